Context: an optimization exercise on an open-source flow, tuned for small area, a short achievable clock period and few clock cycles per item. The choices shown serve that exercise and are no tape-out recipe.
At most, simulation tests tie the RTL to the original design; equivalence was not proved.
Runs are listed by start time; runs that overlapped did not see each other's results, and the first one shown may already differ from the original design.
Not every run is shown, and edits may drop behaviour that the tests do not exercise.
Function not checked in runs 3 to 11, 14, 15, 18, 21 to 27, 29, 31, 32, 35 and 36: the RTL went through the layout flow alone.
No activity file was given, so power comes from the tool's default toggle rates.

==> design/flow/config.mk <==
export PLATFORM = sky130hd
export DESIGN_NAME = huffman_top
export DESIGN_NICKNAME = huffman_top
export VERILOG_FILES = /design/flow/design.v
export SDC_FILE = /design/flow/constraint.sdc
export NUM_CORES = 4
export LEC_CHECK = 0
export CAP_MARGIN = 20
export CORE_MARGIN = 2
export CORE_UTILIZATION = 40
export SLEW_MARGIN = 20
==> design/flow/constraint.sdc <==
create_clock -name core_clock -period 10.0 [get_ports {clk}]
set_input_delay 2.0000 -clock core_clock [delete_from_list [all_inputs] [get_ports {clk}]]
set_output_delay 2.0000 -clock core_clock [all_outputs]
set_load 0.01 [all_outputs]
==> design/flow/design.v <==
module sort (
    in_Aid_all, in_CNT_all,
    out_Aid_all,  out_CNT_all
);
input [47:0]  in_Aid_all;
input [47:0]  in_CNT_all;
output reg [47:0] out_Aid_all;
output reg [47:0] out_CNT_all;
reg [7:0] in_Aid  [5:0];
reg [7:0] in_CNT  [5:0];
reg [7:0] out_Aid [5:0];
reg [7:0] out_CNT [5:0];
always @(*) begin
    {in_Aid[5], in_Aid[4], in_Aid[3], in_Aid[2], in_Aid[1], in_Aid[0]} = in_Aid_all;
    {in_CNT[5], in_CNT[4], in_CNT[3], in_CNT[2], in_CNT[1], in_CNT[0]} = in_CNT_all;
end
wire f0_1 = (in_CNT[0] > in_CNT[1]) ? 1'd1 : 1'd0;
wire f0_2 = (in_CNT[0] > in_CNT[2]) ? 1'd1 : 1'd0;
wire f0_3 = (in_CNT[0] > in_CNT[3]) ? 1'd1 : 1'd0;
wire f0_4 = (in_CNT[0] > in_CNT[4]) ? 1'd1 : 1'd0;
wire f0_5 = (in_CNT[0] > in_CNT[5]) ? 1'd1 : 1'd0;
wire [2:0] addr_0 = f0_1 + f0_2 + f0_3 + f0_4 + f0_5;
wire f1_0 = ~f0_1;
wire f1_2 = (in_CNT[1] > in_CNT[2]) ? 1'd1 : 1'd0;
wire f1_3 = (in_CNT[1] > in_CNT[3]) ? 1'd1 : 1'd0;
wire f1_4 = (in_CNT[1] > in_CNT[4]) ? 1'd1 : 1'd0;
wire f1_5 = (in_CNT[1] > in_CNT[5]) ? 1'd1 : 1'd0;
wire [2:0] addr_1 = f1_0 + f1_2 + f1_3 + f1_4 + f1_5;
wire f2_0 = ~f0_2;
wire f2_1 = ~f1_2;
wire f2_3 = (in_CNT[2] > in_CNT[3]) ? 1'd1 : 1'd0;
wire f2_4 = (in_CNT[2] > in_CNT[4]) ? 1'd1 : 1'd0;
wire f2_5 = (in_CNT[2] > in_CNT[5]) ? 1'd1 : 1'd0;
wire [2:0] addr_2 = f2_0 + f2_1 + f2_3 + f2_4 + f2_5;
wire f3_0 = ~f0_3;
wire f3_1 = ~f1_3;
wire f3_2 = ~f2_3;
wire f3_4 = (in_CNT[3] > in_CNT[4]) ? 1'd1 : 1'd0;
wire f3_5 = (in_CNT[3] > in_CNT[5]) ? 1'd1 : 1'd0;
wire [2:0] addr_3 = f3_0 + f3_1 + f3_2 + f3_4 + f3_5;
wire f4_0 = ~f0_4;
wire f4_1 = ~f1_4;
wire f4_2 = ~f2_4;
wire f4_3 = ~f3_4;
wire f4_5 = (in_CNT[4] > in_CNT[5]) ? 1'd1 : 1'd0;
wire [2:0] addr_4 = f4_0 + f4_1 + f4_2 + f4_3 + f4_5;
wire f5_0 = ~f0_5;
wire f5_1 = ~f1_5;
wire f5_2 = ~f2_5;
wire f5_3 = ~f3_5;
wire f5_4 = ~f4_5;
wire [2:0] addr_5 = f5_0 + f5_1 + f5_2 + f5_3 + f5_4;
always @(*) begin
    out_Aid[0] = 0;
    out_Aid[1] = 0;
    out_Aid[2] = 0;
    out_Aid[3] = 0;
    out_Aid[4] = 0;
    out_Aid[5] = 0;
    out_Aid[addr_0] = in_Aid[0];
    out_Aid[addr_1] = in_Aid[1];
    out_Aid[addr_2] = in_Aid[2];
    out_Aid[addr_3] = in_Aid[3];
    out_Aid[addr_4] = in_Aid[4];
    out_Aid[addr_5] = in_Aid[5];
end
always @(*) begin
    out_CNT[0] = 0;
    out_CNT[1] = 0;
    out_CNT[2] = 0;
    out_CNT[3] = 0;
    out_CNT[4] = 0;
    out_CNT[5] = 0;
    out_CNT[addr_0] = in_CNT[0];
    out_CNT[addr_1] = in_CNT[1];
    out_CNT[addr_2] = in_CNT[2];
    out_CNT[addr_3] = in_CNT[3];
    out_CNT[addr_4] = in_CNT[4];
    out_CNT[addr_5] = in_CNT[5];
end
always @(*) begin
    out_Aid_all = {out_Aid[5], out_Aid[4], out_Aid[3], out_Aid[2], out_Aid[1], out_Aid[0]};
    out_CNT_all = {out_CNT[5], out_CNT[4], out_CNT[3], out_CNT[2], out_CNT[1], out_CNT[0]};
end
endmodule
`timescale 1ns/10ps
module huffman(
    clk,
    reset,
    gray_valid,
    gray_data,
    CNT_valid,
    CNT,
    code_valid,
    HC,
    M,
    in_Aid_all,
    in_CNT_all,
    out_Aid_all,
    out_CNT_all
);
input               clk;
input               reset;
input               gray_valid;
input       [7:0]   gray_data;
output reg          CNT_valid;
output reg  [47:0]  CNT;
output reg          code_valid;
output reg  [47:0]  HC;
output reg  [47:0]  M;
reg [2:0] state, next_state;     
reg [7:0] phase, next_phase;     
reg [7:0] mask [0:5];
reg [7:0] huff_code [0:5];
reg [3:0] ID [0:5];
localparam MAX = 8'd127;
localparam Aid_MAX = 8'd5;
output reg [47:0]   in_Aid_all;
output reg [47:0]   in_CNT_all;
input      [47:0]   out_Aid_all;
input      [47:0]   out_CNT_all;
reg [7:0] in_Aid [5:0];
reg [7:0] in_CNT [5:0];
reg [7:0] out_Aid [5:0];
reg [7:0] out_CNT [5:0];
always @(*) begin
    in_Aid_all = {in_Aid[0], in_Aid[1], in_Aid[2], in_Aid[3], in_Aid[4], in_Aid[5]};
    in_CNT_all = {in_CNT[0], in_CNT[1], in_CNT[2], in_CNT[3], in_CNT[4], in_CNT[5]};
end
always @(*) begin
    {out_Aid[0], out_Aid[1], out_Aid[2], out_Aid[3], out_Aid[4], out_Aid[5]} = out_Aid_all;
    {out_CNT[0], out_CNT[1], out_CNT[2], out_CNT[3], out_CNT[4], out_CNT[5]} = out_CNT_all;
end
always @(*) begin
    CNT = {in_CNT[0], in_CNT[1], in_CNT[2], in_CNT[3], in_CNT[4], in_CNT[5]};
end
localparam IDLE     = 2'd0;
localparam SORTING  = 2'd1;
localparam CODING = 2'd2;
localparam OUT      = 2'd3;
always @(posedge clk or posedge reset) begin
    if(reset)begin
        state <= IDLE;
        phase <= 'd0;
    end
    else begin
        state <= next_state;
        phase <= next_phase;
    end
end
always @(*) begin
    case(state)
        IDLE: begin
            if(gray_valid) begin
                next_state = SORTING;
            end
            else begin
                next_state = IDLE;
            end
            next_phase = 'd0;
        end
        SORTING: begin
            if(phase == 'd99) begin              
                next_state = CODING;
                next_phase = 'd0;
            end
            else begin
                next_state = SORTING;
                next_phase = phase + 'd1;
            end
        end
        CODING: begin
            if(phase == 'd3) begin
                next_state = OUT;
                next_phase = 'd0;
            end
            else begin
                next_state = CODING;
                next_phase = phase + 'd1;
            end
        end
        OUT: begin
            next_state = IDLE;
            next_phase = 'd0;
        end
        default: begin
            next_state = state;
            next_phase = phase;
        end
    endcase
end
always @(posedge clk or posedge reset) begin
    if(reset) begin
        in_CNT[0] <= 'd0;
        in_CNT[1] <= 'd0;
        in_CNT[2] <= 'd0;
        in_CNT[3] <= 'd0;
        in_CNT[4] <= 'd0;
        in_CNT[5] <= 'd0;
    end
    else if(next_state == SORTING) begin
        case(gray_data)
            'd1: in_CNT[0] <= in_CNT[0] + 'd1;
            'd2: in_CNT[1] <= in_CNT[1] + 'd1;
            'd3: in_CNT[2] <= in_CNT[2] + 'd1;
            'd4: in_CNT[3] <= in_CNT[3] + 'd1;
            'd5: in_CNT[4] <= in_CNT[4] + 'd1;
            'd6: in_CNT[5] <= in_CNT[5] + 'd1;
            default: ;
        endcase
    end
    else if(next_state == CODING || next_state == OUT) begin
        in_CNT[0] <= out_CNT[0];
        in_CNT[1] <= out_CNT[1];
        in_CNT[2] <= out_CNT[2];
        in_CNT[3] <= out_CNT[3];
        in_CNT[4] <= out_CNT[4] + out_CNT[5];
        in_CNT[5] <= MAX;
    end
    else if(state == OUT) begin
        in_CNT[0] <= 'd0;
        in_CNT[1] <= 'd0;
        in_CNT[2] <= 'd0;
        in_CNT[3] <= 'd0;
        in_CNT[4] <= 'd0;
        in_CNT[5] <= 'd0;
    end
    else begin
        in_CNT[0] <= in_CNT[0];
        in_CNT[1] <= in_CNT[1];
        in_CNT[2] <= in_CNT[2];
        in_CNT[3] <= in_CNT[3];
        in_CNT[4] <= in_CNT[4];
        in_CNT[5] <= in_CNT[5];
    end
end
always @(posedge clk or posedge reset) begin
    if(reset) begin
        in_Aid[0] <= 'd5;
        in_Aid[1] <= 'd4;
        in_Aid[2] <= 'd3;
        in_Aid[3] <= 'd2;
        in_Aid[4] <= 'd1;
        in_Aid[5] <= 'd0;
    end
    else if(state == OUT) begin
        in_Aid[0] <= 'd5;
        in_Aid[1] <= 'd4;
        in_Aid[2] <= 'd3;
        in_Aid[3] <= 'd2;
        in_Aid[4] <= 'd1;
        in_Aid[5] <= 'd0;
    end
    else if(next_state == CODING || next_state == OUT) begin
        in_Aid[0] <= out_Aid[0];
        in_Aid[1] <= out_Aid[1];
        in_Aid[2] <= out_Aid[2];
        in_Aid[3] <= out_Aid[3];
        in_Aid[4] <= Aid_MAX + next_phase + 1;
        in_Aid[5] <= MAX;
    end
end
reg [3:0] ID_MAX;
always @(posedge clk or posedge reset) begin
    if(reset) begin
        ID_MAX <= 'd6;
    end
    else if(next_state == CODING || next_state == OUT) begin
        if(ID_MAX == 'd10) begin
            ID_MAX <= 'd6;
        end
        else begin
            ID_MAX <= ID_MAX + 'd1;
        end
    end
    else begin
        ID_MAX <= ID_MAX;
    end
end
always @(posedge clk) begin
    if(next_state == CODING || next_state == OUT) begin
        if((ID[0] == out_Aid[5]) || (ID[0] == out_Aid[4])) ID[0] <= ID_MAX;
        else ID[0] <= ID[0];
        if((ID[1] == out_Aid[5]) || (ID[1] == out_Aid[4])) ID[1] <= ID_MAX;
        else ID[1] <= ID[1];
        if((ID[2] == out_Aid[5]) || (ID[2] == out_Aid[4])) ID[2] <= ID_MAX;
        else ID[2] <= ID[2];
        if((ID[3] == out_Aid[5]) || (ID[3] == out_Aid[4])) ID[3] <= ID_MAX;
        else ID[3] <= ID[3];
        if((ID[4] == out_Aid[5]) || (ID[4] == out_Aid[4])) ID[4] <= ID_MAX;
        else ID[4] <= ID[4];
        if((ID[5] == out_Aid[5]) || (ID[5] == out_Aid[4])) ID[5] <= ID_MAX;
        else ID[5] <= ID[5];
    end
    else begin
        ID[0] <= 'd5;
        ID[1] <= 'd4;
        ID[2] <= 'd3;
        ID[3] <= 'd2;
        ID[4] <= 'd1;
        ID[5] <= 'd0;
    end
end
always @(posedge clk) begin
    if(next_state == CODING || next_state == OUT) begin
        if((ID[0] == out_Aid[5]) || (ID[0] == out_Aid[4])) mask[0] <= (mask[0] << 1) + 'd1;
        else mask[0] <= mask[0];
        if((ID[1] == out_Aid[5]) || (ID[1] == out_Aid[4])) mask[1] <= (mask[1] << 1) + 'd1;
        else mask[1] <= mask[1];
        if((ID[2] == out_Aid[5]) || (ID[2] == out_Aid[4])) mask[2] <= (mask[2] << 1) + 'd1;
        else mask[2] <= mask[2];
        if((ID[3] == out_Aid[5]) || (ID[3] == out_Aid[4])) mask[3] <= (mask[3] << 1) + 'd1;
        else mask[3] <= mask[3];
        if((ID[4] == out_Aid[5]) || (ID[4] == out_Aid[4])) mask[4] <= (mask[4] << 1) + 'd1;
        else mask[4] <= mask[4];
        if((ID[5] == out_Aid[5]) || (ID[5] == out_Aid[4])) mask[5] <= (mask[5] << 1) + 'd1;
        else mask[5] <= mask[5];
    end
    else begin
        mask[0] <= 'd0;
        mask[1] <= 'd0;
        mask[2] <= 'd0;
        mask[3] <= 'd0;
        mask[4] <= 'd0;
        mask[5] <= 'd0;
    end
end
reg [2:0] pointer[0:5];
always @(posedge clk) begin
    if(next_state == CODING || next_state == OUT) begin
        if((ID[0] == out_Aid[5]) || (ID[0] == out_Aid[4])) pointer[0] <= pointer[0] + 1;
        else pointer[0] <= pointer[0];
        if((ID[1] == out_Aid[5]) || (ID[1] == out_Aid[4])) pointer[1] <= pointer[1] + 1;
        else pointer[1] <= pointer[1];
        if((ID[2] == out_Aid[5]) || (ID[2] == out_Aid[4])) pointer[2] <= pointer[2] + 1;
        else pointer[2] <= pointer[2];
        if((ID[3] == out_Aid[5]) || (ID[3] == out_Aid[4])) pointer[3] <= pointer[3] + 1;
        else pointer[3] <= pointer[3];
        if((ID[4] == out_Aid[5]) || (ID[4] == out_Aid[4])) pointer[4] <= pointer[4] + 1;
        else pointer[4] <= pointer[4];
        if((ID[5] == out_Aid[5]) || (ID[5] == out_Aid[4])) pointer[5] <= pointer[5] + 1;
        else pointer[5] <= pointer[5];
    end
    else begin
        pointer[0] <= 'd0;
        pointer[1] <= 'd0;
        pointer[2] <= 'd0;
        pointer[3] <= 'd0;
        pointer[4] <= 'd0;
        pointer[5] <= 'd0;
    end
end
always @(posedge clk) begin
    if(next_state == CODING || next_state == OUT) begin
        if(ID[0] == out_Aid[5]) huff_code[0] <= huff_code[0] + ('d1 << pointer[0]);
        else huff_code[0] <= huff_code[0];
        if(ID[1] == out_Aid[5]) huff_code[1] <= huff_code[1] + ('d1 << pointer[1]);
        else huff_code[1] <= huff_code[1];
        if(ID[2] == out_Aid[5]) huff_code[2] <= huff_code[2] + ('d1 << pointer[2]);
        else huff_code[2] <= huff_code[2];
        if(ID[3] == out_Aid[5]) huff_code[3] <= huff_code[3] + ('d1 << pointer[3]);
        else huff_code[3] <= huff_code[3];
        if(ID[4] == out_Aid[5]) huff_code[4] <= huff_code[4] + ('d1 << pointer[4]);
        else huff_code[4] <= huff_code[4];
        if(ID[5] == out_Aid[5]) huff_code[5] <= huff_code[5] + ('d1 << pointer[5]);
        else huff_code[5] <= huff_code[5];
    end
    else begin
        huff_code[0] <= 'd0;
        huff_code[1] <= 'd0;
        huff_code[2] <= 'd0;
        huff_code[3] <= 'd0;
        huff_code[4] <= 'd0;
        huff_code[5] <= 'd0;
    end
end
always @(*) begin
    if(state == SORTING) begin
        if(phase == 'd99) begin
            CNT_valid = 1;
        end
        else begin
            CNT_valid = 0;
        end
    end
    else begin
        CNT_valid = 0;
    end
end
always @(*) begin
    if(state == OUT) begin
        code_valid = 1;
        HC = {huff_code[0], huff_code[1], huff_code[2], huff_code[3], huff_code[4], huff_code[5]};
        M = {mask[0], mask[1], mask[2], mask[3], mask[4], mask[5]};
    end
    else begin
        code_valid = 0;
        HC = 'd0;
        M = 'd0;
    end
end
endmodule
module huffman_top (
    input         clk,
    input         reset,
    input         gray_valid,
    input  [7:0]  gray_data,
    output        CNT_valid,
    output [47:0] CNT,
    output        code_valid,
    output [47:0] HC,
    output [47:0] M
);
wire [47:0] in_Aid_all;
wire [47:0] in_CNT_all;
wire [47:0] out_Aid_all;
wire [47:0] out_CNT_all;
huffman u_huffman (
    .clk        (clk),
    .reset      (reset),
    .gray_valid (gray_valid),
    .gray_data  (gray_data),
    .CNT_valid  (CNT_valid),
    .CNT        (CNT),
    .code_valid (code_valid),
    .HC         (HC),
    .M          (M),
    .in_Aid_all (in_Aid_all),
    .in_CNT_all (in_CNT_all),
    .out_Aid_all(out_Aid_all),
    .out_CNT_all(out_CNT_all)
);
sort u_sort (
    .in_Aid_all (in_Aid_all),
    .in_CNT_all (in_CNT_all),
    .out_Aid_all(out_Aid_all),
    .out_CNT_all(out_CNT_all)
);
endmodule
==> design/flow/run.sh <==
#!/bin/bash
# synth_recipe.tcl (not shown) runs the flow's synth.tcl, then flattens the netlist and writes it again
# the make line also repeats each setting of config.mk as NAME=value (left out here)
make -C /OpenROAD-flow-scripts/flow DESIGN_CONFIG=/design/flow/config.mk WORK_HOME=/design/flow/orfs CLKGATE_MAP_FILE= SYNTH_SCRIPT=/design/flow/synth_recipe.tcl finish
==> results of run 1 <==
-- cells by family after synthesis --
family                     Yosys count  share of synthesized area
AOI/OAI and AO/OA                  757                     0.2336
and+or+nand+nor                    853                     0.2146
muxes                              104                    0.04918
DFF                                242                     0.2537
adders and majority gates          246                     0.1520
xor gates and xnor gates            99                    0.04091
buffers and inverters              288                    0.05608
-- flip-flops by register name (all words and copies together), names as in the netlist --
register / cells
u_huffman.huff_code: 48
u_huffman.in_CNT: 48
u_huffman.mask: 48
u_huffman.in_Aid: 41
u_huffman.ID: 24
u_huffman.pointer: 18
u_huffman.phase: 8
u_huffman.ID_MAX: 4
u_huffman.state: 3
-- power groups by stage --
stage               clock, uW  combinational [uW]  sequential [uW]
floorplan                   0                3570             1160
global placement            0                4590             1220
detailed placement          0                4660             1230
CTS                      1190                4680             1210
global route             1230                5170             1230
finish                   1170                4760             1220
-- worst paths after layout --
check | start | end | cells past startpoint
max | u_huffman.in_CNT[4][1] | u_huffman.in_CNT[4][5] | 30
min | u_huffman.mask[3][7] | u_huffman.mask[3][7] | 2
max reg2reg | u_huffman.in_CNT[4][1] | u_huffman.in_CNT[4][5] | 30
min reg2reg | u_huffman.mask[3][7] | u_huffman.mask[3][7] | 2
max in group asynchronous | reset | u_huffman.ID_MAX[0] | 3
min in group asynchronous | reset | u_huffman.in_CNT[3][3] | 2
-- cells in the mapped netlist, types with 48 or more instances --
cell and n:
a211oi_1 51, a21oi_1 174, a221oi_1 55, and2_1 121, clkbuf_1 134, dfrtp_1 95
dfxtp_1 138, ha_1 227, inv_1 116, mux2i_1 103, nand2_1 178, nand3_1 80
nor2_1 201, nor2b_1 48, nor3_1 48, o21ai_0 226, xnor2_1 48, xor2_1 51
-- area by class of cell --
| type | instances | area [sq um] |
|---|---|---|
| clock buffers | 43 | 932.1 |
| clock inverters | 13 | 142.6 |
| fillers | 4982 | 28200 |
| inverters | 117 | 441.7 |
| multi-input cells | 2059 | 14700 |
| flip-flops and latches | 242 | 5376 |
| well taps | 688 | 860.8 |
| repair buffers | 187 | 1794 |
-- metrics by stage --
step | utilization | hold WS [ps] | instance area [sq um] | setup slack [ps]
3_3_place_gp | 0.4416 | 443.2 | 23160 | 2781
5_1_grt | 0.4624 | 481.8 | 24250 | 1685
2_1_floorplan | - | 433.6 | 21190 | 3684
6_report | 0.4624 | 459.6 | 24250 | 2312
4_1_cts | 0.4624 | 461.1 | 24250 | 2450
3_5_place_dp | 0.4419 | 452.8 | 23170 | 2483
-- cell usage in the layout (no fill, tap or decap), drive strengths merged, types with 12 or more instances in the layout --
master | netlist | final
clkdlybuf4s50 | 0 | 156
and3 | 22 | 22
a21oi | 175 | 175
nor2b | 48 | 48
xor2 | 51 | 51
fa | 19 | 19
nor2 | 208 | 208
xnor2 | 48 | 48
o21a | 38 | 38
or3 | 12 | 12
nand2b | 33 | 33
nand4 | 14 | 14
nor4 | 12 | 12
a31oi | 12 | 12
dfrtp | 95 | 95
and2 | 121 | 121
o22ai | 21 | 21
a21o | 37 | 37
a221oi | 57 | 57
clkbuf | 136 | 43
nand2 | 184 | 184
nor3b | 13 | 13
a211oi | 52 | 52
ha | 227 | 227
o211ai | 20 | 20
nand3 | 80 | 80
buf | 35 | 31
o21ai | 233 | 233
mux2i | 103 | 103
inv | 116 | 121
nor3 | 49 | 49
dfxtp | 138 | 138
o311ai | 22 | 22
-- worst reg2reg max path: cells and delay by family, from the launching register on --
kind                     cells  cell delay [ps]
AO/OA/AOI/OAI               14             2530
XOR/XNOR                     1               80
adder cells (fa/ha/maj)      6             2300
buffers and inverters        3              180
flip-flops                   1              740
AND/OR/NAND/NOR              6             1730
-- layer usage --
layer  vias up  part of all wire
met4         0             0.031
li1       9479                 -
met3       167             0.097
met5         -                 0
met1      9759              0.43
met2       926              0.44
==> key figures, run 1 <==
Pwr
  – Int Power: 3502 uW
  – Pwr Total: 7151 uW
  – Flop pwr share: 0.170
  – Net load switching power: 3649 uW
  – Switching share of power: 0.5102
  – Power per cell area: 294.9 mW/mm^2
  – Peak VDD IR: 0.3129 mV
  – Clock power share: 0.164
  – Leakage Power: 0.009944 uW
  – Part of the power in combinational logic: 0.666

Critical path
  – Crit Path Max Fanout: 17
  – Setup crit start kind: flop
  – WP data required: 10480 ps
  – Critical path's top delay family: compound AO/OA/AOI/OAI gates
  – CP bufs+invs: 3
  – Setup CP Type: reg2reg
  – CP arrival: 8160 ps
  – Slowest-stage cell, CP: nor3b_2
  – Reg2Reg Setup Slack: 2310 ps
  – CP endpoint kind: flop
  – Worst path most repeated cell: o21ai_0
  – Largest stage delay, worst path: 900 ps

Logic synthesis
  – Number of flops mapped to enable cells by yosys: 0
  – Post-synth top area share: 0.1340
  – Mapped Area: 0.02119 sq mm
  – Yosys reg bits: 242
  – Yosys top cell by area: ha_1
  – Register area share after synthesis: 0.2537
  – Largest cells by area after synthesis: ha_1 13%, dfxtp_1 13%, dfrtp_1 11%, o21ai_0 5.3%, mux2i_1 4.9%
  – YS warnings: 14
  – Main synth FF type: dfxtp_1
  – Post-synthesis instance total: 2589
  – Post-synth ARST share: 0.4298
  – Synthesized area per cell: 8.186 sq um
  – Synth cell types: 96

Drt
  – Via density: 6.071
  – Initial DRC count: 1848
  – Pre-antenna DRT Iters: 6
  – Wire per inst: 22.41 um
  – Vias: 20330
  – DRC Markers: 0
  – Final ANT Viol Nets: 0
  – Post-Route WL: 75.06 mm

Layout
  – Area Overhead vs Synth: 14.42%
  – Antenna Cells: 0
  – Post-Layout Cell Count: 3349
  – Layout cell share with drive strength beyond 1: 0.06614
  – Post-layout nets: 2894

CTS
  – Reg clk slew, reported paths: 70 ps
  – Num CTS Buffers: 30
  – Worst-Skew Late Latency: 590 ps
  – Post-CTS Setup Inserts: 0
  – CTS Buffer Depth: 3
  – Hold Buf Count CTS: 0
  – Clock Sinks: 242
  – Post-CTS resize count: 0
  – CTS tree: done
  – H-Tree Depth: 1
  – Root buffer cell: clkbuf_16

Timing
  – Final setup TNS: 0 ps
  – Final Critical Period: 7688 ps
  – RSZ-0062 raised after global routing: false
  – Slew Limit Fails: 0
  – Final Cycle Share: 0.7688
  – Worst-Margin Slew: 1154 ps
  – Worst Skew: 19.11 ps
  – Fmax: 130.1 MHz
  – Worst relative slew slack: 0.2288
  – Final setup viols: 0
  – Count of final hold-check violations: 0

Global route
  – Vias in the first global route: 19510
  – Total GRT Usage: 0.2680
  – Met2 usage: 0.4180
  – Global-route wire length before repair: 114.4 mm
  – Top Usage Layer GRT: met2
  – Met1 Use GR: 0.3660
  – Pin count of the biggest net entering global routing: 88
  – Met3 usage: 0.06274
  – Antenna violations before repair: 0
  – Overflow after GRT: 0

Floorplan
  – Full die area: 0.05484 sq mm
  – Die H: 234.2 um
  – I/O Pins: 157
  – Site Rows: 84
  – Core area: 0.05245 sq mm
  – Initial Utilization: 0.4041
  – Die W: 234.2 um

Min path
  – Hold Crit Class: reg2reg

Run status
  – Status: timing/DRC/antenna clean

Flow run
  – Max cap viols: 0

Placement
  – Dpl hpwl: 53.17 mm
  – Post-placement cell count: 3293
  – Final GP Congestion: 0.9455
  – Port-buffer cells: 156
Testbench counts, summed over its fixed seeds: cycles 33,920, images 320.
==> run 2: changes to the inputs <==
==> design/flow/design.v (replaced) <==
module huffman_top (
    input         clk,
    input         reset,
    input         gray_valid,
    input  [7:0]  gray_data,
    output        CNT_valid,
    output [47:0] CNT,
    output        code_valid,
    output [47:0] HC,
    output [47:0] M
);
localparam [3:0] S_CLR  = 4'd0,   
                 S_IDLE = 4'd1,   
                 S_CNT  = 4'd2,   
                 S_S1   = 4'd3,   
                 S_S5   = 4'd7,
                 S_M1   = 4'd8,   
                 S_M5   = 4'd12,
                 S_DONE = 4'd13;  
reg  [3:0] st;
reg        cnt_v, code_v;
reg  [6:0] R [0:5];
reg  [2:0] p [0:5];
reg  [4:0] hc [0:5];
reg  [4:0] mk [0:5];
wire sort  = (st >= S_S1) && (st <= S_S5);
wire merge = (st >= S_M1) && (st <= S_M5);
wire clr   = (st == S_CLR) || (st == S_DONE);
always @(posedge clk or posedge reset) begin
    if (reset) begin
        st     <= S_CLR;
        cnt_v  <= 1'b0;
        code_v <= 1'b0;
    end else begin
        cnt_v  <= (st == S_CNT) && !gray_valid;
        code_v <= (st == S_M5);
        case (st)
            S_CLR:   st <= S_IDLE;
            S_IDLE:  st <= gray_valid ? S_CNT : S_IDLE;
            S_CNT:   st <= gray_valid ? S_CNT : S_S1;
            S_DONE:  st <= S_IDLE;
            default: st <= st + 4'd1;
        endcase
    end
end
wire [6:0] X = (clr ? 7'd0 : R[0]) + (merge ? R[1] : 7'd0);
reg  [7:0] b;
integer m;
always @(*) begin
    b = 8'd0;
    for (m = 1; m <= 5; m = m + 1)
        b[m] = (R[m] < X) || (sort && (m + st < S_S1 + 5));
    if (merge) b[1] = 1'b0;
end
reg  [2:0] q;
always @(*) begin
    q = 3'd0;
    for (m = 1; m <= 5; m = m + 1)
        if (b[m]) q = q + 3'd1;
end
wire [5:0] inc;
genvar g;
generate for (g = 0; g < 6; g = g + 1) begin : sym
    assign inc[g] = gray_valid && (gray_data[2:0] == ((g == 5) ? 3'd1 : g + 2));
end endgenerate
reg [6:0] Rn [0:5];
reg [6:0] r1, r2;
always @(*) begin
    for (m = 0; m < 6; m = m + 1) begin
        r1 = (m < 5) ? R[m + 1] : 7'd127;
        r2 = (m < 4) ? R[m + 2] : 7'd127;
        if (clr)
            Rn[m] = X;
        else if (sort)
            Rn[m] = b[m + 1] ? r1 : (b[m] || m == 0) ? X : R[m];
        else if (merge)
            Rn[m] = b[m + 2] ? r2 : (b[m + 1] || m == 0) ? X : r1;
        else
            Rn[m] = R[m] + inc[m];
    end
end
always @(posedge clk)
    for (m = 0; m < 6; m = m + 1) R[m] <= Rn[m];
integer k;
always @(posedge clk) begin
    for (k = 0; k < 6; k = k + 1) begin
        if (sort)
            p[k] <= (p[k] == 3'd0) ? q : b[p[k]] ? p[k] - 3'd1 : p[k];
        else if (merge)
            p[k] <= (p[k] < 3'd2) ? q : b[p[k]] ? p[k] - 3'd2 : p[k] - 3'd1;
        else
            p[k] <= (k == 0) ? 3'd5 : k - 1;
        if (merge && p[k] < 3'd2) begin
            mk[k] <= {mk[k][3:0], 1'b1};
            hc[k] <= hc[k] | ((p[k] == 3'd0) ? ({mk[k][3:0], 1'b1} & ~mk[k]) : 5'd0);
        end else if (!merge) begin
            mk[k] <= 5'd0;
            hc[k] <= 5'd0;
        end
    end
end
assign CNT_valid  = cnt_v;
assign code_valid = code_v;
assign CNT = {1'b0, R[5], 1'b0, R[0], 1'b0, R[1], 1'b0, R[2], 1'b0, R[3], 1'b0, R[4]};
assign HC  = {3'b0, hc[0], 3'b0, hc[1], 3'b0, hc[2], 3'b0, hc[3], 3'b0, hc[4], 3'b0, hc[5]};
assign M   = {3'b0, mk[0], 3'b0, mk[1], 3'b0, mk[2], 3'b0, mk[3], 3'b0, mk[4], 3'b0, mk[5]};
endmodule
==> run 2 against run 1 <==
  * Still clean
  * Die area is 54% lower
  * Non-clock buffer count down 65
  * Clock-buffer cell count down 25
  * Maximum frequency up 4.3%
  * Flip-flop and latch count fell by 116
  * Worst setup slack better by 320 ps
  * First-iteration DRC count is 71% lower
  * Final cell count shrank 53%
  * Global-route usage is 5.8 points lower
  * Utilization up 2.1 points
  * Via count down 57%
  * Critical path type unchanged
  * Critical endpoint is now p[4][2]
  * Highest routed layer unchanged
==> key figures, run 2 <==
Run status
  – Status: timing/DRC/antenna clean

CTS
  – CTS tree: done
  – Worst-Skew Late Latency: 430 ps
  – Post-CTS resize count: 0
  – Root buffer cell: clkbuf_16
  – Post-CTS Setup Inserts: 0
  – CTS Buffer Depth: 2
  – Hold Buf Count CTS: 0
  – Num CTS Buffers: 17
  – Clock Sinks: 126
  – H-Tree Depth: 4
  – Reg clk slew, reported paths: 60 ps

Timing
  – Slew Limit Fails: 0
  – Worst relative slew slack: 0.4291
  – Count of final hold-check violations: 0
  – RSZ-0062 raised after global routing: false
  – Final Cycle Share: 0.7373
  – Final setup viols: 0
  – Fmax: 135.6 MHz
  – Final Critical Period: 7373 ps
  – Worst-Margin Slew: 856.4 ps
  – Final setup TNS: 0 ps
  – Worst Skew: 12.73 ps

Global route
  – Pin count of the biggest net entering global routing: 57
  – Vias in the first global route: 8382
  – Total GRT Usage: 0.2097
  – Global-route wire length before repair: 43.39 mm
  – Overflow after GRT: 0
  – Antenna violations before repair: 0

Flow run
  – Max cap viols: 0

Critical path
  – Setup CP Type: reg2reg
  – Reg2Reg Setup Slack: 2630 ps
  – Slowest-stage cell, CP: ha_1
  – Worst path most repeated cell: ha_1
  – CP endpoint kind: flop
  – WP data required: 10140 ps
  – CP bufs+invs: 4
  – Critical R2R Launch: st[0]
  – Crit Path Max Fanout: 12
  – Setup crit start kind: flop
  – CP arrival: 7510 ps
  – Critical path's top delay family: adder cells
  – Largest stage delay, worst path: 530 ps
  – Register-to-Register Path Depth: 27
  – Stages on the worst setup path: 27
  – Reg2Reg Capture Point: p[4][2]

Layout
  – Multi-input gate area: 0.005573 sq mm
  – Top Registers: R: 42 flops, hc: 30 flops, mk: 30 flops
  – Area Overhead vs Synth: 18.41%
  – Antenna Cells: 0
  – Sequential cell area: 0.003343 sq mm
  – Post-layout nets: 1304
  – Layout cell share with drive strength beyond 1: 0.06838
  – Util after Layout: 0.4832
  – FILL cells: 2281
  – Most frequent cells in the layout: 151 x nor2_1, 109 x clkdlybuf4s50_1, 108 x nand2_1, 98 x a21oi_1, 79 x edfxtp_1
  – Commonest non-fill, non-tap cell in the layout: nor2_1
  – Largest register FFs: 42
  – Reg with most FFs: R
  – Post-route cell area: 0.01134 sq mm

Floorplan
  – Site Rows: 56
  – I/O Pins: 157
  – Die W: 158.7 um
  – Initial Utilization: 0.4080
  – Core area: 0.02347 sq mm
  – Full die area: 0.02520 sq mm
  – Die H: 158.7 um

Logic synthesis
  – Register area share after synthesis: 0.3491
  – Yosys top cell by area: edfxtp_1
  – Main synth FF type: edfxtp_1
  – YS warnings: 6
  – Mapped Area: 0.009578 sq mm
  – Largest cells by area after synthesis: edfxtp_1 25%, dfxtp_1 8.6%, ha_1 8.1%, nor2_1 6.0%, a21oi_1 5.1%
  – Most frequent cell after synthesis: nor2_1
  – Synthesized area per cell: 8.321 sq um
  – Synth cell count leaders: 152 x nor2_1, 109 x nand2_1, 98 x a21oi_1
  – Yosys reg bits: 126
  – Synth cell types: 78
  – Post-synth top area share: 0.2477
  – Post-synthesis instance total: 1151
  – Number of flops mapped to enable cells by yosys: 79
  – Post-synth ARST share: 0.04762

Drt
  – Initial DRC count: 536
  – Wire per inst: 16.88 um
  – Met2 routed WL: 12.61 mm
  – Metal-1 WL: 12.15 mm
  – Vias: 8658
  – Top Metal Used: met4
  – Post-Route WL: 26.37 mm
  – DRC Markers: 0
  – Met3 WL: 1.197 mm
  – Via density: 5.543
  – Final ANT Viol Nets: 0
  – Pre-antenna DRT Iters: 5

Placement
  – Port-buffer cells: 109
  – Final GP Congestion: 0.8383
  – Dpl hpwl: 18.29 mm
  – Area of placed instances: 0.01075 sq mm

Min path
  – Worst Hold End: mk[2][0]
  – Hold path cells: 2
  – HP Start: mk[2][0]
  – Hold Crit Class: reg2reg
[run 2: cell type report]
type	instances	share of cell area
flip-flops and latches	126	0.2948
repair buffers	122	0.1048
clock buffers	18	0.03872
well taps	319	0.03519
clock inverters	14	0.01368
inverters	64	0.02140
multi-input cells	899	0.4914
[run 2: tightest hold or removal path, stage by stage (launching register included)]
cell     delay [ps]
dfxtp_1         340
nor2_1          110
nor2_1           40
[run 2: kinds of logic (layout without fill, tap and decap cells)]
group | Yosys count | after routing | synth area share
xor+xnor | 49 | 49 | 0.04873
flops | 126 | 126 | 0.3491
simple gates | 379 | 379 | 0.1732
buf+inv | 167 | 218 | 0.08635
fa+ha+maj | 70 | 70 | 0.09092
mux | 23 | 23 | 0.02547
other cells | 1 | 42 | 0.0003915
compound gates | 336 | 336 | 0.2259
[run 2: worst max path at each step]
stage               start       to
global route        st[0]  p[4][2]
floorplan           st[0]  p[4][2]
detailed placement  st[0]  p[4][2]
CTS                 st[0]  p[4][2]
global placement    st[0]  p[4][2]
finish              st[0]  p[4][2]
[run 2: through the flow]
step | hold WS (ps) | instances | worst slack, ps
after global placement | 515.1 | 1530 | 2691
after floorplan | 527.2 | 1192 | 3050
after detailed placement | 529.1 | 1530 | 2587
after global routing | 557.9 | 1562 | 1946
after CTS | 533.1 | 1562 | 2540
final | 527.0 | 1562 | 2627
[run 2: per-layer routing]
metal,vias up,GRT usage
li1,4224,-
met1,4146,0.2762
met2,251,0.3549
met3,37,0.03213
met4,0,0.06339
met5,-,0
Testbench counts for the RTL of run 2, summed over its fixed seeds: cycles 35,840, images 320.
Power of run 2 is not shown: default switching activity piles up to over one toggle a cycle in this logic, so the estimate is an artifact.
==> run 3: changes to the inputs <==
==> design/flow/design.v (replaced) <==
module huffman_top (
    input         clk,
    input         reset,
    input         gray_valid,
    input  [7:0]  gray_data,
    output        CNT_valid,
    output [47:0] CNT,
    output        code_valid,
    output [47:0] HC,
    output [47:0] M
);
reg        vld, srt, mrg, clr, cnt_v, code_v, srt_d, mrg_d;
reg  [4:1] F;
always @(posedge clk or posedge reset) begin
    if (reset) begin
        vld <= 1'b0; srt <= 1'b0; mrg <= 1'b0; clr <= 1'b1;
        F <= 4'b0; cnt_v <= 1'b0; code_v <= 1'b0;
        srt_d <= 1'b0; mrg_d <= 1'b0;
    end else begin
        vld    <= gray_valid;
        cnt_v  <= vld && !gray_valid;
        code_v <= mrg && !F[1];
        clr    <= mrg && !F[1];
        srt_d  <= srt;
        mrg_d  <= mrg;
        if (vld && !gray_valid) begin
            srt <= 1'b1;
            F   <= 4'b1111;
        end else if (srt || mrg) begin
            if (!F[1]) begin
                srt <= 1'b0;
                mrg <= srt;
                F   <= {4{srt}};
            end else
                F <= {1'b0, F[4:2]};
        end
    end
end
reg  [6:0] R [0:5];
reg  [2:0] p [0:5];
reg  [4:0] hc [0:5];
reg  [4:0] mk [0:5];
reg  [5:1] bq;
wire [6:0] sum = R[0] + R[1];
wire [6:0] X = ({7{srt}} & R[0]) | ({7{mrg}} & sum);
wire [7:0] b;
assign b[0] = 1'b0;
assign b[1] = srt && (F[1] || R[1] < X);
assign b[2] = (srt && F[2]) || R[2] < X;
assign b[3] = (srt && F[3]) || R[3] < X;
assign b[4] = (srt && F[4]) || R[4] < X;
assign b[5] = R[5] < X;
assign b[6] = 1'b0;
assign b[7] = 1'b0;
wire [5:0] inc;
genvar g;
generate for (g = 0; g < 6; g = g + 1) begin : sym
    assign inc[g] = gray_valid && (gray_data[2:0] == ((g == 5) ? 3'd1 : g + 2));
end endgenerate
integer m;
reg [6:0] r1, r2, ra, rb;
reg       s1, s0;
always @(posedge clk) begin
    for (m = 0; m < 6; m = m + 1) begin
        r1 = (m < 5) ? R[m + 1] : 7'd127;
        r2 = (m < 4) ? R[m + 2] : 7'd127;
        ra = srt ? r1 : r2;
        rb = mrg ? r1 : R[m] + inc[m];
        s1 = (srt && b[m + 1]) || (mrg && b[m + 2]);
        s0 = (srt && b[m]) || (mrg && b[m + 1]) || ((srt || mrg) && m == 0) || clr;
        R[m] <= s1 ? ra : s0 ? X : rb;
    end
    bq <= b[5:1];
end
wire [5:1] t = srt_d ? bq[5:1] : {1'b0, bq[5:2]};
wire [2:0] q = {t[4], t[2] & !t[4], (t[1] & !t[2]) | (t[3] & !t[4]) | t[5]};
integer k;
reg [2:0] pc;
reg       bp;
always @(posedge clk) begin
    for (k = 0; k < 6; k = k + 1) begin
        bp = (p[k] == 3'd0) ? 1'b0 : bq[p[k]];
        if (srt_d)
            pc = (p[k] == 3'd0) ? q : bp ? p[k] - 3'd1 : p[k];
        else if (mrg_d)
            pc = (p[k] < 3'd2) ? q : bp ? p[k] - 3'd2 : p[k] - 3'd1;
        else
            pc = p[k];
        if (srt || mrg)
            p[k] <= pc;
        else
            p[k] <= (k == 0) ? 3'd5 : k - 1;
        if (mrg && pc < 3'd2) begin
            mk[k] <= {mk[k][3:0], 1'b1};
            hc[k] <= hc[k] | ((pc == 3'd0) ? ({mk[k][3:0], 1'b1} & ~mk[k]) : 5'd0);
        end else if (!mrg) begin
            mk[k] <= 5'd0;
            hc[k] <= 5'd0;
        end
    end
end
assign CNT_valid  = cnt_v;
assign code_valid = code_v;
assign CNT = {1'b0, R[5], 1'b0, R[0], 1'b0, R[1], 1'b0, R[2], 1'b0, R[3], 1'b0, R[4]};
assign HC  = {3'b0, hc[0], 3'b0, hc[1], 3'b0, hc[2], 3'b0, hc[3], 3'b0, hc[4], 3'b0, hc[5]};
assign M   = {3'b0, mk[0], 3'b0, mk[1], 3'b0, mk[2], 3'b0, mk[3], 3'b0, mk[4], 3'b0, mk[5]};
endmodule
==> run 3 against run 2 <==
  * Utilization down 0.83 points
  * Maximum frequency up 73%
  * Die area up 11%
==> key figures, run 3 <==
Run status
  – Status: timing/DRC/antenna clean

Layout
  – Top Registers: R: 42 flops, hc: 30 flops, mk: 30 flops
  – Most frequent cells in the layout: 109 x clkdlybuf4s50_1, 72 x ha_1, 71 x dfxtp_1, 70 x nor2_1, 69 x nand2_1
  – Area Overhead vs Synth: 16.23%
  – Largest register FFs: 42
  – Layout cell share with drive strength beyond 1: 0.08178
  – Reg with most FFs: R
  – Commonest non-fill, non-tap cell in the layout: clkdlybuf4s50_1
  – Antenna Cells: 0
  – FILL cells: 2534
  – Post-layout nets: 1355

Timing
  – Count of final hold-check violations: 0
  – Final setup TNS: 0 ps
  – RSZ-0062 raised after global routing: false
  – WHS: 527.0 ps
  – Final setup viols: 0
  – Final Cycle Share: 0.4267
  – Slew Limit Fails: 0
  – Final Critical Period: 4267 ps
  – Worst Skew: 12.77 ps
  – Worst-Margin Slew: 903.8 ps
  – Worst relative slew slack: 0.3956
  – Fmax: 234.3 MHz

CTS
  – Num CTS Buffers: 17
  – Root buffer cell: clkbuf_16
  – Reg clk slew, reported paths: 70 ps
  – H-Tree Depth: 4
  – Post-CTS Setup Inserts: 0
  – CTS Buffer Depth: 2
  – Post-CTS resize count: 0
  – Clock Sinks: 137
  – Worst-Skew Late Latency: 430 ps
  – Hold Buf Count CTS: 0
  – CTS tree: done

Drt
  – Wire per inst: 18.22 um
  – Final ANT Viol Nets: 0
  – Vias: 9466
  – Initial DRC count: 792
  – Pre-antenna DRT Iters: 6
  – DRC Markers: 0
  – Via density: 5.847
  – Post-Route WL: 29.50 mm

Floorplan
  – Core area: 0.02621 sq mm
  – Die H: 167.6 um
  – Initial Utilization: 0.4085
  – Die W: 167.6 um
  – Full die area: 0.02809 sq mm
  – I/O Pins: 157
  – Site Rows: 59

Critical path
  – Critical path's top delay family: compound AO/OA/AOI/OAI gates
  – Setup crit start kind: flop
  – CP arrival: 4590 ps
  – CP bufs+invs: 1
  – CP Cell Sequence: ha_1 -> fa_1 -> a21oi_1 -> o31ai_1 -> nor2b_1 -> a22o_1 -> inv_1 -> ha_1 -> o2111ai_1 -> a211o_1 -> a41o_1 -> a31oi_4 -> a21boi_2 -> a222oi_1
  – Largest stage delay, worst path: 470 ps
  – Slowest-stage cell, CP: a31oi_4
  – WP data required: 10320 ps
  – CP endpoint kind: flop
  – Setup CP Type: reg2reg
  – Crit Path Max Fanout: 17
  – Worst path most repeated cell: ha_1

Logic synthesis
  – Post-synth ARST share: 0.08759
  – Synth cell types: 95
  – Synth cell count leaders: 72 x ha_1, 71 x dfxtp_1, 71 x nor2_1
  – Yosys reg bits: 137
  – Synthesized area per cell: 8.892 sq um
  – Main synth FF type: dfxtp_1
  – Mapped Area: 0.01071 sq mm
  – Largest cells by area after synthesis: edfxtp_1 15%, dfxtp_1 13%, ha_1 8.4%, mux2i_1 3.9%, buf_4 2.9%
  – Yosys top cell by area: edfxtp_1
  – Register area share after synthesis: 0.3124
  – Post-synth top area share: 0.1515
  – Synth Area in Compound Gates: 0.2340
  – Number of flops mapped to enable cells by yosys: 54
  – Largest family of logic cells by synthesized area: compound AO/OA/AOI/OAI gates
  – Post-synthesis instance total: 1204
  – Synth Area in Simple Gates: 0.1807
  – Mux cell area share after synthesis: 0.07292
  – Adder-Cell Fraction of Synth Area: 0.08601
  – Most frequent cell after synthesis: ha_1
  – YS warnings: 5
  – Synth Area in XOR/XNOR: 0.03272

Global route
  – Overflow after GRT: 0
  – Total GRT Usage: 0.2081
  – Vias in the first global route: 8902
  – Antenna violations before repair: 0
  – Global-route wire length before repair: 47.86 mm
  – Pin count of the biggest net entering global routing: 56

Placement
  – Dpl hpwl: 20.57 mm
  – Final GP Congestion: 0.8645
  – Port-buffer cells: 109

Min path
  – Hold Crit Class: reg2reg

Flow run
  – Max cap viols: 0
==> run 3: cell count changes after synthesis, moves of 17 or more <==
cell and change:
dfxtp_1 +30, a211oi_1 +17, nand2_1 -40, mux2i_1 +27
nor2_1 -81, nor3_1 +19, edfxtp_1 -25, a21oi_1 -50
==> run 3: layer usage <==
metal / wire length [um] / GRT usage / vias up
met4: 592 / 0.06314 / 0
met5: 0 / 0 / -
met1: 13480 / 0.2778 / 4589
li1: - / - / 4575
met3: 1269 / 0.02978 / 42
met2: 14160 / 0.3498 / 260
==> run 3: final timing paths <==
check / startpoint / endpoint / slack [ps] / cells past startpoint
setup / recovery: R[1][0] / R[4][5] / 5730 / 14
hold / removal: mk[5][0] / mk[5][0] / 530 / 2
setup reg to reg: R[1][0] / R[4][5] / 5730 / 14
hold reg to reg: mk[5][0] / mk[5][0] / 530 / 2
max in group asynchronous: reset / clr / 7720 / 2
min in group asynchronous: reset / srt / 1930 / 2
==> run 3: final cells by class <==
cell class	count	area, sq um	area share
Multi-Input combinational cell	929	6651	0.5345
Tap cell	335	419.2	0.03368
Clock buffer	21	503.0	0.04042
Inverter	67	251.5	0.02021
Clock inverter	11	106.4	0.008546
Sequential cell	137	3347	0.2690
Timing Repair Buffer	119	1166	0.09371
==> run 3: cell families (layout without fill, tap and decap cells) <==
logic type | count (synthesis) | in the layout
muxes | 69 | 69
buffers and inverters | 179 | 218
other | 1 | 42
DFF | 137 | 137
xor gates and xnor gates | 40 | 40
adders and majority gates | 73 | 73
AOI/OAI and AO/OA | 339 | 339
and+or+nand+nor | 366 | 366
==> run 3: worst reg2reg max path: cells and delay by family, from the launching register on <==
kind                     cells  cell delay (ps)
AND/OR/NAND/NOR              1              120
buffers and inverters        1              240
flip-flops                   1              370
AO/OA/AOI/OAI                9             2430
adder cells (fa/ha/maj)      3             1030
==> run 3: per-stage QoR <==
| step | cell area (sq um) | setup slack (ps) | utilization | cells |
|---|---|---|---|---|
| final | 12440 | 5733 | 0.4749 | 1619 |
| after global routing | 12440 | 5402 | 0.4749 | 1619 |
| after CTS | 12440 | 5584 | 0.4749 | 1619 |
| after detailed placement | 11840 | 5576 | 0.4516 | 1587 |
| after global placement | 11830 | 5624 | 0.4515 | 1587 |
| after floorplan | 10860 | 5977 | - | 1245 |
Power of run 3 is left out for the same reason.
==> run 4: changes to the inputs <==
==> design/flow/flow/run.sh (new file) <==
#!/bin/bash
set -euo pipefail
export BUFFER_PORTS_ARGS="-buffer_cell sky130_fd_sc_hd__buf_1"
bash standard.sh finish > flow.log 2>&1
==> design/flow/standard.sh (new file) <==
#!/bin/bash
# synth_recipe.tcl (not shown) runs the flow's synth.tcl, then flattens the netlist and writes it again
# the make line also repeats each setting of config.mk as NAME=value (left out here)
make -C /OpenROAD-flow-scripts/flow DESIGN_CONFIG=/design/flow/config.mk WORK_HOME=/design/flow/orfs CLKGATE_MAP_FILE= SYNTH_SCRIPT=/design/flow/synth_recipe.tcl "${@:-finish}"
removed: design/flow/run.sh
==> run 4 against run 3 <==
  * Still clean on timing, DRC and antenna
  * Non-clock buffer count did not move
  * Register-to-register slack got worse by 110 ps
  * Utilization fell by 2.5 points
  * Via count fell by 0.59%
  * Worst hold slack got worse by 6.2 ps
  * Design area fell by 5.4%
  * Die area did not move
  * Maximum frequency fell by 2.5%
==> key figures, run 4 <==
Timing
  – Final setup TNS: 0 ps
  – RSZ-0062 raised after global routing: false
  – Slew Limit Fails: 0
  – Fmax: 228.5 MHz
  – Count of final hold-check violations: 0
  – Final Critical Period: 4375 ps
  – Worst-Margin Slew: 1021 ps
  – Worst relative slew slack: 0.3195
  – Final setup viols: 0
  – Final Cycle Share: 0.4375
  – Worst Skew: 12.92 ps

Floorplan
  – I/O Pins: 157
  – Site Rows: 59
  – Initial Utilization: 0.4085
  – Full die area: 0.02809 sq mm
  – Die W: 167.6 um
  – Die H: 167.6 um
  – Core area: 0.02621 sq mm

Layout
  – Post-layout nets: 1355
  – Antenna Cells: 0
  – Commonest non-fill, non-tap cell in the layout: buf_1
  – Layout cell share with drive strength beyond 1: 0.08178
  – FILL cells: 2574
  – Most frequent cells in the layout: 109 x buf_1, 72 x ha_1, 71 x dfxtp_1, 70 x nor2_1, 69 x nand2_1
  – Top Registers: R: 42 flops, hc: 30 flops, mk: 30 flops
  – Largest register FFs: 42
  – Area Overhead vs Synth: 9.992%
  – Reg with most FFs: R

Drt
  – Post-Route WL: 28.91 mm
  – Vias: 9410
  – Final ANT Viol Nets: 0
  – Via density: 5.812
  – DRC Markers: 0
  – Wire per inst: 17.86 um
  – Initial DRC count: 721
  – Pre-antenna DRT Iters: 5

CTS
  – Hold Buf Count CTS: 0
  – Worst-Skew Late Latency: 430 ps
  – Num CTS Buffers: 17
  – Post-CTS Setup Inserts: 0
  – Clock Sinks: 137
  – Root buffer cell: clkbuf_16
  – CTS tree: done
  – CTS Buffer Depth: 2
  – Reg clk slew, reported paths: 70 ps
  – H-Tree Depth: 4
  – Post-CTS resize count: 0

Logic synthesis
  – Synthesized area per cell: 8.892 sq um
  – Post-synthesis instance total: 1204
  – Post-synth ARST share: 0.08759
  – Largest cells by area after synthesis: edfxtp_1 15%, dfxtp_1 13%, ha_1 8.4%, mux2i_1 3.9%, buf_4 2.9%
  – Mapped Area: 0.01071 sq mm
  – Main synth FF type: dfxtp_1
  – Synth cell count leaders: 72 x ha_1, 71 x dfxtp_1, 71 x nor2_1
  – Synth cell types: 95
  – Yosys reg bits: 137
  – YS warnings: 5
  – Post-synth top area share: 0.1515
  – Yosys top cell by area: edfxtp_1
  – Most frequent cell after synthesis: ha_1
  – Number of flops mapped to enable cells by yosys: 54
  – Register area share after synthesis: 0.3124

Critical path
  – Largest stage delay, worst path: 590 ps
  – CP arrival: 4680 ps
  – WP data required: 10300 ps
  – CP Cell Sequence: ha_1 -> or3b_2 -> a311o_1 -> o311ai_0 -> a21boi_1 -> buf_4 -> ha_1 -> o2111ai_1 -> a211o_1 -> a41o_1 -> or2_0 -> o311ai_1 -> o21ai_0
  – Worst path most repeated cell: ha_1
  – CP endpoint kind: flop
  – Setup CP Type: reg2reg
  – Setup crit start kind: flop
  – Reg2Reg Setup Slack: 5620 ps
  – Crit Path Max Fanout: 19
  – Slowest-stage cell, CP: or2_0

Min path
  – Hold Crit Class: reg2reg

Global route
  – Total GRT Usage: 0.2045
  – Met1 Use GR: 0.2693
  – Overflow after GRT: 0
  – Global-route wire length before repair: 47.11 mm
  – Met2 usage: 0.3449
  – Pin count of the biggest net entering global routing: 59
  – Met3 usage: 0.03427
  – Vias in the first global route: 9013
  – Antenna violations before repair: 0
  – Top Usage Layer GRT: met2

Flow run
  – Max cap viols: 0

Placement
  – Final GP Congestion: 0.9077
  – Port-buffer cells: 109
  – Dpl hpwl: 20.28 mm

Run status
  – Status: timing/DRC/antenna clean
==> run 4: cell counts after synthesis <==
Identical to the previous run, type by type.
==> run 4: path summary, 6_finish.rpt <==
check	startpoint	cells past startpoint	to
setup / recovery	R[1][5]	13	R[3][1]
hold / removal	mk[5][0]	2	mk[5][0]
setup reg to reg	R[1][5]	13	R[3][1]
hold reg to reg	mk[5][0]	2	mk[5][0]
max in group asynchronous	reset	2	clr
min in group asynchronous	reset	2	mrg_d
==> run 4: final cells by class <==
type,instances,area [sq um],area share
clock buffers,17,425.4,0.03612
inverters,67,251.5,0.02136
clock inverters,15,197.7,0.01679
repair buffers,119,484.2,0.04112
flip-flops and latches,137,3347,0.2842
multi-input cells,929,6651,0.5648
well taps,335,419.2,0.03559
==> run 4: kinds of logic after synthesis <==
family,after synthesis,share of synthesized area
DFF,137,0.3124
muxes,69,0.07292
adders and majority gates,73,0.08601
other,1,0.0003503
buffers and inverters,179,0.08099
xor gates and xnor gates,40,0.03272
and+or+nand+nor,366,0.1807
AOI/OAI and AO/OA,339,0.2340
==> run 4: stage by stage <==
| stage | setup slack [ps] | hold WS (ps) | util | cells | instance area (sq um) |
|---|---|---|---|---|---|
| finish | 5625 | 520.8 | 0.4494 | 1619 | 11780 |
| global route | 5262 | 560.6 | 0.4494 | 1619 | 11780 |
| CTS | 5614 | 522.4 | 0.4494 | 1619 | 11780 |
| detailed placement | 5646 | 511.7 | 0.4256 | 1587 | 11150 |
| global placement | 5647 | 510.8 | 0.4255 | 1587 | 11150 |
| floorplan | 5977 | 348.7 | - | 1245 | 10860 |
==> run 4: worst max-delay path: cells and delay by family (launching register included) <==
family	cells	cell delay [ps]
adders and majority gates	2	760
and+or+nand+nor	2	1060
buffers and inverters	1	220
AOI/OAI and AO/OA	8	1810
DFF	1	390
==> run 4: layer usage <==
metal | share of wire | vias to the layer above
met3 | 0.052 | 30
li1 | - | 4581
met2 | 0.48 | 261
met4 | 0.015 | 0
met1 | 0.45 | 4538
met5 | 0 | -
Power of run 4 is left out for the same reason.
==> run 5: changes to the inputs <==
==> design/flow/flow/run.sh (replaced) <==
#!/bin/bash
set -euo pipefail
export BUFFER_PORTS_ARGS="-buffer_cell sky130_fd_sc_hd__buf_1"
export SETUP_SLACK_MARGIN=5
bash standard.sh finish > flow.log 2>&1
==> run 5 against run 4 <==
  * Clock-buffer cell count stayed put
  * Non-clock buffer count is the same
  * Die area is the same
  * Area after synthesis unchanged
  * Maximum frequency unchanged
  * Register-to-register slack barely moved
  * Flip-flop and latch count unchanged
  * Sequential share of layout area is the same
==> key figures, run 5 <==
CTS
  – Num CTS Buffers: 17
  – CTS Buffer Depth: 2
  – Worst-Skew Late Latency: 430 ps
  – Post-CTS resize count: 0
  – CTS tree: done
  – Reg clk slew, reported paths: 70 ps
  – Clock Sinks: 137
  – Root buffer cell: clkbuf_16
  – H-Tree Depth: 4
  – Hold Buf Count CTS: 0
  – Post-CTS Setup Inserts: 0

Layout
  – Most frequent cells in the layout: 109 x buf_1, 72 x ha_1, 71 x dfxtp_1, 70 x nor2_1, 69 x nand2_1
  – Antenna Cells: 0
  – Layout cell share with drive strength beyond 1: 0.08178
  – Commonest non-fill, non-tap cell in the layout: buf_1
  – Reg with most FFs: R
  – Post-layout nets: 1355
  – FILL cells: 2574
  – Area Overhead vs Synth: 9.992%
  – Largest register FFs: 42
  – Top Registers: R: 42 flops, hc: 30 flops, mk: 30 flops

Global route
  – Antenna violations before repair: 0
  – Vias in the first global route: 9013
  – Overflow after GRT: 0
  – Total GRT Usage: 0.2045
  – Pin count of the biggest net entering global routing: 59
  – Global-route wire length before repair: 47.11 mm

Critical path
  – Slowest-stage cell, CP: or2_0
  – Critical Path End: R[3][1]
  – Worst path most repeated cell: ha_1
  – CP arrival: 4680 ps
  – Setup crit start kind: flop
  – Setup CP Type: reg2reg
  – WP data required: 10300 ps
  – Reg2Reg Capture Point: R[3][1]
  – Setup crit start: R[1][5]
  – Crit Path Max Fanout: 19
  – Reg2Reg Setup Slack: 5620 ps
  – Critical path's top delay family: compound AO/OA/AOI/OAI gates
  – CP bufs+invs: 1
  – Stages on the worst setup path: 13
  – Critical R2R Launch: R[1][5]
  – CP endpoint kind: flop
  – Largest stage delay, worst path: 590 ps
  – Register-to-Register Path Depth: 13
  – CP Cell Sequence: ha_1 -> or3b_2 -> a311o_1 -> o311ai_0 -> a21boi_1 -> buf_4 -> ha_1 -> o2111ai_1 -> a211o_1 -> a41o_1 -> or2_0 -> o311ai_1 -> o21ai_0

Logic synthesis
  – Synthesized area per cell: 8.892 sq um
  – Post-synth ARST share: 0.08759
  – Number of flops mapped to enable cells by yosys: 54
  – Largest family of logic cells by synthesized area: compound AO/OA/AOI/OAI gates
  – Largest cells by area after synthesis: edfxtp_1 15%, dfxtp_1 13%, ha_1 8.4%, mux2i_1 3.9%, buf_4 2.9%
  – Main synth FF type: dfxtp_1
  – Most frequent cell after synthesis: ha_1
  – Synth Area in Compound Gates: 0.2340
  – Synth cell count leaders: 72 x ha_1, 71 x dfxtp_1, 71 x nor2_1
  – Yosys top cell by area: edfxtp_1
  – YS warnings: 5
  – Mapped Area: 0.01071 sq mm
  – Register area share after synthesis: 0.3124
  – Post-synthesis instance total: 1204
  – Synth Area in Simple Gates: 0.1807
  – Mux cell area share after synthesis: 0.07292
  – Synth Area in XOR/XNOR: 0.03272
  – Adder-Cell Fraction of Synth Area: 0.08601
  – Post-synth top area share: 0.1515
  – Synth cell types: 95
  – Yosys reg bits: 137

Flow run
  – Max cap viols: 0

Floorplan
  – Site Rows: 59
  – Initial Utilization: 0.4085
  – Core area: 0.02621 sq mm
  – Full die area: 0.02809 sq mm
  – I/O Pins: 157
  – Die H: 167.6 um
  – Die W: 167.6 um

Timing
  – Final Critical Period: 4375 ps
  – Worst Skew: 12.92 ps
  – Final Cycle Share: 0.4375
  – Worst relative slew slack: 0.3195
  – Worst-Margin Slew: 1021 ps
  – Count of final hold-check violations: 0
  – Final worst slack: 5625 ps
  – RSZ-0062 raised after global routing: false
  – WHS: 520.8 ps
  – Final setup viols: 0
  – Slew Limit Fails: 0
  – Fmax: 228.5 MHz
  – Final setup TNS: 0 ps

Placement
  – Worst slack, placed: 5646 ps
  – Dpl hpwl: 20.28 mm
  – Final GP Congestion: 0.9077
  – Port-buffer cells: 109

Run status
  – Status: timing/DRC/antenna clean

Drt
  – Final ANT Viol Nets: 0
  – Pre-antenna DRT Iters: 5
  – Via density: 5.812
  – Initial DRC count: 721
  – Wire per inst: 17.86 um
  – Post-Route WL: 28.91 mm
  – DRC Markers: 0
  – Vias: 9410

Min path
  – Hold Crit Class: reg2reg
## run 5: worst reg2reg max path, cell delays in order (launching register included)
cell	delay (ps)
dfxtp_1	390
ha_1	440
or3b_2	470
a311o_1	280
o311ai_0	160
a21boi_1	140
buf_4	220
ha_1	320
o2111ai_1	110
a211o_1	290
a41o_1	310
or2_0	590
o311ai_1	410
o21ai_0	110
## run 5: kinds of logic (layout without fill, tap and decap cells)
logic type / count (synthesis) / in the layout
AO/OA/AOI/OAI: 339 / 339
XOR/XNOR: 40 / 40
adder cells (fa/ha/maj): 73 / 73
buffers and inverters: 179 / 218
flip-flops: 137 / 137
multiplexers: 69 / 69
other: 1 / 42
AND/OR/NAND/NOR: 366 / 366
## run 5: worst min path at each step
stage                         from  endpoint  slack, ps  depth (start not counted)
after floorplan                srt     srt_d        350                          0
after global placement    mk[5][0]  mk[5][0]        510                          2
after detailed placement  mk[5][0]  mk[5][0]        510                          2
after CTS                 mk[5][0]  mk[5][0]        520                          2
after global routing      mk[4][0]  mk[4][0]        560                          2
final                     mk[5][0]  mk[5][0]        520                          2
## run 5: through the flow
step	instance area [sq um]	instances	utilization
2_1_floorplan	10860	1245	-
3_3_place_gp	11150	1587	0.4255
3_5_place_dp	11150	1587	0.4256
4_1_cts	11780	1619	0.4494
5_1_grt	11780	1619	0.4494
6_report	11780	1619	0.4494
## run 5: per-layer routing
metal / up-vias / part of all wire / GRT usage
met5: - / 0 / 0
met4: 0 / 0.015 / 0.06125
met3: 30 / 0.052 / 0.03427
met2: 261 / 0.48 / 0.3449
met1: 4538 / 0.45 / 0.2693
li1: 4581 / - / -
## run 5: area by class of cell
| class | instances | area, sq um | share of cell area |
|---|---|---|---|
| Multi-Input combinational cell | 929 | 6651 | 0.5648 |
| Inverter | 67 | 251.5 | 0.02136 |
| Timing Repair Buffer | 119 | 484.2 | 0.04112 |
| Clock inverter | 15 | 197.7 | 0.01679 |
| Clock buffer | 17 | 425.4 | 0.03612 |
| Sequential cell | 137 | 3347 | 0.2842 |
| Tap cell | 335 | 419.2 | 0.03559 |
Power of run 5 is left out for the same reason.
==> run 6: changes to the inputs <==
==> design/flow/flow/run.sh (replaced) <==
#!/bin/bash
set -euo pipefail
export BUFFER_PORTS_ARGS="-buffer_cell sky130_fd_sc_hd__buf_1"
export SETUP_SLACK_MARGIN=6.5
bash standard.sh finish > flow.log 2>&1
==> run 6 against run 5 <==
  * Final cell count rose by 3.3%
  * Wire length rose by 8.2%
  * Register-to-register slack improved by 700 ps
  * Clock skew fell by 3.8 ps
  * Die area did not move
  * Critical path depth rose by 4
  * First-iteration DRC count rose by 19%
  * Area after synthesis did not move
  * Design area rose by 9.9%
  * Maximum frequency rose by 19%
  * Critical endpoint is now R[1][1]
==> key figures, run 6 <==
Run status
  – Status: timing/DRC/antenna clean

Timing
  – Fmax: 272.3 MHz
  – Slew Limit Fails: 0
  – Worst relative slew slack: 0.3851
  – Count of final hold-check violations: 0
  – Final Critical Period: 3672 ps
  – Worst-Margin Slew: 919.5 ps
  – Final setup TNS: 0 ps
  – RSZ-0062 raised after global routing: true
  – Final setup viols: 0
  – Final Cycle Share: 0.3672
  – Worst Skew: 9.083 ps

Placement
  – Dpl hpwl: 20.66 mm
  – Final GP Congestion: 0.8726
  – Port-buffer cells: 109

Drt
  – Post-Route WL: 31.28 mm
  – Final ANT Viol Nets: 0
  – Vias: 9742
  – Wire per inst: 18.71 um
  – Via density: 5.827
  – DRC Markers: 0
  – Pre-antenna DRT Iters: 8
  – Initial DRC count: 857

Logic synthesis
  – Yosys top cell by area: edfxtp_1
  – Yosys reg bits: 137
  – Main synth FF type: dfxtp_1
  – Synth cell count leaders: 72 x ha_1, 71 x dfxtp_1, 71 x nor2_1
  – Register area share after synthesis: 0.3124
  – Mapped Area: 0.01071 sq mm
  – Synth cell types: 95
  – Post-synthesis instance total: 1204
  – Post-synth top area share: 0.1515
  – Synthesized area per cell: 8.892 sq um
  – Most frequent cell after synthesis: ha_1
  – Number of flops mapped to enable cells by yosys: 54
  – Post-synth ARST share: 0.08759
  – Largest cells by area after synthesis: edfxtp_1 15%, dfxtp_1 13%, ha_1 8.4%, mux2i_1 3.9%, buf_4 2.9%
  – YS warnings: 5

Critical path
  – CP endpoint kind: flop
  – Largest stage delay, worst path: 410 ps
  – CP arrival: 3980 ps
  – Crit Path Max Fanout: 10
  – Critical R2R Launch: R[1][0]
  – Slowest-stage cell, CP: o31ai_1
  – Stages on the worst setup path: 17
  – CP Cell Sequence: ha_4 -> fa_2 -> a21oi_4 -> o31ai_4 -> nor2b_1 -> a22o_4 -> clkinvlp_4 -> buf_6 -> ha_4 -> a21oi_4 -> nand2_1 -> o31ai_1 -> a211oi_2 -> buf_4 -> buf_12 -> a211oi_1 -> a21oi_2
  – Register-to-Register Path Depth: 17
  – Setup CP Type: reg2reg
  – Critical path's top delay family: compound AO/OA/AOI/OAI gates
  – Reg2Reg Setup Slack: 6330 ps
  – Setup crit start kind: flop
  – CP bufs+invs: 4
  – WP data required: 10310 ps
  – Reg2Reg Capture Point: R[1][1]

Layout
  – Layout cell share with drive strength beyond 1: 0.1795
  – Util after Layout: 0.4937
  – Reg with most FFs: R
  – Area Overhead vs Synth: 20.85%
  – Largest register FFs: 42
  – Top Registers: R: 42 flops, hc: 30 flops, mk: 30 flops
  – Commonest non-fill, non-tap cell in the layout: buf_1
  – Antenna Cells: 0
  – Most frequent cells in the layout: 109 x buf_1, 69 x nand2_1, 67 x nor2_1, 61 x inv_1, 59 x dfxtp_1
  – Post-layout nets: 1408

Min path
  – HP Start: mk[4][0]
  – Worst Hold End: mk[4][0]
  – Hold Crit Class: reg2reg
  – Hold path cells: 2

CTS
  – Root buffer cell: clkbuf_16
  – Clock Sinks: 137
  – Num CTS Buffers: 17
  – CTS Buffer Depth: 2
  – Worst-Skew Late Latency: 420 ps
  – CTS tree: done
  – Hold Buf Count CTS: 0
  – Reg clk slew, reported paths: 60 ps
  – H-Tree Depth: 4

Floorplan
  – I/O Pins: 157
  – Die W: 167.6 um
  – Die H: 167.6 um
  – Full die area: 0.02809 sq mm
  – Site Rows: 59
  – Initial Utilization: 0.4085
  – Core area: 0.02621 sq mm

Global route
  – Overflow after GRT: 0
  – Antenna violations before repair: 0
  – Global-route wire length before repair: 49.40 mm
  – Total GRT Usage: 0.2152
  – Pin count of the biggest net entering global routing: 60
  – Vias in the first global route: 9376

Flow run
  – Max cap viols: 0
-- run 6: cell counts after synthesis --
No cell type changed its count.
-- run 6: worst min-delay path, stage by stage (launching register included) --
cell and delay [ps]:
dfxtp_1 320, inv_1 90, a21oi_1 60
-- run 6: worst max-delay path by stage --
stage | end | from | slack [ps]
2_1_floorplan | R[4][2] | R[1][0] | 6500
3_3_place_gp | R[2][6] | R[1][0] | 5650
3_5_place_dp | R[2][6] | R[1][0] | 5670
4_1_cts | R[2][5] | R[1][0] | 6440
5_1_grt | R[1][1] | R[1][0] | 6220
6_report | R[1][1] | R[1][0] | 6330
-- run 6: cells by family (layout without fill, tap and decap cells) --
| group | after synthesis | after routing | share of synthesized area |
|---|---|---|---|
| multiplexers | 69 | 69 | 0.07292 |
| AO/OA/AOI/OAI | 339 | 339 | 0.2340 |
| other | 1 | 42 | 0.0003503 |
| flip-flops | 137 | 137 | 0.3124 |
| XOR/XNOR | 40 | 40 | 0.03272 |
| AND/OR/NAND/NOR | 366 | 367 | 0.1807 |
| buffers and inverters | 179 | 270 | 0.08099 |
| adder cells (fa/ha/maj) | 73 | 73 | 0.08601 |
-- run 6: final cells by class --
type,instances,area [sq um]
sequential,137,3377
timing repair buffer,171,962.2
multi-input combinational,930,7247
clock inverter,12,220.2
fill,2433,13270
inverter,67,266.5
clock buffer,20,446.7
tap,335,419.2
-- run 6: timing repair --
item	CTS	global route
cloned	3	0
endpoints found under the setup margin	61	78
pin swaps	30	33
setup buffers	34	17
resized for setup	77	56
-- run 6: metal layers --
layer | vias up | wire length, um | GRT usage
met3 | 39 | 1517 | 0.03782
met2 | 335 | 15450 | 0.3709
met4 | 0 | 581 | 0.06692
met5 | - | 0 | 0
li1 | 4678 | - | -
met1 | 4690 | 13730 | 0.2748
-- run 6: stage by stage --
step / instances / hold WS, ps / area (sq um) / worst slack [ps]
3_3_place_gp: 1585 / 511.3 / 11200 / 5645
6_report: 1672 / 527.3 / 12940 / 6328
5_1_grt: 1672 / 573.2 / 12940 / 6222
3_5_place_dp: 1586 / 519.7 / 11210 / 5672
2_1_floorplan: 1245 / 348.7 / 10930 / 6504
4_1_cts: 1655 / 528.7 / 12540 / 6437
Power of run 6 is left out for the same reason.
==> run 7: changes to the inputs <==
--- a/design/flow/design.v
+++ b/design/flow/design.v
@@ -10,5 +10,5 @@
     output [47:0] M
 );
-reg        vld, srt, mrg, clr, cnt_v, code_v, srt_d, mrg_d;
+reg        vld, srt, mrg, clr, cnt_v, code_v;
 reg  [4:1] F;
 always @(posedge clk or posedge reset) begin
@@ -16,5 +16,4 @@
         vld <= 1'b0; srt <= 1'b0; mrg <= 1'b0; clr <= 1'b1;
         F <= 4'b0; cnt_v <= 1'b0; code_v <= 1'b0;
-        srt_d <= 1'b0; mrg_d <= 1'b0;
     end else begin
         vld    <= gray_valid;
@@ -22,6 +21,4 @@
         code_v <= mrg && !F[1];
         clr    <= mrg && !F[1];
-        srt_d  <= srt;
-        mrg_d  <= mrg;
         if (vld && !gray_valid) begin
             srt <= 1'b1;
@@ -41,5 +38,4 @@
 reg  [4:0] hc [0:5];
 reg  [4:0] mk [0:5];
-reg  [5:1] bq;
 wire [6:0] sum = R[0] + R[1];
 wire [6:0] X = ({7{srt}} & R[0]) | ({7{mrg}} & sum);
@@ -71,27 +67,34 @@
         R[m] <= s1 ? ra : s0 ? X : rb;
     end
-    bq <= b[5:1];
 end
-wire [5:1] t = srt_d ? bq[5:1] : {1'b0, bq[5:2]};
-wire [2:0] q = {t[4], t[2] & !t[4], (t[1] & !t[2]) | (t[3] & !t[4]) | t[5]};
+wire [5:1] t = srt ? b[5:1] : {1'b0, b[5:2]};
+wire [2:0] q = {t[3], t[2] & !t[5], t[1] & !t[4]};
+function [2:0] jdec1(input [2:0] j);    
+    jdec1 = {!j[0], j[2], j[1]};
+endfunction
+function [2:0] jdec2(input [2:0] j);    
+    jdec2 = {!j[1], !j[0], j[2]};
+endfunction
+function [5:0] jhot(input [2:0] j);     
+    jhot = {j[2] & !j[1], j[1] & !j[0], j[2] & j[0], !j[2] & j[1], !j[1] & j[0], !j[2] & !j[0]};
+endfunction
+localparam [17:0] PINIT = {3'b110, 3'b111, 3'b011, 3'b001, 3'b000, 3'b100};
 integer k;
-reg [2:0] pc;
-reg       bp;
+reg [5:0] h;
+reg       bp, first2;
 always @(posedge clk) begin
     for (k = 0; k < 6; k = k + 1) begin
-        bp = (p[k] == 3'd0) ? 1'b0 : bq[p[k]];
-        if (srt_d)
-            pc = (p[k] == 3'd0) ? q : bp ? p[k] - 3'd1 : p[k];
-        else if (mrg_d)
-            pc = (p[k] < 3'd2) ? q : bp ? p[k] - 3'd2 : p[k] - 3'd1;
+        h = jhot(p[k]);
+        bp = |(h[5:1] & b[5:1]);
+        first2 = h[0] | h[1];
+        if (srt)
+            p[k] <= h[0] ? q : bp ? jdec1(p[k]) : p[k];
+        else if (mrg)
+            p[k] <= first2 ? q : bp ? jdec2(p[k]) : jdec1(p[k]);
         else
-            pc = p[k];
-        if (srt || mrg)
-            p[k] <= pc;
-        else
-            p[k] <= (k == 0) ? 3'd5 : k - 1;
-        if (mrg && pc < 3'd2) begin
+            p[k] <= PINIT[3 * k +: 3];
+        if (mrg && first2) begin
             mk[k] <= {mk[k][3:0], 1'b1};
-            hc[k] <= hc[k] | ((pc == 3'd0) ? ({mk[k][3:0], 1'b1} & ~mk[k]) : 5'd0);
+            hc[k] <= hc[k] | (h[0] ? ({mk[k][3:0], 1'b1} & ~mk[k]) : 5'd0);
         end else if (!mrg) begin
             mk[k] <= 5'd0;
==> design/flow/flow/run.sh (replaced) <==
#!/bin/bash
set -euo pipefail
export BUFFER_PORTS_ARGS="-buffer_cell sky130_fd_sc_hd__buf_1"
bash standard.sh finish > flow.log 2>&1
==> run 7 against run 6 <==
  * Still clean
  * Design area fell by 21%
  * Flip-flop and latch count shrank 7
  * Via count fell by 20%
  * Synthesized cell count shrank 16%
  * Highest routed layer unchanged
==> key figures, run 7 <==
Logic synthesis
  – Register area share after synthesis: 0.3719
  – Synth Area in Simple Gates: 0.1538
  – Adder-Cell Fraction of Synth Area: 0.06839
  – Most frequent cell after synthesis: nor2_1
  – Mux cell area share after synthesis: 0.07667
  – Synth Area in Compound Gates: 0.2202
  – Mapped Area: 0.009074 sq mm
  – Number of flops mapped to enable cells by yosys: 72
  – Synth cell count leaders: 121 x nor2_1, 76 x nand2_1, 72 x edfxtp_1
  – Yosys top cell by area: edfxtp_1
  – Post-synth top area share: 0.2383
  – Largest cells by area after synthesis: edfxtp_1 24%, dfxtp_1 11%, ha_1 6.6%, nor2_1 5.0%, mux2i_1 4.2%
  – Yosys reg bits: 130
  – Synth cell types: 87
  – Post-synthesis instance total: 1013
  – YS warnings: 5
  – Synth Area in XOR/XNOR: 0.02992
  – Main synth FF type: edfxtp_1
  – Largest family of logic cells by synthesized area: compound AO/OA/AOI/OAI gates
  – Synthesized area per cell: 8.957 sq um
  – Post-synth ARST share: 0.07692

Floorplan
  – Full die area: 0.02390 sq mm
  – I/O Pins: 157
  – Initial Utilization: 0.4045
  – Site Rows: 55
  – Die H: 154.6 um
  – Core area: 0.02243 sq mm
  – Die W: 154.6 um

CTS
  – CTS Buffer Depth: 2
  – Post-CTS Setup Inserts: 0
  – Reg clk slew, reported paths: 60 ps
  – CTS tree: done
  – Clock Sinks: 130
  – Hold Buf Count CTS: 0
  – Post-CTS resize count: 0
  – H-Tree Depth: 4
  – Num CTS Buffers: 17
  – Worst-Skew Late Latency: 430 ps
  – Root buffer cell: clkbuf_16

Layout
  – Area Overhead vs Synth: 12.04%
  – Layout cell share with drive strength beyond 1: 0.07741
  – Post-route cell area: 0.01017 sq mm
  – Most frequent cells in the layout: 121 x nor2_1, 109 x buf_1, 76 x nand2_1, 72 x edfxtp_1, 56 x a21oi_1
  – Commonest non-fill, non-tap cell in the layout: nor2_1
  – Antenna Cells: 0
  – Top Registers: R: 42 flops, hc: 30 flops, mk: 30 flops
  – Reg with most FFs: R
  – Util after Layout: 0.4532
  – Largest register FFs: 42
  – Post-layout nets: 1158

Min path
  – Hold path cells: 2
  – Hold Crit Class: reg2reg

Timing
  – Fmax: 210.6 MHz
  – Final setup TNS: 0 ps
  – Final Critical Period: 4749 ps
  – Worst-Margin Slew: 963.5 ps
  – Count of final hold-check violations: 0
  – Final setup viols: 0
  – Final Cycle Share: 0.4749
  – Slew Limit Fails: 0
  – Worst relative slew slack: 0.3534
  – Worst Skew: 9.698 ps
  – RSZ-0062 raised after global routing: false

Critical path
  – Register-to-Register Path Depth: 14
  – Setup crit start kind: flop
  – Setup CP Type: reg2reg
  – Reg2Reg Setup Slack: 5250 ps
  – Crit Path Max Fanout: 11
  – CP endpoint kind: flop
  – CP arrival: 5010 ps
  – WP data required: 10260 ps

Placement
  – Dpl hpwl: 17.15 mm
  – Area of placed instances: 0.009533 sq mm
  – Port-buffer cells: 109
  – Final GP Congestion: 0.8400

Global route
  – Total GRT Usage: 0.2057
  – Antenna violations before repair: 0
  – Global-route wire length before repair: 39.70 mm
  – Overflow after GRT: 0
  – Pin count of the biggest net entering global routing: 68
  – Vias in the first global route: 7442

Drt
  – Post-Route WL: 24.48 mm
  – Pre-antenna DRT Iters: 5
  – Initial DRC count: 579
  – Via density: 5.602
  – Wire per inst: 17.53 um
  – Final ANT Viol Nets: 0
  – DRC Markers: 0
  – Vias: 7821

Run status
  – Status: timing/DRC/antenna clean

Flow run
  – Max cap viols: 0
[run 7: cell types whose count changed in the layout (fill, tap and decap cells not counted), moves of 16 or more]
cell,delta
edfxtp_1,+18
o21a_1,-21
buf_4,-38
nor2_1,+54
and2_1,-20
a21oi_1,+16
nand2b_1,-16
[run 7: final cells by class]
cell class,instances,area [sq um]
Sequential cell,130,3377
Multi-Input combinational cell,780,5145
Tap cell,285,356.6
Timing Repair Buffer,116,461.7
Clock buffer,19,442.9
Clock inverter,13,183.9
Fill cell,2240,12270
Inverter,53,198.9
[run 7: routing by layer]
metal	global-route usage	up-vias	routed length (um)
met5	0	-	0
met4	0.05820	0	264
met3	0.03811	18	1191
met2	0.3501	219	11880
met1	0.2679	3760	11140
li1	-	3824	-
[run 7: path summary, 6_finish.rpt]
| path | start | end |
|---|---|---|
| min in group asynchronous | reset | cnt_v |
| max reg2reg | R[1][0] | R[4][4] |
| min reg2reg | vld | srt |
| max in group asynchronous | reset | clr |
| min | vld | srt |
| max | R[1][0] | R[4][4] |
[run 7: kinds of logic after synthesis]
group / count (synthesis)
buf+inv: 144
compound gates: 285
flops: 130
fa+ha+maj: 49
other cells: 1
simple gates: 307
xor+xnor: 31
mux: 66
[run 7: stage by stage]
stage | setup slack (ps) | cells | hold WS [ps]
final | 5251 | 1396 | 502.8
after global routing | 4945 | 1396 | 545.1
after CTS | 5268 | 1396 | 499.2
after detailed placement | 5286 | 1364 | 484.5
after global placement | 5310 | 1364 | 492.8
after floorplan | 6109 | 1054 | 460.9
[run 7: worst max-delay path: stages (launching register included)]
cell      delay (ps)
dfxtp_1          360
ha_1             250
fa_1             410
a21o_1           190
a22o_1           220
mux2i_1          120
a221o_1          360
inv_1            270
ha_1             300
and4_1           210
and2_1           210
a22oi_2          680
a21oi_1          150
o22ai_1          620
a221oi_1         220
Power of run 7 is left out for the same reason.
==> run 8: changes to the inputs <==
--- a/design/flow/design.v
+++ b/design/flow/design.v
@@ -38,13 +38,24 @@
 reg  [4:0] hc [0:5];
 reg  [4:0] mk [0:5];
-wire [6:0] sum = R[0] + R[1];
-wire [6:0] X = ({7{srt}} & R[0]) | ({7{mrg}} & sum);
+wire [6:0] r0g = clr ? 7'd0 : R[0];
+wire [6:0] r1g = mrg ? R[1] : 7'd0;
+wire [6:0] X = r0g + r1g;
+function lt3(input [6:0] a, input [6:0] c, input [6:0] r);
+    reg [6:0] s, k;
+    reg [7:0] t;
+    begin
+        s = a ^ c ^ ~r;
+        k = (a & c) | (a & ~r) | (c & ~r);
+        t = {1'b0, s} + {k[5:0], 1'b0};
+        lt3 = k[6] | t[7];
+    end
+endfunction
 wire [7:0] b;
 assign b[0] = 1'b0;
-assign b[1] = srt && (F[1] || R[1] < X);
-assign b[2] = (srt && F[2]) || R[2] < X;
-assign b[3] = (srt && F[3]) || R[3] < X;
-assign b[4] = (srt && F[4]) || R[4] < X;
-assign b[5] = R[5] < X;
+assign b[1] = srt && (F[1] || R[1] < R[0]);
+assign b[2] = (srt && F[2]) || lt3(r0g, r1g, R[2]);
+assign b[3] = (srt && F[3]) || lt3(r0g, r1g, R[3]);
+assign b[4] = (srt && F[4]) || lt3(r0g, r1g, R[4]);
+assign b[5] = lt3(r0g, r1g, R[5]);
 assign b[6] = 1'b0;
 assign b[7] = 1'b0;
--- a/design/flow/config.mk
+++ b/design/flow/config.mk
@@ -9,3 +9,4 @@
 export CORE_MARGIN = 2
 export CORE_UTILIZATION = 40
+export CTS_BUF_LIST = sky130_fd_sc_hd__clkbuf_8
 export SLEW_MARGIN = 20
==> run 8 against run 7 <==
  * Utilization shrank 1.0 points
  * Area after synthesis increased by 1.8%
  * Critical path type unchanged
  * Flip-flop and latch count unchanged
  * Critical path depth decreased by 1
  * Design area decreased by 1.4%
  * Wire length shrank 0.76%
==> key figures, run 8 <==
Global route
  – Global-route wire length before repair: 38.85 mm
  – Antenna violations before repair: 0
  – Pin count of the biggest net entering global routing: 58
  – Vias in the first global route: 7235
  – Total GRT Usage: 0.2024
  – Overflow after GRT: 0

Floorplan
  – Full die area: 0.02431 sq mm
  – Initial Utilization: 0.4078
  – Site Rows: 55
  – Die W: 155.9 um
  – Die H: 155.9 um
  – Core area: 0.02264 sq mm
  – I/O Pins: 157

Logic synthesis
  – Register area share after synthesis: 0.3655
  – Post-synthesis instance total: 1031
  – Synth cell count leaders: 126 x nor2_1, 83 x inv_1, 72 x edfxtp_1
  – Main synth FF type: edfxtp_1
  – Synthesized area per cell: 8.955 sq um
  – Post-synth ARST share: 0.07692
  – Largest cells by area after synthesis: edfxtp_1 23%, dfxtp_1 10%, ha_1 6.1%, nor2_1 5.1%, fa_1 4.6%
  – Yosys top cell by area: edfxtp_1
  – Most frequent cell after synthesis: nor2_1
  – Number of flops mapped to enable cells by yosys: 72
  – Synth cell types: 77
  – Yosys reg bits: 130
  – Post-synth top area share: 0.2342
  – YS warnings: 5
  – Mapped Area: 0.009233 sq mm

Critical path
  – Setup crit start kind: flop
  – Critical R2R Launch: mrg
  – Register-to-Register Path Depth: 13
  – Largest stage delay, worst path: 890 ps
  – Reg2Reg Setup Slack: 4610 ps
  – Crit Path Max Fanout: 57
  – Worst path most repeated cell: inv_1
  – CP endpoint kind: flop
  – Slowest-stage cell, CP: nor2_1
  – CP Cell Sequence: buf_4 -> and2_1 -> inv_1 -> fa_1 -> inv_1 -> ha_1 -> nand2_1 -> o2111ai_1 -> a21o_1 -> nor2_1 -> o21ai_0 -> a221oi_1 -> o311ai_0
  – WP data required: 10110 ps
  – Setup CP Type: reg2reg
  – CP arrival: 5500 ps
  – Reg2Reg Capture Point: p[3][1]

Min path
  – Hold path cells: 2
  – HP Start: vld
  – Worst Hold End: srt
  – Hold Crit Class: reg2reg

Placement
  – Area of placed instances: 0.009637 sq mm
  – Dpl hpwl: 17.84 mm
  – Port-buffer cells: 109
  – Final GP Congestion: 0.8514

Drt
  – Wire per inst: 17.28 um
  – DRC Markers: 0
  – Initial DRC count: 628
  – Final ANT Viol Nets: 0
  – Post-Route WL: 24.29 mm
  – Via density: 5.392
  – Vias: 7581
  – Pre-antenna DRT Iters: 5

CTS
  – CTS tree: done
  – H-Tree Depth: 4
  – Hold Buf Count CTS: 0
  – Reg clk slew, reported paths: 80 ps
  – Post-CTS Setup Inserts: 0
  – Clock Sinks: 130
  – Worst-Skew Late Latency: 470 ps
  – Post-CTS resize count: 0
  – CTS Buffer Depth: 2
  – Root buffer cell: clkbuf_8
  – Num CTS Buffers: 17

Timing
  – Slew Limit Fails: 0
  – Final setup viols: 0
  – Final Cycle Share: 0.5388
  – Count of final hold-check violations: 0
  – Worst-Margin Slew: 1163 ps
  – Final setup TNS: 0 ps
  – Fmax: 185.6 MHz
  – RSZ-0062 raised after global routing: false
  – Final Critical Period: 5388 ps
  – WHS: 512.7 ps
  – Worst Skew: 20.20 ps
  – Worst relative slew slack: 0.2219

Layout
  – Post-route cell area: 0.01002 sq mm
  – Commonest non-fill, non-tap cell in the layout: nor2_1
  – Top Registers: R: 42 flops, hc: 30 flops, mk: 30 flops
  – Reg with most FFs: R
  – Antenna Cells: 0
  – Most frequent cells in the layout: 126 x nor2_1, 109 x buf_1, 83 x inv_1, 72 x edfxtp_1, 63 x nand2_1
  – Largest register FFs: 42
  – FILL cells: 2255
  – Layout cell share with drive strength beyond 1: 0.06690
  – Post-layout nets: 1185
  – Util after Layout: 0.4428
  – Area Overhead vs Synth: 8.578%

Flow run
  – Max cap viols: 0

Run status
  – Status: timing/DRC/antenna clean
[run 8: kinds of logic (layout without fill, tap and decap cells)]
family	after synthesis	count (layout)	share of synthesized area
other	1	42	0.0004062
muxes	53	53	0.06058
AOI/OAI and AO/OA	259	259	0.1823
DFF	130	130	0.3655
adders and majority gates	66	66	0.1065
buffers and inverters	181	230	0.09310
and+or+nand+nor	294	294	0.1470
xor gates and xnor gates	47	47	0.04459
[run 8: worst max path at each step]
stage / start / to / slack (ps) / depth (start not counted)
after CTS: mrg / p[3][1] / 4660 / 13
after detailed placement: mrg / p[3][0] / 4710 / 13
after floorplan: mrg / p[3][0] / 5810 / 17
after global routing: mrg / p[3][1] / 4300 / 13
after global placement: mrg / p[3][0] / 4730 / 11
final: mrg / p[3][1] / 4610 / 13
[run 8: layout make-up]
class                   instances  area [sq um]  share of cell area
multi-input cells             761          5152              0.5140
inverters                      85         319.1             0.03183
well taps                     285         356.6             0.03557
flip-flops and latches        130          3377              0.3369
clock buffers                  17         234.0             0.02334
repair buffers                113         439.2             0.04381
clock inverters                15         146.4             0.01460
[run 8: per-stage QoR]
stage,worst slack (ps),std cells
2_1_floorplan,5812,1072
3_3_place_gp,4728,1373
3_5_place_dp,4709,1373
4_1_cts,4663,1405
5_1_grt,4302,1406
6_report,4612,1406
[run 8: worst max-delay path, delay by kind of cell, from the launching register on]
family | cells | cell delay, ps
adders and majority gates | 2 | 810
DFF | 1 | 660
buffers and inverters | 3 | 740
AOI/OAI and AO/OA | 5 | 1420
and+or+nand+nor | 3 | 1370
[run 8: routing by layer]
layer | vias to the layer above | GRT usage | wire length [um] | share of wire
li1 | 3737 | - | - | -
met1 | 3631 | 0.2659 | 10990 | 0.45
met2 | 189 | 0.3456 | 11940 | 0.49
met3 | 24 | 0.03139 | 1015 | 0.042
met4 | 0 | 0.05898 | 343 | 0.014
met5 | - | 0 | 0 | 0
Power of run 8 is left out for the same reason.
==> run 9: changes to the inputs <==
--- a/design/flow/config.mk
+++ b/design/flow/config.mk
@@ -9,4 +9,4 @@
 export CORE_MARGIN = 2
 export CORE_UTILIZATION = 40
-export CTS_BUF_LIST = sky130_fd_sc_hd__clkbuf_8
+export CTS_BUF_LIST = sky130_fd_sc_hd__clkbuf_2 sky130_fd_sc_hd__clkbuf_4 sky130_fd_sc_hd__clkbuf_8
 export SLEW_MARGIN = 20
==> run 9 against run 8 <==
  * Die area did not move
  * Design area did not move
  * Still clean
  * Final cell count did not move
  * Critical path depth is the same
==> key figures, run 9 <==
Placement
  – Port-buffer cells: 109
  – Dpl hpwl: 17.84 mm
  – Final GP Congestion: 0.8514

Drt
  – DRC Markers: 0
  – Via density: 5.392
  – Met3 WL: 1.015 mm
  – Top Metal Used: met4
  – Wire per inst: 17.28 um
  – Final ANT Viol Nets: 0
  – Post-Route WL: 24.29 mm
  – Metal-1 WL: 10.99 mm
  – Vias: 7581
  – Pre-antenna DRT Iters: 5
  – Met2 routed WL: 11.94 mm
  – Initial DRC count: 628

CTS
  – CTS tree: done
  – Post-CTS Setup Inserts: 0
  – H-Tree Depth: 4
  – Post-CTS resize count: 0
  – CTS Buffer Depth: 2
  – Root buffer cell: clkbuf_8
  – Reg clk slew, reported paths: 80 ps
  – Clock Sinks: 130
  – Hold Buf Count CTS: 0
  – Worst-Skew Late Latency: 470 ps
  – Num CTS Buffers: 17

Floorplan
  – Die H: 155.9 um
  – Full die area: 0.02431 sq mm
  – Die W: 155.9 um
  – Initial Utilization: 0.4078
  – Core area: 0.02264 sq mm
  – Site Rows: 55
  – I/O Pins: 157

Logic synthesis
  – YS warnings: 5
  – Synth cell count leaders: 126 x nor2_1, 83 x inv_1, 72 x edfxtp_1
  – Post-synth top area share: 0.2342
  – Post-synthesis instance total: 1031
  – Main synth FF type: edfxtp_1
  – Synthesized area per cell: 8.955 sq um
  – Largest cells by area after synthesis: edfxtp_1 23%, dfxtp_1 10%, ha_1 6.1%, nor2_1 5.1%, fa_1 4.6%
  – Mapped Area: 0.009233 sq mm
  – Number of flops mapped to enable cells by yosys: 72
  – Yosys top cell by area: edfxtp_1
  – Post-synth ARST share: 0.07692
  – Synth cell types: 77
  – Yosys reg bits: 130
  – Most frequent cell after synthesis: nor2_1
  – Register area share after synthesis: 0.3655

Global route
  – Overflow after GRT: 0
  – Global-route wire length before repair: 38.85 mm
  – Total GRT Usage: 0.2024
  – Antenna violations before repair: 0
  – Pin count of the biggest net entering global routing: 58
  – Vias in the first global route: 7235

Layout
  – Antenna Cells: 0
  – Largest register FFs: 42
  – Layout cell share with drive strength beyond 1: 0.06690
  – Commonest non-fill, non-tap cell in the layout: nor2_1
  – Reg with most FFs: R
  – Area Overhead vs Synth: 8.578%
  – Top Registers: R: 42 flops, hc: 30 flops, mk: 30 flops
  – Post-layout nets: 1185
  – Most frequent cells in the layout: 126 x nor2_1, 109 x buf_1, 83 x inv_1, 72 x edfxtp_1, 63 x nand2_1

Critical path
  – Setup crit start kind: flop
  – CP endpoint kind: flop
  – Reg2Reg Setup Slack: 4610 ps
  – Reg2Reg Capture Point: p[3][1]
  – Setup CP Type: reg2reg
  – WP data required: 10110 ps
  – CP arrival: 5500 ps
  – Crit Path Max Fanout: 57
  – Critical R2R Launch: mrg
  – Register-to-Register Path Depth: 13

Min path
  – Hold Crit Class: reg2reg
  – Hold path cells: 2
  – HP Start: vld
  – Worst Hold End: srt

Timing
  – Fmax: 185.6 MHz
  – Final setup TNS: 0 ps
  – Slew Limit Fails: 0
  – Worst Skew: 20.20 ps
  – RSZ-0062 raised after global routing: false
  – Final Cycle Share: 0.5388
  – Final Critical Period: 5388 ps
  – Final setup viols: 0
  – Worst-Margin Slew: 1163 ps
  – Worst relative slew slack: 0.2219
  – Count of final hold-check violations: 0

Run status
  – Status: timing/DRC/antenna clean

Flow run
  – Max cap viols: 0
==> run 9: worst max-delay path by stage <==
stage,startpoint,end,cells after the start
after floorplan,mrg,p[3][0],17
after global placement,mrg,p[3][0],11
after detailed placement,mrg,p[3][0],13
after CTS,mrg,p[3][1],13
after global routing,mrg,p[3][1],13
final,mrg,p[3][1],13
==> run 9: cell families after synthesis <==
logic type | count (synthesis) | share of synthesized area
compound gates | 259 | 0.1823
xor+xnor | 47 | 0.04459
fa+ha+maj | 66 | 0.1065
buf+inv | 181 | 0.09310
flops | 130 | 0.3655
mux | 53 | 0.06058
other cells | 1 | 0.0004062
simple gates | 294 | 0.1470
==> run 9: layout make-up <==
cell class | count | area (sq um)
Tap cell | 285 | 356.6
Inverter | 85 | 319.1
Sequential cell | 130 | 3377
Timing Repair Buffer | 113 | 439.2
Clock inverter | 15 | 146.4
Multi-Input combinational cell | 761 | 5152
Clock buffer | 17 | 234.0
Fill cell | 2255 | 12620
==> run 9: metrics by stage <==
step,cell area [sq um],worst slack (ps),utilization,instances,hold WS [ps]
final,10020,4612,0.4428,1406,512.7
after floorplan,9387,5812,-,1072,466.5
after detailed placement,9637,4709,0.4256,1373,502.2
after global placement,9637,4728,0.4256,1373,496.3
after CTS,10020,4663,0.4424,1405,521.4
after global routing,10020,4302,0.4428,1406,559.7
==> run 9: layer usage <==
layer | track usage | vias up
met3 | 0.03139 | 24
met4 | 0.05898 | 0
met2 | 0.3456 | 189
met1 | 0.2659 | 3631
li1 | - | 3737
met5 | 0 | -
==> run 9: critical path, cell delays in order (launching register included) <==
cell and delay [ps]:
dfrtp_2 660, buf_4 590, and2_1 400, inv_1 110, fa_1 510, inv_1 40
ha_1 300, nand2_1 80, o2111ai_1 310, a21o_1 320, nor2_1 890, o21ai_0 170
a221oi_1 280, o311ai_0 340
Power of run 9 is left out for the same reason.
==> run 10: changes to the inputs <==
--- a/design/flow/design.v
+++ b/design/flow/design.v
@@ -66,5 +66,5 @@
 end endgenerate
 integer m;
-reg [6:0] r1, r2, ra, rb;
+reg [6:0] r1, r2, ra, rb, ones;
 reg       s1, s0;
 always @(posedge clk) begin
@@ -73,5 +73,6 @@
         r2 = (m < 4) ? R[m + 2] : 7'd127;
         ra = srt ? r1 : r2;
-        rb = mrg ? r1 : R[m] + inc[m];
+        ones = {&R[m][5:0], &R[m][4:0], &R[m][3:0], &R[m][2:0], &R[m][1:0], R[m][0], 1'b1};
+        rb = mrg ? r1 : R[m] ^ (ones & {7{inc[m]}});
         s1 = (srt && b[m + 1]) || (mrg && b[m + 2]);
         s0 = (srt && b[m]) || (mrg && b[m + 1]) || ((srt || mrg) && m == 0) || clr;
==> design/flow/flow/run.sh (replaced) <==
#!/bin/bash
set -euo pipefail
export BUFFER_PORTS_ARGS="-buffer_cell sky130_fd_sc_hd__buf_1"
export SETUP_SLACK_MARGIN=7
bash standard.sh finish > flow.log 2>&1
--- a/design/flow/config.mk
+++ b/design/flow/config.mk
@@ -9,4 +9,4 @@
 export CORE_MARGIN = 2
 export CORE_UTILIZATION = 40
-export CTS_BUF_LIST = sky130_fd_sc_hd__clkbuf_2 sky130_fd_sc_hd__clkbuf_4 sky130_fd_sc_hd__clkbuf_8
+export CTS_BUF_LIST = sky130_fd_sc_hd__clkbuf_8
 export SLEW_MARGIN = 20
==> run 10 against run 9 <==
  * Largest cell class unchanged
  * Highest routed layer unchanged
  * Still clean
  * Critical endpoint is now R[2][4]
  * Critical path type unchanged
  * Die area up 1.1%
  * Register-to-register slack better by 1800 ps
  * Synthesized cell count up 4.3%
==> key figures, run 10 <==
Placement
  – Final GP Congestion: 0.8961
  – Port-buffer cells: 109
  – Worst slack, placed: 5637 ps
  – Post-placement cell count: 1443
  – Dpl hpwl: 18.61 mm

Critical path
  – Critical path's top delay family: compound AO/OA/AOI/OAI gates
  – CP endpoint kind: flop
  – WP data required: 10360 ps
  – Setup crit start kind: flop
  – CP Cell Sequence: nor2_2 -> inv_2 -> fa_1 -> inv_1 -> ha_1 -> and4_1 -> a21boi_4 -> or4_4 -> a221o_4 -> buf_4 -> a2111oi_4 -> a221oi_2
  – CP arrival: 3930 ps
  – Largest stage delay, worst path: 510 ps
  – Setup CP Type: reg2reg
  – Slowest-stage cell, CP: dfstp_4
  – Crit Path Max Fanout: 4
  – CP bufs+invs: 3

Drt
  – Metal-1 WL: 12.94 mm
  – Met2 routed WL: 15.63 mm
  – Via density: 5.534
  – Final ANT Viol Nets: 0
  – Vias: 9330
  – DRC Markers: 0
  – Top Metal Used: met4
  – Initial DRC count: 743
  – Pre-antenna DRT Iters: 5
  – Post-Route WL: 31.68 mm
  – Wire per inst: 18.79 um
  – Met3 WL: 2.057 mm

Layout
  – Post-Layout Cell Count: 1686
  – Post-layout nets: 1431
  – Largest register FFs: 42
  – Antenna Cells: 0
  – Area Overhead vs Synth: 45.44%
  – Top Registers: R: 42 flops, hc: 30 flops, mk: 30 flops
  – Reg with most FFs: R
  – Layout cell share with drive strength beyond 1: 0.4275
  – Util after Layout: 0.5962
  – Commonest non-fill, non-tap cell in the layout: buf_4
  – Most frequent cells in the layout: 172 x buf_4, 117 x nor2_1, 82 x nand2_1, 72 x edfxtp_1, 70 x inv_1

Global route
  – Total GRT Usage: 0.2409
  – Pin count of the biggest net entering global routing: 63
  – Vias in the first global route: 8406
  – Overflow after GRT: 0
  – Global-route wire length before repair: 45.96 mm
  – Antenna violations before repair: 0

Logic synthesis
  – Largest cells by area after synthesis: edfxtp_1 23%, dfxtp_1 10%, nor2_1 5.6%, ha_1 5.2%, fa_1 4.5%
  – Adder-Cell Fraction of Synth Area: 0.09729
  – Main synth FF type: edfxtp_1
  – Mapped Area: 0.009336 sq mm
  – Yosys top cell by area: edfxtp_1
  – YS warnings: 5
  – Post-synth ARST share: 0.07692
  – Synth cell count leaders: 140 x nor2_1, 90 x nand2_1, 82 x inv_1
  – Synthesized area per cell: 8.685 sq um
  – Largest family of logic cells by synthesized area: compound AO/OA/AOI/OAI gates
  – Post-synthesis instance total: 1075
  – Most frequent cell after synthesis: nor2_1
  – Register area share after synthesis: 0.3614
  – Post-synth top area share: 0.2316
  – Synth Area in Simple Gates: 0.1698
  – Yosys reg bits: 130
  – Mux cell area share after synthesis: 0.04396
  – Synth Area in Compound Gates: 0.1886
  – Number of flops mapped to enable cells by yosys: 72
  – Synth cell types: 81
  – Synth Area in XOR/XNOR: 0.04409

Flow run
  – Max cap viols: 0

Timing
  – Count of final hold-check violations: 0
  – Final Critical Period: 3574 ps
  – Worst Skew: 16.25 ps
  – Worst relative slew slack: 0.3431
  – RSZ-0062 raised after global routing: true
  – Final setup viols: 0
  – Final Cycle Share: 0.3574
  – Final worst slack: 6426 ps
  – Fmax: 279.8 MHz
  – Final setup TNS: 0 ps
  – Slew Limit Fails: 0
  – Worst-Margin Slew: 978.3 ps

Floorplan
  – Core area: 0.02278 sq mm
  – Initial Utilization: 0.4099
  – Die W: 156.8 um
  – Full die area: 0.02458 sq mm
  – Die H: 156.8 um
  – Site Rows: 55
  – I/O Pins: 157

CTS
  – CTS tree: done
  – Worst-Skew Late Latency: 480 ps
  – H-Tree Depth: 4
  – Root buffer cell: clkbuf_8
  – CTS Buffer Depth: 2
  – Num CTS Buffers: 17
  – Hold Buf Count CTS: 0
  – Clock Sinks: 130
  – Reg clk slew, reported paths: 90 ps

Run status
  – Status: timing/DRC/antenna clean

Min path
  – Hold Crit Class: reg2reg
[run 10: worst reg2reg max path, stage by stage, from the launching register on]
cell,delay (ps)
dfstp_4,510
nor2_2,180
inv_2,110
fa_1,500
inv_1,50
ha_1,330
and4_1,250
a21boi_4,150
or4_4,470
a221o_4,470
buf_4,160
a2111oi_4,220
a221oi_2,70
[run 10: cell families after synthesis]
family | Yosys count
other cells | 1
compound gates | 268
simple gates | 342
buf+inv | 188
fa+ha+maj | 60
mux | 39
xor+xnor | 47
flops | 130
[run 10: final timing paths]
path	from	to	slack, ps	depth (start not counted)
min in group asynchronous	reset	F[4]	1490	2
hold / removal	mk[4][0]	mk[4][0]	510	2
hold reg to reg	mk[4][0]	mk[4][0]	510	2
setup / recovery	clr	R[2][4]	6430	12
setup reg to reg	clr	R[2][4]	6430	12
max in group asynchronous	reset	clr	8180	2
[run 10: layout make-up]
class	instances	area (sq um)
clock buffer	18	247.7
clock inverter	14	166.4
fill	1920	9199
inverter	84	317.8
multi-input combinational	801	6289
sequential	130	3548
tap	313	391.6
timing repair buffer	326	2619
[run 10: timing repair]
action                     CTS  global route
cloned                       4             2
setup endpoints to repair  180           172
buffers inserted           134            71
resized for setup          244           190
pin swaps                   52            53
[run 10: layer usage]
layer	global-route usage	vias up
met5	0	-
met3	0.03655	82
met2	0.4081	398
li1	-	4308
met4	0.08912	0
met1	0.3106	4542
[run 10: stage by stage]
stage / instance area [sq um] / hold slack, ps
after floorplan: 9917 / 464.2
after global placement: 10070 / 514.4
after detailed placement: 10070 / 519.6
after CTS: 12400 / 519.6
after global routing: 13580 / 535.7
final: 13580 / 511.7
Power of run 10 is left out for the same reason.
==> run 11: changes to the inputs <==
==> design/flow/flow/run.sh (replaced) <==
#!/bin/bash
set -euo pipefail
export BUFFER_PORTS_ARGS="-buffer_cell sky130_fd_sc_hd__buf_1"
export SETUP_SLACK_MARGIN=6.5
bash standard.sh finish > flow.log 2>&1
==> run 11 against run 10 <==
  * First-iteration DRC count decreased by 1.1%
  * Worst setup slack worse by 3.6 ps
  * Register-to-register slack is essentially flat
  * Wire length decreased by 13%
  * Flip-flop and latch count is the same
  * Sequential share of layout area increased by 4.2 points
  * Global-route usage down 2.0 points
  * Critical path type unchanged
  * Critical endpoint is now p[0][0]
==> key figures, run 11 <==
CTS
  – Hold Buf Count CTS: 0
  – Clock Sinks: 130
  – Reg clk slew, reported paths: 90 ps
  – Num CTS Buffers: 17
  – CTS Buffer Depth: 2
  – H-Tree Depth: 4
  – Worst-Skew Late Latency: 470 ps
  – Root buffer cell: clkbuf_8
  – CTS tree: done

Flow run
  – Max cap viols: 0

Logic synthesis
  – Synth cell types: 81
  – Yosys reg bits: 130
  – Largest cells by area after synthesis: edfxtp_1 23%, dfxtp_1 10%, nor2_1 5.6%, ha_1 5.2%, fa_1 4.5%
  – Mapped Area: 0.009336 sq mm
  – Synth cell count leaders: 140 x nor2_1, 90 x nand2_1, 82 x inv_1
  – Register area share after synthesis: 0.3614
  – Yosys top cell by area: edfxtp_1
  – Synthesized area per cell: 8.685 sq um
  – Main synth FF type: edfxtp_1
  – Most frequent cell after synthesis: nor2_1
  – Number of flops mapped to enable cells by yosys: 72
  – Post-synthesis instance total: 1075
  – Post-synth ARST share: 0.07692
  – Post-synth top area share: 0.2316
  – YS warnings: 5

Layout
  – Area Overhead vs Synth: 19.58%
  – Commonest non-fill, non-tap cell in the layout: nor2_1
  – FILL cells: 2214
  – Post-layout nets: 1266
  – Reg with most FFs: R
  – Most frequent cells in the layout: 130 x nor2_1, 108 x buf_1, 87 x nand2_1, 75 x inv_1, 72 x edfxtp_1
  – Top Registers: R: 42 flops, hc: 30 flops, mk: 30 flops
  – Largest register FFs: 42
  – Antenna Cells: 0
  – Layout cell share with drive strength beyond 1: 0.1589

Timing
  – RSZ-0062 raised after global routing: true
  – Final Critical Period: 3577 ps
  – Worst relative slew slack: 0.3256
  – Worst-Margin Slew: 1012 ps
  – Final setup viols: 0
  – Final Cycle Share: 0.3577
  – Count of final hold-check violations: 0
  – Final setup TNS: 0 ps
  – Slew Limit Fails: 0
  – Fmax: 279.5 MHz
  – Worst Skew: 10.37 ps

Critical path
  – CP Cell Sequence: buf_8 -> nor2_4 -> buf_12 -> fa_1 -> ha_1 -> o21ai_0 -> o211a_1 -> buf_4 -> nand2_4 -> a311o_1 -> a221o_1
  – Slowest-stage cell, CP: dfstp_4
  – Critical path's top delay family: compound AO/OA/AOI/OAI gates
  – CP arrival: 3790 ps
  – WP data required: 10210 ps
  – Setup crit start kind: flop
  – CP bufs+invs: 3
  – Crit Path Max Fanout: 10
  – CP endpoint kind: flop
  – Setup CP Type: reg2reg
  – Largest stage delay, worst path: 720 ps

Drt
  – Vias: 8344
  – Pre-antenna DRT Iters: 6
  – Final ANT Viol Nets: 0
  – Initial DRC count: 735
  – DRC Markers: 0
  – Post-Route WL: 27.52 mm
  – Wire per inst: 18.09 um
  – Via density: 5.486

Global route
  – Pin count of the biggest net entering global routing: 86
  – Vias in the first global route: 7746
  – Overflow after GRT: 0
  – Global-route wire length before repair: 42.19 mm
  – Total GRT Usage: 0.2204
  – Antenna violations before repair: 0

Floorplan
  – Initial Utilization: 0.4099
  – I/O Pins: 157
  – Die H: 156.8 um
  – Full die area: 0.02458 sq mm
  – Core area: 0.02278 sq mm
  – Site Rows: 55
  – Die W: 156.8 um

Placement
  – Dpl hpwl: 18.36 mm
  – Port-buffer cells: 109
  – Final GP Congestion: 0.8921

Run status
  – Status: timing/DRC/antenna clean

Min path
  – Hold Crit Class: reg2reg
==> run 11: cell count changes in the layout (fill, tap and decap cells not counted), moves of 9 or more <==
cell      change
a21oi_1      +10
nor2_4       -10
nor2_1       +13
clkbuf_2     -53
buf_6        -42
dfxtp_1      +45
buf_1       +103
buf_4       -134
dfxtp_4      -43
o21ai_0      +20
buf_2        -28
a21oi_2       -9
o21ai_1      -13
==> run 11: repair_timing <==
item | CTS | global route
endpoints found under the setup margin | 78 | 66
pin swaps | 16 | 22
cloned | 2 | 1
buffers inserted | 31 | 13
gates resized for setup | 56 | 45
==> run 11: cell families (layout without fill, tap and decap cells) <==
group	after synthesis	count (layout)	share of synthesized area
flops	130	130	0.3614
xor+xnor	47	47	0.04409
other cells	1	42	0.0004017
mux	39	39	0.04396
simple gates	342	343	0.1698
compound gates	268	270	0.1886
fa+ha+maj	60	60	0.09729
buf+inv	188	277	0.09448
==> run 11: final timing paths <==
kind | from | to | slack (ps) | cells after the start
worst max register to register | clr | p[0][0] | 6420 | 11
worst max-delay path | clr | p[0][0] | 6420 | 11
worst min-delay path | F[4] | F[4] | 520 | 2
worst min register to register | F[4] | F[4] | 520 | 2
max in group asynchronous | reset | clr | 8190 | 2
min in group asynchronous | reset | F[2] | 1480 | 2
==> run 11: layout make-up <==
type                            count  area (sq um)  share of cell area
Timing Repair Buffer              161         883.3             0.07912
Clock buffer                       17         234.0             0.02096
Tap cell                          313         391.6             0.03508
Multi-Input combinational cell    801          5779              0.5176
Clock inverter                     15         171.4             0.01535
Inverter                           84         317.8             0.02847
Sequential cell                   130          3387              0.3034
==> run 11: stage by stage <==
| stage | cell area, sq um | setup WS [ps] | hold WS, ps | util | instances |
|---|---|---|---|---|---|
| floorplan | 9688 | 6458 | 464.2 | - | 1116 |
| global placement | 9912 | 5526 | 504.9 | 0.4352 | 1441 |
| detailed placement | 9917 | 5443 | 501.5 | 0.4354 | 1442 |
| CTS | 10830 | 6471 | 522.2 | 0.4756 | 1507 |
| global route | 11160 | 6348 | 565.7 | 0.4901 | 1521 |
| finish | 11160 | 6423 | 524.3 | 0.4901 | 1521 |
==> run 11: per-layer routing <==
metal  vias up  global-route usage  routed length [um]
li1       3978                   -                   -
met1      4031              0.2924               11930
met2       293              0.3716               13490
met3        42             0.03406                1668
met4         0             0.06378                 434
met5         -                   0                   0
==> run 11: tightest hold or removal path, delay by kind of cell, from the launching register on <==
family	cells	cell delay, ps
flip-flops	1	380
AND/OR/NAND/NOR	2	120
Power of run 11 is left out for the same reason.
==> run 12: changes to the inputs <==
--- a/design/flow/design.v
+++ b/design/flow/design.v
@@ -10,10 +10,10 @@
     output [47:0] M
 );
-reg        vld, srt, mrg, clr, cnt_v, code_v;
+reg        vld, srt, mrg, clr, cnt_v, code_v, nsrt;
 reg  [4:1] F;
 always @(posedge clk or posedge reset) begin
     if (reset) begin
         vld <= 1'b0; srt <= 1'b0; mrg <= 1'b0; clr <= 1'b1;
-        F <= 4'b0; cnt_v <= 1'b0; code_v <= 1'b0;
+        F <= 4'b0; cnt_v <= 1'b0; code_v <= 1'b0; nsrt <= 1'b1;
     end else begin
         vld    <= gray_valid;
@@ -23,8 +23,10 @@
         if (vld && !gray_valid) begin
             srt <= 1'b1;
+            nsrt <= 1'b0;
             F   <= 4'b1111;
         end else if (srt || mrg) begin
             if (!F[1]) begin
                 srt <= 1'b0;
+                nsrt <= 1'b1;
                 mrg <= srt;
                 F   <= {4{srt}};
@@ -38,7 +40,6 @@
 reg  [4:0] hc [0:5];
 reg  [4:0] mk [0:5];
-wire [6:0] r0g = clr ? 7'd0 : R[0];
-wire [6:0] r1g = mrg ? R[1] : 7'd0;
-wire [6:0] X = r0g + r1g;
+wire [6:0] X = (clr ? 7'd0 : R[0]) + (mrg ? R[1] : 7'd0);
+wire [6:0] r1c = nsrt ? R[1] : 7'd0;
 function lt3(input [6:0] a, input [6:0] c, input [6:0] r);
     reg [6:0] s, k;
@@ -54,8 +55,8 @@
 assign b[0] = 1'b0;
 assign b[1] = srt && (F[1] || R[1] < R[0]);
-assign b[2] = (srt && F[2]) || lt3(r0g, r1g, R[2]);
-assign b[3] = (srt && F[3]) || lt3(r0g, r1g, R[3]);
-assign b[4] = (srt && F[4]) || lt3(r0g, r1g, R[4]);
-assign b[5] = lt3(r0g, r1g, R[5]);
+assign b[2] = (srt && F[2]) || lt3(R[0], r1c, R[2]);
+assign b[3] = (srt && F[3]) || lt3(R[0], r1c, R[3]);
+assign b[4] = (srt && F[4]) || lt3(R[0], r1c, R[4]);
+assign b[5] = lt3(R[0], r1c, R[5]);
 assign b[6] = 1'b0;
 assign b[7] = 1'b0;
==> design/flow/flow/run.sh (replaced) <==
#!/bin/bash
set -euo pipefail
export BUFFER_PORTS_ARGS="-buffer_cell sky130_fd_sc_hd__buf_1"
export SETUP_SLACK_MARGIN=6.8
bash standard.sh finish > flow.log 2>&1
==> run 12 against run 11 <==
  * Still clean
  * Register-to-register slack gained 130 ps
  * Area after synthesis rose by 1.8%
  * Sequential share of layout area fell by 1.4 points
  * First-iteration DRC count shrank 4.4%
  * Non-clock buffer count rose by 20
  * Worst hold slack got worse by 29 ps
  * Global-route usage shrank 0.25 points
  * Via count increased by 1.7%
  * Clock-buffer cell count unchanged
  * Critical path type unchanged
==> key figures, run 12 <==
Drt
  – Via density: 5.434
  – Initial DRC count: 703
  – Post-Route WL: 27.76 mm
  – Wire per inst: 17.78 um
  – Vias: 8482
  – Pre-antenna DRT Iters: 5
  – DRC Markers: 0
  – Final ANT Viol Nets: 0

Layout
  – Layout cell share with drive strength beyond 1: 0.2214
  – Post-layout nets: 1303
  – Area Overhead vs Synth: 25.52%
  – Reg with most FFs: R
  – Most frequent cells in the layout: 125 x nor2_1, 104 x buf_1, 85 x nand2_1, 77 x inv_1, 72 x edfxtp_1
  – Top Registers: R: 42 flops, hc: 30 flops, mk: 30 flops
  – Largest register FFs: 42
  – Commonest non-fill, non-tap cell in the layout: nor2_1
  – Antenna Cells: 0

Run status
  – Status: timing/DRC/antenna clean

Critical path
  – CP endpoint kind: flop
  – WP data required: 10360 ps
  – CP arrival: 3810 ps
  – Critical path's top delay family: simple AND/OR/NAND/NOR gates
  – Largest stage delay, worst path: 630 ps
  – Register-to-Register Path Depth: 14
  – Worst path most repeated cell: buf_6
  – Slowest-stage cell, CP: dfstp_2
  – Reg2Reg Setup Slack: 6550 ps
  – Stages on the worst setup path: 14
  – Crit Path Max Fanout: 7
  – Setup crit start kind: flop
  – CP bufs+invs: 4
  – Setup CP Type: reg2reg
  – CP Cell Sequence: and2_4 -> buf_6 -> buf_6 -> fa_2 -> ha_4 -> and4_4 -> a211oi_2 -> buf_4 -> o21ai_4 -> a22oi_2 -> nor2b_4 -> buf_6 -> mux2i_2 -> o21ai_1

Timing
  – Worst-Margin Slew: 1041 ps
  – Final Critical Period: 3448 ps
  – Count of final hold-check violations: 0
  – Final setup viols: 0
  – Slew Limit Fails: 0
  – Final Cycle Share: 0.3448
  – Worst relative slew slack: 0.3035
  – Worst Skew: 10.99 ps
  – Fmax: 290.0 MHz
  – Final setup TNS: 0 ps
  – RSZ-0062 raised after global routing: true

Logic synthesis
  – Register area share after synthesis: 0.3578
  – Most frequent cell after synthesis: nor2_1
  – Main synth FF type: edfxtp_1
  – Synth cell types: 79
  – Post-synth ARST share: 0.08397
  – YS warnings: 5
  – Largest cells by area after synthesis: edfxtp_1 23%, dfxtp_1 10%, fa_1 5.3%, nor2_1 5.1%, ha_1 5.0%
  – Post-synthesis instance total: 1081
  – Synthesized area per cell: 8.793 sq um
  – Number of flops mapped to enable cells by yosys: 72
  – Post-synth top area share: 0.2275
  – Mapped Area: 0.009505 sq mm
  – Yosys reg bits: 131
  – Yosys top cell by area: edfxtp_1
  – Synth cell count leaders: 129 x nor2_1, 94 x nand2_1, 80 x inv_1

Floorplan
  – Die H: 158.2 um
  – Full die area: 0.02501 sq mm
  – Die W: 158.2 um
  – Core area: 0.02340 sq mm
  – I/O Pins: 157
  – Site Rows: 56
  – Initial Utilization: 0.4062

Min path
  – Hold Crit Class: reg2reg
  – Hold path cells: 2

CTS
  – Hold Buf Count CTS: 0
  – Worst-Skew Late Latency: 480 ps
  – Root buffer cell: clkbuf_8
  – Num CTS Buffers: 17
  – CTS tree: done
  – Reg clk slew, reported paths: 90 ps
  – H-Tree Depth: 4
  – CTS Buffer Depth: 2
  – Clock Sinks: 131

Global route
  – Vias in the first global route: 7804
  – Overflow after GRT: 0
  – Pin count of the biggest net entering global routing: 71
  – Global-route wire length before repair: 42.30 mm
  – Antenna violations before repair: 0
  – Total GRT Usage: 0.2180

Flow run
  – Max cap viols: 0

Placement
  – Port-buffer cells: 109
  – Final GP Congestion: 0.8529
  – Dpl hpwl: 17.72 mm
## run 12: cell count changes after synthesis, sizes merged, moves of 6 or more
cell and delta:
xor2 -7, buf +13, nor2b +13, o31ai +6, mux2i +14, mux2 -7, nor2 -10, clkbuf -19
a31oi -7, o211ai +6
## run 12: logic make-up after synthesis
| kind of cell | Yosys count | synth area share |
|---|---|---|
| flops | 131 | 0.3578 |
| xor+xnor | 43 | 0.03962 |
| buf+inv | 178 | 0.08964 |
| simple gates | 360 | 0.1790 |
| fa+ha+maj | 63 | 0.1027 |
| other cells | 1 | 0.0003945 |
| compound gates | 259 | 0.1817 |
| mux | 46 | 0.04923 |
## run 12: final cells by class
cell class / instances / area (sq um)
clock buffer: 17 / 234.0
clock inverter: 15 / 193.9
fill: 2171 / 11470
inverter: 80 / 304.0
multi-input combinational: 817 / 6162
sequential: 131 / 3447
tap: 319 / 399.1
timing repair buffer: 181 / 1186
timing repair inverter: 1 / 5.005
## run 12: repair_timing
item,4_1_cts,5_1_grt
cloned,5,3
setup endpoints to repair,96,86
buffers inserted,43,21
resized for setup,107,108
pin swaps,42,54
## run 12: path summary, 6_finish.rpt
check	from	end
max	nsrt	R[1][6]
min	R[5][5]	R[4][5]
max reg2reg	nsrt	R[1][6]
min reg2reg	R[5][5]	R[4][5]
max in group asynchronous	reset	mrg
min in group asynchronous	reset	code_v
## run 12: worst reg2reg max path, stage by stage (launching register included)
cell,delay [ps]
dfstp_2,630
and2_4,220
buf_6,100
buf_6,80
fa_2,440
ha_4,170
and4_4,180
a211oi_2,230
buf_4,160
o21ai_4,60
a22oi_2,260
nor2b_4,320
buf_6,150
mux2i_2,210
o21ai_1,100
## run 12: metal layers
| layer | routed length [um] | track usage |
|---|---|---|
| met2 | 13630 | 0.3706 |
| met5 | 0 | 0 |
| met4 | 687 | 0.07465 |
| met1 | 11960 | 0.2792 |
| met3 | 1481 | 0.03915 |
## run 12: per-stage QoR
stage	instance area [sq um]	hold WS, ps	util	setup WS (ps)	std cells
floorplan	9758	449.5	-	6734	1122
global placement	10030	462.4	0.4287	5829	1457
detailed placement	10040	467.0	0.4289	5788	1457
CTS	11270	497.1	0.4817	6647	1537
global route	11930	498.1	0.5098	6473	1561
finish	11930	495.5	0.5098	6552	1561
Testbench counts for the RTL of run 12, summed over its fixed seeds: cycles 35,840, images 320.
Power of run 12 is left out for the same reason.
==> run 13: changes to the inputs <==
==> design/flow/flow/run.sh (replaced) <==
#!/bin/bash
set -euo pipefail
export BUFFER_PORTS_ARGS="-buffer_cell sky130_fd_sc_hd__buf_1"
export SETUP_SLACK_MARGIN=6.5
bash standard.sh finish > flow.log 2>&1
==> run 13 against run 12 <==
  * Maximum frequency is 0.70% higher
  * Non-clock buffer count is 32 lower
  * Critical endpoint is now p[5][1]
  * Wire length is 6.2% lower
  * Highest routed layer unchanged
  * Flip-flop and latch count stayed put
  * Sequential share of layout area is 2.2 points higher
  * Area after synthesis stayed put
  * Synthesized cell count stayed put
  * Global-route usage is 1.3 points lower
  * Clock-buffer cell count stayed put
==> key figures, run 13 <==
Logic synthesis
  – Synth cell count leaders: 129 x nor2_1, 94 x nand2_1, 80 x inv_1
  – Largest family of logic cells by synthesized area: compound AO/OA/AOI/OAI gates
  – Largest cells by area after synthesis: edfxtp_1 23%, dfxtp_1 10%, fa_1 5.3%, nor2_1 5.1%, ha_1 5.0%
  – Yosys top cell by area: edfxtp_1
  – Post-synthesis instance total: 1081
  – Post-synth ARST share: 0.08397
  – Synthesized area per cell: 8.793 sq um
  – Synth Area in Simple Gates: 0.1790
  – Synth cell types: 79
  – Main synth FF type: edfxtp_1
  – Register area share after synthesis: 0.3578
  – Mux cell area share after synthesis: 0.04923
  – Most frequent cell after synthesis: nor2_1
  – Mapped Area: 0.009505 sq mm
  – Number of flops mapped to enable cells by yosys: 72
  – Synth Area in Compound Gates: 0.1817
  – YS warnings: 5
  – Yosys reg bits: 131
  – Adder-Cell Fraction of Synth Area: 0.1027
  – Synth Area in XOR/XNOR: 0.03962
  – Post-synth top area share: 0.2275

Critical path
  – Largest stage delay, worst path: 650 ps
  – Crit Path Max Fanout: 10
  – Critical path's top delay family: compound AO/OA/AOI/OAI gates
  – CP Cell Sequence: and2_4 -> fa_1 -> ha_1 -> nand4_1 -> or2_2 -> o211ai_1 -> buf_6 -> nand2b_2 -> o21a_2 -> o21ai_0 -> a22o_1
  – Slowest-stage cell, CP: dfstp_2
  – CP arrival: 3650 ps
  – CP endpoint kind: flop
  – Setup crit start kind: flop
  – WP data required: 10230 ps
  – CP bufs+invs: 1
  – Setup CP Type: reg2reg

Timing
  – WHS: 487.9 ps
  – Final Critical Period: 3424 ps
  – Fmax: 292.1 MHz
  – Final setup viols: 0
  – Worst relative slew slack: 0.2470
  – Count of final hold-check violations: 0
  – Final setup TNS: 0 ps
  – Worst-Margin Slew: 1125 ps
  – Slew Limit Fails: 0
  – Final Cycle Share: 0.3424
  – Worst Skew: 19.49 ps
  – RSZ-0062 raised after global routing: true

Placement
  – Dpl hpwl: 17.89 mm
  – Port-buffer cells: 109
  – Final GP Congestion: 0.8968
  – Area of placed instances: 0.009960 sq mm

Drt
  – Post-Route WL: 26.04 mm
  – Wire per inst: 17.06 um
  – Final ANT Viol Nets: 0
  – Vias: 8240
  – DRC Markers: 0
  – Via density: 5.396
  – Pre-antenna DRT Iters: 6
  – Initial DRC count: 631

CTS
  – Root buffer cell: clkbuf_8
  – Reg clk slew, reported paths: 90 ps
  – Clock Sinks: 131
  – Hold Buf Count CTS: 0
  – CTS Buffer Depth: 2
  – CTS tree: done
  – Worst-Skew Late Latency: 470 ps
  – Num CTS Buffers: 17
  – H-Tree Depth: 4

Layout
  – Sequential cell area: 0.003403 sq mm
  – Post-route cell area: 0.01094 sq mm
  – Multi-input gate area: 0.005692 sq mm
  – Layout cell share with drive strength beyond 1: 0.1159
  – Antenna Cells: 0
  – Reg with most FFs: R
  – Top Registers: R: 42 flops, hc: 30 flops, mk: 30 flops
  – FILL cells: 2353
  – Util after Layout: 0.4677
  – Largest register FFs: 42
  – Most frequent cells in the layout: 128 x nor2_1, 108 x buf_1, 90 x nand2_1, 80 x inv_1, 72 x edfxtp_1
  – Area Overhead vs Synth: 15.14%
  – Commonest non-fill, non-tap cell in the layout: nor2_1
  – Post-layout nets: 1269

Floorplan
  – Full die area: 0.02501 sq mm
  – I/O Pins: 157
  – Site Rows: 56
  – Die H: 158.2 um
  – Die W: 158.2 um
  – Core area: 0.02340 sq mm
  – Initial Utilization: 0.4062

Run status
  – Status: timing/DRC/antenna clean

Global route
  – Overflow after GRT: 0
  – Pin count of the biggest net entering global routing: 80
  – Global-route wire length before repair: 39.94 mm
  – Antenna violations before repair: 0
  – Total GRT Usage: 0.2049
  – Vias in the first global route: 7381

Min path
  – Hold Crit Class: reg2reg

Flow run
  – Max cap viols: 0
run 13: cell counts after synthesis:
No cell type changed its count.
run 13: final timing paths:
check | startpoint | endpoint | slack (ps) | depth (start not counted)
max in group asynchronous | reset | nsrt | 8170 | 2
min in group asynchronous | reset | F[1] | 1490 | 2
setup / recovery | nsrt | p[5][1] | 6580 | 11
setup reg to reg | nsrt | p[5][1] | 6580 | 11
hold reg to reg | F[4] | F[4] | 490 | 1
hold / removal | F[4] | F[4] | 490 | 1
run 13: per-stage QoR:
step | setup WS (ps) | instances
CTS | 6456 | 1506
global route | 6439 | 1527
global placement | 5661 | 1457
finish | 6576 | 1527
floorplan | 6592 | 1122
detailed placement | 5600 | 1457
run 13: cell families after synthesis:
group / after synthesis
buf+inv: 178
mux: 46
xor+xnor: 43
other cells: 1
flops: 131
simple gates: 360
fa+ha+maj: 63
compound gates: 259
run 13: cell type report:
| cell class | instances | area share |
|---|---|---|
| Tap cell | 319 | 0.03647 |
| Clock inverter | 15 | 0.01235 |
| Multi-Input combinational cell | 815 | 0.5201 |
| Clock buffer | 17 | 0.02138 |
| Sequential cell | 131 | 0.3110 |
| Inverter | 80 | 0.02778 |
| Timing Repair inverter | 1 | 0.0004573 |
| Timing Repair Buffer | 149 | 0.07054 |
run 13: timing repair:
| action | 4_1_cts | 5_1_grt |
|---|---|---|
| gates cloned | 3 | 2 |
| pin swaps | 8 | 17 |
| setup buffers | 14 | 19 |
| resized for setup | 23 | 49 |
| hold endpoints to repair | 0 | 0 |
| setup endpoints to repair | 67 | 68 |
run 13: metal layers:
metal | up-vias | part of all wire | GRT usage
met5 | - | 0 | 0
met4 | 0 | 0.018 | 0.05920
met3 | 37 | 0.057 | 0.03969
met2 | 278 | 0.48 | 0.3391
met1 | 3970 | 0.45 | 0.2725
li1 | 3955 | - | -
Power of run 13 is left out for the same reason.
==> run 14: changes to the inputs <==
--- a/design/flow/design.v
+++ b/design/flow/design.v
@@ -10,10 +10,10 @@
     output [47:0] M
 );
-reg        vld, srt, mrg, clr, cnt_v, code_v, nsrt;
+reg        vld, srt, mrg, clr, cnt_v, code_v, gm;
 reg  [4:1] F;
 always @(posedge clk or posedge reset) begin
     if (reset) begin
         vld <= 1'b0; srt <= 1'b0; mrg <= 1'b0; clr <= 1'b1;
-        F <= 4'b0; cnt_v <= 1'b0; code_v <= 1'b0; nsrt <= 1'b1;
+        F <= 4'b0; cnt_v <= 1'b0; code_v <= 1'b0; gm <= 1'b0;
     end else begin
         vld    <= gray_valid;
@@ -23,10 +23,10 @@
         if (vld && !gray_valid) begin
             srt <= 1'b1;
-            nsrt <= 1'b0;
+            gm  <= 1'b0;
             F   <= 4'b1111;
         end else if (srt || mrg) begin
             if (!F[1]) begin
                 srt <= 1'b0;
-                nsrt <= 1'b1;
+                if (srt) gm <= 1'b1;
                 mrg <= srt;
                 F   <= {4{srt}};
@@ -41,5 +41,5 @@
 reg  [4:0] mk [0:5];
 wire [6:0] X = (clr ? 7'd0 : R[0]) + (mrg ? R[1] : 7'd0);
-wire [6:0] r1c = nsrt ? R[1] : 7'd0;
+wire [6:0] r1c = gm ? R[1] : 7'd0;
 function lt3(input [6:0] a, input [6:0] c, input [6:0] r);
     reg [6:0] s, k;
@@ -95,5 +95,5 @@
 integer k;
 reg [5:0] h;
-reg       bp, first2;
+reg       bp, first2, inv, one;
 always @(posedge clk) begin
     for (k = 0; k < 6; k = k + 1) begin
@@ -101,17 +101,13 @@
         bp = |(h[5:1] & b[5:1]);
         first2 = h[0] | h[1];
-        if (srt)
-            p[k] <= h[0] ? q : bp ? jdec1(p[k]) : p[k];
-        else if (mrg)
-            p[k] <= first2 ? q : bp ? jdec2(p[k]) : jdec1(p[k]);
-        else
-            p[k] <= PINIT[3 * k +: 3];
-        if (mrg && first2) begin
-            mk[k] <= {mk[k][3:0], 1'b1};
-            hc[k] <= hc[k] | (h[0] ? ({mk[k][3:0], 1'b1} & ~mk[k]) : 5'd0);
-        end else if (!mrg) begin
-            mk[k] <= 5'd0;
-            hc[k] <= 5'd0;
-        end
+        p[k] <= ({3{srt & h[0]}} & q) | ({3{srt & !h[0] & bp}} & jdec1(p[k]))
+              | ({3{srt & !h[0] & !bp}} & p[k])
+              | ({3{mrg & first2}} & q) | ({3{mrg & !first2 & bp}} & jdec2(p[k]))
+              | ({3{mrg & !first2 & !bp}} & jdec1(p[k]))
+              | ({3{!srt & !mrg}} & PINIT[3 * k +: 3]);
+        inv = mrg && first2;
+        one = mrg && h[0];
+        mk[k] <= ({5{mrg}} & mk[k]) | ({5{inv}} & {mk[k][3:0], 1'b1});
+        hc[k] <= ({5{mrg}} & hc[k]) | ({5{one}} & {mk[k][3:0], 1'b1} & ~mk[k]);
     end
 end
==> run 14 against run 13 <==
  * Critical endpoint is now p[0][0]
  * Still clean on timing, DRC and antenna
  * Clock skew down 1.8 ps
  * First-iteration DRC count is 4.3% higher
  * Utilization hardly changed
==> key figures, run 14 <==
Global route
  – Pin count of the biggest net entering global routing: 71
  – Vias in the first global route: 7444
  – Overflow after GRT: 0
  – Global-route wire length before repair: 40.01 mm
  – Total GRT Usage: 0.2100
  – Antenna violations before repair: 0

Drt
  – Initial DRC count: 658
  – Via density: 5.417
  – Wire per inst: 16.57 um
  – Post-Route WL: 25.07 mm
  – Pre-antenna DRT Iters: 7
  – Vias: 8196
  – DRC Markers: 0
  – Final ANT Viol Nets: 0

Timing
  – Worst-Margin Slew: 747.8 ps
  – WHS: 470.2 ps
  – Fmax: 291.4 MHz
  – Worst Skew: 17.65 ps
  – Slew Limit Fails: 0
  – Final setup viols: 0
  – Worst relative slew slack: 0.4962
  – Count of final hold-check violations: 0
  – RSZ-0062 raised after global routing: true
  – Final Cycle Share: 0.3432
  – Final setup TNS: 0 ps
  – Final Critical Period: 3432 ps

Run status
  – Status: timing/DRC/antenna clean

Logic synthesis
  – Synth cell types: 77
  – Post-synth ARST share: 0.08397
  – Yosys reg bits: 131
  – Synth Area in Simple Gates: 0.1855
  – Most frequent cell after synthesis: dfxtp_1
  – Synthesized area per cell: 7.940 sq um
  – Synth Area in XOR/XNOR: 0.03999
  – Post-synth top area share: 0.2675
  – Register area share after synthesis: 0.2983
  – Synth Area in Compound Gates: 0.2208
  – Largest cells by area after synthesis: dfxtp_1 27%, o21ai_0 5.9%, fa_1 5.6%, ha_1 5.3%, nor2_1 4.8%
  – YS warnings: 5
  – Post-synthesis instance total: 1131
  – Mapped Area: 0.008980 sq mm
  – Adder-Cell Fraction of Synth Area: 0.1087
  – Main synth FF type: dfxtp_1
  – Largest family of logic cells by synthesized area: compound AO/OA/AOI/OAI gates
  – Synth cell count leaders: 120 x dfxtp_1, 115 x nor2_1, 108 x nand2_1
  – Number of flops mapped to enable cells by yosys: 0
  – Yosys top cell by area: dfxtp_1
  – Mux cell area share after synthesis: 0.04640

Floorplan
  – Core area: 0.02196 sq mm
  – I/O Pins: 157
  – Site Rows: 54
  – Initial Utilization: 0.4089
  – Full die area: 0.02366 sq mm
  – Die W: 153.8 um
  – Die H: 153.8 um

Layout
  – Antenna Cells: 0
  – Layout cell share with drive strength beyond 1: 0.1160
  – Most frequent cells in the layout: 114 x dfxtp_1, 112 x nor2_1, 107 x buf_1, 105 x nand2_1, 102 x o21ai_0
  – Multi-input gate area: 0.005817 sq mm
  – Reg with most FFs: R
  – Post-layout nets: 1295
  – Largest register FFs: 42
  – FILL cells: 2169
  – Area Overhead vs Synth: 14.27%
  – Sequential cell area: 0.002698 sq mm
  – Top Registers: R: 42 flops, hc: 30 flops, mk: 30 flops
  – Commonest non-fill, non-tap cell in the layout: dfxtp_1

CTS
  – CTS Buffer Depth: 2
  – Num CTS Buffers: 17
  – Root buffer cell: clkbuf_8
  – Reg clk slew, reported paths: 80 ps
  – Hold Buf Count CTS: 0
  – Clock Sinks: 131
  – CTS tree: done
  – H-Tree Depth: 4
  – Worst-Skew Late Latency: 470 ps

Placement
  – Final GP Congestion: 0.8380
  – Dpl hpwl: 17.69 mm
  – Port-buffer cells: 109

Critical path
  – CP arrival: 3790 ps
  – WP data required: 10350 ps
  – Setup CP Type: reg2reg
  – Setup crit start kind: flop
  – CP endpoint kind: flop
  – Crit Path Max Fanout: 7

Min path
  – Hold Crit Class: reg2reg

Flow run
  – Max cap viols: 0
==> run 14: cell count changes after synthesis, sizes merged, moves of 9 or more <==
cell    previous run  this run
o21ai             69       110
xnor2             36        27
a21oi             53        62
o22ai             13         4
edfxtp            72         0
a21o               6        16
nor2             130       116
dfxtp             48       120
nand2             94       108
mux2i             40        30
clkbuf            34        50
nor2b             21        10
nand3             16        25
==> run 14: final timing paths <==
| path | from | to | slack [ps] | cells past startpoint |
|---|---|---|---|---|
| setup / recovery | gm | p[0][0] | 6570 | 13 |
| hold / removal | hc[2][3] | hc[2][3] | 470 | 2 |
| setup reg to reg | gm | p[0][0] | 6570 | 13 |
| hold reg to reg | hc[2][3] | hc[2][3] | 470 | 2 |
| max in group asynchronous | reset | mrg | 8170 | 2 |
| min in group asynchronous | reset | srt | 1490 | 2 |
==> run 14: cells by family after synthesis <==
group                    after synthesis
other                                  1
multiplexers                          40
flip-flops                           131
buffers and inverters                189
AND/OR/NAND/NOR                      358
adder cells (fa/ha/maj)               63
AO/OA/AOI/OAI                        308
XOR/XNOR                              41
==> run 14: critical path, cell delays in order (launching register included) <==
cell	delay [ps]
dfrtp_2	480
buf_4	160
and2_2	210
fa_1	380
ha_1	280
a21o_1	130
nand2_1	90
o211a_1	260
buf_4	150
o32a_1	320
o32ai_4	170
a211oi_1	120
a221o_1	330
a211o_1	220
==> run 14: cell type report <==
type	instances	share of cell area
Multi-Input combinational cell	852	0.5669
Sequential cell	131	0.2629
Timing Repair Buffer	138	0.06475
Tap cell	280	0.03414
Inverter	81	0.03036
Clock buffer	18	0.02414
Clock inverter	13	0.01683
==> run 14: through the flow <==
step,cell area [sq um],utilization,setup WS [ps],cells
6_report,10260,0.4673,6568,1513
5_1_grt,10260,0.4673,6426,1513
4_1_cts,9992,0.4550,6458,1500
3_5_place_dp,9356,0.4261,5757,1459
3_3_place_gp,9356,0.4261,5787,1459
2_1_floorplan,9140,-,6589,1172
==> run 14: repair_timing <==
action	CTS	global route
gates resized for setup	33	41
setup buffers	10	13
endpoints found under the setup margin	54	43
pin swaps	6	12
==> run 14: layer usage <==
layer,vias up,part of all wire,global-route usage
met4,0,0.011,0.05830
met5,-,0,0
met3,24,0.047,0.04059
li1,4050,-,-
met1,3879,0.50,0.2989
met2,243,0.45,0.3254
Power of run 14 is left out for the same reason.
==> run 15: changes to the inputs <==
--- a/design/flow/config.mk
+++ b/design/flow/config.mk
@@ -10,3 +10,5 @@
 export CORE_UTILIZATION = 40
 export CTS_BUF_LIST = sky130_fd_sc_hd__clkbuf_8
+export CTS_CLUSTER_DIAMETER = 100
+export CTS_CLUSTER_SIZE = 30
 export SLEW_MARGIN = 20
==> run 15 against run 14 <==
  * Highest routed layer unchanged
  * Clock skew unchanged
  * First-iteration DRC count unchanged
  * Non-clock buffer count unchanged
  * Critical path depth unchanged
  * Register-to-register slack about the same
  * Global-route usage unchanged
  * Utilization unchanged
  * Still clean
==> key figures, run 15 <==
Floorplan
  – Core area: 0.02196 sq mm
  – Full die area: 0.02366 sq mm
  – I/O Pins: 157
  – Initial Utilization: 0.4089
  – Die H: 153.8 um
  – Site Rows: 54
  – Die W: 153.8 um

Logic synthesis
  – Largest cells by area after synthesis: dfxtp_1 27%, o21ai_0 5.9%, fa_1 5.6%, ha_1 5.3%, nor2_1 4.8%
  – Synth cell types: 77
  – Post-synth ARST share: 0.08397
  – YS warnings: 5
  – Mapped Area: 0.008980 sq mm
  – Register area share after synthesis: 0.2983
  – Number of flops mapped to enable cells by yosys: 0
  – Yosys top cell by area: dfxtp_1
  – Synthesized area per cell: 7.940 sq um
  – Yosys reg bits: 131
  – Post-synthesis instance total: 1131
  – Post-synth top area share: 0.2675
  – Most frequent cell after synthesis: dfxtp_1
  – Main synth FF type: dfxtp_1
  – Synth cell count leaders: 120 x dfxtp_1, 115 x nor2_1, 108 x nand2_1

Timing
  – Worst relative slew slack: 0.4962
  – Fmax: 291.4 MHz
  – Final setup TNS: 0 ps
  – Worst-Margin Slew: 747.8 ps
  – RSZ-0062 raised after global routing: true
  – Worst Skew: 17.65 ps
  – Final Critical Period: 3432 ps
  – Count of final hold-check violations: 0
  – WHS: 470.2 ps
  – Final worst slack: 6568 ps
  – Slew Limit Fails: 0
  – Final setup viols: 0
  – Final Cycle Share: 0.3432

Drt
  – Wire per inst: 16.57 um
  – DRC Markers: 0
  – Via density: 5.417
  – Initial DRC count: 658
  – Vias: 8196
  – Pre-antenna DRT Iters: 7
  – Post-Route WL: 25.07 mm
  – Final ANT Viol Nets: 0

Placement
  – Area of placed instances: 0.009356 sq mm
  – Worst slack, placed: 5757 ps
  – Dpl hpwl: 17.69 mm
  – Final GP Congestion: 0.8380
  – Port-buffer cells: 109

Layout
  – Sequential cell area: 0.002698 sq mm
  – FILL cells: 2169
  – Largest register FFs: 42
  – Post-layout nets: 1295
  – Antenna Cells: 0
  – Top Registers: R: 42 flops, hc: 30 flops, mk: 30 flops
  – Commonest non-fill, non-tap cell in the layout: dfxtp_1
  – Multi-input gate area: 0.005817 sq mm
  – Most frequent cells in the layout: 114 x dfxtp_1, 112 x nor2_1, 107 x buf_1, 105 x nand2_1, 102 x o21ai_0
  – Reg with most FFs: R
  – Area Overhead vs Synth: 14.27%
  – Post-route cell area: 0.01026 sq mm
  – Layout cell share with drive strength beyond 1: 0.1160

CTS
  – Clock Sinks: 131
  – Root buffer cell: clkbuf_8
  – CTS Buffer Depth: 2
  – Worst-Skew Late Latency: 470 ps
  – Num CTS Buffers: 17
  – Hold Buf Count CTS: 0
  – Reg clk slew, reported paths: 80 ps
  – H-Tree Depth: 4
  – CTS tree: done

Global route
  – Antenna violations before repair: 0
  – Met3 usage: 0.04059
  – Top Usage Layer GRT: met2
  – Met2 usage: 0.3254
  – Total GRT Usage: 0.2100
  – Vias in the first global route: 7444
  – Met1 Use GR: 0.2989
  – Global-route wire length before repair: 40.01 mm
  – Overflow after GRT: 0
  – Pin count of the biggest net entering global routing: 71

Critical path
  – Crit Path Max Fanout: 7
  – CP endpoint kind: flop
  – WP data required: 10350 ps
  – Setup CP Type: reg2reg
  – CP arrival: 3790 ps
  – Setup crit start kind: flop

Flow run
  – Max cap viols: 0

Run status
  – Status: timing/DRC/antenna clean

Min path
  – Hold Crit Class: reg2reg
run 15: cell counts after synthesis:
No cell type changed its count.
run 15: per-stage QoR:
stage | cells | util
after global routing | 1513 | 0.4673
after CTS | 1500 | 0.4550
after global placement | 1459 | 0.4261
final | 1513 | 0.4673
after floorplan | 1172 | -
after detailed placement | 1459 | 0.4261
run 15: layer usage:
layer	vias up	share of wire	routed length [um]
met4	0	0.011	274
li1	4050	-	-
met3	24	0.047	1190
met5	-	0	0
met2	243	0.45	11170
met1	3879	0.50	12440
run 15: final cells by class:
| class | instances | area share |
|---|---|---|
| Timing Repair Buffer | 138 | 0.06475 |
| Clock inverter | 13 | 0.01683 |
| Inverter | 81 | 0.03036 |
| Tap cell | 280 | 0.03414 |
| Sequential cell | 131 | 0.2629 |
| Clock buffer | 18 | 0.02414 |
| Multi-Input combinational cell | 852 | 0.5669 |
run 15: what timing repair did:
action,CTS,global route
setup endpoints to repair,54,43
gates resized for setup,33,41
buffers inserted,10,13
pin swaps,6,12
run 15: cell families (layout without fill, tap and decap cells):
kind of cell | after synthesis | in the layout | synth area share
other | 1 | 42 | 0.0004176
AO/OA/AOI/OAI | 308 | 308 | 0.2208
AND/OR/NAND/NOR | 358 | 358 | 0.1855
flip-flops | 131 | 131 | 0.2983
adder cells (fa/ha/maj) | 63 | 63 | 0.1087
XOR/XNOR | 41 | 41 | 0.03999
buffers and inverters | 189 | 250 | 0.09990
multiplexers | 40 | 40 | 0.04640
run 15: worst max-delay path, cell delays in order (launching register included):
cell and delay, ps:
dfrtp_2 480, buf_4 160, and2_2 210, fa_1 380, ha_1 280, a21o_1 130, nand2_1 90, o211a_1 260
buf_4 150, o32a_1 320, o32ai_4 170, a211oi_1 120, a221o_1 330, a211o_1 220
run 15: path summary, 6_finish.rpt:
kind / from / endpoint / slack, ps / cells past startpoint
max: gm / p[0][0] / 6570 / 13
min in group asynchronous: reset / srt / 1490 / 2
max in group asynchronous: reset / mrg / 8170 / 2
min reg2reg: hc[2][3] / hc[2][3] / 470 / 2
max reg2reg: gm / p[0][0] / 6570 / 13
min: hc[2][3] / hc[2][3] / 470 / 2
Power of run 15 is left out for the same reason.
==> run 16: changes to the inputs <==
--- a/design/flow/design.v
+++ b/design/flow/design.v
@@ -39,5 +39,5 @@
 reg  [2:0] p [0:5];
 reg  [4:0] hc [0:5];
-reg  [4:0] mk [0:5];
+reg  [2:0] ln [0:5];    
 wire [6:0] X = (clr ? 7'd0 : R[0]) + (mrg ? R[1] : 7'd0);
 wire [6:0] r1c = gm ? R[1] : 7'd0;
@@ -94,5 +94,5 @@
 localparam [17:0] PINIT = {3'b110, 3'b111, 3'b011, 3'b001, 3'b000, 3'b100};
 integer k;
-reg [5:0] h;
+reg [5:0] h, lh;
 reg       bp, first2, inv, one;
 always @(posedge clk) begin
@@ -108,6 +108,7 @@
         inv = mrg && first2;
         one = mrg && h[0];
-        mk[k] <= ({5{mrg}} & mk[k]) | ({5{inv}} & {mk[k][3:0], 1'b1});
-        hc[k] <= ({5{mrg}} & hc[k]) | ({5{one}} & {mk[k][3:0], 1'b1} & ~mk[k]);
+        ln[k] <= ({3{mrg & !first2}} & ln[k]) | ({3{inv}} & {ln[k][1:0], !ln[k][2]});
+        lh = jhot(ln[k]);
+        hc[k] <= ({5{mrg}} & hc[k]) | ({5{one}} & lh[4:0]);
     end
 end
@@ -116,4 +117,7 @@
 assign CNT = {1'b0, R[5], 1'b0, R[0], 1'b0, R[1], 1'b0, R[2], 1'b0, R[3], 1'b0, R[4]};
 assign HC  = {3'b0, hc[0], 3'b0, hc[1], 3'b0, hc[2], 3'b0, hc[3], 3'b0, hc[4], 3'b0, hc[5]};
-assign M   = {3'b0, mk[0], 3'b0, mk[1], 3'b0, mk[2], 3'b0, mk[3], 3'b0, mk[4], 3'b0, mk[5]};
+function [7:0] mask(input [2:0] j);
+    mask = {3'b0, j[2] & !j[1], j[2] & !j[0], j[2], j[2] | j[1], 1'b1};
+endfunction
+assign M   = {mask(ln[0]), mask(ln[1]), mask(ln[2]), mask(ln[3]), mask(ln[4]), mask(ln[5])};
 endmodule
==> design/flow/flow/run.sh (replaced) <==
#!/bin/bash
set -euo pipefail
export BUFFER_PORTS_ARGS="-buffer_cell sky130_fd_sc_hd__buf_1"
export SETUP_SLACK_MARGIN=6.5
export TNS_END_PERCENT=0
bash standard.sh finish > flow.log 2>&1
--- a/design/flow/config.mk
+++ b/design/flow/config.mk
@@ -10,5 +10,3 @@
 export CORE_UTILIZATION = 40
 export CTS_BUF_LIST = sky130_fd_sc_hd__clkbuf_8
-export CTS_CLUSTER_DIAMETER = 100
-export CTS_CLUSTER_SIZE = 30
 export SLEW_MARGIN = 20
==> run 16 against run 15 <==
  * Utilization shrank 1.7 points
  * Clock-buffer cell count grew 1
  * First-iteration DRC count shrank 18%
  * Critical path depth is the same
  * Final cell count shrank 2.7%
  * Non-clock buffer count shrank 18
  * Via count shrank 3.0%
  * Global-route usage shrank 0.27 points
  * Die area shrank 0.40%
  * Flip-flop and latch count shrank 12
  * Wire length shrank 2.9%
  * Critical endpoint is now p[2][1]
  * Highest routed layer unchanged
==> key figures, run 16 <==
Run status
  – Status: timing/DRC/antenna clean

Critical path
  – CP bufs+invs: 3
  – Setup crit start: R[0][4]
  – Critical R2R Launch: R[0][4]
  – CP Cell Sequence: clkinvlp_4 -> buf_4 -> fa_1 -> inv_1 -> ha_1 -> nand4_1 -> nor2_2 -> a21boi_4 -> or3_2 -> o311ai_4 -> a21oi_2 -> mux2i_1 -> or3_1
  – Slowest-stage cell, CP: fa_1
  – WP data required: 10350 ps
  – Stages on the worst setup path: 13
  – CP endpoint kind: flop
  – Largest stage delay, worst path: 490 ps
  – Setup crit start kind: flop
  – CP arrival: 3810 ps
  – Critical path's top delay family: simple AND/OR/NAND/NOR gates
  – Setup CP Type: reg2reg
  – Register-to-Register Path Depth: 13
  – Crit Path Max Fanout: 7

Logic synthesis
  – Yosys reg bits: 119
  – Synth cell types: 90
  – Register area share after synthesis: 0.2727
  – Most frequent cell after synthesis: nor2_1
  – Post-synthesis instance total: 1107
  – YS warnings: 5
  – Synth cell count leaders: 127 x nor2_1, 108 x dfxtp_1, 93 x nand2_1
  – Number of flops mapped to enable cells by yosys: 0
  – Synthesized area per cell: 8.078 sq um
  – Post-synth ARST share: 0.09244
  – Yosys top cell by area: dfxtp_1
  – Largest cells by area after synthesis: dfxtp_1 24%, fa_1 5.6%, nor2_1 5.3%, ha_1 5.3%, buf_4 4.7%
  – Post-synth top area share: 0.2418
  – Mapped Area: 0.008942 sq mm
  – Main synth FF type: dfxtp_1

Layout
  – Antenna Cells: 0
  – Area Overhead vs Synth: 10.35%
  – Layout cell share with drive strength beyond 1: 0.1124
  – Reg with most FFs: R
  – Largest register FFs: 42
  – Post-layout nets: 1253
  – Top Registers: R: 42 flops, hc: 30 flops
  – Most frequent cells in the layout: 123 x nor2_1, 105 x dfxtp_1, 101 x buf_1, 91 x nand2_1, 68 x o21ai_0
  – Commonest non-fill, non-tap cell in the layout: nor2_1

Timing
  – Fmax: 289.6 MHz
  – Count of final hold-check violations: 0
  – Final Critical Period: 3453 ps
  – Worst Skew: 14.08 ps
  – Slew Limit Fails: 0
  – Worst relative slew slack: 0.3889
  – Final setup viols: 0
  – RSZ-0062 raised after global routing: true
  – Worst-Margin Slew: 910.1 ps
  – Final setup TNS: 0 ps
  – Final Cycle Share: 0.3453
  – Final worst slack: 6547 ps

Drt
  – Final ANT Viol Nets: 0
  – Vias: 7947
  – Pre-antenna DRT Iters: 5
  – Wire per inst: 16.54 um
  – Post-Route WL: 24.35 mm
  – Initial DRC count: 542
  – Via density: 5.399
  – DRC Markers: 0

CTS
  – CTS Buffer Depth: 2
  – Reg clk slew, reported paths: 80 ps
  – Clock Sinks: 119
  – H-Tree Depth: 4
  – Worst-Skew Late Latency: 460 ps
  – CTS tree: done
  – Root buffer cell: clkbuf_8
  – Num CTS Buffers: 17
  – Hold Buf Count CTS: 0

Global route
  – Pin count of the biggest net entering global routing: 70
  – Vias in the first global route: 7503
  – Overflow after GRT: 0
  – Total GRT Usage: 0.2073
  – Antenna violations before repair: 0
  – Global-route wire length before repair: 39.86 mm

Min path
  – Hold path cells: 2
  – Hold Crit Class: reg2reg
  – HP Start: hc[3][1]

Placement
  – Final GP Congestion: 0.8346
  – Port-buffer cells: 103
  – Dpl hpwl: 17.21 mm
  – Worst slack, placed: 5601 ps

Floorplan
  – Die W: 153.5 um
  – Initial Utilization: 0.4085
  – Core area: 0.02189 sq mm
  – I/O Pins: 157
  – Site Rows: 54
  – Die H: 153.5 um
  – Full die area: 0.02357 sq mm

Flow run
  – Max cap viols: 0
[run 16: stage by stage]
stage,hold WS (ps),area [sq um],utilization,instances
final,468.3,9868,0.4508,1472
after global routing,504.8,9868,0.4508,1472
after CTS,477.0,9704,0.4433,1461
after detailed placement,457.9,9213,0.4208,1426
after global placement,444.5,9213,0.4208,1426
after floorplan,471.6,9121,-,1153
[run 16: final timing paths]
kind	endpoint	slack, ps
max	p[2][1]	6550
min	hc[3][1]	470
max reg2reg	p[2][1]	6550
min reg2reg	hc[3][1]	470
max in group asynchronous	clr	8170
min in group asynchronous	cnt_v	1500
[run 16: tightest hold or removal path, stage by stage, from the launching register on]
cell	delay [ps]
dfxtp_1	330
a31oi_1	40
nor2_1	70
[run 16: final cells by class]
type	instances	area, sq um
inverter	67	256.5
timing repair buffer	120	524.3
clock buffer	19	261.5
clock inverter	13	148.9
fill	2226	12020
multi-input combinational	854	5881
tap	280	350.3
sequential	119	2446
[run 16: what timing repair did]
action / 4_1_cts / 5_1_grt
setup buffers: 3 / 11
setup endpoints to repair: 51 / 59
pin swaps: 2 / 6
resized for setup: 12 / 27
[run 16: logic make-up after synthesis]
logic type	after synthesis	synth area share
AOI/OAI and AO/OA	288	0.2188
other	2	0.0008398
muxes	54	0.06394
xor gates and xnor gates	41	0.04016
DFF	119	0.2727
buffers and inverters	180	0.1031
adders and majority gates	63	0.1091
and+or+nand+nor	360	0.1913
[run 16: routing by layer]
layer  part of all wire  routed length (um)  GRT usage  vias to the layer above
met2               0.48               11570     0.3437                      246
met1               0.45               11000     0.2741                     3764
met3              0.053                1293    0.04171                       35
li1                   -                   -          -                     3902
met5                  0                   0          0                        -
met4              0.020                 482    0.06073                        0
Testbench counts for the RTL of run 16, summed over its fixed seeds: cycles 35,840, images 320.
Power of run 16 is not shown: the default activity estimate is doubtful for this run.
==> run 17: changes to the inputs <==
==> design/flow/flow/run.sh (replaced) <==
#!/bin/bash
set -euo pipefail
export BUFFER_PORTS_ARGS="-buffer_cell sky130_fd_sc_hd__buf_1"
export SETUP_SLACK_MARGIN=6.5
bash standard.sh finish > flow.log 2>&1
==> run 17 against run 16 <==
  * Critical path depth down 2
  * Utilization is 0.18 points higher
  * Critical path type unchanged
  * Die area unchanged
  * Global-route usage barely moved
  * Synthesized cell count unchanged
  * Largest cell class unchanged
  * Clock skew barely moved
  * Worst hold slack barely moved
  * Design area increased by 0.39%
  * Still clean
==> key figures, run 17 <==
Min path
  – Hold path cells: 2
  – Hold Crit Class: reg2reg
  – HP Start: hc[3][1]

Floorplan
  – Initial Utilization: 0.4085
  – Core area: 0.02189 sq mm
  – I/O Pins: 157
  – Die H: 153.5 um
  – Die W: 153.5 um
  – Full die area: 0.02357 sq mm
  – Site Rows: 54

Logic synthesis
  – Mapped Area: 0.008942 sq mm
  – Post-synth ARST share: 0.09244
  – Synth cell types: 90
  – Most frequent cell after synthesis: nor2_1
  – Main synth FF type: dfxtp_1
  – Number of flops mapped to enable cells by yosys: 0
  – Largest cells by area after synthesis: dfxtp_1 24%, fa_1 5.6%, nor2_1 5.3%, ha_1 5.3%, buf_4 4.7%
  – Yosys reg bits: 119
  – YS warnings: 5
  – Yosys top cell by area: dfxtp_1
  – Synthesized area per cell: 8.078 sq um
  – Synth cell count leaders: 127 x nor2_1, 108 x dfxtp_1, 93 x nand2_1
  – Post-synthesis instance total: 1107
  – Register area share after synthesis: 0.2727
  – Post-synth top area share: 0.2418

Global route
  – Total GRT Usage: 0.2069
  – Antenna violations before repair: 0
  – Global-route wire length before repair: 39.81 mm
  – Overflow after GRT: 0
  – Pin count of the biggest net entering global routing: 70
  – Vias in the first global route: 7506

Timing
  – RSZ-0062 raised after global routing: false
  – Worst Skew: 14.00 ps
  – Fmax: 295.6 MHz
  – Final setup TNS: 0 ps
  – Final Cycle Share: 0.3383
  – Worst relative slew slack: 0.3914
  – Final setup viols: 0
  – Final Critical Period: 3383 ps
  – Slew Limit Fails: 0
  – Count of final hold-check violations: 0
  – Worst-Margin Slew: 906.4 ps
  – Final worst slack: 6617 ps

Placement
  – Area of placed instances: 0.009213 sq mm
  – Port-buffer cells: 103
  – Dpl hpwl: 17.21 mm
  – Post-placement cell count: 1426
  – Worst slack, placed: 5601 ps
  – Final GP Congestion: 0.8346

Layout
  – Area Overhead vs Synth: 10.79%
  – Sequential cell area: 0.002450 sq mm
  – Largest register FFs: 42
  – Layout cell share with drive strength beyond 1: 0.1174
  – Post-Layout Cell Count: 1472
  – Post-layout nets: 1253
  – Most frequent cells in the layout: 123 x nor2_1, 104 x dfxtp_1, 99 x buf_1, 92 x nand2_1, 68 x o21ai_0
  – Commonest non-fill, non-tap cell in the layout: nor2_1
  – Post-route cell area: 0.009907 sq mm
  – Multi-input gate area: 0.005909 sq mm
  – Reg with most FFs: R
  – Antenna Cells: 0
  – FILL cells: 2230
  – Top Registers: R: 42 flops, hc: 30 flops

Critical path
  – Critical R2R Launch: R[0][4]
  – WP data required: 10360 ps
  – Largest stage delay, worst path: 540 ps
  – CP Cell Sequence: clkinvlp_4 -> fa_1 -> inv_1 -> ha_1 -> a211oi_1 -> nor2_4 -> nor2_4 -> o22ai_1 -> o211a_1 -> or4_1 -> a31o_1
  – Setup CP Type: reg2reg
  – CP arrival: 3740 ps
  – Crit Path Max Fanout: 7
  – Setup crit start kind: flop
  – CP endpoint kind: flop
  – Worst path most repeated cell: nor2_4
  – Register-to-Register Path Depth: 11
  – Reg2Reg Setup Slack: 6620 ps
  – Setup crit start: R[0][4]
  – Slowest-stage cell, CP: fa_1

CTS
  – Clock Sinks: 119
  – Reg clk slew, reported paths: 80 ps
  – Worst-Skew Late Latency: 470 ps
  – Hold Buf Count CTS: 0
  – Root buffer cell: clkbuf_8
  – Num CTS Buffers: 17
  – CTS Buffer Depth: 2
  – CTS tree: done
  – H-Tree Depth: 4

Drt
  – Pre-antenna DRT Iters: 6
  – DRC Markers: 0
  – Wire per inst: 16.57 um
  – Post-Route WL: 24.39 mm
  – Final ANT Viol Nets: 0
  – Via density: 5.394
  – Vias: 7940
  – Initial DRC count: 568

Run status
  – Status: timing/DRC/antenna clean

Flow run
  – Max cap viols: 0
[run 17: what timing repair did]
action | 4_1_cts | 5_1_grt
buffers inserted | 5 | 9
pin swaps | 4 | 5
endpoints found under the setup margin | 51 | 44
gates resized for setup | 21 | 29
[run 17: path summary, 6_finish.rpt]
| path | to |
|---|---|
| min in group asynchronous | srt |
| max in group asynchronous | clr |
| min reg2reg | hc[3][1] |
| max reg2reg | p[3][1] |
| min | hc[3][1] |
| max | p[3][1] |
[run 17: logic make-up after synthesis]
| logic type | Yosys count | synth area share |
|---|---|---|
| buffers and inverters | 180 | 0.1031 |
| AO/OA/AOI/OAI | 288 | 0.2188 |
| XOR/XNOR | 41 | 0.04016 |
| multiplexers | 54 | 0.06394 |
| AND/OR/NAND/NOR | 360 | 0.1913 |
| flip-flops | 119 | 0.2727 |
| adder cells (fa/ha/maj) | 63 | 0.1091 |
| other | 2 | 0.0008398 |
[run 17: final cells by class]
cell class,instances,share of cell area
Clock buffer,19,0.02640
Clock inverter,13,0.01503
Inverter,67,0.02589
Multi-Input combinational cell,854,0.5965
Sequential cell,119,0.2473
Tap cell,280,0.03536
Timing Repair Buffer,120,0.05355
[run 17: metal layers]
layer  vias to the layer above  routed length (um)  GRT usage
li1                       3895                   -          -
met1                      3775               11000     0.2732
met2                       237               11710     0.3441
met3                        33                1247    0.04171
met4                         0                 429    0.05898
met5                         -                   0          0
[run 17: critical path: cells and delay by family (launching register included)]
family | cells | cell delay [ps]
AOI/OAI and AO/OA | 4 | 970
and+or+nand+nor | 3 | 840
adders and majority gates | 2 | 850
DFF | 1 | 370
buffers and inverters | 2 | 240
[run 17: per-stage QoR]
stage | hold slack (ps) | util
after floorplan | 471.6 | -
after global placement | 444.5 | 0.4208
after CTS | 477.0 | 0.4450
final | 468.3 | 0.4526
after detailed placement | 457.9 | 0.4208
after global routing | 504.8 | 0.4526
Power of run 17 is not shown: the default activity estimate is doubtful for this run.
==> run 18: changes to the inputs <==
--- a/design/flow/design.v
+++ b/design/flow/design.v
@@ -37,7 +37,4 @@
 end
 reg  [6:0] R [0:5];
-reg  [2:0] p [0:5];
-reg  [4:0] hc [0:5];
-reg  [2:0] ln [0:5];    
 wire [6:0] X = (clr ? 7'd0 : R[0]) + (mrg ? R[1] : 7'd0);
 wire [6:0] r1c = gm ? R[1] : 7'd0;
@@ -81,32 +78,33 @@
     end
 end
-wire [5:1] t = srt ? b[5:1] : {1'b0, b[5:2]};
-wire [2:0] q = {t[3], t[2] & !t[5], t[1] & !t[4]};
-function [2:0] jdec1(input [2:0] j);    
-    jdec1 = {!j[0], j[2], j[1]};
-endfunction
-function [2:0] jdec2(input [2:0] j);    
-    jdec2 = {!j[1], !j[0], j[2]};
-endfunction
+wire [7:0] bb = {b[7:1], 1'b1};
+wire [5:0] A, B, C, Q;
+genvar j;
+generate for (j = 0; j < 6; j = j + 1) begin : pos
+    assign A[j] = srt && j > 0 && !b[j];
+    assign B[j] = (srt && b[j + 1]) || (mrg && j > 0 && !b[j + 1]);
+    assign C[j] = mrg && b[j + 2];
+    assign Q[j] = srt ? (bb[j] && !b[j + 1]) : ((j == 0 || b[j + 1]) && !b[j + 2]);
+end endgenerate
+localparam [35:0] OHINIT = {6'b010000, 6'b001000, 6'b000100, 6'b000010, 6'b000001, 6'b100000};
+reg  [5:0] oh [0:5];
+reg  [2:0] ln [0:5];    
+reg  [4:0] hc [0:5];
 function [5:0] jhot(input [2:0] j);     
     jhot = {j[2] & !j[1], j[1] & !j[0], j[2] & j[0], !j[2] & j[1], !j[1] & j[0], !j[2] & !j[0]};
 endfunction
-localparam [17:0] PINIT = {3'b110, 3'b111, 3'b011, 3'b001, 3'b000, 3'b100};
 integer k;
-reg [5:0] h, lh;
-reg       bp, first2, inv, one;
+reg [7:0] o;
+reg [5:0] lh;
+reg       mv, inv, one;
 always @(posedge clk) begin
     for (k = 0; k < 6; k = k + 1) begin
-        h = jhot(p[k]);
-        bp = |(h[5:1] & b[5:1]);
-        first2 = h[0] | h[1];
-        p[k] <= ({3{srt & h[0]}} & q) | ({3{srt & !h[0] & bp}} & jdec1(p[k]))
-              | ({3{srt & !h[0] & !bp}} & p[k])
-              | ({3{mrg & first2}} & q) | ({3{mrg & !first2 & bp}} & jdec2(p[k]))
-              | ({3{mrg & !first2 & !bp}} & jdec1(p[k]))
-              | ({3{!srt & !mrg}} & PINIT[3 * k +: 3]);
-        inv = mrg && first2;
-        one = mrg && h[0];
-        ln[k] <= ({3{mrg & !first2}} & ln[k]) | ({3{inv}} & {ln[k][1:0], !ln[k][2]});
+        o = {2'b00, oh[k]};
+        mv = (srt && o[0]) || (mrg && (o[0] || o[1]));
+        oh[k] <= (o[5:0] & A) | (o[6:1] & B) | (o[7:2] & C) | ({6{mv}} & Q)
+               | ({6{!srt && !mrg}} & OHINIT[6 * k +: 6]);
+        inv = mrg && (o[0] || o[1]);
+        one = mrg && o[0];
+        ln[k] <= ({3{mrg & !inv}} & ln[k]) | ({3{inv}} & {ln[k][1:0], !ln[k][2]});
         lh = jhot(ln[k]);
         hc[k] <= ({5{mrg}} & hc[k]) | ({5{one}} & lh[4:0]);
==> run 18 against run 17 <==
  * Non-clock buffer count is 11 higher
  * Utilization is 0.62 points higher
  * Final cell count is 0.34% higher
  * Synthesized cell count is 1.1% lower
  * Via count is 0.88% higher
  * Critical path depth is 1 higher
  * Register-to-register slack better by 20 ps
  * Critical path type unchanged
  * Highest routed layer unchanged
==> key figures, run 18 <==
Run status
  – Status: timing/DRC/antenna clean

Layout
  – Top Registers: R: 42 flops, oh: 36 flops, hc: 30 flops
  – Reg with most FFs: R
  – Post-layout nets: 1258
  – Area Overhead vs Synth: 12.69%
  – Antenna Cells: 0
  – Layout cell share with drive strength beyond 1: 0.1019
  – Commonest non-fill, non-tap cell in the layout: nor2_1
  – Largest register FFs: 42
  – Most frequent cells in the layout: 121 x nor2_1, 119 x dfxtp_1, 102 x buf_1, 88 x o21ai_0, 82 x nand2_1

Critical path
  – Reg2Reg Setup Slack: 6630 ps
  – CP endpoint kind: flop
  – CP arrival: 3700 ps
  – Reg2Reg Capture Point: R[3][0]
  – WP data required: 10330 ps
  – Setup CP Type: reg2reg
  – Setup crit start kind: flop
  – Critical R2R Launch: gm
  – Register-to-Register Path Depth: 12
  – Crit Path Max Fanout: 8

Logic synthesis
  – Mapped Area: 0.008884 sq mm
  – Yosys top cell by area: dfxtp_1
  – Largest cells by area after synthesis: dfxtp_1 28%, fa_1 5.6%, ha_1 5.4%, nor2_1 5.2%, o21ai_0 5.0%
  – Synth cell types: 69
  – Post-synthesis instance total: 1095
  – Post-synth top area share: 0.2839
  – Synth cell count leaders: 126 x dfxtp_1, 124 x nor2_1, 88 x o21ai_0
  – Most frequent cell after synthesis: dfxtp_1
  – Main synth FF type: dfxtp_1
  – Register area share after synthesis: 0.3151
  – YS warnings: 5
  – Yosys reg bits: 137
  – Number of flops mapped to enable cells by yosys: 0
  – Post-synth ARST share: 0.08029
  – Synthesized area per cell: 8.113 sq um

Drt
  – Via density: 5.423
  – DRC Markers: 0
  – Final ANT Viol Nets: 0
  – Wire per inst: 16.77 um
  – Vias: 8010
  – Metal-1 WL: 11.46 mm
  – Met3 WL: 1.220 mm
  – Initial DRC count: 585
  – Post-Route WL: 24.77 mm
  – Pre-antenna DRT Iters: 5
  – Met2 routed WL: 11.71 mm
  – Top Metal Used: met4

Flow run
  – Max cap viols: 0

Timing
  – Slew Limit Fails: 0
  – Final setup viols: 0
  – Fmax: 297.0 MHz
  – Final Cycle Share: 0.3368
  – Worst relative slew slack: 0.4327
  – Count of final hold-check violations: 0
  – Worst-Margin Slew: 845.0 ps
  – Worst Skew: 10.97 ps
  – RSZ-0062 raised after global routing: true
  – Final setup TNS: 0 ps
  – Final Critical Period: 3368 ps

Placement
  – Final GP Congestion: 0.8672
  – Dpl hpwl: 17.23 mm
  – Port-buffer cells: 103

CTS
  – Num CTS Buffers: 17
  – Clock Sinks: 137
  – Root buffer cell: clkbuf_8
  – Worst-Skew Late Latency: 450 ps
  – CTS tree: done
  – H-Tree Depth: 4
  – Reg clk slew, reported paths: 80 ps
  – CTS Buffer Depth: 2
  – Hold Buf Count CTS: 0

Global route
  – Antenna violations before repair: 0
  – Pin count of the biggest net entering global routing: 64
  – Overflow after GRT: 0
  – Total GRT Usage: 0.2059
  – Global-route wire length before repair: 39.41 mm
  – Vias in the first global route: 7279

Floorplan
  – Site Rows: 54
  – Core area: 0.02182 sq mm
  – Initial Utilization: 0.4071
  – Full die area: 0.02342 sq mm
  – Die W: 153.0 um
  – I/O Pins: 157
  – Die H: 153.0 um

Min path
  – HP Start: hc[3][0]
  – Hold Crit Class: reg2reg
  – Hold path cells: 2
  – Worst Hold End: hc[3][0]
==> run 18: cell types whose count changed in the layout (fill, tap and decap cells not counted), sizes merged, moves of 11 or more <==
cell	change
buf	+14
inv	+21
nor2b	-12
a21oi	+13
dfxtp	+18
mux2	-14
mux2i	-20
a221oi	+11
a22oi	+12
==> run 18: logic make-up (layout without fill, tap and decap cells) <==
family / Yosys count / count (layout) / share of synthesized area
multiplexers: 20 / 20 / 0.02282
AO/OA/AOI/OAI: 335 / 335 / 0.2476
other: 2 / 48 / 0.0008454
XOR/XNOR: 40 / 40 / 0.03944
flip-flops: 137 / 137 / 0.3151
buffers and inverters: 191 / 246 / 0.1063
AND/OR/NAND/NOR: 306 / 307 / 0.1568
adder cells (fa/ha/maj): 64 / 64 / 0.1111
==> run 18: per-stage QoR <==
| stage | worst slack, ps | hold slack (ps) | instance area [sq um] | utilization | instances |
|---|---|---|---|---|---|
| 5_1_grt | 6463 | 490.4 | 10010 | 0.4587 | 1477 |
| 4_1_cts | 6470 | 475.5 | 9674 | 0.4433 | 1456 |
| 3_3_place_gp | 5980 | 446.2 | 9218 | 0.4224 | 1423 |
| 3_5_place_dp | 5939 | 455.5 | 9218 | 0.4224 | 1423 |
| 2_1_floorplan | 6687 | 453.3 | 9056 | - | 1141 |
| 6_report | 6632 | 469.9 | 10010 | 0.4587 | 1477 |
==> run 18: timing repair <==
| item | 4_1_cts | 5_1_grt |
|---|---|---|
| pin swaps | 1 | 8 |
| resized for setup | 19 | 36 |
| gates cloned | 0 | 2 |
| buffers inserted | 1 | 19 |
| endpoints found under the setup margin | 55 | 59 |
==> run 18: routing by layer <==
| metal | up-vias | track usage |
|---|---|---|
| met3 | 27 | 0.03799 |
| li1 | 3949 | - |
| met4 | 0 | 0.04453 |
| met1 | 3785 | 0.2830 |
| met5 | - | 0 |
| met2 | 249 | 0.3382 |
==> run 18: area by class of cell <==
type / count / area, sq um
sequential: 137 / 2814
clock inverter: 12 / 115.1
timing repair buffer: 131 / 628.1
clock buffer: 20 / 275.3
inverter: 83 / 315.3
fill: 2183 / 11810
multi-input combinational: 814 / 5513
tap: 280 / 350.3
==> run 18: worst max-delay path, stage by stage, from the launching register on <==
cell and delay [ps]:
dfrtp_2 470, nand2_2 130, inv_2 80, fa_1 440, ha_1 330, a211oi_1 210, nand2_1 170, a2111oi_4 290
buf_4 190, nor2_4 70, a221o_2 490, a2111oi_4 290, a221oi_1 100
==> run 18: worst max-delay path by stage <==
stage	from	endpoint	slack, ps
after floorplan	gray_data[2]	R[1][6]	6690
after global placement	gray_valid	R[5][4]	5980
after CTS	R[1][6]	R[3][0]	6470
after detailed placement	gray_valid	R[5][4]	5940
after global routing	gm	R[2][4]	6460
final	gm	R[3][0]	6630
Power of run 18 is left out: the tool's default activity adds up to more than one toggle a clock period on the data nets, which glitch-free logic cannot reach.
==> run 19: changes to the inputs <==
==> design/flow/design.v: back to that of run 16 <==
--- a/design/flow/config.mk
+++ b/design/flow/config.mk
@@ -6,4 +6,5 @@
 export NUM_CORES = 4
 export LEC_CHECK = 0
+export ABC_AREA = 1
 export CAP_MARGIN = 20
 export CORE_MARGIN = 2
==> run 19 against run 18 <==
  * First-iteration DRC count is 3.6% lower
  * Clock-buffer cell count is 2 lower
  * Clock skew decreased by 2.1 ps
  * Sequential share of layout area down 2.6 points
  * Maximum frequency grew 0.33%
  * Worst setup slack better by 11 ps
  * Critical endpoint is now CNT[35]
==> key figures, run 19 <==
Logic synthesis
  – Post-synthesis instance total: 1308
  – YS warnings: 5
  – Post-synth ARST share: 0.09244
  – Main synth FF type: dfxtp_1
  – Largest cells by area after synthesis: dfxtp_1 25%, nand2_1 15%, inv_1 7.6%, fa_1 5.7%, ha_1 5.4%
  – Yosys reg bits: 119
  – Number of flops mapped to enable cells by yosys: 0
  – Most frequent cell after synthesis: nand2_1
  – Register area share after synthesis: 0.2784
  – Synth cell types: 47
  – Synthesized area per cell: 6.697 sq um
  – Yosys top cell by area: dfxtp_1
  – Mapped Area: 0.008760 sq mm
  – Synth cell count leaders: 359 x nand2_1, 177 x inv_1, 124 x nor2_1
  – Post-synth top area share: 0.2468

Min path
  – Hold Crit Class: reg2reg

Layout
  – Most frequent cells in the layout: 357 x nand2_1, 177 x inv_1, 123 x nor2_1, 106 x dfxtp_1, 102 x buf_1
  – Reg with most FFs: R
  – FILL cells: 2338
  – Post-layout nets: 1469
  – Area Overhead vs Synth: 9.527%
  – Top Registers: R: 42 flops, hc: 30 flops
  – Sequential cell area: 0.002445 sq mm
  – Antenna Cells: 0
  – Multi-input gate area: 0.005260 sq mm
  – Largest register FFs: 42
  – Layout cell share with drive strength beyond 1: 0.05540
  – Commonest non-fill, non-tap cell in the layout: nand2_1

CTS
  – CTS Buffer Depth: 2
  – Reg clk slew, reported paths: 90 ps
  – CTS tree: done
  – H-Tree Depth: 4
  – Worst-Skew Late Latency: 460 ps
  – Clock Sinks: 119
  – Hold Buf Count CTS: 0
  – Root buffer cell: clkbuf_8
  – Post-CTS Setup Inserts: 0
  – Num CTS Buffers: 17

Critical path
  – CP endpoint kind: output pin
  – Setup crit start kind: flop
  – Slowest-stage cell, CP: dfxtp_1
  – Setup CP Type: reg2out
  – CP bufs+invs: 1
  – Largest stage delay, worst path: 690 ps
  – Crit Path Max Fanout: 9
  – WP data required: 8000 ps
  – CP Cell Sequence: buf_1
  – Critical path's top delay family: flip-flops
  – CP arrival: 1360 ps

Global route
  – Overflow after GRT: 0
  – Total GRT Usage: 0.2114
  – Antenna violations before repair: 0
  – Pin count of the biggest net entering global routing: 74
  – Vias in the first global route: 7782
  – Global-route wire length before repair: 39.95 mm

Placement
  – Worst slack, placed: 6057 ps
  – Dpl hpwl: 18.30 mm
  – Final GP Congestion: 0.9098
  – Port-buffer cells: 103

Drt
  – Vias: 8487
  – Post-Route WL: 24.56 mm
  – Via density: 5.028
  – DRC Markers: 0
  – Final ANT Viol Nets: 0
  – Wire per inst: 14.55 um
  – Initial DRC count: 564
  – Pre-antenna DRT Iters: 5

Floorplan
  – I/O Pins: 157
  – Die W: 152.0 um
  – Die H: 152.0 um
  – Full die area: 0.02310 sq mm
  – Initial Utilization: 0.4039
  – Site Rows: 54
  – Core area: 0.02169 sq mm

Timing
  – Worst relative slew slack: 0.3671
  – Final Cycle Share: 0.3357
  – Fmax: 297.9 MHz
  – Final worst slack: 6643 ps
  – Final Critical Period: 3357 ps
  – Final setup TNS: 0 ps
  – Slew Limit Fails: 0
  – Worst-Margin Slew: 948.2 ps
  – Worst Skew: 8.835 ps
  – RSZ-0062 raised after global routing: false
  – Final setup viols: 0
  – Count of final hold-check violations: 0

Flow run
  – Max cap viols: 0

Run status
  – Status: timing/DRC/antenna clean
run 19: cells by family after synthesis:
group                      count (synthesis)  synth area share
buffers and inverters                    268            0.1434
other                                      2         0.0008573
adders and majority gates                 63            0.1114
muxes                                      1          0.001143
xor gates and xnor gates                  12           0.01200
and+or+nand+nor                          601            0.2895
AOI/OAI and AO/OA                        242            0.1633
DFF                                      119            0.2784
run 19: stage by stage:
stage | cell area, sq um | instances | util | hold WS (ps)
after floorplan | 8932 | 1354 | - | 444.6
after global placement | 9131 | 1656 | 0.4210 | 439.5
after detailed placement | 9131 | 1656 | 0.4210 | 445.9
after CTS | 9572 | 1688 | 0.4413 | 469.0
after global routing | 9594 | 1688 | 0.4424 | 494.0
final | 9594 | 1688 | 0.4424 | 463.2
run 19: worst paths after layout:
check | startpoint | to | slack, ps | cells after the start
worst max-delay path | R[0][3] | CNT[35] | 6640 | 1
worst min-delay path | hc[5][2] | hc[5][2] | 460 | 2
worst max register to register | R[1][5] | R[4][2] | 6800 | 16
worst min register to register | hc[5][2] | hc[5][2] | 460 | 2
max in group asynchronous | reset | clr | 8190 | 2
min in group asynchronous | reset | cnt_v | 1490 | 2
run 19: routing by layer:
| layer | share of wire | track usage | vias to the layer above |
|---|---|---|---|
| li1 | - | - | 4309 |
| met1 | 0.46 | 0.2805 | 3905 |
| met2 | 0.47 | 0.3477 | 244 |
| met3 | 0.049 | 0.04050 | 29 |
| met4 | 0.021 | 0.06854 | 0 |
| met5 | 0 | 0 | - |
run 19: layout make-up:
class / instances / area share
multi-input combinational: 967 / 0.5483
sequential: 119 / 0.2548
inverter: 184 / 0.07225
timing repair buffer: 106 / 0.04278
tap: 280 / 0.03652
clock buffer: 18 / 0.02582
clock inverter: 14 / 0.01956
run 19: repair_timing:
action                                  CTS  global route
gates resized for setup                   1             9
pin swaps                                 0             1
endpoints found under the setup margin    7            31
Testbench counts for the RTL of run 19, summed over its fixed seeds: cycles 35,840, images 320.
Power of run 19 is left out for the same reason.
==> run 20: changes to the inputs <==
--- a/design/flow/config.mk
+++ b/design/flow/config.mk
@@ -6,8 +6,7 @@
 export NUM_CORES = 4
 export LEC_CHECK = 0
-export ABC_AREA = 1
 export CAP_MARGIN = 20
 export CORE_MARGIN = 2
-export CORE_UTILIZATION = 40
+export CORE_UTILIZATION = 55
 export CTS_BUF_LIST = sky130_fd_sc_hd__clkbuf_8
 export SLEW_MARGIN = 20
==> run 20 against run 19 <==
  * Worst hold slack improved by 3.4 ps
  * Worst setup slack got worse by 250 ps
  * Maximum frequency fell by 6.8%
  * Critical path type is now in2reg
==> key figures, run 20 <==
Run status
  – Status: timing/DRC/antenna clean

CTS
  – H-Tree Depth: 4
  – Reg clk slew, reported paths: 80 ps
  – Clock Sinks: 119
  – Num CTS Buffers: 17
  – CTS Buffer Depth: 2
  – Root buffer cell: clkbuf_8
  – CTS tree: done
  – Hold Buf Count CTS: 0
  – Worst-Skew Late Latency: 450 ps

Drt
  – Pre-antenna DRT Iters: 5
  – Initial DRC count: 701
  – Wire per inst: 17.01 um
  – Final ANT Viol Nets: 0
  – Post-Route WL: 24.02 mm
  – Vias: 8001
  – Via density: 5.666
  – DRC Markers: 0

Layout
  – Post-layout nets: 1257
  – Util after Layout: 0.6207
  – Largest register FFs: 42
  – FILL cells: 1489
  – Antenna Cells: 0
  – Layout cell share with drive strength beyond 1: 0.1237
  – Top Registers: R: 42 flops, hc: 30 flops
  – Most frequent cells in the layout: 124 x nor2_1, 102 x buf_1, 100 x dfxtp_1, 92 x nand2_1, 69 x o21ai_0
  – Reg with most FFs: R
  – Commonest non-fill, non-tap cell in the layout: nor2_1
  – Area Overhead vs Synth: 10.26%

Floorplan
  – Core area: 0.01589 sq mm
  – Full die area: 0.01729 sq mm
  – Site Rows: 46
  – Initial Utilization: 0.5629
  – Die W: 131.5 um
  – I/O Pins: 157
  – Die H: 131.5 um

Critical path
  – Reg2Reg Capture Point: p[3][1]
  – Setup crit start kind: input port
  – Setup CP Type: in2reg
  – Crit Path Max Fanout: 7
  – Register-to-Register Path Depth: 11
  – Critical R2R Launch: R[0][2]
  – Reg2Reg Setup Slack: 6600 ps
  – CP arrival: 3900 ps
  – CP endpoint kind: flop
  – WP data required: 10300 ps

Logic synthesis
  – Main synth FF type: dfxtp_1
  – Synth Area in Simple Gates: 0.1913
  – Largest family of logic cells by synthesized area: compound AO/OA/AOI/OAI gates
  – Yosys reg bits: 119
  – Mux cell area share after synthesis: 0.06394
  – Synth cell types: 90
  – Register area share after synthesis: 0.2727
  – YS warnings: 5
  – Synth Area in XOR/XNOR: 0.04016
  – Post-synthesis instance total: 1107
  – Synthesized area per cell: 8.078 sq um
  – Mapped Area: 0.008942 sq mm
  – Synth Area in Compound Gates: 0.2188
  – Post-synth ARST share: 0.09244
  – Largest cells by area after synthesis: dfxtp_1 24%, fa_1 5.6%, nor2_1 5.3%, ha_1 5.3%, buf_4 4.7%
  – Post-synth top area share: 0.2418
  – Synth cell count leaders: 127 x nor2_1, 108 x dfxtp_1, 93 x nand2_1
  – Most frequent cell after synthesis: nor2_1
  – Yosys top cell by area: dfxtp_1
  – Number of flops mapped to enable cells by yosys: 0
  – Adder-Cell Fraction of Synth Area: 0.1091

Timing
  – Final worst slack: 6398 ps
  – Worst relative slew slack: 0.3633
  – Worst-Margin Slew: 948.3 ps
  – RSZ-0062 raised after global routing: true
  – Worst Skew: 10.45 ps
  – Final setup TNS: 0 ps
  – Final Critical Period: 3602 ps
  – Fmax: 277.6 MHz
  – Final Cycle Share: 0.3602
  – Count of final hold-check violations: 0
  – Final setup viols: 0
  – Slew Limit Fails: 0

Min path
  – Hold Crit Class: reg2reg
  – HP Start: hc[0][4]
  – Hold path cells: 2
  – Worst Hold End: hc[0][4]

Global route
  – Global-route wire length before repair: 38.01 mm
  – Antenna violations before repair: 0
  – Pin count of the biggest net entering global routing: 60
  – Vias in the first global route: 7036
  – Total GRT Usage: 0.2736
  – Overflow after GRT: 0

Placement
  – Worst slack, placed: 5562 ps
  – Final GP Congestion: 0.8761
  – Dpl hpwl: 16.76 mm
  – Port-buffer cells: 103

Flow run
  – Max cap viols: 0
-- run 20: how the worst max path moves through the flow --
stage	start	endpoint	depth (start not counted)
final	gray_data[0]	R[5][5]	8
after global routing	gray_data[0]	R[5][5]	8
after CTS	R[1][6]	p[2][1]	11
after detailed placement	R[1][4]	R[4][0]	12
after global placement	R[1][4]	R[4][4]	12
after floorplan	gray_valid	R[2][6]	8
-- run 20: routing by layer --
layer  share of wire  GRT usage  up-vias
li1                -          -     3906
met1            0.48     0.4074     3768
met2            0.44     0.4139      302
met3           0.064    0.04861       25
met4           0.012    0.05857        0
met5               0          0        -
-- run 20: area by class of cell --
type                            count  area (sq um)  area share
Clock buffer                       17         234.0     0.02373
Inverter                           67         259.0     0.02627
Multi-Input combinational cell    854          5924      0.6009
Sequential cell                   119          2455      0.2490
Clock inverter                     15         167.7     0.01701
Tap cell                          216         270.3     0.02741
Timing Repair Buffer              124         549.3     0.05571
-- run 20: kinds of logic (layout without fill, tap and decap cells) --
family,Yosys count,count (layout)
flip-flops,119,119
AND/OR/NAND/NOR,360,360
AO/OA/AOI/OAI,288,288
XOR/XNOR,41,41
buffers and inverters,180,223
adder cells (fa/ha/maj),63,63
other,2,48
multiplexers,54,54
-- run 20: metrics by stage --
step / std cells / hold slack, ps / area (sq um)
after detailed placement: 1362 / 451.9 / 9133
final: 1412 / 466.6 / 9859
after global routing: 1412 / 493.7 / 9859
after floorplan: 1153 / 471.6 / 9121
after global placement: 1362 / 447.3 / 9133
after CTS: 1401 / 471.6 / 9678
-- run 20: repair_timing --
| action | CTS | global route |
|---|---|---|
| endpoints found under the hold margin | 0 | 0 |
| resized for setup | 21 | 27 |
| endpoints found under the setup margin | 49 | 49 |
| buffers inserted | 7 | 11 |
| pin swaps | 2 | 4 |
-- run 20: worst max-delay path, stage by stage --
cell and delay (ps):
buf_1 310, nor4bb_2 580, and3_1 280, and2_1 220, nand3_1 140, xnor2_1 150, o21ai_0 130, o21ai_0 90
Power of run 20 is left out for the same reason.
==> run 21: changes to the inputs <==
--- a/design/flow/design.v
+++ b/design/flow/design.v
@@ -10,10 +10,10 @@
     output [47:0] M
 );
-reg        vld, srt, mrg, clr, cnt_v, code_v, gm;
+reg        vld, srt, mrg, clr, cnt_v, code_v;
 reg  [4:1] F;
 always @(posedge clk or posedge reset) begin
     if (reset) begin
         vld <= 1'b0; srt <= 1'b0; mrg <= 1'b0; clr <= 1'b1;
-        F <= 4'b0; cnt_v <= 1'b0; code_v <= 1'b0; gm <= 1'b0;
+        F <= 4'b0; cnt_v <= 1'b0; code_v <= 1'b0;
     end else begin
         vld    <= gray_valid;
@@ -23,10 +23,8 @@
         if (vld && !gray_valid) begin
             srt <= 1'b1;
-            gm  <= 1'b0;
             F   <= 4'b1111;
         end else if (srt || mrg) begin
             if (!F[1]) begin
                 srt <= 1'b0;
-                if (srt) gm <= 1'b1;
                 mrg <= srt;
                 F   <= {4{srt}};
@@ -40,25 +38,19 @@
 reg  [4:0] hc [0:5];
 reg  [2:0] ln [0:5];    
-wire [6:0] X = (clr ? 7'd0 : R[0]) + (mrg ? R[1] : 7'd0);
-wire [6:0] r1c = gm ? R[1] : 7'd0;
-function lt3(input [6:0] a, input [6:0] c, input [6:0] r);
-    reg [6:0] s, k;
-    reg [7:0] t;
-    begin
-        s = a ^ c ^ ~r;
-        k = (a & c) | (a & ~r) | (c & ~r);
-        t = {1'b0, s} + {k[5:0], 1'b0};
-        lt3 = k[6] | t[7];
-    end
-endfunction
+reg  [6:0] S;
+wire [6:0] X = ({7{srt}} & R[0]) | ({7{mrg}} & S);
 wire [7:0] b;
 assign b[0] = 1'b0;
-assign b[1] = srt && (F[1] || R[1] < R[0]);
-assign b[2] = (srt && F[2]) || lt3(R[0], r1c, R[2]);
-assign b[3] = (srt && F[3]) || lt3(R[0], r1c, R[3]);
-assign b[4] = (srt && F[4]) || lt3(R[0], r1c, R[4]);
-assign b[5] = lt3(R[0], r1c, R[5]);
+assign b[1] = srt && (F[1] || R[1] < X);
+assign b[2] = (srt && F[2]) || R[2] < X;
+assign b[3] = (srt && F[3]) || R[3] < X;
+assign b[4] = (srt && F[4]) || R[4] < X;
+assign b[5] = R[5] < X;
 assign b[6] = 1'b0;
 assign b[7] = 1'b0;
+wire [6:0] A1 = R[2] + (srt ? R[1] : R[3]);
+wire [6:0] A2 = (srt ? R[0] : R[2]) + (srt ? R[1] : S);
+always @(posedge clk)
+    S <= (srt ? b[2] : b[3]) ? A1 : A2;
 wire [5:0] inc;
 genvar g;
--- a/design/flow/config.mk
+++ b/design/flow/config.mk
@@ -8,5 +8,5 @@
 export CAP_MARGIN = 20
 export CORE_MARGIN = 2
-export CORE_UTILIZATION = 55
+export CORE_UTILIZATION = 40
 export CTS_BUF_LIST = sky130_fd_sc_hd__clkbuf_8
 export SLEW_MARGIN = 20
==> run 21 against run 20 <==
  * Final cell count grew 5.0%
  * Synthesized cell count grew 0.36%
  * First-iteration DRC count shrank 1.3%
  * Utilization shrank 17 points
  * Die area grew 38%
  * Non-clock buffer count grew 15
  * Critical endpoint is now R[0][6]
==> key figures, run 21 <==
Logic synthesis
  – YS warnings: 5
  – Yosys reg bits: 125
  – Synth cell count leaders: 115 x dfxtp_1, 95 x nor2_1, 87 x nand2_1
  – Mapped Area: 0.009071 sq mm
  – Synthesized area per cell: 8.165 sq um
  – Largest cells by area after synthesis: dfxtp_1 25%, buf_4 4.6%, o21ai_0 4.6%, ha_1 4.4%, mux2i_1 4.2%
  – Main synth FF type: dfxtp_1
  – Number of flops mapped to enable cells by yosys: 0
  – Post-synthesis instance total: 1111
  – Yosys top cell by area: dfxtp_1
  – Synth cell types: 100
  – Most frequent cell after synthesis: dfxtp_1
  – Register area share after synthesis: 0.2815
  – Post-synth top area share: 0.2538
  – Post-synth ARST share: 0.08000

Min path
  – Hold Crit Class: reg2reg
  – Worst Hold End: hc[2][4]
  – Hold path cells: 2
  – HP Start: hc[2][4]

CTS
  – Num CTS Buffers: 17
  – Reg clk slew, reported paths: 90 ps
  – Worst-Skew Late Latency: 450 ps
  – CTS Buffer Depth: 2
  – H-Tree Depth: 4
  – Clock Sinks: 125
  – Root buffer cell: clkbuf_8
  – CTS tree: done

Floorplan
  – Initial Utilization: 0.4044
  – I/O Pins: 157
  – Full die area: 0.02390 sq mm
  – Die W: 154.6 um
  – Site Rows: 55
  – Core area: 0.02243 sq mm
  – Die H: 154.6 um

Critical path
  – Register-to-Register Path Depth: 13
  – WP data required: 10340 ps
  – Setup crit start kind: input port
  – CP arrival: 3750 ps
  – Reg2Reg Capture Point: p[0][2]
  – CP endpoint kind: flop
  – Reg2Reg Setup Slack: 6650 ps
  – Critical R2R Launch: mrg
  – Setup CP Type: in2reg
  – Crit Path Max Fanout: 6

Timing
  – Worst Skew: 9.170 ps
  – Final setup viols: 0
  – Final setup TNS: 0 ps
  – Final Critical Period: 3408 ps
  – Final Cycle Share: 0.3408
  – RSZ-0062 raised after global routing: true
  – Slew Limit Fails: 0
  – Worst relative slew slack: 0.4051
  – Worst-Margin Slew: 892.3 ps
  – Count of final hold-check violations: 0
  – Fmax: 293.4 MHz

Layout
  – Area Overhead vs Synth: 11.20%
  – Antenna Cells: 0
  – Layout cell share with drive strength beyond 1: 0.1319
  – Post-layout nets: 1230
  – Commonest non-fill, non-tap cell in the layout: dfxtp_1
  – Reg with most FFs: R
  – Top Registers: R: 42 flops, hc: 30 flops
  – Largest register FFs: 42
  – Most frequent cells in the layout: 115 x dfxtp_1, 102 x buf_1, 95 x nor2_1, 86 x nand2_1, 83 x o21ai_0

Placement
  – Port-buffer cells: 103
  – Dpl hpwl: 15.97 mm
  – Final GP Congestion: 0.8291

Drt
  – Final ANT Viol Nets: 0
  – Via density: 5.555
  – Pre-antenna DRT Iters: 5
  – Wire per inst: 16.59 um
  – Vias: 8238
  – Initial DRC count: 692
  – DRC Markers: 0
  – Post-Route WL: 24.60 mm

Global route
  – Vias in the first global route: 7396
  – Antenna violations before repair: 0
  – Total GRT Usage: 0.2044
  – Overflow after GRT: 0
  – Global-route wire length before repair: 39.44 mm
  – Pin count of the biggest net entering global routing: 79

Run status
  – Status: timing/DRC/antenna clean

Flow run
  – Max cap viols: 0
[run 21: cell count changes in the layout (fill, tap and decap cells not counted), moves of 12 or more]
| cell | previous run | this run |
|---|---|---|
| inv_1 | 63 | 48 |
| fa_1 | 25 | 2 |
| nor2_1 | 124 | 95 |
| mux2_2 | 9 | 21 |
| dfxtp_1 | 100 | 115 |
| o21ai_0 | 69 | 83 |
[run 21: cell families (layout without fill, tap and decap cells)]
family,count (synthesis),in the layout,synth area share
AO/OA/AOI/OAI,350,351,0.2748
XOR/XNOR,49,49,0.04814
adder cells (fa/ha/maj),34,34,0.04855
buffers and inverters,180,220,0.1072
flip-flops,125,125,0.2815
multiplexers,62,62,0.07296
other,2,48,0.0008279
AND/OR/NAND/NOR,309,309,0.1661
[run 21: cell type report]
type / count / area (sq um)
tap: 285 / 356.6
clock inverter: 13 / 110.1
fill: 2268 / 12350
multi-input combinational: 853 / 5838
inverter: 49 / 187.7
timing repair buffer: 139 / 774.5
clock buffer: 19 / 261.5
sequential: 125 / 2559
[run 21: metrics by stage]
step / instances / setup WS, ps / utilization / cell area (sq um) / hold WS [ps]
after global routing: 1483 / 6429 / 0.4496 / 10090 / 507.5
after CTS: 1473 / 6511 / 0.4432 / 9943 / 477.8
after floorplan: 1157 / 6506 / - / 9260 / 455.6
after global placement: 1422 / 5389 / 0.4133 / 9273 / 449.7
after detailed placement: 1422 / 5390 / 0.4133 / 9273 / 456.2
final: 1483 / 6592 / 0.4496 / 10090 / 470.5
[run 21: how the worst max path moves through the flow]
stage	from	to	slack [ps]	cells past startpoint
after floorplan	gray_valid	R[3][4]	6510	9
after global routing	gray_data[2]	R[4][6]	6430	9
after CTS	mrg	p[3][0]	6510	12
after detailed placement	mrg	R[1][0]	5390	12
after global placement	mrg	R[1][0]	5390	12
final	gray_data[1]	R[0][6]	6590	9
[run 21: routing by layer]
metal,up-vias,track usage,part of all wire
met3,23,0.03783,0.061
met1,3878,0.2835,0.47
li1,4061,-,-
met4,0,0.05071,0.0096
met5,-,0,0
met2,276,0.3291,0.46
[run 21: worst max-delay path, cell delays in order]
cell,delay (ps)
buf_1,230
nor4bb_2,410
and3_1,230
and2_0,280
nand4_1,160
xor2_1,160
nand2_1,60
o211ai_1,110
o21ai_0,100
[run 21: repair_timing]
item                                    4_1_cts  5_1_grt
resized for setup                            18       15
pin swaps                                     4        6
endpoints found under the setup margin       63       27
hold buffers                                  0        0
gates cloned                                  2        1
buffers inserted                             17        9
Power of run 21 is not shown: the default activity estimate is doubtful for this run.
==> run 22: changes to the inputs <==
--- a/design/flow/design.v
+++ b/design/flow/design.v
@@ -88,4 +88,5 @@
 reg [5:0] h, lh;
 reg       bp, first2, inv, one;
+reg [2:0] base, nxt;
 always @(posedge clk) begin
     for (k = 0; k < 6; k = k + 1) begin
@@ -93,9 +94,8 @@
         bp = |(h[5:1] & b[5:1]);
         first2 = h[0] | h[1];
-        p[k] <= ({3{srt & h[0]}} & q) | ({3{srt & !h[0] & bp}} & jdec1(p[k]))
-              | ({3{srt & !h[0] & !bp}} & p[k])
-              | ({3{mrg & first2}} & q) | ({3{mrg & !first2 & bp}} & jdec2(p[k]))
-              | ({3{mrg & !first2 & !bp}} & jdec1(p[k]))
-              | ({3{!srt & !mrg}} & PINIT[3 * k +: 3]);
+        base = srt ? p[k] : jdec1(p[k]);
+        nxt = bp ? jdec1(base) : base;
+        p[k] <= (srt || mrg) ? (((srt && h[0]) || (mrg && first2)) ? q : nxt)
+                             : PINIT[3 * k +: 3];
         inv = mrg && first2;
         one = mrg && h[0];
--- a/design/flow/config.mk
+++ b/design/flow/config.mk
@@ -6,4 +6,5 @@
 export NUM_CORES = 4
 export LEC_CHECK = 0
+export ABC_AREA = 1
 export CAP_MARGIN = 20
 export CORE_MARGIN = 2
==> run 22 against run 21 <==
  * Clock skew is 5.8 ps higher
  * Worst hold slack got worse by 16 ps
  * Final cell count increased by 19%
  * Synthesized cell count increased by 24%
  * Via count rose by 7.8%
  * Sequential share of layout area increased by 0.67 points
  * Area after synthesis decreased by 1.9%
  * Non-clock buffer count is 19 lower
  * Die area down 1.9%
  * Register-to-register slack improved by 90 ps
  * Global-route usage is 1.1 points higher
  * Critical path type unchanged
==> key figures, run 22 <==
Timing
  – RSZ-0062 raised after global routing: true
  – Worst-Margin Slew: 887.1 ps
  – Count of final hold-check violations: 0
  – Slew Limit Fails: 0
  – Final Critical Period: 3314 ps
  – Worst relative slew slack: 0.4023
  – Final Cycle Share: 0.3314
  – Final setup TNS: 0 ps
  – Final setup viols: 0
  – Fmax: 301.7 MHz
  – Worst Skew: 14.96 ps

Critical path
  – Reg2Reg Capture Point: p[4][1]
  – Crit Path Max Fanout: 3
  – CP arrival: 3670 ps
  – WP data required: 10350 ps
  – Setup CP Type: in2reg
  – CP endpoint kind: flop
  – Register-to-Register Path Depth: 16
  – Critical R2R Launch: mrg
  – Setup crit start kind: input port
  – Reg2Reg Setup Slack: 6740 ps

Layout
  – Layout cell share with drive strength beyond 1: 0.08108
  – Area Overhead vs Synth: 10.56%
  – Util after Layout: 0.4507
  – Top Registers: R: 42 flops, hc: 30 flops
  – Post-route cell area: 0.009836 sq mm
  – Commonest non-fill, non-tap cell in the layout: nand2_1
  – Reg with most FFs: R
  – Post-Layout Cell Count: 1760
  – Largest register FFs: 42
  – Post-layout nets: 1512
  – Most frequent cells in the layout: 377 x nand2_1, 170 x inv_1, 123 x o21ai_0, 115 x dfxtp_1
  – Antenna Cells: 0

Drt
  – Final ANT Viol Nets: 0
  – Initial DRC count: 509
  – Post-Route WL: 25.58 mm
  – Vias: 8881
  – Pre-antenna DRT Iters: 5
  – Wire per inst: 14.54 um
  – DRC Markers: 0
  – Via density: 5.046

Placement
  – Dpl hpwl: 18.71 mm
  – Area of placed instances: 0.009258 sq mm
  – Post-placement cell count: 1717
  – Port-buffer cells: 103
  – Final GP Congestion: 0.9094

Logic synthesis
  – YS warnings: 5
  – Post-synth ARST share: 0.08000
  – Yosys reg bits: 125
  – Number of flops mapped to enable cells by yosys: 0
  – Yosys top cell by area: dfxtp_1
  – Largest cells by area after synthesis: dfxtp_1 26%, nand2_1 16%, inv_1 7.3%, o21ai_0 6.9%, nand3_1 5.5%
  – Most frequent cell after synthesis: nand2_1
  – Synth cell types: 46
  – Main synth FF type: dfxtp_1
  – Synthesized area per cell: 6.479 sq um
  – Post-synthesis instance total: 1373
  – Register area share after synthesis: 0.2871
  – Synth cell count leaders: 380 x nand2_1, 172 x inv_1, 123 x o21ai_0
  – Post-synth top area share: 0.2588
  – Mapped Area: 0.008896 sq mm

CTS
  – Clock Sinks: 125
  – CTS tree: done
  – Reg clk slew, reported paths: 90 ps
  – Worst-Skew Late Latency: 470 ps
  – Hold Buf Count CTS: 0
  – Root buffer cell: clkbuf_8
  – Num CTS Buffers: 17
  – CTS Buffer Depth: 2
  – H-Tree Depth: 4

Flow run
  – Max cap viols: 0

Run status
  – Status: timing/DRC/antenna clean

Min path
  – Worst Hold End: hc[0][2]
  – Hold Crit Class: reg2reg
  – HP Start: hc[0][2]
  – Hold path cells: 2

Floorplan
  – Full die area: 0.02345 sq mm
  – Die W: 153.1 um
  – Die H: 153.1 um
  – Core area: 0.02182 sq mm
  – I/O Pins: 157
  – Initial Utilization: 0.4076
  – Site Rows: 54

Global route
  – Antenna violations before repair: 0
  – Vias in the first global route: 7816
  – Global-route wire length before repair: 40.90 mm
  – Pin count of the biggest net entering global routing: 70
  – Overflow after GRT: 0
  – Total GRT Usage: 0.2149
run 22: worst max-delay path by stage:
stage,from,endpoint,slack (ps),depth (start not counted)
2_1_floorplan,gray_data[2],R[0][6],6660,11
3_3_place_gp,gray_valid,R[0][6],6040,11
3_5_place_dp,gray_valid,R[0][6],6010,11
4_1_cts,gray_valid,R[0][6],6520,11
5_1_grt,mrg,p[4][1],6480,16
6_report,gray_data[2],R[0][6],6690,12
run 22: cell type report:
type                            instances  area, sq um
Clock buffer                           17        234.0
Clock inverter                         15        186.4
Fill cell                            2362        11990
Inverter                              179        690.7
Multi-Input combinational cell       1024         5280
Sequential cell                       125         2561
Tap cell                              280        350.3
Timing Repair Buffer                  120        533.0
run 22: timing repair:
action	CTS	global route
gates resized for setup	2	18
setup buffers	1	10
setup endpoints to repair	19	37
pin swaps	0	1
run 22: cell families after synthesis:
kind of cell / share of synthesized area
AO/OA/AOI/OAI: 0.1907
XOR/XNOR: 0.01477
multiplexers: 0.001125
buffers and inverters: 0.1436
adder cells (fa/ha/maj): 0.04951
flip-flops: 0.2871
other: 0.0008442
AND/OR/NAND/NOR: 0.3124
run 22: routing by layer:
| metal | GRT usage | wire [um] | vias to the layer above |
|---|---|---|---|
| met4 | 0.07231 | 590 | 0 |
| met1 | 0.2797 | 11860 | 4002 |
| met5 | 0 | 0 | - |
| met3 | 0.03572 | 1152 | 43 |
| li1 | - | - | 4587 |
| met2 | 0.3614 | 11980 | 249 |
run 22: worst max-delay path, cell delays in order:
cell	delay [ps]
buf_1	130
inv_1	100
nand3_1	80
nor2_2	210
nand4_1	160
or2_2	350
nor2_2	170
nand2_1	90
o21ai_0	150
o21ai_0	90
nand2_1	70
o21ai_0	70
run 22: stage by stage:
step	worst slack [ps]	hold slack (ps)
after floorplan	6660	444.6
after global placement	6044	438.8
after detailed placement	6012	440.7
after CTS	6516	460.7
after global routing	6482	478.8
final	6686	454.8
Power of run 22 is not shown: the default activity estimate is doubtful for this run.
==> run 23: changes to the inputs <==
--- a/design/flow/design.v
+++ b/design/flow/design.v
@@ -53,8 +53,11 @@
 always @(posedge clk)
     S <= (srt ? b[2] : b[3]) ? A1 : A2;
+reg  [2:0] px;
+always @(posedge clk)
+    px <= gray_data[2:0];
 wire [5:0] inc;
 genvar g;
 generate for (g = 0; g < 6; g = g + 1) begin : sym
-    assign inc[g] = gray_valid && (gray_data[2:0] == ((g == 5) ? 3'd1 : g + 2));
+    assign inc[g] = vld && (px == ((g == 5) ? 3'd1 : g + 2));
 end endgenerate
 integer m;
==> run 23 against run 22 <==
  * Area after synthesis up 0.98%
  * Maximum frequency is essentially flat
  * Worst setup slack improved by 2.0 ps
  * Final cell count is 0.63% lower
  * Critical path type is now reg2reg
  * Highest routed layer unchanged
==> key figures, run 23 <==
Drt
  – Pre-antenna DRT Iters: 5
  – DRC Markers: 0
  – Met2 routed WL: 11.96 mm
  – Post-Route WL: 25.10 mm
  – Vias: 8828
  – Metal-1 WL: 11.53 mm
  – Top Metal Used: met4
  – Via density: 5.047
  – Met3 WL: 1.303 mm
  – Wire per inst: 14.35 um
  – Final ANT Viol Nets: 0
  – Initial DRC count: 630

Global route
  – Overflow after GRT: 0
  – Vias in the first global route: 7898
  – Antenna violations before repair: 0
  – Total GRT Usage: 0.2088
  – Pin count of the biggest net entering global routing: 75
  – Global-route wire length before repair: 40.02 mm

Logic synthesis
  – Yosys top cell by area: dfxtp_1
  – Largest cells by area after synthesis: dfxtp_1 26%, nand2_1 15%, inv_1 6.8%, o21ai_0 6.6%, nor2_1 5.4%
  – Mapped Area: 0.008984 sq mm
  – Yosys reg bits: 128
  – Post-synth ARST share: 0.07813
  – Synth cell count leaders: 362 x nand2_1, 162 x inv_1, 129 x nor2_1
  – Main synth FF type: dfxtp_1
  – Most frequent cell after synthesis: nand2_1
  – Post-synthesis instance total: 1370
  – Register area share after synthesis: 0.2909
  – Number of flops mapped to enable cells by yosys: 0
  – Synth cell types: 55
  – Post-synth top area share: 0.2630
  – Synthesized area per cell: 6.557 sq um
  – YS warnings: 5

CTS
  – CTS tree: done
  – Clock Sinks: 128
  – CTS Buffer Depth: 2
  – Reg clk slew, reported paths: 90 ps
  – Root buffer cell: clkbuf_8
  – Worst-Skew Late Latency: 460 ps
  – H-Tree Depth: 4
  – Num CTS Buffers: 17

Layout
  – Top Registers: R: 42 flops, hc: 30 flops
  – Layout cell share with drive strength beyond 1: 0.07897
  – Post-layout nets: 1501
  – Area Overhead vs Synth: 8.928%
  – Most frequent cells in the layout: 362 x nand2_1, 161 x inv_1, 129 x nor2_1, 118 x dfxtp_1, 118 x o21ai_0
  – Commonest non-fill, non-tap cell in the layout: nand2_1
  – Largest register FFs: 42
  – Post-route cell area: 0.009786 sq mm
  – Antenna Cells: 0
  – Multi-input gate area: 0.005290 sq mm
  – Sequential cell area: 0.002621 sq mm
  – Reg with most FFs: R
  – FILL cells: 2349

Floorplan
  – Site Rows: 54
  – Initial Utilization: 0.4091
  – Die H: 153.9 um
  – Full die area: 0.02367 sq mm
  – I/O Pins: 157
  – Die W: 153.9 um
  – Core area: 0.02196 sq mm

Critical path
  – CP arrival: 3650 ps
  – CP endpoint kind: flop
  – Setup crit start kind: flop
  – WP data required: 10340 ps
  – Crit Path Max Fanout: 37
  – Setup CP Type: reg2reg

Timing
  – Count of final hold-check violations: 0
  – Worst Skew: 11.48 ps
  – Final setup viols: 0
  – Worst relative slew slack: 0.4204
  – Fmax: 301.9 MHz
  – Final Critical Period: 3312 ps
  – Slew Limit Fails: 0
  – Worst-Margin Slew: 869.4 ps
  – RSZ-0062 raised after global routing: true
  – Final setup TNS: 0 ps
  – Final Cycle Share: 0.3312

Flow run
  – Max cap viols: 0

Run status
  – Status: timing/DRC/antenna clean

Placement
  – Port-buffer cells: 103
  – Area of placed instances: 0.009333 sq mm
  – Dpl hpwl: 18.33 mm
  – Final GP Congestion: 0.8837

Min path
  – Hold Crit Class: reg2reg
run 23: worst max-delay path, cell delays in order, from the launching register on:
cell and delay, ps:
dfrtp_4 440, clkinvlp_4 150, buf_6 230, o21ai_0 210, buf_4 190, clkinvlp_4 200, ha_1 370, inv_1 40
o21ai_0 200, nor2_2 80, nand2_4 160, nand2_4 130, a21oi_4 280, nand2_4 180, o21ai_0 180, o21ai_0 100
run 23: timing repair:
item,4_1_cts,5_1_grt
endpoints found under the hold margin,0,0
gates resized for setup,2,8
buffers inserted,1,2
hold buffers,0,0
endpoints found under the setup margin,29,54
run 23: per-layer routing:
| layer | vias to the layer above | global-route usage |
|---|---|---|
| met3 | 28 | 0.03269 |
| met5 | - | 0 |
| met2 | 287 | 0.3655 |
| met1 | 3959 | 0.2694 |
| met4 | 0 | 0.05162 |
| li1 | 4554 | - |
run 23: final cells by class:
class | instances | area share
Inverter | 171 | 0.06802
Tap cell | 280 | 0.03580
Timing Repair Buffer | 111 | 0.04641
Sequential cell | 128 | 0.2679
Multi-Input combinational cell | 1027 | 0.5406
Clock buffer | 17 | 0.02391
Clock inverter | 15 | 0.01739
run 23: through the flow:
stage | hold slack, ps | instances | util | worst slack, ps
finish | 457.1 | 1749 | 0.4456 | 6688
global route | 479.2 | 1749 | 0.4456 | 6476
CTS | 462.5 | 1747 | 0.4441 | 6484
detailed placement | 441.6 | 1714 | 0.4250 | 6332
global placement | 434.7 | 1714 | 0.4250 | 6353
floorplan | 444.6 | 1416 | - | 7053
run 23: kinds of logic after synthesis:
family                     synth area share
other                             0.0008360
DFF                                  0.2909
muxes                              0.001114
and+or+nand+nor                      0.3109
buffers and inverters                0.1394
xor gates and xnor gates            0.01657
AOI/OAI and AO/OA                    0.1912
adders and majority gates           0.04902
run 23: final timing paths:
kind,endpoint,slack [ps],from,cells past startpoint
worst max-delay path,R[1][5],6690,mrg,15
worst min-delay path,hc[0][1],460,hc[0][1],2
worst max register to register,R[1][5],6690,mrg,15
worst min register to register,hc[0][1],460,hc[0][1],2
max in group asynchronous,srt,8140,reset,2
min in group asynchronous,mrg,1510,reset,2
Power of run 23 is not shown: the default activity estimate is doubtful for this run.
==> run 24: changes to the inputs <==
--- a/design/flow/design.v
+++ b/design/flow/design.v
@@ -10,10 +10,10 @@
     output [47:0] M
 );
-reg        vld, srt, mrg, clr, cnt_v, code_v;
+reg        vld, srt, mrg, clr, cnt_v, code_v, gm;
 reg  [4:1] F;
 always @(posedge clk or posedge reset) begin
     if (reset) begin
         vld <= 1'b0; srt <= 1'b0; mrg <= 1'b0; clr <= 1'b1;
-        F <= 4'b0; cnt_v <= 1'b0; code_v <= 1'b0;
+        F <= 4'b0; cnt_v <= 1'b0; code_v <= 1'b0; gm <= 1'b0;
     end else begin
         vld    <= gray_valid;
@@ -23,8 +23,10 @@
         if (vld && !gray_valid) begin
             srt <= 1'b1;
+            gm  <= 1'b0;
             F   <= 4'b1111;
         end else if (srt || mrg) begin
             if (!F[1]) begin
                 srt <= 1'b0;
+                if (srt) gm <= 1'b1;
                 mrg <= srt;
                 F   <= {4{srt}};
@@ -38,19 +40,25 @@
 reg  [4:0] hc [0:5];
 reg  [2:0] ln [0:5];    
-reg  [6:0] S;
-wire [6:0] X = ({7{srt}} & R[0]) | ({7{mrg}} & S);
+wire [6:0] X = (clr ? 7'd0 : R[0]) + (mrg ? R[1] : 7'd0);
+wire [6:0] r1c = gm ? R[1] : 7'd0;
+function lt3(input [6:0] a, input [6:0] c, input [6:0] r);
+    reg [6:0] s, k;
+    reg [7:0] t;
+    begin
+        s = a ^ c ^ ~r;
+        k = (a & c) | (a & ~r) | (c & ~r);
+        t = {1'b0, s} + {k[5:0], 1'b0};
+        lt3 = k[6] | t[7];
+    end
+endfunction
 wire [7:0] b;
 assign b[0] = 1'b0;
-assign b[1] = srt && (F[1] || R[1] < X);
-assign b[2] = (srt && F[2]) || R[2] < X;
-assign b[3] = (srt && F[3]) || R[3] < X;
-assign b[4] = (srt && F[4]) || R[4] < X;
-assign b[5] = R[5] < X;
+assign b[1] = srt && (F[1] || R[1] < R[0]);
+assign b[2] = (srt && F[2]) || lt3(R[0], r1c, R[2]);
+assign b[3] = (srt && F[3]) || lt3(R[0], r1c, R[3]);
+assign b[4] = (srt && F[4]) || lt3(R[0], r1c, R[4]);
+assign b[5] = lt3(R[0], r1c, R[5]);
 assign b[6] = 1'b0;
 assign b[7] = 1'b0;
-wire [6:0] A1 = R[2] + (srt ? R[1] : R[3]);
-wire [6:0] A2 = (srt ? R[0] : R[2]) + (srt ? R[1] : S);
-always @(posedge clk)
-    S <= (srt ? b[2] : b[3]) ? A1 : A2;
 reg  [2:0] px;
 always @(posedge clk)
@@ -91,5 +99,4 @@
 reg [5:0] h, lh;
 reg       bp, first2, inv, one;
-reg [2:0] base, nxt;
 always @(posedge clk) begin
     for (k = 0; k < 6; k = k + 1) begin
@@ -97,8 +104,9 @@
         bp = |(h[5:1] & b[5:1]);
         first2 = h[0] | h[1];
-        base = srt ? p[k] : jdec1(p[k]);
-        nxt = bp ? jdec1(base) : base;
-        p[k] <= (srt || mrg) ? (((srt && h[0]) || (mrg && first2)) ? q : nxt)
-                             : PINIT[3 * k +: 3];
+        p[k] <= ({3{srt & h[0]}} & q) | ({3{srt & !h[0] & bp}} & jdec1(p[k]))
+              | ({3{srt & !h[0] & !bp}} & p[k])
+              | ({3{mrg & first2}} & q) | ({3{mrg & !first2 & bp}} & jdec2(p[k]))
+              | ({3{mrg & !first2 & !bp}} & jdec1(p[k]))
+              | ({3{!srt & !mrg}} & PINIT[3 * k +: 3]);
         inv = mrg && first2;
         one = mrg && h[0];
==> run 24 against run 23 <==
  * Clock skew up 7.4 ps
  * Sequential share of layout area shrank 0.92 points
  * Wire length shrank 0.60%
  * Maximum frequency shrank 1.0%
  * Non-clock buffer count down 4
  * First-iteration DRC count fell by 13%
  * Critical path depth fell by 14
  * Worst setup slack got worse by 34 ps
  * Clock-buffer cell count is 3 higher
==> key figures, run 24 <==
Run status
  – Status: timing/DRC/antenna clean

Floorplan
  – Site Rows: 54
  – Initial Utilization: 0.4057
  – Full die area: 0.02327 sq mm
  – Die W: 152.6 um
  – Core area: 0.02176 sq mm
  – I/O Pins: 157
  – Die H: 152.6 um

Drt
  – Post-Route WL: 24.95 mm
  – Vias: 8576
  – Initial DRC count: 546
  – Wire per inst: 14.74 um
  – Via density: 5.069
  – DRC Markers: 0
  – Final ANT Viol Nets: 0
  – Pre-antenna DRT Iters: 5

Global route
  – Global-route wire length before repair: 39.99 mm
  – Vias in the first global route: 7768
  – Overflow after GRT: 0
  – Total GRT Usage: 0.2120
  – Antenna violations before repair: 0
  – Pin count of the biggest net entering global routing: 70

CTS
  – Reg clk slew, reported paths: 90 ps
  – Num CTS Buffers: 17
  – Root buffer cell: clkbuf_8
  – CTS Buffer Depth: 2
  – CTS tree: done
  – Hold Buf Count CTS: 0
  – Worst-Skew Late Latency: 460 ps
  – Post-CTS Setup Inserts: 0
  – H-Tree Depth: 4
  – Clock Sinks: 122

Critical path
  – Crit Path Max Fanout: 9
  – CP endpoint kind: output pin
  – CP bufs+invs: 1
  – Setup CP Type: reg2out
  – Setup crit start: R[0][3]
  – Critical R2R Launch: R[1][4]
  – Critical path's top delay family: flip-flops
  – Slowest-stage cell, CP: dfxtp_1
  – CP arrival: 1350 ps
  – CP Cell Sequence: buf_1
  – Largest stage delay, worst path: 660 ps
  – WP data required: 8000 ps
  – Setup crit start kind: flop

Logic synthesis
  – Post-synthesis instance total: 1312
  – Synth Area in Simple Gates: 0.2873
  – Adder-Cell Fraction of Synth Area: 0.1106
  – Register area share after synthesis: 0.2831
  – Post-synth ARST share: 0.09016
  – Most frequent cell after synthesis: nand2_1
  – Yosys reg bits: 122
  – YS warnings: 5
  – Largest cells by area after synthesis: dfxtp_1 25%, nand2_1 15%, inv_1 7.6%, fa_1 5.7%, nor2_1 5.4%
  – Number of flops mapped to enable cells by yosys: 0
  – Mux cell area share after synthesis: 0.001134
  – Synth cell count leaders: 356 x nand2_1, 178 x inv_1, 127 x nor2_1
  – Main synth FF type: dfxtp_1
  – Synthesized area per cell: 6.728 sq um
  – Synth Area in XOR/XNOR: 0.01191
  – Largest family of logic cells by synthesized area: simple AND/OR/NAND/NOR gates
  – Synth Area in Compound Gates: 0.1620
  – Yosys top cell by area: dfxtp_1
  – Synth cell types: 46
  – Post-synth top area share: 0.2517
  – Mapped Area: 0.008827 sq mm

Placement
  – Dpl hpwl: 18.60 mm
  – Port-buffer cells: 103
  – Final GP Congestion: 0.8650

Timing
  – Worst-Margin Slew: 888.7 ps
  – Worst relative slew slack: 0.4069
  – Count of final hold-check violations: 0
  – Final Cycle Share: 0.3347
  – Final setup TNS: 0 ps
  – Worst Skew: 18.84 ps
  – Final Critical Period: 3347 ps
  – Fmax: 298.8 MHz
  – Slew Limit Fails: 0
  – Final setup viols: 0
  – RSZ-0062 raised after global routing: false

Layout
  – Most frequent cells in the layout: 355 x nand2_1, 179 x inv_1, 127 x nor2_1, 111 x dfxtp_1, 103 x buf_1
  – FILL cells: 2329
  – Post-layout nets: 1473
  – Layout cell share with drive strength beyond 1: 0.05099
  – Area Overhead vs Synth: 9.582%
  – Top Registers: R: 42 flops, hc: 30 flops
  – Reg with most FFs: R
  – Largest register FFs: 42
  – Antenna Cells: 0
  – Commonest non-fill, non-tap cell in the layout: nand2_1

Flow run
  – Max cap viols: 0

Min path
  – Hold Crit Class: reg2reg
  – HP Start: hc[5][2]
-- run 24: cell types whose count changed after synthesis, sizes merged, moves of 5 or more --
cell | previous run | this run
dfxtp | 118 | 111
xor2 | 12 | 7
clkbuf | 21 | 12
fa | 2 | 25
ha | 32 | 38
inv | 169 | 183
nand2 | 398 | 368
o21ai | 135 | 83
-- run 24: timing repair --
item | CTS | global route
setup endpoints to repair | 9 | 33
gates resized for setup | 2 | 2
pin swaps | 0 | 0
-- run 24: cell families after synthesis --
family,count (synthesis)
AOI/OAI and AO/OA,242
xor gates and xnor gates,12
adders and majority gates,63
buffers and inverters,269
DFF,122
muxes,1
other,2
and+or+nand+nor,601
-- run 24: worst paths after layout --
path                            end  slack (ps)  cells past startpoint
max                         CNT[35]        6650                      1
min                        hc[5][2]         460                      2
max reg2reg                 R[5][5]        6730                     12
min reg2reg                hc[5][2]         460                      2
max in group asynchronous        gm        8030                      2
min in group asynchronous       vld        1560                      2
-- run 24: area by class of cell --
cell class | count | area, sq um | share of cell area
repair buffers | 107 | 416.7 | 0.04307
clock inverters | 12 | 182.7 | 0.01888
multi-input cells | 967 | 5250 | 0.5428
clock buffers | 20 | 275.3 | 0.02846
well taps | 280 | 350.3 | 0.03622
inverters | 184 | 695.7 | 0.07192
flip-flops and latches | 122 | 2502 | 0.2587
-- run 24: routing by layer --
metal	global-route usage	up-vias	wire, um
li1	-	4328	-
met1	0.2732	3972	11100
met2	0.3625	240	12130
met3	0.03527	36	1208
met4	0.07011	0	505
met5	0	-	0
-- run 24: through the flow --
stage | cells | setup WS, ps | hold WS (ps) | instance area, sq um | util
floorplan | 1358 | 7284 | 444.6 | 9000 | -
global placement | 1660 | 6294 | 439.0 | 9201 | 0.4229
detailed placement | 1660 | 6268 | 445.7 | 9201 | 0.4229
CTS | 1692 | 6564 | 468.3 | 9667 | 0.4443
global route | 1692 | 6518 | 490.7 | 9673 | 0.4446
finish | 1692 | 6653 | 461.7 | 9673 | 0.4446
Power of run 24 is not shown: default switching activity piles up to over one toggle a cycle in this logic, so the estimate is an artifact.
==> run 25: changes to the inputs <==
==> design/flow/flow/run.sh (replaced) <==
#!/bin/bash
set -euo pipefail
export BUFFER_PORTS_ARGS="-buffer_cell sky130_fd_sc_hd__buf_1"
export SETUP_SLACK_MARGIN=6.7
bash standard.sh finish > flow.log 2>&1
==> run 25 against run 24 <==
  * Wire length up 1.3%
  * Flip-flop and latch count unchanged
  * Final cell count up 0.47%
  * Via count up 0.16%
  * Largest cell class unchanged
==> key figures, run 25 <==
Critical path
  – Register-to-Register Path Depth: 7
  – CP Cell Sequence: buf_1
  – Stages on the worst setup path: 1
  – WP data required: 8000 ps
  – Crit Path Max Fanout: 8
  – Slowest-stage cell, CP: dfxtp_1
  – Setup crit start kind: flop
  – Critical path's top delay family: flip-flops
  – Setup CP Type: reg2out
  – CP bufs+invs: 1
  – Largest stage delay, worst path: 590 ps
  – CP endpoint kind: output pin
  – CP arrival: 1240 ps

Logic synthesis
  – Post-synthesis instance total: 1312
  – Yosys reg bits: 122
  – Synth cell count leaders: 356 x nand2_1, 178 x inv_1, 127 x nor2_1
  – Number of flops mapped to enable cells by yosys: 0
  – Yosys top cell by area: dfxtp_1
  – Largest cells by area after synthesis: dfxtp_1 25%, nand2_1 15%, inv_1 7.6%, fa_1 5.7%, nor2_1 5.4%
  – Register area share after synthesis: 0.2831
  – Synth cell types: 46
  – Post-synth ARST share: 0.09016
  – YS warnings: 5
  – Most frequent cell after synthesis: nand2_1
  – Mapped Area: 0.008827 sq mm
  – Main synth FF type: dfxtp_1
  – Synthesized area per cell: 6.728 sq um
  – Post-synth top area share: 0.2517

Run status
  – Status: timing/DRC/antenna clean

Layout
  – Top Registers: R: 42 flops, hc: 30 flops
  – Layout cell share with drive strength beyond 1: 0.07183
  – Commonest non-fill, non-tap cell in the layout: nand2_1
  – Largest register FFs: 42
  – Reg with most FFs: R
  – Area Overhead vs Synth: 11.01%
  – Antenna Cells: 0
  – Post-layout nets: 1481
  – Most frequent cells in the layout: 352 x nand2_1, 175 x inv_1, 126 x nor2_1, 103 x buf_1, 97 x dfxtp_1
  – FILL cells: 2323

Floorplan
  – I/O Pins: 157
  – Core area: 0.02176 sq mm
  – Initial Utilization: 0.4057
  – Full die area: 0.02327 sq mm
  – Die H: 152.6 um
  – Die W: 152.6 um
  – Site Rows: 54

Drt
  – Final ANT Viol Nets: 0
  – Vias: 8590
  – Post-Route WL: 25.27 mm
  – Wire per inst: 14.87 um
  – Via density: 5.053
  – DRC Markers: 0
  – Pre-antenna DRT Iters: 5
  – Initial DRC count: 550

Global route
  – Pin count of the biggest net entering global routing: 70
  – Antenna violations before repair: 0
  – Vias in the first global route: 7769
  – Overflow after GRT: 0
  – Global-route wire length before repair: 40.01 mm
  – Total GRT Usage: 0.2121

Min path
  – Hold path cells: 2
  – Hold Crit Class: reg2reg

Timing
  – Final setup viols: 0
  – Fmax: 308.6 MHz
  – Worst-Margin Slew: 894.6 ps
  – Worst relative slew slack: 0.4029
  – Final Critical Period: 3240 ps
  – Final Cycle Share: 0.3240
  – Count of final hold-check violations: 0
  – Worst Skew: 13.09 ps
  – Final setup TNS: 0 ps
  – Slew Limit Fails: 0
  – RSZ-0062 raised after global routing: true

CTS
  – H-Tree Depth: 4
  – Clock Sinks: 122
  – CTS Buffer Depth: 2
  – Hold Buf Count CTS: 0
  – CTS tree: done
  – Root buffer cell: clkbuf_8
  – Worst-Skew Late Latency: 460 ps
  – Reg clk slew, reported paths: 80 ps
  – Num CTS Buffers: 17

Placement
  – Port-buffer cells: 103
  – Dpl hpwl: 18.60 mm
  – Final GP Congestion: 0.8650

Flow run
  – Max cap viols: 0
run 25: cell counts after synthesis:
No cell type changed its count.
run 25: worst paths after layout:
kind | slack (ps) | start | endpoint
max in group asynchronous | 8030 | reset | gm
min in group asynchronous | 1560 | reset | vld
worst min-delay path | 460 | hc[5][2] | hc[5][2]
worst max register to register | 6840 | mrg | R[0][5]
worst min register to register | 460 | hc[5][2] | hc[5][2]
worst max-delay path | 6760 | R[2][4] | CNT[20]
run 25: cell type report:
type	count	area [sq um]	area share
multi-input combinational	969	5291	0.5400
timing repair buffer	112	466.7	0.04763
tap	280	350.3	0.03575
clock inverter	12	182.7	0.01864
clock buffer	20	275.3	0.02809
inverter	184	705.7	0.07201
timing repair inverter	1	7.507	0.0007661
sequential	122	2520	0.2572
run 25: cell families (layout without fill, tap and decap cells):
group	count (synthesis)	after routing	share of synthesized area
AO/OA/AOI/OAI	242	242	0.1620
XOR/XNOR	12	12	0.01191
adder cells (fa/ha/maj)	63	63	0.1106
buffers and inverters	269	329	0.1432
flip-flops	122	122	0.2831
multiplexers	1	1	0.001134
other	2	48	0.0008508
AND/OR/NAND/NOR	601	603	0.2873
run 25: layer usage:
metal	track usage	up-vias	part of all wire
met4	0.07011	0	0.020
met3	0.03527	36	0.055
met2	0.3623	247	0.49
li1	-	4341	-
met1	0.2735	3966	0.44
met5	0	-	0
run 25: what timing repair did:
item                       CTS  global route
setup buffers                0             5
pin swaps                    0             2
setup endpoints to repair   21            63
gates resized for setup      8            22
gates cloned                 0             3
run 25: stage by stage:
| step | worst slack, ps | instance area, sq um | instances | utilization | hold slack (ps) |
|---|---|---|---|---|---|
| after CTS | 6652 | 9674 | 1692 | 0.4447 | 468.3 |
| after global routing | 6643 | 9799 | 1700 | 0.4504 | 490.8 |
| final | 6760 | 9799 | 1700 | 0.4504 | 461.6 |
| after detailed placement | 6268 | 9201 | 1660 | 0.4229 | 445.7 |
| after global placement | 6294 | 9201 | 1660 | 0.4229 | 439.0 |
| after floorplan | 7284 | 9000 | 1358 | - | 444.6 |
Power of run 25 is left out for the same reason.
==> run 26: changes to the inputs <==
==> design/flow/flow/run.sh (replaced) <==
#!/bin/bash
set -euo pipefail
export BUFFER_PORTS_ARGS="-buffer_cell sky130_fd_sc_hd__buf_1"
export SETUP_SLACK_MARGIN=6.9
bash standard.sh finish > flow.log 2>&1
==> run 26 against run 25 <==
  * Die area unchanged
  * Critical endpoint is now CNT[28]
  * Worst hold slack about the same
  * Non-clock buffer count increased by 44
  * Worst setup slack better by 160 ps
  * Via count rose by 2.4%
  * Flip-flop and latch count unchanged
  * Maximum frequency grew 5.2%
  * Wire length is 2.6% higher
  * Sequential share of layout area decreased by 1.1 points
  * Global-route usage increased by 0.19 points
  * Design area rose by 7.7%
  * Final cell count increased by 2.6%
==> key figures, run 26 <==
Global route
  – Antenna violations before repair: 0
  – Vias in the first global route: 7853
  – Total GRT Usage: 0.2139
  – Global-route wire length before repair: 40.34 mm
  – Overflow after GRT: 0
  – Pin count of the biggest net entering global routing: 70

Logic synthesis
  – Yosys top cell by area: dfxtp_1
  – YS warnings: 5
  – Post-synth top area share: 0.2517
  – Most frequent cell after synthesis: nand2_1
  – Synthesized area per cell: 6.728 sq um
  – Number of flops mapped to enable cells by yosys: 0
  – Yosys reg bits: 122
  – Post-synthesis instance total: 1312
  – Largest cells by area after synthesis: dfxtp_1 25%, nand2_1 15%, inv_1 7.6%, fa_1 5.7%, nor2_1 5.4%
  – Register area share after synthesis: 0.2831
  – Synth cell types: 46
  – Main synth FF type: dfxtp_1
  – Mapped Area: 0.008827 sq mm
  – Post-synth ARST share: 0.09016
  – Synth cell count leaders: 356 x nand2_1, 178 x inv_1, 127 x nor2_1

Critical path
  – CP arrival: 1080 ps
  – Largest stage delay, worst path: 450 ps
  – Setup crit start kind: flop
  – CP endpoint kind: output pin
  – Crit Path Max Fanout: 8
  – Setup CP Type: reg2out
  – CP Cell Sequence: buf_2
  – WP data required: 8000 ps
  – CP bufs+invs: 1
  – Slowest-stage cell, CP: dfxtp_2
  – Critical path's top delay family: flip-flops

Placement
  – Worst slack, placed: 6268 ps
  – Port-buffer cells: 103
  – Dpl hpwl: 18.60 mm
  – Final GP Congestion: 0.8650

Drt
  – Vias: 8798
  – Final ANT Viol Nets: 0
  – Pre-antenna DRT Iters: 6
  – Post-Route WL: 25.92 mm
  – Via density: 5.045
  – Initial DRC count: 496
  – DRC Markers: 0
  – Wire per inst: 14.86 um

Layout
  – Area Overhead vs Synth: 19.55%
  – Antenna Cells: 0
  – Most frequent cells in the layout: 338 x nand2_1, 160 x inv_1, 116 x nor2_1, 76 x nand3_1, 76 x buf_1
  – Commonest non-fill, non-tap cell in the layout: nand2_1
  – Top Registers: R: 42 flops, hc: 30 flops
  – Largest register FFs: 42
  – Reg with most FFs: R
  – Post-layout nets: 1525
  – Layout cell share with drive strength beyond 1: 0.1721

Timing
  – RSZ-0062 raised after global routing: true
  – Count of final hold-check violations: 0
  – Final worst slack: 6919 ps
  – Final setup viols: 0
  – Final Cycle Share: 0.3081
  – Slew Limit Fails: 0
  – Fmax: 324.6 MHz
  – Worst Skew: 14.87 ps
  – Final Critical Period: 3081 ps
  – Worst-Margin Slew: 896.5 ps
  – Worst relative slew slack: 0.4017
  – Final setup TNS: 0 ps

Run status
  – Status: timing/DRC/antenna clean

CTS
  – CTS tree: done
  – H-Tree Depth: 4
  – Worst-Skew Late Latency: 460 ps
  – Num CTS Buffers: 17
  – CTS Buffer Depth: 2
  – Reg clk slew, reported paths: 80 ps
  – Clock Sinks: 122
  – Hold Buf Count CTS: 0
  – Root buffer cell: clkbuf_8

Flow run
  – Max cap viols: 0

Min path
  – Hold Crit Class: reg2reg

Floorplan
  – Initial Utilization: 0.4057
  – Site Rows: 54
  – Die W: 152.6 um
  – I/O Pins: 157
  – Full die area: 0.02327 sq mm
  – Die H: 152.6 um
  – Core area: 0.02176 sq mm
==> run 26: cells by family (layout without fill, tap and decap cells) <==
group / after synthesis / after routing / synth area share
simple gates: 601 / 604 / 0.2873
buf+inv: 269 / 372 / 0.1432
compound gates: 242 / 242 / 0.1620
flops: 122 / 122 / 0.2831
fa+ha+maj: 63 / 63 / 0.1106
xor+xnor: 12 / 12 / 0.01191
other cells: 2 / 48 / 0.0008508
mux: 1 / 1 / 0.001134
==> run 26: worst paths after layout <==
check                          from        to  slack (ps)  cells past startpoint
max in group asynchronous     reset       mrg        8000                      2
max reg2reg                 R[0][4]   R[1][5]        7040                     13
min in group asynchronous     reset       vld        1560                      2
max                         R[1][4]   CNT[28]        6920                      1
min                        hc[0][0]  hc[0][0]         460                      2
min reg2reg                hc[0][0]  hc[0][0]         460                      2
==> run 26: final cells by class <==
type | instances | area, sq um
inverter | 184 | 735.7
fill | 2231 | 11200
sequential | 122 | 2599
timing repair buffer | 156 | 885.9
clock buffer | 20 | 275.3
multi-input combinational | 970 | 5524
tap | 280 | 350.3
clock inverter | 12 | 182.7
==> run 26: what timing repair did <==
action	CTS	global route
resized for setup	93	105
pin swaps	3	29
setup endpoints to repair	104	92
cloned	0	3
setup buffers	16	33
==> run 26: through the flow <==
stage | area (sq um) | cells | util | hold WS [ps]
after floorplan | 9000 | 1358 | - | 444.6
after global placement | 9201 | 1660 | 0.4229 | 439.0
after detailed placement | 9201 | 1660 | 0.4229 | 445.7
after CTS | 9915 | 1708 | 0.4557 | 468.3
after global routing | 10550 | 1744 | 0.4850 | 481.4
final | 10550 | 1744 | 0.4850 | 461.4
==> run 26: metal layers <==
| metal | GRT usage | up-vias | wire length (um) |
|---|---|---|---|
| met4 | 0.07011 | 0 | 562 |
| met2 | 0.3670 | 250 | 12600 |
| met5 | 0 | - | 0 |
| met1 | 0.2734 | 4065 | 11410 |
| met3 | 0.03783 | 42 | 1346 |
| li1 | - | 4441 | - |
Power of run 26 is left out for the same reason.
==> run 27: changes to the inputs <==
--- a/design/flow/design.v
+++ b/design/flow/design.v
@@ -70,5 +70,5 @@
 end endgenerate
 integer m;
-reg [6:0] r1, r2, ra, rb, ones;
+reg [6:0] r1, r2, ones;
 reg       s1, s0;
 always @(posedge clk) begin
@@ -76,10 +76,13 @@
         r1 = (m < 5) ? R[m + 1] : 7'd127;
         r2 = (m < 4) ? R[m + 2] : 7'd127;
-        ra = srt ? r1 : r2;
         ones = {&R[m][5:0], &R[m][4:0], &R[m][3:0], &R[m][2:0], &R[m][1:0], R[m][0], 1'b1};
-        rb = mrg ? r1 : R[m] ^ (ones & {7{inc[m]}});
-        s1 = (srt && b[m + 1]) || (mrg && b[m + 2]);
-        s0 = (srt && b[m]) || (mrg && b[m + 1]) || ((srt || mrg) && m == 0) || clr;
-        R[m] <= s1 ? ra : s0 ? X : rb;
+        s0 = (srt && (b[m] || m == 0)) || (mrg && !b[m + 2]) || clr;
+        s1 = (srt && !b[m + 1] && (b[m] || m == 0)) || (mrg && (b[m + 1] || m == 0)) || clr;
+        case ({s1, s0})
+            2'd0: R[m] <= R[m] ^ (ones & {7{inc[m]}});
+            2'd1: R[m] <= r1;
+            2'd2: R[m] <= r2;
+            2'd3: R[m] <= X;
+        endcase
     end
 end
==> design/flow/flow/run.sh (replaced) <==
#!/bin/bash
set -euo pipefail
export BUFFER_PORTS_ARGS="-buffer_cell sky130_fd_sc_hd__buf_1"
export SETUP_SLACK_MARGIN=6.5
bash standard.sh finish > flow.log 2>&1
==> run 27 against run 26 <==
  * Still clean
  * Register-to-register slack got worse by 390 ps
  * Area after synthesis fell by 2.8%
  * Wire length is 6.7% lower
  * Flip-flop and latch count unchanged
  * Sequential share of layout area increased by 1.9 points
  * Critical path type is now reg2reg
==> key figures, run 27 <==
Run status
  – Status: timing/DRC/antenna clean

Critical path
  – Setup CP Type: reg2reg
  – Crit Path Max Fanout: 11
  – CP arrival: 3710 ps
  – CP endpoint kind: flop
  – Reg2Reg Setup Slack: 6650 ps
  – WP data required: 10360 ps
  – CP Cell Sequence: clkinvlp_4 -> fa_1 -> inv_1 -> ha_1 -> a21oi_1 -> o21a_1 -> nand3b_4 -> nand2_1 -> inv_1 -> nor2_1 -> inv_1 -> ha_1 -> nor2_4 -> inv_1 -> a21oi_1 -> a21oi_1
  – Register-to-Register Path Depth: 16
  – Critical path's top delay family: adder cells
  – CP bufs+invs: 5
  – Critical R2R Launch: R[0][4]
  – Slowest-stage cell, CP: fa_1
  – Reg2Reg Capture Point: R[5][1]
  – Worst path most repeated cell: inv_1
  – Setup crit start kind: flop
  – Largest stage delay, worst path: 580 ps

Min path
  – Hold path cells: 2
  – Hold Crit Class: reg2reg
  – HP Start: p[5][1]
  – Worst Hold End: p[5][0]

Logic synthesis
  – Register area share after synthesis: 0.2913
  – Mux cell area share after synthesis: 0
  – Post-synthesis instance total: 1210
  – Yosys reg bits: 122
  – Largest family of logic cells by synthesized area: simple AND/OR/NAND/NOR gates
  – YS warnings: 5
  – Post-synth ARST share: 0.09016
  – Main synth FF type: dfxtp_1
  – Adder-Cell Fraction of Synth Area: 0.1167
  – Synthesized area per cell: 7.089 sq um
  – Synth cell count leaders: 322 x nand2_1, 152 x inv_1, 113 x nand3_1
  – Synth Area in Simple Gates: 0.3406
  – Synth cell types: 47
  – Synth Area in XOR/XNOR: 0.02553
  – Yosys top cell by area: dfxtp_1
  – Number of flops mapped to enable cells by yosys: 0
  – Most frequent cell after synthesis: nand2_1
  – Mapped Area: 0.008578 sq mm
  – Synth Area in Compound Gates: 0.09510
  – Largest cells by area after synthesis: dfxtp_1 26%, nand2_1 14%, inv_1 6.7%, nand3_1 6.6%, fa_1 5.8%
  – Post-synth top area share: 0.2590

Floorplan
  – Full die area: 0.02263 sq mm
  – Site Rows: 53
  – I/O Pins: 157
  – Core area: 0.02102 sq mm
  – Initial Utilization: 0.4081
  – Die H: 150.4 um
  – Die W: 150.4 um

Layout
  – Area Overhead vs Synth: 10.24%
  – Commonest non-fill, non-tap cell in the layout: nand2_1
  – Most frequent cells in the layout: 322 x nand2_1, 152 x inv_1, 113 x nand3_1, 107 x dfxtp_1, 103 x buf_1
  – Multi-input gate area: 0.005171 sq mm
  – FILL cells: 2205
  – Antenna Cells: 0
  – Post-layout nets: 1393
  – Top Registers: R: 42 flops, hc: 30 flops
  – Util after Layout: 0.4499
  – Reg with most FFs: R
  – Sequential cell area: 0.002506 sq mm
  – Post-route cell area: 0.009457 sq mm
  – Largest register FFs: 42
  – Layout cell share with drive strength beyond 1: 0.07970

Placement
  – Dpl hpwl: 18.05 mm
  – Port-buffer cells: 103
  – Area of placed instances: 0.008986 sq mm
  – Final GP Congestion: 0.8634

CTS
  – CTS tree: done
  – Root buffer cell: clkbuf_8
  – Reg clk slew, reported paths: 80 ps
  – Num CTS Buffers: 17
  – Clock Sinks: 122
  – CTS Buffer Depth: 2
  – Hold Buf Count CTS: 0
  – Worst-Skew Late Latency: 470 ps
  – H-Tree Depth: 4

Timing
  – Fmax: 298.5 MHz
  – Final setup TNS: 0 ps
  – Final setup viols: 0
  – Slew Limit Fails: 0
  – WHS: 443.1 ps
  – Count of final hold-check violations: 0
  – Worst-Margin Slew: 1029 ps
  – RSZ-0062 raised after global routing: true
  – Final Cycle Share: 0.3351
  – Final Critical Period: 3351 ps
  – Worst relative slew slack: 0.3117
  – Worst Skew: 13.73 ps

Flow run
  – Max cap viols: 0

Drt
  – Wire per inst: 15.06 um
  – Final ANT Viol Nets: 0
  – Via density: 5.061
  – Post-Route WL: 24.17 mm
  – DRC Markers: 0
  – Vias: 8123
  – Pre-antenna DRT Iters: 5
  – Initial DRC count: 414

Global route
  – Antenna violations before repair: 0
  – Pin count of the biggest net entering global routing: 57
  – Total GRT Usage: 0.2168
  – Overflow after GRT: 0
  – Vias in the first global route: 7389
  – Global-route wire length before repair: 38.23 mm
## run 27: cell count changes after synthesis, moves of 9 or more
cell / before / now
o21ai_0: 78 / 15
nand4_1: 7 / 48
nand2_1: 356 / 322
nand3_1: 79 / 113
nor2_1: 127 / 100
inv_1: 178 / 152
a21oi_1: 58 / 43
o211ai_1: 18 / 3
xor2_1: 7 / 21
buf_2: 13 / 1
o22ai_1: 28 / 18
nor2_4: 2 / 11
## run 27: through the flow
stage          cells  setup slack (ps)
4_1_cts         1598              6501
6_report        1605              6649
3_5_place_dp    1566              6307
2_1_floorplan   1256              6904
5_1_grt         1605              6489
3_3_place_gp    1566              6356
## run 27: worst max-delay path by stage
stage / from / endpoint / slack [ps] / cells past startpoint
floorplan: R[1][4] / R[5][6] / 6900 / 17
global placement: gm / R[5][1] / 6360 / 16
detailed placement: gm / R[5][1] / 6310 / 16
CTS: R[1][2] / R[2][3] / 6500 / 17
global route: gm / R[5][1] / 6490 / 19
finish: R[0][4] / R[5][1] / 6650 / 16
## run 27: cells by family after synthesis
| family | Yosys count |
|---|---|
| adders and majority gates | 65 |
| xor gates and xnor gates | 25 |
| buffers and inverters | 231 |
| other | 2 |
| AOI/OAI and AO/OA | 127 |
| DFF | 122 |
| and+or+nand+nor | 638 |
## run 27: final cells by class
type                            count  area share
Multi-Input combinational cell    903      0.5468
Clock buffer                       18     0.02620
Tap cell                          275     0.03639
Inverter                          162     0.06496
Timing Repair Buffer              111     0.04856
Sequential cell                   122      0.2650
Clock inverter                     14     0.01204
## run 27: what timing repair did
item                                   CTS  global route
resized for setup                        4             7
setup endpoints to repair               21            39
setup buffers                            0             7
pin swaps                                0             1
endpoints found under the hold margin    0             0
## run 27: worst min-delay path: stages, from the launching register on
cell     delay (ps)
dfxtp_1         310
nand2_1          60
nand2_1          40
## run 27: metal layers
metal / track usage / vias up / routed length, um
met5: 0 / - / 0
met4: 0.09906 / 0 / 864
met3: 0.03788 / 48 / 1403
met2: 0.3530 / 259 / 11200
met1: 0.2803 / 3756 / 10710
li1: - / 4060 / -
Power of run 27 is left out for the same reason.
==> run 28: changes to the inputs <==
--- a/design/flow/design.v
+++ b/design/flow/design.v
@@ -102,4 +102,5 @@
 reg [5:0] h, lh;
 reg       bp, first2, inv, one;
+reg [2:0] base, nxt;
 always @(posedge clk) begin
     for (k = 0; k < 6; k = k + 1) begin
@@ -107,9 +108,8 @@
         bp = |(h[5:1] & b[5:1]);
         first2 = h[0] | h[1];
-        p[k] <= ({3{srt & h[0]}} & q) | ({3{srt & !h[0] & bp}} & jdec1(p[k]))
-              | ({3{srt & !h[0] & !bp}} & p[k])
-              | ({3{mrg & first2}} & q) | ({3{mrg & !first2 & bp}} & jdec2(p[k]))
-              | ({3{mrg & !first2 & !bp}} & jdec1(p[k]))
-              | ({3{!srt & !mrg}} & PINIT[3 * k +: 3]);
+        base = srt ? p[k] : jdec1(p[k]);
+        nxt = bp ? jdec1(base) : base;
+        p[k] <= (srt || mrg) ? (((srt && h[0]) || (mrg && first2)) ? q : nxt)
+                             : PINIT[3 * k +: 3];
         inv = mrg && first2;
         one = mrg && h[0];
==> design/flow/flow/run.sh (replaced) <==
#!/bin/bash
set -euo pipefail
export BUFFER_PORTS_ARGS="-buffer_cell sky130_fd_sc_hd__buf_1"
export SETUP_SLACK_MARGIN=6.8
bash standard.sh finish > flow.log 2>&1
==> run 28 against run 27 <==
  * Die area decreased by 0.36%
  * Sequential share of layout area decreased by 0.26 points
  * Via count increased by 0.74%
  * Wire length increased by 1.0%
  * Register-to-register slack improved by 300 ps
  * Global-route usage increased by 0.12 points
  * Non-clock buffer count increased by 25
  * Worst setup slack improved by 170 ps
  * Design area increased by 3.4%
  * Critical path type is now reg2out
  * Critical endpoint is now CNT[25]
==> key figures, run 28 <==
Min path
  – HP Start: ln[1][1]
  – Hold Crit Class: reg2reg

Critical path
  – CP bufs+invs: 1
  – Largest stage delay, worst path: 520 ps
  – CP Cell Sequence: buf_1
  – Setup CP Type: reg2out
  – Critical path's top delay family: flip-flops
  – Critical R2R Launch: R[0][4]
  – Crit Path Max Fanout: 7
  – Setup crit start: R[1][1]
  – Critical Path End: CNT[25]
  – Slowest-stage cell, CP: dfxtp_1
  – Reg2Reg Setup Slack: 6950 ps
  – Setup crit start kind: flop
  – CP arrival: 1180 ps
  – Stages on the worst setup path: 1
  – CP endpoint kind: output pin
  – Register-to-Register Path Depth: 14
  – Reg2Reg Capture Point: R[3][1]
  – WP data required: 8000 ps

Global route
  – Pin count of the biggest net entering global routing: 57
  – Vias in the first global route: 7515
  – Total GRT Usage: 0.2180
  – Overflow after GRT: 0
  – Antenna violations before repair: 0
  – Global-route wire length before repair: 38.51 mm

CTS
  – Hold Buf Count CTS: 0
  – CTS tree: done
  – Clock Sinks: 122
  – CTS Buffer Depth: 2
  – H-Tree Depth: 4
  – Reg clk slew, reported paths: 80 ps
  – Root buffer cell: clkbuf_8
  – Worst-Skew Late Latency: 470 ps
  – Num CTS Buffers: 17

Logic synthesis
  – Largest cells by area after synthesis: dfxtp_1 26%, nand2_1 14%, nand3_1 7.4%, inv_1 6.1%, fa_1 5.9%
  – Most frequent cell after synthesis: nand2_1
  – Number of flops mapped to enable cells by yosys: 0
  – Post-synth top area share: 0.2600
  – Post-synthesis instance total: 1212
  – YS warnings: 5
  – Yosys top cell by area: dfxtp_1
  – Main synth FF type: dfxtp_1
  – Register area share after synthesis: 0.2923
  – Yosys reg bits: 122
  – Mapped Area: 0.008547 sq mm
  – Synth cell types: 44
  – Post-synth ARST share: 0.09016
  – Synth cell count leaders: 317 x nand2_1, 140 x inv_1, 126 x nand3_1
  – Synthesized area per cell: 7.052 sq um

Floorplan
  – Die W: 150.2 um
  – Core area: 0.02102 sq mm
  – Die H: 150.2 um
  – Full die area: 0.02255 sq mm
  – I/O Pins: 157
  – Initial Utilization: 0.4066
  – Site Rows: 53

Layout
  – Top Registers: R: 42 flops, hc: 30 flops
  – Post-layout nets: 1409
  – Antenna Cells: 0
  – Layout cell share with drive strength beyond 1: 0.1345
  – Sequential cell area: 0.002565 sq mm
  – Commonest non-fill, non-tap cell in the layout: nand2_1
  – FILL cells: 2191
  – Area Overhead vs Synth: 14.36%
  – Post-route cell area: 0.009774 sq mm
  – Post-Layout Cell Count: 1621
  – Multi-input gate area: 0.005236 sq mm
  – Reg with most FFs: R
  – Most frequent cells in the layout: 311 x nand2_1, 133 x inv_1, 125 x nand3_1, 90 x nor2_1, 89 x buf_1
  – Largest register FFs: 42

Drt
  – DRC Markers: 0
  – Initial DRC count: 422
  – Via density: 5.048
  – Final ANT Viol Nets: 0
  – Pre-antenna DRT Iters: 5
  – Wire per inst: 15.06 um
  – Post-Route WL: 24.42 mm
  – Vias: 8183

Flow run
  – Max cap viols: 0

Placement
  – Dpl hpwl: 17.76 mm
  – Final GP Congestion: 0.8630
  – Worst slack, placed: 6152 ps
  – Port-buffer cells: 103
  – Post-placement cell count: 1558
  – Area of placed instances: 0.008902 sq mm

Run status
  – Status: timing/DRC/antenna clean

Timing
  – Final Cycle Share: 0.3176
  – Slew Limit Fails: 0
  – Final setup viols: 0
  – Count of final hold-check violations: 0
  – Final setup TNS: 0 ps
  – Worst-Margin Slew: 981.9 ps
  – Final Critical Period: 3176 ps
  – Fmax: 314.9 MHz
  – Final worst slack: 6824 ps
  – Worst Skew: 17.00 ps
  – RSZ-0062 raised after global routing: true
  – Worst relative slew slack: 0.3446
run 28: cell count changes in the layout (fill, tap and decap cells not counted), sizes merged, moves of 4 or more:
cell	delta
o21ai	+30
inv	-14
clkbuf	+9
o211ai	-5
buf	+17
nor2	-10
nand2	-15
o221ai	-4
nand4	-6
nand3	+17
run 28: routing by layer:
layer	routed length (um)	GRT usage
met3	1169	0.02879
met5	0	0
met2	11550	0.3703
met1	10990	0.2801
met4	702	0.08774
run 28: final cells by class:
class | instances | share of cell area
Sequential cell | 122 | 0.2624
Timing Repair Buffer | 136 | 0.07271
Tap cell | 275 | 0.03520
Inverter | 147 | 0.05735
Clock buffer | 19 | 0.02675
Multi-Input combinational cell | 909 | 0.5357
Clock inverter | 13 | 0.009857
run 28: cells by family after synthesis:
logic type | after synthesis | share of synthesized area
AND/OR/NAND/NOR | 621 | 0.3286
AO/OA/AOI/OAI | 147 | 0.1015
other | 2 | 0.0008787
buffers and inverters | 227 | 0.1309
flip-flops | 122 | 0.2923
XOR/XNOR | 28 | 0.02869
adder cells (fa/ha/maj) | 65 | 0.1171
run 28: worst register-to-register path, stage by stage, from the launching register on:
cell and delay [ps]:
dfxtp_4 380, clkinvlp_4 160, buf_4 180, fa_1 490, inv_1 50, ha_1 300, a21oi_1 140, o21a_1 120
nand4_1 180, buf_4 240, nand2_1 120, nand3_4 160, buf_4 240, nand3_1 70, nand4_1 110
run 28: stage by stage:
step	hold slack [ps]	utilization
floorplan	444.6	-
global placement	442.2	0.4235
detailed placement	442.7	0.4235
CTS	462.0	0.4500
global route	473.1	0.4650
finish	454.0	0.4650
run 28: how the worst min path moves through the flow:
stage,end,cells after the start
after floorplan,hc[4][1],1
after global placement,hc[5][2],2
after detailed placement,hc[0][2],2
after CTS,hc[0][2],2
after global routing,hc[5][1],1
final,hc[1][1],1
run 28: repair_timing:
| action | in CTS | in global routing |
|---|---|---|
| setup endpoints to repair | 88 | 84 |
| buffers inserted | 12 | 18 |
| pin swaps | 3 | 11 |
| resized for setup | 39 | 55 |
| gates cloned | 0 | 1 |
Testbench counts for the RTL of run 28, summed over its fixed seeds: cycles 35,840, images 320.
Power of run 28 is not shown: the default activity estimate is doubtful for this run.
==> run 29: changes to the inputs <==
--- a/design/flow/design.v
+++ b/design/flow/design.v
@@ -61,11 +61,8 @@
 assign b[6] = 1'b0;
 assign b[7] = 1'b0;
-reg  [2:0] px;
-always @(posedge clk)
-    px <= gray_data[2:0];
 wire [5:0] inc;
 genvar g;
 generate for (g = 0; g < 6; g = g + 1) begin : sym
-    assign inc[g] = vld && (px == ((g == 5) ? 3'd1 : g + 2));
+    assign inc[g] = gray_valid && (gray_data[2:0] == ((g == 5) ? 3'd1 : g + 2));
 end endgenerate
 integer m;
==> design/flow/flow/run.sh (replaced) <==
#!/bin/bash
set -euo pipefail
export BUFFER_PORTS_ARGS="-buffer_cell sky130_fd_sc_hd__buf_1"
export SETUP_SLACK_MARGIN=6.7
bash standard.sh finish > flow.log 2>&1
==> run 29 against run 28 <==
  * Still clean
  * Worst hold slack better by 4.4 ps
  * Critical path depth up 10
  * Sequential share of layout area down 0.40 points
  * First-iteration DRC count up 26%
  * Via count down 4.4%
  * Non-clock buffer count down 15
  * Largest cell class unchanged
  * Wire length down 7.6%
==> key figures, run 29 <==
Floorplan
  – Die H: 149.7 um
  – I/O Pins: 157
  – Die W: 149.7 um
  – Full die area: 0.02240 sq mm
  – Core area: 0.02096 sq mm
  – Site Rows: 53
  – Initial Utilization: 0.4050

Global route
  – Antenna violations before repair: 0
  – Met3 usage: 0.03872
  – Overflow after GRT: 0
  – Global-route wire length before repair: 36.41 mm
  – Vias in the first global route: 7225
  – Total GRT Usage: 0.2041
  – Pin count of the biggest net entering global routing: 51
  – Top Usage Layer GRT: met2
  – Met2 usage: 0.3466
  – Met1 Use GR: 0.2674

Min path
  – Hold Crit Class: reg2reg
  – Worst Hold End: hc[2][1]
  – HP Start: hc[2][1]
  – Hold path cells: 2

CTS
  – CTS tree: done
  – CTS Buffer Depth: 2
  – Hold Buf Count CTS: 0
  – H-Tree Depth: 4
  – Worst-Skew Late Latency: 450 ps
  – Num CTS Buffers: 17
  – Root buffer cell: clkbuf_8
  – Clock Sinks: 119
  – Reg clk slew, reported paths: 80 ps

Critical path
  – Critical R2R Launch: gm
  – CP Cell Sequence: buf_2 -> nand2_1 -> nor2_1 -> nand4_1 -> nor2_1 -> nand2_1 -> nor2_1 -> nand2_1 -> xor2_1 -> nand3_1 -> nand4_1
  – CP arrival: 3530 ps
  – CP endpoint kind: flop
  – Register-to-Register Path Depth: 14
  – WP data required: 10320 ps
  – Largest stage delay, worst path: 240 ps
  – Slowest-stage cell, CP: nor2_1
  – Reg2Reg Capture Point: p[3][0]
  – CP bufs+invs: 1
  – Setup CP Type: in2reg
  – Reg2Reg Setup Slack: 6930 ps
  – Crit Path Max Fanout: 4
  – Critical path's top delay family: simple AND/OR/NAND/NOR gates
  – Setup crit start kind: input port

Layout
  – Most frequent cells in the layout: 316 x nand2_1, 140 x inv_1, 126 x nand3_1, 99 x buf_1, 95 x dfxtp_1
  – Util after Layout: 0.4542
  – Top Registers: R: 42 flops, hc: 30 flops
  – Antenna Cells: 0
  – Layout cell share with drive strength beyond 1: 0.09714
  – Largest register FFs: 42
  – Area Overhead vs Synth: 12.15%
  – Reg with most FFs: R
  – Commonest non-fill, non-tap cell in the layout: nand2_1
  – Post-layout nets: 1391

Logic synthesis
  – Yosys reg bits: 119
  – Synth cell types: 44
  – Post-synth top area share: 0.2548
  – Number of flops mapped to enable cells by yosys: 0
  – Main synth FF type: dfxtp_1
  – Synthesized area per cell: 7.020 sq um
  – Yosys top cell by area: dfxtp_1
  – Mapped Area: 0.008487 sq mm
  – Post-synth ARST share: 0.09244
  – Post-synthesis instance total: 1209
  – YS warnings: 5
  – Most frequent cell after synthesis: nand2_1
  – Synth cell count leaders: 318 x nand2_1, 140 x inv_1, 126 x nand3_1
  – Register area share after synthesis: 0.2873
  – Largest cells by area after synthesis: dfxtp_1 25%, nand2_1 14%, nand3_1 7.4%, inv_1 6.2%, fa_1 5.9%

Timing
  – WHS: 458.4 ps
  – Slew Limit Fails: 0
  – Final worst slack: 6792 ps
  – Fmax: 311.8 MHz
  – Final setup viols: 0
  – Final Critical Period: 3208 ps
  – Worst Skew: 13.09 ps
  – Worst-Margin Slew: 937.3 ps
  – Final setup TNS: 0 ps
  – Count of final hold-check violations: 0
  – Final Cycle Share: 0.3208
  – RSZ-0062 raised after global routing: true
  – Worst relative slew slack: 0.3745

Drt
  – DRC Markers: 0
  – Wire per inst: 14.07 um
  – Initial DRC count: 533
  – Via density: 4.883
  – Vias: 7827
  – Pre-antenna DRT Iters: 5
  – Post-Route WL: 22.56 mm
  – Final ANT Viol Nets: 0

Placement
  – Worst slack, placed: 6125 ps
  – Final GP Congestion: 0.8723
  – Port-buffer cells: 103
  – Dpl hpwl: 17.31 mm

Flow run
  – Max cap viols: 0

Run status
  – Status: timing/DRC/antenna clean
-- run 29: area by class of cell --
class,instances,area (sq um)
clock buffers,19,261.5
clock inverters,13,146.4
fillers,2211,11440
inverters,147,554.3
multi-input cells,909,5187
flip-flops and latches,119,2460
well taps,275,344.1
repair buffers,121,564.3
-- run 29: worst max-delay path by stage --
stage | from | to | slack [ps] | cells after the start
2_1_floorplan | gray_data[0] | R[3][6] | 6780 | 10
3_3_place_gp | gray_valid | R[5][6] | 6190 | 12
3_5_place_dp | gray_valid | R[5][6] | 6130 | 12
4_1_cts | R[1][6] | R[1][5] | 6710 | 13
5_1_grt | gray_valid | R[2][6] | 6690 | 11
6_report | gray_valid | R[2][6] | 6790 | 11
-- run 29: logic make-up (layout without fill, tap and decap cells) --
| group | after synthesis | after routing | share of synthesized area |
|---|---|---|---|
| and+or+nand+nor | 621 | 621 | 0.3310 |
| buffers and inverters | 227 | 300 | 0.1318 |
| AOI/OAI and AO/OA | 147 | 147 | 0.1022 |
| DFF | 119 | 119 | 0.2873 |
| adders and majority gates | 65 | 65 | 0.1179 |
| xor gates and xnor gates | 28 | 28 | 0.02890 |
| other | 2 | 48 | 0.0008849 |
-- run 29: per-layer routing --
| metal | share of wire | vias to the layer above | wire length [um] |
|---|---|---|---|
| met1 | 0.47 | 3576 | 10510 |
| li1 | - | 4071 | - |
| met2 | 0.48 | 165 | 10790 |
| met3 | 0.042 | 15 | 946 |
| met4 | 0.014 | 0 | 308 |
| met5 | 0 | - | 0 |
-- run 29: through the flow --
stage / std cells / area (sq um)
floorplan: 1255 / 8660
global placement: 1555 / 8842
detailed placement: 1555 / 8842
CTS: 1593 / 9358
global route: 1603 / 9518
finish: 1603 / 9518
-- run 29: worst register-to-register path: stages (launching register included) --
cell and delay [ps]:
dfrtp_2 470, nand2_1 70, inv_1 170, fa_1 450, ha_1 320, a21oi_1 130, a21boi_1 280, nand4_4 200
buf_4 190, nand2_2 80, nand2_1 70, nand3_1 240, inv_1 130, nand2_1 70, nand3_1 70
-- run 29: repair_timing --
item / 4_1_cts / 5_1_grt
resized for setup: 12 / 27
setup buffers: 6 / 10
pin swaps: 3 / 7
gates cloned: 0 / 0
setup endpoints to repair: 62 / 57
Power of run 29 is not shown: the default activity estimate is doubtful for this run.
==> run 30: changes to the inputs <==
--- a/design/flow/design.v
+++ b/design/flow/design.v
@@ -61,8 +61,11 @@
 assign b[6] = 1'b0;
 assign b[7] = 1'b0;
+reg  [2:0] px;
+always @(posedge clk)
+    px <= gray_data[2:0];
 wire [5:0] inc;
 genvar g;
 generate for (g = 0; g < 6; g = g + 1) begin : sym
-    assign inc[g] = gray_valid && (gray_data[2:0] == ((g == 5) ? 3'd1 : g + 2));
+    assign inc[g] = vld && (px == ((g == 5) ? 3'd1 : g + 2));
 end endgenerate
 integer m;
==> run 30 against run 29 <==
  * Register-to-register slack lost 30 ps
  * Still clean
  * Worst setup slack got worse by 3.7 ps
  * Wire length grew 5.9%
  * Critical path type is now reg2out
  * Clock-buffer cell count stayed put
  * Critical endpoint is now CNT[42]
  * Critical path depth is 10 lower
  * Synthesized cell count rose by 0.25%
==> key figures, run 30 <==
Logic synthesis
  – Synth cell count leaders: 317 x nand2_1, 140 x inv_1, 126 x nand3_1
  – Synthesized area per cell: 7.052 sq um
  – Mapped Area: 0.008547 sq mm
  – Main synth FF type: dfxtp_1
  – Post-synthesis instance total: 1212
  – Post-synth ARST share: 0.09016
  – YS warnings: 5
  – Largest cells by area after synthesis: dfxtp_1 26%, nand2_1 14%, nand3_1 7.4%, inv_1 6.1%, fa_1 5.9%
  – Most frequent cell after synthesis: nand2_1
  – Synth cell types: 44
  – Number of flops mapped to enable cells by yosys: 0
  – Yosys reg bits: 122
  – Post-synth top area share: 0.2600
  – Register area share after synthesis: 0.2923
  – Yosys top cell by area: dfxtp_1

Critical path
  – Critical path's top delay family: flip-flops
  – Stages on the worst setup path: 1
  – CP Cell Sequence: buf_1
  – CP bufs+invs: 1
  – CP endpoint kind: output pin
  – WP data required: 8000 ps
  – Slowest-stage cell, CP: dfxtp_1
  – Critical Path End: CNT[42]
  – Crit Path Max Fanout: 7
  – Register-to-Register Path Depth: 17
  – Reg2Reg Setup Slack: 6900 ps
  – Setup CP Type: reg2out
  – Critical R2R Launch: R[0][4]
  – CP arrival: 1210 ps
  – Setup crit start: R[5][2]
  – Setup crit start kind: flop
  – Largest stage delay, worst path: 560 ps
  – Reg2Reg Capture Point: p[1][0]

Layout
  – Most frequent cells in the layout: 313 x nand2_1, 140 x inv_1, 126 x nand3_1, 101 x buf_1, 95 x dfxtp_1
  – Reg with most FFs: R
  – Post-layout nets: 1398
  – Area Overhead vs Synth: 11.29%
  – Commonest non-fill, non-tap cell in the layout: nand2_1
  – Post-Layout Cell Count: 1610
  – Post-route cell area: 0.009512 sq mm
  – Largest register FFs: 42
  – Layout cell share with drive strength beyond 1: 0.09513
  – Top Registers: R: 42 flops, hc: 30 flops
  – Antenna Cells: 0

Run status
  – Status: timing/DRC/antenna clean

Global route
  – Antenna violations before repair: 0
  – Vias in the first global route: 7464
  – Total GRT Usage: 0.2169
  – Global-route wire length before repair: 38.35 mm
  – Overflow after GRT: 0
  – Pin count of the biggest net entering global routing: 57

Timing
  – Count of final hold-check violations: 0
  – Final Critical Period: 3211 ps
  – Worst Skew: 16.14 ps
  – Final Cycle Share: 0.3211
  – Fmax: 311.4 MHz
  – Slew Limit Fails: 0
  – Final setup TNS: 0 ps
  – RSZ-0062 raised after global routing: false
  – Worst-Margin Slew: 963.3 ps
  – Final setup viols: 0
  – Worst relative slew slack: 0.3571
  – Final worst slack: 6789 ps

CTS
  – CTS Buffer Depth: 2
  – Num CTS Buffers: 17
  – Root buffer cell: clkbuf_8
  – CTS tree: done
  – H-Tree Depth: 4
  – Reg clk slew, reported paths: 70 ps
  – Worst-Skew Late Latency: 470 ps
  – Hold Buf Count CTS: 0
  – Clock Sinks: 122

Placement
  – Final GP Congestion: 0.8630
  – Port-buffer cells: 103
  – Post-placement cell count: 1558
  – Dpl hpwl: 17.76 mm
  – Worst slack, placed: 6152 ps
  – Area of placed instances: 0.008902 sq mm

Drt
  – Final ANT Viol Nets: 0
  – DRC Markers: 0
  – Pre-antenna DRT Iters: 5
  – Vias: 8080
  – Wire per inst: 14.84 um
  – Via density: 5.019
  – Initial DRC count: 352
  – Post-Route WL: 23.89 mm

Floorplan
  – Initial Utilization: 0.4066
  – Die H: 150.2 um
  – Full die area: 0.02255 sq mm
  – I/O Pins: 157
  – Core area: 0.02102 sq mm
  – Die W: 150.2 um
  – Site Rows: 53

Min path
  – Hold Crit Class: reg2reg

Flow run
  – Max cap viols: 0
## run 30: worst min-delay path by stage
| stage | start | to | slack [ps] | cells after the start |
|---|---|---|---|---|
| global route | hc[0][0] | hc[0][0] | 490 | 2 |
| finish | hc[0][2] | hc[0][2] | 460 | 2 |
| global placement | hc[5][2] | hc[5][2] | 440 | 2 |
| detailed placement | hc[0][2] | hc[0][2] | 440 | 2 |
| floorplan | ln[4][1] | hc[4][1] | 440 | 1 |
| CTS | hc[0][2] | hc[0][2] | 460 | 2 |
## run 30: stage by stage
step	utilization	hold slack, ps
finish	0.4525	457.8
global route	0.4525	488.4
CTS	0.4454	462.0
detailed placement	0.4235	442.7
global placement	0.4235	442.2
floorplan	-	444.6
## run 30: cells by family (layout without fill, tap and decap cells)
kind of cell	Yosys count	in the layout	synth area share
other cells	2	48	0.0008787
flops	122	122	0.2923
simple gates	621	621	0.3286
buf+inv	227	304	0.1309
fa+ha+maj	65	65	0.1171
compound gates	147	147	0.1015
xor+xnor	28	28	0.02869
## run 30: repair_timing
item / 4_1_cts / 5_1_grt
endpoints found under the setup margin: 67 / 51
resized for setup: 16 / 18
pin swaps: 4 / 5
buffers inserted: 6 / 14
## run 30: layer usage
metal	vias up	GRT usage	routed length, um
met5	-	0	0
met2	197	0.3689	11370
met1	3751	0.2807	10870
li1	4094	-	-
met4	0	0.08349	630
met3	38	0.02727	1011
## run 30: layout make-up
class                   count  area, sq um
fillers                  2210        11510
repair buffers            125        566.8
clock inverters            13        96.34
inverters                 147        558.0
flip-flops and latches    122         2521
multi-input cells         909         5164
well taps                 275        344.1
clock buffers              19        261.5
## run 30: worst register-to-register path, delay by kind of cell, from the launching register on
kind	cells	cell delay (ps)
adder cells (fa/ha/maj)	2	810
flip-flops	1	380
AO/OA/AOI/OAI	2	330
buffers and inverters	5	690
AND/OR/NAND/NOR	8	800
Testbench counts for the RTL of run 30, summed over its fixed seeds: cycles 35,840, images 320.
Power of run 30 is not shown: the default activity estimate is doubtful for this run.
==> run 31: changes to the inputs <==
--- a/design/flow/design.v
+++ b/design/flow/design.v
@@ -99,4 +99,7 @@
 endfunction
 localparam [17:0] PINIT = {3'b110, 3'b111, 3'b011, 3'b001, 3'b000, 3'b100};
+reg hk;
+always @(posedge clk)
+    hk <= (srt && !F[1]) || mrg;
 integer k;
 reg [5:0] h, lh;
@@ -112,9 +115,9 @@
         p[k] <= (srt || mrg) ? (((srt && h[0]) || (mrg && first2)) ? q : nxt)
                              : PINIT[3 * k +: 3];
-        inv = mrg && first2;
-        one = mrg && h[0];
-        ln[k] <= ({3{mrg & !first2}} & ln[k]) | ({3{inv}} & {ln[k][1:0], !ln[k][2]});
+        inv = hk && first2;
+        one = hk && h[0];
+        ln[k] <= ({3{hk & !first2}} & ln[k]) | ({3{inv}} & {ln[k][1:0], !ln[k][2]});
         lh = jhot(ln[k]);
-        hc[k] <= ({5{mrg}} & hc[k]) | ({5{one}} & lh[4:0]);
+        hc[k] <= ({5{hk}} & hc[k]) | ({5{one}} & lh[4:0]);
     end
 end
==> run 31 against run 30 <==
  * Design area is 1.7% higher
  * Largest cell class unchanged
  * Register-to-register slack got worse by 20 ps
  * Critical endpoint is now M[4]
  * Flip-flop and latch count up 1
  * Critical path depth grew 2
  * Highest routed layer unchanged
  * Still clean on timing, DRC and antenna
==> key figures, run 31 <==
Run status
  – Status: timing/DRC/antenna clean

Logic synthesis
  – Synth cell count leaders: 311 x nand2_1, 144 x inv_1, 119 x nand3_1
  – Post-synth top area share: 0.2570
  – Yosys top cell by area: dfxtp_1
  – Mapped Area: 0.008726 sq mm
  – Register area share after synthesis: 0.2886
  – Post-synthesis instance total: 1222
  – Yosys reg bits: 123
  – Largest cells by area after synthesis: dfxtp_1 26%, nand2_1 13%, nand3_1 6.8%, inv_1 6.2%, fa_1 5.7%
  – Main synth FF type: dfxtp_1
  – Synth cell types: 44
  – Post-synth ARST share: 0.08943
  – Number of flops mapped to enable cells by yosys: 0
  – Synthesized area per cell: 7.141 sq um
  – Most frequent cell after synthesis: nand2_1
  – YS warnings: 5

Global route
  – Met1 Use GR: 0.2642
  – Top Usage Layer GRT: met2
  – Pin count of the biggest net entering global routing: 49
  – Vias in the first global route: 7357
  – Met2 usage: 0.3455
  – Total GRT Usage: 0.2047
  – Global-route wire length before repair: 37.20 mm
  – Overflow after GRT: 0
  – Met3 usage: 0.03922
  – Antenna violations before repair: 0

Drt
  – Initial DRC count: 439
  – Via density: 4.998
  – Vias: 8087
  – DRC Markers: 0
  – Pre-antenna DRT Iters: 5
  – Final ANT Viol Nets: 0
  – Wire per inst: 14.20 um
  – Post-Route WL: 22.97 mm

Floorplan
  – Die W: 151.7 um
  – Site Rows: 54
  – Full die area: 0.02301 sq mm
  – Core area: 0.02162 sq mm
  – Initial Utilization: 0.4036
  – Die H: 151.7 um
  – I/O Pins: 157

Layout
  – Layout cell share with drive strength beyond 1: 0.09791
  – Multi-input gate area: 0.005265 sq mm
  – FILL cells: 2248
  – Antenna Cells: 0
  – Commonest non-fill, non-tap cell in the layout: nand2_1
  – Top Registers: R: 42 flops, hc: 30 flops
  – Post-route cell area: 0.009671 sq mm
  – Most frequent cells in the layout: 308 x nand2_1, 145 x inv_1, 119 x nand3_1, 101 x buf_1, 99 x dfxtp_1
  – Sequential cell area: 0.002539 sq mm
  – Post-layout nets: 1401
  – Reg with most FFs: R
  – Area Overhead vs Synth: 10.83%
  – Largest register FFs: 42

Timing
  – Worst-Margin Slew: 748.3 ps
  – Worst relative slew slack: 0.4993
  – Final Cycle Share: 0.3203
  – Final setup TNS: 0 ps
  – RSZ-0062 raised after global routing: false
  – Slew Limit Fails: 0
  – Final setup viols: 0
  – Fmax: 312.2 MHz
  – Worst Skew: 20.13 ps
  – Count of final hold-check violations: 0
  – WHS: 464.0 ps
  – Final Critical Period: 3203 ps

CTS
  – CTS Buffer Depth: 2
  – CTS tree: done
  – Clock Sinks: 123
  – Hold Buf Count CTS: 0
  – H-Tree Depth: 4
  – Root buffer cell: clkbuf_8
  – Worst-Skew Late Latency: 470 ps
  – Num CTS Buffers: 17
  – Reg clk slew, reported paths: 90 ps

Placement
  – Dpl hpwl: 17.35 mm
  – Final GP Congestion: 0.8784
  – Area of placed instances: 0.009066 sq mm
  – Port-buffer cells: 103

Critical path
  – CP Cell Sequence: inv_1 -> nor2_1 -> buf_1
  – Setup crit start kind: flop
  – Largest stage delay, worst path: 370 ps
  – Slowest-stage cell, CP: dfxtp_2
  – WP data required: 8000 ps
  – CP arrival: 1200 ps
  – Setup CP Type: reg2out
  – CP endpoint kind: output pin
  – Crit Path Max Fanout: 5

Min path
  – Hold Crit Class: reg2reg

Flow run
  – Max cap viols: 0
[run 31: cell count changes after synthesis, moves of 3 or more]
cell,delta
buf_4,-3
buf_6,+5
inv_1,+4
nand2_1,-6
nand2_2,+8
nand3_1,-7
o21ai_0,-4
o22ai_1,+6
[run 31: metrics by stage]
step,util,std cells,setup WS [ps]
2_1_floorplan,-,1268,7017
3_3_place_gp,0.4193,1573,6376
3_5_place_dp,0.4193,1573,6370
4_1_cts,0.4421,1608,6708
5_1_grt,0.4473,1618,6691
6_report,0.4473,1618,6797
[run 31: worst paths after layout]
| check | start | endpoint | slack [ps] | cells after the start |
|---|---|---|---|---|
| min in group asynchronous | reset | cnt_v | 1490 | 2 |
| hold reg to reg | hc[5][0] | hc[5][0] | 460 | 2 |
| hold / removal | hc[5][0] | hc[5][0] | 460 | 2 |
| setup / recovery | ln[5][2] | M[4] | 6800 | 3 |
| max in group asynchronous | reset | clr | 8190 | 2 |
| setup reg to reg | R[1][5] | R[1][6] | 6880 | 14 |
[run 31: logic make-up (layout without fill, tap and decap cells)]
kind of cell             Yosys count  after routing  share of synthesized area
adder cells (fa/ha/maj)           65             65                     0.1147
AO/OA/AOI/OAI                    151            151                     0.1034
flip-flops                       123            123                     0.2886
AND/OR/NAND/NOR                  619            619                     0.3302
other                              2             48                  0.0008607
buffers and inverters            234            304                     0.1341
XOR/XNOR                          28             28                    0.02810
[run 31: timing repair]
item / CTS / global route
cloned: 0 / 0
setup endpoints to repair: 50 / 63
endpoints found under the hold margin: 0 / 0
setup buffers: 3 / 10
resized for setup: 11 / 16
pin swaps: 1 / 3
[run 31: layer usage]
layer,share of wire,wire [um],vias to the layer above
li1,-,-,4110
met5,0,0,-
met3,0.049,1129,31
met1,0.46,10560,3710
met4,0.019,431,0
met2,0.47,10850,236
[run 31: cell type report]
| type | instances | area share |
|---|---|---|
| Clock buffer | 17 | 0.02419 |
| Clock inverter | 15 | 0.01928 |
| Inverter | 153 | 0.05965 |
| Multi-Input combinational cell | 911 | 0.5444 |
| Sequential cell | 123 | 0.2625 |
| Tap cell | 280 | 0.03623 |
| Timing Repair Buffer | 119 | 0.05369 |
[run 31: worst max-delay path, delay by kind of cell, from the launching register on]
kind                   cells  cell delay (ps)
AND/OR/NAND/NOR            1              110
flip-flops                 1              370
buffers and inverters      2              260
Power of run 31 is not shown: the default activity estimate is doubtful for this run.
==> run 32: changes to the inputs <==
--- a/design/flow/design.v
+++ b/design/flow/design.v
@@ -12,8 +12,13 @@
 reg        vld, srt, mrg, clr, cnt_v, code_v, gm;
 reg  [4:1] F;
+always @(posedge clk)
+    if (vld && !gray_valid)
+        F <= 4'b1111;
+    else if (srt || mrg)
+        F <= F[1] ? {1'b0, F[4:2]} : {4{srt}};
 always @(posedge clk or posedge reset) begin
     if (reset) begin
         vld <= 1'b0; srt <= 1'b0; mrg <= 1'b0; clr <= 1'b1;
-        F <= 4'b0; cnt_v <= 1'b0; code_v <= 1'b0; gm <= 1'b0;
+        cnt_v <= 1'b0; code_v <= 1'b0; gm <= 1'b0;
     end else begin
         vld    <= gray_valid;
@@ -24,13 +29,8 @@
             srt <= 1'b1;
             gm  <= 1'b0;
-            F   <= 4'b1111;
-        end else if (srt || mrg) begin
-            if (!F[1]) begin
-                srt <= 1'b0;
-                if (srt) gm <= 1'b1;
-                mrg <= srt;
-                F   <= {4{srt}};
-            end else
-                F <= {1'b0, F[4:2]};
+        end else if ((srt || mrg) && !F[1]) begin
+            srt <= 1'b0;
+            if (srt) gm <= 1'b1;
+            mrg <= srt;
         end
     end
@@ -99,7 +99,4 @@
 endfunction
 localparam [17:0] PINIT = {3'b110, 3'b111, 3'b011, 3'b001, 3'b000, 3'b100};
-reg hk;
-always @(posedge clk)
-    hk <= (srt && !F[1]) || mrg;
 integer k;
 reg [5:0] h, lh;
@@ -115,9 +112,9 @@
         p[k] <= (srt || mrg) ? (((srt && h[0]) || (mrg && first2)) ? q : nxt)
                              : PINIT[3 * k +: 3];
-        inv = hk && first2;
-        one = hk && h[0];
-        ln[k] <= ({3{hk & !first2}} & ln[k]) | ({3{inv}} & {ln[k][1:0], !ln[k][2]});
+        inv = mrg && first2;
+        one = mrg && h[0];
+        ln[k] <= ({3{mrg & !first2}} & ln[k]) | ({3{inv}} & {ln[k][1:0], !ln[k][2]});
         lh = jhot(ln[k]);
-        hc[k] <= ({5{hk}} & hc[k]) | ({5{one}} & lh[4:0]);
+        hc[k] <= ({5{mrg}} & hc[k]) | ({5{one}} & lh[4:0]);
     end
 end
==> run 32 against run 31 <==
  * Critical path depth is the same
  * Clock skew is 4.6 ps lower
  * Worst setup slack better by 6.8 ps
  * Via count decreased by 3.6%
==> key figures, run 32 <==
Logic synthesis
  – Post-synth top area share: 0.2744
  – Main synth FF type: dfxtp_1
  – Yosys reg bits: 122
  – Post-synthesis instance total: 1180
  – Synth cell count leaders: 296 x nand2_1, 139 x inv_1, 115 x dfxtp_1
  – Most frequent cell after synthesis: nand2_1
  – Mapped Area: 0.008391 sq mm
  – Yosys top cell by area: dfxtp_1
  – Post-synth ARST share: 0.05738
  – YS warnings: 5
  – Largest cells by area after synthesis: dfxtp_1 27%, nand2_1 13%, nand3_1 6.6%, inv_1 6.2%, fa_1 6.0%
  – Synthesized area per cell: 7.111 sq um
  – Register area share after synthesis: 0.2954
  – Synth cell types: 50
  – Number of flops mapped to enable cells by yosys: 0

Critical path
  – Setup CP Type: reg2out
  – Largest stage delay, worst path: 370 ps
  – CP Cell Sequence: inv_1 -> nor2_1 -> buf_1
  – CP bufs+invs: 2
  – Critical path's top delay family: flip-flops
  – Setup crit start kind: flop
  – CP arrival: 1200 ps
  – Slowest-stage cell, CP: dfxtp_2
  – WP data required: 8000 ps
  – CP endpoint kind: output pin
  – Crit Path Max Fanout: 5

Floorplan
  – I/O Pins: 157
  – Die H: 148.8 um
  – Site Rows: 52
  – Initial Utilization: 0.4107
  – Die W: 148.8 um
  – Full die area: 0.02215 sq mm
  – Core area: 0.02043 sq mm

CTS
  – Num CTS Buffers: 17
  – Clock Sinks: 122
  – Reg clk slew, reported paths: 80 ps
  – Hold Buf Count CTS: 0
  – H-Tree Depth: 4
  – Worst-Skew Late Latency: 460 ps
  – CTS tree: done
  – CTS Buffer Depth: 2
  – Root buffer cell: clkbuf_8

Placement
  – Port-buffer cells: 103
  – Final GP Congestion: 0.8653
  – Dpl hpwl: 17.09 mm
  – Area of placed instances: 0.008778 sq mm

Global route
  – Global-route wire length before repair: 36.29 mm
  – Antenna violations before repair: 0
  – Overflow after GRT: 0
  – Total GRT Usage: 0.2063
  – Vias in the first global route: 7187
  – Pin count of the biggest net entering global routing: 59

Min path
  – Hold Crit Class: reg2reg

Layout
  – Most frequent cells in the layout: 292 x nand2_1, 136 x inv_1, 110 x nand3_1, 101 x buf_1, 100 x dfxtp_1
  – Top Registers: R: 42 flops, hc: 30 flops
  – Area Overhead vs Synth: 13.93%
  – Layout cell share with drive strength beyond 1: 0.1089
  – Multi-input gate area: 0.005096 sq mm
  – Antenna Cells: 0
  – Post-route cell area: 0.009559 sq mm
  – Largest register FFs: 42
  – Reg with most FFs: R
  – Commonest non-fill, non-tap cell in the layout: nand2_1
  – Util after Layout: 0.4679
  – FILL cells: 2127
  – Post-layout nets: 1376
  – Sequential cell area: 0.002500 sq mm

Timing
  – Final Critical Period: 3196 ps
  – Worst relative slew slack: 0.5658
  – Final setup TNS: 0 ps
  – RSZ-0062 raised after global routing: false
  – Worst Skew: 15.49 ps
  – Fmax: 312.9 MHz
  – Slew Limit Fails: 0
  – Final setup viols: 0
  – Final Cycle Share: 0.3196
  – Worst-Margin Slew: 649.1 ps
  – WHS: 463.8 ps
  – Count of final hold-check violations: 0

Drt
  – Post-Route WL: 22.63 mm
  – Initial DRC count: 454
  – Vias: 7796
  – Pre-antenna DRT Iters: 6
  – Wire per inst: 14.30 um
  – Via density: 4.925
  – DRC Markers: 0
  – Final ANT Viol Nets: 0

Flow run
  – Max cap viols: 0

Run status
  – Status: timing/DRC/antenna clean
[run 32: cell types whose count changed in the layout (fill, tap and decap cells not counted), moves of 4 or more]
cell,before,now
nand2_1,308,292
nand3_1,119,110
inv_1,145,136
nand4_1,40,27
nand2_2,15,11
or2_2,0,4
dfrtp_1,9,4
o211ai_1,0,4
o22ai_1,24,18
buf_4,14,26
o21ai_0,39,44
[run 32: layout make-up]
type                       instances  area share
multi-input combinational        881      0.5331
timing repair buffer             131     0.06531
sequential                       122      0.2615
clock inverter                    15     0.02212
clock buffer                      17     0.02448
tap                              270     0.03534
inverter                         147     0.05812
[run 32: logic make-up (layout without fill, tap and decap cells)]
| logic type | Yosys count | after routing | synth area share |
|---|---|---|---|
| AND/OR/NAND/NOR | 573 | 573 | 0.3050 |
| buffers and inverters | 223 | 310 | 0.1284 |
| AO/OA/AOI/OAI | 167 | 167 | 0.1218 |
| flip-flops | 122 | 122 | 0.2954 |
| adder cells (fa/ha/maj) | 65 | 65 | 0.1193 |
| XOR/XNOR | 28 | 28 | 0.02923 |
| other | 2 | 48 | 0.0008951 |
[run 32: repair_timing]
action / 4_1_cts / 5_1_grt
gates resized for setup: 19 / 24
pin swaps: 4 / 10
setup buffers: 10 / 16
endpoints found under the setup margin: 59 / 60
[run 32: routing by layer]
| layer | track usage | vias to the layer above | part of all wire |
|---|---|---|---|
| met5 | 0 | - | 0 |
| met4 | 0.05857 | 0 | 0.017 |
| met3 | 0.03180 | 23 | 0.040 |
| met2 | 0.3639 | 180 | 0.49 |
| met1 | 0.2617 | 3577 | 0.45 |
| li1 | - | 4016 | - |
[run 32: path summary, 6_finish.rpt]
check                              start        to  slack [ps]  depth (start not counted)
max in group asynchronous          reset       clr        8320                          2
worst min register to register  hc[4][4]  hc[4][4]         460                          2
worst min-delay path            hc[4][4]  hc[4][4]         460                          2
worst max register to register        gm   R[3][1]        6950                         18
worst max-delay path            ln[5][2]      M[4]        6800                          3
min in group asynchronous          reset     cnt_v        1420                          2
[run 32: per-stage QoR]
stage	worst slack, ps	cells
finish	6804	1583
floorplan	6885	1226
global route	6691	1583
CTS	6701	1567
detailed placement	6110	1525
global placement	6144	1525
[run 32: worst register-to-register path: cells and delay by family, from the launching register on]
family / cells / cell delay [ps]
and+or+nand+nor: 13 / 1500
adders and majority gates: 2 / 680
buffers and inverters: 2 / 290
DFF: 1 / 480
AOI/OAI and AO/OA: 1 / 40
Power of run 32 is not shown: the default activity estimate is doubtful for this run.
==> run 33: changes to the inputs <==
--- a/design/flow/design.v
+++ b/design/flow/design.v
@@ -12,13 +12,8 @@
 reg        vld, srt, mrg, clr, cnt_v, code_v, gm;
 reg  [4:1] F;
-always @(posedge clk)
-    if (vld && !gray_valid)
-        F <= 4'b1111;
-    else if (srt || mrg)
-        F <= F[1] ? {1'b0, F[4:2]} : {4{srt}};
 always @(posedge clk or posedge reset) begin
     if (reset) begin
         vld <= 1'b0; srt <= 1'b0; mrg <= 1'b0; clr <= 1'b1;
-        cnt_v <= 1'b0; code_v <= 1'b0; gm <= 1'b0;
+        F <= 4'b0; cnt_v <= 1'b0; code_v <= 1'b0; gm <= 1'b0;
     end else begin
         vld    <= gray_valid;
@@ -29,8 +24,13 @@
             srt <= 1'b1;
             gm  <= 1'b0;
-        end else if ((srt || mrg) && !F[1]) begin
-            srt <= 1'b0;
-            if (srt) gm <= 1'b1;
-            mrg <= srt;
+            F   <= 4'b1111;
+        end else if (srt || mrg) begin
+            if (!F[1]) begin
+                srt <= 1'b0;
+                if (srt) gm <= 1'b1;
+                mrg <= srt;
+                F   <= {4{srt}};
+            end else
+                F <= {1'b0, F[4:2]};
         end
     end
--- a/design/flow/config.mk
+++ b/design/flow/config.mk
@@ -7,7 +7,7 @@
 export LEC_CHECK = 0
 export ABC_AREA = 1
-export CAP_MARGIN = 20
+export CAP_MARGIN = 0
 export CORE_MARGIN = 2
 export CORE_UTILIZATION = 40
 export CTS_BUF_LIST = sky130_fd_sc_hd__clkbuf_8
-export SLEW_MARGIN = 20
+export SLEW_MARGIN = 0
==> run 33 against run 32 <==
  * Via count is 3.6% higher
  * Utilization is 1.5 points lower
  * Wire length is 5.5% higher
  * Non-clock buffer count is 6 lower
  * Final cell count is 1.7% higher
  * Design area is 0.50% lower
  * Global-route usage is 1.1 points higher
  * Worst setup slack worse by 15 ps
  * Maximum frequency is 0.47% lower
  * Register-to-register slack worse by 50 ps
  * Area after synthesis is 1.9% higher
  * Critical endpoint is now CNT[42]
==> key figures, run 33 <==
Critical path
  – Crit Path Max Fanout: 7
  – Critical path's top delay family: flip-flops
  – Largest stage delay, worst path: 560 ps
  – WP data required: 8000 ps
  – Setup crit start kind: flop
  – CP arrival: 1210 ps
  – Setup CP Type: reg2out
  – CP bufs+invs: 1
  – Slowest-stage cell, CP: dfxtp_1
  – CP Cell Sequence: buf_1
  – CP endpoint kind: output pin

Logic synthesis
  – Synthesized area per cell: 7.052 sq um
  – Register area share after synthesis: 0.2923
  – Number of flops mapped to enable cells by yosys: 0
  – Yosys top cell by area: dfxtp_1
  – Synth cell count leaders: 317 x nand2_1, 140 x inv_1, 126 x nand3_1
  – Most frequent cell after synthesis: nand2_1
  – Post-synth ARST share: 0.09016
  – Post-synthesis instance total: 1212
  – Post-synth top area share: 0.2600
  – Synth cell types: 44
  – Mapped Area: 0.008547 sq mm
  – Main synth FF type: dfxtp_1
  – Largest cells by area after synthesis: dfxtp_1 26%, nand2_1 14%, nand3_1 7.4%, inv_1 6.1%, fa_1 5.9%
  – YS warnings: 5
  – Yosys reg bits: 122

Layout
  – Largest register FFs: 42
  – Sequential cell area: 0.002521 sq mm
  – Area Overhead vs Synth: 11.29%
  – Commonest non-fill, non-tap cell in the layout: nand2_1
  – Multi-input gate area: 0.005164 sq mm
  – Layout cell share with drive strength beyond 1: 0.09513
  – Antenna Cells: 0
  – Top Registers: R: 42 flops, hc: 30 flops
  – Post-layout nets: 1398
  – FILL cells: 2210
  – Reg with most FFs: R
  – Util after Layout: 0.4525
  – Most frequent cells in the layout: 313 x nand2_1, 140 x inv_1, 126 x nand3_1, 101 x buf_1, 95 x dfxtp_1

Timing
  – Fmax: 311.4 MHz
  – Final setup TNS: 0 ps
  – Slew Limit Fails: 0
  – Final Critical Period: 3211 ps
  – RSZ-0062 raised after global routing: false
  – Count of final hold-check violations: 0
  – Final setup viols: 0
  – Worst Skew: 16.14 ps
  – Worst relative slew slack: 0.3571
  – Final worst slack: 6789 ps
  – Final Cycle Share: 0.3211
  – Worst-Margin Slew: 963.3 ps

Drt
  – DRC Markers: 0
  – Vias: 8080
  – Initial DRC count: 352
  – Via density: 5.019
  – Post-Route WL: 23.89 mm
  – Wire per inst: 14.84 um
  – Pre-antenna DRT Iters: 5
  – Final ANT Viol Nets: 0

Floorplan
  – Initial Utilization: 0.4066
  – Site Rows: 53
  – Die H: 150.2 um
  – I/O Pins: 157
  – Full die area: 0.02255 sq mm
  – Die W: 150.2 um
  – Core area: 0.02102 sq mm

Global route
  – Overflow after GRT: 0
  – Global-route wire length before repair: 38.35 mm
  – Pin count of the biggest net entering global routing: 57
  – Vias in the first global route: 7464
  – Antenna violations before repair: 0
  – Total GRT Usage: 0.2169

CTS
  – CTS Buffer Depth: 2
  – Worst-Skew Late Latency: 470 ps
  – Root buffer cell: clkbuf_8
  – Clock Sinks: 122
  – CTS tree: done
  – Reg clk slew, reported paths: 70 ps
  – Num CTS Buffers: 17
  – H-Tree Depth: 4
  – Hold Buf Count CTS: 0

Run status
  – Status: timing/DRC/antenna clean

Flow run
  – Max cap viols: 0

Placement
  – Final GP Congestion: 0.8630
  – Dpl hpwl: 17.76 mm
  – Port-buffer cells: 103
  – Worst slack, placed: 6152 ps

Min path
  – Hold Crit Class: reg2reg
[run 33: cell count changes after synthesis, sizes merged, moves of 4 or more]
| cell | before | now |
|---|---|---|
| nor2 | 106 | 111 |
| dfrtp | 6 | 10 |
| o21ai | 51 | 47 |
| nand2 | 306 | 324 |
| dfxtp | 115 | 111 |
| nand3 | 114 | 132 |
| o211ai | 5 | 0 |
| nand4 | 30 | 44 |
| buf | 67 | 72 |
[run 33: layout make-up]
cell class / count / share of cell area
clock inverters: 13 / 0.01013
well taps: 275 / 0.03617
inverters: 147 / 0.05867
clock buffers: 19 / 0.02749
flip-flops and latches: 122 / 0.2651
multi-input cells: 909 / 0.5429
repair buffers: 125 / 0.05959
[run 33: cells by family after synthesis]
kind of cell | share of synthesized area
other cells | 0.0008787
simple gates | 0.3286
compound gates | 0.1015
buf+inv | 0.1309
fa+ha+maj | 0.1171
xor+xnor | 0.02869
flops | 0.2923
[run 33: metal layers]
layer,vias up,part of all wire,routed length (um),GRT usage
met5,-,0,0,0
met4,0,0.026,630,0.08349
met3,38,0.042,1011,0.02727
met2,197,0.48,11370,0.3689
met1,3751,0.46,10870,0.2807
li1,4094,-,-,-
[run 33: what timing repair did]
item	CTS	global route
gates resized for setup	16	18
buffers inserted	6	14
pin swaps	4	5
cloned	0	0
setup endpoints to repair	67	51
[run 33: final timing paths]
| path | start | endpoint | slack, ps | depth (start not counted) |
|---|---|---|---|---|
| hold reg to reg | hc[0][2] | hc[0][2] | 460 | 2 |
| setup reg to reg | R[0][4] | p[1][0] | 6900 | 17 |
| min in group asynchronous | reset | srt | 1480 | 2 |
| max in group asynchronous | reset | clr | 8190 | 2 |
| hold / removal | hc[0][2] | hc[0][2] | 460 | 2 |
| setup / recovery | R[5][2] | CNT[42] | 6790 | 1 |
[run 33: metrics by stage]
stage,hold slack (ps),cells,area (sq um)
finish,457.8,1610,9512
global placement,442.2,1558,8902
global route,488.4,1610,9512
detailed placement,442.7,1558,8902
floorplan,444.6,1258,8720
CTS,462.0,1596,9363
Testbench counts for the RTL of run 33, summed over its fixed seeds: cycles 35,840, images 320.
Power of run 33 is not shown: the default activity estimate is doubtful for this run.
==> run 34: changes to the inputs <==
==> design/flow/flow/run.sh (replaced) <==
#!/bin/bash
set -euo pipefail
export BUFFER_PORTS_ARGS="-buffer_cell sky130_fd_sc_hd__buf_1"
export SETUP_SLACK_MARGIN=6.75
bash standard.sh finish > flow.log 2>&1
--- a/design/flow/config.mk
+++ b/design/flow/config.mk
@@ -7,7 +7,7 @@
 export LEC_CHECK = 0
 export ABC_AREA = 1
-export CAP_MARGIN = 0
+export CAP_MARGIN = 20
 export CORE_MARGIN = 2
 export CORE_UTILIZATION = 40
 export CTS_BUF_LIST = sky130_fd_sc_hd__clkbuf_8
-export SLEW_MARGIN = 0
+export SLEW_MARGIN = 20
==> run 34 against run 33 <==
  * Wire length increased by 1.9%
  * Die area unchanged
  * Sequential share of layout area decreased by 0.29 points
  * Worst setup slack improved by 26 ps
  * Critical endpoint is now M[44]
  * Largest cell class unchanged
==> key figures, run 34 <==
Run status
  – Status: timing/DRC/antenna clean

Logic synthesis
  – Number of flops mapped to enable cells by yosys: 0
  – Post-synthesis instance total: 1212
  – Yosys top cell by area: dfxtp_1
  – Post-synth ARST share: 0.09016
  – Synth cell count leaders: 317 x nand2_1, 140 x inv_1, 126 x nand3_1
  – Synthesized area per cell: 7.052 sq um
  – Synth cell types: 44
  – Main synth FF type: dfxtp_1
  – Most frequent cell after synthesis: nand2_1
  – Post-synth top area share: 0.2600
  – Yosys reg bits: 122
  – YS warnings: 5
  – Register area share after synthesis: 0.2923
  – Largest cells by area after synthesis: dfxtp_1 26%, nand2_1 14%, nand3_1 7.4%, inv_1 6.1%, fa_1 5.9%
  – Mapped Area: 0.008547 sq mm

Floorplan
  – Initial Utilization: 0.4066
  – Full die area: 0.02255 sq mm
  – Core area: 0.02102 sq mm
  – Site Rows: 53
  – I/O Pins: 157
  – Die H: 150.2 um
  – Die W: 150.2 um

Global route
  – Pin count of the biggest net entering global routing: 57
  – Antenna violations before repair: 0
  – Vias in the first global route: 7503
  – Overflow after GRT: 0
  – Total GRT Usage: 0.2176
  – Global-route wire length before repair: 38.44 mm

CTS
  – CTS tree: done
  – Hold Buf Count CTS: 0
  – CTS Buffer Depth: 2
  – Root buffer cell: clkbuf_8
  – Num CTS Buffers: 17
  – Worst-Skew Late Latency: 460 ps
  – H-Tree Depth: 4
  – Clock Sinks: 122
  – Reg clk slew, reported paths: 80 ps

Critical path
  – Crit Path Max Fanout: 5
  – Critical path's top delay family: flip-flops
  – WP data required: 8000 ps
  – Reg2Reg Capture Point: R[3][1]
  – Reg2Reg Setup Slack: 6890 ps
  – CP endpoint kind: output pin
  – Register-to-Register Path Depth: 14
  – Critical R2R Launch: R[0][4]
  – Slowest-stage cell, CP: dfxtp_2
  – CP Cell Sequence: inv_1 -> nor2_1 -> clkbuf_2
  – Setup crit start kind: flop
  – CP arrival: 1190 ps
  – Setup CP Type: reg2out
  – CP bufs+invs: 2
  – Largest stage delay, worst path: 370 ps

Timing
  – Final Cycle Share: 0.3186
  – Count of final hold-check violations: 0
  – Slew Limit Fails: 0
  – Worst relative slew slack: 0.3505
  – Final setup TNS: 0 ps
  – RSZ-0062 raised after global routing: true
  – Worst-Margin Slew: 973.2 ps
  – Worst Skew: 16.50 ps
  – Fmax: 313.9 MHz
  – Final setup viols: 0
  – Final Critical Period: 3186 ps

Drt
  – DRC Markers: 0
  – Via density: 5.046
  – Vias: 8154
  – Pre-antenna DRT Iters: 6
  – Wire per inst: 15.06 um
  – Final ANT Viol Nets: 0
  – Post-Route WL: 24.33 mm
  – Initial DRC count: 395

Layout
  – Reg with most FFs: R
  – Area Overhead vs Synth: 12.96%
  – Antenna Cells: 0
  – Commonest non-fill, non-tap cell in the layout: nand2_1
  – Most frequent cells in the layout: 311 x nand2_1, 139 x inv_1, 126 x nand3_1, 96 x buf_1
  – Util after Layout: 0.4593
  – FILL cells: 2206
  – Largest register FFs: 42
  – Post-layout nets: 1404
  – Post-route cell area: 0.009654 sq mm
  – Layout cell share with drive strength beyond 1: 0.1081
  – Top Registers: R: 42 flops, hc: 30 flops

Min path
  – Hold path cells: 2
  – Worst Hold End: hc[0][2]
  – HP Start: hc[0][2]
  – Hold Crit Class: reg2reg

Placement
  – Final GP Congestion: 0.8630
  – Dpl hpwl: 17.76 mm
  – Port-buffer cells: 103
  – Area of placed instances: 0.008902 sq mm

Flow run
  – Max cap viols: 0
==> run 34: cell counts after synthesis <==
Identical to the previous run, type by type.
==> run 34: stage by stage <==
step	worst slack [ps]	cells	hold slack (ps)
finish	6814	1616	458.8
global route	6728	1616	488.4
CTS	6756	1601	462.0
detailed placement	6152	1558	442.7
global placement	6159	1558	442.2
floorplan	6994	1258	444.6
==> run 34: logic make-up (layout without fill, tap and decap cells) <==
family          count (synthesis)  count (layout)  share of synthesized area
buf+inv                       227             310                     0.1309
flops                         122             122                     0.2923
simple gates                  621             621                     0.3286
fa+ha+maj                      65              65                     0.1171
xor+xnor                       28              28                    0.02869
compound gates                147             147                     0.1015
other cells                     2              48                  0.0008787
==> run 34: worst reg2reg max path: stages (launching register included) <==
cell and delay, ps:
dfxtp_4 380, clkinvlp_4 160, buf_4 180, fa_1 500, inv_1 40, ha_1 300
a21oi_1 140, o21a_1 160, nand4_4 260, nand2_2 230, nand3_4 160, inv_4 230
nor2_4 90, nand2_1 70, nand4_1 80
==> run 34: how the worst max path moves through the flow <==
stage | from | endpoint | slack (ps) | cells after the start
finish | ln[0][2] | M[44] | 6810 | 3
global route | R[0][4] | R[3][2] | 6730 | 14
CTS | ln[2][2] | M[28] | 6760 | 3
detailed placement | R[1][4] | R[4][3] | 6150 | 13
global placement | R[1][4] | R[4][3] | 6160 | 13
floorplan | R[1][4] | R[5][4] | 6990 | 14
==> run 34: area by class of cell <==
cell class	count	area, sq um	share of cell area
well taps	275	344.1	0.03564
flip-flops and latches	122	2531	0.2622
inverters	147	560.5	0.05806
repair buffers	131	664.4	0.06882
clock buffers	19	261.5	0.02709
multi-input cells	909	5196	0.5382
clock inverters	13	96.34	0.009979
==> run 34: repair_timing <==
| action | CTS | global route |
|---|---|---|
| pin swaps | 4 | 10 |
| gates cloned | 0 | 1 |
| buffers inserted | 11 | 14 |
| resized for setup | 24 | 31 |
| setup endpoints to repair | 80 | 65 |
==> run 34: per-layer routing <==
metal / GRT usage / wire [um]
met1: 0.2801 / 10830
met2: 0.3685 / 11650
met3: 0.02879 / 1202
met4: 0.08868 / 650
met5: 0 / 0
Power of run 34 is not shown: the default activity estimate is doubtful for this run.
==> run 35: changes to the inputs <==
--- a/design/flow/design.v
+++ b/design/flow/design.v
@@ -10,10 +10,10 @@
     output [47:0] M
 );
-reg        vld, srt, mrg, clr, cnt_v, code_v, gm;
+reg        vld, srt, mrg, clr, cnt_v, code_v;
 reg  [4:1] F;
 always @(posedge clk or posedge reset) begin
     if (reset) begin
         vld <= 1'b0; srt <= 1'b0; mrg <= 1'b0; clr <= 1'b1;
-        F <= 4'b0; cnt_v <= 1'b0; code_v <= 1'b0; gm <= 1'b0;
+        F <= 4'b0; cnt_v <= 1'b0; code_v <= 1'b0;
     end else begin
         vld    <= gray_valid;
@@ -23,10 +23,8 @@
         if (vld && !gray_valid) begin
             srt <= 1'b1;
-            gm  <= 1'b0;
             F   <= 4'b1111;
         end else if (srt || mrg) begin
             if (!F[1]) begin
                 srt <= 1'b0;
-                if (srt) gm <= 1'b1;
                 mrg <= srt;
                 F   <= {4{srt}};
@@ -41,22 +39,11 @@
 reg  [2:0] ln [0:5];    
 wire [6:0] X = (clr ? 7'd0 : R[0]) + (mrg ? R[1] : 7'd0);
-wire [6:0] r1c = gm ? R[1] : 7'd0;
-function lt3(input [6:0] a, input [6:0] c, input [6:0] r);
-    reg [6:0] s, k;
-    reg [7:0] t;
-    begin
-        s = a ^ c ^ ~r;
-        k = (a & c) | (a & ~r) | (c & ~r);
-        t = {1'b0, s} + {k[5:0], 1'b0};
-        lt3 = k[6] | t[7];
-    end
-endfunction
 wire [7:0] b;
 assign b[0] = 1'b0;
-assign b[1] = srt && (F[1] || R[1] < R[0]);
-assign b[2] = (srt && F[2]) || lt3(R[0], r1c, R[2]);
-assign b[3] = (srt && F[3]) || lt3(R[0], r1c, R[3]);
-assign b[4] = (srt && F[4]) || lt3(R[0], r1c, R[4]);
-assign b[5] = lt3(R[0], r1c, R[5]);
+assign b[1] = srt && (F[1] || R[1] < X);
+assign b[2] = (srt && F[2]) || R[2] < X;
+assign b[3] = (srt && F[3]) || R[3] < X;
+assign b[4] = (srt && F[4]) || R[4] < X;
+assign b[5] = R[5] < X;
 assign b[6] = 1'b0;
 assign b[7] = 1'b0;
==> design/flow/flow/run.sh (replaced) <==
#!/bin/bash
set -euo pipefail
export BUFFER_PORTS_ARGS="-buffer_cell sky130_fd_sc_hd__buf_1"
export SETUP_SLACK_MARGIN=6.5
bash standard.sh finish > flow.log 2>&1
==> run 35 against run 34 <==
  * Still clean
  * Final cell count fell by 1.1%
  * Critical path depth rose by 19
  * Via count fell by 3.0%
  * Clock-buffer cell count fell by 2
  * Wire length fell by 6.9%
  * Non-clock buffer count rose by 23
==> key figures, run 35 <==
Run status
  – Status: timing/DRC/antenna clean

CTS
  – Reg clk slew, reported paths: 80 ps
  – Clock Sinks: 121
  – Num CTS Buffers: 17
  – Root buffer cell: clkbuf_8
  – H-Tree Depth: 4
  – Worst-Skew Late Latency: 460 ps
  – CTS Buffer Depth: 2
  – CTS tree: done

Floorplan
  – I/O Pins: 157
  – Initial Utilization: 0.4038
  – Die W: 143.7 um
  – Site Rows: 51
  – Die H: 143.7 um
  – Core area: 0.01933 sq mm
  – Full die area: 0.02065 sq mm

Layout
  – Top Registers: R: 42 flops, hc: 30 flops
  – Reg with most FFs: R
  – Layout cell share with drive strength beyond 1: 0.1949
  – Commonest non-fill, non-tap cell in the layout: nand2_1
  – Most frequent cells in the layout: 295 x nand2_1, 141 x inv_1, 111 x dfxtp_1, 103 x buf_1, 84 x nor2_1
  – Antenna Cells: 0
  – Post-layout nets: 1367
  – Area Overhead vs Synth: 27.74%
  – Largest register FFs: 42

Placement
  – Port-buffer cells: 103
  – Dpl hpwl: 15.59 mm
  – Final GP Congestion: 0.8610
  – Worst slack, placed: 5622 ps

Critical path
  – CP bufs+invs: 5
  – Register-to-Register Path Depth: 22
  – Largest stage delay, worst path: 640 ps
  – Critical Path End: R[1][6]
  – CP Cell Sequence: nor2_2 -> ha_2 -> fa_2 -> clkinvlp_4 -> buf_6 -> ha_1 -> nand3_1 -> nand2_1 -> nand2_1 -> nand2_1 -> nand2_1 -> nand3_1 -> nand2_1 -> nand2_2 -> nand2_4 -> buf_6 -> buf_4 -> nor2_4 -> nor2_4 -> inv_4 -> nand3_2 -> nand4_1
  – Critical path's top delay family: simple AND/OR/NAND/NOR gates
  – Stages on the worst setup path: 22
  – CP endpoint kind: flop
  – Reg2Reg Setup Slack: 6380 ps
  – Reg2Reg Capture Point: R[1][6]
  – CP arrival: 3950 ps
  – Setup CP Type: reg2reg
  – Critical R2R Launch: clr
  – Crit Path Max Fanout: 7
  – Setup crit start kind: flop
  – Slowest-stage cell, CP: fa_2
  – WP data required: 10330 ps
  – Worst path most repeated cell: nand2_1
  – Setup crit start: clr

Timing
  – Fmax: 276.3 MHz
  – Worst Skew: 19.01 ps
  – Worst-Margin Slew: 773.0 ps
  – Final Critical Period: 3619 ps
  – WHS: 460.6 ps
  – Count of final hold-check violations: 0
  – Final worst slack: 6381 ps
  – RSZ-0062 raised after global routing: true
  – Final setup viols: 0
  – Final setup TNS: 0 ps
  – Slew Limit Fails: 0
  – Final Cycle Share: 0.3619
  – Worst relative slew slack: 0.4827

Logic synthesis
  – Register area share after synthesis: 0.3168
  – Post-synthesis instance total: 1177
  – Largest cells by area after synthesis: dfxtp_1 28%, nand2_1 16%, inv_1 7.2%, nand3_1 6.8%, ha_1 5.4%
  – YS warnings: 5
  – Yosys top cell by area: dfxtp_1
  – Synthesized area per cell: 6.633 sq um
  – Number of flops mapped to enable cells by yosys: 0
  – Post-synth ARST share: 0.08264
  – Synth cell count leaders: 343 x nand2_1, 149 x inv_1, 111 x dfxtp_1
  – Synth cell types: 45
  – Main synth FF type: dfxtp_1
  – Most frequent cell after synthesis: nand2_1
  – Post-synth top area share: 0.2846
  – Mapped Area: 0.007807 sq mm
  – Yosys reg bits: 121

Drt
  – Metal-1 WL: 10.89 mm
  – Met3 WL: 1.293 mm
  – Vias: 7909
  – Final ANT Viol Nets: 0
  – Initial DRC count: 535
  – Via density: 4.946
  – Post-Route WL: 22.65 mm
  – Pre-antenna DRT Iters: 5
  – Met2 routed WL: 10.13 mm
  – Wire per inst: 14.17 um
  – Top Metal Used: met4
  – DRC Markers: 0

Global route
  – Global-route wire length before repair: 34.95 mm
  – Total GRT Usage: 0.2159
  – Pin count of the biggest net entering global routing: 62
  – Overflow after GRT: 0
  – Vias in the first global route: 6979
  – Antenna violations before repair: 0

Flow run
  – Max cap viols: 0

Min path
  – Hold Crit Class: reg2reg
-- run 35: cell count changes after synthesis, sizes merged, moves of 4 or more --
cell / delta
inv: +8
nand3: -24
buf: -11
nand2: +27
ha: -6
xnor2: +5
fa: -24
nand4: -11
clkbuf: +6
xor2: -7
a21oi: -8
o221ai: +4
-- run 35: timing repair --
| item | 4_1_cts | 5_1_grt |
|---|---|---|
| pin swaps | 69 | 41 |
| buffers inserted | 34 | 15 |
| resized for setup | 106 | 56 |
| gates cloned | 0 | 0 |
| hold buffers | 0 | 0 |
| setup endpoints to repair | 60 | 60 |
-- run 35: routing by layer --
layer	vias up	GRT usage
met5	-	0
met4	0	0.05779
met3	22	0.04199
met2	244	0.3391
met1	3639	0.3031
li1	4004	-
-- run 35: cell type report --
cell class | instances | area [sq um]
Tap cell | 265 | 331.6
Fill cell | 1958 | 9361
Sequential cell | 121 | 2475
Clock buffer | 17 | 234.0
Multi-Input combinational cell | 869 | 5243
Clock inverter | 15 | 163.9
Inverter | 158 | 621.8
Timing Repair Buffer | 154 | 904.6
-- run 35: cell families after synthesis --
logic type	count (synthesis)	synth area share
adders and majority gates	35	0.05705
buffers and inverters	233	0.1413
AOI/OAI and AO/OA	146	0.1133
DFF	121	0.3168
xor gates and xnor gates	26	0.02917
other	2	0.0009619
and+or+nand+nor	614	0.3413
-- run 35: worst min path at each step --
stage          startpoint  endpoint  slack [ps]  depth (start not counted)
3_5_place_dp     hc[3][2]  hc[3][2]         440                          2
3_3_place_gp     hc[4][4]  hc[4][4]         440                          2
5_1_grt          ln[0][1]  hc[0][1]         480                          1
6_report         hc[4][0]  hc[4][0]         460                          2
4_1_cts          hc[3][2]  hc[3][2]         470                          2
2_1_floorplan    ln[2][1]  hc[2][1]         440                          1
-- run 35: worst min-delay path, stage by stage (launching register included) --
cell,delay [ps]
dfxtp_1,330
nand2_1,50
o31ai_1,50
-- run 35: stage by stage --
step,instance area [sq um],std cells,utilization
after floorplan,8259,1223,-
after global placement,8437,1518,0.4364
after detailed placement,8437,1518,0.4364
after CTS,9625,1584,0.4978
after global routing,9973,1599,0.5158
final,9973,1599,0.5158
Power of run 35 is not shown: default switching activity piles up to over one toggle a cycle in this logic, so the estimate is an artifact.
==> run 36: changes to the inputs <==
==> design/flow/flow/run.sh (replaced) <==
#!/bin/bash
set -euo pipefail
export BUFFER_PORTS_ARGS="-buffer_cell sky130_fd_sc_hd__buf_1"
export SETUP_SLACK_MARGIN=6.7
bash standard.sh finish > flow.log 2>&1
==> run 36 against run 35 <==
  * Clock-buffer cell count did not move
  * Synthesized cell count did not move
  * Still clean
  * Flip-flop and latch count did not move
  * Utilization fell by 0.67 points
  * First-iteration DRC count rose by 6.0%
  * Worst hold slack got worse by 2.5 ps
==> key figures, run 36 <==
Logic synthesis
  – Yosys top cell by area: dfxtp_1
  – Largest cells by area after synthesis: dfxtp_1 28%, nand2_1 16%, inv_1 7.2%, nand3_1 6.8%, ha_1 5.4%
  – Synth cell types: 45
  – Post-synth ARST share: 0.08264
  – Most frequent cell after synthesis: nand2_1
  – Synthesized area per cell: 6.633 sq um
  – Main synth FF type: dfxtp_1
  – Synth cell count leaders: 343 x nand2_1, 149 x inv_1, 111 x dfxtp_1
  – Post-synthesis instance total: 1177
  – Register area share after synthesis: 0.3168
  – YS warnings: 5
  – Yosys reg bits: 121
  – Post-synth top area share: 0.2846
  – Mapped Area: 0.007807 sq mm
  – Number of flops mapped to enable cells by yosys: 0

Flow run
  – Max cap viols: 0

Timing
  – Final Cycle Share: 0.3610
  – Final setup TNS: 0 ps
  – Slew Limit Fails: 0
  – Worst relative slew slack: 0.3926
  – Worst-Margin Slew: 907.7 ps
  – Final worst slack: 6390 ps
  – Fmax: 277.0 MHz
  – Count of final hold-check violations: 0
  – Final setup viols: 0
  – Worst Skew: 14.36 ps
  – Final Critical Period: 3610 ps
  – RSZ-0062 raised after global routing: true

CTS
  – Root buffer cell: clkbuf_8
  – Num CTS Buffers: 17
  – Hold Buf Count CTS: 0
  – H-Tree Depth: 4
  – Worst-Skew Late Latency: 480 ps
  – CTS Buffer Depth: 2
  – Reg clk slew, reported paths: 80 ps
  – Clock Sinks: 121
  – CTS tree: done

Layout
  – Commonest non-fill, non-tap cell in the layout: nand2_1
  – Area Overhead vs Synth: 26.07%
  – Top Registers: R: 42 flops, hc: 30 flops
  – Largest register FFs: 42
  – Post-route cell area: 0.009843 sq mm
  – Reg with most FFs: R
  – Layout cell share with drive strength beyond 1: 0.1813
  – Antenna Cells: 0
  – Most frequent cells in the layout: 303 x nand2_1, 139 x inv_1, 105 x dfxtp_1, 103 x buf_1
  – Post-layout nets: 1373

Floorplan
  – Full die area: 0.02065 sq mm
  – Core area: 0.01933 sq mm
  – Site Rows: 51
  – Die W: 143.7 um
  – Initial Utilization: 0.4038
  – I/O Pins: 157
  – Die H: 143.7 um

Drt
  – Vias: 7859
  – Post-Route WL: 22.61 mm
  – Final ANT Viol Nets: 0
  – Initial DRC count: 567
  – DRC Markers: 0
  – Wire per inst: 14.09 um
  – Via density: 4.897
  – Pre-antenna DRT Iters: 8

Min path
  – HP Start: hc[2][1]
  – Worst Hold End: hc[2][1]
  – Hold Crit Class: reg2reg
  – Hold path cells: 2

Critical path
  – Reg2Reg Setup Slack: 6390 ps
  – Setup crit start kind: flop
  – Reg2Reg Capture Point: R[0][4]
  – CP Cell Sequence: buf_4 -> nor2_1 -> fa_2 -> nand3_2 -> nand3_2 -> nand2_2 -> nand2_2 -> a21oi_4 -> xnor2_4 -> ha_1 -> nand2_1 -> inv_1 -> nand2_1 -> nand2_2 -> nand2_4 -> nand2_1 -> nand2_2 -> nand2_2 -> a21oi_4 -> nand2_1 -> nand4_1
  – Critical R2R Launch: clr
  – Critical path's top delay family: simple AND/OR/NAND/NOR gates
  – Setup CP Type: reg2reg
  – CP bufs+invs: 2
  – Largest stage delay, worst path: 640 ps
  – Crit Path Max Fanout: 7
  – Worst path most repeated cell: nand2_2
  – CP endpoint kind: flop
  – WP data required: 10410 ps
  – Setup crit start: clr
  – Register-to-Register Path Depth: 21
  – CP arrival: 4020 ps
  – Slowest-stage cell, CP: dfstp_2

Global route
  – Total GRT Usage: 0.2156
  – Antenna violations before repair: 0
  – Vias in the first global route: 6844
  – Overflow after GRT: 0
  – Global-route wire length before repair: 34.92 mm
  – Pin count of the biggest net entering global routing: 43

Placement
  – Final GP Congestion: 0.8782
  – Port-buffer cells: 103
  – Dpl hpwl: 15.36 mm
  – Worst slack, placed: 5497 ps
  – Area of placed instances: 0.008439 sq mm

Run status
  – Status: timing/DRC/antenna clean
==> run 36: worst min-delay path, delay by kind of cell (launching register included) <==
family          cells  cell delay [ps]
flops               1              330
compound gates      1               50
simple gates        1               50
==> run 36: logic make-up (layout without fill, tap and decap cells) <==
| family | count (synthesis) | count (layout) | share of synthesized area |
|---|---|---|---|
| compound gates | 146 | 146 | 0.1133 |
| xor+xnor | 26 | 26 | 0.02917 |
| fa+ha+maj | 35 | 35 | 0.05705 |
| buf+inv | 233 | 350 | 0.1413 |
| flops | 121 | 121 | 0.3168 |
| other cells | 2 | 48 | 0.0009619 |
| simple gates | 614 | 614 | 0.3413 |
==> run 36: timing repair <==
action                     CTS  global route
setup endpoints to repair   61            71
gates cloned                 2             1
setup buffers               34            18
gates resized for setup     78            48
pin swaps                   40            38
==> run 36: per-stage QoR <==
stage          hold WS (ps)  cells  utilization
3_3_place_gp          438.8   1518       0.4365
6_report              458.1   1605       0.5091
4_1_cts               463.1   1586       0.4897
5_1_grt               481.0   1605       0.5091
3_5_place_dp          441.7   1518       0.4365
2_1_floorplan         444.6   1223            -
==> run 36: layout make-up <==
cell class                 count  area, sq um
fill                        2005         9492
multi-input combinational    869         5092
sequential                   121         2482
timing repair buffer         160        968.4
inverter                     158        616.8
tap                          265        331.6
clock buffer                  17        234.0
clock inverter                15        117.6
==> run 36: worst max-delay path by stage <==
stage	to	slack (ps)	depth (start not counted)
floorplan	R[5][4]	6300	28
global placement	p[1][1]	5520	23
detailed placement	p[1][1]	5500	23
CTS	p[0][0]	6440	24
global route	R[0][4]	6170	21
finish	R[0][4]	6390	21
==> run 36: layer usage <==
metal,routed length (um),track usage,vias up
li1,-,-,4029
met1,11100,0.3180,3590
met2,10060,0.3223,215
met3,1117,0.03532,25
met4,337,0.06295,0
met5,0,0,-
Power of run 36 is left out for the same reason.
==> run 37: changes to the inputs <==
--- a/design/flow/design.v
+++ b/design/flow/design.v
@@ -10,10 +10,10 @@
     output [47:0] M
 );
-reg        vld, srt, mrg, clr, cnt_v, code_v;
+reg        vld, srt, mrg, clr, cnt_v, code_v, gm;
 reg  [4:1] F;
 always @(posedge clk or posedge reset) begin
     if (reset) begin
         vld <= 1'b0; srt <= 1'b0; mrg <= 1'b0; clr <= 1'b1;
-        F <= 4'b0; cnt_v <= 1'b0; code_v <= 1'b0;
+        F <= 4'b0; cnt_v <= 1'b0; code_v <= 1'b0; gm <= 1'b0;
     end else begin
         vld    <= gray_valid;
@@ -23,8 +23,10 @@
         if (vld && !gray_valid) begin
             srt <= 1'b1;
+            gm  <= 1'b0;
             F   <= 4'b1111;
         end else if (srt || mrg) begin
             if (!F[1]) begin
                 srt <= 1'b0;
+                if (srt) gm <= 1'b1;
                 mrg <= srt;
                 F   <= {4{srt}};
@@ -39,11 +41,22 @@
 reg  [2:0] ln [0:5];    
 wire [6:0] X = (clr ? 7'd0 : R[0]) + (mrg ? R[1] : 7'd0);
+wire [6:0] r1c = gm ? R[1] : 7'd0;
+function lt3(input [6:0] a, input [6:0] c, input [6:0] r);
+    reg [6:0] s, k;
+    reg [7:0] t;
+    begin
+        s = a ^ c ^ ~r;
+        k = (a & c) | (a & ~r) | (c & ~r);
+        t = {1'b0, s} + {k[5:0], 1'b0};
+        lt3 = k[6] | t[7];
+    end
+endfunction
 wire [7:0] b;
 assign b[0] = 1'b0;
-assign b[1] = srt && (F[1] || R[1] < X);
-assign b[2] = (srt && F[2]) || R[2] < X;
-assign b[3] = (srt && F[3]) || R[3] < X;
-assign b[4] = (srt && F[4]) || R[4] < X;
-assign b[5] = R[5] < X;
+assign b[1] = srt && (F[1] || R[1] < R[0]);
+assign b[2] = (srt && F[2]) || lt3(R[0], r1c, R[2]);
+assign b[3] = (srt && F[3]) || lt3(R[0], r1c, R[3]);
+assign b[4] = (srt && F[4]) || lt3(R[0], r1c, R[4]);
+assign b[5] = lt3(R[0], r1c, R[5]);
 assign b[6] = 1'b0;
 assign b[7] = 1'b0;
--- a/design/flow/config.mk
+++ b/design/flow/config.mk
@@ -11,3 +11,4 @@
 export CORE_UTILIZATION = 40
 export CTS_BUF_LIST = sky130_fd_sc_hd__clkbuf_8
+export PLACE_DENSITY = 0.75
 export SLEW_MARGIN = 20
==> run 37 against run 36 <==
  * Clock-buffer cell count grew 2
  * Worst setup slack better by 360 ps
  * Sequential share of layout area rose by 1.0 points
  * Final cell count is essentially flat
  * Critical path depth down 20
  * Global-route usage down 0.14 points
  * Area after synthesis increased by 9.5%
  * Utilization down 5.2 points
  * Flip-flop and latch count rose by 1
==> key figures, run 37 <==
Global route
  – Antenna violations before repair: 0
  – Global-route wire length before repair: 38.08 mm
  – Vias in the first global route: 7552
  – Total GRT Usage: 0.2142
  – Overflow after GRT: 0
  – Pin count of the biggest net entering global routing: 64

Layout
  – Top Registers: R: 42 flops, hc: 30 flops
  – Area Overhead vs Synth: 12.37%
  – Post-route cell area: 0.009604 sq mm
  – Post-layout nets: 1392
  – FILL cells: 2112
  – Most frequent cells in the layout: 315 x nand2_1, 139 x inv_1, 126 x nand3_1, 102 x buf_1, 96 x dfxtp_1
  – Antenna Cells: 0
  – Reg with most FFs: R
  – Commonest non-fill, non-tap cell in the layout: nand2_1
  – Largest register FFs: 42
  – Layout cell share with drive strength beyond 1: 0.08879

Critical path
  – Critical path's top delay family: flip-flops
  – CP Cell Sequence: buf_1
  – Critical R2R Launch: R[0][4]
  – Setup CP Type: reg2out
  – CP endpoint kind: output pin
  – Crit Path Max Fanout: 8
  – Setup crit start: R[1][0]
  – Largest stage delay, worst path: 590 ps
  – CP bufs+invs: 1
  – CP arrival: 1250 ps
  – Setup crit start kind: flop
  – Slowest-stage cell, CP: dfxtp_1
  – WP data required: 8000 ps

Min path
  – Hold Crit Class: reg2reg
  – HP Start: hc[0][0]

CTS
  – CTS tree: done
  – Root buffer cell: clkbuf_8
  – Worst-Skew Late Latency: 470 ps
  – Reg clk slew, reported paths: 70 ps
  – H-Tree Depth: 4
  – Num CTS Buffers: 17
  – CTS Buffer Depth: 2
  – Hold Buf Count CTS: 0
  – Clock Sinks: 122

Logic synthesis
  – Post-synth ARST share: 0.09016
  – Synth cell count leaders: 317 x nand2_1, 140 x inv_1, 126 x nand3_1
  – Main synth FF type: dfxtp_1
  – Yosys reg bits: 122
  – Number of flops mapped to enable cells by yosys: 0
  – YS warnings: 5
  – Post-synthesis instance total: 1212
  – Yosys top cell by area: dfxtp_1
  – Mapped Area: 0.008547 sq mm
  – Post-synth top area share: 0.2600
  – Synth cell types: 44
  – Most frequent cell after synthesis: nand2_1
  – Synthesized area per cell: 7.052 sq um
  – Register area share after synthesis: 0.2923
  – Largest cells by area after synthesis: dfxtp_1 26%, nand2_1 14%, nand3_1 7.4%, inv_1 6.1%, fa_1 5.9%

Timing
  – RSZ-0062 raised after global routing: true
  – Final setup viols: 0
  – Final Cycle Share: 0.3253
  – Fmax: 307.4 MHz
  – Final Critical Period: 3253 ps
  – Final worst slack: 6747 ps
  – Slew Limit Fails: 0
  – WHS: 461.6 ps
  – Worst relative slew slack: 0.3066
  – Worst-Margin Slew: 1033 ps
  – Final setup TNS: 0 ps
  – Count of final hold-check violations: 0
  – Worst Skew: 21.01 ps

Drt
  – DRC Markers: 0
  – Initial DRC count: 610
  – Via density: 5.231
  – Pre-antenna DRT Iters: 6
  – Wire per inst: 15.01 um
  – Vias: 8391
  – Final ANT Viol Nets: 0
  – Post-Route WL: 24.07 mm

Floorplan
  – Site Rows: 53
  – I/O Pins: 157
  – Die H: 150.2 um
  – Full die area: 0.02255 sq mm
  – Core area: 0.02102 sq mm
  – Initial Utilization: 0.4066
  – Die W: 150.2 um

Placement
  – Final GP Congestion: 0.9415
  – Area of placed instances: 0.008902 sq mm
  – Port-buffer cells: 103
  – Dpl hpwl: 17.53 mm
  – Worst slack, placed: 6324 ps

Run status
  – Status: timing/DRC/antenna clean

Flow run
  – Max cap viols: 0
[run 37: logic make-up (layout without fill, tap and decap cells)]
logic type,Yosys count,after routing,share of synthesized area
other,2,48,0.0008787
adders and majority gates,65,65,0.1171
and+or+nand+nor,621,622,0.3286
xor gates and xnor gates,28,28,0.02869
AOI/OAI and AO/OA,147,147,0.1015
buffers and inverters,227,297,0.1309
DFF,122,122,0.2923
[run 37: repair_timing]
action                                  CTS  global route
buffers inserted                          6             7
gates resized for setup                  13            18
cloned                                    0             1
pin swaps                                 3             3
endpoints found under the setup margin   56            56
[run 37: area by class of cell]
cell class                      count  area (sq um)  share of cell area
Inverter                          147         558.0             0.05810
Clock buffer                       19         261.5             0.02723
Timing Repair Buffer              118         525.5             0.05472
Multi-Input combinational cell    910          5181              0.5395
Clock inverter                     13         214.0             0.02228
Sequential cell                   122          2520              0.2624
Tap cell                          275         344.1             0.03583
[run 37: final timing paths]
check                           end  slack [ps]  cells past startpoint
setup / recovery            CNT[24]        6750                      1
hold / removal             hc[0][0]         460                      2
setup reg to reg            R[5][4]        6780                     14
hold reg to reg            hc[0][0]         460                      2
max in group asynchronous       clr        8190                      2
min in group asynchronous      F[3]        1470                      2
[run 37: metal layers]
| layer | GRT usage | up-vias | share of wire |
|---|---|---|---|
| met5 | 0 | - | 0 |
| met3 | 0.04273 | 64 | 0.089 |
| met1 | 0.2800 | 3882 | 0.42 |
| met2 | 0.3397 | 360 | 0.45 |
| li1 | - | 4085 | - |
| met4 | 0.1019 | 0 | 0.040 |
[run 37: metrics by stage]
stage                     std cells    util
after CTS                      1596  0.4506
final                          1604  0.4569
after global routing           1604  0.4569
after global placement         1558  0.4235
after detailed placement       1558  0.4235
after floorplan                1258       -
Testbench counts for the RTL of run 37, summed over its fixed seeds: cycles 35,840, images 320.
Power of run 37 is not shown: the default activity estimate is doubtful for this run.
==> run 38: changes to the inputs <==
==> design/flow/flow/run.sh (replaced) <==
#!/bin/bash
set -euo pipefail
export BUFFER_PORTS_ARGS="-buffer_cell sky130_fd_sc_hd__buf_1"
export SETUP_SLACK_MARGIN=6.65
bash standard.sh finish > flow.log 2>&1
--- a/design/flow/config.mk
+++ b/design/flow/config.mk
@@ -11,4 +11,3 @@
 export CORE_UTILIZATION = 40
 export CTS_BUF_LIST = sky130_fd_sc_hd__clkbuf_8
-export PLACE_DENSITY = 0.75
 export SLEW_MARGIN = 20
==> run 38 against run 37 <==
  * Still clean on timing, DRC and antenna
  * Design area decreased by 1.5%
  * Global-route usage increased by 0.25 points
  * Flip-flop and latch count unchanged
  * Non-clock buffer count increased by 2
  * Critical path type unchanged
  * Largest cell class unchanged
==> key figures, run 38 <==
Run status
  – Status: timing/DRC/antenna clean

Critical path
  – CP Cell Sequence: buf_1
  – Slowest-stage cell, CP: dfxtp_1
  – Largest stage delay, worst path: 630 ps
  – Critical path's top delay family: flip-flops
  – CP endpoint kind: output pin
  – Register-to-Register Path Depth: 14
  – CP arrival: 1290 ps
  – Setup crit start kind: flop
  – Stages on the worst setup path: 1
  – Setup CP Type: reg2out
  – Crit Path Max Fanout: 7
  – WP data required: 8000 ps
  – CP bufs+invs: 1

Placement
  – Dpl hpwl: 17.76 mm
  – Worst slack, placed: 6152 ps
  – Port-buffer cells: 103
  – Final GP Congestion: 0.8630

Logic synthesis
  – Synth cell count leaders: 317 x nand2_1, 140 x inv_1, 126 x nand3_1
  – Yosys reg bits: 122
  – Post-synth top area share: 0.2600
  – Largest cells by area after synthesis: dfxtp_1 26%, nand2_1 14%, nand3_1 7.4%, inv_1 6.1%, fa_1 5.9%
  – Synth cell types: 44
  – YS warnings: 5
  – Yosys top cell by area: dfxtp_1
  – Number of flops mapped to enable cells by yosys: 0
  – Synthesized area per cell: 7.052 sq um
  – Main synth FF type: dfxtp_1
  – Post-synthesis instance total: 1212
  – Post-synth ARST share: 0.09016
  – Most frequent cell after synthesis: nand2_1
  – Mapped Area: 0.008547 sq mm
  – Register area share after synthesis: 0.2923

Timing
  – Worst relative slew slack: 0.3460
  – Final setup TNS: 0 ps
  – Fmax: 303.6 MHz
  – Worst Skew: 15.88 ps
  – Final Critical Period: 3294 ps
  – Final setup viols: 0
  – Count of final hold-check violations: 0
  – Final worst slack: 6706 ps
  – Slew Limit Fails: 0
  – Worst-Margin Slew: 980.0 ps
  – RSZ-0062 raised after global routing: false
  – Final Cycle Share: 0.3294

CTS
  – CTS Buffer Depth: 2
  – Clock Sinks: 122
  – Num CTS Buffers: 17
  – Hold Buf Count CTS: 0
  – H-Tree Depth: 4
  – CTS tree: done
  – Root buffer cell: clkbuf_8
  – Reg clk slew, reported paths: 70 ps
  – Worst-Skew Late Latency: 470 ps

Floorplan
  – I/O Pins: 157
  – Die W: 150.2 um
  – Die H: 150.2 um
  – Site Rows: 53
  – Full die area: 0.02255 sq mm
  – Initial Utilization: 0.4066
  – Core area: 0.02102 sq mm

Layout
  – Area Overhead vs Synth: 10.64%
  – Commonest non-fill, non-tap cell in the layout: nand2_1
  – Antenna Cells: 0
  – Layout cell share with drive strength beyond 1: 0.08647
  – Most frequent cells in the layout: 314 x nand2_1, 140 x inv_1, 126 x nand3_1, 103 x buf_1, 98 x dfxtp_1
  – Largest register FFs: 42
  – Top Registers: R: 42 flops, hc: 30 flops
  – Reg with most FFs: R
  – Post-layout nets: 1393
  – FILL cells: 2211

Flow run
  – Max cap viols: 0

Drt
  – Via density: 5.013
  – DRC Markers: 0
  – Post-Route WL: 23.81 mm
  – Pre-antenna DRT Iters: 5
  – Vias: 8046
  – Wire per inst: 14.83 um
  – Final ANT Viol Nets: 0
  – Initial DRC count: 463

Min path
  – Hold path cells: 2
  – Hold Crit Class: reg2reg

Global route
  – Total GRT Usage: 0.2167
  – Vias in the first global route: 7447
  – Pin count of the biggest net entering global routing: 57
  – Antenna violations before repair: 0
  – Global-route wire length before repair: 38.33 mm
  – Overflow after GRT: 0
[run 38: cell counts after synthesis]
No cell type changed its count.
[run 38: worst paths after layout]
path	startpoint	endpoint	slack, ps
setup / recovery	R[0][6]	CNT[38]	6710
hold / removal	hc[0][2]	hc[0][2]	460
setup reg to reg	R[0][4]	R[3][4]	6860
hold reg to reg	hc[0][2]	hc[0][2]	460
max in group asynchronous	reset	clr	8190
min in group asynchronous	reset	srt	1480
[run 38: timing repair]
| action | CTS | global route |
|---|---|---|
| setup endpoints to repair | 62 | 49 |
| setup buffers | 4 | 11 |
| pin swaps | 4 | 3 |
| resized for setup | 11 | 15 |
[run 38: kinds of logic after synthesis]
family,count (synthesis),share of synthesized area
other,2,0.0008787
and+or+nand+nor,621,0.3286
DFF,122,0.2923
buffers and inverters,227,0.1309
xor gates and xnor gates,28,0.02869
adders and majority gates,65,0.1171
AOI/OAI and AO/OA,147,0.1015
[run 38: per-layer routing]
| layer | wire, um | vias up | global-route usage |
|---|---|---|---|
| met3 | 1147 | 35 | 0.02727 |
| met2 | 11410 | 215 | 0.3712 |
| met1 | 10710 | 3711 | 0.2805 |
| met4 | 533 | 0 | 0.07783 |
| met5 | 0 | - | 0 |
| li1 | - | 4085 | - |
[run 38: area by class of cell]
type,count,area [sq um],area share
multi-input combinational,909,5152,0.5449
sequential,122,2517,0.2662
inverter,147,558.0,0.05901
timing repair buffer,120,526.8,0.05570
tap,275,344.1,0.03639
clock buffer,19,261.5,0.02765
clock inverter,13,96.34,0.01019
[run 38: per-stage QoR]
step	util	instances	hold WS (ps)	area (sq um)
global route	0.4499	1605	488.4	9457
CTS	0.4442	1594	462.0	9338
finish	0.4499	1605	458.1	9457
floorplan	-	1258	444.6	8720
detailed placement	0.4235	1558	442.7	8902
global placement	0.4235	1558	442.2	8902
Power of run 38 is not shown: the default activity estimate is doubtful for this run.

-- afterwards: timing with drivers on the ports --
The flow's constraints put no driver on any port. The routed layouts listed below were extracted and timed again, unchanged, in two steps.
Step 1 sets driving cells, clkbuf_16 on the clock port and buf_2 on the other inputs (assumed; they add their load-dependent delay and slew).
Step 2 adds t to the input delays and takes it off the output delays; t is the mean of the earliest and latest rising clock arrival at the registers after step 1. Input paths then give back, and output paths get back, about the clock's delay inside the block.
a / b / c = no drivers / after step 1 / after step 2; a / b = the first two.
| run | t, ns | setup slack, ns | hold slack, ns | worst register clock-pin slew, ns | cell pins on the clock port's net |
|---|---|---|---|---|---|
| run 1 | 0.641 | 2.312 / 2.312 / 2.312 | 0.460 / 0.460 / 0.460 | 0.07 / 0.07 | 1 |
| run 2 | 0.466 | 2.627 / 2.627 / 2.627 | 0.527 / 0.527 / 0.527 | 0.07 / 0.07 | 1 |
| run 3 | 0.467 | 5.733 / 5.733 / 5.733 | 0.527 / 0.527 / 0.527 | 0.07 / 0.07 | 1 |
| run 4 | 0.470 | 5.625 / 5.625 / 5.625 | 0.521 / 0.521 / 0.521 | 0.07 / 0.07 | 1 |
| run 5 | 0.470 | 5.625 / 5.625 / 5.625 | 0.521 / 0.521 / 0.521 | 0.07 / 0.07 | 1 |
| run 6 | 0.465 | 6.328 / 6.328 / 6.148 | 0.527 / 0.527 / 0.527 | 0.06 / 0.06 | 1 |
| run 7 | 0.463 | 5.251 / 5.251 / 5.251 | 0.503 / 0.503 / 0.503 | 0.06 / 0.06 | 1 |
| run 8 | 0.500 | 4.612 / 4.612 / 4.612 | 0.513 / 0.513 / 0.513 | 0.10 / 0.10 | 1 |
| run 9 | 0.500 | 4.612 / 4.612 / 4.612 | 0.513 / 0.513 / 0.513 | 0.10 / 0.10 | 1 |
| run 10 | 0.511 | 6.426 / 6.426 / 6.298 | 0.512 / 0.512 / 0.512 | 0.10 / 0.10 | 1 |
| run 11 | 0.508 | 6.423 / 6.423 / 6.199 | 0.524 / 0.524 / 0.524 | 0.09 / 0.09 | 1 |
| run 12 | 0.518 | 6.552 / 6.552 / 6.287 | 0.495 / 0.495 / 0.495 | 0.09 / 0.09 | 1 |
| run 13 | 0.500 | 6.576 / 6.576 / 6.208 | 0.488 / 0.488 / 0.488 | 0.10 / 0.10 | 1 |
| run 14 | 0.498 | 6.568 / 6.568 / 6.150 | 0.470 / 0.470 / 0.470 | 0.09 / 0.09 | 1 |
| run 15 | 0.498 | 6.568 / 6.568 / 6.150 | 0.470 / 0.470 / 0.470 | 0.09 / 0.09 | 1 |
| run 16 | 0.498 | 6.547 / 6.547 / 6.086 | 0.468 / 0.468 / 0.468 | 0.08 / 0.08 | 1 |
| run 17 | 0.500 | 6.617 / 6.617 / 6.155 | 0.468 / 0.468 / 0.468 | 0.08 / 0.08 | 1 |
| run 18 | 0.490 | 6.632 / 6.619 / 6.230 | 0.470 / 0.470 / 0.470 | 0.09 / 0.09 | 1 |
| run 19 | 0.492 | 6.643 / 6.604 / 6.280 | 0.463 / 0.463 / 0.463 | 0.09 / 0.09 | 1 |
| run 20 | 0.482 | 6.398 / 6.416 / 5.934 | 0.467 / 0.467 / 0.467 | 0.09 / 0.09 | 1 |
| run 21 | 0.491 | 6.592 / 6.607 / 6.116 | 0.471 / 0.471 / 0.471 | 0.09 / 0.09 | 1 |
| run 22 | 0.499 | 6.686 / 6.687 / 6.206 | 0.455 / 0.455 / 0.455 | 0.09 / 0.09 | 1 |
| run 23 | 0.496 | 6.688 / 6.688 / 6.688 | 0.457 / 0.457 / 0.457 | 0.09 / 0.09 | 1 |
| run 24 | 0.497 | 6.653 / 6.611 / 6.726 | 0.462 / 0.462 / 0.462 | 0.09 / 0.09 | 1 |
| run 25 | 0.492 | 6.760 / 6.717 / 6.808 | 0.462 / 0.462 / 0.462 | 0.09 / 0.09 | 1 |
| run 26 | 0.494 | 6.919 / 6.877 / 6.783 | 0.461 / 0.461 / 0.461 | 0.09 / 0.09 | 1 |
| run 27 | 0.501 | 6.649 / 6.636 / 6.649 | 0.443 / 0.443 / 0.443 | 0.09 / 0.09 | 1 |
| run 28 | 0.497 | 6.824 / 6.784 / 6.947 | 0.454 / 0.454 / 0.454 | 0.09 / 0.09 | 1 |
| run 29 | 0.490 | 6.792 / 6.774 / 6.323 | 0.458 / 0.458 / 0.458 | 0.08 / 0.08 | 1 |
| run 30 | 0.497 | 6.789 / 6.748 / 6.896 | 0.458 / 0.458 / 0.458 | 0.09 / 0.09 | 1 |
| run 31 | 0.498 | 6.797 / 6.758 / 6.881 | 0.464 / 0.464 / 0.464 | 0.09 / 0.09 | 1 |
| run 32 | 0.496 | 6.804 / 6.763 / 6.952 | 0.464 / 0.464 / 0.464 | 0.09 / 0.09 | 1 |
| run 33 | 0.497 | 6.789 / 6.748 / 6.896 | 0.458 / 0.458 / 0.458 | 0.09 / 0.09 | 1 |
| run 34 | 0.495 | 6.814 / 6.774 / 6.889 | 0.459 / 0.459 / 0.459 | 0.09 / 0.09 | 1 |
| run 35 | 0.502 | 6.381 / 6.381 / 6.381 | 0.461 / 0.461 / 0.461 | 0.09 / 0.09 | 1 |
| run 36 | 0.514 | 6.390 / 6.390 / 6.390 | 0.458 / 0.458 / 0.458 | 0.09 / 0.09 | 1 |
| run 37 | 0.497 | 6.747 / 6.710 / 6.780 | 0.462 / 0.462 / 0.462 | 0.09 / 0.09 | 1 |
| run 38 | 0.498 | 6.706 / 6.666 / 6.860 | 0.458 / 0.458 / 0.458 | 0.09 / 0.09 | 1 |
After both steps setup and hold are still met in every run listed. The setup slack of run 22, which loses most, moves by +0.001 ns with the drivers and by -0.480 ns with both steps.
